From an optimization exercise on the open Yosys and OpenROAD flow, aimed at small area, a short achievable clock period and few clock cycles per item; shortcuts taken in it are not production practice. At most, simulation tests tie the RTL to the original design; equivalence was not proved. Runs are listed by start time; runs that overlapped did not see each other's results, and the first one shown may already differ from the original design. The series may have gaps, and a smaller design here may also do less where the tests do not look. Only the layout flow was run in runs 2 and 3; the RTL was not checked for function there. Power is estimated from default activity; no workload was simulated.

`flow/design.v`:
```
module sub_block_left(
    input logic [159:0] data_in, 
    input logic [31:0] m, 
    input logic [7:0] s, 
    input logic [31:0] K, 
    input logic [2:0] t, 
    output logic [159:0] left_out
);
    function logic [31:0] F1(input logic [31:0] B,C,D);
        F1=B^C^D;
    endfunction
    function logic [31:0] F2(input logic [31:0] B,C,D);
        F2 = (B&C)|(~B&D);
    endfunction
    function logic [31:0] F3(input logic [31:0] B,C,D);
        F3 = (B|~C)^D;
    endfunction
    function logic [31:0] F4(input logic [31:0] B,C,D);
        F4 = (B&D)|(C&~D);
    endfunction
    function logic [31:0] F5(input logic [31:0] B,C,D);
        F5 = B^(C|~D);
    endfunction
    logic [31:0] temp;
    logic [31:0] f_out;
    logic [31:0]A,B,C,D,E;
    always_comb begin
        A=data_in[159:128];
        B=data_in[127:96];
        C=data_in[95:64];
        D=data_in[63:32];
        E=data_in[31:0];
        left_out[31:0] = D;  
        left_out[63:32] = {C[21:0],C[31:22]};  
        left_out[95:64] = B;  
        unique casez(t)
            4'h0: f_out = F1(data_in[127:96], data_in[95:64], data_in[63:32]);
            4'h1: f_out = F2(data_in[127:96], data_in[95:64], data_in[63:32]);
            4'h2: f_out = F3(data_in[127:96], data_in[95:64], data_in[63:32]);
            4'h3: f_out = F4(data_in[127:96], data_in[95:64], data_in[63:32]);
            4'h4: f_out = F5(data_in[127:96], data_in[95:64], data_in[63:32]);
            default: f_out = 'x;
        endcase
        temp = A + m + K + f_out;
        unique casez(s)
            8'd1: left_out[127:96] = {temp[30:0],temp[31]};
            8'd2: left_out[127:96] = {temp[29:0],temp[31:30]};
            8'd3: left_out[127:96] = {temp[28:0],temp[31:29]};
            8'd4: left_out[127:96] = {temp[27:0],temp[31:28]};
            8'd5: left_out[127:96] = {temp[26:0],temp[31:27]};
            8'd6: left_out[127:96] = {temp[25:0],temp[31:26]};
            8'd7: left_out[127:96] = {temp[24:0],temp[31:25]};
            8'd8: left_out[127:96] = {temp[23:0],temp[31:24]};
            8'd9: left_out[127:96] = {temp[22:0],temp[31:23]};
            8'd10: left_out[127:96] = {temp[21:0],temp[31:22]};
            8'd11: left_out[127:96] = {temp[20:0],temp[31:21]};
            8'd12: left_out[127:96] = {temp[19:0],temp[31:20]};
            8'd13: left_out[127:96] = {temp[18:0],temp[31:19]};
            8'd14: left_out[127:96] = {temp[17:0],temp[31:18]};
            8'd15: left_out[127:96] = {temp[16:0],temp[31:17]};
            default: left_out[127:96] = temp;
        endcase
        left_out[127:96] = left_out[127:96] + E;
        left_out[159:128] = E;  
    end
endmodule
module sub_block_right (
    input logic [159:0] data_in, 
    input logic [31:0] m, 
    input logic [7:0] s, 
    input logic [31:0] K, 
    input logic [2:0] t, 
    output logic [159:0] right_out
);
function logic [31:0] F1(input logic [31:0] B,C,D);
    F1=B^C^D;
endfunction
function logic [31:0] F2(input logic [31:0] B,C,D);
    F2 = (B&C)|(~B&D);
endfunction
function logic [31:0] F3(input logic [31:0] B,C,D);
    F3 = (B|~C)^D;
endfunction
function logic [31:0] F4(input logic [31:0] B,C,D);
    F4 = (B&D)|(C&~D);
endfunction
function logic [31:0] F5(input logic [31:0] B,C,D);
    F5 = B^(C|~D);
endfunction
    logic [31:0] temp;
    logic [31:0] f_out;
    logic [31:0] A,B,C,D,E;
    always_comb begin
        A=data_in[159:128];
        B=data_in[127:96];
        C=data_in[95:64];
        D=data_in[63:32];
        E=data_in[31:0];
        right_out[31:0] = D;  
        right_out[63:32] = {C[21:0],C[31:22]};  
        right_out[95:64] = B;  
        unique casez(t)
            4'h0: f_out = F5(data_in[127:96], data_in[95:64], data_in[63:32]);
            4'h1: f_out = F4(data_in[127:96], data_in[95:64], data_in[63:32]);
            4'h2: f_out = F3(data_in[127:96], data_in[95:64], data_in[63:32]);
            4'h3: f_out = F2(data_in[127:96], data_in[95:64], data_in[63:32]);
            4'h4: f_out = F1(data_in[127:96], data_in[95:64], data_in[63:32]);
            default: f_out = 'x;
        endcase
        temp = A + m + K + f_out;
        unique casez(s)
            8'd1: right_out[127:96] = {temp[30:0],temp[31]};
            8'd2: right_out[127:96] = {temp[29:0],temp[31:30]};
            8'd3: right_out[127:96] = {temp[28:0],temp[31:29]};
            8'd4: right_out[127:96] = {temp[27:0],temp[31:28]};
            8'd5: right_out[127:96] = {temp[26:0],temp[31:27]};
            8'd6: right_out[127:96] = {temp[25:0],temp[31:26]};
            8'd7: right_out[127:96] = {temp[24:0],temp[31:25]};
            8'd8: right_out[127:96] = {temp[23:0],temp[31:24]};
            8'd9: right_out[127:96] = {temp[22:0],temp[31:23]};
            8'd10: right_out[127:96] = {temp[21:0],temp[31:22]};
            8'd11: right_out[127:96] = {temp[20:0],temp[31:21]};
            8'd12: right_out[127:96] = {temp[19:0],temp[31:20]};
            8'd13: right_out[127:96] = {temp[18:0],temp[31:19]};
            8'd14: right_out[127:96] = {temp[17:0],temp[31:18]};
            8'd15: right_out[127:96] = {temp[16:0],temp[31:17]};
            default: right_out[127:96] = temp;
        endcase
        right_out[127:96] = right_out[127:96] + E;
        right_out[159:128] = E;  
    end
endmodule
module ripemd160
(
    input logic clk,
    input logic rst,
    input logic valid_in,
    output logic valid_out,
    input logic [439:0] message,
    output logic [159:0] Hash_result
);
parameter H0 = 32'h67452301;
parameter H1 = 32'hefcdab89;
parameter H2 = 32'h98badcfe;
parameter H3 = 32'h10325476;
parameter H4 = 32'hc3d2e1f0;
parameter K0 = 32'h0;
parameter K1 = 32'h5A827999;
parameter K2 = 32'h6ED9EBA1;
parameter K3 = 32'h8F1BBCDC;
parameter K4 = 32'hA953FD4E;
parameter K0_1 = 32'h50A28BE6;
parameter K1_1 = 32'h5C4DD124;
parameter K2_1 = 32'h6D703EF3;
parameter K3_1 = 32'h7A6D76E9;
parameter K4_1 = 32'h0;
logic [7:0] sub_block_iter_counter;
logic [2:0] stage;
logic [4:0][31:0] round_out;
enum logic [1:0] {INIT, START_HASH, END} state, next_state;
logic [159:0] sub_block_left_datain;
logic [159:0] sub_block_right_datain;
logic [31:0] sub_block_left_message_in;
logic [31:0] sub_block_right_message_in;
logic [7:0] sub_block_left_shift_amount;
logic [7:0] sub_block_right_shift_amount;
logic [31:0] sub_block_left_K_val;
logic [31:0] sub_block_right_K_val;
logic [159:0] sub_block_left_out;
logic [159:0] sub_block_right_out;
logic [511:0] chunk;
logic [15:0][31:0] padded_msg;
logic [159:0] hash_words;
sub_block_left left_combo(
    .data_in    (sub_block_left_datain),
    .m          (sub_block_left_message_in),
    .s          (sub_block_left_shift_amount),
    .K          (sub_block_left_K_val),
    .t          (stage),
    .left_out   (sub_block_left_out)
);
sub_block_right right_combo(
    .data_in    (sub_block_right_datain),
    .m          (sub_block_right_message_in),
    .s          (sub_block_right_shift_amount),
    .K          (sub_block_right_K_val),
    .t          (stage),
    .right_out  (sub_block_right_out)
);
always_comb begin
    for(int i=0;i<16;i++) begin
        padded_msg[i] = {chunk[480-32*i +: 8], chunk[488-32*i +: 8], chunk[496-32*i +: 8], chunk[504-32*i +: 8]};
    end
end
always_ff @(posedge clk) begin:ripemd_statemachine
    if (rst) begin:reset
        state <= INIT;
    end:reset
    else begin
        if(valid_in & (state==INIT || state==END)) begin
            state <= START_HASH;
            chunk <= {message, 8'h80, 8'hb8, 8'h01, 48'b0};
        end
        else if(state==END)
            state <= INIT;
        if(state==START_HASH && stage==4 && sub_block_iter_counter==15)
            state <= END;
    end
end:ripemd_statemachine
always_ff @(posedge clk) begin
    if (state==INIT || state==END) begin: initialize_counter_stage
        sub_block_iter_counter=0;
        stage=0;
        sub_block_left_datain={H0,H1,H2,H3,H4};
        sub_block_right_datain={H0,H1,H2,H3,H4};
    end: initialize_counter_stage
    if(state==START_HASH) begin
        sub_block_left_datain <= sub_block_left_out;
        sub_block_right_datain <= sub_block_right_out;
        stage <= sub_block_iter_counter == 15 ? stage+1 : stage;
        sub_block_iter_counter <= sub_block_iter_counter==15 ? 0 : sub_block_iter_counter+1;
    end
end
always_comb begin
    if(state==END) begin
        hash_words = { H1+sub_block_left_datain[95:64]+sub_block_right_datain[63:32],
                       H2+sub_block_left_datain[63:32]+sub_block_right_datain[31:0],
                       H3+sub_block_left_datain[31:0]+sub_block_right_datain[159:128],
                       H4+sub_block_left_datain[159:128]+sub_block_right_datain[127:96],
                       H0+sub_block_left_datain[127:96]+sub_block_right_datain[95:64]};
        for(int i=0;i<5;i++)
            Hash_result[32*i +: 32] = {hash_words[32*i +: 8], hash_words[32*i+8 +: 8], hash_words[32*i+16 +: 8], hash_words[32*i+24 +: 8]};
        valid_out = 1;
    end
    else begin
        hash_words = 'x;
        Hash_result = 'x;
        valid_out = 0;
    end
end
always_comb begin
    sub_block_left_K_val = 'x;
    sub_block_right_K_val = 'x;
    sub_block_left_message_in = 'x;
    sub_block_left_shift_amount = 'x;
    sub_block_right_message_in = 'x;
    sub_block_right_shift_amount = 'x;
    if(state==START_HASH) begin
        if(stage==0) begin
            sub_block_left_K_val = K0;
            sub_block_right_K_val = K0_1;
            unique casez(sub_block_iter_counter)
                8'd0: begin
                    sub_block_left_message_in = padded_msg[0];
                    sub_block_left_shift_amount = 'd11;
                    sub_block_right_message_in = padded_msg[5];
                    sub_block_right_shift_amount = 'd8;
                end
                8'd1: begin
                    sub_block_left_message_in = padded_msg[1];
                    sub_block_left_shift_amount = 'd14;
                    sub_block_right_message_in = padded_msg[14];
                    sub_block_right_shift_amount = 'd9;
                end
                8'd2: begin
                    sub_block_left_message_in = padded_msg[2];
                    sub_block_left_shift_amount = 'd15;
                    sub_block_right_message_in = padded_msg[7];
                    sub_block_right_shift_amount = 'd9;
                end
                8'd3: begin
                    sub_block_left_message_in = padded_msg[3];
                    sub_block_left_shift_amount = 'd12;
                    sub_block_right_message_in = padded_msg[0];
                    sub_block_right_shift_amount = 'd11;
                end
                8'd4: begin
                    sub_block_left_message_in = padded_msg[4];
                    sub_block_left_shift_amount = 'd5;
                    sub_block_right_message_in = padded_msg[9];
                    sub_block_right_shift_amount = 'd13;
                end
                8'd5: begin
                    sub_block_left_message_in = padded_msg[5];
                    sub_block_left_shift_amount = 'd8;
                    sub_block_right_message_in = padded_msg[2];
                    sub_block_right_shift_amount = 'd15;
                end
                8'd6: begin
                    sub_block_left_message_in = padded_msg[6];
                    sub_block_left_shift_amount = 'd7;
                    sub_block_right_message_in = padded_msg[11];
                    sub_block_right_shift_amount = 'd15;
                end
                8'd7: begin
                    sub_block_left_message_in = padded_msg[7];
                    sub_block_left_shift_amount = 'd9;
                    sub_block_right_message_in = padded_msg[4];
                    sub_block_right_shift_amount = 'd5;
                end
                8'd8: begin
                    sub_block_left_message_in = padded_msg[8];
                    sub_block_left_shift_amount = 'd11;
                    sub_block_right_message_in = padded_msg[13];
                    sub_block_right_shift_amount = 'd7;
                end
                8'd9: begin
                    sub_block_left_message_in = padded_msg[9];
                    sub_block_left_shift_amount = 'd13;
                    sub_block_right_message_in = padded_msg[6];
                    sub_block_right_shift_amount = 'd7;
                end
                8'd10: begin
                    sub_block_left_message_in = padded_msg[10];
                    sub_block_left_shift_amount = 'd14;
                    sub_block_right_message_in = padded_msg[15];
                    sub_block_right_shift_amount = 'd8;
                end
                8'd11: begin
                    sub_block_left_message_in = padded_msg[11];
                    sub_block_left_shift_amount = 'd15;
                    sub_block_right_message_in = padded_msg[8];
                    sub_block_right_shift_amount = 'd11;
                end
                8'd12: begin
                    sub_block_left_message_in = padded_msg[12];
                    sub_block_left_shift_amount = 'd6;
                    sub_block_right_message_in = padded_msg[1];
                    sub_block_right_shift_amount = 'd14;
                end
                8'd13: begin
                    sub_block_left_message_in = padded_msg[13];
                    sub_block_left_shift_amount = 'd7;
                    sub_block_right_message_in = padded_msg[10];
                    sub_block_right_shift_amount = 'd14;
                end
                8'd14: begin
                    sub_block_left_message_in = padded_msg[14];
                    sub_block_left_shift_amount = 'd9;
                    sub_block_right_message_in = padded_msg[3];
                    sub_block_right_shift_amount = 'd12;
                end
                8'd15: begin
                    sub_block_left_message_in = padded_msg[15];
                    sub_block_left_shift_amount = 'd8;
                    sub_block_right_message_in = padded_msg[12];
                    sub_block_right_shift_amount = 'd6;
                end
                default: begin
                    sub_block_left_message_in='x;
                    sub_block_left_shift_amount='x;
                    sub_block_right_message_in='x;
                    sub_block_right_shift_amount='x;
                end
            endcase
        end
        if(stage==1) begin
            sub_block_left_K_val = K1;
            sub_block_right_K_val = K1_1;
            unique casez(sub_block_iter_counter)
                8'd0: begin
                    sub_block_left_message_in = padded_msg[7];
                    sub_block_left_shift_amount = 'd7;
                    sub_block_right_message_in = padded_msg[6];
                    sub_block_right_shift_amount = 'd9;
                end
                8'd1: begin
                    sub_block_left_message_in = padded_msg[4];
                    sub_block_left_shift_amount = 'd6;
                    sub_block_right_message_in = padded_msg[11];
                    sub_block_right_shift_amount = 'd13;
                end
                8'd2: begin
                    sub_block_left_message_in = padded_msg[13];
                    sub_block_left_shift_amount = 'd8;
                    sub_block_right_message_in = padded_msg[3];
                    sub_block_right_shift_amount = 'd15;
                end
                8'd3: begin
                    sub_block_left_message_in = padded_msg[1];
                    sub_block_left_shift_amount = 'd13;
                    sub_block_right_message_in = padded_msg[7];
                    sub_block_right_shift_amount = 'd7;
                end
                8'd4: begin
                    sub_block_left_message_in = padded_msg[10];
                    sub_block_left_shift_amount = 'd11;
                    sub_block_right_message_in = padded_msg[0];
                    sub_block_right_shift_amount = 'd12;
                end
                8'd5: begin
                    sub_block_left_message_in = padded_msg[6];
                    sub_block_left_shift_amount = 'd9;
                    sub_block_right_message_in = padded_msg[13];
                    sub_block_right_shift_amount = 'd8;
                end
                8'd6: begin
                    sub_block_left_message_in = padded_msg[15];
                    sub_block_left_shift_amount = 'd7;
                    sub_block_right_message_in = padded_msg[5];
                    sub_block_right_shift_amount = 'd9;
                end
                8'd7: begin
                    sub_block_left_message_in = padded_msg[3];
                    sub_block_left_shift_amount = 'd15;
                    sub_block_right_message_in = padded_msg[10];
                    sub_block_right_shift_amount = 'd11;
                end
                8'd8: begin
                    sub_block_left_message_in = padded_msg[12];
                    sub_block_left_shift_amount = 'd7;
                    sub_block_right_message_in = padded_msg[14];
                    sub_block_right_shift_amount = 'd7;
                end
                8'd9: begin
                    sub_block_left_message_in = padded_msg[0];
                    sub_block_left_shift_amount = 'd12;
                    sub_block_right_message_in = padded_msg[15];
                    sub_block_right_shift_amount = 'd7;
                end
                8'd10: begin
                    sub_block_left_message_in = padded_msg[9];
                    sub_block_left_shift_amount = 'd15;
                    sub_block_right_message_in = padded_msg[8];
                    sub_block_right_shift_amount = 'd12;
                end
                8'd11: begin
                    sub_block_left_message_in = padded_msg[5];
                    sub_block_left_shift_amount = 'd9;
                    sub_block_right_message_in = padded_msg[12];
                    sub_block_right_shift_amount = 'd7;
                end
                8'd12: begin
                    sub_block_left_message_in = padded_msg[2];
                    sub_block_left_shift_amount = 'd11;
                    sub_block_right_message_in = padded_msg[4];
                    sub_block_right_shift_amount = 'd6;
                end
                8'd13: begin
                    sub_block_left_message_in = padded_msg[14];
                    sub_block_left_shift_amount = 'd7;
                    sub_block_right_message_in = padded_msg[9];
                    sub_block_right_shift_amount = 'd15;
                end
                8'd14: begin
                    sub_block_left_message_in = padded_msg[11];
                    sub_block_left_shift_amount = 'd13;
                    sub_block_right_message_in = padded_msg[1];
                    sub_block_right_shift_amount = 'd13;
                end
                8'd15: begin
                    sub_block_left_message_in = padded_msg[8];
                    sub_block_left_shift_amount = 'd12;
                    sub_block_right_message_in = padded_msg[2];
                    sub_block_right_shift_amount = 'd11;
                end
                default: begin
                    sub_block_left_message_in='x;
                    sub_block_left_shift_amount='x;
                    sub_block_right_message_in='x;
                    sub_block_right_shift_amount='x;
                end
            endcase
        end
        if(stage==2) begin
            sub_block_left_K_val = K2;
            sub_block_right_K_val = K2_1;
            unique casez(sub_block_iter_counter)
                8'd0: begin
                    sub_block_left_message_in = padded_msg[3];
                    sub_block_left_shift_amount = 'd11;
                    sub_block_right_message_in = padded_msg[15];
                    sub_block_right_shift_amount = 'd9;
                end
                8'd1: begin
                    sub_block_left_message_in = padded_msg[10];
                    sub_block_left_shift_amount = 'd13;
                    sub_block_right_message_in = padded_msg[5];
                    sub_block_right_shift_amount = 'd7;
                end
                8'd2: begin
                    sub_block_left_message_in = padded_msg[14];
                    sub_block_left_shift_amount = 'd6;
                    sub_block_right_message_in = padded_msg[1];
                    sub_block_right_shift_amount = 'd15;
                end
                8'd3: begin
                    sub_block_left_message_in = padded_msg[4];
                    sub_block_left_shift_amount = 'd7;
                    sub_block_right_message_in = padded_msg[3];
                    sub_block_right_shift_amount = 'd11;
                end
                8'd4: begin
                    sub_block_left_message_in = padded_msg[9];
                    sub_block_left_shift_amount = 'd14;
                    sub_block_right_message_in = padded_msg[7];
                    sub_block_right_shift_amount = 'd8;
                end
                8'd5: begin
                    sub_block_left_message_in = padded_msg[15];
                    sub_block_left_shift_amount = 'd9;
                    sub_block_right_message_in = padded_msg[14];
                    sub_block_right_shift_amount = 'd6;
                end
                8'd6: begin
                    sub_block_left_message_in = padded_msg[8];
                    sub_block_left_shift_amount = 'd13;
                    sub_block_right_message_in = padded_msg[6];
                    sub_block_right_shift_amount = 'd6;
                end
                8'd7: begin
                    sub_block_left_message_in = padded_msg[1];
                    sub_block_left_shift_amount = 'd15;
                    sub_block_right_message_in = padded_msg[9];
                    sub_block_right_shift_amount = 'd14;
                end
                8'd8: begin
                    sub_block_left_message_in = padded_msg[2];
                    sub_block_left_shift_amount = 'd14;
                    sub_block_right_message_in = padded_msg[11];
                    sub_block_right_shift_amount = 'd12;
                end
                8'd9: begin
                    sub_block_left_message_in = padded_msg[7];
                    sub_block_left_shift_amount = 'd8;
                    sub_block_right_message_in = padded_msg[8];
                    sub_block_right_shift_amount = 'd13;
                end
                8'd10: begin
                    sub_block_left_message_in = padded_msg[0];
                    sub_block_left_shift_amount = 'd13;
                    sub_block_right_message_in = padded_msg[12];
                    sub_block_right_shift_amount = 'd5;
                end
                8'd11: begin
                    sub_block_left_message_in = padded_msg[6];
                    sub_block_left_shift_amount = 'd6;
                    sub_block_right_message_in = padded_msg[2];
                    sub_block_right_shift_amount = 'd14;
                end
                8'd12: begin
                    sub_block_left_message_in = padded_msg[13];
                    sub_block_left_shift_amount = 'd5;
                    sub_block_right_message_in = padded_msg[10];
                    sub_block_right_shift_amount = 'd13;
                end
                8'd13: begin
                    sub_block_left_message_in = padded_msg[11];
                    sub_block_left_shift_amount = 'd12;
                    sub_block_right_message_in = padded_msg[0];
                    sub_block_right_shift_amount = 'd13;
                end
                8'd14: begin
                    sub_block_left_message_in = padded_msg[5];
                    sub_block_left_shift_amount = 'd7;
                    sub_block_right_message_in = padded_msg[4];
                    sub_block_right_shift_amount = 'd7;
                end
                8'd15: begin
                    sub_block_left_message_in = padded_msg[12];
                    sub_block_left_shift_amount = 'd5;
                    sub_block_right_message_in = padded_msg[13];
                    sub_block_right_shift_amount = 'd5;
                end
                default: begin
                    sub_block_left_message_in='x;
                    sub_block_left_shift_amount='x;
                    sub_block_right_message_in='x;
                    sub_block_right_shift_amount='x;
                end
            endcase
        end
        if(stage==3) begin
            sub_block_left_K_val = K3;
            sub_block_right_K_val = K3_1;
            unique casez(sub_block_iter_counter)
                8'd0: begin
                    sub_block_left_message_in = padded_msg[1];
                    sub_block_left_shift_amount = 'd11;
                    sub_block_right_message_in = padded_msg[8];
                    sub_block_right_shift_amount = 'd15;
                end
                8'd1: begin
                    sub_block_left_message_in = padded_msg[9];
                    sub_block_left_shift_amount = 'd12;
                    sub_block_right_message_in = padded_msg[6];
                    sub_block_right_shift_amount = 'd5;
                end
                8'd2: begin
                    sub_block_left_message_in = padded_msg[11];
                    sub_block_left_shift_amount = 'd14;
                    sub_block_right_message_in = padded_msg[4];
                    sub_block_right_shift_amount = 'd8;
                end
                8'd3: begin
                    sub_block_left_message_in = padded_msg[10];
                    sub_block_left_shift_amount = 'd15;
                    sub_block_right_message_in = padded_msg[1];
                    sub_block_right_shift_amount = 'd11;
                end
                8'd4: begin
                    sub_block_left_message_in = padded_msg[0];
                    sub_block_left_shift_amount = 'd14;
                    sub_block_right_message_in = padded_msg[3];
                    sub_block_right_shift_amount = 'd14;
                end
                8'd5: begin
                    sub_block_left_message_in = padded_msg[8];
                    sub_block_left_shift_amount = 'd15;
                    sub_block_right_message_in = padded_msg[11];
                    sub_block_right_shift_amount = 'd14;
                end
                8'd6: begin
                    sub_block_left_message_in = padded_msg[12];
                    sub_block_left_shift_amount = 'd9;
                    sub_block_right_message_in = padded_msg[15];
                    sub_block_right_shift_amount = 'd6;
                end
                8'd7: begin
                    sub_block_left_message_in = padded_msg[4];
                    sub_block_left_shift_amount = 'd8;
                    sub_block_right_message_in = padded_msg[0];
                    sub_block_right_shift_amount = 'd14;
                end
                8'd8: begin
                    sub_block_left_message_in = padded_msg[13];
                    sub_block_left_shift_amount = 'd9;
                    sub_block_right_message_in = padded_msg[5];
                    sub_block_right_shift_amount = 'd6;
                end
                8'd9: begin
                    sub_block_left_message_in = padded_msg[3];
                    sub_block_left_shift_amount = 'd14;
                    sub_block_right_message_in = padded_msg[12];
                    sub_block_right_shift_amount = 'd9;
                end
                8'd10: begin
                    sub_block_left_message_in = padded_msg[7];
                    sub_block_left_shift_amount = 'd5;
                    sub_block_right_message_in = padded_msg[2];
                    sub_block_right_shift_amount = 'd12;
                end
                8'd11: begin
                    sub_block_left_message_in = padded_msg[15];
                    sub_block_left_shift_amount = 'd6;
                    sub_block_right_message_in = padded_msg[13];
                    sub_block_right_shift_amount = 'd9;
                end
                8'd12: begin
                    sub_block_left_message_in = padded_msg[14];
                    sub_block_left_shift_amount = 'd8;
                    sub_block_right_message_in = padded_msg[9];
                    sub_block_right_shift_amount = 'd12;
                end
                8'd13: begin
                    sub_block_left_message_in = padded_msg[5];
                    sub_block_left_shift_amount = 'd6;
                    sub_block_right_message_in = padded_msg[7];
                    sub_block_right_shift_amount = 'd5;
                end
                8'd14: begin
                    sub_block_left_message_in = padded_msg[6];
                    sub_block_left_shift_amount = 'd5;
                    sub_block_right_message_in = padded_msg[10];
                    sub_block_right_shift_amount = 'd15;
                end
                8'd15: begin
                    sub_block_left_message_in = padded_msg[2];
                    sub_block_left_shift_amount = 'd12;
                    sub_block_right_message_in = padded_msg[14];
                    sub_block_right_shift_amount = 'd8;
                end
                default: begin
                    sub_block_left_message_in='x;
                    sub_block_left_shift_amount='x;
                    sub_block_right_message_in='x;
                    sub_block_right_shift_amount='x;
                end
            endcase
        end
        if(stage==4) begin
            sub_block_left_K_val = K4;
            sub_block_right_K_val = K4_1;
            unique casez(sub_block_iter_counter)
                8'd0: begin
                    sub_block_left_message_in = padded_msg[4];
                    sub_block_left_shift_amount = 'd9;
                    sub_block_right_message_in = padded_msg[12];
                    sub_block_right_shift_amount = 'd8;
                end
                8'd1: begin
                    sub_block_left_message_in = padded_msg[0];
                    sub_block_left_shift_amount = 'd15;
                    sub_block_right_message_in = padded_msg[15];
                    sub_block_right_shift_amount = 'd5;
                end
                8'd2: begin
                    sub_block_left_message_in = padded_msg[5];
                    sub_block_left_shift_amount = 'd5;
                    sub_block_right_message_in = padded_msg[10];
                    sub_block_right_shift_amount = 'd12;
                end
                8'd3: begin
                    sub_block_left_message_in = padded_msg[9];
                    sub_block_left_shift_amount = 'd11;
                    sub_block_right_message_in = padded_msg[4];
                    sub_block_right_shift_amount = 'd9;
                end
                8'd4: begin
                    sub_block_left_message_in = padded_msg[7];
                    sub_block_left_shift_amount = 'd6;
                    sub_block_right_message_in = padded_msg[1];
                    sub_block_right_shift_amount = 'd12;
                end
                8'd5: begin
                    sub_block_left_message_in = padded_msg[12];
                    sub_block_left_shift_amount = 'd8;
                    sub_block_right_message_in = padded_msg[5];
                    sub_block_right_shift_amount = 'd5;
                end
                8'd6: begin
                    sub_block_left_message_in = padded_msg[2];
                    sub_block_left_shift_amount = 'd13;
                    sub_block_right_message_in = padded_msg[8];
                    sub_block_right_shift_amount = 'd14;
                end
                8'd7: begin
                    sub_block_left_message_in = padded_msg[10];
                    sub_block_left_shift_amount = 'd12;
                    sub_block_right_message_in = padded_msg[7];
                    sub_block_right_shift_amount = 'd6;
                end
                8'd8: begin
                    sub_block_left_message_in = padded_msg[14];
                    sub_block_left_shift_amount = 'd5;
                    sub_block_right_message_in = padded_msg[6];
                    sub_block_right_shift_amount = 'd8;
                end
                8'd9: begin
                    sub_block_left_message_in = padded_msg[1];
                    sub_block_left_shift_amount = 'd12;
                    sub_block_right_message_in = padded_msg[2];
                    sub_block_right_shift_amount = 'd13;
                end
                8'd10: begin
                    sub_block_left_message_in = padded_msg[3];
                    sub_block_left_shift_amount = 'd13;
                    sub_block_right_message_in = padded_msg[13];
                    sub_block_right_shift_amount = 'd6;
                end
                8'd11: begin
                    sub_block_left_message_in = padded_msg[8];
                    sub_block_left_shift_amount = 'd14;
                    sub_block_right_message_in = padded_msg[14];
                    sub_block_right_shift_amount = 'd5;
                end
                8'd12: begin
                    sub_block_left_message_in = padded_msg[11];
                    sub_block_left_shift_amount = 'd11;
                    sub_block_right_message_in = padded_msg[0];
                    sub_block_right_shift_amount = 'd15;
                end
                8'd13: begin
                    sub_block_left_message_in = padded_msg[6];
                    sub_block_left_shift_amount = 'd8;
                    sub_block_right_message_in = padded_msg[3];
                    sub_block_right_shift_amount = 'd13;
                end
                8'd14: begin
                    sub_block_left_message_in = padded_msg[15];
                    sub_block_left_shift_amount = 'd5;
                    sub_block_right_message_in = padded_msg[9];
                    sub_block_right_shift_amount = 'd11;
                end
                8'd15: begin
                    sub_block_left_message_in = padded_msg[13];
                    sub_block_left_shift_amount = 'd6;
                    sub_block_right_message_in = padded_msg[11];
                    sub_block_right_shift_amount = 'd11;
                end
                default: begin
                    sub_block_left_message_in='x;
                    sub_block_left_shift_amount='x;
                    sub_block_right_message_in='x;
                    sub_block_right_shift_amount='x;
                end
            endcase
        end        
    end
    else begin
        sub_block_left_K_val = 'x;
        sub_block_right_K_val='x;
        sub_block_left_message_in = 'x;
        sub_block_left_shift_amount = 'x;
        sub_block_right_message_in='x;
        sub_block_right_shift_amount='x;
    end
end
endmodule
```
`flow/constraint.sdc`:
```
create_clock -name core_clock -period 14.0 [get_ports {clk}]
set_input_delay 2.8000 -clock core_clock [delete_from_list [all_inputs] [get_ports {clk}]]
set_output_delay 2.8000 -clock core_clock [all_outputs]
set_load 0.01 [all_outputs]
```
`flow/config.mk`:
```
export PLATFORM = sky130hd
export DESIGN_NAME = ripemd160
export DESIGN_NICKNAME = ripemd160
export VERILOG_FILES = /design/flow/design.v
export SDC_FILE = /design/flow/constraint.sdc
export NUM_CORES = 8
export LEC_CHECK = 0
export CAP_MARGIN = 20
export CORE_MARGIN = 2
export CORE_UTILIZATION = 25
export SLEW_MARGIN = 20
```
`flow/run.sh`:
```
#!/bin/bash
# synth_recipe.tcl (not shown) runs the flow's synth.tcl, then flattens the netlist and writes it again
# the make line also repeats each setting of config.mk as NAME=value (left out here)
make -C /OpenROAD-flow-scripts/flow DESIGN_CONFIG=/design/flow/config.mk WORK_HOME=/design/flow/orfs CLKGATE_MAP_FILE= SYNTH_SCRIPT=/design/flow/synth_recipe.tcl finish
```
==> results of run 1 <==
-- cells by family after synthesis --
group                      count (synthesis)  synth area share [%]
AOI/OAI and AO/OA                       3638                 33.17
DFF                                      773                 28.82
buffers and inverters                   1740                 8.388
adders and majority gates                627                 11.00
and+or+nand+nor                         2149                 12.92
muxes                                    139                 1.826
xor gates and xnor gates                 350                 3.865
-- sequential cells by signal, indices dropped and copies added (netlist names) --
signal and flops:
chunk 440, sub_block_right_datain 160, state 2, stage 3, sub_block_iter_counter 8, sub_block_left_datain 160
-- area by class of cell --
type / instances / area (um2) / share of cell area [%]
multi-input cells: 6903 / 50600 / 55.07
flip-flops and latches: 773 / 23100 / 25.14
repair buffers: 769 / 7577 / 8.246
well taps: 4180 / 5230 / 5.691
clock buffers: 98 / 2303 / 2.507
inverters: 591 / 2236 / 2.433
clock inverters: 68 / 790.8 / 0.8605
diodes: 20 / 50.05 / 0.05446
-- through the flow --
stage / total power, uW / cell area [um2] / setup WS (ns)
CTS: 17050 / 91780 / 2.894
floorplan: 10250 / 80090 / -0.3498
detailed placement: 14440 / 88690 / 2.915
finish: 17320 / 91900 / 2.526
global placement: 14510 / 88690 / 2.982
global route: 18300 / 91870 / 1.927
-- tightest hold or removal path, delay by kind of cell, from the launching register on --
kind / cells / cell delay (ns)
DFF: 1 / 0.35
AOI/OAI and AO/OA: 2 / 0.15
-- how the worst max path moves through the flow --
| stage | start | to |
|---|---|---|
| after floorplan | valid_in | chunk[100]$_DFFE_PP_ |
| after global placement | sub_block_iter_counter[4]$_DFF_P_ | sub_block_right_datain[126]$_SDFFCE_PP1P_ |
| after detailed placement | sub_block_iter_counter[3]$_DFF_P_ | sub_block_left_datain[126]$_SDFFCE_PP1P_ |
| after CTS | sub_block_iter_counter[3]$_DFF_P_ | sub_block_left_datain[126]$_SDFFCE_PP1P_ |
| after global routing | sub_block_iter_counter[3]$_DFF_P_ | sub_block_left_datain[126]$_SDFFCE_PP1P_ |
| final | sub_block_iter_counter[3]$_DFF_P_ | sub_block_left_datain[126]$_SDFFCE_PP1P_ |
-- where the power goes --
group	switching [uW]	internal [uW]	leakage (uW)
Combinational	7080	4400	0.0241
Clock	1110	1430	0.00152
Sequential	484	2810	0.00750
-- cells in the mapped netlist (all sizes together) (16+ instances only) --
master,n
nand2,554
a211oi,52
and2,67
o311ai,16
nor2b,60
o211ai,46
nor3,121
a222oi,305
nor2,513
fa,129
o22ai,188
o221ai,65
o21ai,502
a21o,108
a221o,79
and4,16
or2,16
and3,101
nand4,175
or3,22
o21a,42
nand3,347
xor2,90
buf,358
o21bai,32
a22o,125
a2111oi,25
a31oi,106
a22oi,1087
mux2,24
xnor2,260
ha,497
a211o,17
clkbuf,791
nand2b,100
a221oi,288
a21oi,394
o2111ai,19
edfxtp,760
mux2i,112
inv,591
nor4,16
-- metal layers --
metal,vias to the layer above,global-route usage (%)
met5,-,0
met4,36,18.54
met3,1687,8.732
met2,7712,36.04
met1,41440,31.61
li1,36090,-
==> out/qor.csv, run 1 <==
stage,metric,value,unit
hold_path,min_path_type,flip-flop to flip-flop,
worst_setup_path,cp_max_fo,155,
worst_setup_path,worstPathArrival,11.95,ns
final_layout,final_cell_mix,"1,083 x a22oi_1, 760 x edfxtp_1, 603 x clkdlybuf4s50_1",
final_layout,stdcell_count,13400,
timing,max_clock_freq,0.08715,GHz
power_and_ir_drop,powerDensity,188.5,nW/um2
route,drc,0,
route,via_count,86960,
synth,ys.flop_type,edfxtp_1,
global_route,grt_overflow,0,
clocking,clock_latency,0.78,ns
worst_setup_path,crit_path_frequent_cell,o21ai_0,
clocking,cts_setup_buffers,0,
route,wl_met1,159.4,mm
die,io_pins,604,
route,dr_wl_met2,175.0,mm
synth,yosys.area.top_type,edfxtp_1,
flow_run,drv_cap,0,
die,die_x,570.0,um
synth,synth_nets,10490,
route,drt_iter0_drc,18900,
die,fp.dieH,570.0,um
global_route,grtUsageTotal,25.36,%
global_route,grt_pass1_wl,610.2,mm
timing,fin_crit_sh,81.96,%
worst_setup_path,cp-end-kind,flip-flop,
worst_setup_path,cp-start-kind,flip-flop,
route,highest_layer,met5,
timing,setup_violations,0,
synth,ys_async_sr_fraction,0,%
hold_path,whs_path_depth,2,
timing,slew-limit-headroom,11.65,%
final_layout,areaGrowthSynthToFinish,14.75,%
synth,ys_seq_elements,773,
synth,synth_top_area_share,28.50,%
global_route,grt_start_max_net_pins,185,
die,rows,207,
hold_path,min_to,sub_block_iter_counter[7]$_DFF_P_,
route,drt_wl_total,433.4,mm
clocking,ctsResizeCount,0,
timing,fin_tns_setup,0,ns
timing,worst_slew_pin_slew,1.325,ns
global_route,grt_pass1_vias,80450,
route,route.met3.wl,59.93,mm
synth,synthCells,9416,
worst_setup_path,crit_cells,36,
synth,syn_area,80080,um2
synth,ys_warn_count,3,
power_and_ir_drop,vdd_drop_max,143.4,uV
worst_setup_path,ff2ff_setup_slack,2.53,ns
final_layout,final_layout_size_suffix_gt1_share,4.869,%
die,core,318300,um2
route,ant_nets,0,
global_route,antenna_found_initial,46,
die,initial_core_util,25.16,%
clocking,clk_pin_slew_worst_paths,0.08,ns
worst_setup_path,required,14.48,ns
timing,drv_slew,0,
worst_setup_path,r2r_end,sub_block_left_datain[126]$_SDFFCE_PP1P_,
synth,synth-edff-count,760,
final_layout,fill_cells,33500,
timing,holdWs,0.5475,ns
synth,postSynthAreaPerCell,8.505,um2
place,dpl.hpwl,303.6,mm
clocking,ctsHoldBuffers,0,
clocking,cts-buffers-inserted,91,
final_layout,layout.cells.most_common,a22oi_1,
worst_setup_path,critical_path_class,flip-flop to flip-flop,
worst_setup_path,slowest_stage,a31oi_1,
worst_setup_path,reg2reg_depth,36,
route,post_drt_wl_per_cell,32.34,um
worst_setup_path,critPathBufInv,2,
place,portBuffers,603,
place,dpl.cell_count,13210,
power_and_ir_drop,total_leakage_power,0.03309,uW
place,gp_congestion,1.004,
clocking,cts.sinks,773,
final_layout,utilization,28.87,%
worst_setup_path,r2r_start,sub_block_iter_counter[3]$_DFF_P_,
worst_setup_path,cpLargestDelayFamily,compound AO/OA/AOI/OAI gates,
timing,grt_setup_unrepaired,false,
clocking,clock-root-buffer,clkbuf_16,
die,die_area,324900,um2
outcome,outcome,"complete, no violations",
synth,synth_seq_area_share,28.82,%
route,dr.pass1.iters,13,
clocking,cts_buffer_depth,3,
final_layout,fin_nets,10200,
hold_path,hp-start,sub_block_iter_counter[7]$_DFF_P_,
clocking,htreeDepth,3,
timing,finalHoldViolations,0,
synth,synthTopCellsByArea,"edfxtp_1 28%, a22oi_1 10%, ha_1 7.8%, a222oi_1 3.8%, clkbuf_1 3.7%",
timing,min_period,11.47,ns
worst_setup_path,critPathMaxStageDelay,0.78,ns
synth,synth_cell_types,100,
timing,skew,0.06255,ns
route,avgViaCountPerCell,6.489,
clocking,cts_tree,done,
Testbench counts, summed over its fixed seeds: cycles 20,744, hashes 256.
==> run 2: changes to the inputs <==
==> flow/design.v (replaced) <==
module rmd_line #(
    parameter bit LEFT = 1
) (
    input  logic         clk,
    input  logic         busy,       
    input  logic         first,      
    input  logic [31:0]  x_first,    
    input  logic [511:0] xw,         
    input  logic [15:0]  selx,       
    input  logic [4:0]   krnd,       
    input  logic [10:0]  rot,        
    input  logic [5:0]   fsel,       
    output logic [31:0]  B, C, D, E, P
);
    localparam logic [31:0] H0 = 32'h67452301;
    localparam logic [31:0] H1 = 32'hefcdab89;
    localparam logic [31:0] H2 = 32'h98badcfe;
    localparam logic [31:0] H3 = 32'h10325476;
    localparam logic [31:0] H4 = 32'hc3d2e1f0;
    localparam logic [159:0] KL = {32'hA953FD4E, 32'h8F1BBCDC, 32'h6ED9EBA1, 32'h5A827999, 32'h00000000};
    localparam logic [159:0] KR = {32'h00000000, 32'h7A6D76E9, 32'h6D703EF3, 32'h5C4DD124, 32'h50A28BE6};
    localparam logic [31:0] C0 = LEFT ? ((H1 ^ H2 ^ H3) + H0 + KL[31:0])
                                      : ((H1 ^ (H2 | ~H3)) + H0 + KR[31:0]);
    logic [4:0][31:0] h0, h1;
    logic [31:0] g0, g1, f, x, k, S, R, T, Pn;
    always_comb begin
        h1[0] = ~(C ^ D);  h0[0] = C ^ D;
        h1[1] = C;         h0[1] = D;
        h1[2] = ~D;        h0[2] = ~(C ^ D);
        h1[3] = C | D;     h0[3] = C & ~D;
        h1[4] = ~C & D;    h0[4] = C | ~D;
        g0 = '0;
        g1 = '0;
        for (int i = 0; i < 5; i++) begin
            g1 = g1 | ({32{fsel[i]}} & h1[LEFT ? i : 4 - i]);
            g0 = g0 | ({32{fsel[i]}} & h0[LEFT ? i : 4 - i]);
        end
        g1 = g1 | ({32{fsel[5]}} & C0);
        g0 = g0 | ({32{fsel[5]}} & C0);
        f = (B & g1) | (~B & g0);
        S = f + P;
        R = '0;
        for (int i = 0; i < 11; i++)
            R = R | (((S << (5 + i)) | (S >> (27 - i))) & {32{rot[i]}});
        T = R + E;
        x = '0;
        for (int i = 0; i < 16; i++)
            x = x | (xw[32*i +: 32] & {32{selx[i]}});
        k = '0;
        for (int i = 0; i < 5; i++)
            k = k | ((LEFT ? KL[32*i +: 32] : KR[32*i +: 32]) & {32{krnd[i]}});
        Pn = E + x + k;
    end
    always_ff @(posedge clk) begin
        B <= T;
        C <= !busy ? H2 : first ? H1 : B;
        D <= !busy ? H3 : {C[21:0], C[31:22]};
        E <= !busy ? H4 : D;
        P <= !busy ? x_first : Pn;
    end
endmodule
module ripemd160
(
    input  logic         clk,
    input  logic         rst,
    input  logic         valid_in,
    output logic         valid_out,
    input  logic [439:0] message,
    output logic [159:0] Hash_result
);
localparam logic [31:0] H0 = 32'h67452301;
localparam logic [31:0] H1 = 32'hefcdab89;
localparam logic [31:0] H2 = 32'h98badcfe;
localparam logic [31:0] H3 = 32'h10325476;
localparam logic [31:0] H4 = 32'hc3d2e1f0;
function automatic logic [15:0] selx_l(input logic [6:0] t);
    case (t)
        7'd0: selx_l = 16'b0000000000000010;
        7'd1: selx_l = 16'b0000000000000100;
        7'd2: selx_l = 16'b0000000000001000;
        7'd3: selx_l = 16'b0000000000010000;
        7'd4: selx_l = 16'b0000000000100000;
        7'd5: selx_l = 16'b0000000001000000;
        7'd6: selx_l = 16'b0000000010000000;
        7'd7: selx_l = 16'b0000000100000000;
        7'd8: selx_l = 16'b0000001000000000;
        7'd9: selx_l = 16'b0000010000000000;
        7'd10: selx_l = 16'b0000100000000000;
        7'd11: selx_l = 16'b0001000000000000;
        7'd12: selx_l = 16'b0010000000000000;
        7'd13: selx_l = 16'b0100000000000000;
        7'd14: selx_l = 16'b1000000000000000;
        7'd15: selx_l = 16'b0000000010000000;
        7'd16: selx_l = 16'b0000000000010000;
        7'd17: selx_l = 16'b0010000000000000;
        7'd18: selx_l = 16'b0000000000000010;
        7'd19: selx_l = 16'b0000010000000000;
        7'd20: selx_l = 16'b0000000001000000;
        7'd21: selx_l = 16'b1000000000000000;
        7'd22: selx_l = 16'b0000000000001000;
        7'd23: selx_l = 16'b0001000000000000;
        7'd24: selx_l = 16'b0000000000000001;
        7'd25: selx_l = 16'b0000001000000000;
        7'd26: selx_l = 16'b0000000000100000;
        7'd27: selx_l = 16'b0000000000000100;
        7'd28: selx_l = 16'b0100000000000000;
        7'd29: selx_l = 16'b0000100000000000;
        7'd30: selx_l = 16'b0000000100000000;
        7'd31: selx_l = 16'b0000000000001000;
        7'd32: selx_l = 16'b0000010000000000;
        7'd33: selx_l = 16'b0100000000000000;
        7'd34: selx_l = 16'b0000000000010000;
        7'd35: selx_l = 16'b0000001000000000;
        7'd36: selx_l = 16'b1000000000000000;
        7'd37: selx_l = 16'b0000000100000000;
        7'd38: selx_l = 16'b0000000000000010;
        7'd39: selx_l = 16'b0000000000000100;
        7'd40: selx_l = 16'b0000000010000000;
        7'd41: selx_l = 16'b0000000000000001;
        7'd42: selx_l = 16'b0000000001000000;
        7'd43: selx_l = 16'b0010000000000000;
        7'd44: selx_l = 16'b0000100000000000;
        7'd45: selx_l = 16'b0000000000100000;
        7'd46: selx_l = 16'b0001000000000000;
        7'd47: selx_l = 16'b0000000000000010;
        7'd48: selx_l = 16'b0000001000000000;
        7'd49: selx_l = 16'b0000100000000000;
        7'd50: selx_l = 16'b0000010000000000;
        7'd51: selx_l = 16'b0000000000000001;
        7'd52: selx_l = 16'b0000000100000000;
        7'd53: selx_l = 16'b0001000000000000;
        7'd54: selx_l = 16'b0000000000010000;
        7'd55: selx_l = 16'b0010000000000000;
        7'd56: selx_l = 16'b0000000000001000;
        7'd57: selx_l = 16'b0000000010000000;
        7'd58: selx_l = 16'b1000000000000000;
        7'd59: selx_l = 16'b0100000000000000;
        7'd60: selx_l = 16'b0000000000100000;
        7'd61: selx_l = 16'b0000000001000000;
        7'd62: selx_l = 16'b0000000000000100;
        7'd63: selx_l = 16'b0000000000010000;
        7'd64: selx_l = 16'b0000000000000001;
        7'd65: selx_l = 16'b0000000000100000;
        7'd66: selx_l = 16'b0000001000000000;
        7'd67: selx_l = 16'b0000000010000000;
        7'd68: selx_l = 16'b0001000000000000;
        7'd69: selx_l = 16'b0000000000000100;
        7'd70: selx_l = 16'b0000010000000000;
        7'd71: selx_l = 16'b0100000000000000;
        7'd72: selx_l = 16'b0000000000000010;
        7'd73: selx_l = 16'b0000000000001000;
        7'd74: selx_l = 16'b0000000100000000;
        7'd75: selx_l = 16'b0000100000000000;
        7'd76: selx_l = 16'b0000000001000000;
        7'd77: selx_l = 16'b1000000000000000;
        7'd78: selx_l = 16'b0010000000000000;
        7'd79: selx_l = 16'd0;
        7'd80: selx_l = 16'd0;
        default: selx_l = 'x;
    endcase
endfunction
function automatic logic [15:0] selx_r(input logic [6:0] t);
    case (t)
        7'd0: selx_r = 16'b0100000000000000;
        7'd1: selx_r = 16'b0000000010000000;
        7'd2: selx_r = 16'b0000000000000001;
        7'd3: selx_r = 16'b0000001000000000;
        7'd4: selx_r = 16'b0000000000000100;
        7'd5: selx_r = 16'b0000100000000000;
        7'd6: selx_r = 16'b0000000000010000;
        7'd7: selx_r = 16'b0010000000000000;
        7'd8: selx_r = 16'b0000000001000000;
        7'd9: selx_r = 16'b1000000000000000;
        7'd10: selx_r = 16'b0000000100000000;
        7'd11: selx_r = 16'b0000000000000010;
        7'd12: selx_r = 16'b0000010000000000;
        7'd13: selx_r = 16'b0000000000001000;
        7'd14: selx_r = 16'b0001000000000000;
        7'd15: selx_r = 16'b0000000001000000;
        7'd16: selx_r = 16'b0000100000000000;
        7'd17: selx_r = 16'b0000000000001000;
        7'd18: selx_r = 16'b0000000010000000;
        7'd19: selx_r = 16'b0000000000000001;
        7'd20: selx_r = 16'b0010000000000000;
        7'd21: selx_r = 16'b0000000000100000;
        7'd22: selx_r = 16'b0000010000000000;
        7'd23: selx_r = 16'b0100000000000000;
        7'd24: selx_r = 16'b1000000000000000;
        7'd25: selx_r = 16'b0000000100000000;
        7'd26: selx_r = 16'b0001000000000000;
        7'd27: selx_r = 16'b0000000000010000;
        7'd28: selx_r = 16'b0000001000000000;
        7'd29: selx_r = 16'b0000000000000010;
        7'd30: selx_r = 16'b0000000000000100;
        7'd31: selx_r = 16'b1000000000000000;
        7'd32: selx_r = 16'b0000000000100000;
        7'd33: selx_r = 16'b0000000000000010;
        7'd34: selx_r = 16'b0000000000001000;
        7'd35: selx_r = 16'b0000000010000000;
        7'd36: selx_r = 16'b0100000000000000;
        7'd37: selx_r = 16'b0000000001000000;
        7'd38: selx_r = 16'b0000001000000000;
        7'd39: selx_r = 16'b0000100000000000;
        7'd40: selx_r = 16'b0000000100000000;
        7'd41: selx_r = 16'b0001000000000000;
        7'd42: selx_r = 16'b0000000000000100;
        7'd43: selx_r = 16'b0000010000000000;
        7'd44: selx_r = 16'b0000000000000001;
        7'd45: selx_r = 16'b0000000000010000;
        7'd46: selx_r = 16'b0010000000000000;
        7'd47: selx_r = 16'b0000000100000000;
        7'd48: selx_r = 16'b0000000001000000;
        7'd49: selx_r = 16'b0000000000010000;
        7'd50: selx_r = 16'b0000000000000010;
        7'd51: selx_r = 16'b0000000000001000;
        7'd52: selx_r = 16'b0000100000000000;
        7'd53: selx_r = 16'b1000000000000000;
        7'd54: selx_r = 16'b0000000000000001;
        7'd55: selx_r = 16'b0000000000100000;
        7'd56: selx_r = 16'b0001000000000000;
        7'd57: selx_r = 16'b0000000000000100;
        7'd58: selx_r = 16'b0010000000000000;
        7'd59: selx_r = 16'b0000001000000000;
        7'd60: selx_r = 16'b0000000010000000;
        7'd61: selx_r = 16'b0000010000000000;
        7'd62: selx_r = 16'b0100000000000000;
        7'd63: selx_r = 16'b0001000000000000;
        7'd64: selx_r = 16'b1000000000000000;
        7'd65: selx_r = 16'b0000010000000000;
        7'd66: selx_r = 16'b0000000000010000;
        7'd67: selx_r = 16'b0000000000000010;
        7'd68: selx_r = 16'b0000000000100000;
        7'd69: selx_r = 16'b0000000100000000;
        7'd70: selx_r = 16'b0000000010000000;
        7'd71: selx_r = 16'b0000000001000000;
        7'd72: selx_r = 16'b0000000000000100;
        7'd73: selx_r = 16'b0010000000000000;
        7'd74: selx_r = 16'b0100000000000000;
        7'd75: selx_r = 16'b0000000000000001;
        7'd76: selx_r = 16'b0000000000001000;
        7'd77: selx_r = 16'b0000001000000000;
        7'd78: selx_r = 16'b0000100000000000;
        7'd79: selx_r = 16'd0;
        7'd80: selx_r = 16'd0;
        default: selx_r = 'x;
    endcase
endfunction
function automatic logic [4:0] krnd_of(input logic [6:0] t);
    case (t)
        7'd0: krnd_of = 5'b00001;
        7'd1: krnd_of = 5'b00001;
        7'd2: krnd_of = 5'b00001;
        7'd3: krnd_of = 5'b00001;
        7'd4: krnd_of = 5'b00001;
        7'd5: krnd_of = 5'b00001;
        7'd6: krnd_of = 5'b00001;
        7'd7: krnd_of = 5'b00001;
        7'd8: krnd_of = 5'b00001;
        7'd9: krnd_of = 5'b00001;
        7'd10: krnd_of = 5'b00001;
        7'd11: krnd_of = 5'b00001;
        7'd12: krnd_of = 5'b00001;
        7'd13: krnd_of = 5'b00001;
        7'd14: krnd_of = 5'b00001;
        7'd15: krnd_of = 5'b00010;
        7'd16: krnd_of = 5'b00010;
        7'd17: krnd_of = 5'b00010;
        7'd18: krnd_of = 5'b00010;
        7'd19: krnd_of = 5'b00010;
        7'd20: krnd_of = 5'b00010;
        7'd21: krnd_of = 5'b00010;
        7'd22: krnd_of = 5'b00010;
        7'd23: krnd_of = 5'b00010;
        7'd24: krnd_of = 5'b00010;
        7'd25: krnd_of = 5'b00010;
        7'd26: krnd_of = 5'b00010;
        7'd27: krnd_of = 5'b00010;
        7'd28: krnd_of = 5'b00010;
        7'd29: krnd_of = 5'b00010;
        7'd30: krnd_of = 5'b00010;
        7'd31: krnd_of = 5'b00100;
        7'd32: krnd_of = 5'b00100;
        7'd33: krnd_of = 5'b00100;
        7'd34: krnd_of = 5'b00100;
        7'd35: krnd_of = 5'b00100;
        7'd36: krnd_of = 5'b00100;
        7'd37: krnd_of = 5'b00100;
        7'd38: krnd_of = 5'b00100;
        7'd39: krnd_of = 5'b00100;
        7'd40: krnd_of = 5'b00100;
        7'd41: krnd_of = 5'b00100;
        7'd42: krnd_of = 5'b00100;
        7'd43: krnd_of = 5'b00100;
        7'd44: krnd_of = 5'b00100;
        7'd45: krnd_of = 5'b00100;
        7'd46: krnd_of = 5'b00100;
        7'd47: krnd_of = 5'b01000;
        7'd48: krnd_of = 5'b01000;
        7'd49: krnd_of = 5'b01000;
        7'd50: krnd_of = 5'b01000;
        7'd51: krnd_of = 5'b01000;
        7'd52: krnd_of = 5'b01000;
        7'd53: krnd_of = 5'b01000;
        7'd54: krnd_of = 5'b01000;
        7'd55: krnd_of = 5'b01000;
        7'd56: krnd_of = 5'b01000;
        7'd57: krnd_of = 5'b01000;
        7'd58: krnd_of = 5'b01000;
        7'd59: krnd_of = 5'b01000;
        7'd60: krnd_of = 5'b01000;
        7'd61: krnd_of = 5'b01000;
        7'd62: krnd_of = 5'b01000;
        7'd63: krnd_of = 5'b10000;
        7'd64: krnd_of = 5'b10000;
        7'd65: krnd_of = 5'b10000;
        7'd66: krnd_of = 5'b10000;
        7'd67: krnd_of = 5'b10000;
        7'd68: krnd_of = 5'b10000;
        7'd69: krnd_of = 5'b10000;
        7'd70: krnd_of = 5'b10000;
        7'd71: krnd_of = 5'b10000;
        7'd72: krnd_of = 5'b10000;
        7'd73: krnd_of = 5'b10000;
        7'd74: krnd_of = 5'b10000;
        7'd75: krnd_of = 5'b10000;
        7'd76: krnd_of = 5'b10000;
        7'd77: krnd_of = 5'b10000;
        7'd78: krnd_of = 5'b10000;
        7'd79: krnd_of = 5'd0;
        7'd80: krnd_of = 5'd0;
        default: krnd_of = 'x;
    endcase
endfunction
function automatic logic [10:0] rot_l(input logic [6:0] t);
    case (t)
        7'd0: rot_l = 11'b00001000000;
        7'd1: rot_l = 11'b01000000000;
        7'd2: rot_l = 11'b10000000000;
        7'd3: rot_l = 11'b00010000000;
        7'd4: rot_l = 11'b00000000001;
        7'd5: rot_l = 11'b00000001000;
        7'd6: rot_l = 11'b00000000100;
        7'd7: rot_l = 11'b00000010000;
        7'd8: rot_l = 11'b00001000000;
        7'd9: rot_l = 11'b00100000000;
        7'd10: rot_l = 11'b01000000000;
        7'd11: rot_l = 11'b10000000000;
        7'd12: rot_l = 11'b00000000010;
        7'd13: rot_l = 11'b00000000100;
        7'd14: rot_l = 11'b00000010000;
        7'd15: rot_l = 11'b00000001000;
        7'd16: rot_l = 11'b00000000100;
        7'd17: rot_l = 11'b00000000010;
        7'd18: rot_l = 11'b00000001000;
        7'd19: rot_l = 11'b00100000000;
        7'd20: rot_l = 11'b00001000000;
        7'd21: rot_l = 11'b00000010000;
        7'd22: rot_l = 11'b00000000100;
        7'd23: rot_l = 11'b10000000000;
        7'd24: rot_l = 11'b00000000100;
        7'd25: rot_l = 11'b00010000000;
        7'd26: rot_l = 11'b10000000000;
        7'd27: rot_l = 11'b00000010000;
        7'd28: rot_l = 11'b00001000000;
        7'd29: rot_l = 11'b00000000100;
        7'd30: rot_l = 11'b00100000000;
        7'd31: rot_l = 11'b00010000000;
        7'd32: rot_l = 11'b00001000000;
        7'd33: rot_l = 11'b00100000000;
        7'd34: rot_l = 11'b00000000010;
        7'd35: rot_l = 11'b00000000100;
        7'd36: rot_l = 11'b01000000000;
        7'd37: rot_l = 11'b00000010000;
        7'd38: rot_l = 11'b00100000000;
        7'd39: rot_l = 11'b10000000000;
        7'd40: rot_l = 11'b01000000000;
        7'd41: rot_l = 11'b00000001000;
        7'd42: rot_l = 11'b00100000000;
        7'd43: rot_l = 11'b00000000010;
        7'd44: rot_l = 11'b00000000001;
        7'd45: rot_l = 11'b00010000000;
        7'd46: rot_l = 11'b00000000100;
        7'd47: rot_l = 11'b00000000001;
        7'd48: rot_l = 11'b00001000000;
        7'd49: rot_l = 11'b00010000000;
        7'd50: rot_l = 11'b01000000000;
        7'd51: rot_l = 11'b10000000000;
        7'd52: rot_l = 11'b01000000000;
        7'd53: rot_l = 11'b10000000000;
        7'd54: rot_l = 11'b00000010000;
        7'd55: rot_l = 11'b00000001000;
        7'd56: rot_l = 11'b00000010000;
        7'd57: rot_l = 11'b01000000000;
        7'd58: rot_l = 11'b00000000001;
        7'd59: rot_l = 11'b00000000010;
        7'd60: rot_l = 11'b00000001000;
        7'd61: rot_l = 11'b00000000010;
        7'd62: rot_l = 11'b00000000001;
        7'd63: rot_l = 11'b00010000000;
        7'd64: rot_l = 11'b00000010000;
        7'd65: rot_l = 11'b10000000000;
        7'd66: rot_l = 11'b00000000001;
        7'd67: rot_l = 11'b00001000000;
        7'd68: rot_l = 11'b00000000010;
        7'd69: rot_l = 11'b00000001000;
        7'd70: rot_l = 11'b00100000000;
        7'd71: rot_l = 11'b00010000000;
        7'd72: rot_l = 11'b00000000001;
        7'd73: rot_l = 11'b00010000000;
        7'd74: rot_l = 11'b00100000000;
        7'd75: rot_l = 11'b01000000000;
        7'd76: rot_l = 11'b00001000000;
        7'd77: rot_l = 11'b00000001000;
        7'd78: rot_l = 11'b00000000001;
        7'd79: rot_l = 11'b00000000010;
        default: rot_l = 'x;
    endcase
endfunction
function automatic logic [10:0] rot_r(input logic [6:0] t);
    case (t)
        7'd0: rot_r = 11'b00000001000;
        7'd1: rot_r = 11'b00000010000;
        7'd2: rot_r = 11'b00000010000;
        7'd3: rot_r = 11'b00001000000;
        7'd4: rot_r = 11'b00100000000;
        7'd5: rot_r = 11'b10000000000;
        7'd6: rot_r = 11'b10000000000;
        7'd7: rot_r = 11'b00000000001;
        7'd8: rot_r = 11'b00000000100;
        7'd9: rot_r = 11'b00000000100;
        7'd10: rot_r = 11'b00000001000;
        7'd11: rot_r = 11'b00001000000;
        7'd12: rot_r = 11'b01000000000;
        7'd13: rot_r = 11'b01000000000;
        7'd14: rot_r = 11'b00010000000;
        7'd15: rot_r = 11'b00000000010;
        7'd16: rot_r = 11'b00000010000;
        7'd17: rot_r = 11'b00100000000;
        7'd18: rot_r = 11'b10000000000;
        7'd19: rot_r = 11'b00000000100;
        7'd20: rot_r = 11'b00010000000;
        7'd21: rot_r = 11'b00000001000;
        7'd22: rot_r = 11'b00000010000;
        7'd23: rot_r = 11'b00001000000;
        7'd24: rot_r = 11'b00000000100;
        7'd25: rot_r = 11'b00000000100;
        7'd26: rot_r = 11'b00010000000;
        7'd27: rot_r = 11'b00000000100;
        7'd28: rot_r = 11'b00000000010;
        7'd29: rot_r = 11'b10000000000;
        7'd30: rot_r = 11'b00100000000;
        7'd31: rot_r = 11'b00001000000;
        7'd32: rot_r = 11'b00000010000;
        7'd33: rot_r = 11'b00000000100;
        7'd34: rot_r = 11'b10000000000;
        7'd35: rot_r = 11'b00001000000;
        7'd36: rot_r = 11'b00000001000;
        7'd37: rot_r = 11'b00000000010;
        7'd38: rot_r = 11'b00000000010;
        7'd39: rot_r = 11'b01000000000;
        7'd40: rot_r = 11'b00010000000;
        7'd41: rot_r = 11'b00100000000;
        7'd42: rot_r = 11'b00000000001;
        7'd43: rot_r = 11'b01000000000;
        7'd44: rot_r = 11'b00100000000;
        7'd45: rot_r = 11'b00100000000;
        7'd46: rot_r = 11'b00000000100;
        7'd47: rot_r = 11'b00000000001;
        7'd48: rot_r = 11'b10000000000;
        7'd49: rot_r = 11'b00000000001;
        7'd50: rot_r = 11'b00000001000;
        7'd51: rot_r = 11'b00001000000;
        7'd52: rot_r = 11'b01000000000;
        7'd53: rot_r = 11'b01000000000;
        7'd54: rot_r = 11'b00000000010;
        7'd55: rot_r = 11'b01000000000;
        7'd56: rot_r = 11'b00000000010;
        7'd57: rot_r = 11'b00000010000;
        7'd58: rot_r = 11'b00010000000;
        7'd59: rot_r = 11'b00000010000;
        7'd60: rot_r = 11'b00010000000;
        7'd61: rot_r = 11'b00000000001;
        7'd62: rot_r = 11'b10000000000;
        7'd63: rot_r = 11'b00000001000;
        7'd64: rot_r = 11'b00000001000;
        7'd65: rot_r = 11'b00000000001;
        7'd66: rot_r = 11'b00010000000;
        7'd67: rot_r = 11'b00000010000;
        7'd68: rot_r = 11'b00010000000;
        7'd69: rot_r = 11'b00000000001;
        7'd70: rot_r = 11'b01000000000;
        7'd71: rot_r = 11'b00000000010;
        7'd72: rot_r = 11'b00000001000;
        7'd73: rot_r = 11'b00100000000;
        7'd74: rot_r = 11'b00000000010;
        7'd75: rot_r = 11'b00000000001;
        7'd76: rot_r = 11'b10000000000;
        7'd77: rot_r = 11'b00100000000;
        7'd78: rot_r = 11'b00001000000;
        7'd79: rot_r = 11'b00001000000;
        default: rot_r = 'x;
    endcase
endfunction
function automatic logic [5:0] fsel_of(input logic [6:0] t);
    case (t)
        7'd0: fsel_of = 6'b100000;
        7'd1: fsel_of = 6'b000001;
        7'd2: fsel_of = 6'b000001;
        7'd3: fsel_of = 6'b000001;
        7'd4: fsel_of = 6'b000001;
        7'd5: fsel_of = 6'b000001;
        7'd6: fsel_of = 6'b000001;
        7'd7: fsel_of = 6'b000001;
        7'd8: fsel_of = 6'b000001;
        7'd9: fsel_of = 6'b000001;
        7'd10: fsel_of = 6'b000001;
        7'd11: fsel_of = 6'b000001;
        7'd12: fsel_of = 6'b000001;
        7'd13: fsel_of = 6'b000001;
        7'd14: fsel_of = 6'b000001;
        7'd15: fsel_of = 6'b000001;
        7'd16: fsel_of = 6'b000010;
        7'd17: fsel_of = 6'b000010;
        7'd18: fsel_of = 6'b000010;
        7'd19: fsel_of = 6'b000010;
        7'd20: fsel_of = 6'b000010;
        7'd21: fsel_of = 6'b000010;
        7'd22: fsel_of = 6'b000010;
        7'd23: fsel_of = 6'b000010;
        7'd24: fsel_of = 6'b000010;
        7'd25: fsel_of = 6'b000010;
        7'd26: fsel_of = 6'b000010;
        7'd27: fsel_of = 6'b000010;
        7'd28: fsel_of = 6'b000010;
        7'd29: fsel_of = 6'b000010;
        7'd30: fsel_of = 6'b000010;
        7'd31: fsel_of = 6'b000010;
        7'd32: fsel_of = 6'b000100;
        7'd33: fsel_of = 6'b000100;
        7'd34: fsel_of = 6'b000100;
        7'd35: fsel_of = 6'b000100;
        7'd36: fsel_of = 6'b000100;
        7'd37: fsel_of = 6'b000100;
        7'd38: fsel_of = 6'b000100;
        7'd39: fsel_of = 6'b000100;
        7'd40: fsel_of = 6'b000100;
        7'd41: fsel_of = 6'b000100;
        7'd42: fsel_of = 6'b000100;
        7'd43: fsel_of = 6'b000100;
        7'd44: fsel_of = 6'b000100;
        7'd45: fsel_of = 6'b000100;
        7'd46: fsel_of = 6'b000100;
        7'd47: fsel_of = 6'b000100;
        7'd48: fsel_of = 6'b001000;
        7'd49: fsel_of = 6'b001000;
        7'd50: fsel_of = 6'b001000;
        7'd51: fsel_of = 6'b001000;
        7'd52: fsel_of = 6'b001000;
        7'd53: fsel_of = 6'b001000;
        7'd54: fsel_of = 6'b001000;
        7'd55: fsel_of = 6'b001000;
        7'd56: fsel_of = 6'b001000;
        7'd57: fsel_of = 6'b001000;
        7'd58: fsel_of = 6'b001000;
        7'd59: fsel_of = 6'b001000;
        7'd60: fsel_of = 6'b001000;
        7'd61: fsel_of = 6'b001000;
        7'd62: fsel_of = 6'b001000;
        7'd63: fsel_of = 6'b001000;
        7'd64: fsel_of = 6'b010000;
        7'd65: fsel_of = 6'b010000;
        7'd66: fsel_of = 6'b010000;
        7'd67: fsel_of = 6'b010000;
        7'd68: fsel_of = 6'b010000;
        7'd69: fsel_of = 6'b010000;
        7'd70: fsel_of = 6'b010000;
        7'd71: fsel_of = 6'b010000;
        7'd72: fsel_of = 6'b010000;
        7'd73: fsel_of = 6'b010000;
        7'd74: fsel_of = 6'b010000;
        7'd75: fsel_of = 6'b010000;
        7'd76: fsel_of = 6'b010000;
        7'd77: fsel_of = 6'b010000;
        7'd78: fsel_of = 6'b010000;
        7'd79: fsel_of = 6'b010000;
        default: fsel_of = 'x;
    endcase
endfunction
function automatic logic [31:0] bswap(input logic [31:0] x);
    bswap = {x[7:0], x[15:8], x[23:16], x[31:24]};
endfunction
logic [439:0] msg_q;
logic         busy;
logic         vout;
logic [6:0]   t;
logic [15:0]  selxL, selxR;
logic [4:0]   krnd;
logic [10:0]  rotL, rotR;
logic [5:0]   fsel;
logic [511:0] xw;              
logic [31:0]  x0_in, x5_in;    
logic [31:0]  BL, CL, DL, EL, PL;
logic [31:0]  BR, CR, DR, ER, PR;
logic [159:0] hash_q;
wire accept = valid_in & ~busy;
wire [6:0] t_next = busy ? t + 7'd1 : 7'd0;
always_comb begin
    for (int i = 0; i < 13; i++)
        xw[32*i +: 32] = bswap(msg_q[439-32*i -: 32]);
    xw[32*13 +: 32] = {8'h80, msg_q[7:0], msg_q[15:8], msg_q[23:16]};
    xw[32*14 +: 32] = 32'h000001b8;
    xw[32*15 +: 32] = 32'h00000000;
    x0_in = bswap(message[439 -: 32]);
    x5_in = bswap(message[439-32*5 -: 32]);
end
always_ff @(posedge clk) begin
    if (!busy)
        msg_q <= message;
end
always_ff @(posedge clk) begin
    if (rst) begin
        busy <= 1'b0;
        vout <= 1'b0;
    end else begin
        vout <= busy & (t == 7'd80);
        if (accept)
            busy <= 1'b1;
        else if (t == 7'd80)
            busy <= 1'b0;
    end
end
always_ff @(posedge clk) begin
    t     <= t_next;
    selxL <= selx_l(t_next);
    selxR <= selx_r(t_next);
    krnd  <= krnd_of(t_next);
    rotL  <= rot_l(t_next);
    rotR  <= rot_r(t_next);
    fsel  <= fsel_of(t_next);
end
rmd_line #(.LEFT(1)) u_left (
    .clk(clk), .busy(busy), .first(fsel[5]), .x_first(x0_in), .xw(xw),
    .selx(selxL), .krnd(krnd), .rot(rotL), .fsel(fsel),
    .B(BL), .C(CL), .D(DL), .E(EL), .P(PL)
);
rmd_line #(.LEFT(0)) u_right (
    .clk(clk), .busy(busy), .first(fsel[5]), .x_first(x5_in), .xw(xw),
    .selx(selxR), .krnd(krnd), .rot(rotR), .fsel(fsel),
    .B(BR), .C(CR), .D(DR), .E(ER), .P(PR)
);
always_ff @(posedge clk) begin
    hash_q <= {bswap(H1 + CL + DR), bswap(H2 + DL + ER), bswap(H3 + EL + PR),
               bswap(H4 + PL + BR), bswap(H0 + BL + CR)};
end
assign valid_out   = vout;
assign Hash_result = hash_q;
endmodule
==> run 2 against run 1 <==
Compared with the run above: still clean; via count down 31%; sequential cell count up 216; sequential share of layout area grew 6.0 points; first-iteration DRC count down 49%; design area is 15% lower; core utilization is 1.8 points higher; critical path depth is 9 lower; worst setup slack better by 1.8 ns.
==> out/qor.csv, run 2 <==
stage,metric,value,unit
timing,setup_violations,0,
die,die_area,259200,um2
die,initial_core_util,25.12,%
flow_run,drv_cap,0,
place,portBuffers,603,
hold_path,hp-start,u_left.B[9]$_DFF_P_,
final_layout,largest_reg_flops,440,
timing,fin_tns_setup,0,ns
worst_setup_path,ff2ff_setup_slack,4.30,ns
synth,yosys.area_share.xor_xnor,4.225,%
timing,worst_slew_pin_slew,1.224,ns
clocking,ctsResizeCount,0,
hold_path,whs_path_depth,2,
timing,max_clock_freq,0.1031,GHz
timing,drv_slew,0,
outcome,outcome,"complete, no violations",
final_layout,fin_nets,8454,
route,via_count,60400,
worst_setup_path,cp_max_fo,28,
worst_setup_path,required,14.70,ns
clocking,clk_pin_slew_worst_paths,0.06,ns
place,dpl.hpwl,264.1,mm
worst_setup_path,reg2reg_depth,27,
die,rows,185,
synth,yosys.area_share.adder,15.92,%
clocking,cts_setup_buffers,0,
synth,synth_cell_types,98,
route,ant_nets,0,
final_layout,final_cell_mix,"698 x ha_1, 603 x clkdlybuf4s50_1, 564 x nand2_1",
synth,ys_async_sr_fraction,0,%
global_route,grt_start_max_net_pins,176,
synth,synthTopCellsByArea,"edfxtp_1 21%, dfxtp_1 17%, ha_1 14%, a22oi_1 4.3%, nand2_1 3.3%",
die,core,253900,um2
synth,ys.flop_type,dfxtp_1,
clocking,cts.sinks,989,
route,drc,0,
hold_path,min_path_type,flip-flop to flip-flop,
synth,synth_top_family_by_area,compound AO/OA/AOI/OAI gates,
global_route,grt_pass1_vias,56970,
clocking,clock_latency,0.87,ns
global_route,grtUsageTotal,25.13,%
synth,synth-edff-count,440,
route,post_drt_wl_per_cell,31.61,um
worst_setup_path,critical_path_class,flip-flop to flip-flop,
synth,synthCells,6738,
final_layout,areaGrowthSynthToFinish,22.07,%
worst_setup_path,worstPathArrival,10.40,ns
clocking,ctsHoldBuffers,0,
die,die_x,509.1,um
synth,synth_nets,7950,
route,dr.pass1.iters,10,
global_route,grt_pass1_wl,460.0,mm
synth,netlist_top_cells_count,"698 x ha_1, 564 x nand2_1, 549 x dfxtp_1",
worst_setup_path,r2r_end,u_right.B[31]$_DFF_P_,
die,fp.dieH,509.1,um
route,avgViaCountPerCell,5.633,
final_layout,utilization,30.67,%
synth,syn_area,63790,um2
timing,slew-limit-headroom,18.37,%
global_route,antenna_found_initial,64,
worst_setup_path,cp-end-kind,flip-flop,
clocking,cts_buffer_depth,3,
clocking,clock-root-buffer,clkbuf_16,
clocking,htreeDepth,3,
power_and_ir_drop,total_leakage_power,0.03189,uW
timing,min_period,9.699,ns
clocking,cts_tree,done,
route,drt_wl_total,338.9,mm
synth,ys_warn_count,3,
hold_path,min_to,u_left.C[9]$_SDFF_PN0_,
final_layout,layout.cells.most_common,ha_1,
timing,fin_crit_sh,69.28,%
clocking,cts-buffers-inserted,113,
route,drt_iter0_drc,9557,
synth,yosys.area.top_type,edfxtp_1,
synth,synth_top_area_share,20.71,%
final_layout,reg_top3,"msg_q (440), hash_q (160)",
power_and_ir_drop,vdd_drop_max,137.8,uV
worst_setup_path,cp-start-kind,flip-flop,
synth,synth_most_common_cell,ha_1,
global_route,grt_overflow,0,
synth,ys_seq_elements,989,
synth,synth_seq_area_share,37.94,%
synth,synth_mux_area_share,1.246,%
timing,grt_setup_unrepaired,false,
die,io_pins,604,
timing,finalHoldViolations,0,
timing,skew,0.1493,ns
synth,synth-compound-area-share,23.82,%
synth,postSynthAreaPerCell,9.467,um2
final_layout,regMostFlops,msg_q,
synth,yosys.area_share.simple,11.76,%
final_layout,final_layout_size_suffix_gt1_share,5.574,%
worst_setup_path,r2r_start,fsel[4]$_DFF_P_,
place,gp_congestion,1.023,
power_and_ir_drop,powerDensity,221.9,nW/um2
timing,holdWs,0.5098,ns
run 2: cell count changes in the layout (fill, tap and decap cells not counted), sizes merged, moves of 111 or more:
cell	before	now
a221oi	288	177
o21ai	502	278
nand3	347	177
a222oi	305	97
edfxtp	760	440
a22oi	1087	366
o22ai	188	67
ha	497	698
dfxtp	13	549
run 2: per-stage QoR:
step           area, um2  std cells  power (uW)  setup WS (ns)
6_report           77870      10720       17280          4.301
5_1_grt            77830      10710       18180          4.088
4_1_cts            77790      10700       17130          4.633
3_5_place_dp       73680      10490       13820          4.652
3_3_place_gp       73660      10490       13810          4.598
2_1_floorplan      63790       6738       10020          6.647
run 2: how the worst max path moves through the flow:
stage                      start                    end  slack (ns)  cells past startpoint
5_1_grt          fsel[4]$_DFF_P_  u_right.B[31]$_DFF_P_        4.09                     27
3_5_place_dp     fsel[4]$_DFF_P_  u_right.B[31]$_DFF_P_        4.65                     27
4_1_cts          fsel[4]$_DFF_P_  u_right.B[31]$_DFF_P_        4.63                     27
2_1_floorplan  busy$_SDFFE_PP0P_     msg_q[0]$_DFFE_PN_        6.65                      5
6_report         fsel[4]$_DFF_P_  u_right.B[31]$_DFF_P_        4.30                     27
3_3_place_gp     fsel[4]$_DFF_P_  u_right.B[31]$_DFF_P_        4.60                     27
run 2: power by group:
part           internal (uW)  switching, uW
registers               3640            757
logic                   3670           5950
clock network           1880           1370
total                   9200           8080
run 2: area by class of cell:
type                    instances  area (um2)
flip-flops and latches        989       24220
repair buffers                716        6914
clock buffers                 148        3231
multi-input cells            4888       36360
fillers                     26100      176100
inverters                     534        2012
well taps                    3366        4212
clock inverters                63       877.1
diodes                         17       42.54
run 2: cells by family (layout without fill, tap and decap cells):
| family | after synthesis | count (layout) |
|---|---|---|
| muxes | 75 | 75 |
| DFF | 989 | 989 |
| other | 0 | 17 |
| adders and majority gates | 769 | 769 |
| buffers and inverters | 861 | 1461 |
| AOI/OAI and AO/OA | 2117 | 2117 |
| and+or+nand+nor | 1621 | 1621 |
| xor gates and xnor gates | 306 | 306 |
run 2: critical path, cell delays in order, from the launching register on:
cell	delay, ns
dfxtp_4	0.34
inv_1	0.67
buf_4	0.49
buf_4	0.46
o22ai_1	0.13
o31ai_1	0.23
o21ai_0	0.40
ha_1	0.61
nand4_1	0.18
nor3_1	0.22
a21oi_1	0.15
a21oi_1	0.68
a221oi_4	0.16
a21oi_1	0.28
mux2i_1	0.22
nand4_1	0.51
a22oi_1	0.37
nand4_1	0.19
ha_1	0.37
or4_1	0.49
a31oi_1	0.30
a21oi_1	0.18
nor4_2	0.67
o31ai_1	0.25
o31ai_1	0.39
o21ai_0	0.21
a31oi_1	0.25
xnor2_1	0.14
run 2: layer usage:
| metal | GRT usage (%) | part of all wire, % |
|---|---|---|
| met1 | 33.09 | 41 |
| met2 | 37.85 | 42 |
| met3 | 5.879 | 10 |
| met4 | 13.66 | 6.4 |
| met5 | 0 | 0.12 |
==> run 3: changes to the inputs <==
==> flow/design.v (replaced) <==
module ripemd160
(
    input  logic         clk,
    input  logic         rst,
    input  logic         valid_in,
    output logic         valid_out,
    input  logic [439:0] message,
    output logic [159:0] Hash_result
);
localparam logic [31:0] H0 = 32'h67452301;
localparam logic [31:0] H1 = 32'hefcdab89;
localparam logic [31:0] H2 = 32'h98badcfe;
localparam logic [31:0] H3 = 32'h10325476;
localparam logic [31:0] H4 = 32'hc3d2e1f0;
localparam logic [31:0] KL1 = 32'h5A827999, KL2 = 32'h6ED9EBA1, KL3 = 32'h8F1BBCDC, KL4 = 32'hA953FD4E;
localparam logic [31:0] KR0 = 32'h50A28BE6, KR1 = 32'h5C4DD124, KR2 = 32'h6D703EF3, KR3 = 32'h7A6D76E9;
localparam logic [31:0] CL0 = (H1 ^ H2 ^ H3) + H0;
localparam logic [31:0] CR0 = (H1 ^ (H2 | ~H3)) + H0 - H4;
function automatic logic [6:0] fsel_of(input logic [7:0] t);
    case (t)
        8'd0: fsel_of = 7'd0;
        8'd1: fsel_of = 7'b0100000;
        8'd2: fsel_of = 7'b1000000;
        8'd3: fsel_of = 7'b0000001;
        8'd4: fsel_of = 7'b0010000;
        8'd5: fsel_of = 7'b0000001;
        8'd6: fsel_of = 7'b0010000;
        8'd7: fsel_of = 7'b0000001;
        8'd8: fsel_of = 7'b0010000;
        8'd9: fsel_of = 7'b0000001;
        8'd10: fsel_of = 7'b0010000;
        8'd11: fsel_of = 7'b0000001;
        8'd12: fsel_of = 7'b0010000;
        8'd13: fsel_of = 7'b0000001;
        8'd14: fsel_of = 7'b0010000;
        8'd15: fsel_of = 7'b0000001;
        8'd16: fsel_of = 7'b0010000;
        8'd17: fsel_of = 7'b0000001;
        8'd18: fsel_of = 7'b0010000;
        8'd19: fsel_of = 7'b0000001;
        8'd20: fsel_of = 7'b0010000;
        8'd21: fsel_of = 7'b0000001;
        8'd22: fsel_of = 7'b0010000;
        8'd23: fsel_of = 7'b0000001;
        8'd24: fsel_of = 7'b0010000;
        8'd25: fsel_of = 7'b0000001;
        8'd26: fsel_of = 7'b0010000;
        8'd27: fsel_of = 7'b0000001;
        8'd28: fsel_of = 7'b0010000;
        8'd29: fsel_of = 7'b0000001;
        8'd30: fsel_of = 7'b0010000;
        8'd31: fsel_of = 7'b0000001;
        8'd32: fsel_of = 7'b0010000;
        8'd33: fsel_of = 7'b0000010;
        8'd34: fsel_of = 7'b0001000;
        8'd35: fsel_of = 7'b0000010;
        8'd36: fsel_of = 7'b0001000;
        8'd37: fsel_of = 7'b0000010;
        8'd38: fsel_of = 7'b0001000;
        8'd39: fsel_of = 7'b0000010;
        8'd40: fsel_of = 7'b0001000;
        8'd41: fsel_of = 7'b0000010;
        8'd42: fsel_of = 7'b0001000;
        8'd43: fsel_of = 7'b0000010;
        8'd44: fsel_of = 7'b0001000;
        8'd45: fsel_of = 7'b0000010;
        8'd46: fsel_of = 7'b0001000;
        8'd47: fsel_of = 7'b0000010;
        8'd48: fsel_of = 7'b0001000;
        8'd49: fsel_of = 7'b0000010;
        8'd50: fsel_of = 7'b0001000;
        8'd51: fsel_of = 7'b0000010;
        8'd52: fsel_of = 7'b0001000;
        8'd53: fsel_of = 7'b0000010;
        8'd54: fsel_of = 7'b0001000;
        8'd55: fsel_of = 7'b0000010;
        8'd56: fsel_of = 7'b0001000;
        8'd57: fsel_of = 7'b0000010;
        8'd58: fsel_of = 7'b0001000;
        8'd59: fsel_of = 7'b0000010;
        8'd60: fsel_of = 7'b0001000;
        8'd61: fsel_of = 7'b0000010;
        8'd62: fsel_of = 7'b0001000;
        8'd63: fsel_of = 7'b0000010;
        8'd64: fsel_of = 7'b0001000;
        8'd65: fsel_of = 7'b0000100;
        8'd66: fsel_of = 7'b0000100;
        8'd67: fsel_of = 7'b0000100;
        8'd68: fsel_of = 7'b0000100;
        8'd69: fsel_of = 7'b0000100;
        8'd70: fsel_of = 7'b0000100;
        8'd71: fsel_of = 7'b0000100;
        8'd72: fsel_of = 7'b0000100;
        8'd73: fsel_of = 7'b0000100;
        8'd74: fsel_of = 7'b0000100;
        8'd75: fsel_of = 7'b0000100;
        8'd76: fsel_of = 7'b0000100;
        8'd77: fsel_of = 7'b0000100;
        8'd78: fsel_of = 7'b0000100;
        8'd79: fsel_of = 7'b0000100;
        8'd80: fsel_of = 7'b0000100;
        8'd81: fsel_of = 7'b0000100;
        8'd82: fsel_of = 7'b0000100;
        8'd83: fsel_of = 7'b0000100;
        8'd84: fsel_of = 7'b0000100;
        8'd85: fsel_of = 7'b0000100;
        8'd86: fsel_of = 7'b0000100;
        8'd87: fsel_of = 7'b0000100;
        8'd88: fsel_of = 7'b0000100;
        8'd89: fsel_of = 7'b0000100;
        8'd90: fsel_of = 7'b0000100;
        8'd91: fsel_of = 7'b0000100;
        8'd92: fsel_of = 7'b0000100;
        8'd93: fsel_of = 7'b0000100;
        8'd94: fsel_of = 7'b0000100;
        8'd95: fsel_of = 7'b0000100;
        8'd96: fsel_of = 7'b0000100;
        8'd97: fsel_of = 7'b0001000;
        8'd98: fsel_of = 7'b0000010;
        8'd99: fsel_of = 7'b0001000;
        8'd100: fsel_of = 7'b0000010;
        8'd101: fsel_of = 7'b0001000;
        8'd102: fsel_of = 7'b0000010;
        8'd103: fsel_of = 7'b0001000;
        8'd104: fsel_of = 7'b0000010;
        8'd105: fsel_of = 7'b0001000;
        8'd106: fsel_of = 7'b0000010;
        8'd107: fsel_of = 7'b0001000;
        8'd108: fsel_of = 7'b0000010;
        8'd109: fsel_of = 7'b0001000;
        8'd110: fsel_of = 7'b0000010;
        8'd111: fsel_of = 7'b0001000;
        8'd112: fsel_of = 7'b0000010;
        8'd113: fsel_of = 7'b0001000;
        8'd114: fsel_of = 7'b0000010;
        8'd115: fsel_of = 7'b0001000;
        8'd116: fsel_of = 7'b0000010;
        8'd117: fsel_of = 7'b0001000;
        8'd118: fsel_of = 7'b0000010;
        8'd119: fsel_of = 7'b0001000;
        8'd120: fsel_of = 7'b0000010;
        8'd121: fsel_of = 7'b0001000;
        8'd122: fsel_of = 7'b0000010;
        8'd123: fsel_of = 7'b0001000;
        8'd124: fsel_of = 7'b0000010;
        8'd125: fsel_of = 7'b0001000;
        8'd126: fsel_of = 7'b0000010;
        8'd127: fsel_of = 7'b0001000;
        8'd128: fsel_of = 7'b0000010;
        8'd129: fsel_of = 7'b0010000;
        8'd130: fsel_of = 7'b0000001;
        8'd131: fsel_of = 7'b0010000;
        8'd132: fsel_of = 7'b0000001;
        8'd133: fsel_of = 7'b0010000;
        8'd134: fsel_of = 7'b0000001;
        8'd135: fsel_of = 7'b0010000;
        8'd136: fsel_of = 7'b0000001;
        8'd137: fsel_of = 7'b0010000;
        8'd138: fsel_of = 7'b0000001;
        8'd139: fsel_of = 7'b0010000;
        8'd140: fsel_of = 7'b0000001;
        8'd141: fsel_of = 7'b0010000;
        8'd142: fsel_of = 7'b0000001;
        8'd143: fsel_of = 7'b0010000;
        8'd144: fsel_of = 7'b0000001;
        8'd145: fsel_of = 7'b0010000;
        8'd146: fsel_of = 7'b0000001;
        8'd147: fsel_of = 7'b0010000;
        8'd148: fsel_of = 7'b0000001;
        8'd149: fsel_of = 7'b0010000;
        8'd150: fsel_of = 7'b0000001;
        8'd151: fsel_of = 7'b0010000;
        8'd152: fsel_of = 7'b0000001;
        8'd153: fsel_of = 7'b0010000;
        8'd154: fsel_of = 7'b0000001;
        8'd155: fsel_of = 7'b0010000;
        8'd156: fsel_of = 7'b0000001;
        8'd157: fsel_of = 7'b0010000;
        8'd158: fsel_of = 7'b0000001;
        8'd159: fsel_of = 7'b0010000;
        8'd160: fsel_of = 7'b0000001;
        8'd161: fsel_of = 7'd0;
        8'd162: fsel_of = 7'd0;
        8'd163: fsel_of = 7'd0;
        8'd164: fsel_of = 7'd0;
        8'd165: fsel_of = 7'd0;
        8'd166: fsel_of = 7'd0;
        8'd167: fsel_of = 7'd0;
        default: fsel_of = 7'd0;
    endcase
endfunction
function automatic logic [8:0] selx_lo(input logic [7:0] t);
    case (t)
        8'd0: selx_lo = 9'd0;
        8'd1: selx_lo = 9'b000000010;
        8'd2: selx_lo = 9'd0;
        8'd3: selx_lo = 9'b000000100;
        8'd4: selx_lo = 9'b010000000;
        8'd5: selx_lo = 9'b000001000;
        8'd6: selx_lo = 9'b000000001;
        8'd7: selx_lo = 9'b000010000;
        8'd8: selx_lo = 9'd0;
        8'd9: selx_lo = 9'b000100000;
        8'd10: selx_lo = 9'b000000100;
        8'd11: selx_lo = 9'b001000000;
        8'd12: selx_lo = 9'd0;
        8'd13: selx_lo = 9'b010000000;
        8'd14: selx_lo = 9'b000010000;
        8'd15: selx_lo = 9'b100000000;
        8'd16: selx_lo = 9'd0;
        8'd17: selx_lo = 9'd0;
        8'd18: selx_lo = 9'b001000000;
        8'd19: selx_lo = 9'd0;
        8'd20: selx_lo = 9'd0;
        8'd21: selx_lo = 9'd0;
        8'd22: selx_lo = 9'b100000000;
        8'd23: selx_lo = 9'd0;
        8'd24: selx_lo = 9'b000000010;
        8'd25: selx_lo = 9'd0;
        8'd26: selx_lo = 9'd0;
        8'd27: selx_lo = 9'd0;
        8'd28: selx_lo = 9'b000001000;
        8'd29: selx_lo = 9'd0;
        8'd30: selx_lo = 9'd0;
        8'd31: selx_lo = 9'b010000000;
        8'd32: selx_lo = 9'b001000000;
        8'd33: selx_lo = 9'b000010000;
        8'd34: selx_lo = 9'd0;
        8'd35: selx_lo = 9'd0;
        8'd36: selx_lo = 9'b000001000;
        8'd37: selx_lo = 9'b000000010;
        8'd38: selx_lo = 9'b010000000;
        8'd39: selx_lo = 9'd0;
        8'd40: selx_lo = 9'b000000001;
        8'd41: selx_lo = 9'b001000000;
        8'd42: selx_lo = 9'd0;
        8'd43: selx_lo = 9'd0;
        8'd44: selx_lo = 9'b000100000;
        8'd45: selx_lo = 9'b000001000;
        8'd46: selx_lo = 9'd0;
        8'd47: selx_lo = 9'd0;
        8'd48: selx_lo = 9'd0;
        8'd49: selx_lo = 9'b000000001;
        8'd50: selx_lo = 9'd0;
        8'd51: selx_lo = 9'd0;
        8'd52: selx_lo = 9'b100000000;
        8'd53: selx_lo = 9'b000100000;
        8'd54: selx_lo = 9'd0;
        8'd55: selx_lo = 9'b000000100;
        8'd56: selx_lo = 9'b000010000;
        8'd57: selx_lo = 9'd0;
        8'd58: selx_lo = 9'd0;
        8'd59: selx_lo = 9'd0;
        8'd60: selx_lo = 9'b000000010;
        8'd61: selx_lo = 9'b100000000;
        8'd62: selx_lo = 9'b000000100;
        8'd63: selx_lo = 9'b000001000;
        8'd64: selx_lo = 9'd0;
        8'd65: selx_lo = 9'd0;
        8'd66: selx_lo = 9'b000100000;
        8'd67: selx_lo = 9'd0;
        8'd68: selx_lo = 9'b000000010;
        8'd69: selx_lo = 9'b000010000;
        8'd70: selx_lo = 9'b000001000;
        8'd71: selx_lo = 9'd0;
        8'd72: selx_lo = 9'b010000000;
        8'd73: selx_lo = 9'd0;
        8'd74: selx_lo = 9'd0;
        8'd75: selx_lo = 9'b100000000;
        8'd76: selx_lo = 9'b001000000;
        8'd77: selx_lo = 9'b000000010;
        8'd78: selx_lo = 9'd0;
        8'd79: selx_lo = 9'b000000100;
        8'd80: selx_lo = 9'd0;
        8'd81: selx_lo = 9'b010000000;
        8'd82: selx_lo = 9'b100000000;
        8'd83: selx_lo = 9'b000000001;
        8'd84: selx_lo = 9'd0;
        8'd85: selx_lo = 9'b001000000;
        8'd86: selx_lo = 9'b000000100;
        8'd87: selx_lo = 9'd0;
        8'd88: selx_lo = 9'd0;
        8'd89: selx_lo = 9'd0;
        8'd90: selx_lo = 9'b000000001;
        8'd91: selx_lo = 9'b000100000;
        8'd92: selx_lo = 9'b000010000;
        8'd93: selx_lo = 9'd0;
        8'd94: selx_lo = 9'd0;
        8'd95: selx_lo = 9'b000000010;
        8'd96: selx_lo = 9'b100000000;
        8'd97: selx_lo = 9'd0;
        8'd98: selx_lo = 9'b001000000;
        8'd99: selx_lo = 9'd0;
        8'd100: selx_lo = 9'b000010000;
        8'd101: selx_lo = 9'd0;
        8'd102: selx_lo = 9'b000000010;
        8'd103: selx_lo = 9'b000000001;
        8'd104: selx_lo = 9'b000001000;
        8'd105: selx_lo = 9'b100000000;
        8'd106: selx_lo = 9'd0;
        8'd107: selx_lo = 9'd0;
        8'd108: selx_lo = 9'd0;
        8'd109: selx_lo = 9'b000010000;
        8'd110: selx_lo = 9'b000000001;
        8'd111: selx_lo = 9'd0;
        8'd112: selx_lo = 9'b000100000;
        8'd113: selx_lo = 9'b000001000;
        8'd114: selx_lo = 9'd0;
        8'd115: selx_lo = 9'b010000000;
        8'd116: selx_lo = 9'b000000100;
        8'd117: selx_lo = 9'd0;
        8'd118: selx_lo = 9'd0;
        8'd119: selx_lo = 9'd0;
        8'd120: selx_lo = 9'd0;
        8'd121: selx_lo = 9'b000100000;
        8'd122: selx_lo = 9'b010000000;
        8'd123: selx_lo = 9'b001000000;
        8'd124: selx_lo = 9'd0;
        8'd125: selx_lo = 9'b000000100;
        8'd126: selx_lo = 9'd0;
        8'd127: selx_lo = 9'b000010000;
        8'd128: selx_lo = 9'd0;
        8'd129: selx_lo = 9'b000000001;
        8'd130: selx_lo = 9'd0;
        8'd131: selx_lo = 9'b000100000;
        8'd132: selx_lo = 9'd0;
        8'd133: selx_lo = 9'd0;
        8'd134: selx_lo = 9'b000010000;
        8'd135: selx_lo = 9'b010000000;
        8'd136: selx_lo = 9'b000000010;
        8'd137: selx_lo = 9'd0;
        8'd138: selx_lo = 9'b000100000;
        8'd139: selx_lo = 9'b000000100;
        8'd140: selx_lo = 9'b100000000;
        8'd141: selx_lo = 9'd0;
        8'd142: selx_lo = 9'b010000000;
        8'd143: selx_lo = 9'd0;
        8'd144: selx_lo = 9'b001000000;
        8'd145: selx_lo = 9'b000000010;
        8'd146: selx_lo = 9'b000000100;
        8'd147: selx_lo = 9'b000001000;
        8'd148: selx_lo = 9'd0;
        8'd149: selx_lo = 9'b100000000;
        8'd150: selx_lo = 9'd0;
        8'd151: selx_lo = 9'd0;
        8'd152: selx_lo = 9'b000000001;
        8'd153: selx_lo = 9'b001000000;
        8'd154: selx_lo = 9'b000001000;
        8'd155: selx_lo = 9'd0;
        8'd156: selx_lo = 9'd0;
        8'd157: selx_lo = 9'd0;
        8'd158: selx_lo = 9'd0;
        8'd159: selx_lo = 9'd0;
        8'd160: selx_lo = 9'd0;
        8'd161: selx_lo = 9'd0;
        8'd162: selx_lo = 9'd0;
        8'd163: selx_lo = 9'd0;
        8'd164: selx_lo = 9'd0;
        8'd165: selx_lo = 9'd0;
        8'd166: selx_lo = 9'd0;
        8'd167: selx_lo = 9'd0;
        default: selx_lo = 9'd0;
    endcase
endfunction
function automatic logic [7:0] selx_hi(input logic [7:0] t);
    case (t)
        8'd0: selx_hi = 8'd0;
        8'd1: selx_hi = 8'd0;
        8'd2: selx_hi = 8'b00100000;
        8'd3: selx_hi = 8'd0;
        8'd4: selx_hi = 8'd0;
        8'd5: selx_hi = 8'd0;
        8'd6: selx_hi = 8'd0;
        8'd7: selx_hi = 8'd0;
        8'd8: selx_hi = 8'b00000001;
        8'd9: selx_hi = 8'd0;
        8'd10: selx_hi = 8'd0;
        8'd11: selx_hi = 8'd0;
        8'd12: selx_hi = 8'b00000100;
        8'd13: selx_hi = 8'd0;
        8'd14: selx_hi = 8'd0;
        8'd15: selx_hi = 8'd0;
        8'd16: selx_hi = 8'b00010000;
        8'd17: selx_hi = 8'b00000001;
        8'd18: selx_hi = 8'd0;
        8'd19: selx_hi = 8'b00000010;
        8'd20: selx_hi = 8'b01000000;
        8'd21: selx_hi = 8'b00000100;
        8'd22: selx_hi = 8'd0;
        8'd23: selx_hi = 8'b00001000;
        8'd24: selx_hi = 8'd0;
        8'd25: selx_hi = 8'b00010000;
        8'd26: selx_hi = 8'b00000010;
        8'd27: selx_hi = 8'b00100000;
        8'd28: selx_hi = 8'd0;
        8'd29: selx_hi = 8'b01000000;
        8'd30: selx_hi = 8'b00001000;
        8'd31: selx_hi = 8'd0;
        8'd32: selx_hi = 8'd0;
        8'd33: selx_hi = 8'd0;
        8'd34: selx_hi = 8'b00000100;
        8'd35: selx_hi = 8'b00010000;
        8'd36: selx_hi = 8'd0;
        8'd37: selx_hi = 8'd0;
        8'd38: selx_hi = 8'd0;
        8'd39: selx_hi = 8'b00000010;
        8'd40: selx_hi = 8'd0;
        8'd41: selx_hi = 8'd0;
        8'd42: selx_hi = 8'b00010000;
        8'd43: selx_hi = 8'b01000000;
        8'd44: selx_hi = 8'd0;
        8'd45: selx_hi = 8'd0;
        8'd46: selx_hi = 8'b00000010;
        8'd47: selx_hi = 8'b00001000;
        8'd48: selx_hi = 8'b00100000;
        8'd49: selx_hi = 8'd0;
        8'd50: selx_hi = 8'b01000000;
        8'd51: selx_hi = 8'b00000001;
        8'd52: selx_hi = 8'd0;
        8'd53: selx_hi = 8'd0;
        8'd54: selx_hi = 8'b00001000;
        8'd55: selx_hi = 8'd0;
        8'd56: selx_hi = 8'd0;
        8'd57: selx_hi = 8'b00100000;
        8'd58: selx_hi = 8'b00000001;
        8'd59: selx_hi = 8'b00000100;
        8'd60: selx_hi = 8'd0;
        8'd61: selx_hi = 8'd0;
        8'd62: selx_hi = 8'd0;
        8'd63: selx_hi = 8'd0;
        8'd64: selx_hi = 8'b01000000;
        8'd65: selx_hi = 8'b00000010;
        8'd66: selx_hi = 8'd0;
        8'd67: selx_hi = 8'b00100000;
        8'd68: selx_hi = 8'd0;
        8'd69: selx_hi = 8'd0;
        8'd70: selx_hi = 8'd0;
        8'd71: selx_hi = 8'b00000001;
        8'd72: selx_hi = 8'd0;
        8'd73: selx_hi = 8'b01000000;
        8'd74: selx_hi = 8'b00100000;
        8'd75: selx_hi = 8'd0;
        8'd76: selx_hi = 8'd0;
        8'd77: selx_hi = 8'd0;
        8'd78: selx_hi = 8'b00000001;
        8'd79: selx_hi = 8'd0;
        8'd80: selx_hi = 8'b00000100;
        8'd81: selx_hi = 8'd0;
        8'd82: selx_hi = 8'd0;
        8'd83: selx_hi = 8'd0;
        8'd84: selx_hi = 8'b00001000;
        8'd85: selx_hi = 8'd0;
        8'd86: selx_hi = 8'd0;
        8'd87: selx_hi = 8'b00010000;
        8'd88: selx_hi = 8'b00000010;
        8'd89: selx_hi = 8'b00000100;
        8'd90: selx_hi = 8'd0;
        8'd91: selx_hi = 8'd0;
        8'd92: selx_hi = 8'd0;
        8'd93: selx_hi = 8'b00001000;
        8'd94: selx_hi = 8'b00010000;
        8'd95: selx_hi = 8'd0;
        8'd96: selx_hi = 8'd0;
        8'd97: selx_hi = 8'b00000001;
        8'd98: selx_hi = 8'd0;
        8'd99: selx_hi = 8'b00000100;
        8'd100: selx_hi = 8'd0;
        8'd101: selx_hi = 8'b00000010;
        8'd102: selx_hi = 8'd0;
        8'd103: selx_hi = 8'd0;
        8'd104: selx_hi = 8'd0;
        8'd105: selx_hi = 8'd0;
        8'd106: selx_hi = 8'b00000100;
        8'd107: selx_hi = 8'b00001000;
        8'd108: selx_hi = 8'b01000000;
        8'd109: selx_hi = 8'd0;
        8'd110: selx_hi = 8'd0;
        8'd111: selx_hi = 8'b00010000;
        8'd112: selx_hi = 8'd0;
        8'd113: selx_hi = 8'd0;
        8'd114: selx_hi = 8'b00001000;
        8'd115: selx_hi = 8'd0;
        8'd116: selx_hi = 8'd0;
        8'd117: selx_hi = 8'b01000000;
        8'd118: selx_hi = 8'b00010000;
        8'd119: selx_hi = 8'b00100000;
        8'd120: selx_hi = 8'b00000001;
        8'd121: selx_hi = 8'd0;
        8'd122: selx_hi = 8'd0;
        8'd123: selx_hi = 8'd0;
        8'd124: selx_hi = 8'b00000010;
        8'd125: selx_hi = 8'd0;
        8'd126: selx_hi = 8'b00100000;
        8'd127: selx_hi = 8'd0;
        8'd128: selx_hi = 8'b00001000;
        8'd129: selx_hi = 8'd0;
        8'd130: selx_hi = 8'b01000000;
        8'd131: selx_hi = 8'd0;
        8'd132: selx_hi = 8'b00000010;
        8'd133: selx_hi = 8'b00000001;
        8'd134: selx_hi = 8'd0;
        8'd135: selx_hi = 8'd0;
        8'd136: selx_hi = 8'd0;
        8'd137: selx_hi = 8'b00001000;
        8'd138: selx_hi = 8'd0;
        8'd139: selx_hi = 8'd0;
        8'd140: selx_hi = 8'd0;
        8'd141: selx_hi = 8'b00000010;
        8'd142: selx_hi = 8'd0;
        8'd143: selx_hi = 8'b00100000;
        8'd144: selx_hi = 8'd0;
        8'd145: selx_hi = 8'd0;
        8'd146: selx_hi = 8'd0;
        8'd147: selx_hi = 8'd0;
        8'd148: selx_hi = 8'b00010000;
        8'd149: selx_hi = 8'd0;
        8'd150: selx_hi = 8'b00100000;
        8'd151: selx_hi = 8'b00000100;
        8'd152: selx_hi = 8'd0;
        8'd153: selx_hi = 8'd0;
        8'd154: selx_hi = 8'd0;
        8'd155: selx_hi = 8'b01000000;
        8'd156: selx_hi = 8'b00000001;
        8'd157: selx_hi = 8'b00010000;
        8'd158: selx_hi = 8'b00000100;
        8'd159: selx_hi = 8'd0;
        8'd160: selx_hi = 8'b10000000;
        8'd161: selx_hi = 8'd0;
        8'd162: selx_hi = 8'b10000000;
        8'd163: selx_hi = 8'd0;
        8'd164: selx_hi = 8'b10000000;
        8'd165: selx_hi = 8'd0;
        8'd166: selx_hi = 8'b10000000;
        8'd167: selx_hi = 8'd0;
        default: selx_hi = 8'd0;
    endcase
endfunction
function automatic logic [11:0] rot_of(input logic [7:0] t);
    case (t)
        8'd0: rot_of = 12'd0;
        8'd1: rot_of = 12'd0;
        8'd2: rot_of = 12'b000001000000;
        8'd3: rot_of = 12'b000000001000;
        8'd4: rot_of = 12'b001000000000;
        8'd5: rot_of = 12'b000000010000;
        8'd6: rot_of = 12'b010000000000;
        8'd7: rot_of = 12'b000000010000;
        8'd8: rot_of = 12'b000010000000;
        8'd9: rot_of = 12'b000001000000;
        8'd10: rot_of = 12'b000000000001;
        8'd11: rot_of = 12'b000100000000;
        8'd12: rot_of = 12'b000000001000;
        8'd13: rot_of = 12'b010000000000;
        8'd14: rot_of = 12'b000000000100;
        8'd15: rot_of = 12'b010000000000;
        8'd16: rot_of = 12'b000000010000;
        8'd17: rot_of = 12'b000000000001;
        8'd18: rot_of = 12'b000001000000;
        8'd19: rot_of = 12'b000000000100;
        8'd20: rot_of = 12'b000100000000;
        8'd21: rot_of = 12'b000000000100;
        8'd22: rot_of = 12'b001000000000;
        8'd23: rot_of = 12'b000000001000;
        8'd24: rot_of = 12'b010000000000;
        8'd25: rot_of = 12'b000001000000;
        8'd26: rot_of = 12'b000000000010;
        8'd27: rot_of = 12'b001000000000;
        8'd28: rot_of = 12'b000000000100;
        8'd29: rot_of = 12'b001000000000;
        8'd30: rot_of = 12'b000000010000;
        8'd31: rot_of = 12'b000010000000;
        8'd32: rot_of = 12'b000000001000;
        8'd33: rot_of = 12'b000000000010;
        8'd34: rot_of = 12'b000000000100;
        8'd35: rot_of = 12'b000000010000;
        8'd36: rot_of = 12'b000000000010;
        8'd37: rot_of = 12'b000100000000;
        8'd38: rot_of = 12'b000000001000;
        8'd39: rot_of = 12'b010000000000;
        8'd40: rot_of = 12'b000100000000;
        8'd41: rot_of = 12'b000000000100;
        8'd42: rot_of = 12'b000001000000;
        8'd43: rot_of = 12'b000010000000;
        8'd44: rot_of = 12'b000000010000;
        8'd45: rot_of = 12'b000000001000;
        8'd46: rot_of = 12'b000000000100;
        8'd47: rot_of = 12'b000000010000;
        8'd48: rot_of = 12'b010000000000;
        8'd49: rot_of = 12'b000001000000;
        8'd50: rot_of = 12'b000000000100;
        8'd51: rot_of = 12'b000000000100;
        8'd52: rot_of = 12'b000010000000;
        8'd53: rot_of = 12'b000000000100;
        8'd54: rot_of = 12'b010000000000;
        8'd55: rot_of = 12'b000010000000;
        8'd56: rot_of = 12'b000000010000;
        8'd57: rot_of = 12'b000000000100;
        8'd58: rot_of = 12'b000001000000;
        8'd59: rot_of = 12'b000000000010;
        8'd60: rot_of = 12'b000000000100;
        8'd61: rot_of = 12'b010000000000;
        8'd62: rot_of = 12'b000100000000;
        8'd63: rot_of = 12'b000100000000;
        8'd64: rot_of = 12'b000010000000;
        8'd65: rot_of = 12'b000001000000;
        8'd66: rot_of = 12'b000001000000;
        8'd67: rot_of = 12'b000000010000;
        8'd68: rot_of = 12'b000100000000;
        8'd69: rot_of = 12'b000000000100;
        8'd70: rot_of = 12'b000000000010;
        8'd71: rot_of = 12'b010000000000;
        8'd72: rot_of = 12'b000000000100;
        8'd73: rot_of = 12'b000001000000;
        8'd74: rot_of = 12'b001000000000;
        8'd75: rot_of = 12'b000000001000;
        8'd76: rot_of = 12'b000000010000;
        8'd77: rot_of = 12'b000000000010;
        8'd78: rot_of = 12'b000100000000;
        8'd79: rot_of = 12'b000000000010;
        8'd80: rot_of = 12'b010000000000;
        8'd81: rot_of = 12'b001000000000;
        8'd82: rot_of = 12'b001000000000;
        8'd83: rot_of = 12'b000010000000;
        8'd84: rot_of = 12'b000000001000;
        8'd85: rot_of = 12'b000100000000;
        8'd86: rot_of = 12'b000100000000;
        8'd87: rot_of = 12'b000000000001;
        8'd88: rot_of = 12'b000000000010;
        8'd89: rot_of = 12'b001000000000;
        8'd90: rot_of = 12'b000000000001;
        8'd91: rot_of = 12'b000100000000;
        8'd92: rot_of = 12'b000010000000;
        8'd93: rot_of = 12'b000100000000;
        8'd94: rot_of = 12'b000000000100;
        8'd95: rot_of = 12'b000000000100;
        8'd96: rot_of = 12'b000000000001;
        8'd97: rot_of = 12'b000000000001;
        8'd98: rot_of = 12'b000001000000;
        8'd99: rot_of = 12'b010000000000;
        8'd100: rot_of = 12'b000010000000;
        8'd101: rot_of = 12'b000000000001;
        8'd102: rot_of = 12'b001000000000;
        8'd103: rot_of = 12'b000000001000;
        8'd104: rot_of = 12'b010000000000;
        8'd105: rot_of = 12'b000001000000;
        8'd106: rot_of = 12'b001000000000;
        8'd107: rot_of = 12'b001000000000;
        8'd108: rot_of = 12'b010000000000;
        8'd109: rot_of = 12'b001000000000;
        8'd110: rot_of = 12'b000000010000;
        8'd111: rot_of = 12'b000000000010;
        8'd112: rot_of = 12'b000000001000;
        8'd113: rot_of = 12'b001000000000;
        8'd114: rot_of = 12'b000000010000;
        8'd115: rot_of = 12'b000000000010;
        8'd116: rot_of = 12'b001000000000;
        8'd117: rot_of = 12'b000000010000;
        8'd118: rot_of = 12'b000000000001;
        8'd119: rot_of = 12'b000010000000;
        8'd120: rot_of = 12'b000000000010;
        8'd121: rot_of = 12'b000000010000;
        8'd122: rot_of = 12'b000000001000;
        8'd123: rot_of = 12'b000010000000;
        8'd124: rot_of = 12'b000000000010;
        8'd125: rot_of = 12'b000000000001;
        8'd126: rot_of = 12'b000000000001;
        8'd127: rot_of = 12'b010000000000;
        8'd128: rot_of = 12'b000010000000;
        8'd129: rot_of = 12'b000000001000;
        8'd130: rot_of = 12'b000000010000;
        8'd131: rot_of = 12'b000000001000;
        8'd132: rot_of = 12'b010000000000;
        8'd133: rot_of = 12'b000000000001;
        8'd134: rot_of = 12'b000000000001;
        8'd135: rot_of = 12'b000010000000;
        8'd136: rot_of = 12'b000001000000;
        8'd137: rot_of = 12'b000000010000;
        8'd138: rot_of = 12'b000000000010;
        8'd139: rot_of = 12'b000010000000;
        8'd140: rot_of = 12'b000000001000;
        8'd141: rot_of = 12'b000000000001;
        8'd142: rot_of = 12'b000100000000;
        8'd143: rot_of = 12'b001000000000;
        8'd144: rot_of = 12'b000010000000;
        8'd145: rot_of = 12'b000000000010;
        8'd146: rot_of = 12'b000000000001;
        8'd147: rot_of = 12'b000000001000;
        8'd148: rot_of = 12'b000010000000;
        8'd149: rot_of = 12'b000100000000;
        8'd150: rot_of = 12'b000100000000;
        8'd151: rot_of = 12'b000000000010;
        8'd152: rot_of = 12'b001000000000;
        8'd153: rot_of = 12'b000000000001;
        8'd154: rot_of = 12'b000001000000;
        8'd155: rot_of = 12'b010000000000;
        8'd156: rot_of = 12'b000000001000;
        8'd157: rot_of = 12'b000100000000;
        8'd158: rot_of = 12'b000000000001;
        8'd159: rot_of = 12'b000001000000;
        8'd160: rot_of = 12'b000000000010;
        8'd161: rot_of = 12'b000001000000;
        8'd162: rot_of = 12'b100000000000;
        8'd163: rot_of = 12'b100000000000;
        8'd164: rot_of = 12'b100000000000;
        8'd165: rot_of = 12'b100000000000;
        8'd166: rot_of = 12'b100000000000;
        8'd167: rot_of = 12'b100000000000;
        default: rot_of = 12'd0;
    endcase
endfunction
function automatic logic [14:0] ksel_of(input logic [7:0] t);
    case (t)
        8'd0: ksel_of = 15'd0;
        8'd1: ksel_of = 15'b000000000100000;
        8'd2: ksel_of = 15'b000000000000001;
        8'd3: ksel_of = 15'b000000000100000;
        8'd4: ksel_of = 15'b000000000000001;
        8'd5: ksel_of = 15'b000000000100000;
        8'd6: ksel_of = 15'b000000000000001;
        8'd7: ksel_of = 15'b000000000100000;
        8'd8: ksel_of = 15'b000000000000001;
        8'd9: ksel_of = 15'b000000000100000;
        8'd10: ksel_of = 15'b000000000000001;
        8'd11: ksel_of = 15'b000000000100000;
        8'd12: ksel_of = 15'b000000000000001;
        8'd13: ksel_of = 15'b000000000100000;
        8'd14: ksel_of = 15'b000000000000001;
        8'd15: ksel_of = 15'b000000000100000;
        8'd16: ksel_of = 15'b000000000000001;
        8'd17: ksel_of = 15'b000000000100000;
        8'd18: ksel_of = 15'b000000000000001;
        8'd19: ksel_of = 15'b000000000100000;
        8'd20: ksel_of = 15'b000000000000001;
        8'd21: ksel_of = 15'b000000000100000;
        8'd22: ksel_of = 15'b000000000000001;
        8'd23: ksel_of = 15'b000000000100000;
        8'd24: ksel_of = 15'b000000000000001;
        8'd25: ksel_of = 15'b000000000100000;
        8'd26: ksel_of = 15'b000000000000001;
        8'd27: ksel_of = 15'b000000000100000;
        8'd28: ksel_of = 15'b000000000000001;
        8'd29: ksel_of = 15'b000000000100000;
        8'd30: ksel_of = 15'b000000000000001;
        8'd31: ksel_of = 15'b000000000100000;
        8'd32: ksel_of = 15'b000000000000010;
        8'd33: ksel_of = 15'b000000001000000;
        8'd34: ksel_of = 15'b000000000000010;
        8'd35: ksel_of = 15'b000000001000000;
        8'd36: ksel_of = 15'b000000000000010;
        8'd37: ksel_of = 15'b000000001000000;
        8'd38: ksel_of = 15'b000000000000010;
        8'd39: ksel_of = 15'b000000001000000;
        8'd40: ksel_of = 15'b000000000000010;
        8'd41: ksel_of = 15'b000000001000000;
        8'd42: ksel_of = 15'b000000000000010;
        8'd43: ksel_of = 15'b000000001000000;
        8'd44: ksel_of = 15'b000000000000010;
        8'd45: ksel_of = 15'b000000001000000;
        8'd46: ksel_of = 15'b000000000000010;
        8'd47: ksel_of = 15'b000000001000000;
        8'd48: ksel_of = 15'b000000000000010;
        8'd49: ksel_of = 15'b000000001000000;
        8'd50: ksel_of = 15'b000000000000010;
        8'd51: ksel_of = 15'b000000001000000;
        8'd52: ksel_of = 15'b000000000000010;
        8'd53: ksel_of = 15'b000000001000000;
        8'd54: ksel_of = 15'b000000000000010;
        8'd55: ksel_of = 15'b000000001000000;
        8'd56: ksel_of = 15'b000000000000010;
        8'd57: ksel_of = 15'b000000001000000;
        8'd58: ksel_of = 15'b000000000000010;
        8'd59: ksel_of = 15'b000000001000000;
        8'd60: ksel_of = 15'b000000000000010;
        8'd61: ksel_of = 15'b000000001000000;
        8'd62: ksel_of = 15'b000000000000010;
        8'd63: ksel_of = 15'b000000001000000;
        8'd64: ksel_of = 15'b000000000000100;
        8'd65: ksel_of = 15'b000000010000000;
        8'd66: ksel_of = 15'b000000000000100;
        8'd67: ksel_of = 15'b000000010000000;
        8'd68: ksel_of = 15'b000000000000100;
        8'd69: ksel_of = 15'b000000010000000;
        8'd70: ksel_of = 15'b000000000000100;
        8'd71: ksel_of = 15'b000000010000000;
        8'd72: ksel_of = 15'b000000000000100;
        8'd73: ksel_of = 15'b000000010000000;
        8'd74: ksel_of = 15'b000000000000100;
        8'd75: ksel_of = 15'b000000010000000;
        8'd76: ksel_of = 15'b000000000000100;
        8'd77: ksel_of = 15'b000000010000000;
        8'd78: ksel_of = 15'b000000000000100;
        8'd79: ksel_of = 15'b000000010000000;
        8'd80: ksel_of = 15'b000000000000100;
        8'd81: ksel_of = 15'b000000010000000;
        8'd82: ksel_of = 15'b000000000000100;
        8'd83: ksel_of = 15'b000000010000000;
        8'd84: ksel_of = 15'b000000000000100;
        8'd85: ksel_of = 15'b000000010000000;
        8'd86: ksel_of = 15'b000000000000100;
        8'd87: ksel_of = 15'b000000010000000;
        8'd88: ksel_of = 15'b000000000000100;
        8'd89: ksel_of = 15'b000000010000000;
        8'd90: ksel_of = 15'b000000000000100;
        8'd91: ksel_of = 15'b000000010000000;
        8'd92: ksel_of = 15'b000000000000100;
        8'd93: ksel_of = 15'b000000010000000;
        8'd94: ksel_of = 15'b000000000000100;
        8'd95: ksel_of = 15'b000000010000000;
        8'd96: ksel_of = 15'b000000000001000;
        8'd97: ksel_of = 15'b000000100000000;
        8'd98: ksel_of = 15'b000000000001000;
        8'd99: ksel_of = 15'b000000100000000;
        8'd100: ksel_of = 15'b000000000001000;
        8'd101: ksel_of = 15'b000000100000000;
        8'd102: ksel_of = 15'b000000000001000;
        8'd103: ksel_of = 15'b000000100000000;
        8'd104: ksel_of = 15'b000000000001000;
        8'd105: ksel_of = 15'b000000100000000;
        8'd106: ksel_of = 15'b000000000001000;
        8'd107: ksel_of = 15'b000000100000000;
        8'd108: ksel_of = 15'b000000000001000;
        8'd109: ksel_of = 15'b000000100000000;
        8'd110: ksel_of = 15'b000000000001000;
        8'd111: ksel_of = 15'b000000100000000;
        8'd112: ksel_of = 15'b000000000001000;
        8'd113: ksel_of = 15'b000000100000000;
        8'd114: ksel_of = 15'b000000000001000;
        8'd115: ksel_of = 15'b000000100000000;
        8'd116: ksel_of = 15'b000000000001000;
        8'd117: ksel_of = 15'b000000100000000;
        8'd118: ksel_of = 15'b000000000001000;
        8'd119: ksel_of = 15'b000000100000000;
        8'd120: ksel_of = 15'b000000000001000;
        8'd121: ksel_of = 15'b000000100000000;
        8'd122: ksel_of = 15'b000000000001000;
        8'd123: ksel_of = 15'b000000100000000;
        8'd124: ksel_of = 15'b000000000001000;
        8'd125: ksel_of = 15'b000000100000000;
        8'd126: ksel_of = 15'b000000000001000;
        8'd127: ksel_of = 15'b000000100000000;
        8'd128: ksel_of = 15'b000000000010000;
        8'd129: ksel_of = 15'b000001000000000;
        8'd130: ksel_of = 15'b000000000010000;
        8'd131: ksel_of = 15'b000001000000000;
        8'd132: ksel_of = 15'b000000000010000;
        8'd133: ksel_of = 15'b000001000000000;
        8'd134: ksel_of = 15'b000000000010000;
        8'd135: ksel_of = 15'b000001000000000;
        8'd136: ksel_of = 15'b000000000010000;
        8'd137: ksel_of = 15'b000001000000000;
        8'd138: ksel_of = 15'b000000000010000;
        8'd139: ksel_of = 15'b000001000000000;
        8'd140: ksel_of = 15'b000000000010000;
        8'd141: ksel_of = 15'b000001000000000;
        8'd142: ksel_of = 15'b000000000010000;
        8'd143: ksel_of = 15'b000001000000000;
        8'd144: ksel_of = 15'b000000000010000;
        8'd145: ksel_of = 15'b000001000000000;
        8'd146: ksel_of = 15'b000000000010000;
        8'd147: ksel_of = 15'b000001000000000;
        8'd148: ksel_of = 15'b000000000010000;
        8'd149: ksel_of = 15'b000001000000000;
        8'd150: ksel_of = 15'b000000000010000;
        8'd151: ksel_of = 15'b000001000000000;
        8'd152: ksel_of = 15'b000000000010000;
        8'd153: ksel_of = 15'b000001000000000;
        8'd154: ksel_of = 15'b000000000010000;
        8'd155: ksel_of = 15'b000001000000000;
        8'd156: ksel_of = 15'b000000000010000;
        8'd157: ksel_of = 15'b000001000000000;
        8'd158: ksel_of = 15'b000000000010000;
        8'd159: ksel_of = 15'b000001000000000;
        8'd160: ksel_of = 15'b100000000000000;
        8'd161: ksel_of = 15'b010000000000000;
        8'd162: ksel_of = 15'd0;
        8'd163: ksel_of = 15'b001000000000000;
        8'd164: ksel_of = 15'd0;
        8'd165: ksel_of = 15'b000100000000000;
        8'd166: ksel_of = 15'd0;
        8'd167: ksel_of = 15'b000010000000000;
        default: ksel_of = 15'd0;
    endcase
endfunction
function automatic logic [2:0] ein_of(input logic [7:0] t);
    case (t)
        8'd0: ein_of = 3'b001;
        8'd1: ein_of = 3'b001;
        8'd2: ein_of = 3'b001;
        8'd3: ein_of = 3'b001;
        8'd4: ein_of = 3'b001;
        8'd5: ein_of = 3'b001;
        8'd6: ein_of = 3'b001;
        8'd7: ein_of = 3'b001;
        8'd8: ein_of = 3'b001;
        8'd9: ein_of = 3'b001;
        8'd10: ein_of = 3'b001;
        8'd11: ein_of = 3'b001;
        8'd12: ein_of = 3'b001;
        8'd13: ein_of = 3'b001;
        8'd14: ein_of = 3'b001;
        8'd15: ein_of = 3'b001;
        8'd16: ein_of = 3'b001;
        8'd17: ein_of = 3'b001;
        8'd18: ein_of = 3'b001;
        8'd19: ein_of = 3'b001;
        8'd20: ein_of = 3'b001;
        8'd21: ein_of = 3'b001;
        8'd22: ein_of = 3'b001;
        8'd23: ein_of = 3'b001;
        8'd24: ein_of = 3'b001;
        8'd25: ein_of = 3'b001;
        8'd26: ein_of = 3'b001;
        8'd27: ein_of = 3'b001;
        8'd28: ein_of = 3'b001;
        8'd29: ein_of = 3'b001;
        8'd30: ein_of = 3'b001;
        8'd31: ein_of = 3'b001;
        8'd32: ein_of = 3'b001;
        8'd33: ein_of = 3'b001;
        8'd34: ein_of = 3'b001;
        8'd35: ein_of = 3'b001;
        8'd36: ein_of = 3'b001;
        8'd37: ein_of = 3'b001;
        8'd38: ein_of = 3'b001;
        8'd39: ein_of = 3'b001;
        8'd40: ein_of = 3'b001;
        8'd41: ein_of = 3'b001;
        8'd42: ein_of = 3'b001;
        8'd43: ein_of = 3'b001;
        8'd44: ein_of = 3'b001;
        8'd45: ein_of = 3'b001;
        8'd46: ein_of = 3'b001;
        8'd47: ein_of = 3'b001;
        8'd48: ein_of = 3'b001;
        8'd49: ein_of = 3'b001;
        8'd50: ein_of = 3'b001;
        8'd51: ein_of = 3'b001;
        8'd52: ein_of = 3'b001;
        8'd53: ein_of = 3'b001;
        8'd54: ein_of = 3'b001;
        8'd55: ein_of = 3'b001;
        8'd56: ein_of = 3'b001;
        8'd57: ein_of = 3'b001;
        8'd58: ein_of = 3'b001;
        8'd59: ein_of = 3'b001;
        8'd60: ein_of = 3'b001;
        8'd61: ein_of = 3'b001;
        8'd62: ein_of = 3'b001;
        8'd63: ein_of = 3'b001;
        8'd64: ein_of = 3'b001;
        8'd65: ein_of = 3'b001;
        8'd66: ein_of = 3'b001;
        8'd67: ein_of = 3'b001;
        8'd68: ein_of = 3'b001;
        8'd69: ein_of = 3'b001;
        8'd70: ein_of = 3'b001;
        8'd71: ein_of = 3'b001;
        8'd72: ein_of = 3'b001;
        8'd73: ein_of = 3'b001;
        8'd74: ein_of = 3'b001;
        8'd75: ein_of = 3'b001;
        8'd76: ein_of = 3'b001;
        8'd77: ein_of = 3'b001;
        8'd78: ein_of = 3'b001;
        8'd79: ein_of = 3'b001;
        8'd80: ein_of = 3'b001;
        8'd81: ein_of = 3'b001;
        8'd82: ein_of = 3'b001;
        8'd83: ein_of = 3'b001;
        8'd84: ein_of = 3'b001;
        8'd85: ein_of = 3'b001;
        8'd86: ein_of = 3'b001;
        8'd87: ein_of = 3'b001;
        8'd88: ein_of = 3'b001;
        8'd89: ein_of = 3'b001;
        8'd90: ein_of = 3'b001;
        8'd91: ein_of = 3'b001;
        8'd92: ein_of = 3'b001;
        8'd93: ein_of = 3'b001;
        8'd94: ein_of = 3'b001;
        8'd95: ein_of = 3'b001;
        8'd96: ein_of = 3'b001;
        8'd97: ein_of = 3'b001;
        8'd98: ein_of = 3'b001;
        8'd99: ein_of = 3'b001;
        8'd100: ein_of = 3'b001;
        8'd101: ein_of = 3'b001;
        8'd102: ein_of = 3'b001;
        8'd103: ein_of = 3'b001;
        8'd104: ein_of = 3'b001;
        8'd105: ein_of = 3'b001;
        8'd106: ein_of = 3'b001;
        8'd107: ein_of = 3'b001;
        8'd108: ein_of = 3'b001;
        8'd109: ein_of = 3'b001;
        8'd110: ein_of = 3'b001;
        8'd111: ein_of = 3'b001;
        8'd112: ein_of = 3'b001;
        8'd113: ein_of = 3'b001;
        8'd114: ein_of = 3'b001;
        8'd115: ein_of = 3'b001;
        8'd116: ein_of = 3'b001;
        8'd117: ein_of = 3'b001;
        8'd118: ein_of = 3'b001;
        8'd119: ein_of = 3'b001;
        8'd120: ein_of = 3'b001;
        8'd121: ein_of = 3'b001;
        8'd122: ein_of = 3'b001;
        8'd123: ein_of = 3'b001;
        8'd124: ein_of = 3'b001;
        8'd125: ein_of = 3'b001;
        8'd126: ein_of = 3'b001;
        8'd127: ein_of = 3'b001;
        8'd128: ein_of = 3'b001;
        8'd129: ein_of = 3'b001;
        8'd130: ein_of = 3'b001;
        8'd131: ein_of = 3'b001;
        8'd132: ein_of = 3'b001;
        8'd133: ein_of = 3'b001;
        8'd134: ein_of = 3'b001;
        8'd135: ein_of = 3'b001;
        8'd136: ein_of = 3'b001;
        8'd137: ein_of = 3'b001;
        8'd138: ein_of = 3'b001;
        8'd139: ein_of = 3'b001;
        8'd140: ein_of = 3'b001;
        8'd141: ein_of = 3'b001;
        8'd142: ein_of = 3'b001;
        8'd143: ein_of = 3'b001;
        8'd144: ein_of = 3'b001;
        8'd145: ein_of = 3'b001;
        8'd146: ein_of = 3'b001;
        8'd147: ein_of = 3'b001;
        8'd148: ein_of = 3'b001;
        8'd149: ein_of = 3'b001;
        8'd150: ein_of = 3'b001;
        8'd151: ein_of = 3'b001;
        8'd152: ein_of = 3'b001;
        8'd153: ein_of = 3'b001;
        8'd154: ein_of = 3'b001;
        8'd155: ein_of = 3'b001;
        8'd156: ein_of = 3'b001;
        8'd157: ein_of = 3'b001;
        8'd158: ein_of = 3'b001;
        8'd159: ein_of = 3'b001;
        8'd160: ein_of = 3'b001;
        8'd161: ein_of = 3'b001;
        8'd162: ein_of = 3'b010;
        8'd163: ein_of = 3'b100;
        8'd164: ein_of = 3'b100;
        8'd165: ein_of = 3'b100;
        8'd166: ein_of = 3'b100;
        8'd167: ein_of = 3'b100;
        default: ein_of = 3'd0;
    endcase
endfunction
function automatic logic [31:0] bswap(input logic [31:0] x);
    bswap = {x[7:0], x[15:8], x[23:16], x[31:24]};
endfunction
logic [439:0] msg_q;
logic         busy;
logic         vout;
logic [7:0]   n;
logic [6:0]   fsel;
logic [16:0]  selx;
logic [11:0]  rot;
logic [14:0]  ksel;
logic [2:0]   ein;
logic         init, first, unrot;
logic [31:0]  B0, C0, D0, E0, P0;    
logic [31:0]  B1, C1, D1, E1;        
logic [31:0]  Sq, Xq;
logic [511:0] xw;
logic [31:0]  x, g0, g1, f, S, R, ea, T, k, Pn;
logic [4:0][31:0] h0, h1;
wire accept = valid_in & ~busy;
wire [7:0] n_next = busy ? n + 8'd1 : 8'd1;
always_comb begin
    for (int i = 0; i < 13; i++)
        xw[32*i +: 32] = bswap(msg_q[439-32*i -: 32]);
    xw[32*13 +: 32] = {8'h80, msg_q[7:0], msg_q[15:8], msg_q[23:16]};
    xw[32*14 +: 32] = 32'h000001b8;
    xw[32*15 +: 32] = 32'h00000000;
end
always_ff @(posedge clk) begin
    if (!busy)
        msg_q <= message;
end
always_ff @(posedge clk) begin
    if (rst) begin
        busy <= 1'b0;
        vout <= 1'b0;
    end else begin
        vout <= busy & (n == 8'd167);
        if (accept)
            busy <= 1'b1;
        else if (n == 8'd167)
            busy <= 1'b0;
    end
end
always_ff @(posedge clk) begin
    n     <= n_next;
    fsel  <= fsel_of(n_next);
    selx  <= {selx_hi(n_next), selx_lo(n_next)};
    rot   <= rot_of(n_next);
    ksel  <= ksel_of(n_next);
    ein   <= ein_of(n_next);
    init  <= !busy;                        
    first <= busy && (n == 8'd1 || n == 8'd2);
    unrot <= busy && n >= 8'd161;
end
always_comb begin
    h1[0] = ~(C0 ^ D0);  h0[0] = C0 ^ D0;
    h1[1] = C0;          h0[1] = D0;
    h1[2] = ~D0;         h0[2] = ~(C0 ^ D0);
    h1[3] = C0 | D0;     h0[3] = C0 & ~D0;
    h1[4] = ~C0 & D0;    h0[4] = C0 | ~D0;
    g0 = ({32{fsel[5]}} & CL0) | ({32{fsel[6]}} & CR0);
    g1 = g0;
    for (int i = 0; i < 5; i++) begin
        g1 = g1 | ({32{fsel[i]}} & h1[i]);
        g0 = g0 | ({32{fsel[i]}} & h0[i]);
    end
    f = g0 ^ (B0 & (g0 ^ g1));
    S = f + P0;
    x = {32{selx[16]}} & D1;
    for (int i = 0; i < 16; i++)
        x = x | (xw[32*i +: 32] & {32{selx[i]}});
end
always_comb begin
    R = {32{rot[11]}} & Sq;
    for (int i = 0; i < 11; i++)
        R = R | (((Sq << (5 + i)) | (Sq >> (27 - i))) & {32{rot[i]}});
    ea = ({32{ein[0]}} & E1) | ({32{ein[1]}} & B0);
    T = R + ea;
    k = ({32{ksel[1]}} & KL1) | ({32{ksel[2]}} & KL2) | ({32{ksel[3]}} & KL3) | ({32{ksel[4]}} & KL4)
      | ({32{ksel[5]}} & KR0) | ({32{ksel[6]}} & KR1) | ({32{ksel[7]}} & KR2) | ({32{ksel[8]}} & KR3)
      | ({32{ksel[10]}} & H0) | ({32{ksel[11]}} & H1) | ({32{ksel[12]}} & H2)
      | ({32{ksel[13]}} & H3) | ({32{ksel[14]}} & H4);
    Pn = E1 + Xq + k;
end
always_ff @(posedge clk) begin
    Sq <= S;
    Xq <= busy ? x : bswap(message[439-32*5 -: 32]);       
    B1 <= B0;
    C1 <= C0;
    D1 <= D0;
    E1 <= busy ? E0 : H4;                                  
    B0 <= T;
    C0 <= (init || !busy) ? H2 : first ? H1 : B1;
    D0 <= (init || !busy) ? H3 : unrot ? C1 : {C1[21:0], C1[31:22]};
    E0 <= (init || !busy) ? H4 : D1;
    P0 <= busy ? Pn : bswap(message[439 -: 32]);           
end
assign valid_out   = vout;
assign Hash_result = {bswap(B0), bswap(C0), bswap(D0), bswap(D1), bswap(P0)};
endmodule
==> run 3 against run 2 <==
Compared with the run above: sequential share of layout area is 11 points higher; worst hold slack worse by 0.16 ns; synthesized cell count fell by 48%; largest power group is now registers; critical path type is now flip-flop to output port.
==> out/qor.csv, run 3 <==
stage,metric,value,unit
outcome,outcome,"complete, no violations",
worst_setup_path,required,11.20,ns
clocking,cts.sinks,854,
die,fp.dieH,401.2,um
worst_setup_path,ff2ff_setup_slack,9.26,ns
worst_setup_path,crit_chain,clkdlybuf4s50_1,
route,post_drt_wl_per_cell,30.77,um
worst_setup_path,reg2reg_depth,16,
route,drt_wl_total,190.8,mm
die,io_pins,604,
synth,netlist_top_cells_count,"440 x edfxtp_1, 414 x dfxtp_1, 227 x nand2_1",
place,dp_slack,9.436,ns
final_layout,final_layout_size_suffix_gt1_share,8.063,%
hold_path,min_path_type,flip-flop to flip-flop,
final_layout,utilization,32.81,%
die,initial_core_util,25.22,%
worst_setup_path,cp-end-kind,output port,
synth,synth_top_area_share,33.50,%
clocking,htreeDepth,3,
final_layout,fin_nets,4718,
place,portBuffers,603,
worst_setup_path,r2r_start,fsel[3]$_SDFF_PP0_,
final_layout,regArea,21530,um2
synth,synth_nets,4180,
timing,fin_tns_setup,0,ns
route,highest_layer,met5,
worst_setup_path,worstPathArrival,2.28,ns
worst_setup_path,cp-start-kind,flip-flop,
worst_setup_path,slowest_stage,dfxtp_1,
worst_setup_path,cp_max_fo,2,
hold_path,hp-start,B1[19]$_DFF_P_,
synth,synthCells,3506,
final_layout,areaGrowthSynthToFinish,30.09,%
global_route,grt_overflow,0,
hold_path,whs_path_depth,1,
timing,skew,0.1087,ns
route,avgViaCountPerCell,5.395,
timing,grt_setup_unrepaired,false,
global_route,grt_start_max_net_pins,172,
synth,synth_most_common_cell,edfxtp_1,
global_route,grtUsageTotal,22.86,%
clocking,cts-buffers-inserted,99,
timing,slew-limit-headroom,29.16,%
timing,fin_crit_sh,36.26,%
route,via_count,33450,
synth,syn_area,39440,um2
route,drt_iter0_drc,4544,
global_route,antenna_found_initial,37,
power_and_ir_drop,powerDensity,152.7,nW/um2
clocking,cts_tree,done,
flow_run,drv_cap,0,
power_and_ir_drop,total_leakage_power,0.01922,uW
final_layout,largest_reg_flops,440,
final_layout,final_cell_mix,"603 x clkdlybuf4s50_1, 440 x edfxtp_1, 391 x dfxtp_1",
timing,drv_slew,0,
clocking,cts_buffer_depth,3,
worst_setup_path,critPathMaxStageDelay,0.84,ns
synth,synth_cell_types,82,
worst_setup_path,critPathBufInv,1,
power_and_ir_drop,vdd_drop_max,109.4,uV
worst_setup_path,crit_start,P0[31]$_DFF_P_,
synth,postSynthAreaPerCell,11.25,um2
synth,yosys.area.top_type,edfxtp_1,
power_and_ir_drop,seqPwrFrac,43.5,%
route,drc,0,
timing,max_clock_freq,0.1970,GHz
timing,finalHoldViolations,0,
clocking,ctsHoldBuffers,0,
clocking,clock-root-buffer,clkbuf_16,
timing,setup_violations,0,
synth,ys.flop_type,edfxtp_1,
die,rows,145,
worst_setup_path,critical_path_class,flip-flop to output port,
place,dpl.hpwl,144.7,mm
timing,worst_slew_pin_slew,1.063,ns
synth,synthTopCellsByArea,"edfxtp_1 34%, dfxtp_1 21%, ha_1 6.2%, a22oi_1 3.8%, a22o_1 2.7%",
clocking,clock_latency,0.76,ns
synth,ys_async_sr_fraction,0,%
timing,setup_slack,8.924,ns
die,die_x,401.2,um
global_route,grt_pass1_vias,32420,
hold_path,min_to,C0[19]$_SDFF_PP1_,
synth,ys_seq_elements,854,
die,die_area,160900,um2
worst_setup_path,r2r_end,Sq[31]$_DFF_P_,
clocking,cts_setup_buffers,0,
route,ant_nets,0,
synth,synth_seq_area_share,54.52,%
final_layout,layout.cells.most_common,clkdlybuf4s50_1,
power_and_ir_drop,switching_share,33.26,%
route,wl_met1,78.55,mm
timing,min_period,5.076,ns
synth,ys_warn_count,1,
final_layout,regMostFlops,msg_q,
clocking,ctsResizeCount,0,
route,dr_wl_met2,88.85,mm
global_route,grt_pass1_wl,261.3,mm
synth,synth-edff-count,440,
final_layout,fill_cells,15780,
die,core,156400,um2
place,gp_congestion,0.9238,
power_and_ir_drop,pwr-share-comb,21.1,%
route,route.met3.wl,17.29,mm
worst_setup_path,cpLargestDelayFamily,flip-flops,
power_and_ir_drop,power.switching,2606,uW
clocking,clk_pin_slew_worst_paths,0.06,ns
power_and_ir_drop,p_int,5229,uW
route,dr.pass1.iters,10,
final_layout,multi_input_area,16560,um2
power_and_ir_drop,clock_power_share,35.4,%
==> run 3: changes by cell type in the layout (fill, tap and decap cells not counted), sizes merged, moves of 167 or more <==
cell / before / now
ha: 698 / 197
inv: 536 / 137
nand2: 564 / 229
a21oi: 376 / 148
nor2: 415 / 187
a22oi: 366 / 199
==> run 3: logic make-up (layout without fill, tap and decap cells) <==
logic type	count (synthesis)	count (layout)	share of synthesized area, %
AOI/OAI and AO/OA	1123	1123	20.78
DFF	854	854	54.52
xor gates and xnor gates	95	95	2.176
muxes	56	56	1.488
and+or+nand+nor	779	779	9.511
buffers and inverters	368	992	3.556
other	0	12	0
adders and majority gates	231	231	7.976
==> run 3: per-stage QoR <==
stage	power (uW)	hold slack, ns	cells	instance area [um2]
2_1_floorplan	4177	0.3863	3506	39450
3_3_place_gp	5082	0.3917	6001	47760
3_5_place_dp	5064	0.3918	6001	47770
4_1_cts	7857	0.3583	6188	51280
5_1_grt	8120	0.3713	6193	51290
6_report	7835	0.3528	6200	51310
==> run 3: how the worst max path moves through the flow <==
stage / cells past startpoint / slack, ns / end
floorplan: 4 / 0.96 / init$_DFF_P_
global placement: 16 / 9.40 / Sq[30]$_DFF_P_
detailed placement: 16 / 9.44 / Sq[28]$_DFF_P_
CTS: 1 / 8.88 / Hash_result[7]
global route: 1 / 8.85 / Hash_result[43]
finish: 1 / 8.92 / Hash_result[7]
==> run 3: routing by layer <==
layer	up-vias	GRT usage [%]
met5	-	0
met4	20	6.905
met3	296	5.927
met2	1923	37.42
met1	16680	29.47
li1	14530	-
==> run 3: power by group through the flow <==
| stage | clock [uW] | combinational (uW) | sequential [uW] |
|---|---|---|---|
| finish | 2770 | 1650 | 3410 |
| global route | 2920 | 1770 | 3420 |
| CTS | 2830 | 1640 | 3390 |
| detailed placement | 0 | 1630 | 3440 |
| global placement | 0 | 1640 | 3450 |
| floorplan | 0 | 1020 | 3150 |
==> run 3: area by class of cell <==
class,count,area share (%)
flip-flops and latches,854,41.97
multi-input cells,2284,32.28
repair buffers,674,12.85
clock buffers,118,5.136
well taps,2058,5.019
clock inverters,69,1.705
inverters,131,0.9755
diodes,12,0.05853
==> run 4: changes to the inputs <==
==> flow/design.v (replaced) <==
module ripemd160
(
    input  logic         clk,
    input  logic         rst,
    input  logic         valid_in,
    output logic         valid_out,
    input  logic [439:0] message,
    output logic [159:0] Hash_result
);
localparam logic [31:0] H0 = 32'h67452301;
localparam logic [31:0] H1 = 32'hefcdab89;
localparam logic [31:0] H2 = 32'h98badcfe;
localparam logic [31:0] H3 = 32'h10325476;
localparam logic [31:0] H4 = 32'hc3d2e1f0;
localparam logic [31:0] KL1 = 32'h5A827999, KL2 = 32'h6ED9EBA1, KL3 = 32'h8F1BBCDC, KL4 = 32'hA953FD4E;
localparam logic [31:0] KR0 = 32'h50A28BE6, KR1 = 32'h5C4DD124, KR2 = 32'h6D703EF3, KR3 = 32'h7A6D76E9;
localparam logic [31:0] CL0 = H1 ^ H2 ^ H3;
localparam logic [31:0] CR0 = (H1 ^ (H2 | ~H3)) + KR0;
function automatic logic [7:0] tt_next(input logic [7:0] t);
    case (t)
        8'd0: tt_next = 8'd0;
        8'd1: tt_next = 8'd0;
        8'd2: tt_next = 8'd150;
        8'd3: tt_next = 8'd45;
        8'd4: tt_next = 8'd150;
        8'd5: tt_next = 8'd45;
        8'd6: tt_next = 8'd150;
        8'd7: tt_next = 8'd45;
        8'd8: tt_next = 8'd150;
        8'd9: tt_next = 8'd45;
        8'd10: tt_next = 8'd150;
        8'd11: tt_next = 8'd45;
        8'd12: tt_next = 8'd150;
        8'd13: tt_next = 8'd45;
        8'd14: tt_next = 8'd150;
        8'd15: tt_next = 8'd45;
        8'd16: tt_next = 8'd150;
        8'd17: tt_next = 8'd45;
        8'd18: tt_next = 8'd150;
        8'd19: tt_next = 8'd45;
        8'd20: tt_next = 8'd150;
        8'd21: tt_next = 8'd45;
        8'd22: tt_next = 8'd150;
        8'd23: tt_next = 8'd45;
        8'd24: tt_next = 8'd150;
        8'd25: tt_next = 8'd45;
        8'd26: tt_next = 8'd150;
        8'd27: tt_next = 8'd45;
        8'd28: tt_next = 8'd150;
        8'd29: tt_next = 8'd45;
        8'd30: tt_next = 8'd150;
        8'd31: tt_next = 8'd45;
        8'd32: tt_next = 8'd202;
        8'd33: tt_next = 8'd228;
        8'd34: tt_next = 8'd202;
        8'd35: tt_next = 8'd228;
        8'd36: tt_next = 8'd202;
        8'd37: tt_next = 8'd228;
        8'd38: tt_next = 8'd202;
        8'd39: tt_next = 8'd228;
        8'd40: tt_next = 8'd202;
        8'd41: tt_next = 8'd228;
        8'd42: tt_next = 8'd202;
        8'd43: tt_next = 8'd228;
        8'd44: tt_next = 8'd202;
        8'd45: tt_next = 8'd228;
        8'd46: tt_next = 8'd202;
        8'd47: tt_next = 8'd228;
        8'd48: tt_next = 8'd202;
        8'd49: tt_next = 8'd228;
        8'd50: tt_next = 8'd202;
        8'd51: tt_next = 8'd228;
        8'd52: tt_next = 8'd202;
        8'd53: tt_next = 8'd228;
        8'd54: tt_next = 8'd202;
        8'd55: tt_next = 8'd228;
        8'd56: tt_next = 8'd202;
        8'd57: tt_next = 8'd228;
        8'd58: tt_next = 8'd202;
        8'd59: tt_next = 8'd228;
        8'd60: tt_next = 8'd202;
        8'd61: tt_next = 8'd228;
        8'd62: tt_next = 8'd202;
        8'd63: tt_next = 8'd228;
        8'd64: tt_next = 8'd89;
        8'd65: tt_next = 8'd89;
        8'd66: tt_next = 8'd89;
        8'd67: tt_next = 8'd89;
        8'd68: tt_next = 8'd89;
        8'd69: tt_next = 8'd89;
        8'd70: tt_next = 8'd89;
        8'd71: tt_next = 8'd89;
        8'd72: tt_next = 8'd89;
        8'd73: tt_next = 8'd89;
        8'd74: tt_next = 8'd89;
        8'd75: tt_next = 8'd89;
        8'd76: tt_next = 8'd89;
        8'd77: tt_next = 8'd89;
        8'd78: tt_next = 8'd89;
        8'd79: tt_next = 8'd89;
        8'd80: tt_next = 8'd89;
        8'd81: tt_next = 8'd89;
        8'd82: tt_next = 8'd89;
        8'd83: tt_next = 8'd89;
        8'd84: tt_next = 8'd89;
        8'd85: tt_next = 8'd89;
        8'd86: tt_next = 8'd89;
        8'd87: tt_next = 8'd89;
        8'd88: tt_next = 8'd89;
        8'd89: tt_next = 8'd89;
        8'd90: tt_next = 8'd89;
        8'd91: tt_next = 8'd89;
        8'd92: tt_next = 8'd89;
        8'd93: tt_next = 8'd89;
        8'd94: tt_next = 8'd89;
        8'd95: tt_next = 8'd89;
        8'd96: tt_next = 8'd228;
        8'd97: tt_next = 8'd202;
        8'd98: tt_next = 8'd228;
        8'd99: tt_next = 8'd202;
        8'd100: tt_next = 8'd228;
        8'd101: tt_next = 8'd202;
        8'd102: tt_next = 8'd228;
        8'd103: tt_next = 8'd202;
        8'd104: tt_next = 8'd228;
        8'd105: tt_next = 8'd202;
        8'd106: tt_next = 8'd228;
        8'd107: tt_next = 8'd202;
        8'd108: tt_next = 8'd228;
        8'd109: tt_next = 8'd202;
        8'd110: tt_next = 8'd228;
        8'd111: tt_next = 8'd202;
        8'd112: tt_next = 8'd228;
        8'd113: tt_next = 8'd202;
        8'd114: tt_next = 8'd228;
        8'd115: tt_next = 8'd202;
        8'd116: tt_next = 8'd228;
        8'd117: tt_next = 8'd202;
        8'd118: tt_next = 8'd228;
        8'd119: tt_next = 8'd202;
        8'd120: tt_next = 8'd228;
        8'd121: tt_next = 8'd202;
        8'd122: tt_next = 8'd228;
        8'd123: tt_next = 8'd202;
        8'd124: tt_next = 8'd228;
        8'd125: tt_next = 8'd202;
        8'd126: tt_next = 8'd228;
        8'd127: tt_next = 8'd202;
        8'd128: tt_next = 8'd45;
        8'd129: tt_next = 8'd150;
        8'd130: tt_next = 8'd45;
        8'd131: tt_next = 8'd150;
        8'd132: tt_next = 8'd45;
        8'd133: tt_next = 8'd150;
        8'd134: tt_next = 8'd45;
        8'd135: tt_next = 8'd150;
        8'd136: tt_next = 8'd45;
        8'd137: tt_next = 8'd150;
        8'd138: tt_next = 8'd45;
        8'd139: tt_next = 8'd150;
        8'd140: tt_next = 8'd45;
        8'd141: tt_next = 8'd150;
        8'd142: tt_next = 8'd45;
        8'd143: tt_next = 8'd150;
        8'd144: tt_next = 8'd45;
        8'd145: tt_next = 8'd150;
        8'd146: tt_next = 8'd45;
        8'd147: tt_next = 8'd150;
        8'd148: tt_next = 8'd45;
        8'd149: tt_next = 8'd150;
        8'd150: tt_next = 8'd45;
        8'd151: tt_next = 8'd150;
        8'd152: tt_next = 8'd45;
        8'd153: tt_next = 8'd150;
        8'd154: tt_next = 8'd45;
        8'd155: tt_next = 8'd150;
        8'd156: tt_next = 8'd45;
        8'd157: tt_next = 8'd150;
        8'd158: tt_next = 8'd45;
        8'd159: tt_next = 8'd150;
        8'd160: tt_next = 8'd0;
        8'd161: tt_next = 8'd0;
        8'd162: tt_next = 8'd0;
        8'd163: tt_next = 8'd0;
        8'd164: tt_next = 8'd0;
        8'd165: tt_next = 8'd0;
        8'd166: tt_next = 8'd0;
        8'd167: tt_next = 8'd0;
        8'd168: tt_next = 8'd0;
        8'd169: tt_next = 8'd0;
        default: tt_next = 8'd0;
    endcase
endfunction
function automatic logic [3:0] kidx_next(input logic [7:0] t);
    case (t)
        8'd0: kidx_next = 4'd14;
        8'd1: kidx_next = 4'd15;
        8'd2: kidx_next = 4'd0;
        8'd3: kidx_next = 4'd5;
        8'd4: kidx_next = 4'd0;
        8'd5: kidx_next = 4'd5;
        8'd6: kidx_next = 4'd0;
        8'd7: kidx_next = 4'd5;
        8'd8: kidx_next = 4'd0;
        8'd9: kidx_next = 4'd5;
        8'd10: kidx_next = 4'd0;
        8'd11: kidx_next = 4'd5;
        8'd12: kidx_next = 4'd0;
        8'd13: kidx_next = 4'd5;
        8'd14: kidx_next = 4'd0;
        8'd15: kidx_next = 4'd5;
        8'd16: kidx_next = 4'd0;
        8'd17: kidx_next = 4'd5;
        8'd18: kidx_next = 4'd0;
        8'd19: kidx_next = 4'd5;
        8'd20: kidx_next = 4'd0;
        8'd21: kidx_next = 4'd5;
        8'd22: kidx_next = 4'd0;
        8'd23: kidx_next = 4'd5;
        8'd24: kidx_next = 4'd0;
        8'd25: kidx_next = 4'd5;
        8'd26: kidx_next = 4'd0;
        8'd27: kidx_next = 4'd5;
        8'd28: kidx_next = 4'd0;
        8'd29: kidx_next = 4'd5;
        8'd30: kidx_next = 4'd0;
        8'd31: kidx_next = 4'd5;
        8'd32: kidx_next = 4'd1;
        8'd33: kidx_next = 4'd6;
        8'd34: kidx_next = 4'd1;
        8'd35: kidx_next = 4'd6;
        8'd36: kidx_next = 4'd1;
        8'd37: kidx_next = 4'd6;
        8'd38: kidx_next = 4'd1;
        8'd39: kidx_next = 4'd6;
        8'd40: kidx_next = 4'd1;
        8'd41: kidx_next = 4'd6;
        8'd42: kidx_next = 4'd1;
        8'd43: kidx_next = 4'd6;
        8'd44: kidx_next = 4'd1;
        8'd45: kidx_next = 4'd6;
        8'd46: kidx_next = 4'd1;
        8'd47: kidx_next = 4'd6;
        8'd48: kidx_next = 4'd1;
        8'd49: kidx_next = 4'd6;
        8'd50: kidx_next = 4'd1;
        8'd51: kidx_next = 4'd6;
        8'd52: kidx_next = 4'd1;
        8'd53: kidx_next = 4'd6;
        8'd54: kidx_next = 4'd1;
        8'd55: kidx_next = 4'd6;
        8'd56: kidx_next = 4'd1;
        8'd57: kidx_next = 4'd6;
        8'd58: kidx_next = 4'd1;
        8'd59: kidx_next = 4'd6;
        8'd60: kidx_next = 4'd1;
        8'd61: kidx_next = 4'd6;
        8'd62: kidx_next = 4'd1;
        8'd63: kidx_next = 4'd6;
        8'd64: kidx_next = 4'd2;
        8'd65: kidx_next = 4'd7;
        8'd66: kidx_next = 4'd2;
        8'd67: kidx_next = 4'd7;
        8'd68: kidx_next = 4'd2;
        8'd69: kidx_next = 4'd7;
        8'd70: kidx_next = 4'd2;
        8'd71: kidx_next = 4'd7;
        8'd72: kidx_next = 4'd2;
        8'd73: kidx_next = 4'd7;
        8'd74: kidx_next = 4'd2;
        8'd75: kidx_next = 4'd7;
        8'd76: kidx_next = 4'd2;
        8'd77: kidx_next = 4'd7;
        8'd78: kidx_next = 4'd2;
        8'd79: kidx_next = 4'd7;
        8'd80: kidx_next = 4'd2;
        8'd81: kidx_next = 4'd7;
        8'd82: kidx_next = 4'd2;
        8'd83: kidx_next = 4'd7;
        8'd84: kidx_next = 4'd2;
        8'd85: kidx_next = 4'd7;
        8'd86: kidx_next = 4'd2;
        8'd87: kidx_next = 4'd7;
        8'd88: kidx_next = 4'd2;
        8'd89: kidx_next = 4'd7;
        8'd90: kidx_next = 4'd2;
        8'd91: kidx_next = 4'd7;
        8'd92: kidx_next = 4'd2;
        8'd93: kidx_next = 4'd7;
        8'd94: kidx_next = 4'd2;
        8'd95: kidx_next = 4'd7;
        8'd96: kidx_next = 4'd3;
        8'd97: kidx_next = 4'd8;
        8'd98: kidx_next = 4'd3;
        8'd99: kidx_next = 4'd8;
        8'd100: kidx_next = 4'd3;
        8'd101: kidx_next = 4'd8;
        8'd102: kidx_next = 4'd3;
        8'd103: kidx_next = 4'd8;
        8'd104: kidx_next = 4'd3;
        8'd105: kidx_next = 4'd8;
        8'd106: kidx_next = 4'd3;
        8'd107: kidx_next = 4'd8;
        8'd108: kidx_next = 4'd3;
        8'd109: kidx_next = 4'd8;
        8'd110: kidx_next = 4'd3;
        8'd111: kidx_next = 4'd8;
        8'd112: kidx_next = 4'd3;
        8'd113: kidx_next = 4'd8;
        8'd114: kidx_next = 4'd3;
        8'd115: kidx_next = 4'd8;
        8'd116: kidx_next = 4'd3;
        8'd117: kidx_next = 4'd8;
        8'd118: kidx_next = 4'd3;
        8'd119: kidx_next = 4'd8;
        8'd120: kidx_next = 4'd3;
        8'd121: kidx_next = 4'd8;
        8'd122: kidx_next = 4'd3;
        8'd123: kidx_next = 4'd8;
        8'd124: kidx_next = 4'd3;
        8'd125: kidx_next = 4'd8;
        8'd126: kidx_next = 4'd3;
        8'd127: kidx_next = 4'd8;
        8'd128: kidx_next = 4'd4;
        8'd129: kidx_next = 4'd0;
        8'd130: kidx_next = 4'd4;
        8'd131: kidx_next = 4'd0;
        8'd132: kidx_next = 4'd4;
        8'd133: kidx_next = 4'd0;
        8'd134: kidx_next = 4'd4;
        8'd135: kidx_next = 4'd0;
        8'd136: kidx_next = 4'd4;
        8'd137: kidx_next = 4'd0;
        8'd138: kidx_next = 4'd4;
        8'd139: kidx_next = 4'd0;
        8'd140: kidx_next = 4'd4;
        8'd141: kidx_next = 4'd0;
        8'd142: kidx_next = 4'd4;
        8'd143: kidx_next = 4'd0;
        8'd144: kidx_next = 4'd4;
        8'd145: kidx_next = 4'd0;
        8'd146: kidx_next = 4'd4;
        8'd147: kidx_next = 4'd0;
        8'd148: kidx_next = 4'd4;
        8'd149: kidx_next = 4'd0;
        8'd150: kidx_next = 4'd4;
        8'd151: kidx_next = 4'd0;
        8'd152: kidx_next = 4'd4;
        8'd153: kidx_next = 4'd0;
        8'd154: kidx_next = 4'd4;
        8'd155: kidx_next = 4'd0;
        8'd156: kidx_next = 4'd4;
        8'd157: kidx_next = 4'd0;
        8'd158: kidx_next = 4'd4;
        8'd159: kidx_next = 4'd0;
        8'd160: kidx_next = 4'd13;
        8'd161: kidx_next = 4'd0;
        8'd162: kidx_next = 4'd12;
        8'd163: kidx_next = 4'd0;
        8'd164: kidx_next = 4'd11;
        8'd165: kidx_next = 4'd0;
        8'd166: kidx_next = 4'd10;
        8'd167: kidx_next = 4'd0;
        8'd168: kidx_next = 4'd9;
        8'd169: kidx_next = 4'd0;
        default: kidx_next = 4'd0;
    endcase
endfunction
function automatic logic [4:0] selx_next(input logic [7:0] t);
    case (t)
        8'd0: selx_next = 5'd5;
        8'd1: selx_next = 5'd1;
        8'd2: selx_next = 5'd14;
        8'd3: selx_next = 5'd2;
        8'd4: selx_next = 5'd7;
        8'd5: selx_next = 5'd3;
        8'd6: selx_next = 5'd0;
        8'd7: selx_next = 5'd4;
        8'd8: selx_next = 5'd9;
        8'd9: selx_next = 5'd5;
        8'd10: selx_next = 5'd2;
        8'd11: selx_next = 5'd6;
        8'd12: selx_next = 5'd11;
        8'd13: selx_next = 5'd7;
        8'd14: selx_next = 5'd4;
        8'd15: selx_next = 5'd8;
        8'd16: selx_next = 5'd13;
        8'd17: selx_next = 5'd9;
        8'd18: selx_next = 5'd6;
        8'd19: selx_next = 5'd10;
        8'd20: selx_next = 5'd15;
        8'd21: selx_next = 5'd11;
        8'd22: selx_next = 5'd8;
        8'd23: selx_next = 5'd12;
        8'd24: selx_next = 5'd1;
        8'd25: selx_next = 5'd13;
        8'd26: selx_next = 5'd10;
        8'd27: selx_next = 5'd14;
        8'd28: selx_next = 5'd3;
        8'd29: selx_next = 5'd15;
        8'd30: selx_next = 5'd12;
        8'd31: selx_next = 5'd7;
        8'd32: selx_next = 5'd6;
        8'd33: selx_next = 5'd4;
        8'd34: selx_next = 5'd11;
        8'd35: selx_next = 5'd13;
        8'd36: selx_next = 5'd3;
        8'd37: selx_next = 5'd1;
        8'd38: selx_next = 5'd7;
        8'd39: selx_next = 5'd10;
        8'd40: selx_next = 5'd0;
        8'd41: selx_next = 5'd6;
        8'd42: selx_next = 5'd13;
        8'd43: selx_next = 5'd15;
        8'd44: selx_next = 5'd5;
        8'd45: selx_next = 5'd3;
        8'd46: selx_next = 5'd10;
        8'd47: selx_next = 5'd12;
        8'd48: selx_next = 5'd14;
        8'd49: selx_next = 5'd0;
        8'd50: selx_next = 5'd15;
        8'd51: selx_next = 5'd9;
        8'd52: selx_next = 5'd8;
        8'd53: selx_next = 5'd5;
        8'd54: selx_next = 5'd12;
        8'd55: selx_next = 5'd2;
        8'd56: selx_next = 5'd4;
        8'd57: selx_next = 5'd14;
        8'd58: selx_next = 5'd9;
        8'd59: selx_next = 5'd11;
        8'd60: selx_next = 5'd1;
        8'd61: selx_next = 5'd8;
        8'd62: selx_next = 5'd2;
        8'd63: selx_next = 5'd3;
        8'd64: selx_next = 5'd15;
        8'd65: selx_next = 5'd10;
        8'd66: selx_next = 5'd5;
        8'd67: selx_next = 5'd14;
        8'd68: selx_next = 5'd1;
        8'd69: selx_next = 5'd4;
        8'd70: selx_next = 5'd3;
        8'd71: selx_next = 5'd9;
        8'd72: selx_next = 5'd7;
        8'd73: selx_next = 5'd15;
        8'd74: selx_next = 5'd14;
        8'd75: selx_next = 5'd8;
        8'd76: selx_next = 5'd6;
        8'd77: selx_next = 5'd1;
        8'd78: selx_next = 5'd9;
        8'd79: selx_next = 5'd2;
        8'd80: selx_next = 5'd11;
        8'd81: selx_next = 5'd7;
        8'd82: selx_next = 5'd8;
        8'd83: selx_next = 5'd0;
        8'd84: selx_next = 5'd12;
        8'd85: selx_next = 5'd6;
        8'd86: selx_next = 5'd2;
        8'd87: selx_next = 5'd13;
        8'd88: selx_next = 5'd10;
        8'd89: selx_next = 5'd11;
        8'd90: selx_next = 5'd0;
        8'd91: selx_next = 5'd5;
        8'd92: selx_next = 5'd4;
        8'd93: selx_next = 5'd12;
        8'd94: selx_next = 5'd13;
        8'd95: selx_next = 5'd1;
        8'd96: selx_next = 5'd8;
        8'd97: selx_next = 5'd9;
        8'd98: selx_next = 5'd6;
        8'd99: selx_next = 5'd11;
        8'd100: selx_next = 5'd4;
        8'd101: selx_next = 5'd10;
        8'd102: selx_next = 5'd1;
        8'd103: selx_next = 5'd0;
        8'd104: selx_next = 5'd3;
        8'd105: selx_next = 5'd8;
        8'd106: selx_next = 5'd11;
        8'd107: selx_next = 5'd12;
        8'd108: selx_next = 5'd15;
        8'd109: selx_next = 5'd4;
        8'd110: selx_next = 5'd0;
        8'd111: selx_next = 5'd13;
        8'd112: selx_next = 5'd5;
        8'd113: selx_next = 5'd3;
        8'd114: selx_next = 5'd12;
        8'd115: selx_next = 5'd7;
        8'd116: selx_next = 5'd2;
        8'd117: selx_next = 5'd15;
        8'd118: selx_next = 5'd13;
        8'd119: selx_next = 5'd14;
        8'd120: selx_next = 5'd9;
        8'd121: selx_next = 5'd5;
        8'd122: selx_next = 5'd7;
        8'd123: selx_next = 5'd6;
        8'd124: selx_next = 5'd10;
        8'd125: selx_next = 5'd2;
        8'd126: selx_next = 5'd14;
        8'd127: selx_next = 5'd4;
        8'd128: selx_next = 5'd12;
        8'd129: selx_next = 5'd0;
        8'd130: selx_next = 5'd15;
        8'd131: selx_next = 5'd5;
        8'd132: selx_next = 5'd10;
        8'd133: selx_next = 5'd9;
        8'd134: selx_next = 5'd4;
        8'd135: selx_next = 5'd7;
        8'd136: selx_next = 5'd1;
        8'd137: selx_next = 5'd12;
        8'd138: selx_next = 5'd5;
        8'd139: selx_next = 5'd2;
        8'd140: selx_next = 5'd8;
        8'd141: selx_next = 5'd10;
        8'd142: selx_next = 5'd7;
        8'd143: selx_next = 5'd14;
        8'd144: selx_next = 5'd6;
        8'd145: selx_next = 5'd1;
        8'd146: selx_next = 5'd2;
        8'd147: selx_next = 5'd3;
        8'd148: selx_next = 5'd13;
        8'd149: selx_next = 5'd8;
        8'd150: selx_next = 5'd14;
        8'd151: selx_next = 5'd11;
        8'd152: selx_next = 5'd0;
        8'd153: selx_next = 5'd6;
        8'd154: selx_next = 5'd3;
        8'd155: selx_next = 5'd15;
        8'd156: selx_next = 5'd9;
        8'd157: selx_next = 5'd13;
        8'd158: selx_next = 5'd11;
        8'd159: selx_next = 5'd15;
        8'd160: selx_next = 5'd15;
        8'd161: selx_next = 5'd16;
        8'd162: selx_next = 5'd15;
        8'd163: selx_next = 5'd16;
        8'd164: selx_next = 5'd15;
        8'd165: selx_next = 5'd16;
        8'd166: selx_next = 5'd15;
        8'd167: selx_next = 5'd16;
        8'd168: selx_next = 5'd15;
        8'd169: selx_next = 5'd15;
        default: selx_next = 5'd15;
    endcase
endfunction
function automatic logic [3:0] rlo_next(input logic [7:0] t);
    case (t)
        8'd0: rlo_next = 4'd0;
        8'd1: rlo_next = 4'b1000;
        8'd2: rlo_next = 4'b0001;
        8'd3: rlo_next = 4'b0100;
        8'd4: rlo_next = 4'b0010;
        8'd5: rlo_next = 4'b1000;
        8'd6: rlo_next = 4'b0010;
        8'd7: rlo_next = 4'b0001;
        8'd8: rlo_next = 4'b1000;
        8'd9: rlo_next = 4'b0010;
        8'd10: rlo_next = 4'b0010;
        8'd11: rlo_next = 4'b0001;
        8'd12: rlo_next = 4'b1000;
        8'd13: rlo_next = 4'b1000;
        8'd14: rlo_next = 4'b1000;
        8'd15: rlo_next = 4'b0010;
        8'd16: rlo_next = 4'b0010;
        8'd17: rlo_next = 4'b1000;
        8'd18: rlo_next = 4'b1000;
        8'd19: rlo_next = 4'b0010;
        8'd20: rlo_next = 4'b1000;
        8'd21: rlo_next = 4'b0100;
        8'd22: rlo_next = 4'b0001;
        8'd23: rlo_next = 4'b1000;
        8'd24: rlo_next = 4'b1000;
        8'd25: rlo_next = 4'b0100;
        8'd26: rlo_next = 4'b0100;
        8'd27: rlo_next = 4'b1000;
        8'd28: rlo_next = 4'b0100;
        8'd29: rlo_next = 4'b0010;
        8'd30: rlo_next = 4'b0001;
        8'd31: rlo_next = 4'b0001;
        8'd32: rlo_next = 4'b0100;
        8'd33: rlo_next = 4'b1000;
        8'd34: rlo_next = 4'b0010;
        8'd35: rlo_next = 4'b0100;
        8'd36: rlo_next = 4'b0010;
        8'd37: rlo_next = 4'b0001;
        8'd38: rlo_next = 4'b1000;
        8'd39: rlo_next = 4'b0010;
        8'd40: rlo_next = 4'b1000;
        8'd41: rlo_next = 4'b1000;
        8'd42: rlo_next = 4'b0001;
        8'd43: rlo_next = 4'b0010;
        8'd44: rlo_next = 4'b0001;
        8'd45: rlo_next = 4'b1000;
        8'd46: rlo_next = 4'b0010;
        8'd47: rlo_next = 4'b1000;
        8'd48: rlo_next = 4'b1000;
        8'd49: rlo_next = 4'b1000;
        8'd50: rlo_next = 4'b1000;
        8'd51: rlo_next = 4'b0001;
        8'd52: rlo_next = 4'b1000;
        8'd53: rlo_next = 4'b1000;
        8'd54: rlo_next = 4'b0001;
        8'd55: rlo_next = 4'b0010;
        8'd56: rlo_next = 4'b1000;
        8'd57: rlo_next = 4'b1000;
        8'd58: rlo_next = 4'b0100;
        8'd59: rlo_next = 4'b1000;
        8'd60: rlo_next = 4'b1000;
        8'd61: rlo_next = 4'b0010;
        8'd62: rlo_next = 4'b0010;
        8'd63: rlo_next = 4'b0001;
        8'd64: rlo_next = 4'b1000;
        8'd65: rlo_next = 4'b1000;
        8'd66: rlo_next = 4'b0010;
        8'd67: rlo_next = 4'b0010;
        8'd68: rlo_next = 4'b1000;
        8'd69: rlo_next = 4'b0100;
        8'd70: rlo_next = 4'b1000;
        8'd71: rlo_next = 4'b1000;
        8'd72: rlo_next = 4'b1000;
        8'd73: rlo_next = 4'b0100;
        8'd74: rlo_next = 4'b0001;
        8'd75: rlo_next = 4'b0010;
        8'd76: rlo_next = 4'b0100;
        8'd77: rlo_next = 4'b0010;
        8'd78: rlo_next = 4'b0100;
        8'd79: rlo_next = 4'b1000;
        8'd80: rlo_next = 4'b0100;
        8'd81: rlo_next = 4'b0100;
        8'd82: rlo_next = 4'b0001;
        8'd83: rlo_next = 4'b0001;
        8'd84: rlo_next = 4'b0010;
        8'd85: rlo_next = 4'b0010;
        8'd86: rlo_next = 4'b0010;
        8'd87: rlo_next = 4'b0100;
        8'd88: rlo_next = 4'b0100;
        8'd89: rlo_next = 4'b0010;
        8'd90: rlo_next = 4'b0010;
        8'd91: rlo_next = 4'b0001;
        8'd92: rlo_next = 4'b0010;
        8'd93: rlo_next = 4'b1000;
        8'd94: rlo_next = 4'b1000;
        8'd95: rlo_next = 4'b0010;
        8'd96: rlo_next = 4'b0010;
        8'd97: rlo_next = 4'b1000;
        8'd98: rlo_next = 4'b1000;
        8'd99: rlo_next = 4'b0001;
        8'd100: rlo_next = 4'b0010;
        8'd101: rlo_next = 4'b0100;
        8'd102: rlo_next = 4'b0001;
        8'd103: rlo_next = 4'b1000;
        8'd104: rlo_next = 4'b1000;
        8'd105: rlo_next = 4'b0100;
        8'd106: rlo_next = 4'b0100;
        8'd107: rlo_next = 4'b1000;
        8'd108: rlo_next = 4'b0100;
        8'd109: rlo_next = 4'b0010;
        8'd110: rlo_next = 4'b0100;
        8'd111: rlo_next = 4'b0001;
        8'd112: rlo_next = 4'b0100;
        8'd113: rlo_next = 4'b0010;
        8'd114: rlo_next = 4'b0100;
        8'd115: rlo_next = 4'b0100;
        8'd116: rlo_next = 4'b0010;
        8'd117: rlo_next = 4'b0010;
        8'd118: rlo_next = 4'b0001;
        8'd119: rlo_next = 4'b0100;
        8'd120: rlo_next = 4'b0010;
        8'd121: rlo_next = 4'b0001;
        8'd122: rlo_next = 4'b0001;
        8'd123: rlo_next = 4'b0100;
        8'd124: rlo_next = 4'b0010;
        8'd125: rlo_next = 4'b0010;
        8'd126: rlo_next = 4'b1000;
        8'd127: rlo_next = 4'b0001;
        8'd128: rlo_next = 4'b0001;
        8'd129: rlo_next = 4'b0010;
        8'd130: rlo_next = 4'b0001;
        8'd131: rlo_next = 4'b1000;
        8'd132: rlo_next = 4'b0010;
        8'd133: rlo_next = 4'b0010;
        8'd134: rlo_next = 4'b0001;
        8'd135: rlo_next = 4'b1000;
        8'd136: rlo_next = 4'b0010;
        8'd137: rlo_next = 4'b0100;
        8'd138: rlo_next = 4'b0001;
        8'd139: rlo_next = 4'b0001;
        8'd140: rlo_next = 4'b0010;
        8'd141: rlo_next = 4'b0010;
        8'd142: rlo_next = 4'b0100;
        8'd143: rlo_next = 4'b0001;
        8'd144: rlo_next = 4'b0100;
        8'd145: rlo_next = 4'b0010;
        8'd146: rlo_next = 4'b0001;
        8'd147: rlo_next = 4'b0001;
        8'd148: rlo_next = 4'b0010;
        8'd149: rlo_next = 4'b0010;
        8'd150: rlo_next = 4'b0100;
        8'd151: rlo_next = 4'b0100;
        8'd152: rlo_next = 4'b0010;
        8'd153: rlo_next = 4'b1000;
        8'd154: rlo_next = 4'b1000;
        8'd155: rlo_next = 4'b0001;
        8'd156: rlo_next = 4'b0010;
        8'd157: rlo_next = 4'b0010;
        8'd158: rlo_next = 4'b1000;
        8'd159: rlo_next = 4'b0100;
        8'd160: rlo_next = 4'b1000;
        8'd161: rlo_next = 4'b0001;
        8'd162: rlo_next = 4'b0001;
        8'd163: rlo_next = 4'b0001;
        8'd164: rlo_next = 4'b0001;
        8'd165: rlo_next = 4'b0001;
        8'd166: rlo_next = 4'b0001;
        8'd167: rlo_next = 4'b0001;
        8'd168: rlo_next = 4'b0001;
        8'd169: rlo_next = 4'd0;
        default: rlo_next = 4'd1;
    endcase
endfunction
function automatic logic [3:0] rhi_next(input logic [7:0] t);
    case (t)
        8'd0: rhi_next = 4'd0;
        8'd1: rhi_next = 4'b0100;
        8'd2: rhi_next = 4'b0100;
        8'd3: rhi_next = 4'b1000;
        8'd4: rhi_next = 4'b0100;
        8'd5: rhi_next = 4'b1000;
        8'd6: rhi_next = 4'b0100;
        8'd7: rhi_next = 4'b1000;
        8'd8: rhi_next = 4'b0100;
        8'd9: rhi_next = 4'b0010;
        8'd10: rhi_next = 4'b1000;
        8'd11: rhi_next = 4'b0100;
        8'd12: rhi_next = 4'b1000;
        8'd13: rhi_next = 4'b0010;
        8'd14: rhi_next = 4'b1000;
        8'd15: rhi_next = 4'b0100;
        8'd16: rhi_next = 4'b0010;
        8'd17: rhi_next = 4'b0100;
        8'd18: rhi_next = 4'b0010;
        8'd19: rhi_next = 4'b1000;
        8'd20: rhi_next = 4'b0010;
        8'd21: rhi_next = 4'b1000;
        8'd22: rhi_next = 4'b0100;
        8'd23: rhi_next = 4'b1000;
        8'd24: rhi_next = 4'b0100;
        8'd25: rhi_next = 4'b0010;
        8'd26: rhi_next = 4'b1000;
        8'd27: rhi_next = 4'b0010;
        8'd28: rhi_next = 4'b1000;
        8'd29: rhi_next = 4'b0100;
        8'd30: rhi_next = 4'b1000;
        8'd31: rhi_next = 4'b0100;
        8'd32: rhi_next = 4'b0010;
        8'd33: rhi_next = 4'b0010;
        8'd34: rhi_next = 4'b0100;
        8'd35: rhi_next = 4'b0010;
        8'd36: rhi_next = 4'b1000;
        8'd37: rhi_next = 4'b0100;
        8'd38: rhi_next = 4'b1000;
        8'd39: rhi_next = 4'b1000;
        8'd40: rhi_next = 4'b0010;
        8'd41: rhi_next = 4'b0100;
        8'd42: rhi_next = 4'b1000;
        8'd43: rhi_next = 4'b0100;
        8'd44: rhi_next = 4'b0100;
        8'd45: rhi_next = 4'b0010;
        8'd46: rhi_next = 4'b0100;
        8'd47: rhi_next = 4'b1000;
        8'd48: rhi_next = 4'b0100;
        8'd49: rhi_next = 4'b0010;
        8'd50: rhi_next = 4'b0010;
        8'd51: rhi_next = 4'b1000;
        8'd52: rhi_next = 4'b0010;
        8'd53: rhi_next = 4'b1000;
        8'd54: rhi_next = 4'b1000;
        8'd55: rhi_next = 4'b0100;
        8'd56: rhi_next = 4'b0010;
        8'd57: rhi_next = 4'b0100;
        8'd58: rhi_next = 4'b0010;
        8'd59: rhi_next = 4'b0010;
        8'd60: rhi_next = 4'b1000;
        8'd61: rhi_next = 4'b1000;
        8'd62: rhi_next = 4'b1000;
        8'd63: rhi_next = 4'b1000;
        8'd64: rhi_next = 4'b0100;
        8'd65: rhi_next = 4'b0100;
        8'd66: rhi_next = 4'b0100;
        8'd67: rhi_next = 4'b1000;
        8'd68: rhi_next = 4'b0010;
        8'd69: rhi_next = 4'b0010;
        8'd70: rhi_next = 4'b1000;
        8'd71: rhi_next = 4'b0010;
        8'd72: rhi_next = 4'b0100;
        8'd73: rhi_next = 4'b1000;
        8'd74: rhi_next = 4'b0100;
        8'd75: rhi_next = 4'b0100;
        8'd76: rhi_next = 4'b0010;
        8'd77: rhi_next = 4'b1000;
        8'd78: rhi_next = 4'b0010;
        8'd79: rhi_next = 4'b1000;
        8'd80: rhi_next = 4'b1000;
        8'd81: rhi_next = 4'b1000;
        8'd82: rhi_next = 4'b1000;
        8'd83: rhi_next = 4'b0100;
        8'd84: rhi_next = 4'b1000;
        8'd85: rhi_next = 4'b1000;
        8'd86: rhi_next = 4'b0010;
        8'd87: rhi_next = 4'b0010;
        8'd88: rhi_next = 4'b1000;
        8'd89: rhi_next = 4'b0010;
        8'd90: rhi_next = 4'b1000;
        8'd91: rhi_next = 4'b1000;
        8'd92: rhi_next = 4'b1000;
        8'd93: rhi_next = 4'b0010;
        8'd94: rhi_next = 4'b0010;
        8'd95: rhi_next = 4'b0010;
        8'd96: rhi_next = 4'b0010;
        8'd97: rhi_next = 4'b0100;
        8'd98: rhi_next = 4'b1000;
        8'd99: rhi_next = 4'b1000;
        8'd100: rhi_next = 4'b0010;
        8'd101: rhi_next = 4'b1000;
        8'd102: rhi_next = 4'b0100;
        8'd103: rhi_next = 4'b1000;
        8'd104: rhi_next = 4'b0100;
        8'd105: rhi_next = 4'b1000;
        8'd106: rhi_next = 4'b1000;
        8'd107: rhi_next = 4'b1000;
        8'd108: rhi_next = 4'b1000;
        8'd109: rhi_next = 4'b0100;
        8'd110: rhi_next = 4'b0010;
        8'd111: rhi_next = 4'b0100;
        8'd112: rhi_next = 4'b1000;
        8'd113: rhi_next = 4'b0100;
        8'd114: rhi_next = 4'b0010;
        8'd115: rhi_next = 4'b1000;
        8'd116: rhi_next = 4'b0100;
        8'd117: rhi_next = 4'b0010;
        8'd118: rhi_next = 4'b1000;
        8'd119: rhi_next = 4'b0010;
        8'd120: rhi_next = 4'b0100;
        8'd121: rhi_next = 4'b0100;
        8'd122: rhi_next = 4'b1000;
        8'd123: rhi_next = 4'b0010;
        8'd124: rhi_next = 4'b0010;
        8'd125: rhi_next = 4'b0010;
        8'd126: rhi_next = 4'b1000;
        8'd127: rhi_next = 4'b1000;
        8'd128: rhi_next = 4'b0100;
        8'd129: rhi_next = 4'b0100;
        8'd130: rhi_next = 4'b0100;
        8'd131: rhi_next = 4'b1000;
        8'd132: rhi_next = 4'b0010;
        8'd133: rhi_next = 4'b0010;
        8'd134: rhi_next = 4'b1000;
        8'd135: rhi_next = 4'b0100;
        8'd136: rhi_next = 4'b0100;
        8'd137: rhi_next = 4'b0010;
        8'd138: rhi_next = 4'b1000;
        8'd139: rhi_next = 4'b0100;
        8'd140: rhi_next = 4'b0010;
        8'd141: rhi_next = 4'b1000;
        8'd142: rhi_next = 4'b1000;
        8'd143: rhi_next = 4'b1000;
        8'd144: rhi_next = 4'b0010;
        8'd145: rhi_next = 4'b0010;
        8'd146: rhi_next = 4'b0100;
        8'd147: rhi_next = 4'b1000;
        8'd148: rhi_next = 4'b1000;
        8'd149: rhi_next = 4'b1000;
        8'd150: rhi_next = 4'b0010;
        8'd151: rhi_next = 4'b1000;
        8'd152: rhi_next = 4'b0010;
        8'd153: rhi_next = 4'b0100;
        8'd154: rhi_next = 4'b1000;
        8'd155: rhi_next = 4'b0100;
        8'd156: rhi_next = 4'b1000;
        8'd157: rhi_next = 4'b0010;
        8'd158: rhi_next = 4'b0100;
        8'd159: rhi_next = 4'b0010;
        8'd160: rhi_next = 4'b0100;
        8'd161: rhi_next = 4'b0001;
        8'd162: rhi_next = 4'b0001;
        8'd163: rhi_next = 4'b0001;
        8'd164: rhi_next = 4'b0001;
        8'd165: rhi_next = 4'b0001;
        8'd166: rhi_next = 4'b0001;
        8'd167: rhi_next = 4'b0001;
        8'd168: rhi_next = 4'b0001;
        8'd169: rhi_next = 4'd0;
        default: rhi_next = 4'd1;
    endcase
endfunction
function automatic logic [1:0] ein_next(input logic [7:0] t);
    case (t)
        8'd0: ein_next = 2'd1;
        8'd1: ein_next = 2'd1;
        8'd2: ein_next = 2'd1;
        8'd3: ein_next = 2'd1;
        8'd4: ein_next = 2'd1;
        8'd5: ein_next = 2'd1;
        8'd6: ein_next = 2'd1;
        8'd7: ein_next = 2'd1;
        8'd8: ein_next = 2'd1;
        8'd9: ein_next = 2'd1;
        8'd10: ein_next = 2'd1;
        8'd11: ein_next = 2'd1;
        8'd12: ein_next = 2'd1;
        8'd13: ein_next = 2'd1;
        8'd14: ein_next = 2'd1;
        8'd15: ein_next = 2'd1;
        8'd16: ein_next = 2'd1;
        8'd17: ein_next = 2'd1;
        8'd18: ein_next = 2'd1;
        8'd19: ein_next = 2'd1;
        8'd20: ein_next = 2'd1;
        8'd21: ein_next = 2'd1;
        8'd22: ein_next = 2'd1;
        8'd23: ein_next = 2'd1;
        8'd24: ein_next = 2'd1;
        8'd25: ein_next = 2'd1;
        8'd26: ein_next = 2'd1;
        8'd27: ein_next = 2'd1;
        8'd28: ein_next = 2'd1;
        8'd29: ein_next = 2'd1;
        8'd30: ein_next = 2'd1;
        8'd31: ein_next = 2'd1;
        8'd32: ein_next = 2'd1;
        8'd33: ein_next = 2'd1;
        8'd34: ein_next = 2'd1;
        8'd35: ein_next = 2'd1;
        8'd36: ein_next = 2'd1;
        8'd37: ein_next = 2'd1;
        8'd38: ein_next = 2'd1;
        8'd39: ein_next = 2'd1;
        8'd40: ein_next = 2'd1;
        8'd41: ein_next = 2'd1;
        8'd42: ein_next = 2'd1;
        8'd43: ein_next = 2'd1;
        8'd44: ein_next = 2'd1;
        8'd45: ein_next = 2'd1;
        8'd46: ein_next = 2'd1;
        8'd47: ein_next = 2'd1;
        8'd48: ein_next = 2'd1;
        8'd49: ein_next = 2'd1;
        8'd50: ein_next = 2'd1;
        8'd51: ein_next = 2'd1;
        8'd52: ein_next = 2'd1;
        8'd53: ein_next = 2'd1;
        8'd54: ein_next = 2'd1;
        8'd55: ein_next = 2'd1;
        8'd56: ein_next = 2'd1;
        8'd57: ein_next = 2'd1;
        8'd58: ein_next = 2'd1;
        8'd59: ein_next = 2'd1;
        8'd60: ein_next = 2'd1;
        8'd61: ein_next = 2'd1;
        8'd62: ein_next = 2'd1;
        8'd63: ein_next = 2'd1;
        8'd64: ein_next = 2'd1;
        8'd65: ein_next = 2'd1;
        8'd66: ein_next = 2'd1;
        8'd67: ein_next = 2'd1;
        8'd68: ein_next = 2'd1;
        8'd69: ein_next = 2'd1;
        8'd70: ein_next = 2'd1;
        8'd71: ein_next = 2'd1;
        8'd72: ein_next = 2'd1;
        8'd73: ein_next = 2'd1;
        8'd74: ein_next = 2'd1;
        8'd75: ein_next = 2'd1;
        8'd76: ein_next = 2'd1;
        8'd77: ein_next = 2'd1;
        8'd78: ein_next = 2'd1;
        8'd79: ein_next = 2'd1;
        8'd80: ein_next = 2'd1;
        8'd81: ein_next = 2'd1;
        8'd82: ein_next = 2'd1;
        8'd83: ein_next = 2'd1;
        8'd84: ein_next = 2'd1;
        8'd85: ein_next = 2'd1;
        8'd86: ein_next = 2'd1;
        8'd87: ein_next = 2'd1;
        8'd88: ein_next = 2'd1;
        8'd89: ein_next = 2'd1;
        8'd90: ein_next = 2'd1;
        8'd91: ein_next = 2'd1;
        8'd92: ein_next = 2'd1;
        8'd93: ein_next = 2'd1;
        8'd94: ein_next = 2'd1;
        8'd95: ein_next = 2'd1;
        8'd96: ein_next = 2'd1;
        8'd97: ein_next = 2'd1;
        8'd98: ein_next = 2'd1;
        8'd99: ein_next = 2'd1;
        8'd100: ein_next = 2'd1;
        8'd101: ein_next = 2'd1;
        8'd102: ein_next = 2'd1;
        8'd103: ein_next = 2'd1;
        8'd104: ein_next = 2'd1;
        8'd105: ein_next = 2'd1;
        8'd106: ein_next = 2'd1;
        8'd107: ein_next = 2'd1;
        8'd108: ein_next = 2'd1;
        8'd109: ein_next = 2'd1;
        8'd110: ein_next = 2'd1;
        8'd111: ein_next = 2'd1;
        8'd112: ein_next = 2'd1;
        8'd113: ein_next = 2'd1;
        8'd114: ein_next = 2'd1;
        8'd115: ein_next = 2'd1;
        8'd116: ein_next = 2'd1;
        8'd117: ein_next = 2'd1;
        8'd118: ein_next = 2'd1;
        8'd119: ein_next = 2'd1;
        8'd120: ein_next = 2'd1;
        8'd121: ein_next = 2'd1;
        8'd122: ein_next = 2'd1;
        8'd123: ein_next = 2'd1;
        8'd124: ein_next = 2'd1;
        8'd125: ein_next = 2'd1;
        8'd126: ein_next = 2'd1;
        8'd127: ein_next = 2'd1;
        8'd128: ein_next = 2'd1;
        8'd129: ein_next = 2'd1;
        8'd130: ein_next = 2'd1;
        8'd131: ein_next = 2'd1;
        8'd132: ein_next = 2'd1;
        8'd133: ein_next = 2'd1;
        8'd134: ein_next = 2'd1;
        8'd135: ein_next = 2'd1;
        8'd136: ein_next = 2'd1;
        8'd137: ein_next = 2'd1;
        8'd138: ein_next = 2'd1;
        8'd139: ein_next = 2'd1;
        8'd140: ein_next = 2'd1;
        8'd141: ein_next = 2'd1;
        8'd142: ein_next = 2'd1;
        8'd143: ein_next = 2'd1;
        8'd144: ein_next = 2'd1;
        8'd145: ein_next = 2'd1;
        8'd146: ein_next = 2'd1;
        8'd147: ein_next = 2'd1;
        8'd148: ein_next = 2'd1;
        8'd149: ein_next = 2'd1;
        8'd150: ein_next = 2'd1;
        8'd151: ein_next = 2'd1;
        8'd152: ein_next = 2'd1;
        8'd153: ein_next = 2'd1;
        8'd154: ein_next = 2'd1;
        8'd155: ein_next = 2'd1;
        8'd156: ein_next = 2'd1;
        8'd157: ein_next = 2'd1;
        8'd158: ein_next = 2'd1;
        8'd159: ein_next = 2'd1;
        8'd160: ein_next = 2'd1;
        8'd161: ein_next = 2'd2;
        8'd162: ein_next = 2'd0;
        8'd163: ein_next = 2'd0;
        8'd164: ein_next = 2'd0;
        8'd165: ein_next = 2'd0;
        8'd166: ein_next = 2'd0;
        8'd167: ein_next = 2'd0;
        8'd168: ein_next = 2'd0;
        8'd169: ein_next = 2'd0;
        default: ein_next = 2'd0;
    endcase
endfunction
function automatic logic [31:0] k_of(input logic [3:0] i);
    case (i)
        4'd1:    k_of = KL1;
        4'd2:    k_of = KL2;
        4'd3:    k_of = KL3;
        4'd4:    k_of = KL4;
        4'd5:    k_of = KR0;
        4'd6:    k_of = KR1;
        4'd7:    k_of = KR2;
        4'd8:    k_of = KR3;
        4'd9:    k_of = H0;
        4'd10:   k_of = H1;
        4'd11:   k_of = H2;
        4'd12:   k_of = H3;
        4'd13:   k_of = H4;
        4'd14:   k_of = CL0;
        4'd15:   k_of = CR0;
        default: k_of = '0;
    endcase
endfunction
function automatic logic [31:0] bswap(input logic [31:0] x);
    bswap = {x[7:0], x[15:8], x[23:16], x[31:24]};
endfunction
logic [439:0] msg_q;
logic         busy;
logic         vout;
logic [7:0]   n;
logic [7:0]   tt;
logic [31:0]  kq;
logic [4:0]   selx;
logic [3:0]   rlo, rhi;
logic [1:0]   ein;
logic         init, first, unrot;
logic [31:0]  A0, B0, C0, D0, E0;    
logic [31:0]  B1, C1, D1, E1;        
logic [31:0]  Sq, Xq;
logic [511:0] xw;
logic [31:0]  x, f, k, s1, c1, s2, c2, S, R1, R, ea, T;
wire accept = valid_in & ~busy;
wire [7:0] n_next = busy ? n + 8'd1 : 8'd1;
wire [7:0] n_idx  = busy ? n : 8'd0;
always_comb begin
    for (int i = 0; i < 13; i++)
        xw[32*i +: 32] = bswap(msg_q[439-32*i -: 32]);
    xw[32*13 +: 32] = {8'h80, msg_q[7:0], msg_q[15:8], msg_q[23:16]};
    xw[32*14 +: 32] = 32'h000001b8;
    xw[32*15 +: 32] = 32'h00000000;
end
always_ff @(posedge clk) begin
    if (!busy)
        msg_q <= message;
end
always_ff @(posedge clk) begin
    if (rst) begin
        busy <= 1'b0;
        vout <= 1'b0;
    end else begin
        vout <= busy & (n == 8'd169);
        if (accept)
            busy <= 1'b1;
        else if (n == 8'd169)
            busy <= 1'b0;
    end
end
always_ff @(posedge clk) begin
    n     <= n_next;
    tt    <= tt_next(n_idx);
    kq    <= k_of(kidx_next(n_idx));
    selx  <= selx_next(n_idx);
    rlo   <= rlo_next(n_idx);
    rhi   <= rhi_next(n_idx);
    ein   <= ein_next(n_idx);
    init  <= !busy;                        
    first <= busy && (n == 8'd1 || n == 8'd2);
    unrot <= busy && n >= 8'd161;
end
always_comb begin
    for (int i = 0; i < 32; i++)
        f[i] = tt[{B0[i], C0[i], D0[i]}];
    k = kq;
    s1 = A0 ^ Xq ^ k;
    c1 = {(A0[30:0] & Xq[30:0]) | (A0[30:0] & k[30:0]) | (Xq[30:0] & k[30:0]), 1'b0};
    s2 = f ^ s1 ^ c1;
    c2 = {(f[30:0] & s1[30:0]) | (f[30:0] & c1[30:0]) | (s1[30:0] & c1[30:0]), 1'b0};
    S = s2 + c2;
    x = (selx == 5'd16) ? A0 : '0;
    for (int i = 0; i < 16; i++)
        x = x | (xw[32*i +: 32] & {32{selx == i}});
end
always_comb begin
    R1 = ({32{rlo[0]}} & Sq) | ({32{rlo[1]}} & {Sq[30:0], Sq[31]})
       | ({32{rlo[2]}} & {Sq[29:0], Sq[31:30]}) | ({32{rlo[3]}} & {Sq[28:0], Sq[31:29]});
    R  = ({32{rhi[0]}} & R1) | ({32{rhi[1]}} & {R1[27:0], R1[31:28]})
       | ({32{rhi[2]}} & {R1[23:0], R1[31:24]}) | ({32{rhi[3]}} & {R1[19:0], R1[31:20]});
    ea = ({32{ein[0]}} & E1) | ({32{ein[1]}} & B0);
    T = R + ea;
end
always_ff @(posedge clk) begin
    Sq <= S;
    Xq <= busy ? x : bswap(message[439 -: 32]);            
    B1 <= B0;
    C1 <= C0;
    D1 <= D0;
    E1 <= E0;
    B0 <= T;
    C0 <= (init || !busy) ? H2 : first ? H1 : B1;
    D0 <= (init || !busy) ? H3 : unrot ? C1 : {C1[21:0], C1[31:22]};
    E0 <= (init || !busy) ? H4 : D1;
    A0 <= (init || !busy) ? H0 : E1;
end
assign valid_out   = vout;
assign Hash_result = {bswap(B1), bswap(C1), bswap(D1), bswap(E1), bswap(Sq)};
endmodule
--- a/flow/config.mk
+++ b/flow/config.mk
@@ -8,4 +8,4 @@
 export CAP_MARGIN = 20
 export CORE_MARGIN = 2
-export CORE_UTILIZATION = 25
-export SLEW_MARGIN = 20
+export CORE_UTILIZATION = 50
+export SLEW_MARGIN = 70
==> run 4 against run 3 <==
Compared with the run above: wire length is 24% lower; critical path type is now flip-flop to flip-flop; combinational power is 8% lower; maximum frequency increased by 8.3%; sequential share of layout area up 2.6 points; clock power fell by 13%; sequential cell count is 6 higher; design area decreased by 5.3%; via count is 9.1% lower; register-to-register slack better by 0.05 ns; global-route usage grew 13 points; critical endpoint is now Sq[31]$_DFF_P_; highest routed layer unchanged; synthesized cell count fell by 11%; total power decreased by 9.4%.
==> out/qor.csv, run 4 <==
stage,metric,value,unit
outcome,outcome,"complete, no violations",
synth,synth-compound-area-share,17.29,%
synth,yosys.area_share.adder,6.403,%
timing,setup_slack,9.311,ns
global_route,grt_overflow,0,
place,dpl.cell_count,4580,
worst_setup_path,critical_path_class,flip-flop to flip-flop,
synth,ys_seq_elements,860,
global_route,antenna_found_initial,36,
final_layout,regMostFlops,msg_q,
synth,ys.flop_type,edfxtp_1,
die,fp.dieH,278.5,um
timing,grt_setup_unrepaired,false,
timing,finalHoldViolations,0,
route,avgViaCountPerCell,6.366,
die,rows,100,
timing,drv_slew,0,
place,dpl.hpwl,106.2,mm
hold_path,whs_path_depth,0,
route,post_drt_wl_per_cell,30.23,um
final_layout,fill_cells,5609,
timing,skew,0.03706,ns
global_route,grt_start_max_net_pins,61,
power_and_ir_drop,powerDensity,146.0,nW/um2
synth,synth-edff-count,440,
final_layout,final_cell_mix,"604 x clkdlybuf4s50_1, 440 x edfxtp_1, 403 x dfxtp_1",
synth,synthTopCellsByArea,"edfxtp_1 35%, dfxtp_1 22%, a22oi_1 4.8%, mux4_2 3.8%, fa_1 3.3%",
synth,syn_area,37680,um2
worst_setup_path,worstPathArrival,5.24,ns
synth,synth_top_family_by_area,compound AO/OA/AOI/OAI gates,
synth,postSynthAreaPerCell,12.03,um2
synth,synth_top_area_share,35.07,%
final_layout,post-route-cell-area,48590,um2
global_route,grt_pass1_vias,29580,
place,dp_slack,9.284,ns
timing,setup_violations,0,
die,die_x,278.5,um
clocking,cts_tree,done,
global_route,grtUsageTotal,36.29,%
power_and_ir_drop,total_leakage_power,0.01818,uW
final_layout,largest_reg_flops,440,
timing,slew-limit-headroom,68.18,%
place,placed_cell_area,45430,um2
clocking,htreeDepth,3,
final_layout,fin_nets,4304,
final_layout,stdcell_count,4778,
worst_setup_path,reg2reg_depth,16,
global_route,grt_pass1_wl,204.9,mm
worst_setup_path,required,14.55,ns
route,ant_nets,0,
synth,synth_most_common_cell,edfxtp_1,
route,drt_iter0_drc,4293,
synth,synth_cell_types,79,
final_layout,final_layout_size_suffix_gt1_share,11.24,%
place,portBuffers,603,
synth,yosys.area_share.xor_xnor,1.627,%
synth,yosys.area.top_type,edfxtp_1,
synth,ys_warn_count,1,
final_layout,areaGrowthSynthToFinish,28.96,%
worst_setup_path,cp-start-kind,flip-flop,
clocking,cts_setup_buffers,0,
clocking,cts.sinks,860,
final_layout,utilization,65.16,%
place,gp_congestion,0.9562,
timing,fin_tns_setup,0,ns
hold_path,min_path_type,flip-flop to flip-flop,
flow_run,drv_cap,0,
synth,synth_mux_area_share,5.689,%
die,io_pins,604,
power_and_ir_drop,vdd_drop_max,94.24,uV
synth,ys_async_sr_fraction,0,%
clocking,clock-root-buffer,clkbuf_16,
timing,max_clock_freq,0.2133,GHz
synth,netlist_top_cells_count,"440 x edfxtp_1, 420 x dfxtp_1, 242 x a22oi_1",
route,dr.pass1.iters,9,
worst_setup_path,cp_max_fo,32,
die,initial_core_util,50.53,%
synth,yosys.area_share.simple,8.216,%
clocking,clock_latency,0.67,ns
route,drt_wl_total,144.4,mm
synth,synthCells,3132,
clocking,cts_buffer_depth,3,
route,via_count,30420,
synth,synth_nets,3730,
die,die_area,77570,um2
clocking,ctsHoldBuffers,0,
clocking,ctsResizeCount,0,
timing,min_period,4.689,ns
worst_setup_path,cp-end-kind,flip-flop,
route,drc,0,
die,core,74570,um2
timing,worst_slew_pin_slew,0.4723,ns
timing,fin_crit_sh,33.49,%
clocking,clk_pin_slew_worst_paths,0.06,ns
clocking,cts-buffers-inserted,88,
final_layout,layout.cells.most_common,clkdlybuf4s50_1,
synth,synth_seq_area_share,57.38,%
==> run 4: cell types whose count changed in the layout (fill, tap and decap cells not counted), moves of 29 or more <==
cell,before,now
o21ai_0,136,106
a222oi_1,40,9
a221oi_1,102,55
a22o_1,123,84
ha_1,197,86
mux4_2,0,64
fa_1,34,63
buf_4,69,40
a22oi_1,199,242
==> run 4: logic make-up (layout without fill, tap and decap cells) <==
kind of cell | count (synthesis) | in the layout
buf+inv | 332 | 981
xor+xnor | 70 | 70
simple gates | 676 | 676
other cells | 0 | 28
mux | 132 | 132
flops | 860 | 860
compound gates | 907 | 907
fa+ha+maj | 155 | 155
==> run 4: worst paths after layout <==
check,from,endpoint,slack (ns)
setup / recovery,tt[7]$_DFF_P_,Sq[31]$_DFF_P_,9.31
hold / removal,E0[21]$_SDFF_PP0_,E1[21]$_DFF_P_,0.33
setup reg to reg,tt[7]$_DFF_P_,Sq[31]$_DFF_P_,9.31
hold reg to reg,E0[21]$_SDFF_PP0_,E1[21]$_DFF_P_,0.33
==> run 4: stage by stage <==
step / power (uW) / hold WS [ns]
global placement: 4644 / 0.3100
global route: 7342 / 0.3222
finish: 7096 / 0.3251
detailed placement: 4703 / 0.3121
floorplan: 4001 / 0.3096
CTS: 7074 / 0.3258
==> run 4: area by class of cell <==
cell class	instances	area [um2]	area share [%]
Tap cell	969	1212	2.495
Multi-Input combinational cell	1940	15190	31.26
Clock inverter	35	494.2	1.017
Sequential cell	860	21670	44.60
Clock buffer	130	2450	5.042
Inverter	127	489.2	1.007
Timing Repair Buffer	689	7017	14.44
Antenna cell	28	70.07	0.1442
==> run 4: critical path: stages (launching register included) <==
cell	delay [ns]
dfxtp_4	0.45
mux4_2	0.51
mux2i_1	0.28
fa_1	0.47
inv_1	0.07
ha_1	0.19
inv_1	0.08
fa_1	0.46
nand2b_2	0.22
a211oi_2	0.27
o311a_4	0.27
a31oi_4	0.11
o41ai_4	0.41
a211oi_4	0.14
o21ai_2	0.27
o221ai_1	0.20
xnor2_1	0.15
==> run 4: power breakdown <==
part | switching [uW] | internal [uW] | leakage, uW | total, uW
logic | 826 | 699 | 0.00888 | 1520
clock network | 1030 | 1360 | 0.00141 | 2400
registers | 260 | 2910 | 0.00789 | 3170
total | 2120 | 4980 | 0.0182 | 7100
==> run 4: routing by layer <==
metal	vias up	global-route usage, %	routed length [um]
li1	13040	-	-
met1	15160	47.80	54940
met2	1869	57.94	69010
met3	339	6.615	13060
met4	12	18.16	7336
met5	-	0	81
Testbench counts for the RTL of run 4, summed over its fixed seeds: cycles 43,528, hashes 256.
==> run 5: changes to the inputs <==
--- a/flow/design.v
+++ b/flow/design.v
@@ -1087,4 +1087,22 @@
     endcase
 endfunction
+function automatic logic [31:0] add32(input logic [31:0] a, input logic [31:0] b);
+    logic [31:0] g, p, gn, pn;
+    begin
+        g = a & b;
+        p = a ^ b;
+        for (int l = 0; l < 5; l++) begin
+            gn = g;
+            pn = p;
+            for (int i = (1 << l); i < 32; i++) begin
+                gn[i] = g[i] | (p[i] & g[i - (1 << l)]);
+                pn[i] = p[i] & p[i - (1 << l)];
+            end
+            g = gn;
+            p = pn;
+        end
+        add32 = a ^ b ^ {g[30:0], 1'b0};
+    end
+endfunction
 function automatic logic [31:0] bswap(input logic [31:0] x);
     bswap = {x[7:0], x[15:8], x[23:16], x[31:24]};
@@ -1094,5 +1112,5 @@
 logic         vout;
 logic [7:0]   n;
-logic [7:0]   tt;
+logic [7:0]   ttn;
 logic [31:0]  kq;
 logic [4:0]   selx;
@@ -1103,4 +1121,5 @@
 logic [31:0]  B1, C1, D1, E1;        
 logic [31:0]  Sq, Xq;
+logic [31:0]  G0, G1, G0n, G1n, C0n, D0n;
 logic [511:0] xw;
 logic [31:0]  x, f, k, s1, c1, s2, c2, S, R1, R, ea, T;
@@ -1133,5 +1152,4 @@
 always_ff @(posedge clk) begin
     n     <= n_next;
-    tt    <= tt_next(n_idx);
     kq    <= k_of(kidx_next(n_idx));
     selx  <= selx_next(n_idx);
@@ -1144,6 +1162,5 @@
 end
 always_comb begin
-    for (int i = 0; i < 32; i++)
-        f[i] = tt[{B0[i], C0[i], D0[i]}];
+    f = (B0 & G1) | (~B0 & G0);
     k = kq;
     s1 = A0 ^ Xq ^ k;
@@ -1151,5 +1168,5 @@
     s2 = f ^ s1 ^ c1;
     c2 = {(f[30:0] & s1[30:0]) | (f[30:0] & c1[30:0]) | (s1[30:0] & c1[30:0]), 1'b0};
-    S = s2 + c2;
+    S = add32(s2, c2);
     x = (selx == 5'd16) ? A0 : '0;
     for (int i = 0; i < 16; i++)
@@ -1162,5 +1179,14 @@
        | ({32{rhi[2]}} & {R1[23:0], R1[31:24]}) | ({32{rhi[3]}} & {R1[19:0], R1[31:20]});
     ea = ({32{ein[0]}} & E1) | ({32{ein[1]}} & B0);
-    T = R + ea;
+    T = add32(R, ea);
+end
+always_comb begin
+    C0n = (init || !busy) ? H2 : first ? H1 : B1;
+    D0n = (init || !busy) ? H3 : unrot ? C1 : {C1[21:0], C1[31:22]};
+    ttn = tt_next(n_idx);
+    for (int i = 0; i < 32; i++) begin
+        G1n[i] = ttn[{1'b1, C0n[i], D0n[i]}];
+        G0n[i] = ttn[{1'b0, C0n[i], D0n[i]}];
+    end
 end
 always_ff @(posedge clk) begin
@@ -1172,6 +1198,8 @@
     E1 <= E0;
     B0 <= T;
-    C0 <= (init || !busy) ? H2 : first ? H1 : B1;
-    D0 <= (init || !busy) ? H3 : unrot ? C1 : {C1[21:0], C1[31:22]};
+    C0 <= C0n;
+    D0 <= D0n;
+    G1 <= G1n;
+    G0 <= G0n;
     E0 <= (init || !busy) ? H4 : D1;
     A0 <= (init || !busy) ? H0 : E1;
==> flow/flow/run.sh (new file) <==
#!/bin/bash
set -euo pipefail
cd "$(dirname "$0")/.."
export BUFFER_PORTS_ARGS="-buffer_cell sky130_fd_sc_hd__buf_2"
export SETUP_SLACK_MARGIN=10
bash ./standard.sh > standard.log 2>&1
==> flow/standard.sh (new file) <==
#!/bin/bash
# synth_recipe.tcl (not shown) runs the flow's synth.tcl, then flattens the netlist and writes it again
# the make line also repeats each setting of config.mk as NAME=value (left out here)
make -C /OpenROAD-flow-scripts/flow DESIGN_CONFIG=/design/flow/config.mk WORK_HOME=/design/flow/orfs CLKGATE_MAP_FILE= SYNTH_SCRIPT=/design/flow/synth_recipe.tcl "${@:-finish}"
--- a/flow/config.mk
+++ b/flow/config.mk
@@ -9,3 +9,5 @@
 export CORE_MARGIN = 2
 export CORE_UTILIZATION = 50
-export SLEW_MARGIN = 70
+export CTS_CLUSTER_DIAMETER = 100
+export CTS_CLUSTER_SIZE = 30
+export SLEW_MARGIN = 20
removed: flow/run.sh
==> run 5 against run 4 <==
Compared with the run above: global-route usage increased by 1.8 points; synthesized cell count increased by 7.8%; combinational power decreased by 7%; die area increased by 3.7%; count of clock-buffer cells in the layout decreased by 80.
==> out/qor.csv, run 5 <==
stage,metric,value,unit
route,wl_met1,61.42,mm
die,fp.dieH,283.6,um
worst_setup_path,required,11.20,ns
global_route,grt_overflow,0,
worst_setup_path,critical_path_class,flip-flop to output port,
synth,synthTopCellsByArea,"edfxtp_1 34%, dfxtp_1 24%, a22oi_1 4.6%, fa_1 3.2%, nand2_1 3.0%",
clocking,cts.sinks,916,
timing,worst_slew_pin_slew,1.164,ns
timing,slew-limit-headroom,22.29,%
synth,ys_seq_elements,916,
die,die_x,283.6,um
clocking,cts_buffer_depth,3,
synth,ys_async_sr_fraction,0,%
synth,synth_seq_area_share,58.18,%
route,dr_wl_met2,71.50,mm
power_and_ir_drop,power.switching,1993,uW
hold_path,whs_path_depth,0,
route,drt_iter0_drc,4106,
global_route,grtUsageTotal,38.11,%
synth,postSynthAreaPerCell,11.57,um2
worst_setup_path,ff2ff_setup_slack,10.03,ns
route,post_drt_wl_per_cell,31.44,um
route,drt_wl_total,157.5,mm
final_layout,areaGrowthSynthToFinish,16.61,%
worst_setup_path,reg2reg_depth,9,
timing,min_period,4.002,ns
worst_setup_path,critPathBufInv,1,
synth,synth_nets,3975,
worst_setup_path,r2r_end,kq[14]$_DFF_P_,
route,avgViaCountPerCell,6.365,
synth,synthCells,3377,
final_layout,stdcell_count,5010,
power_and_ir_drop,clock_power_share,23.7,%
clocking,clock_latency,0.65,ns
outcome,outcome,"complete, no violations",
synth,netlist_top_cells_count,"476 x dfxtp_1, 440 x edfxtp_1, 308 x nand2_1",
power_and_ir_drop,powerDensity,136.6,nW/um2
synth,ys_warn_count,1,
route,highest_layer,met5,
worst_setup_path,cp-start-kind,flip-flop,
global_route,grt_pass1_wl,223.5,mm
final_layout,fill_cells,6489,
worst_setup_path,worstPathArrival,1.20,ns
timing,max_clock_freq,0.2499,GHz
final_layout,final_layout_size_suffix_gt1_share,26.88,%
timing,skew,0.05699,ns
timing,fin_tns_setup,0,ns
clocking,clock-root-buffer,clkbuf_16,
worst_setup_path,critPathMaxStageDelay,0.46,ns
timing,grt_setup_unrepaired,true,
power_and_ir_drop,p_int,4233,uW
power_and_ir_drop,seqPwrFrac,53.5,%
final_layout,final_cell_mix,"580 x buf_2, 440 x edfxtp_1, 324 x dfxtp_1",
die,core,77470,um2
clocking,htreeDepth,2,
timing,setup_violations,0,
worst_setup_path,slowest_stage,dfxtp_4,
die,io_pins,604,
die,initial_core_util,50.46,%
timing,fin_crit_sh,28.59,%
route,ant_nets,0,
place,dpl.hpwl,117.9,mm
timing,drv_slew,0,
flow_run,drv_cap,0,
final_layout,largest_reg_flops,440,
worst_setup_path,cp-end-kind,output port,
power_and_ir_drop,pwr-share-comb,22.9,%
final_layout,regMostFlops,msg_q,
route,dr.pass1.iters,8,
clocking,clk_pin_slew_worst_paths,0.11,ns
hold_path,hp-start,E0[5]$_SDFF_PN1_,
synth,synth-edff-count,440,
hold_path,min_path_type,flip-flop to flip-flop,
power_and_ir_drop,switching_share,32.02,%
final_layout,layout.cells.most_common,buf_2,
clocking,cts-buffers-inserted,40,
place,gp_congestion,0.9986,
die,rows,102,
clocking,cts_tree,done,
synth,synth_cell_types,77,
hold_path,min_to,E1[5]$_DFF_P_,
timing,finalHoldViolations,0,
worst_setup_path,cp_max_fo,2,
worst_setup_path,crit_start,B1[15]$_DFF_P_,
final_layout,fin_nets,4522,
synth,synth_top_area_share,33.80,%
global_route,grt_start_max_net_pins,102,
clocking,ctsHoldBuffers,0,
worst_setup_path,crit_chain,buf_6,
worst_setup_path,r2r_start,busy$_SDFFE_PP0P_,
synth,ys.flop_type,dfxtp_1,
global_route,antenna_found_initial,40,
synth,yosys.area.top_type,edfxtp_1,
worst_setup_path,cpLargestDelayFamily,flip-flops,
place,portBuffers,603,
place,dpl.cell_count,4863,
power_and_ir_drop,vdd_drop_max,111.9,uV
global_route,grt_pass1_vias,31300,
route,drc,0,
route,route.met3.wl,13.54,mm
route,via_count,31890,
die,die_area,80430,um2
synth,synth_most_common_cell,dfxtp_1,
power_and_ir_drop,total_leakage_power,0.01817,uW
synth,syn_area,39090,um2
run 5: routing by layer:
layer	up-vias	track usage, %
met5	-	0
met4	26	22.16
met3	411	6.696
met2	1956	59.98
met1	15720	49.73
li1	13780	-
run 5: cell type report:
class | count | area, um2 | share of cell area, %
antenna | 23 | 57.56 | 0.1263
clock inverter | 15 | 229.0 | 0.5023
inverter | 49 | 193.9 | 0.4255
sequential | 916 | 23170 | 50.83
timing repair buffer | 721 | 4053 | 8.891
tap | 1040 | 1301 | 2.855
clock buffer | 50 | 1039 | 2.278
multi-input combinational | 2196 | 15540 | 34.09
run 5: worst max-delay path by stage:
stage,depth (start not counted),end,slack (ns)
floorplan,16,kq[6]$_DFF_P_,10.26
CTS,13,kq[14]$_DFF_P_,9.90
finish,1,Hash_result[151],10.0
global route,9,kq[14]$_DFF_P_,9.95
global placement,9,kq[13]$_DFF_P_,9.50
detailed placement,12,kq[14]$_DFF_P_,9.69
run 5: logic make-up (layout without fill, tap and decap cells):
kind of cell               after synthesis  in the layout  synth area share [%]
muxes                                  129            129                 3.566
and+or+nand+nor                        774            774                 9.113
buffers and inverters                  266            835                 2.634
DFF                                    916            916                 58.18
adders and majority gates              155            155                 6.172
xor gates and xnor gates                69             69                 1.546
other                                    0             23                     0
AOI/OAI and AO/OA                     1068           1069                 18.79
run 5: what timing repair did:
| action | in CTS | in global routing |
|---|---|---|
| gates cloned | 1 | 0 |
| pin swaps | 1 | 3 |
| endpoints found under the setup margin | 156 | 148 |
| buffers inserted | 41 | 17 |
| hold endpoints to repair | 0 | 0 |
| gates resized for setup | 234 | 59 |
run 5: through the flow:
stage / setup WS, ns / cell area, um2 / utilization (%) / hold slack [ns] / power [uW]
2_1_floorplan: 10.26 / 39100 / - / 0.3096 / 4075
3_3_place_gp: 9.499 / 43140 / 55.69 / 0.3099 / 4647
3_5_place_dp: 9.690 / 43150 / 55.70 / 0.3121 / 4675
4_1_cts: 9.900 / 45180 / 58.32 / 0.3183 / 6138
5_1_grt: 9.952 / 45570 / 58.83 / 0.3085 / 6434
6_report: 9.998 / 45580 / 58.84 / 0.3106 / 6226
run 5: power groups by stage:
stage	sequential, uW	clock (uW)	combinational (uW)
after CTS	3320	1480	1340
after global routing	3340	1570	1520
after global placement	3370	0	1280
final	3330	1470	1420
after floorplan	3280	0	797
after detailed placement	3370	0	1310
Testbench counts for the RTL of run 5, summed over its fixed seeds: cycles 43,528, hashes 256.
==> run 6: changes to the inputs <==
==> flow/design.v (replaced) <==
module ripemd160
(
    input  logic         clk,
    input  logic         rst,
    input  logic         valid_in,
    output logic         valid_out,
    input  logic [439:0] message,
    output logic [159:0] Hash_result
);
localparam logic [31:0] H0 = 32'h67452301;
localparam logic [31:0] H1 = 32'hefcdab89;
localparam logic [31:0] H2 = 32'h98badcfe;
localparam logic [31:0] H3 = 32'h10325476;
localparam logic [31:0] H4 = 32'hc3d2e1f0;
localparam logic [31:0] KL1 = 32'h5A827999, KL2 = 32'h6ED9EBA1, KL3 = 32'h8F1BBCDC, KL4 = 32'hA953FD4E;
localparam logic [31:0] KR0 = 32'h50A28BE6, KR1 = 32'h5C4DD124, KR2 = 32'h6D703EF3, KR3 = 32'h7A6D76E9;
localparam logic [31:0] CL0 = H1 ^ H2 ^ H3;
localparam logic [31:0] CR0 = (H1 ^ (H2 | ~H3)) + KR0;
function automatic logic [7:0] tt_next(input logic [7:0] t);
    case (t)
        8'd0: tt_next = 8'd0;
        8'd1: tt_next = 8'd0;
        8'd2: tt_next = 8'd150;
        8'd3: tt_next = 8'd45;
        8'd4: tt_next = 8'd150;
        8'd5: tt_next = 8'd45;
        8'd6: tt_next = 8'd150;
        8'd7: tt_next = 8'd45;
        8'd8: tt_next = 8'd150;
        8'd9: tt_next = 8'd45;
        8'd10: tt_next = 8'd150;
        8'd11: tt_next = 8'd45;
        8'd12: tt_next = 8'd150;
        8'd13: tt_next = 8'd45;
        8'd14: tt_next = 8'd150;
        8'd15: tt_next = 8'd45;
        8'd16: tt_next = 8'd150;
        8'd17: tt_next = 8'd45;
        8'd18: tt_next = 8'd150;
        8'd19: tt_next = 8'd45;
        8'd20: tt_next = 8'd150;
        8'd21: tt_next = 8'd45;
        8'd22: tt_next = 8'd150;
        8'd23: tt_next = 8'd45;
        8'd24: tt_next = 8'd150;
        8'd25: tt_next = 8'd45;
        8'd26: tt_next = 8'd150;
        8'd27: tt_next = 8'd45;
        8'd28: tt_next = 8'd150;
        8'd29: tt_next = 8'd45;
        8'd30: tt_next = 8'd150;
        8'd31: tt_next = 8'd45;
        8'd32: tt_next = 8'd202;
        8'd33: tt_next = 8'd228;
        8'd34: tt_next = 8'd202;
        8'd35: tt_next = 8'd228;
        8'd36: tt_next = 8'd202;
        8'd37: tt_next = 8'd228;
        8'd38: tt_next = 8'd202;
        8'd39: tt_next = 8'd228;
        8'd40: tt_next = 8'd202;
        8'd41: tt_next = 8'd228;
        8'd42: tt_next = 8'd202;
        8'd43: tt_next = 8'd228;
        8'd44: tt_next = 8'd202;
        8'd45: tt_next = 8'd228;
        8'd46: tt_next = 8'd202;
        8'd47: tt_next = 8'd228;
        8'd48: tt_next = 8'd202;
        8'd49: tt_next = 8'd228;
        8'd50: tt_next = 8'd202;
        8'd51: tt_next = 8'd228;
        8'd52: tt_next = 8'd202;
        8'd53: tt_next = 8'd228;
        8'd54: tt_next = 8'd202;
        8'd55: tt_next = 8'd228;
        8'd56: tt_next = 8'd202;
        8'd57: tt_next = 8'd228;
        8'd58: tt_next = 8'd202;
        8'd59: tt_next = 8'd228;
        8'd60: tt_next = 8'd202;
        8'd61: tt_next = 8'd228;
        8'd62: tt_next = 8'd202;
        8'd63: tt_next = 8'd228;
        8'd64: tt_next = 8'd89;
        8'd65: tt_next = 8'd89;
        8'd66: tt_next = 8'd89;
        8'd67: tt_next = 8'd89;
        8'd68: tt_next = 8'd89;
        8'd69: tt_next = 8'd89;
        8'd70: tt_next = 8'd89;
        8'd71: tt_next = 8'd89;
        8'd72: tt_next = 8'd89;
        8'd73: tt_next = 8'd89;
        8'd74: tt_next = 8'd89;
        8'd75: tt_next = 8'd89;
        8'd76: tt_next = 8'd89;
        8'd77: tt_next = 8'd89;
        8'd78: tt_next = 8'd89;
        8'd79: tt_next = 8'd89;
        8'd80: tt_next = 8'd89;
        8'd81: tt_next = 8'd89;
        8'd82: tt_next = 8'd89;
        8'd83: tt_next = 8'd89;
        8'd84: tt_next = 8'd89;
        8'd85: tt_next = 8'd89;
        8'd86: tt_next = 8'd89;
        8'd87: tt_next = 8'd89;
        8'd88: tt_next = 8'd89;
        8'd89: tt_next = 8'd89;
        8'd90: tt_next = 8'd89;
        8'd91: tt_next = 8'd89;
        8'd92: tt_next = 8'd89;
        8'd93: tt_next = 8'd89;
        8'd94: tt_next = 8'd89;
        8'd95: tt_next = 8'd89;
        8'd96: tt_next = 8'd228;
        8'd97: tt_next = 8'd202;
        8'd98: tt_next = 8'd228;
        8'd99: tt_next = 8'd202;
        8'd100: tt_next = 8'd228;
        8'd101: tt_next = 8'd202;
        8'd102: tt_next = 8'd228;
        8'd103: tt_next = 8'd202;
        8'd104: tt_next = 8'd228;
        8'd105: tt_next = 8'd202;
        8'd106: tt_next = 8'd228;
        8'd107: tt_next = 8'd202;
        8'd108: tt_next = 8'd228;
        8'd109: tt_next = 8'd202;
        8'd110: tt_next = 8'd228;
        8'd111: tt_next = 8'd202;
        8'd112: tt_next = 8'd228;
        8'd113: tt_next = 8'd202;
        8'd114: tt_next = 8'd228;
        8'd115: tt_next = 8'd202;
        8'd116: tt_next = 8'd228;
        8'd117: tt_next = 8'd202;
        8'd118: tt_next = 8'd228;
        8'd119: tt_next = 8'd202;
        8'd120: tt_next = 8'd228;
        8'd121: tt_next = 8'd202;
        8'd122: tt_next = 8'd228;
        8'd123: tt_next = 8'd202;
        8'd124: tt_next = 8'd228;
        8'd125: tt_next = 8'd202;
        8'd126: tt_next = 8'd228;
        8'd127: tt_next = 8'd202;
        8'd128: tt_next = 8'd45;
        8'd129: tt_next = 8'd150;
        8'd130: tt_next = 8'd45;
        8'd131: tt_next = 8'd150;
        8'd132: tt_next = 8'd45;
        8'd133: tt_next = 8'd150;
        8'd134: tt_next = 8'd45;
        8'd135: tt_next = 8'd150;
        8'd136: tt_next = 8'd45;
        8'd137: tt_next = 8'd150;
        8'd138: tt_next = 8'd45;
        8'd139: tt_next = 8'd150;
        8'd140: tt_next = 8'd45;
        8'd141: tt_next = 8'd150;
        8'd142: tt_next = 8'd45;
        8'd143: tt_next = 8'd150;
        8'd144: tt_next = 8'd45;
        8'd145: tt_next = 8'd150;
        8'd146: tt_next = 8'd45;
        8'd147: tt_next = 8'd150;
        8'd148: tt_next = 8'd45;
        8'd149: tt_next = 8'd150;
        8'd150: tt_next = 8'd45;
        8'd151: tt_next = 8'd150;
        8'd152: tt_next = 8'd45;
        8'd153: tt_next = 8'd150;
        8'd154: tt_next = 8'd45;
        8'd155: tt_next = 8'd150;
        8'd156: tt_next = 8'd45;
        8'd157: tt_next = 8'd150;
        8'd158: tt_next = 8'd45;
        8'd159: tt_next = 8'd150;
        8'd160: tt_next = 8'd0;
        8'd161: tt_next = 8'd0;
        8'd162: tt_next = 8'd0;
        8'd163: tt_next = 8'd0;
        8'd164: tt_next = 8'd0;
        8'd165: tt_next = 8'd0;
        8'd166: tt_next = 8'd0;
        8'd167: tt_next = 8'd0;
        8'd168: tt_next = 8'd0;
        default: tt_next = 8'd0;
    endcase
endfunction
function automatic logic [3:0] kidx_next2(input logic [7:0] t);
    case (t)
        8'd0: kidx_next2 = 4'd15;
        8'd1: kidx_next2 = 4'd0;
        8'd2: kidx_next2 = 4'd5;
        8'd3: kidx_next2 = 4'd0;
        8'd4: kidx_next2 = 4'd5;
        8'd5: kidx_next2 = 4'd0;
        8'd6: kidx_next2 = 4'd5;
        8'd7: kidx_next2 = 4'd0;
        8'd8: kidx_next2 = 4'd5;
        8'd9: kidx_next2 = 4'd0;
        8'd10: kidx_next2 = 4'd5;
        8'd11: kidx_next2 = 4'd0;
        8'd12: kidx_next2 = 4'd5;
        8'd13: kidx_next2 = 4'd0;
        8'd14: kidx_next2 = 4'd5;
        8'd15: kidx_next2 = 4'd0;
        8'd16: kidx_next2 = 4'd5;
        8'd17: kidx_next2 = 4'd0;
        8'd18: kidx_next2 = 4'd5;
        8'd19: kidx_next2 = 4'd0;
        8'd20: kidx_next2 = 4'd5;
        8'd21: kidx_next2 = 4'd0;
        8'd22: kidx_next2 = 4'd5;
        8'd23: kidx_next2 = 4'd0;
        8'd24: kidx_next2 = 4'd5;
        8'd25: kidx_next2 = 4'd0;
        8'd26: kidx_next2 = 4'd5;
        8'd27: kidx_next2 = 4'd0;
        8'd28: kidx_next2 = 4'd5;
        8'd29: kidx_next2 = 4'd0;
        8'd30: kidx_next2 = 4'd5;
        8'd31: kidx_next2 = 4'd1;
        8'd32: kidx_next2 = 4'd6;
        8'd33: kidx_next2 = 4'd1;
        8'd34: kidx_next2 = 4'd6;
        8'd35: kidx_next2 = 4'd1;
        8'd36: kidx_next2 = 4'd6;
        8'd37: kidx_next2 = 4'd1;
        8'd38: kidx_next2 = 4'd6;
        8'd39: kidx_next2 = 4'd1;
        8'd40: kidx_next2 = 4'd6;
        8'd41: kidx_next2 = 4'd1;
        8'd42: kidx_next2 = 4'd6;
        8'd43: kidx_next2 = 4'd1;
        8'd44: kidx_next2 = 4'd6;
        8'd45: kidx_next2 = 4'd1;
        8'd46: kidx_next2 = 4'd6;
        8'd47: kidx_next2 = 4'd1;
        8'd48: kidx_next2 = 4'd6;
        8'd49: kidx_next2 = 4'd1;
        8'd50: kidx_next2 = 4'd6;
        8'd51: kidx_next2 = 4'd1;
        8'd52: kidx_next2 = 4'd6;
        8'd53: kidx_next2 = 4'd1;
        8'd54: kidx_next2 = 4'd6;
        8'd55: kidx_next2 = 4'd1;
        8'd56: kidx_next2 = 4'd6;
        8'd57: kidx_next2 = 4'd1;
        8'd58: kidx_next2 = 4'd6;
        8'd59: kidx_next2 = 4'd1;
        8'd60: kidx_next2 = 4'd6;
        8'd61: kidx_next2 = 4'd1;
        8'd62: kidx_next2 = 4'd6;
        8'd63: kidx_next2 = 4'd2;
        8'd64: kidx_next2 = 4'd7;
        8'd65: kidx_next2 = 4'd2;
        8'd66: kidx_next2 = 4'd7;
        8'd67: kidx_next2 = 4'd2;
        8'd68: kidx_next2 = 4'd7;
        8'd69: kidx_next2 = 4'd2;
        8'd70: kidx_next2 = 4'd7;
        8'd71: kidx_next2 = 4'd2;
        8'd72: kidx_next2 = 4'd7;
        8'd73: kidx_next2 = 4'd2;
        8'd74: kidx_next2 = 4'd7;
        8'd75: kidx_next2 = 4'd2;
        8'd76: kidx_next2 = 4'd7;
        8'd77: kidx_next2 = 4'd2;
        8'd78: kidx_next2 = 4'd7;
        8'd79: kidx_next2 = 4'd2;
        8'd80: kidx_next2 = 4'd7;
        8'd81: kidx_next2 = 4'd2;
        8'd82: kidx_next2 = 4'd7;
        8'd83: kidx_next2 = 4'd2;
        8'd84: kidx_next2 = 4'd7;
        8'd85: kidx_next2 = 4'd2;
        8'd86: kidx_next2 = 4'd7;
        8'd87: kidx_next2 = 4'd2;
        8'd88: kidx_next2 = 4'd7;
        8'd89: kidx_next2 = 4'd2;
        8'd90: kidx_next2 = 4'd7;
        8'd91: kidx_next2 = 4'd2;
        8'd92: kidx_next2 = 4'd7;
        8'd93: kidx_next2 = 4'd2;
        8'd94: kidx_next2 = 4'd7;
        8'd95: kidx_next2 = 4'd3;
        8'd96: kidx_next2 = 4'd8;
        8'd97: kidx_next2 = 4'd3;
        8'd98: kidx_next2 = 4'd8;
        8'd99: kidx_next2 = 4'd3;
        8'd100: kidx_next2 = 4'd8;
        8'd101: kidx_next2 = 4'd3;
        8'd102: kidx_next2 = 4'd8;
        8'd103: kidx_next2 = 4'd3;
        8'd104: kidx_next2 = 4'd8;
        8'd105: kidx_next2 = 4'd3;
        8'd106: kidx_next2 = 4'd8;
        8'd107: kidx_next2 = 4'd3;
        8'd108: kidx_next2 = 4'd8;
        8'd109: kidx_next2 = 4'd3;
        8'd110: kidx_next2 = 4'd8;
        8'd111: kidx_next2 = 4'd3;
        8'd112: kidx_next2 = 4'd8;
        8'd113: kidx_next2 = 4'd3;
        8'd114: kidx_next2 = 4'd8;
        8'd115: kidx_next2 = 4'd3;
        8'd116: kidx_next2 = 4'd8;
        8'd117: kidx_next2 = 4'd3;
        8'd118: kidx_next2 = 4'd8;
        8'd119: kidx_next2 = 4'd3;
        8'd120: kidx_next2 = 4'd8;
        8'd121: kidx_next2 = 4'd3;
        8'd122: kidx_next2 = 4'd8;
        8'd123: kidx_next2 = 4'd3;
        8'd124: kidx_next2 = 4'd8;
        8'd125: kidx_next2 = 4'd3;
        8'd126: kidx_next2 = 4'd8;
        8'd127: kidx_next2 = 4'd4;
        8'd128: kidx_next2 = 4'd0;
        8'd129: kidx_next2 = 4'd4;
        8'd130: kidx_next2 = 4'd0;
        8'd131: kidx_next2 = 4'd4;
        8'd132: kidx_next2 = 4'd0;
        8'd133: kidx_next2 = 4'd4;
        8'd134: kidx_next2 = 4'd0;
        8'd135: kidx_next2 = 4'd4;
        8'd136: kidx_next2 = 4'd0;
        8'd137: kidx_next2 = 4'd4;
        8'd138: kidx_next2 = 4'd0;
        8'd139: kidx_next2 = 4'd4;
        8'd140: kidx_next2 = 4'd0;
        8'd141: kidx_next2 = 4'd4;
        8'd142: kidx_next2 = 4'd0;
        8'd143: kidx_next2 = 4'd4;
        8'd144: kidx_next2 = 4'd0;
        8'd145: kidx_next2 = 4'd4;
        8'd146: kidx_next2 = 4'd0;
        8'd147: kidx_next2 = 4'd4;
        8'd148: kidx_next2 = 4'd0;
        8'd149: kidx_next2 = 4'd4;
        8'd150: kidx_next2 = 4'd0;
        8'd151: kidx_next2 = 4'd4;
        8'd152: kidx_next2 = 4'd0;
        8'd153: kidx_next2 = 4'd4;
        8'd154: kidx_next2 = 4'd0;
        8'd155: kidx_next2 = 4'd4;
        8'd156: kidx_next2 = 4'd0;
        8'd157: kidx_next2 = 4'd4;
        8'd158: kidx_next2 = 4'd0;
        8'd159: kidx_next2 = 4'd13;
        8'd160: kidx_next2 = 4'd12;
        8'd161: kidx_next2 = 4'd0;
        8'd162: kidx_next2 = 4'd11;
        8'd163: kidx_next2 = 4'd0;
        8'd164: kidx_next2 = 4'd10;
        8'd165: kidx_next2 = 4'd0;
        8'd166: kidx_next2 = 4'd9;
        8'd167: kidx_next2 = 4'd0;
        8'd168: kidx_next2 = 4'd0;
        default: kidx_next2 = 4'd0;
    endcase
endfunction
function automatic logic [1:0] ein_next(input logic [7:0] t);
    case (t)
        8'd0: ein_next = 2'd1;
        8'd1: ein_next = 2'd1;
        8'd2: ein_next = 2'd1;
        8'd3: ein_next = 2'd1;
        8'd4: ein_next = 2'd1;
        8'd5: ein_next = 2'd1;
        8'd6: ein_next = 2'd1;
        8'd7: ein_next = 2'd1;
        8'd8: ein_next = 2'd1;
        8'd9: ein_next = 2'd1;
        8'd10: ein_next = 2'd1;
        8'd11: ein_next = 2'd1;
        8'd12: ein_next = 2'd1;
        8'd13: ein_next = 2'd1;
        8'd14: ein_next = 2'd1;
        8'd15: ein_next = 2'd1;
        8'd16: ein_next = 2'd1;
        8'd17: ein_next = 2'd1;
        8'd18: ein_next = 2'd1;
        8'd19: ein_next = 2'd1;
        8'd20: ein_next = 2'd1;
        8'd21: ein_next = 2'd1;
        8'd22: ein_next = 2'd1;
        8'd23: ein_next = 2'd1;
        8'd24: ein_next = 2'd1;
        8'd25: ein_next = 2'd1;
        8'd26: ein_next = 2'd1;
        8'd27: ein_next = 2'd1;
        8'd28: ein_next = 2'd1;
        8'd29: ein_next = 2'd1;
        8'd30: ein_next = 2'd1;
        8'd31: ein_next = 2'd1;
        8'd32: ein_next = 2'd1;
        8'd33: ein_next = 2'd1;
        8'd34: ein_next = 2'd1;
        8'd35: ein_next = 2'd1;
        8'd36: ein_next = 2'd1;
        8'd37: ein_next = 2'd1;
        8'd38: ein_next = 2'd1;
        8'd39: ein_next = 2'd1;
        8'd40: ein_next = 2'd1;
        8'd41: ein_next = 2'd1;
        8'd42: ein_next = 2'd1;
        8'd43: ein_next = 2'd1;
        8'd44: ein_next = 2'd1;
        8'd45: ein_next = 2'd1;
        8'd46: ein_next = 2'd1;
        8'd47: ein_next = 2'd1;
        8'd48: ein_next = 2'd1;
        8'd49: ein_next = 2'd1;
        8'd50: ein_next = 2'd1;
        8'd51: ein_next = 2'd1;
        8'd52: ein_next = 2'd1;
        8'd53: ein_next = 2'd1;
        8'd54: ein_next = 2'd1;
        8'd55: ein_next = 2'd1;
        8'd56: ein_next = 2'd1;
        8'd57: ein_next = 2'd1;
        8'd58: ein_next = 2'd1;
        8'd59: ein_next = 2'd1;
        8'd60: ein_next = 2'd1;
        8'd61: ein_next = 2'd1;
        8'd62: ein_next = 2'd1;
        8'd63: ein_next = 2'd1;
        8'd64: ein_next = 2'd1;
        8'd65: ein_next = 2'd1;
        8'd66: ein_next = 2'd1;
        8'd67: ein_next = 2'd1;
        8'd68: ein_next = 2'd1;
        8'd69: ein_next = 2'd1;
        8'd70: ein_next = 2'd1;
        8'd71: ein_next = 2'd1;
        8'd72: ein_next = 2'd1;
        8'd73: ein_next = 2'd1;
        8'd74: ein_next = 2'd1;
        8'd75: ein_next = 2'd1;
        8'd76: ein_next = 2'd1;
        8'd77: ein_next = 2'd1;
        8'd78: ein_next = 2'd1;
        8'd79: ein_next = 2'd1;
        8'd80: ein_next = 2'd1;
        8'd81: ein_next = 2'd1;
        8'd82: ein_next = 2'd1;
        8'd83: ein_next = 2'd1;
        8'd84: ein_next = 2'd1;
        8'd85: ein_next = 2'd1;
        8'd86: ein_next = 2'd1;
        8'd87: ein_next = 2'd1;
        8'd88: ein_next = 2'd1;
        8'd89: ein_next = 2'd1;
        8'd90: ein_next = 2'd1;
        8'd91: ein_next = 2'd1;
        8'd92: ein_next = 2'd1;
        8'd93: ein_next = 2'd1;
        8'd94: ein_next = 2'd1;
        8'd95: ein_next = 2'd1;
        8'd96: ein_next = 2'd1;
        8'd97: ein_next = 2'd1;
        8'd98: ein_next = 2'd1;
        8'd99: ein_next = 2'd1;
        8'd100: ein_next = 2'd1;
        8'd101: ein_next = 2'd1;
        8'd102: ein_next = 2'd1;
        8'd103: ein_next = 2'd1;
        8'd104: ein_next = 2'd1;
        8'd105: ein_next = 2'd1;
        8'd106: ein_next = 2'd1;
        8'd107: ein_next = 2'd1;
        8'd108: ein_next = 2'd1;
        8'd109: ein_next = 2'd1;
        8'd110: ein_next = 2'd1;
        8'd111: ein_next = 2'd1;
        8'd112: ein_next = 2'd1;
        8'd113: ein_next = 2'd1;
        8'd114: ein_next = 2'd1;
        8'd115: ein_next = 2'd1;
        8'd116: ein_next = 2'd1;
        8'd117: ein_next = 2'd1;
        8'd118: ein_next = 2'd1;
        8'd119: ein_next = 2'd1;
        8'd120: ein_next = 2'd1;
        8'd121: ein_next = 2'd1;
        8'd122: ein_next = 2'd1;
        8'd123: ein_next = 2'd1;
        8'd124: ein_next = 2'd1;
        8'd125: ein_next = 2'd1;
        8'd126: ein_next = 2'd1;
        8'd127: ein_next = 2'd1;
        8'd128: ein_next = 2'd1;
        8'd129: ein_next = 2'd1;
        8'd130: ein_next = 2'd1;
        8'd131: ein_next = 2'd1;
        8'd132: ein_next = 2'd1;
        8'd133: ein_next = 2'd1;
        8'd134: ein_next = 2'd1;
        8'd135: ein_next = 2'd1;
        8'd136: ein_next = 2'd1;
        8'd137: ein_next = 2'd1;
        8'd138: ein_next = 2'd1;
        8'd139: ein_next = 2'd1;
        8'd140: ein_next = 2'd1;
        8'd141: ein_next = 2'd1;
        8'd142: ein_next = 2'd1;
        8'd143: ein_next = 2'd1;
        8'd144: ein_next = 2'd1;
        8'd145: ein_next = 2'd1;
        8'd146: ein_next = 2'd1;
        8'd147: ein_next = 2'd1;
        8'd148: ein_next = 2'd1;
        8'd149: ein_next = 2'd1;
        8'd150: ein_next = 2'd1;
        8'd151: ein_next = 2'd1;
        8'd152: ein_next = 2'd1;
        8'd153: ein_next = 2'd1;
        8'd154: ein_next = 2'd1;
        8'd155: ein_next = 2'd1;
        8'd156: ein_next = 2'd1;
        8'd157: ein_next = 2'd1;
        8'd158: ein_next = 2'd1;
        8'd159: ein_next = 2'd1;
        8'd160: ein_next = 2'd1;
        8'd161: ein_next = 2'd2;
        8'd162: ein_next = 2'd0;
        8'd163: ein_next = 2'd0;
        8'd164: ein_next = 2'd0;
        8'd165: ein_next = 2'd0;
        8'd166: ein_next = 2'd0;
        8'd167: ein_next = 2'd0;
        8'd168: ein_next = 2'd0;
        default: ein_next = 2'd0;
    endcase
endfunction
function automatic logic [3:0] rho_pow(input logic [2:0] k, input logic [3:0] x);
    case ({k, x})
        7'd0: rho_pow = 4'd0;
        7'd1: rho_pow = 4'd1;
        7'd2: rho_pow = 4'd2;
        7'd3: rho_pow = 4'd3;
        7'd4: rho_pow = 4'd4;
        7'd5: rho_pow = 4'd5;
        7'd6: rho_pow = 4'd6;
        7'd7: rho_pow = 4'd7;
        7'd8: rho_pow = 4'd8;
        7'd9: rho_pow = 4'd9;
        7'd10: rho_pow = 4'd10;
        7'd11: rho_pow = 4'd11;
        7'd12: rho_pow = 4'd12;
        7'd13: rho_pow = 4'd13;
        7'd14: rho_pow = 4'd14;
        7'd15: rho_pow = 4'd15;
        7'd16: rho_pow = 4'd7;
        7'd17: rho_pow = 4'd4;
        7'd18: rho_pow = 4'd13;
        7'd19: rho_pow = 4'd1;
        7'd20: rho_pow = 4'd10;
        7'd21: rho_pow = 4'd6;
        7'd22: rho_pow = 4'd15;
        7'd23: rho_pow = 4'd3;
        7'd24: rho_pow = 4'd12;
        7'd25: rho_pow = 4'd0;
        7'd26: rho_pow = 4'd9;
        7'd27: rho_pow = 4'd5;
        7'd28: rho_pow = 4'd2;
        7'd29: rho_pow = 4'd14;
        7'd30: rho_pow = 4'd11;
        7'd31: rho_pow = 4'd8;
        7'd32: rho_pow = 4'd3;
        7'd33: rho_pow = 4'd10;
        7'd34: rho_pow = 4'd14;
        7'd35: rho_pow = 4'd4;
        7'd36: rho_pow = 4'd9;
        7'd37: rho_pow = 4'd15;
        7'd38: rho_pow = 4'd8;
        7'd39: rho_pow = 4'd1;
        7'd40: rho_pow = 4'd2;
        7'd41: rho_pow = 4'd7;
        7'd42: rho_pow = 4'd0;
        7'd43: rho_pow = 4'd6;
        7'd44: rho_pow = 4'd13;
        7'd45: rho_pow = 4'd11;
        7'd46: rho_pow = 4'd5;
        7'd47: rho_pow = 4'd12;
        7'd48: rho_pow = 4'd1;
        7'd49: rho_pow = 4'd9;
        7'd50: rho_pow = 4'd11;
        7'd51: rho_pow = 4'd10;
        7'd52: rho_pow = 4'd0;
        7'd53: rho_pow = 4'd8;
        7'd54: rho_pow = 4'd12;
        7'd55: rho_pow = 4'd4;
        7'd56: rho_pow = 4'd13;
        7'd57: rho_pow = 4'd3;
        7'd58: rho_pow = 4'd7;
        7'd59: rho_pow = 4'd15;
        7'd60: rho_pow = 4'd14;
        7'd61: rho_pow = 4'd5;
        7'd62: rho_pow = 4'd6;
        7'd63: rho_pow = 4'd2;
        7'd64: rho_pow = 4'd4;
        7'd65: rho_pow = 4'd0;
        7'd66: rho_pow = 4'd5;
        7'd67: rho_pow = 4'd9;
        7'd68: rho_pow = 4'd7;
        7'd69: rho_pow = 4'd12;
        7'd70: rho_pow = 4'd2;
        7'd71: rho_pow = 4'd10;
        7'd72: rho_pow = 4'd14;
        7'd73: rho_pow = 4'd1;
        7'd74: rho_pow = 4'd3;
        7'd75: rho_pow = 4'd8;
        7'd76: rho_pow = 4'd11;
        7'd77: rho_pow = 4'd6;
        7'd78: rho_pow = 4'd15;
        7'd79: rho_pow = 4'd13;
        default: rho_pow = 4'd15;
    endcase
endfunction
function automatic logic [3:0] shift_of(input logic [2:0] k, input logic [3:0] w);
    case ({k, w})
        7'd0: shift_of = 4'd11;
        7'd1: shift_of = 4'd14;
        7'd2: shift_of = 4'd15;
        7'd3: shift_of = 4'd12;
        7'd4: shift_of = 4'd5;
        7'd5: shift_of = 4'd8;
        7'd6: shift_of = 4'd7;
        7'd7: shift_of = 4'd9;
        7'd8: shift_of = 4'd11;
        7'd9: shift_of = 4'd13;
        7'd10: shift_of = 4'd14;
        7'd11: shift_of = 4'd15;
        7'd12: shift_of = 4'd6;
        7'd13: shift_of = 4'd7;
        7'd14: shift_of = 4'd9;
        7'd15: shift_of = 4'd8;
        7'd16: shift_of = 4'd12;
        7'd17: shift_of = 4'd13;
        7'd18: shift_of = 4'd11;
        7'd19: shift_of = 4'd15;
        7'd20: shift_of = 4'd6;
        7'd21: shift_of = 4'd9;
        7'd22: shift_of = 4'd9;
        7'd23: shift_of = 4'd7;
        7'd24: shift_of = 4'd12;
        7'd25: shift_of = 4'd15;
        7'd26: shift_of = 4'd11;
        7'd27: shift_of = 4'd13;
        7'd28: shift_of = 4'd7;
        7'd29: shift_of = 4'd8;
        7'd30: shift_of = 4'd7;
        7'd31: shift_of = 4'd7;
        7'd32: shift_of = 4'd13;
        7'd33: shift_of = 4'd15;
        7'd34: shift_of = 4'd14;
        7'd35: shift_of = 4'd11;
        7'd36: shift_of = 4'd7;
        7'd37: shift_of = 4'd7;
        7'd38: shift_of = 4'd6;
        7'd39: shift_of = 4'd8;
        7'd40: shift_of = 4'd13;
        7'd41: shift_of = 4'd14;
        7'd42: shift_of = 4'd13;
        7'd43: shift_of = 4'd12;
        7'd44: shift_of = 4'd5;
        7'd45: shift_of = 4'd5;
        7'd46: shift_of = 4'd6;
        7'd47: shift_of = 4'd9;
        7'd48: shift_of = 4'd14;
        7'd49: shift_of = 4'd11;
        7'd50: shift_of = 4'd12;
        7'd51: shift_of = 4'd14;
        7'd52: shift_of = 4'd8;
        7'd53: shift_of = 4'd6;
        7'd54: shift_of = 4'd5;
        7'd55: shift_of = 4'd5;
        7'd56: shift_of = 4'd15;
        7'd57: shift_of = 4'd12;
        7'd58: shift_of = 4'd15;
        7'd59: shift_of = 4'd14;
        7'd60: shift_of = 4'd9;
        7'd61: shift_of = 4'd9;
        7'd62: shift_of = 4'd8;
        7'd63: shift_of = 4'd6;
        7'd64: shift_of = 4'd15;
        7'd65: shift_of = 4'd12;
        7'd66: shift_of = 4'd13;
        7'd67: shift_of = 4'd13;
        7'd68: shift_of = 4'd9;
        7'd69: shift_of = 4'd5;
        7'd70: shift_of = 4'd8;
        7'd71: shift_of = 4'd6;
        7'd72: shift_of = 4'd14;
        7'd73: shift_of = 4'd11;
        7'd74: shift_of = 4'd12;
        7'd75: shift_of = 4'd11;
        7'd76: shift_of = 4'd8;
        7'd77: shift_of = 4'd6;
        7'd78: shift_of = 4'd5;
        7'd79: shift_of = 4'd5;
        default: shift_of = 4'd0;
    endcase
endfunction
function automatic logic [31:0] k_of(input logic [3:0] i);
    case (i)
        4'd1:    k_of = KL1;
        4'd2:    k_of = KL2;
        4'd3:    k_of = KL3;
        4'd4:    k_of = KL4;
        4'd5:    k_of = KR0;
        4'd6:    k_of = KR1;
        4'd7:    k_of = KR2;
        4'd8:    k_of = KR3;
        4'd9:    k_of = H0;
        4'd10:   k_of = H1;
        4'd11:   k_of = H2;
        4'd12:   k_of = H3;
        4'd13:   k_of = H4;
        4'd14:   k_of = CL0;
        4'd15:   k_of = CR0;
        default: k_of = '0;
    endcase
endfunction
function automatic logic [31:0] add32(input logic [31:0] a, input logic [31:0] b);
    logic [31:0] g, p, gn, pn;
    begin
        g = a & b;
        p = a ^ b;
        for (int l = 0; l < 5; l++) begin
            gn = g;
            pn = p;
            for (int i = 0; i < 32; i++)
                if (((i >> l) & 1) == 1) begin
                    gn[i] = g[i] | (p[i] & g[((i >> l) << l) - 1]);
                    pn[i] = p[i] & p[((i >> l) << l) - 1];
                end
            g = gn;
            p = pn;
        end
        add32 = a ^ b ^ {g[30:0], 1'b0};
    end
endfunction
function automatic logic [31:0] bswap(input logic [31:0] x);
    bswap = {x[7:0], x[15:8], x[23:16], x[31:24]};
endfunction
logic [439:0] msg_q;
logic         busy;
logic         vout;
logic [7:0]   n;
logic [7:0]   ttn;
logic [3:0]   rlo, rhi;
logic [6:0]   wq;                    
logic [2:0]   xr;
logic [3:0]   xj, xin, xi, sh;
logic         xok, xe;               
logic [1:0]   ein;
logic [3:0]   kidx;                  
logic         init, first, unrot;
logic [31:0]  B0, C0, D0, E0;        
logic [31:0]  B1, C1, D1, E1;        
logic [31:0]  AXs, AXc;              
logic [31:0]  Sq;
logic [31:0]  G0, G1, G0n, G1n, C0n, D0n;
logic [511:0] xw;
logic [31:0]  x, xn, an, k, f, s2, c2, S, R1, R, ea, T;
wire accept = valid_in & ~busy;
wire [7:0] n_next = busy ? n + 8'd1 : 8'd1;
wire [7:0] n_idx  = busy ? n : 8'd0;
always_comb begin
    for (int i = 0; i < 13; i++)
        xw[32*i +: 32] = bswap(msg_q[439-32*i -: 32]);
    xw[32*13 +: 32] = {8'h80, msg_q[7:0], msg_q[15:8], msg_q[23:16]};
    xw[32*14 +: 32] = 32'h000001b8;
    xw[32*15 +: 32] = 32'h00000000;
end
always_ff @(posedge clk) begin
    if (!busy)
        msg_q <= message;
end
always_ff @(posedge clk) begin
    if (rst) begin
        busy <= 1'b0;
        vout <= 1'b0;
    end else begin
        vout <= busy & (n == 8'd168);
        if (accept)
            busy <= 1'b1;
        else if (n == 8'd168)
            busy <= 1'b0;
    end
end
always_ff @(posedge clk) begin
    n     <= n_next;
    wq    <= busy ? {n[7:5], xi} : 7'd0;    
    xi    <= xin;
    xok   <= n_next <= 8'd159;
    xe    <= n_next >= 8'd161 && n_next[0];
    rlo   <= (busy && n >= 8'd161) ? 4'b0001 : 4'b0001 << sh[1:0];
    rhi   <= (busy && n >= 8'd161) ? 4'b0001 : 4'b0001 << sh[3:2];
    ein   <= ein_next(n_idx);
    kidx  <= kidx_next2(n_idx);
    init  <= !busy;                        
    first <= busy && (n == 8'd1 || n == 8'd2);
    unrot <= busy && n >= 8'd161;
end
always_comb begin
    f = (B0 & G1) | (~B0 & G0);
    s2 = f ^ AXs ^ AXc;
    c2 = {(f[30:0] & AXs[30:0]) | (f[30:0] & AXc[30:0]) | (AXs[30:0] & AXc[30:0]), 1'b0};
    S = add32(s2, c2);
end
always_comb begin
    R1 = ({32{rlo[0]}} & Sq) | ({32{rlo[1]}} & {Sq[30:0], Sq[31]})
       | ({32{rlo[2]}} & {Sq[29:0], Sq[31:30]}) | ({32{rlo[3]}} & {Sq[28:0], Sq[31:29]});
    R  = ({32{rhi[0]}} & R1) | ({32{rhi[1]}} & {R1[27:0], R1[31:28]})
       | ({32{rhi[2]}} & {R1[23:0], R1[31:24]}) | ({32{rhi[3]}} & {R1[19:0], R1[31:20]});
    ea = ({32{ein[0]}} & E1) | ({32{ein[1]}} & B0);
    T = add32(R, ea);
end
always_comb begin
    sh = shift_of(wq[6:4], wq[3:0]);
    xr  = n_next[7:5];
    xj  = n_next[0] ? n_next[4:1] + {n_next[1], 3'b101} : n_next[4:1];
    xin = rho_pow(xr, xj);
    x = xe ? E0 : '0;                      
    for (int i = 0; i < 16; i++)
        x = x | (xw[32*i +: 32] & {32{xok && xi == i}});
    xn = busy ? x : bswap(message[439 -: 32]);             
    an = (init || !busy) ? H0 : E1;                         
    k  = busy ? k_of(kidx) : CL0;                          
    C0n = (init || !busy) ? H2 : first ? H1 : B1;
    D0n = (init || !busy) ? H3 : unrot ? C1 : {C1[21:0], C1[31:22]};
    ttn = tt_next(n_idx);
    for (int i = 0; i < 32; i++) begin
        G1n[i] = ttn[{1'b1, C0n[i], D0n[i]}];
        G0n[i] = ttn[{1'b0, C0n[i], D0n[i]}];
    end
end
always_ff @(posedge clk) begin
    Sq <= S;
    AXs <= an ^ xn ^ k;
    AXc <= {(an[30:0] & xn[30:0]) | (an[30:0] & k[30:0]) | (xn[30:0] & k[30:0]), 1'b0};
    B1 <= B0;
    C1 <= C0;
    D1 <= D0;
    E1 <= E0;
    B0 <= T;
    C0 <= C0n;
    D0 <= D0n;
    E0 <= (init || !busy) ? H4 : D1;
    G1 <= G1n;
    G0 <= G0n;
end
assign valid_out   = vout;
assign Hash_result = {bswap(B1), bswap(C1), bswap(D1), bswap(E0), bswap(Sq)};
endmodule
==> flow/flow/run.sh (replaced) <==
#!/bin/bash
set -euo pipefail
cd "$(dirname "$0")/.."
export BUFFER_PORTS_ARGS="-buffer_cell sky130_fd_sc_hd__buf_1"
export SETUP_SLACK_MARGIN=10
bash ./standard.sh > standard.log 2>&1
--- a/flow/config.mk
+++ b/flow/config.mk
@@ -8,5 +8,5 @@
 export CAP_MARGIN = 20
 export CORE_MARGIN = 2
-export CORE_UTILIZATION = 50
+export CORE_UTILIZATION = 65
 export CTS_CLUSTER_DIAMETER = 100
 export CTS_CLUSTER_SIZE = 30
==> run 6 against run 5 <==
Compared with the run above: still clean on timing, DRC and antenna; via count down 6.5%; count of clock-buffer cells in the layout grew 3; wire length decreased by 12%; sequential share of layout area up 3.5 points; total power increased by 5.7%; clock power decreased by 9%; critical endpoint is now Hash_result[36]; highest routed layer unchanged.
==> out/qor.csv, run 6 <==
stage,metric,value,unit
worst_setup_path,crit_cells,1,
timing,grt_setup_unrepaired,true,
final_layout,areaGrowthSynthToFinish,13.16,%
synth,synth_nets,3580,
clocking,clk_pin_slew_worst_paths,0.11,ns
worst_setup_path,worstPathArrival,1.24,ns
route,drc,0,
timing,min_period,4.035,ns
timing,fin_crit_sh,28.82,%
route,via_count,29820,
clocking,ctsHoldBuffers,0,
timing,worst_slew_pin_slew,1.111,ns
synth,ys_warn_count,1,
timing,setup_slack,9.965,ns
die,die_x,241.9,um
synth,synthTopCellsByArea,"edfxtp_1 36%, dfxtp_1 25%, a22oi_1 4.8%, fa_1 3.8%, ha_1 2.9%",
synth,ys_seq_elements,892,
route,post_drt_wl_per_cell,32.30,um
global_route,grt_start_max_net_pins,186,
clocking,cts_tree,done,
power_and_ir_drop,powerDensity,158.0,nW/um2
worst_setup_path,r2r_start,xi[2]$_DFF_P_,
final_layout,regMostFlops,msg_q,
flow_run,drv_cap,0,
power_and_ir_drop,vdd_drop_max,154.7,uV
synth,yosys.area.top_type,edfxtp_1,
global_route,grt.busiest_layer,met2,
global_route,grt_use_met1,57.53,%
die,fp.dieH,241.9,um
worst_setup_path,cp-end-kind,output port,
worst_setup_path,cp-start-kind,flip-flop,
clocking,cts_buffer_depth,3,
global_route,grt_overflow,0,
hold_path,min_path_type,flip-flop to flip-flop,
die,die_area,58540,um2
synth,synth_most_common_cell,dfxtp_1,
worst_setup_path,slowest_stage,dfxtp_4,
route,drt_iter0_drc,5582,
power_and_ir_drop,total_leakage_power,0.01519,uW
worst_setup_path,critical_path_class,flip-flop to output port,
hold_path,whs_path_depth,0,
place,dpl.hpwl,103.2,mm
clocking,cts.sinks,892,
synth,synthCells,2982,
clocking,htreeDepth,2,
synth,ys.flop_type,dfxtp_1,
synth,synth_top_area_share,35.90,%
outcome,outcome,"complete, no violations",
synth,ys_async_sr_fraction,0,%
die,core,56170,um2
route,ant_nets,0,
final_layout,layout.cells.most_common,buf_1,
synth,syn_area,36800,um2
timing,finalHoldViolations,0,
timing,skew,0.03925,ns
timing,drv_slew,0,
final_layout,final_cell_mix,"534 x buf_1, 440 x edfxtp_1, 320 x dfxtp_1",
worst_setup_path,ff2ff_setup_slack,10.04,ns
worst_setup_path,crit_chain,buf_6,
global_route,antenna_found_initial,37,
clocking,cts-buffers-inserted,36,
timing,max_clock_freq,0.2478,GHz
final_layout,final_layout_size_suffix_gt1_share,12.36,%
synth,postSynthAreaPerCell,12.34,um2
worst_setup_path,cp_max_fo,3,
final_layout,largest_reg_flops,440,
timing,setup_violations,0,
global_route,grtUsageTotal,46.43,%
route,dr.pass1.iters,9,
place,dp_slack,9.664,ns
global_route,grtUsageMet3,11.58,%
global_route,use_met2,70.48,%
synth,synth_cell_types,79,
worst_setup_path,critPathBufInv,1,
clocking,clock_latency,0.63,ns
worst_setup_path,crit_start,E0[28]$_SDFF_PP0_,
timing,fin_tns_setup,0,ns
timing,holdWs,0.3260,ns
worst_setup_path,cp-endpoint,Hash_result[36],
final_layout,fin_nets,4113,
synth,netlist_top_cells_count,"452 x dfxtp_1, 440 x edfxtp_1, 237 x a22oi_1",
worst_setup_path,r2r_end,AXs[0]$_DFF_P_,
final_layout,fill_cells,3671,
place,portBuffers,603,
worst_setup_path,cpLargestDelayFamily,flip-flops,
route,drt_wl_total,139.4,mm
place,gp_congestion,1.079,
clocking,clock-root-buffer,clkbuf_16,
worst_setup_path,critPathMaxStageDelay,0.48,ns
global_route,grt_pass1_vias,28230,
worst_setup_path,reg2reg_depth,7,
global_route,grt_pass1_wl,196.0,mm
route,avgViaCountPerCell,6.909,
power_and_ir_drop,power.total,6581,uW
die,initial_core_util,65.52,%
synth,synth_seq_area_share,60.49,%
die,io_pins,604,
worst_setup_path,required,11.20,ns
synth,synth-edff-count,440,
timing,slew-limit-headroom,25.94,%
die,rows,87,
-- run 6: kinds of logic after synthesis --
group | share of synthesized area, %
adders and majority gates | 6.698
muxes | 3.587
xor gates and xnor gates | 1.425
DFF | 60.49
and+or+nand+nor | 8.850
buffers and inverters | 2.652
AOI/OAI and AO/OA | 16.30
-- run 6: where the power goes --
group          switching, uW  internal, uW
Combinational           1120           647
Clock                    814           523
Sequential               353          3120
Total                   2290          4290
-- run 6: cell type report --
| cell class | count | area, um2 | share of cell area (%) |
|---|---|---|---|
| flip-flops and latches | 892 | 22610 | 54.28 |
| multi-input cells | 1845 | 13710 | 32.91 |
| repair buffers | 673 | 2979 | 7.153 |
| clock buffers | 53 | 1017 | 2.443 |
| well taps | 756 | 945.9 | 2.271 |
| inverters | 67 | 267.8 | 0.6429 |
| clock inverters | 6 | 63.81 | 0.1532 |
| diodes | 24 | 60.06 | 0.1442 |
-- run 6: timing repair --
item,in CTS,in global routing
pin swaps,0,2
setup endpoints to repair,126,84
buffers inserted,20,5
gates resized for setup,216,83
-- run 6: routing by layer --
| metal | up-vias | wire, um | part of all wire, % |
|---|---|---|---|
| met5 | - | 107 | 0.077 |
| met4 | 16 | 13530 | 9.7 |
| met3 | 600 | 17610 | 13 |
| met2 | 2671 | 62220 | 45 |
| met1 | 14200 | 45930 | 33 |
| li1 | 12340 | - | - |
-- run 6: how the worst min path moves through the flow --
stage,startpoint,end,slack (ns)
2_1_floorplan,C0[0]$_DFF_P_,C1[0]$_DFF_P_,0.31
3_3_place_gp,C0[5]$_DFF_P_,C1[5]$_DFF_P_,0.31
3_5_place_dp,C0[30]$_DFF_P_,C1[30]$_DFF_P_,0.31
4_1_cts,C0[7]$_DFF_P_,C1[7]$_DFF_P_,0.33
5_1_grt,D0[9]$_DFF_P_,D1[9]$_DFF_P_,0.33
6_report,D0[9]$_DFF_P_,D1[9]$_DFF_P_,0.33
-- run 6: stage by stage --
stage | util (%) | std cells | area, um2
after floorplan | - | 2982 | 36820
after global placement | 70.76 | 4206 | 39750
after detailed placement | 70.78 | 4207 | 39750
after CTS | 73.64 | 4286 | 41360
after global routing | 74.13 | 4313 | 41640
final | 74.14 | 4316 | 41650
Testbench counts for the RTL of run 6, summed over its fixed seeds: cycles 43,272, hashes 256.
==> run 7: changes to the inputs <==
--- a/flow/design.v
+++ b/flow/design.v
@@ -181,11 +181,8 @@
         8'd160: tt_next = 8'd0;
         8'd161: tt_next = 8'd0;
-        8'd162: tt_next = 8'd0;
+        8'd162: tt_next = 8'd170;
         8'd163: tt_next = 8'd0;
-        8'd164: tt_next = 8'd0;
+        8'd164: tt_next = 8'd170;
         8'd165: tt_next = 8'd0;
-        8'd166: tt_next = 8'd0;
-        8'd167: tt_next = 8'd0;
-        8'd168: tt_next = 8'd0;
         default: tt_next = 8'd0;
     endcase
@@ -354,12 +351,9 @@
         8'd159: kidx_next2 = 4'd13;
         8'd160: kidx_next2 = 4'd12;
-        8'd161: kidx_next2 = 4'd0;
+        8'd161: kidx_next2 = 4'd10;
         8'd162: kidx_next2 = 4'd11;
-        8'd163: kidx_next2 = 4'd0;
-        8'd164: kidx_next2 = 4'd10;
+        8'd163: kidx_next2 = 4'd9;
+        8'd164: kidx_next2 = 4'd0;
         8'd165: kidx_next2 = 4'd0;
-        8'd166: kidx_next2 = 4'd9;
-        8'd167: kidx_next2 = 4'd0;
-        8'd168: kidx_next2 = 4'd0;
         default: kidx_next2 = 4'd0;
     endcase
@@ -533,7 +527,4 @@
         8'd164: ein_next = 2'd0;
         8'd165: ein_next = 2'd0;
-        8'd166: ein_next = 2'd0;
-        8'd167: ein_next = 2'd0;
-        8'd168: ein_next = 2'd0;
         default: ein_next = 2'd0;
     endcase
@@ -756,9 +747,10 @@
 logic [7:0]   n;
 logic [7:0]   ttn;
-logic [3:0]   rlo, rhi;
+logic [3:0]   rlo, rhi;              
 logic [6:0]   wq;                    
 logic [2:0]   xr;
 logic [3:0]   xj, xin, xi, sh;
-logic         xok, xe;               
+logic         xok, xe, xd;           
+logic         az;                    
 logic [1:0]   ein;
 logic [3:0]   kidx;                  
@@ -768,7 +760,7 @@
 logic [31:0]  AXs, AXc;              
 logic [31:0]  Sq;
-logic [31:0]  G0, G1, G0n, G1n, C0n, D0n;
+logic [31:0]  Fq, G0n, G1n, C0n, D0n;
 logic [511:0] xw;
-logic [31:0]  x, xn, an, k, f, s2, c2, S, R1, R, ea, T;
+logic [31:0]  x, xn, an, k, s2, c2, S, R1, R, ea, T;
 wire accept = valid_in & ~busy;
 wire [7:0] n_next = busy ? n + 8'd1 : 8'd1;
@@ -790,8 +782,8 @@
         vout <= 1'b0;
     end else begin
-        vout <= busy & (n == 8'd168);
+        vout <= busy & (n == 8'd165);
         if (accept)
             busy <= 1'b1;
-        else if (n == 8'd168)
+        else if (n == 8'd165)
             busy <= 1'b0;
     end
@@ -802,6 +794,7 @@
     xi    <= xin;
     xok   <= n_next <= 8'd159;
-    xe    <= n_next >= 8'd161 && n_next[0];
-    rlo   <= (busy && n >= 8'd161) ? 4'b0001 : 4'b0001 << sh[1:0];
+    xe    <= n_next == 8'd161 || n_next == 8'd163;
+    xd    <= n_next == 8'd162 || n_next == 8'd164;
+    az    <= n_next == 8'd162 || n_next == 8'd164;
     rhi   <= (busy && n >= 8'd161) ? 4'b0001 : 4'b0001 << sh[3:2];
     ein   <= ein_next(n_idx);
@@ -812,27 +805,27 @@
 end
 always_comb begin
-    f = (B0 & G1) | (~B0 & G0);
-    s2 = f ^ AXs ^ AXc;
-    c2 = {(f[30:0] & AXs[30:0]) | (f[30:0] & AXc[30:0]) | (AXs[30:0] & AXc[30:0]), 1'b0};
+    s2 = Fq ^ AXs ^ AXc;
+    c2 = {(Fq[30:0] & AXs[30:0]) | (Fq[30:0] & AXc[30:0]) | (AXs[30:0] & AXc[30:0]), 1'b0};
     S = add32(s2, c2);
+    sh = shift_of(wq[6:4], wq[3:0]);
+    rlo = (busy && n >= 8'd161) ? 4'b0001 : 4'b0001 << sh[1:0];
+    R1 = ({32{rlo[0]}} & S) | ({32{rlo[1]}} & {S[30:0], S[31]})
+       | ({32{rlo[2]}} & {S[29:0], S[31:30]}) | ({32{rlo[3]}} & {S[28:0], S[31:29]});
 end
 always_comb begin
-    R1 = ({32{rlo[0]}} & Sq) | ({32{rlo[1]}} & {Sq[30:0], Sq[31]})
-       | ({32{rlo[2]}} & {Sq[29:0], Sq[31:30]}) | ({32{rlo[3]}} & {Sq[28:0], Sq[31:29]});
-    R  = ({32{rhi[0]}} & R1) | ({32{rhi[1]}} & {R1[27:0], R1[31:28]})
-       | ({32{rhi[2]}} & {R1[23:0], R1[31:24]}) | ({32{rhi[3]}} & {R1[19:0], R1[31:20]});
+    R  = ({32{rhi[0]}} & Sq) | ({32{rhi[1]}} & {Sq[27:0], Sq[31:28]})
+       | ({32{rhi[2]}} & {Sq[23:0], Sq[31:24]}) | ({32{rhi[3]}} & {Sq[19:0], Sq[31:20]});
     ea = ({32{ein[0]}} & E1) | ({32{ein[1]}} & B0);
     T = add32(R, ea);
 end
 always_comb begin
-    sh = shift_of(wq[6:4], wq[3:0]);
     xr  = n_next[7:5];
     xj  = n_next[0] ? n_next[4:1] + {n_next[1], 3'b101} : n_next[4:1];
     xin = rho_pow(xr, xj);
-    x = xe ? E0 : '0;                      
+    x = ({32{xe}} & E0) | ({32{xd}} & D0);   
     for (int i = 0; i < 16; i++)
         x = x | (xw[32*i +: 32] & {32{xok && xi == i}});
     xn = busy ? x : bswap(message[439 -: 32]);             
-    an = (init || !busy) ? H0 : E1;                         
+    an = (init || !busy) ? H0 : az ? '0 : E1;               
     k  = busy ? k_of(kidx) : CL0;                          
     C0n = (init || !busy) ? H2 : first ? H1 : B1;
@@ -845,5 +838,5 @@
 end
 always_ff @(posedge clk) begin
-    Sq <= S;
+    Sq <= R1;
     AXs <= an ^ xn ^ k;
     AXc <= {(an[30:0] & xn[30:0]) | (an[30:0] & k[30:0]) | (xn[30:0] & k[30:0]), 1'b0};
@@ -856,8 +849,7 @@
     D0 <= D0n;
     E0 <= (init || !busy) ? H4 : D1;
-    G1 <= G1n;
-    G0 <= G0n;
+    Fq <= (T & G1n) | (~T & G0n);
 end
 assign valid_out   = vout;
-assign Hash_result = {bswap(B1), bswap(C1), bswap(D1), bswap(E0), bswap(Sq)};
+assign Hash_result = {bswap(B1), bswap(B0), bswap(C0), bswap(C1), bswap(Sq)};
 endmodule
--- a/flow/config.mk
+++ b/flow/config.mk
@@ -9,5 +9,5 @@
 export CORE_MARGIN = 2
 export CORE_UTILIZATION = 65
-export CTS_CLUSTER_DIAMETER = 100
-export CTS_CLUSTER_SIZE = 30
+export CTS_CLUSTER_DIAMETER = 80
+export CTS_CLUSTER_SIZE = 25
 export SLEW_MARGIN = 20
==> run 7 against run 6 <==
Compared with the run above: count of clock-buffer cells in the layout up 10; largest cell class unchanged; final cell count about the same; maximum frequency rose by 0.56%; critical path depth unchanged; critical endpoint is now Hash_result[147]; clock skew increased by 0.0031 ns; still clean on timing, DRC and antenna.
==> out/qor.csv, run 7 <==
stage,metric,value,unit
route,ant_nets,0,
worst_setup_path,worstPathArrival,1.21,ns
timing,grt_setup_unrepaired,true,
synth,yosys.area.top_type,edfxtp_1,
worst_setup_path,slowest_stage,dfxtp_1,
worst_setup_path,required,11.20,ns
final_layout,post-route-cell-area,41820,um2
final_layout,final_layout_size_suffix_gt1_share,10.54,%
synth,yosys.area_share.simple,8.055,%
synth,synth_top_family_by_area,compound AO/OA/AOI/OAI gates,
synth,ys_async_sr_fraction,0,%
synth,netlist_top_cells_count,"440 x edfxtp_1, 417 x dfxtp_1, 218 x a22oi_1",
power_and_ir_drop,total_leakage_power,0.01531,uW
place,portBuffers,603,
die,initial_core_util,65.70,%
synth,synth_top_area_share,35.66,%
route,avgViaCountPerCell,6.968,
global_route,grtUsageTotal,45.98,%
route,dr.pass1.iters,7,
die,fp.dieH,242.7,um
synth,ys_warn_count,1,
timing,finalHoldViolations,0,
worst_setup_path,cp-start-kind,flip-flop,
power_and_ir_drop,power.total,7537,uW
final_layout,fill_cells,3684,
synth,synth_most_common_cell,edfxtp_1,
synth,yosys.area_share.adder,6.924,%
worst_setup_path,critical_path_class,flip-flop to output port,
timing,setup_violations,0,
clocking,cts_buffer_depth,3,
synth,synth_mux_area_share,5.802,%
clocking,cts_tree,done,
route,post_drt_wl_per_cell,32.38,um
final_layout,areaGrowthSynthToFinish,12.89,%
die,die_x,242.7,um
power_and_ir_drop,powerDensity,180.2,nW/um2
final_layout,fin_nets,4122,
global_route,grt_pass1_vias,28230,
global_route,grt_pass1_wl,195.6,mm
final_layout,largest_reg_flops,440,
die,core,56390,um2
clocking,htreeDepth,2,
place,placed_cell_area,40000,um2
synth,synthCells,3005,
power_and_ir_drop,vdd_drop_max,145.6,uV
place,dpl.hpwl,105.4,mm
synth,yosys.area_share.xor_xnor,1.513,%
timing,min_period,4.013,ns
worst_setup_path,cp-end-kind,output port,
timing,skew,0.04236,ns
outcome,outcome,"complete, no violations",
timing,slew-limit-headroom,20.00,%
synth,synth_nets,3611,
worst_setup_path,critPathMaxStageDelay,0.40,ns
worst_setup_path,crit_chain,buf_1,
synth,synth_seq_area_share,58.20,%
final_layout,regArea,21770,um2
synth,synth-compound-area-share,16.65,%
route,wl_met1,47.22,mm
die,rows,87,
route,route.met3.wl,19.48,mm
timing,drv_slew,0,
die,io_pins,604,
synth,synth-edff-count,440,
timing,max_clock_freq,0.2492,GHz
timing,fin_tns_setup,0,ns
timing,setup_slack,9.987,ns
route,via_count,30100,
timing,holdWs,0.3319,ns
clocking,ctsHoldBuffers,0,
route,drt_iter0_drc,5337,
final_layout,final_cell_mix,"563 x buf_1, 440 x edfxtp_1, 320 x dfxtp_1",
die,die_area,58920,um2
worst_setup_path,critPathBufInv,1,
place,dp_slack,9.669,ns
final_layout,layout.cells.most_common,buf_1,
global_route,antenna_found_initial,16,
synth,synth_cell_types,94,
synth,ys.flop_type,edfxtp_1,
worst_setup_path,cpLargestDelayFamily,flip-flops,
global_route,grt_overflow,0,
final_layout,multi_input_area,14630,um2
clocking,cts-buffers-inserted,45,
synth,ys_seq_elements,857,
worst_setup_path,cp_max_fo,2,
synth,synthTopCellsByArea,"edfxtp_1 36%, dfxtp_1 23%, a22oi_1 4.4%, fa_1 3.8%, mux2i_1 3.7%",
clocking,clk_pin_slew_worst_paths,0.10,ns
route,drt_wl_total,139.9,mm
flow_run,drv_cap,0,
clocking,clock_latency,0.64,ns
route,drc,0,
clocking,cts.sinks,857,
timing,fin_crit_sh,28.66,%
final_layout,regMostFlops,msg_q,
route,highest_layer,met5,
place,gp_congestion,1.033,
global_route,grt_start_max_net_pins,131,
synth,postSynthAreaPerCell,12.33,um2
clocking,clock-root-buffer,clkbuf_16,
route,dr_wl_met2,61.28,mm
synth,syn_area,37050,um2
hold_path,min_path_type,flip-flop to flip-flop,
timing,worst_slew_pin_slew,1.197,ns
run 7: area by class of cell:
type / instances / share of cell area (%)
Clock inverter: 15 / 0.4996
Clock buffer: 63 / 2.905
Timing Repair Buffer: 652 / 6.447
Multi-Input combinational cell: 1880 / 34.98
Inverter: 80 / 0.7450
Tap cell: 756 / 2.262
Antenna cell: 17 / 0.1017
Sequential cell: 857 / 52.06
run 7: final timing paths:
check	end	startpoint	cells after the start	slack [ns]
max reg2reg	Fq[7]$_DFF_P_	busy$_SDFFE_PP0P_	9	10.08
min reg2reg	E1[12]$_DFF_P_	E0[12]$_SDFF_PN0_	0	0.33
max	Hash_result[147]	B1[11]$_DFF_P_	1	9.99
min	E1[12]$_DFF_P_	E0[12]$_SDFF_PN0_	0	0.33
run 7: routing by layer:
metal | GRT usage [%] | up-vias
met5 | 0 | -
met4 | 31.14 | 4
met3 | 12.39 | 521
met2 | 68.46 | 2753
met1 | 59.24 | 14410
li1 | - | 12410
run 7: report_power, final:
part	internal (uW)	total, uW	switching [uW]
Combinational	973	2600	1630
Clock	646	1490	847
Sequential	3050	3440	392
Total	4670	7540	2870
run 7: timing repair:
item | 4_1_cts | 5_1_grt
setup buffers | 0 | 1
setup endpoints to repair | 117 | 75
pin swaps | 0 | 1
gates resized for setup | 145 | 36
cloned | 0 | 2
run 7: logic make-up (layout without fill, tap and decap cells):
group                      after synthesis  count (layout)
and+or+nand+nor                        630             630
adders and majority gates              163             163
buffers and inverters                  270             810
other                                    0              17
muxes                                  173             173
DFF                                    857             857
xor gates and xnor gates                61              61
AOI/OAI and AO/OA                      851             853
run 7: metrics by stage:
step,utilization [%],cells
3_5_place_dp,70.94,4222
3_3_place_gp,70.94,4222
2_1_floorplan,-,3005
5_1_grt,74.13,4312
6_report,74.17,4320
4_1_cts,73.87,4300
run 7: worst reg2reg max path: cells and delay by family (launching register included):
family / cells / cell delay (ns)
AO/OA/AOI/OAI: 3 / 1.20
multiplexers: 2 / 0.63
flip-flops: 1 / 0.59
AND/OR/NAND/NOR: 2 / 0.54
buffers and inverters: 1 / 0.53
adder cells (fa/ha/maj): 1 / 0.34
Testbench counts for the RTL of run 7, summed over its fixed seeds: cycles 42,504, hashes 256.
==> run 8: changes to the inputs <==
--- a/flow/design.v
+++ b/flow/design.v
@@ -1,2 +1,25 @@
+module rmd_add32 (
+    input  logic [31:0] a,
+    input  logic [31:0] b,
+    output logic [31:0] s
+);
+    logic [31:0] g [0:5];
+    logic [31:0] p [0:5];
+    assign g[0] = a & b;
+    assign p[0] = a ^ b;
+    for (genvar l = 0; l < 5; l++) begin : lvl
+        for (genvar i = 0; i < 32; i++) begin : bit_
+            if (((i >> l) & 1) == 1) begin : merge
+                localparam int J = ((i >> l) << l) - 1;
+                assign g[l+1][i] = g[l][i] | (p[l][i] & g[l][J]);
+                assign p[l+1][i] = p[l][i] & p[l][J];
+            end else begin : pass
+                assign g[l+1][i] = g[l][i];
+                assign p[l+1][i] = p[l][i];
+            end
+        end
+    end
+    assign s = p[0] ^ {g[5][30:0], 1'b0};
+endmodule
 module ripemd160
 (
@@ -720,21 +743,11 @@
     endcase
 endfunction
-function automatic logic [31:0] add32(input logic [31:0] a, input logic [31:0] b);
-    logic [31:0] g, p, gn, pn;
+function automatic logic [31:0] pick_x(input logic [511:0] w, input logic ok, input logic [3:0] i);
+    logic [31:0] v;
     begin
-        g = a & b;
-        p = a ^ b;
-        for (int l = 0; l < 5; l++) begin
-            gn = g;
-            pn = p;
-            for (int i = 0; i < 32; i++)
-                if (((i >> l) & 1) == 1) begin
-                    gn[i] = g[i] | (p[i] & g[((i >> l) << l) - 1]);
-                    pn[i] = p[i] & p[((i >> l) << l) - 1];
-                end
-            g = gn;
-            p = pn;
-        end
-        add32 = a ^ b ^ {g[30:0], 1'b0};
+        v = '0;
+        for (int j = 0; j < 16; j++)
+            v = v | (w[32*j +: 32] & {32{ok && i == j}});
+        pick_x = v;
     end
 endfunction
@@ -766,11 +779,10 @@
 wire [7:0] n_next = busy ? n + 8'd1 : 8'd1;
 wire [7:0] n_idx  = busy ? n : 8'd0;
-always_comb begin
-    for (int i = 0; i < 13; i++)
-        xw[32*i +: 32] = bswap(msg_q[439-32*i -: 32]);
-    xw[32*13 +: 32] = {8'h80, msg_q[7:0], msg_q[15:8], msg_q[23:16]};
-    xw[32*14 +: 32] = 32'h000001b8;
-    xw[32*15 +: 32] = 32'h00000000;
+for (genvar i = 0; i < 13; i++) begin : g_xw
+    assign xw[32*i +: 32] = bswap(msg_q[439-32*i -: 32]);
 end
+assign xw[32*13 +: 32] = {8'h80, msg_q[7:0], msg_q[15:8], msg_q[23:16]};
+assign xw[32*14 +: 32] = 32'h000001b8;
+assign xw[32*15 +: 32] = 32'h00000000;
 always_ff @(posedge clk) begin
     if (!busy)
@@ -804,36 +816,28 @@
     unrot <= busy && n >= 8'd161;
 end
-always_comb begin
-    s2 = Fq ^ AXs ^ AXc;
-    c2 = {(Fq[30:0] & AXs[30:0]) | (Fq[30:0] & AXc[30:0]) | (AXs[30:0] & AXc[30:0]), 1'b0};
-    S = add32(s2, c2);
-    sh = shift_of(wq[6:4], wq[3:0]);
-    rlo = (busy && n >= 8'd161) ? 4'b0001 : 4'b0001 << sh[1:0];
-    R1 = ({32{rlo[0]}} & S) | ({32{rlo[1]}} & {S[30:0], S[31]})
-       | ({32{rlo[2]}} & {S[29:0], S[31:30]}) | ({32{rlo[3]}} & {S[28:0], S[31:29]});
-end
-always_comb begin
-    R  = ({32{rhi[0]}} & Sq) | ({32{rhi[1]}} & {Sq[27:0], Sq[31:28]})
-       | ({32{rhi[2]}} & {Sq[23:0], Sq[31:24]}) | ({32{rhi[3]}} & {Sq[19:0], Sq[31:20]});
-    ea = ({32{ein[0]}} & E1) | ({32{ein[1]}} & B0);
-    T = add32(R, ea);
-end
-always_comb begin
-    xr  = n_next[7:5];
-    xj  = n_next[0] ? n_next[4:1] + {n_next[1], 3'b101} : n_next[4:1];
-    xin = rho_pow(xr, xj);
-    x = ({32{xe}} & E0) | ({32{xd}} & D0);   
-    for (int i = 0; i < 16; i++)
-        x = x | (xw[32*i +: 32] & {32{xok && xi == i}});
-    xn = busy ? x : bswap(message[439 -: 32]);             
-    an = (init || !busy) ? H0 : az ? '0 : E1;               
-    k  = busy ? k_of(kidx) : CL0;                          
-    C0n = (init || !busy) ? H2 : first ? H1 : B1;
-    D0n = (init || !busy) ? H3 : unrot ? C1 : {C1[21:0], C1[31:22]};
-    ttn = tt_next(n_idx);
-    for (int i = 0; i < 32; i++) begin
-        G1n[i] = ttn[{1'b1, C0n[i], D0n[i]}];
-        G0n[i] = ttn[{1'b0, C0n[i], D0n[i]}];
-    end
+assign s2 = Fq ^ AXs ^ AXc;
+assign c2 = {(Fq[30:0] & AXs[30:0]) | (Fq[30:0] & AXc[30:0]) | (AXs[30:0] & AXc[30:0]), 1'b0};
+rmd_add32 u_add_s (.a(s2), .b(c2), .s(S));
+assign sh  = shift_of(wq[6:4], wq[3:0]);
+assign rlo = (busy && n >= 8'd161) ? 4'b0001 : 4'b0001 << sh[1:0];
+assign R1  = ({32{rlo[0]}} & S) | ({32{rlo[1]}} & {S[30:0], S[31]})
+           | ({32{rlo[2]}} & {S[29:0], S[31:30]}) | ({32{rlo[3]}} & {S[28:0], S[31:29]});
+assign R  = ({32{rhi[0]}} & Sq) | ({32{rhi[1]}} & {Sq[27:0], Sq[31:28]})
+          | ({32{rhi[2]}} & {Sq[23:0], Sq[31:24]}) | ({32{rhi[3]}} & {Sq[19:0], Sq[31:20]});
+assign ea = ({32{ein[0]}} & E1) | ({32{ein[1]}} & B0);
+rmd_add32 u_add_t (.a(R), .b(ea), .s(T));
+assign xr  = n_next[7:5];
+assign xj  = n_next[0] ? n_next[4:1] + {n_next[1], 3'b101} : n_next[4:1];
+assign xin = rho_pow(xr, xj);
+assign x   = pick_x(xw, xok, xi) | ({32{xe}} & E0) | ({32{xd}} & D0);   
+assign xn  = busy ? x : bswap(message[439 -: 32]);           
+assign an  = (init || !busy) ? H0 : az ? '0 : E1;             
+assign k   = busy ? k_of(kidx) : CL0;                        
+assign C0n = (init || !busy) ? H2 : first ? H1 : B1;
+assign D0n = (init || !busy) ? H3 : unrot ? C1 : {C1[21:0], C1[31:22]};
+assign ttn = tt_next(n_idx);
+for (genvar i = 0; i < 32; i++) begin : g_lut
+    assign G1n[i] = ttn[{1'b1, C0n[i], D0n[i]}];
+    assign G0n[i] = ttn[{1'b0, C0n[i], D0n[i]}];
 end
 always_ff @(posedge clk) begin
==> run 8 against run 7 <==
Compared with the run above: final cell count decreased by 1.0%; maximum frequency is 0.13% higher; still clean; synthesized area down 0.20%; global-route usage is 0.30 points lower; clock skew is 0.011 ns higher; critical path depth stayed put; first-iteration DRC count is 1.7% higher; combinational power is 3% higher; core utilization decreased by 0.33 points; count of clock-buffer cells in the layout is 1 lower; worst setup slack better by 0.0054 ns; total power increased by 0.21%.
==> out/qor.csv, run 8 <==
stage,metric,value,unit
outcome,outcome,"complete, no violations",
clocking,cts.sinks,857,
synth,netlist_top_cells_count,"440 x edfxtp_1, 417 x dfxtp_1, 231 x a22oi_1",
flow_run,drv_cap,0,
synth,ys.flop_type,edfxtp_1,
worst_setup_path,crit_start,B1[22]$_DFF_P_,
die,die_x,242.5,um
synth,synth_top_area_share,35.74,%
synth,synth_cell_types,92,
synth,postSynthAreaPerCell,12.44,um2
timing,grt_setup_unrepaired,false,
global_route,grt_overflow,0,
timing,max_clock_freq,0.2495,GHz
timing,fin_crit_sh,28.63,%
synth,synth_nets,3577,
worst_setup_path,cp_max_fo,2,
synth,syn_area,36970,um2
synth,ys_async_sr_fraction,0,%
timing,drv_slew,0,
clocking,cts-buffers-inserted,43,
die,fp.dieH,242.5,um
hold_path,hp-start,E0[22]$_SDFF_PN1_,
synth,synth_seq_area_share,58.32,%
final_layout,final_cell_mix,"551 x buf_1, 440 x edfxtp_1, 330 x dfxtp_1",
place,gp_congestion,1.019,
timing,setup_slack,9.992,ns
timing,finalHoldViolations,0,
route,dr.pass1.iters,8,
die,initial_core_util,65.70,%
synth,ys_seq_elements,857,
timing,slew-limit-headroom,24.34,%
final_layout,largest_reg_flops,440,
global_route,grtUsageMet3,12.14,%
route,via_count,29720,
final_layout,final_layout_size_suffix_gt1_share,10.14,%
worst_setup_path,worstPathArrival,1.21,ns
worst_setup_path,critPathBufInv,1,
timing,fin_tns_setup,0,ns
route,post_drt_wl_per_cell,32.34,um
synth,synth-edff-count,440,
route,drt_iter0_drc,5430,
synth,synth_most_common_cell,edfxtp_1,
global_route,grt.busiest_layer,met2,
worst_setup_path,slowest_stage,dfxtp_1,
final_layout,layout.cells.most_common,buf_1,
worst_setup_path,cpLargestDelayFamily,flip-flops,
power_and_ir_drop,total_leakage_power,0.01516,uW
die,core,56280,um2
timing,worst_slew_pin_slew,1.135,ns
clocking,cts_buffer_depth,3,
synth,ys_warn_count,4,
timing,min_period,4.008,ns
clocking,clock-root-buffer,clkbuf_16,
worst_setup_path,critical_path_class,flip-flop to output port,
place,dpl.hpwl,104.6,mm
worst_setup_path,critPathMaxStageDelay,0.40,ns
global_route,grt_pass1_vias,27790,
final_layout,areaGrowthSynthToFinish,12.39,%
global_route,grt_start_max_net_pins,198,
route,drc,0,
place,portBuffers,603,
global_route,grt_use_met1,57.61,%
worst_setup_path,cp-end-kind,output port,
global_route,antenna_found_initial,18,
power_and_ir_drop,powerDensity,181.8,nW/um2
global_route,use_met2,69.36,%
hold_path,min_path_type,flip-flop to flip-flop,
global_route,grt_pass1_wl,193.4,mm
synth,synthTopCellsByArea,"edfxtp_1 36%, dfxtp_1 23%, a22oi_1 4.7%, mux2i_1 4.1%, fa_1 3.8%",
die,io_pins,604,
worst_setup_path,required,11.20,ns
timing,skew,0.05292,ns
worst_setup_path,crit_chain,buf_1,
clocking,clk_pin_slew_worst_paths,0.10,ns
worst_setup_path,r2r_start,Fq[13]$_DFF_P_,
clocking,cts_tree,done,
clocking,clock_latency,0.64,ns
clocking,htreeDepth,2,
route,avgViaCountPerCell,6.949,
worst_setup_path,cp-start-kind,flip-flop,
die,die_area,58800,um2
route,ant_nets,0,
worst_setup_path,ff2ff_setup_slack,10.07,ns
synth,yosys.area.top_type,edfxtp_1,
timing,setup_violations,0,
place,dp_slack,9.997,ns
final_layout,regMostFlops,msg_q,
die,rows,87,
global_route,grtUsageTotal,45.69,%
route,drt_wl_total,138.3,mm
synth,synthCells,2971,
final_layout,fin_nets,4079,
power_and_ir_drop,vdd_drop_max,138.0,uV
==> run 8: cell count changes after synthesis, sizes merged, moves of 8 or more <==
cell    before  now
nand2      180  145
a21oi      159  142
mux2i      136  151
a22oi      218  232
a221oi      30   17
o211ai      30   19
a211oi      17   27
nor2b        9   19
a31oi       22   13
inv         79   70
nand2b      21   13
nand3       46   54
==> run 8: layout make-up <==
class	instances	area, um2
fill	3678	14730
antenna	19	47.55
inverter	74	285.3
multi-input combinational	1847	14510
timing repair buffer	650	2736
tap	756	945.9
clock buffer	62	1157
sequential	857	21720
clock inverter	12	148.9
==> run 8: timing repair <==
item	4_1_cts	5_1_grt
endpoints found under the setup margin	181	71
hold buffers	0	0
gates resized for setup	104	62
buffers inserted	0	1
cloned	0	0
==> run 8: metal layers <==
layer,wire (um),share of wire (%),vias up
met5,55,0.040,-
met4,11610,8.4,8
met3,18970,14,541
met2,61660,45,2721
met1,46030,33,14150
li1,-,-,12300
==> run 8: final timing paths <==
path / cells after the start / to
worst max-delay path: 1 / Hash_result[142]
worst min-delay path: 0 / E1[22]$_DFF_P_
worst max register to register: 11 / Sq[28]$_DFF_P_
worst min register to register: 0 / E1[22]$_DFF_P_
==> run 8: worst register-to-register path: stages, from the launching register on <==
cell and delay, ns:
dfxtp_1 0.48, fa_1 0.49, ha_1 0.36, a21o_1 0.22, a211oi_2 0.29, o211ai_2 0.21
a31oi_4 0.40, o21ai_2 0.14, a21oi_2 0.31, mux2i_1 0.29, o31ai_1 0.11, a211oi_1 0.46
==> run 8: logic make-up (layout without fill, tap and decap cells) <==
group                    after synthesis  in the layout  share of synthesized area, %
AO/OA/AOI/OAI                        838            838                         16.34
other                                  0             19                             0
XOR/XNOR                              56             56                         1.327
multiplexers                         193            193                         6.498
buffers and inverters                267            798                         2.843
flip-flops                           857            857                         58.32
AND/OR/NAND/NOR                      597            597                         7.743
adder cells (fa/ha/maj)              163            163                         6.938
==> run 8: through the flow <==
stage               hold WS [ns]  cells  total power (uW)  util (%)  instance area, um2
CTS                       0.3474   4256              7359     73.43               41320
detailed placement        0.3366   4182              5942     70.85               39870
global route              0.3525   4269              7772     73.80               41530
floorplan                 0.3305   2971              4903         -               36990
finish                    0.3438   4277              7553     73.83               41550
global placement          0.3328   4182              5882     70.85               39870
==> run 8: power by group <==
part	switching, uW	leakage, uW	internal (uW)
sequential	387	0.00787	3040
combinational	1700	0.00666	991
clock	822	0.000628	616
total	2900	0.0152	4650
Testbench counts for the RTL of run 8, summed over its fixed seeds: cycles 42,504, hashes 256.
==> run 9: changes to the inputs <==
==> flow/run.sh (new file) <==
#!/bin/bash
# synth_recipe.tcl (not shown) runs the flow's synth.tcl, then flattens the netlist and writes it again
# the make line also repeats each setting of config.mk as NAME=value (left out here)
make -C /OpenROAD-flow-scripts/flow DESIGN_CONFIG=/design/flow/config.mk WORK_HOME=/design/flow/orfs CLKGATE_MAP_FILE= SYNTH_SCRIPT=/design/flow/synth_recipe.tcl finish
--- a/flow/config.mk
+++ b/flow/config.mk
@@ -8,6 +8,6 @@
 export CAP_MARGIN = 20
 export CORE_MARGIN = 2
-export CORE_UTILIZATION = 65
+export CORE_UTILIZATION = 60
 export CTS_CLUSTER_DIAMETER = 80
 export CTS_CLUSTER_SIZE = 25
-export SLEW_MARGIN = 20
+export SLEW_MARGIN = 70
removed: flow/flow/run.sh
removed: flow/standard.sh
==> run 9 against run 8 <==
Compared with the run above: still clean on timing, DRC and antenna; total power increased by 5.6%; global-route usage fell by 0.71 points; sequential power decreased by 1%; synthesized area stayed put; sequential share of layout area decreased by 5.6 points; via count up 0.95%; wire length up 6.6%; design area is 11% higher; maximum frequency shrank 12%; non-clock buffer count up 47; worst hold slack got worse by 0.022 ns; critical path depth stayed put.
==> out/qor.csv, run 9 <==
stage,metric,value,unit
clocking,cts_buffer_depth,3,
place,dpl.hpwl,111.8,mm
route,drt_wl_total,147.4,mm
clocking,ctsResizeCount,0,
global_route,grt_pass1_wl,203.3,mm
global_route,grtUsageTotal,44.97,%
power_and_ir_drop,total_leakage_power,0.01707,uW
global_route,grt_start_max_net_pins,97,
final_layout,fin_nets,4128,
global_route,grt_overflow,0,
route,drt_iter0_drc,5205,
worst_setup_path,critPathMaxStageDelay,0.60,ns
synth,netlist_top_cells_count,"440 x edfxtp_1, 417 x dfxtp_1, 231 x a22oi_1",
worst_setup_path,cp_max_fo,3,
route,ant_nets,0,
timing,grt_setup_unrepaired,false,
power_and_ir_drop,vdd_drop_max,132.9,uV
timing,setup_violations,0,
timing,skew,0.06436,ns
clocking,ctsHoldBuffers,0,
global_route,antenna_found_initial,32,
clocking,htreeDepth,2,
worst_setup_path,slowest_stage,clkdlybuf4s50_1,
synth,synth_seq_area_share,58.32,%
clocking,cts_setup_buffers,0,
synth,synth_most_common_cell,edfxtp_1,
route,post_drt_wl_per_cell,33.77,um
timing,drv_slew,0,
timing,fin_tns_setup,0,ns
synth,synth_nets,3577,
die,die_area,63620,um2
route,drc,0,
final_layout,fill_cells,3659,
timing,max_clock_freq,0.2189,GHz
synth,ys_seq_elements,857,
timing,worst_slew_pin_slew,0.5023,ns
synth,ys_warn_count,4,
route,dr.pass1.iters,9,
die,initial_core_util,61.03,%
synth,synthTopCellsByArea,"edfxtp_1 36%, dfxtp_1 23%, a22oi_1 4.7%, mux2i_1 4.1%, fa_1 3.8%",
final_layout,areaGrowthSynthToFinish,25.21,%
worst_setup_path,worstPathArrival,1.77,ns
outcome,outcome,"complete, no violations",
place,dpl.cell_count,4250,
power_and_ir_drop,power.total,7979,uW
worst_setup_path,crit_chain,clkdlybuf4s50_1,
synth,postSynthAreaPerCell,12.44,um2
worst_setup_path,cp-end-kind,output port,
power_and_ir_drop,powerDensity,172.3,nW/um2
worst_setup_path,critical_path_class,flip-flop to output port,
final_layout,final_cell_mix,"604 x clkdlybuf4s50_1, 440 x edfxtp_1, 402 x dfxtp_1",
route,avgViaCountPerCell,6.875,
die,core,60580,um2
clocking,clk_pin_slew_worst_paths,0.10,ns
place,dp_slack,9.852,ns
synth,synthCells,2971,
worst_setup_path,cpLargestDelayFamily,buffers and inverters,
worst_setup_path,cp-start-kind,flip-flop,
clocking,clock-root-buffer,clkbuf_16,
worst_setup_path,required,11.20,ns
timing,setup_slack,9.431,ns
flow_run,drv_cap,0,
synth,yosys.area.top_type,edfxtp_1,
synth,synth-edff-count,440,
final_layout,layout.cells.most_common,clkdlybuf4s50_1,
synth,syn_area,36970,um2
timing,min_period,4.569,ns
place,gp_congestion,1.068,
die,io_pins,604,
synth,ys.flop_type,edfxtp_1,
place,portBuffers,603,
synth,synth_top_area_share,35.74,%
global_route,grt_pass1_vias,28550,
die,fp.dieH,252.2,um
hold_path,min_path_type,flip-flop to flip-flop,
timing,finalHoldViolations,0,
timing,fin_crit_sh,32.64,%
clocking,cts-buffers-inserted,45,
synth,ys_async_sr_fraction,0,%
die,rows,90,
synth,synth_cell_types,92,
final_layout,stdcell_count,4364,
clocking,clock_latency,0.67,ns
timing,slew-limit-headroom,66.51,%
die,die_x,252.2,um
final_layout,final_layout_size_suffix_gt1_share,10.24,%
route,via_count,30000,
clocking,cts_tree,done,
final_layout,largest_reg_flops,440,
worst_setup_path,critPathBufInv,1,
final_layout,regMostFlops,msg_q,
clocking,cts.sinks,857,
-- run 9: layer usage --
metal / global-route usage, % / up-vias / part of all wire, %
met1: 56.59 / 14280 / 33
met4: 33.80 / 4 / 9.6
met3: 10.64 / 577 / 13
li1: - / 12420 / -
met2: 67.99 / 2723 / 44
met5: 0 / - / 0.018
-- run 9: cells by family after synthesis --
logic type               Yosys count  share of synthesized area (%)
multiplexers                     193                          6.498
flip-flops                       857                          58.32
adder cells (fa/ha/maj)          163                          6.938
AO/OA/AOI/OAI                    838                          16.34
AND/OR/NAND/NOR                  597                          7.743
buffers and inverters            267                          2.843
XOR/XNOR                          56                          1.327
-- run 9: power breakdown --
| part | internal [uW] | switching [uW] |
|---|---|---|
| Clock | 645 | 873 |
| Combinational | 1320 | 1750 |
| Sequential | 3000 | 386 |
-- run 9: final timing paths --
path | startpoint | endpoint | cells past startpoint | slack [ns]
setup reg to reg | AXc[12]$_DFF_P_ | Sq[28]$_DFF_P_ | 11 | 10.11
hold / removal | E0[29]$_SDFF_PN0_ | E1[29]$_DFF_P_ | 0 | 0.32
hold reg to reg | E0[29]$_SDFF_PN0_ | E1[29]$_DFF_P_ | 0 | 0.32
setup / recovery | B0[16]$_DFF_P_ | Hash_result[104] | 1 | 9.43
-- run 9: cell type report --
type / count / area (um2) / area share, %
Multi-Input combinational cell: 1847 / 14980 / 32.36
Antenna cell: 27 / 67.56 / 0.1460
Clock buffer: 65 / 1232 / 2.662
Inverter: 74 / 306.5 / 0.6622
Tap cell: 782 / 978.4 / 2.114
Timing Repair Buffer: 697 / 6950 / 15.01
Clock inverter: 15 / 182.7 / 0.3946
Sequential cell: 857 / 21590 / 46.65
-- run 9: stage by stage --
| stage | util (%) | area (um2) | hold slack (ns) |
|---|---|---|---|
| 5_1_grt | 76.40 | 46280 | 0.3433 |
| 3_5_place_dp | 73.51 | 44530 | 0.3389 |
| 4_1_cts | 75.84 | 45950 | 0.3321 |
| 6_report | 76.41 | 46290 | 0.3220 |
| 3_3_place_gp | 72.10 | 43680 | 0.3347 |
| 2_1_floorplan | - | 36980 | 0.3305 |
==> run 10: changes to the inputs <==
--- a/flow/config.mk
+++ b/flow/config.mk
@@ -8,6 +8,6 @@
 export CAP_MARGIN = 20
 export CORE_MARGIN = 2
-export CORE_UTILIZATION = 60
+export CORE_UTILIZATION = 65
 export CTS_CLUSTER_DIAMETER = 80
 export CTS_CLUSTER_SIZE = 25
-export SLEW_MARGIN = 70
+export SLEW_MARGIN = 20
==> run 10 against run 9 <==
Compared with the run above: total power down 2.2%; combinational power down 4%; core utilization up 3.7 points; largest cell class unchanged; highest routed layer unchanged.
==> out/qor.csv, run 10 <==
stage,metric,value,unit
global_route,grt_use_met1,58.43,%
synth,synth_most_common_cell,edfxtp_1,
outcome,outcome,"complete, no violations",
synth,synth-edff-count,440,
worst_setup_path,critical_path_class,flip-flop to output port,
timing,min_period,4.552,ns
synth,netlist_top_cells_count,"440 x edfxtp_1, 417 x dfxtp_1, 231 x a22oi_1",
clocking,cts_buffer_depth,3,
global_route,antenna_found_initial,46,
power_and_ir_drop,total_leakage_power,0.01664,uW
final_layout,regMostFlops,msg_q,
die,core,56280,um2
die,io_pins,604,
clocking,cts.sinks,857,
timing,fin_tns_setup,0,ns
die,die_area,58800,um2
power_and_ir_drop,vdd_drop_max,119.0,uV
worst_setup_path,required,11.20,ns
synth,postSynthAreaPerCell,12.44,um2
worst_setup_path,cp-start-kind,flip-flop,
clocking,ctsHoldBuffers,0,
clocking,htreeDepth,2,
synth,syn_area,36970,um2
clocking,clock_latency,0.64,ns
global_route,grtUsageTotal,49.22,%
place,portBuffers,603,
final_layout,areaGrowthSynthToFinish,22.00,%
timing,setup_slack,9.448,ns
timing,worst_slew_pin_slew,1.262,ns
flow_run,drv_cap,0,
place,gp_congestion,1.059,
clocking,clk_pin_slew_worst_paths,0.10,ns
timing,skew,0.03948,ns
clocking,cts_setup_buffers,0,
route,drt_iter0_drc,6118,
timing,slew-limit-headroom,15.85,%
global_route,grt_overflow,0,
timing,grt_setup_unrepaired,false,
global_route,grt.busiest_layer,met2,
power_and_ir_drop,power.total,7801,uW
final_layout,fin_nets,4079,
hold_path,min_path_type,flip-flop to flip-flop,
synth,synth_nets,3577,
timing,drv_slew,0,
place,dp_slack,9.721,ns
clocking,cts-buffers-inserted,43,
final_layout,largest_reg_flops,440,
clocking,cts_tree,done,
route,drc,0,
worst_setup_path,slowest_stage,clkdlybuf4s50_1,
synth,synth_cell_types,92,
global_route,grtUsageMet3,15.56,%
worst_setup_path,r2r_start,busy$_SDFFE_PP0P_,
place,dpl.hpwl,109.5,mm
hold_path,min_to,E1[10]$_DFF_P_,
global_route,grt_start_max_net_pins,97,
worst_setup_path,ff2ff_setup_slack,9.49,ns
worst_setup_path,crit_chain,clkdlybuf4s50_1,
global_route,use_met2,73.97,%
synth,synth_top_area_share,35.74,%
global_route,grt_pass1_vias,29540,
power_and_ir_drop,powerDensity,173.0,nW/um2
timing,setup_violations,0,
hold_path,whs_path_depth,0,
synth,synthCells,2971,
die,rows,87,
timing,max_clock_freq,0.2197,GHz
worst_setup_path,critPathMaxStageDelay,0.61,ns
timing,fin_crit_sh,32.52,%
synth,synthTopCellsByArea,"edfxtp_1 36%, dfxtp_1 23%, a22oi_1 4.7%, mux2i_1 4.1%, fa_1 3.8%",
worst_setup_path,reg2reg_depth,7,
clocking,ctsResizeCount,0,
die,initial_core_util,65.70,%
synth,ys_async_sr_fraction,0,%
die,die_x,242.5,um
final_layout,final_layout_size_suffix_gt1_share,5.941,%
worst_setup_path,cp-end-kind,output port,
worst_setup_path,worstPathArrival,1.75,ns
route,dr.pass1.iters,10,
final_layout,final_cell_mix,"603 x clkdlybuf4s50_1, 440 x edfxtp_1, 416 x dfxtp_1",
timing,finalHoldViolations,0,
worst_setup_path,r2r_end,Fq[27]$_DFF_P_,
worst_setup_path,critPathBufInv,1,
final_layout,layout.cells.most_common,clkdlybuf4s50_1,
clocking,clock-root-buffer,clkbuf_16,
route,ant_nets,0,
route,post_drt_wl_per_cell,35.00,um
global_route,grt_pass1_wl,207.5,mm
route,drt_wl_total,150.6,mm
synth,synth_seq_area_share,58.32,%
synth,ys_seq_elements,857,
route,avgViaCountPerCell,7.206,
die,fp.dieH,242.5,um
synth,yosys.area.top_type,edfxtp_1,
synth,ys.flop_type,edfxtp_1,
route,via_count,31000,
worst_setup_path,cpLargestDelayFamily,buffers and inverters,
synth,ys_warn_count,4,
worst_setup_path,cp_max_fo,3,
hold_path,hp-start,E0[10]$_SDFF_PN0_,
[run 10: metal layers]
layer | wire length [um] | vias up
li1 | - | 12330
met1 | 46250 | 14530
met2 | 65200 | 3323
met3 | 22910 | 815
met4 | 16170 | 6
met5 | 35 | -
[run 10: logic make-up (layout without fill, tap and decap cells)]
logic type               after synthesis  count (layout)  synth area share (%)
XOR/XNOR                              56              56                 1.327
multiplexers                         193             193                 6.498
adder cells (fa/ha/maj)              163             163                 6.938
other                                  0              45                     0
AND/OR/NAND/NOR                      597             597                 7.743
flip-flops                           857             857                 58.32
AO/OA/AOI/OAI                        838             838                 16.34
buffers and inverters                267             797                 2.843
[run 10: worst max-delay path by stage]
stage	startpoint	endpoint	slack (ns)	cells past startpoint
after global routing	Sq[6]$_DFF_P_	Hash_result[30]	9.44	1
final	B0[2]$_DFF_P_	Hash_result[122]	9.45	1
after floorplan	busy$_SDFFE_PP0P_	AXs[12]$_DFF_P_	0.25	7
after detailed placement	busy$_SDFFE_PP0P_	msg_q[330]$_DFFE_PN_	9.72	5
after global placement	message[423]	AXs[23]$_DFF_P_	9.83	3
after CTS	Sq[10]$_DFF_P_	Hash_result[18]	9.45	1
[run 10: power by group]
group          total (uW)  leakage [uW]  switching (uW)  internal, uW
Clock                1470      0.000634             852           616
Sequential           3390       0.00786             387          3000
Combinational        2940       0.00814            1710          1230
Total                7800        0.0166            2950          4850
[run 10: layout make-up]
type	instances	area, um2
Sequential cell	857	21560
Multi-Input combinational cell	1847	14480
Fill cell	3033	11170
Timing Repair Buffer	650	6412
Clock buffer	63	1194
Tap cell	756	945.9
Inverter	74	285.3
Antenna cell	45	112.6
Clock inverter	10	111.4
[run 10: metrics by stage]
| stage | instances | util [%] | hold WS [ns] | cell area [um2] |
|---|---|---|---|---|
| floorplan | 2971 | - | 0.3305 | 36980 |
| global placement | 4183 | 77.56 | 0.3329 | 43650 |
| detailed placement | 4183 | 77.56 | 0.3369 | 43650 |
| CTS | 4256 | 79.88 | 0.3537 | 44950 |
| global route | 4296 | 80.12 | 0.3605 | 45090 |
| finish | 4302 | 80.15 | 0.3548 | 45100 |

[afterwards: timing with drivers on the ports]
In the flow no input, the clock included, has a driving cell. The finished layouts below were timed again as built, in two steps.
Step 1: set_driving_cell puts a clkbuf_16 on clk and a buf_2 on each other input, an assumption about the parent block.
Step 2 adds t to the input delays and takes it off the output delays; t is the mean of the earliest and latest rising clock arrival at the registers after step 1. Input paths then give back, and output paths get back, about the clock's delay inside the block.
Slacks: ideal ports / drivers / drivers and shift; pairs: ideal ports / drivers.
| run | t (ns) | slack for setup (ns) | worst hold slack (ns) | worst register clock-pin slew, ns |
|---|---|---|---|---|
| run 1 | 0.836 | 2.526 / 2.526 / 2.526 | 0.547 / 0.547 / 0.547 | 0.08 / 0.08 |
| run 2 | 0.888 | 4.301 / 4.301 / 4.301 | 0.510 / 0.510 / 0.510 | 0.07 / 0.07 |
| run 3 | 0.791 | 8.924 / 8.842 / 9.256 | 0.353 / 0.353 / 0.353 | 0.07 / 0.07 |
| run 4 | 0.730 | 9.311 / 9.308 / 9.311 | 0.325 / 0.325 / 0.325 | 0.07 / 0.07 |
| run 5 | 0.689 | 9.998 / 9.927 / 10.028 | 0.311 / 0.311 / 0.311 | 0.12 / 0.12 |
| run 6 | 0.673 | 9.965 / 9.899 / 9.966 | 0.326 / 0.326 / 0.326 | 0.12 / 0.12 |
| run 7 | 0.684 | 9.987 / 9.918 / 10.003 | 0.332 / 0.332 / 0.332 | 0.10 / 0.10 |
| run 8 | 0.678 | 9.992 / 9.924 / 10.070 | 0.344 / 0.344 / 0.344 | 0.10 / 0.10 |
| run 9 | 0.706 | 9.431 / 9.363 / 9.794 | 0.322 / 0.322 / 0.322 | 0.11 / 0.11 |
| run 10 | 0.695 | 9.448 / 9.373 / 9.495 | 0.355 / 0.355 / 0.355 | 0.12 / 0.12 |
After both steps every run listed still meets setup and hold.
